From an optimization exercise on the open Yosys and OpenROAD flow, aimed at small area, a short achievable clock period and few clock cycles per item; shortcuts taken in it are not production practice. Where RTL was checked, it was by simulation tests only, not by an equivalence proof against the original. Order is by start time. A run may have started before the one above it ended, and the first run may already hold edits. Not every run is shown, and edits may drop behaviour that the tests do not exercise. Only the layout flow was run in runs 2 to 9, 13, 15, 17 to 19, 28 and 29; the RTL was not checked for function there.

==> flow/config.mk <==
export PLATFORM = sky130hd
export DESIGN_NAME = cordic_core
export DESIGN_NICKNAME = cordic_core
export VERILOG_FILES = /design/flow/design.v
export SDC_FILE = /design/flow/constraint.sdc
export NUM_CORES = 4
export LEC_CHECK = 0
export CAP_MARGIN = 20
export CORE_MARGIN = 2
export CORE_UTILIZATION = 40
export SLEW_MARGIN = 20
==> flow/constraint.sdc <==
create_clock -name core_clock -period 5.0 [get_ports {clk}]
set_input_delay 1.0000 -clock core_clock [delete_from_list [all_inputs] [get_ports {clk}]]
set_output_delay 1.0000 -clock core_clock [all_outputs]
set_load 0.01 [all_outputs]
==> flow/design.v <==
module cordic_core (
    input wire clk,               
    input wire rst,               
    input wire start,             
    input wire [15:0] angle,      
    output reg [15:0] sin_out,    
    output reg [15:0] cos_out,    
    output reg busy               
);
    localparam PI_OVER_2      = 16'd16384;   
    localparam PI             = 16'd32768;   
    localparam THREE_PI_OVER_2 = 16'd49152;  
    localparam X_INIT         = 16'sd9951;   
    reg signed [15:0] x, y, z;    
    reg signed [15:0] angle_accum;  
    reg [3:0] iter;               
    reg [1:0] Q_reg;              
    reg [1:0] Q;                  
    reg [15:0] theta_prime;       
    always @(*) begin
        if (angle < PI_OVER_2) begin
            Q = 2'd0;
            theta_prime = angle;
        end else if (angle < PI) begin
            Q = 2'd1;
            theta_prime = angle - PI_OVER_2;
        end else if (angle < THREE_PI_OVER_2) begin
            Q = 2'd2;
            theta_prime = angle - PI;
        end else begin
            Q = 2'd3;
            theta_prime = angle - THREE_PI_OVER_2;
        end
    end
    reg [15:0] atan_val;
    always @(*) begin
        case (iter)
            4'd0:  atan_val = 16'd8192;   
            4'd1:  atan_val = 16'd4836;   
            4'd2:  atan_val = 16'd2555;   
            4'd3:  atan_val = 16'd1297;   
            4'd4:  atan_val = 16'd651;    
            4'd5:  atan_val = 16'd326;    
            4'd6:  atan_val = 16'd163;    
            4'd7:  atan_val = 16'd81;     
            4'd8:  atan_val = 16'd41;     
            4'd9:  atan_val = 16'd20;     
            4'd10: atan_val = 16'd10;     
            4'd11: atan_val = 16'd5;      
            4'd12: atan_val = 16'd3;      
            4'd13: atan_val = 16'd1;      
            4'd14: atan_val = 16'd1;      
            4'd15: atan_val = 16'd0;      
            default: atan_val = 16'd0;
        endcase
    end
    always @(posedge clk or posedge rst) begin
        if (rst) begin
            busy <= 0;
            sin_out <= 0;
            cos_out <= 0;
            x <= 0;
            y <= 0;
            z <= 0;
            iter <= 0;
            Q_reg <= 0;
            angle_accum <= 0;
        end else begin
            if (start && !busy) begin
                busy <= 1;
                iter <= 0;
                Q_reg <= Q;
                x <= X_INIT;       
                y <= 16'sd0;
                z <= theta_prime;  
                angle_accum <= 0;  
            end else if (busy) begin
                if (iter < 16) begin
                    if (z >= 0) begin
                        x <= x - (y >>> iter);
                        y <= y + (x >>> iter);
                        z <= z - atan_val;
                    end else begin
                        x <= x + (y >>> iter);
                        y <= y - (x >>> iter);
                        z <= z + atan_val;
                    end
                    angle_accum <= angle_accum + (z >= 0 ? atan_val : -atan_val);
                    iter <= iter + 1;
                end
                if (iter == 15) begin
                    busy <= 0;
                    case (Q_reg)
                        2'd0: begin   
                            sin_out <= y;
                            cos_out <= x;
                        end
                        2'd1: begin   
                            sin_out <= x;
                            cos_out <= -y;
                        end
                        2'd2: begin   
                            sin_out <= -y;
                            cos_out <= -x;
                        end
                        2'd3: begin   
                            sin_out <= -x;
                            cos_out <= y;
                        end
                    endcase
                end
            end
        end
    end
endmodule
==> flow/run.sh <==
#!/bin/bash
# synth_recipe.tcl (not shown) runs the flow's synth.tcl, then flattens the netlist and writes it again
# the make line also repeats each setting of config.mk as NAME=value (left out here)
make -C /OpenROAD-flow-scripts/flow DESIGN_CONFIG=/design/flow/config.mk WORK_HOME=/design/flow/orfs CLKGATE_MAP_FILE= SYNTH_SCRIPT=/design/flow/synth_recipe.tcl finish
==> summary.txt, run 1 <==
Critical path:
- The critical path endpoint category is a register.
- The worst register-to-register path ends at x[15].
- The slowest stage of the critical path belongs to the cell sky130_fd_sc_hd__mux4_2.
- The worst register-to-register path begins at iter[0].
- The largest single stage delay on the critical path is between 0.5 and 0.6 ns.
- The type of origin of the critical path is a register.
- The signal on the critical path passes through mux4_2 > mux4_2 > or2_1 > or3_4 > or2_1 > o31ai_2 > xnor2_1 > ha_1 > and3_1 > a221o_1 > a21oi_1 > nor2b_1 > a311oi_2 > o21ai_1 > xnor2_1 > a21o_1.
- The critical path is of the register to register type.
- The top cell family by delay on the critical path is compound AO/OA/AOI/OAI gates.
- The logic depth of the worst register-to-register path is 16.
- Data on the critical path is required at its endpoint by roughly 5.3 ns.
- The critical path contains buffers and inverters numbering 0 combined.
- Data on the critical path arrives at its endpoint at between 5 and 6 ns.
- In this run the register-to-register setup slack is about 0.25 ns.
- Of all nets on the critical path, the largest fanout is 8.

Cells and area:
- The post-layout instance count excluding filler cells is around 1,500.
- The number of antenna cells inserted is 0.
- After the last flow step, the layout net total stands at roughly 1,200.
- Of the cells placed in the final design, the portion with a size suffix greater than 1 is 0.149.
- From synthesis to final layout, the design area changed by 14.1%.

STA:
- In the finished design, the share of the clock period the worst path needs comes to 0.950.
- Headroom to the max-slew limit came out at 0.366.
- The clock period minus worst slack is 4.75 ns.
- Setup repair after global routing could not meet its margin everywhere.
- Static timing analysis puts the maximum clock frequency at approximately 210 MHz.
- For the final database, setup skew stands at between 0.01 and 0.015 ns.
- The number of failing hold endpoints at the final stage is 0.
- The max-slew violation count is 0.
- The transition time of the tightest slew-check pin is approximately 0.95 ns.
- The number of setup violations in the final report is 0.

Floorplan:
- The die width is 157 um.
- The standard cell core area is between 0.02 and 0.025 mm2.
- The site row count is 56.
- In this run the vertical extent of the chip is around 160 um.
- The initial core utilization is 0.405.
- 52 I/O pins were placed.
- The total die area is roughly 0.025 mm2.

Clocking:
- The maximum clock path buffer count is 2.
- The cell sitting at the root of the clock tree is a sky130_fd_sc_hd__clkbuf_16.
- Clock latency on the worst-skew pair, taken at its later pin, is about 0.37 ns.
- The CTS clock-pin slew for the worst setup and hold paths is about 0.080 ns.
- The total CTS buffers is 9.
- The total clock sinks is 87.
- The H-tree was split into 3 levels.
- Hold repair after CTS inserted 0 buffers.
- The TritonCTS clock tree is built.

Synth:
- After synthesis, the mean cell area works out to 8.43 um2.
- The top cell type's share of synthesized area is 0.231.
- In this run the cell area of the synthesized design comes to 0.00942 mm2.
- Ranked by total cell area, the synthesized netlist is headed by sky130_fd_sc_hd__dfrtp_1 23%, sky130_fd_sc_hd__mux4_2 12%, sky130_fd_sc_hd__ha_1 7.8%.
- The number of flops mapped to enable cells by yosys is 0.
- In this run, distinct cell masters in the synthesized netlist total 72.
- The leading area contributor after synthesis is sky130_fd_sc_hd__dfrtp_1.
- For this run, the number of Yosys warnings is 1.
- Synthesis produced between 1,000 and 1,500 cells.
- The fraction of synthesis flops using an asynchronous set or reset pin is 1.00.
- The share of the Yosys chip area taken by registers is 0.231.
- The most instantiated flip-flop cell in the synthesis netlist is sky130_fd_sc_hd__dfrtp_1.
- The number of register bits inferred by synthesis is 87.
- The post-synth net total is around 1,200.

Placement:
- The total placed cells including tap cells is roughly 1,500.
- In this run the tool buffered the top-level ports with 51 buffer cells.
- Detailed placement ended at an HPWL of between 15,000 and 20,000 um.
- The final weighted congestion in routability-driven placement is roughly 0.93.

Global routing:
- The most used routing layer in global routing is met2.
- The met1 demand-to-capacity share in global routing is 0.314.
- The first global-routing pass estimated approximately 44,000 um of wire.
- In the global route stage, overall resource usage came out at 0.223.
- The number of antenna violations at the first check in global routing is 0.
- The number of global-route vias before repair was ~8,000.
- The met2 global-route usage is 0.361.
- For met3 alone, demand over resource in global routing was 0.0278.
- For this run the aggregate overflow at the end of global routing stands at 0.
- Entering global routing, the biggest net connects 66 pins.

Routing:
- For this run, the detailed router's first-pass iteration total came to 5.
- The total number of vias is 8,510.
- The iteration-0 DRC count of the detailed router is about 800.
- The routed wire length per instance is roughly 18 um.
- Once detail routing completed, the nets flagged for antenna violations numbered 0.
- After detailed routing, the number of remaining DRC violations is 0.
- The final layout contains routed wiring with a total length of 26,500 um.
- The number of vias per cell after detailed routing is ~5.8.

Worst hold path:
- The launch instance of the worst min-delay path is cos_out[2].
- The worst min-delay path class is register to register.
- The number of cells on the worst hold path is 2.
- For hold timing, the worst endpoint is cos_out[2].

Run status:
- The flow ran to the end and the layout has no timing, DRC or antenna violations.

Flow run:
- Across the run, the number of max-cap violations was 0.
-- cell type report --
type | instances | area, um2
fillers | 2333 | 12500
multi-input cells | 901 | 6770
flip-flops and latches | 87 | 2180
repair buffers | 111 | 968
well taps | 319 | 399
clock buffers | 9 | 225
inverters | 36 | 136
clock inverters | 7 | 72.6
-- layout by cell type (no fill, tap or decap), types with 8 or more instances in the layout --
cell type	instances
sky130_fd_sc_hd__a211oi_1	9
sky130_fd_sc_hd__a21o_1	20
sky130_fd_sc_hd__a21oi_1	71
sky130_fd_sc_hd__a31oi_1	8
sky130_fd_sc_hd__buf_4	58
sky130_fd_sc_hd__clkbuf_16	9
sky130_fd_sc_hd__clkdlybuf4s50_1	51
sky130_fd_sc_hd__dfrtp_1	82
sky130_fd_sc_hd__ha_1	59
sky130_fd_sc_hd__inv_1	33
sky130_fd_sc_hd__mux2_2	22
sky130_fd_sc_hd__mux2i_1	31
sky130_fd_sc_hd__mux4_2	49
sky130_fd_sc_hd__nand2_1	146
sky130_fd_sc_hd__nand2b_1	14
sky130_fd_sc_hd__nand3_1	25
sky130_fd_sc_hd__nor2_1	48
sky130_fd_sc_hd__nor2b_1	15
sky130_fd_sc_hd__nor3_1	31
sky130_fd_sc_hd__o211ai_1	15
sky130_fd_sc_hd__o21a_1	8
sky130_fd_sc_hd__o21ai_0	108
sky130_fd_sc_hd__o31ai_1	10
sky130_fd_sc_hd__or3_1	16
sky130_fd_sc_hd__xnor2_1	44
sky130_fd_sc_hd__xor2_1	30
-- metrics by stage --
stage | TNS (ns) | utilization | setup WS (ns) | area (um2) | hold slack (ns)
after detailed placement | 0 | 0.448 | 0.106 | 10400 | 0.470
after floorplan | 0 | - | 0.124 | 9420 | 0.504
after CTS | 0 | 0.461 | 0.0622 | 10700 | 0.486
after global routing | -0.0323 | 0.462 | -0.0323 | 10800 | 0.510
after global placement | 0 | 0.448 | 0.172 | 10400 | 0.462
final | 0 | 0.462 | 0.249 | 10800 | 0.478
-- worst min-delay path: stages, from the launching register on --
cell and delay, ns:
sky130_fd_sc_hd__dfrtp_1 0.34, sky130_fd_sc_hd__nand2_1 0.04, sky130_fd_sc_hd__o21ai_0 0.06
-- repair_timing --
action,CTS,global route
buffers inserted,0,0
endpoints found under the setup margin,0,8
gates resized for setup,0,8
-- worst max path at each step --
stage	start	slack (ns)	cells after the start	to
after floorplan	iter[1]	0.12	20	z[15]
after global placement	iter[0]	0.17	17	x[15]
after detailed placement	iter[0]	0.11	17	x[15]
after CTS	iter[0]	0.06	17	x[15]
after global routing	iter[0]	-0.03	18	y[15]
final	iter[0]	0.25	16	x[15]
-- layer usage --
metal	share of wire	vias up
met1	0.47	4105
met4	0.020	0
met5	0	-
met3	0.044	30
li1	-	4147
met2	0.47	228
-- synth_stat cells, drive strengths merged (5+ instances only) --
| library cell | number |
|---|---|
| nand2 | 146 |
| o21ai | 115 |
| dfrtp | 87 |
| a21oi | 71 |
| clkbuf | 70 |
| ha | 59 |
| mux4 | 49 |
| nor2 | 48 |
| xnor2 | 44 |
| inv | 35 |
| nor3 | 32 |
| mux2i | 31 |
| xor2 | 30 |
| mux2 | 25 |
| nand3 | 25 |
| buf | 23 |
| a21o | 20 |
| or3 | 18 |
| nor2b | 15 |
| o211ai | 15 |
| nand2b | 14 |
| o31ai | 12 |
| or2 | 12 |
| a211oi | 10 |
| a31oi | 8 |
| o21a | 8 |
| and3 | 7 |
| o22ai | 7 |
| a21boi | 6 |
| a221o | 6 |
| nand4 | 5 |
| o311ai | 5 |
-- cell families after synthesis --
group,count (synthesis),share of synthesized area
buf+inv,129,0.0531
xor+xnor,74,0.0688
fa+ha+maj,62,0.0847
mux,105,0.180
compound gates,320,0.213
flops,87,0.231
simple gates,340,0.170
Testbench counts, summed over its fixed seeds: cycles 81,608, items 4,800.
Power of run 1 is left out: the tool's default activity adds up to more than one toggle a clock period on the data nets, which glitch-free logic cannot reach.
==> inputs of run 2 (changes only) <==
==> flow/design.v (replaced) <==
module cordic_core (
    input  wire        clk,
    input  wire        rst,
    input  wire        start,
    input  wire [15:0] angle,
    output wire [15:0] sin_out,
    output wire [15:0] cos_out,
    output reg         busy
);
    reg  [15:0] u, v;       
    reg  [13:0] z;          
    reg  [3:0]  i;          
    reg  [1:0]  q;          
    assign sin_out = u;
    assign cos_out = v;
    wire swp = q[0];           
    wire pu  = q[1];           
    wire pv  = q[1] ^ q[0];    
    wire last = (i == 4'd14);
    wire        acc   = start & ~busy;
    wire [13:0] z1    = {~angle[13], angle[12:0]};       
    wire [13:0] zin   = busy ? z : z1;
    wire [3:0]  ia    = busy ? i : 4'd1;
    reg  [13:0] atan;
    always @(*) begin
        case (ia)
            4'd1:  atan = 14'd4836;
            4'd2:  atan = 14'd2555;
            4'd3:  atan = 14'd1297;
            4'd4:  atan = 14'd651;
            4'd5:  atan = 14'd326;
            4'd6:  atan = 14'd163;
            4'd7:  atan = 14'd81;
            4'd8:  atan = 14'd41;
            4'd9:  atan = 14'd20;
            4'd10: atan = 14'd10;
            4'd11: atan = 14'd5;
            4'd12: atan = 14'd3;
            4'd13: atan = 14'd1;
            4'd14: atan = 14'd1;
            default: atan = 14'd0;
        endcase
    end
    wire        dz   = ~zin[13];                         
    wire [13:0] znxt = dz ? zin - atan : zin + atan;
    wire        d    = ~z[13];
    wire [15:0] su   = $signed(u) >>> i;
    wire [15:0] sv   = $signed(v) >>> i;
    wire        subu = ~(swp ^ d) ^ pu;
    wire        subv = (swp ^ d) ^ pv;
    wire [15:0] opu0 = sv ^ {16{pv ^ subu}};
    wire [15:0] opv0 = su ^ {16{pu ^ subv}};
    wire        fixu = last & pu & subu;
    wire        fixv = last & pv & subv;
    wire [15:0] opu  = fixu ? {14'd0, ~opu0[1], opu0[0]} : opu0;
    wire [15:0] opv  = fixv ? {14'd0, ~opv0[1], opv0[0]} : opv0;
    wire        ciu  = fixu ? 1'b0 : (subu | (last & pu));
    wire        civ  = fixv ? 1'b0 : (subv | (last & pv));
    wire [15:0] unxt = u + opu + {15'd0, ciu};
    wire [15:0] vnxt = v + opv + {15'd0, civ};
    wire        qa0 = angle[14], qa1 = angle[15];
    wire [15:0] xa  = angle[13] ? 16'd4976  : 16'd14926;
    wire [15:0] ya  = angle[13] ? 16'd14926 : 16'd4976;
    wire [15:0] uini = (qa0 ? xa : ya) ^ {16{qa1}};
    wire [15:0] vini = (qa0 ? ya : xa) ^ {16{qa1 ^ qa0}};
    always @(posedge clk or posedge rst) begin
        if (rst) begin
            busy <= 1'b0;
            i    <= 4'd0;
            q    <= 2'd0;
        end else if (acc) begin
            busy <= 1'b1;
            i    <= 4'd2;
            q    <= angle[15:14];
        end else if (busy) begin
            i    <= i + 4'd1;
            if (last) busy <= 1'b0;
        end
    end
    always @(posedge clk) begin
        if (acc) begin
            u <= uini;
            v <= vini;
            z <= znxt;
        end else if (busy) begin
            u <= unxt;
            v <= vnxt;
            z <= znxt;
        end
    end
endmodule
==> run 2 against run 1 <==
Non-clock buffer count shrank 45; sequential share of layout area increased by 0.64 points; register-to-register slack gained 0.27 ns; synthesized cell count fell by 34%; critical path depth rose by 1; critical path type unchanged; largest cell class unchanged.
==> summary.txt, run 2 <==
Routing:
- The number of vias per cell after detailed routing is 5.91 (was 5.79).
- The routed wire length per instance came to 18.6 um (was 18.0 um).
- The total number of vias is 5,817 (was 8,510).
- The routed wire length is 18,300 um (was 26,500 um).
- The residual DRC count is 0 (unchanged).
- The number of search-and-repair iterations in the first detailed-routing pass was 5 (unchanged).
- The post-detailed-route count of antenna-violating nets was 0 (unchanged).
- The iteration-0 DRC count of the detailed router is 458 (was 796).

Synth:
- The main combinational cell family by area after synthesis is compound AO/OA/AOI/OAI gates (unchanged).
- The mux share of post-synthesis cell area is 0.158 (was 0.180).
- The number of register bits inferred by synthesis is 53 (was 87).
- The number of flops mapped to enable cells by yosys came to 46 (was 0).
- The share of the yosys chip area belonging to registers is 0.237 (was 0.231).
- The top cell type's share of synthesized area was 0.210 (was 0.231).
- The most instantiated flip-flop cell in the synthesis netlist is sky130_fd_sc_hd__edfxtp_1 (was sky130_fd_sc_hd__dfrtp_1).
- The leading area contributor after synthesis is sky130_fd_sc_hd__edfxtp_1 (was sky130_fd_sc_hd__dfrtp_1).
- The fraction of synthesis flops using an asynchronous set or reset pin is 0.132 (was 1.00).
- Most used standard cells in the synthesized netlist: 58 x sky130_fd_sc_hd__nand2_1, 58 x sky130_fd_sc_hd__o21ai_0, 56 x sky130_fd_sc_hd__a21oi_1, 56 x sky130_fd_sc_hd__ha_1, 53 x sky130_fd_sc_hd__mux2i_1 (was 146 x sky130_fd_sc_hd__nand2_1, 109 x sky130_fd_sc_hd__o21ai_0, 87 x sky130_fd_sc_hd__dfrtp_1, 71 x sky130_fd_sc_hd__a21oi_1, 69 x sky130_fd_sc_hd__clkbuf_1).
- The post-synth net total is 818 (was 1,198).
- The unique cell type count in the Yosys netlist is 67 (was 72).
- The mean post-synth cell area is 8.91 um2 (was 8.43 um2).
- The simple logic cell fraction of the synthesized area came to 0.143 (was 0.170).
- The netlist area before placement is 0.00658 mm2 (was 0.00942 mm2).
- The adder and majority gate portion of the synthesized area came to 0.122 (was 0.0847).
- Ranking of synthesized cells by area: sky130_fd_sc_hd__edfxtp_1 21%, sky130_fd_sc_hd__ha_1 11%, sky130_fd_sc_hd__mux2i_1 8.1% (was sky130_fd_sc_hd__dfrtp_1 23%, sky130_fd_sc_hd__mux4_2 12%, sky130_fd_sc_hd__ha_1 7.8%).
- The xor/xnor cell area share of the yosys netlist is 0.0932 (was 0.0688).
- The post-synthesis compound-gate area fraction was 0.207 (was 0.213).
- The post-synthesis instance total is 738 (was 1,117).
- The number of warnings issued by yosys is 1 (unchanged).

Floorplan:
- The site row count is 46 (was 56).
- The total die area is 0.0175 mm2 (was 0.0248 mm2).
- The die width is 132 um (was 157 um).
- The die boundary height is 132 um (was 157 um).
- The standard cell core area is 0.0160 mm2 (was 0.0233 mm2).
- The initial core utilization is 0.411 (was 0.405).
- The I/O pin total is 52 (unchanged).

Critical path:
- The category of the critical setup timing path is register to register (unchanged).
- The required time of the critical path is 5.06 ns (was 5.26 ns).
- The type of origin of the critical path is a register (unchanged).
- The top cell family by delay on the critical path was compound AO/OA/AOI/OAI gates (unchanged).
- The startpoint of the lowest-slack register-to-register path is busy (was iter[0]).
- The maximum net fanout on the critical path was 13 (was 8).
- The number of buffers and inverters on the critical path is 2 (was 0).
- The worst-path cell with the longest stage delay is sky130_fd_sc_hd__dfrtp_1 (was sky130_fd_sc_hd__mux4_2).
- The largest stage delay on the critical path was 0.52 ns (was 0.59 ns).
- The setup slack of the most critical reg-to-reg path was 0.51 ns (was 0.25 ns).
- The signal arrival time at the worst endpoint was 4.55 ns (was 5.01 ns).
- The capturing point of the worst reg2reg path was z[12] (was x[15]).
- The logic depth of the worst register-to-register path is 17 (was 16).
- The critical path endpoint category is a register (unchanged).
- Ordered list of cells on the worst path: inv_2 > nor2_1 > inv_1 > ha_1 > mux2i_1 > o21ai_0 > nand2_1 > ha_1 > nand2_1 > o21ai_0 > fa_1 > a211oi_1 > o21bai_1 > a2111oi_2 > o31ai_1 > a21oi_1 > xnor2_1 (was mux4_2 > mux4_2 > or2_1 > or3_4 > or2_1 > o31ai_2 > xnor2_1 > ha_1 > and3_1 > a221o_1 > a21oi_1 > nor2b_1 > a311oi_2 > o21ai_1 > xnor2_1 > a21o_1).

Clocking:
- The maximum clock path buffer count came to 2 (unchanged).
- The number of H-tree levels came to 2 (was 3).
- The total clock sinks is 53 (was 87).
- The total CTS buffers came to 5 (was 9).
- The TritonCTS clock tree was built (unchanged).
- The post-cts gate resize count came to 0 (unchanged).
- The CTS clock-pin slew for the worst setup and hold paths is 0.07 ns (was 0.08 ns).
- The post-CTS setup buffer count was 0 (unchanged).
- The clock latency of the later-clocked register in the worst-skew pair came to 0.31 ns (was 0.37 ns).
- The clock root buffer was sky130_fd_sc_hd__clkbuf_16 (unchanged).
- The number of buffers inserted for hold repair after clock tree synthesis is 0 (unchanged).

Placement:
- The final weighted congestion in routability-driven placement came to 0.941 (was 0.926).
- The number of I/O port buffers came to 51 (unchanged).
- The total placed cells including tap cells came to 977 (was 1,454).
- The HPWL reported at the end of detailed placement came to 14,000 um (was 20,000 um).
- The cell area after placement is 0.00730 mm2 (was 0.0104 mm2).

Cells and area:
- The number of antenna cells inserted was 0 (unchanged).
- The post-layout instance count excluding filler cells is 984 (was 1,470).
- The fraction of final layout cells sized beyond drive strength 1 is 0.0964 (was 0.149).
- The area overhead of the layout relative to synthesis is 13.0% (was 14.1%).
- The largest registers in the layout are u x16, v x16, z x14.
- The final design instance area without fill came to 0.00744 mm2 (was 0.0108 mm2).
- The final net count is 848 (was 1,227).
- Highest-count cells in the layout ignoring fill and taps: 58 x sky130_fd_sc_hd__nand2_1, 58 x sky130_fd_sc_hd__o21ai_0, 56 x sky130_fd_sc_hd__a21oi_1, 56 x sky130_fd_sc_hd__ha_1, 53 x sky130_fd_sc_hd__mux2i_1 (was 146 x sky130_fd_sc_hd__nand2_1, 108 x sky130_fd_sc_hd__o21ai_0, 82 x sky130_fd_sc_hd__dfrtp_1, 71 x sky130_fd_sc_hd__a21oi_1, 59 x sky130_fd_sc_hd__ha_1).

STA:
- The headroom to the max-slew limit is 0.454 (was 0.366).
- The transition time of the tightest slew-check pin is 0.817 ns (was 0.951 ns).
- The final sum of negative setup slack is 0 ns (unchanged).
- The setup skew after layout came to 0.00871 ns (was 0.0140 ns).
- The number of setup violations in the final report is 0 (unchanged).
- The period utilization was 0.897 (was 0.950).
- The number of failing hold endpoints at the final stage was 0 (unchanged).
- The max-slew violation count is 0 (unchanged).
- Setup repair after global routing missed its margin: no (was yes).
- The fmax is 223 MHz (was 210 MHz).
- The clock period minus worst slack was 4.49 ns (was 4.75 ns).

Worst hold path:
- The worst min-delay path class is register to register (unchanged).
- The launch instance of the worst min-delay path is q[0] (was cos_out[2]).
- The capture endpoint of the worst hold path is q[0] (was cos_out[2]).
- The number of cells on the worst hold path is 2 (unchanged).

Run status:
- Result of the run: timing/DRC/antenna clean (unchanged).

Global routing:
- The number of antenna violations at the first check in global routing came to 0 (unchanged).
- The pin count of the biggest net entering global routing is 34 (was 66).
- The sum of overflow across all layers after global routing came to 0 (unchanged).
- The global router's overall resource usage was 0.209 (was 0.223).
- The number of global-route vias before repair is 5,922 (was 7,934).
- The first-pass GRT wire length is 29,800 um (was 43,600 um).

Flow run:
- The number of maximum-capacitance violations came to 0 (unchanged).
## run 2: cell count changes in the layout (fill, tap and decap cells not counted), moves of 38 or more
cell,before,now
sky130_fd_sc_hd__buf_4,58,14
sky130_fd_sc_hd__nand2_1,146,58
sky130_fd_sc_hd__mux4_2,49,11
sky130_fd_sc_hd__edfxtp_1,0,46
sky130_fd_sc_hd__dfrtp_1,82,6
sky130_fd_sc_hd__o21ai_0,108,58
## run 2: per-layer routing
layer,GRT usage,share of wire
met3,0.0319,0.042
met4,0.0615,0.018
met5,0,0
met1,0.270,0.46
met2,0.362,0.48
## run 2: area by class of cell
type	count	area, um2
clock buffer	6	129
clock inverter	1	3.75
fill	1578	8560
inverter	21	78.8
multi-input combinational	621	4750
sequential	53	1560
tap	216	270
timing repair buffer	66	643
## run 2: stage by stage
| step | setup WS (ns) | hold slack, ns | util |
|---|---|---|---|
| floorplan | 0.715 | 0.467 | - |
| global placement | 0.686 | 0.488 | 0.455 |
| detailed placement | 0.606 | 0.493 | 0.456 |
| CTS | 0.579 | 0.509 | 0.465 |
| global route | 0.170 | 0.534 | 0.465 |
| finish | 0.514 | 0.507 | 0.465 |
## run 2: worst reg2reg max path: stages, from the launching register on
cell	delay, ns
sky130_fd_sc_hd__dfrtp_1	0.52
sky130_fd_sc_hd__inv_2	0.19
sky130_fd_sc_hd__nor2_1	0.25
sky130_fd_sc_hd__inv_1	0.10
sky130_fd_sc_hd__ha_1	0.39
sky130_fd_sc_hd__mux2i_1	0.09
sky130_fd_sc_hd__o21ai_0	0.15
sky130_fd_sc_hd__nand2_1	0.10
sky130_fd_sc_hd__ha_1	0.31
sky130_fd_sc_hd__nand2_1	0.05
sky130_fd_sc_hd__o21ai_0	0.14
sky130_fd_sc_hd__fa_1	0.49
sky130_fd_sc_hd__a211oi_1	0.40
sky130_fd_sc_hd__o21bai_1	0.18
sky130_fd_sc_hd__a2111oi_2	0.47
sky130_fd_sc_hd__o31ai_1	0.13
sky130_fd_sc_hd__a21oi_1	0.20
sky130_fd_sc_hd__xnor2_1	0.08
## run 2: logic make-up after synthesis
kind of cell	after synthesis
fa+ha+maj	61
xor+xnor	70
mux	87
compound gates	212
flops	53
buf+inv	64
simple gates	191
## run 2: worst max-delay path by stage
stage | start | end | cells past startpoint | slack [ns]
2_1_floorplan | i[3] | u[13] | 18 | 0.72
3_3_place_gp | angle[13] | z[12] | 11 | 0.69
3_5_place_dp | busy | z[12] | 17 | 0.61
4_1_cts | busy | z[12] | 17 | 0.58
5_1_grt | busy | z[12] | 17 | 0.17
6_report | busy | z[12] | 17 | 0.51
Power of run 2 is left out for the same reason.
==> inputs of run 3 (changes only) <==
==> flow/design.v (replaced) <==
module cordic_core (
    input  wire        clk,
    input  wire        rst,
    input  wire        start,
    input  wire [15:0] angle,
    output wire [15:0] sin_out,
    output wire [15:0] cos_out,
    output reg         busy
);
    reg  [15:0] u, v;        
    reg  [12:0] z;           
    reg  [3:0]  i;           
    reg  [1:0]  q;           
    assign sin_out = u;
    assign cos_out = v;
    wire acc  = start & ~busy;
    wire swp  = q[0];           
    wire pu   = q[1];           
    wire pv   = q[1] ^ q[0];    
    wire last = (i == 4'd14);
    wire [13:0] th = angle[13:0];
    reg d1;
    reg d2;
    always @(*) begin
        d1 = (th >= 14'd8192);
        case ({d1})
            1'b0: d2 = (th >= 14'd3356);
            1'b1: d2 = (th >= 14'd13028);
            default: d2 = 1'b0;
        endcase
    end
    reg [15:0] x0, y0;
    reg [12:0] c0;
    always @(*) begin
        case ({d1,d2})
            2'b00: begin x0 = 16'd16170; y0 = 16'd1245; c0 = 13'd801; end
            2'b01: begin x0 = 16'd13682; y0 = 16'd8707; c0 = 13'd5911; end
            2'b10: begin x0 = 16'd8707; y0 = 16'd13682; c0 = 13'd2281; end
            2'b11: begin x0 = 16'd1245; y0 = 16'd16170; c0 = 13'd7391; end
            default: begin x0 = 16'd0; y0 = 16'd0; c0 = 13'd0; end
        endcase
    end
    wire [15:0] uini = (angle[14] ? x0 : y0) ^ {16{angle[15]}};
    wire [15:0] vini = (angle[14] ? y0 : x0) ^ {16{angle[15] ^ angle[14]}};
    reg [12:0] at;
    always @(*) begin
        case (i)
            4'd3: at = 13'd1297;
            4'd4: at = 13'd651;
            4'd5: at = 13'd326;
            4'd6: at = 13'd163;
            4'd7: at = 13'd81;
            4'd8: at = 13'd41;
            4'd9: at = 13'd20;
            4'd10: at = 13'd10;
            4'd11: at = 13'd5;
            4'd12: at = 13'd3;
            4'd13: at = 13'd1;
            4'd14: at = 13'd1;
            default: at = 13'd0;
        endcase
    end
    wire        d    = ~z[12];
    wire        zsub = busy ? d : 1'b1;
    wire [12:0] za   = busy ? z : angle[12:0];
    wire [12:0] zb   = busy ? at : c0;
    wire [12:0] znxt = za + (zb ^ {13{zsub}}) + {12'd0, zsub};
    wire [15:0] su   = $signed(u) >>> i;
    wire [15:0] sv   = $signed(v) >>> i;
    wire        subu = ~(swp ^ d) ^ pu;
    wire        subv = (swp ^ d) ^ pv;
    wire [15:0] opu0 = sv ^ {16{pv ^ subu}};
    wire [15:0] opv0 = su ^ {16{pu ^ subv}};
    wire        fixu = last & pu & subu;
    wire        fixv = last & pv & subv;
    wire [15:0] opu  = fixu ? {14'd0, ~opu0[1], opu0[0]} : opu0;
    wire [15:0] opv  = fixv ? {14'd0, ~opv0[1], opv0[0]} : opv0;
    wire        ciu  = ~fixu & (subu | (last & pu));
    wire        civ  = ~fixv & (subv | (last & pv));
    wire [15:0] unxt = u + opu + {15'd0, ciu};
    wire [15:0] vnxt = v + opv + {15'd0, civ};
    always @(posedge clk or posedge rst) begin
        if (rst)
            busy <= 1'b0;
        else
            busy <= acc | (busy & ~last);
    end
    always @(posedge clk) begin
        i <= busy ? i + 4'd1 : 4'd3;
        z <= znxt;
        if (!busy) q <= angle[15:14];
        if (acc) begin
            u <= uini;
            v <= vini;
        end else if (busy) begin
            u <= unxt;
            v <= vnxt;
        end
    end
endmodule
--- a/flow/config.mk
+++ b/flow/config.mk
@@ -6,4 +6,5 @@
 export NUM_CORES = 4
 export LEC_CHECK = 0
+export ABC_AREA = 1
 export CAP_MARGIN = 20
 export CORE_MARGIN = 2
==> run 3 against run 2 <==
Still clean on timing, DRC and antenna; critical path depth rose by 2; maximum frequency rose by 26%; utilization fell by 0.75 points; first-iteration DRC count rose by 45%; cell count rose by 48%; via count rose by 34%; sequential share of layout area fell by 1.2 points; clock skew barely moved; non-clock buffer count fell by 2; highest routed layer unchanged.
==> summary.txt, run 3 <==
Clocking:
- The post-cts gate resize count came to 0 (unchanged).
- The clock root buffer is sky130_fd_sc_hd__clkbuf_16 (unchanged).
- The number of H-tree levels came to 3 (was 2).
- The total CTS buffers is 9 (was 5).
- The number of buffers inserted for hold repair after clock tree synthesis came to 0 (unchanged).
- The clock latency of the later-clocked register in the worst-skew pair is 0.36 ns (was 0.31 ns).
- The total clock sinks came to 63 (was 53).
- The post-CTS setup buffer count is 0 (unchanged).
- The maximum clock path buffer count is 2 (unchanged).
- The TritonCTS clock tree is built (unchanged).
- The CTS clock-pin slew for the worst setup and hold paths is 0.06 ns (was 0.07 ns).

Placement:
- The number of I/O port buffers was 51 (unchanged).
- The final weighted congestion in routability-driven placement is 0.909 (was 0.941).
- The HPWL reported at the end of detailed placement is 17,800 um (was 14,000 um).

Floorplan:
- The initial core utilization came to 0.404 (was 0.411).
- The total die area is 0.0191 mm2 (was 0.0175 mm2).
- The standard cell core area is 0.0178 mm2 (was 0.0160 mm2).
- The site row count is 49 (was 46).
- The I/O pin total is 52 (unchanged).
- The die boundary height is 138 um (was 132 um).
- The die width is 138 um (was 132 um).

STA:
- The number of failing hold endpoints at the final stage is 0 (unchanged).
- The hold slack came to 0.477 ns (was 0.507 ns).
- The max-slew violation count is 0 (unchanged).
- The headroom to the max-slew limit is 0.312 (was 0.454).
- The number of setup violations in the final report is 0 (unchanged).
- The clock period minus worst slack is 3.56 ns (was 4.49 ns).
- The final sum of negative setup slack came to 0 ns (unchanged).
- The period utilization was 0.711 (was 0.897).
- Setup repair after global routing missed its margin: no (unchanged).
- The fmax came to 281 MHz (was 223 MHz).
- The setup skew after layout was 0.00864 ns (was 0.00871 ns).
- The transition time of the tightest slew-check pin is 1.02 ns (was 0.817 ns).

Synth:
- The post-synthesis instance total is 1,199 (was 738).
- The number of register bits inferred by synthesis is 63 (was 53).
- The top cell type's share of synthesized area is 0.215 (was 0.210).
- The unique cell type count in the Yosys netlist came to 42 (was 67).
- The number of warnings issued by yosys is 1 (unchanged).
- The most instantiated flip-flop cell in the synthesis netlist is sky130_fd_sc_hd__edfxtp_1 (unchanged).
- The mean post-synth cell area was 6.01 um2 (was 8.91 um2).
- The number of flops mapped to enable cells by yosys is 34 (was 46).
- The leading area contributor after synthesis is sky130_fd_sc_hd__nand2_1 (was sky130_fd_sc_hd__edfxtp_1).
- Most used standard cells in the synthesized netlist: 413 x sky130_fd_sc_hd__nand2_1, 182 x sky130_fd_sc_hd__nand3_1, 107 x sky130_fd_sc_hd__inv_1, 89 x sky130_fd_sc_hd__nor2_1, 74 x sky130_fd_sc_hd__a21oi_1 (was 58 x sky130_fd_sc_hd__nand2_1, 58 x sky130_fd_sc_hd__o21ai_0, 56 x sky130_fd_sc_hd__a21oi_1, 56 x sky130_fd_sc_hd__ha_1, 53 x sky130_fd_sc_hd__mux2i_1).
- Ranking of synthesized cells by area: sky130_fd_sc_hd__nand2_1 22%, sky130_fd_sc_hd__edfxtp_1 14%, sky130_fd_sc_hd__nand3_1 13% (was sky130_fd_sc_hd__edfxtp_1 21%, sky130_fd_sc_hd__ha_1 11%, sky130_fd_sc_hd__mux2i_1 8.1%).
- The post-synth net total is 1,270 (was 818).
- The share of the yosys chip area belonging to registers is 0.223 (was 0.237).
- The netlist area before placement is 0.00721 mm2 (was 0.00658 mm2).
- The most common cell in the netlist is sky130_fd_sc_hd__nand2_1.
- The fraction of synthesis flops using an asynchronous set or reset pin is 0.0159 (was 0.132).

Global routing:
- The met1 demand-to-capacity share in global routing is 0.321 (was 0.270).
- The sum of overflow across all layers after global routing is 0 (unchanged).
- The global router's overall resource usage is 0.237 (was 0.209).
- The met2 global-route usage was 0.388 (was 0.362).
- The global-route track usage on met3 is 0.0391 (was 0.0319).
- The first-pass GRT wire length is 36,300 um (was 29,800 um).
- The number of antenna violations at the first check in global routing is 0 (unchanged).
- The pin count of the biggest net entering global routing is 53 (was 34).
- The number of global-route vias before repair is 6,946 (was 5,922).
- The most used routing layer in global routing is met2 (unchanged).

Worst hold path:
- The worst min-delay path class is register to register (unchanged).
- The capture endpoint of the worst hold path is z[0] (was q[0]).
- The launch instance of the worst min-delay path is z[0] (was q[0]).
- The number of cells on the worst hold path is 2 (unchanged).

Routing:
- The post-detailed-route count of antenna-violating nets is 0 (unchanged).
- The number of search-and-repair iterations in the first detailed-routing pass is 5 (unchanged).
- The residual DRC count is 0 (unchanged).
- The routed wire length per instance came to 15.6 um (was 18.6 um).
- The total number of vias came to 7,801 (was 5,817).
- The routed wire length is 22,800 um (was 18,300 um).
- The number of vias per cell after detailed routing is 5.35 (was 5.91).
- The iteration-0 DRC count of the detailed router came to 663 (was 458).

Critical path:
- The maximum net fanout on the critical path is 24 (was 13).
- The startpoint of the lowest-slack register-to-register path is i[1] (was busy).
- The category of the critical setup timing path was register to register (unchanged).
- The logic depth of the worst register-to-register path is 19 (was 17).
- The required time of the critical path was 5.10 ns (was 5.06 ns).
- The capturing point of the worst reg2reg path is u[14] (was z[12]).
- The critical path endpoint category is a register (unchanged).
- The signal arrival time at the worst endpoint came to 3.66 ns (was 4.55 ns).
- The setup slack of the most critical reg-to-reg path is 1.44 ns (was 0.51 ns).
- The type of origin of the critical path is a register (unchanged).

Cells and area:
- The area overhead of the layout relative to synthesis came to 13.2% (was 13.0%).
- The fraction of final layout cells sized beyond drive strength 1 is 0.0455 (was 0.0964).
- The count of filler cells inserted in the layout is 1,894 (was 1,578).
- Leaving out fill and tap cells, the most frequent cell in the layout is sky130_fd_sc_hd__nand2_1.
- Regs by FF count: u x16, v x16, z x13 (was u x16, v x16, z x14).
- The final net count is 1,296 (was 848).
- The sequential standard cell area came to 0.00161 mm2 (was 0.00156 mm2).
- The area of the multi-input gates is 0.00491 mm2 (was 0.00475 mm2).
- The number of antenna cells inserted was 0 (unchanged).
- Highest-count cells in the layout ignoring fill and taps: 413 x sky130_fd_sc_hd__nand2_1, 182 x sky130_fd_sc_hd__nand3_1, 107 x sky130_fd_sc_hd__inv_1, 89 x sky130_fd_sc_hd__nor2_1, 74 x sky130_fd_sc_hd__a21oi_1 (was 58 x sky130_fd_sc_hd__nand2_1, 58 x sky130_fd_sc_hd__o21ai_0, 56 x sky130_fd_sc_hd__a21oi_1, 56 x sky130_fd_sc_hd__ha_1, 53 x sky130_fd_sc_hd__mux2i_1).

Flow run:
- The number of maximum-capacitance violations is 0 (unchanged).

Run status:
- Result of the run: timing/DRC/antenna clean (unchanged).
## run 3: cell types whose count changed in the layout (fill, tap and decap cells not counted), moves of 18 or more
cell	previous run	this run
sky130_fd_sc_hd__mux2_2	23	0
sky130_fd_sc_hd__mux2i_1	53	0
sky130_fd_sc_hd__nand2_1	58	413
sky130_fd_sc_hd__a21oi_1	56	74
sky130_fd_sc_hd__nor2_1	47	89
sky130_fd_sc_hd__nand3_1	15	182
sky130_fd_sc_hd__xnor2_1	46	7
sky130_fd_sc_hd__inv_1	17	107
sky130_fd_sc_hd__dfxtp_1	0	27
## run 3: cells by family (layout without fill, tap and decap cells)
logic type | count (synthesis) | after routing | synth area share
AND/OR/NAND/NOR | 724 | 724 | 0.425
AO/OA/AOI/OAI | 175 | 175 | 0.134
buffers and inverters | 163 | 194 | 0.0957
flip-flops | 63 | 63 | 0.223
adder cells (fa/ha/maj) | 52 | 52 | 0.0955
XOR/XNOR | 22 | 22 | 0.0267
## run 3: layout make-up
| type | count | area share |
|---|---|---|
| multi-input cells | 973 | 0.602 |
| flip-flops and latches | 63 | 0.197 |
| inverters | 114 | 0.0525 |
| well taps | 229 | 0.0351 |
| clock inverters | 5 | 0.00506 |
| clock buffers | 11 | 0.0337 |
| repair buffers | 64 | 0.0746 |
## run 3: worst max path at each step
stage | start | endpoint | slack, ns | cells after the start
2_1_floorplan | angle[6] | z[12] | 1.99 | 19
3_3_place_gp | angle[2] | z[7] | 1.18 | 18
3_5_place_dp | angle[2] | z[7] | 1.09 | 18
4_1_cts | i[1] | u[8] | 1.46 | 19
5_1_grt | i[1] | u[8] | 1.08 | 20
6_report | i[1] | u[14] | 1.44 | 19
## run 3: critical path, cell delays in order (launching register included)
cell and delay (ns):
sky130_fd_sc_hd__dfxtp_1 0.31, sky130_fd_sc_hd__inv_1 0.60, sky130_fd_sc_hd__buf_4 0.29, sky130_fd_sc_hd__o211ai_1 0.10, sky130_fd_sc_hd__o211ai_1 0.11, sky130_fd_sc_hd__nand3_1 0.13
sky130_fd_sc_hd__nand3_1 0.10, sky130_fd_sc_hd__nand2_1 0.08, sky130_fd_sc_hd__fa_1 0.42, sky130_fd_sc_hd__inv_1 0.10, sky130_fd_sc_hd__fa_1 0.24, sky130_fd_sc_hd__nand3_1 0.08
sky130_fd_sc_hd__nand2_1 0.14, sky130_fd_sc_hd__nand2_1 0.06, sky130_fd_sc_hd__nand2_1 0.12, sky130_fd_sc_hd__nand3_1 0.13, sky130_fd_sc_hd__nand2_1 0.09, sky130_fd_sc_hd__nand2_1 0.04
sky130_fd_sc_hd__nand3_1 0.08, sky130_fd_sc_hd__nand2_1 0.06
## run 3: through the flow
step           setup WS [ns]  utilization  area [um2]  std cells
6_report                1.44        0.457        8160       1459
4_1_cts                 1.46        0.457        8160       1459
5_1_grt                 1.08        0.457        8160       1459
2_1_floorplan           1.99            -        7210       1199
3_5_place_dp            1.09        0.439        7840       1443
3_3_place_gp            1.18        0.439        7840       1443
## run 3: metal layers
metal / wire [um] / share of wire / vias to the layer above
met5: 0 / 0 / -
met4: 598 / 0.026 / 0
met3: 1140 / 0.050 / 35
met2: 10600 / 0.46 / 213
met1: 10500 / 0.46 / 3541
li1: - / - / 4012
Power of run 3 is left out for the same reason.
==> inputs of run 4 (changes only) <==
--- a/flow/design.v
+++ b/flow/design.v
@@ -9,5 +9,5 @@
 );
     reg  [15:0] u, v;        
-    reg  [12:0] z;           
+    reg  [11:0] z;           
     reg  [3:0]  i;           
     reg  [1:0]  q;           
@@ -22,4 +22,5 @@
     reg d1;
     reg d2;
+    reg d3;
     always @(*) begin
         d1 = (th >= 14'd8192);
@@ -29,41 +30,51 @@
             default: d2 = 1'b0;
         endcase
+        case ({d1,d2})
+            2'b00: d3 = (th >= 14'd801);
+            2'b01: d3 = (th >= 14'd5911);
+            2'b10: d3 = (th >= 14'd10473);
+            2'b11: d3 = (th >= 14'd15583);
+            default: d3 = 1'b0;
+        endcase
     end
     reg [15:0] x0, y0;
-    reg [12:0] c0;
+    reg [11:0] c0;
     always @(*) begin
-        case ({d1,d2})
-            2'b00: begin x0 = 16'd16170; y0 = 16'd1245; c0 = 13'd801; end
-            2'b01: begin x0 = 16'd13682; y0 = 16'd8707; c0 = 13'd5911; end
-            2'b10: begin x0 = 16'd8707; y0 = 16'd13682; c0 = 13'd2281; end
-            2'b11: begin x0 = 16'd1245; y0 = 16'd16170; c0 = 13'd7391; end
-            default: begin x0 = 16'd0; y0 = 16'd0; c0 = 13'd0; end
+        case ({d1,d2,d3})
+            3'b000: begin x0 = 16'd16325; y0 = 16'd64760; c0 = 12'd3600; end
+            3'b001: begin x0 = 16'd16015; y0 = 16'd3266; c0 = 12'd2098; end
+            3'b010: begin x0 = 16'd14770; y0 = 16'd6997; c0 = 12'd518; end
+            3'b011: begin x0 = 16'd12594; y0 = 16'd10417; c0 = 12'd3112; end
+            3'b100: begin x0 = 16'd10417; y0 = 16'd12594; c0 = 12'd984; end
+            3'b101: begin x0 = 16'd6997; y0 = 16'd14770; c0 = 12'd3578; end
+            3'b110: begin x0 = 16'd3266; y0 = 16'd16015; c0 = 12'd1998; end
+            3'b111: begin x0 = 16'd64760; y0 = 16'd16325; c0 = 12'd496; end
+            default: begin x0 = 16'd0; y0 = 16'd0; c0 = 12'd0; end
         endcase
     end
     wire [15:0] uini = (angle[14] ? x0 : y0) ^ {16{angle[15]}};
     wire [15:0] vini = (angle[14] ? y0 : x0) ^ {16{angle[15] ^ angle[14]}};
-    reg [12:0] at;
+    reg [11:0] at;
     always @(*) begin
         case (i)
-            4'd3: at = 13'd1297;
-            4'd4: at = 13'd651;
-            4'd5: at = 13'd326;
-            4'd6: at = 13'd163;
-            4'd7: at = 13'd81;
-            4'd8: at = 13'd41;
-            4'd9: at = 13'd20;
-            4'd10: at = 13'd10;
-            4'd11: at = 13'd5;
-            4'd12: at = 13'd3;
-            4'd13: at = 13'd1;
-            4'd14: at = 13'd1;
-            default: at = 13'd0;
+            4'd4: at = 12'd651;
+            4'd5: at = 12'd326;
+            4'd6: at = 12'd163;
+            4'd7: at = 12'd81;
+            4'd8: at = 12'd41;
+            4'd9: at = 12'd20;
+            4'd10: at = 12'd10;
+            4'd11: at = 12'd5;
+            4'd12: at = 12'd3;
+            4'd13: at = 12'd1;
+            4'd14: at = 12'd1;
+            default: at = 12'd0;
         endcase
     end
-    wire        d    = ~z[12];
+    wire        d    = ~z[11];
     wire        zsub = busy ? d : 1'b1;
-    wire [12:0] za   = busy ? z : angle[12:0];
-    wire [12:0] zb   = busy ? at : c0;
-    wire [12:0] znxt = za + (zb ^ {13{zsub}}) + {12'd0, zsub};
+    wire [11:0] za   = busy ? z : angle[11:0];
+    wire [11:0] zb   = busy ? at : c0;
+    wire [11:0] znxt = za + (zb ^ {12{zsub}}) + {11'd0, zsub};
     wire [15:0] su   = $signed(u) >>> i;
     wire [15:0] sv   = $signed(v) >>> i;
@@ -87,5 +98,5 @@
     end
     always @(posedge clk) begin
-        i <= busy ? i + 4'd1 : 4'd3;
+        i <= busy ? i + 4'd1 : 4'd4;
         z <= znxt;
         if (!busy) q <= angle[15:14];
==> run 4 against run 3 <==
Cell count shrank 5.0%; register-to-register slack lost 0.57 ns; critical endpoint is now z[10]; setup slack lost 1.1 ns; still clean.
==> summary.txt, run 4 <==
Run status:
- Result of the run: timing/DRC/antenna clean (unchanged).

STA:
- The final sum of negative setup slack came to 0 ns (unchanged).
- Setup repair after global routing missed its margin: no (unchanged).
- The setup skew after layout came to 0.0152 ns (was 0.00864 ns).
- The headroom to the max-slew limit is 0.368 (was 0.312).
- The max-slew violation count is 0 (unchanged).
- The fmax is 215 MHz (was 281 MHz).
- The number of setup violations in the final report is 0 (unchanged).
- The transition time of the tightest slew-check pin was 0.947 ns (was 1.02 ns).
- The number of failing hold endpoints at the final stage is 0 (unchanged).
- The clock period minus worst slack came to 4.65 ns (was 3.56 ns).
- The period utilization is 0.929 (was 0.711).

Clocking:
- The total clock sinks came to 61 (was 63).
- The TritonCTS clock tree is built (unchanged).
- The clock root buffer was sky130_fd_sc_hd__clkbuf_16 (unchanged).
- The clock latency of the later-clocked register in the worst-skew pair is 0.33 ns (was 0.36 ns).
- The total CTS buffers came to 9 (unchanged).
- The number of H-tree levels is 3 (unchanged).
- The post-cts gate resize count is 0 (unchanged).
- The post-CTS setup buffer count is 0 (unchanged).
- The CTS clock-pin slew for the worst setup and hold paths came to 0.06 ns (about the same).
- The maximum clock path buffer count is 2 (unchanged).
- The number of buffers inserted for hold repair after clock tree synthesis is 0 (unchanged).

Placement:
- The HPWL reported at the end of detailed placement is 17,100 um (was 17,800 um).
- The number of I/O port buffers came to 51 (unchanged).
- The final weighted congestion in routability-driven placement is 0.952 (was 0.909).

Critical path:
- The type of origin of the critical path is an input pin (was register).
- The launching element of the worst setup path is angle[5] (was i[1]).
- The startpoint of the lowest-slack register-to-register path was i[0] (was i[1]).
- The category of the critical setup timing path was input pin to register (was register to register).
- The most numerous cell on the critical path is sky130_fd_sc_hd__nand2_1 (unchanged).
- The required time of the critical path is 5.23 ns (was 5.10 ns).
- The signal arrival time at the worst endpoint came to 4.87 ns (was 3.66 ns).
- The maximum net fanout on the critical path was 6 (was 24).
- The largest stage delay on the critical path is 0.48 ns (was 0.60 ns).
- The critical path endpoint category is a register (unchanged).
- The worst-path cell with the longest stage delay is sky130_fd_sc_hd__clkdlybuf4s50_1 (was sky130_fd_sc_hd__inv_1).

Synth:
- The netlist area before placement is 0.00726 mm2 (was 0.00721 mm2).
- The post-synthesis instance total was 1,121 (was 1,199).
- The number of warnings issued by yosys was 1 (unchanged).
- The post-synth net total is 1,201 (was 1,270).
- Ranking of synthesized cells by area: sky130_fd_sc_hd__nand2_1 14%, sky130_fd_sc_hd__edfxtp_1 14%, sky130_fd_sc_hd__o21ai_0 10% (was sky130_fd_sc_hd__nand2_1 22%, sky130_fd_sc_hd__edfxtp_1 14%, sky130_fd_sc_hd__nand3_1 13%).
- The fraction of synthesis flops using an asynchronous set or reset pin is 0.0164 (was 0.0159).
- The number of flops mapped to enable cells by yosys is 34 (unchanged).
- The top cell type's share of synthesized area is 0.143 (was 0.215).
- The most common cell in the netlist is sky130_fd_sc_hd__nand2_1 (unchanged).
- Most used standard cells in the synthesized netlist: 276 x sky130_fd_sc_hd__nand2_1, 150 x sky130_fd_sc_hd__o21ai_0, 101 x sky130_fd_sc_hd__inv_1, 86 x sky130_fd_sc_hd__nor2_1, 84 x sky130_fd_sc_hd__a21oi_1 (was 413 x sky130_fd_sc_hd__nand2_1, 182 x sky130_fd_sc_hd__nand3_1, 107 x sky130_fd_sc_hd__inv_1, 89 x sky130_fd_sc_hd__nor2_1, 74 x sky130_fd_sc_hd__a21oi_1).
- The share of the yosys chip area belonging to registers is 0.216 (was 0.223).
- The number of register bits inferred by synthesis is 61 (was 63).
- The most instantiated flip-flop cell in the synthesis netlist is sky130_fd_sc_hd__edfxtp_1 (unchanged).
- The leading area contributor after synthesis is sky130_fd_sc_hd__nand2_1 (unchanged).
- The unique cell type count in the Yosys netlist came to 46 (was 42).
- The mean post-synth cell area came to 6.47 um2 (was 6.01 um2).

Floorplan:
- The I/O pin total is 52 (unchanged).
- The site row count was 49 (unchanged).
- The die width was 139 um (was 138 um).
- The initial core utilization is 0.405 (was 0.404).
- The total die area is 0.0192 mm2 (was 0.0191 mm2).
- The standard cell core area is 0.0179 mm2 (was 0.0178 mm2).
- The die boundary height is 139 um (was 138 um).

Routing:
- The routed wire length is 21,900 um (was 22,800 um).
- The residual DRC count was 0 (unchanged).
- The routed wire length per instance is 15.8 um (was 15.6 um).
- The post-detailed-route count of antenna-violating nets is 0 (unchanged).
- The total number of vias is 7,370 (was 7,801).
- The number of search-and-repair iterations in the first detailed-routing pass is 5 (unchanged).
- The iteration-0 DRC count of the detailed router came to 576 (was 663).
- The number of vias per cell after detailed routing is 5.32 (was 5.35).

Cells and area:
- The most common cell after layout, fill and taps aside was sky130_fd_sc_hd__nand2_1 (unchanged).
- Regs by FF count: u x16, v x16, z x12 (was u x16, v x16, z x13).
- The count of filler cells inserted in the layout is 1,910 (was 1,894).
- The fraction of final layout cells sized beyond drive strength 1 came to 0.0726 (was 0.0455).
- The area overhead of the layout relative to synthesis is 14.3% (was 13.2%).
- The number of antenna cells inserted is 0 (unchanged).
- The final net count came to 1,232 (was 1,296).
- Highest-count cells in the layout ignoring fill and taps: 276 x sky130_fd_sc_hd__nand2_1, 150 x sky130_fd_sc_hd__o21ai_0, 101 x sky130_fd_sc_hd__inv_1, 85 x sky130_fd_sc_hd__nor2_1, 83 x sky130_fd_sc_hd__a21oi_1 (was 413 x sky130_fd_sc_hd__nand2_1, 182 x sky130_fd_sc_hd__nand3_1, 107 x sky130_fd_sc_hd__inv_1, 89 x sky130_fd_sc_hd__nor2_1, 74 x sky130_fd_sc_hd__a21oi_1).

Global routing:
- The first-pass GRT wire length came to 36,400 um (was 36,300 um).
- The met2 global-route usage came to 0.370 (was 0.388).
- The met1 demand-to-capacity share in global routing is 0.336 (was 0.321).
- The number of global-route vias before repair is 7,073 (was 6,946).
- The global-route track usage on met3 came to 0.0211 (was 0.0391).
- The pin count of the biggest net entering global routing was 52 (was 53).
- The global router's overall resource usage is 0.232 (was 0.237).
- The most used routing layer in global routing is met2 (unchanged).
- The number of antenna violations at the first check in global routing is 0 (unchanged).
- The sum of overflow across all layers after global routing is 0 (unchanged).

Flow run:
- The number of maximum-capacitance violations was 0 (unchanged).

Worst hold path:
- The worst min-delay path class is register to register (unchanged).
- The launch instance of the worst min-delay path was z[0] (unchanged).
[run 4: layout make-up]
class,instances,area (um2),share of cell area
multi-input cells,893,5000,0.603
clock buffers,12,278,0.0335
inverters,112,423,0.0510
flip-flops and latches,61,1570,0.189
well taps,229,287,0.0346
clock inverters,4,35.0,0.00422
repair buffers,75,703,0.0848
[run 4: cells by family (layout without fill, tap and decap cells)]
| family | count (synthesis) | after routing | synth area share |
|---|---|---|---|
| AND/OR/NAND/NOR | 462 | 462 | 0.265 |
| XOR/XNOR | 64 | 64 | 0.0798 |
| buffers and inverters | 167 | 203 | 0.0962 |
| multiplexers | 9 | 9 | 0.0124 |
| adder cells (fa/ha/maj) | 61 | 61 | 0.110 |
| flip-flops | 61 | 61 | 0.216 |
| AO/OA/AOI/OAI | 297 | 297 | 0.220 |
[run 4: final timing paths]
path	to	slack (ns)	cells past startpoint
hold / removal	z[0]	0.56	4
setup / recovery	z[10]	0.35	28
min in group asynchronous	busy	0.80	2
max in group asynchronous	busy	4.11	2
setup reg to reg	u[12]	0.87	22
hold reg to reg	z[0]	0.56	4
[run 4: worst max-delay path, delay by kind of cell]
family | cells | cell delay (ns)
compound gates | 7 | 0.97
xor+xnor | 1 | 0.12
fa+ha+maj | 3 | 0.96
buf+inv | 4 | 0.75
simple gates | 13 | 1.05
[run 4: per-stage QoR]
step	cells	area, um2	util	setup WS [ns]	hold slack [ns]
global placement	1370	7980	0.446	0.156	0.553
global route	1386	8290	0.463	0.00212	0.625
detailed placement	1370	7980	0.446	0.0231	0.561
floorplan	1121	7260	-	0.627	0.536
CTS	1386	8290	0.463	0.372	0.572
finish	1386	8290	0.463	0.353	0.564
[run 4: per-layer routing]
metal | part of all wire | wire length [um]
met1 | 0.49 | 10600
met2 | 0.45 | 9750
met3 | 0.052 | 1130
met4 | 0.016 | 359
met5 | 0 | 0
Power of run 4 is left out for the same reason.
==> inputs of run 5 (changes only) <==
==> flow/design.v (replaced) <==
module cordic_core (
    input  wire        clk,
    input  wire        rst,
    input  wire        start,
    input  wire [15:0] angle,
    output wire [15:0] sin_out,
    output wire [15:0] cos_out,
    output reg         busy
);
    reg  [15:0] u, v;        
    reg  [12:0] z;           
    reg  [3:0]  i;           
    reg  [3:0]  iu;          
    reg  [1:0]  q;           
    assign sin_out = u;
    assign cos_out = v;
    wire acc  = start & ~busy;
    wire swp  = q[0];           
    wire pu   = q[1];           
    wire pv   = q[1] ^ q[0];    
    wire last = (i == 4'd14);
    wire [13:0] th = angle[13:0];
    reg d1;
    reg d2;
    always @(*) begin
        d1 = (th >= 14'd8192);
        case ({d1})
            1'b0: d2 = (th >= 14'd3356);
            1'b1: d2 = (th >= 14'd13028);
            default: d2 = 1'b0;
        endcase
    end
    reg [15:0] x0, y0;
    reg [12:0] c0;
    always @(*) begin
        case ({d1,d2})
            2'b00: begin x0 = 16'd16170; y0 = 16'd1245; c0 = 13'd801; end
            2'b01: begin x0 = 16'd13682; y0 = 16'd8707; c0 = 13'd5911; end
            2'b10: begin x0 = 16'd8707; y0 = 16'd13682; c0 = 13'd2281; end
            2'b11: begin x0 = 16'd1245; y0 = 16'd16170; c0 = 13'd7391; end
            default: begin x0 = 16'd0; y0 = 16'd0; c0 = 13'd0; end
        endcase
    end
    wire [15:0] uini = (angle[14] ? x0 : y0) ^ {16{angle[15]}};
    wire [15:0] vini = (angle[14] ? y0 : x0) ^ {16{angle[15] ^ angle[14]}};
    reg [12:0] at;
    always @(*) begin
        case (i)
            4'd3: at = 13'd1297;
            4'd4: at = 13'd651;
            4'd5: at = 13'd326;
            4'd6: at = 13'd163;
            4'd7: at = 13'd81;
            4'd8: at = 13'd41;
            4'd9: at = 13'd20;
            4'd10: at = 13'd10;
            4'd11: at = 13'd5;
            4'd12: at = 13'd3;
            4'd13: at = 13'd1;
            4'd14: at = 13'd1;
            default: at = 13'd0;
        endcase
    end
    wire        d    = ~z[12];
    wire        zsub = busy ? d : 1'b1;
    wire [12:0] za   = busy ? z : angle[12:0];
    wire [12:0] zb   = busy ? at : c0;
    wire [12:0] znxt = za + (zb ^ {13{zsub}}) + {12'd0, zsub};
    wire [15:0] su   = $signed(u) >>> iu;
    wire [15:0] sv   = $signed(v) >>> i;
    wire        subu = ~(swp ^ d) ^ pu;
    wire        subv = (swp ^ d) ^ pv;
    wire [15:0] opu0 = sv ^ {16{pv ^ subu}};
    wire [15:0] opv0 = su ^ {16{pu ^ subv}};
    wire        fixu = last & pu & subu;
    wire        fixv = last & pv & subv;
    wire [15:0] opu  = fixu ? {14'd0, ~opu0[1], opu0[0]} : opu0;
    wire [15:0] opv  = fixv ? {14'd0, ~opv0[1], opv0[0]} : opv0;
    wire        ciu  = ~fixu & (subu | (last & pu));
    wire        civ  = ~fixv & (subv | (last & pv));
    wire [15:0] unxt = u + opu + {15'd0, ciu};
    wire [15:0] vnxt = v + opv + {15'd0, civ};
    always @(posedge clk or posedge rst) begin
        if (rst)
            busy <= 1'b0;
        else
            busy <= acc | (busy & ~last);
    end
    always @(posedge clk) begin
        i <= busy ? i + 4'd1 : 4'd3;
        iu <= busy ? iu + 4'd1 : 4'd3;
        z <= znxt;
        if (!busy) q <= angle[15:14];
        if (acc) begin
            u <= uini;
            v <= vini;
        end else if (busy) begin
            u <= unxt;
            v <= vnxt;
        end
    end
endmodule
--- a/flow/config.mk
+++ b/flow/config.mk
@@ -10,3 +10,5 @@
 export CORE_MARGIN = 2
 export CORE_UTILIZATION = 40
+export CTS_BUF_LIST = sky130_fd_sc_hd__clkbuf_8
+export SETUP_SLACK_MARGIN = 2.1
 export SLEW_MARGIN = 20
==> run 5 against run 4 <==
Clock skew increased by 0.0032 ns; sequential cell count up 6; still clean on timing, DRC and antenna; synthesized cell count grew 9.0%; highest routed layer unchanged.
==> summary.txt, run 5 <==
Cells and area:
- The post-layout instance count excluding filler cells was 1,572 (was 1,386).
- The final net count was 1,410 (was 1,232).
- The area overhead of the layout relative to synthesis came to 43.6% (was 14.3%).
- Regs by FF count: u x16, v x16, z x13 (was u x16, v x16, z x12).
- The most common cell after layout, fill and taps aside is sky130_fd_sc_hd__nand2_1 (unchanged).
- The number of antenna cells inserted is 0 (unchanged).
- The count of filler cells inserted in the layout is 1,727 (was 1,910).
- The fraction of final layout cells sized beyond drive strength 1 is 0.322 (was 0.0726).
- Highest-count cells in the layout ignoring fill and taps: 341 x sky130_fd_sc_hd__nand2_1, 147 x sky130_fd_sc_hd__nand3_1, 88 x sky130_fd_sc_hd__inv_1, 79 x sky130_fd_sc_hd__buf_4, 63 x sky130_fd_sc_hd__nand2_2 (was 276 x sky130_fd_sc_hd__nand2_1, 150 x sky130_fd_sc_hd__o21ai_0, 101 x sky130_fd_sc_hd__inv_1, 85 x sky130_fd_sc_hd__nor2_1, 83 x sky130_fd_sc_hd__a21oi_1).

STA:
- The period utilization is 0.581 (was 0.929).
- The max-slew violation count is 0 (unchanged).
- The final worst-path setup slack came to 2.09 ns (was 0.353 ns).
- The transition time of the tightest slew-check pin is 0.953 ns (was 0.947 ns).
- The fmax is 344 MHz (was 215 MHz).
- The setup skew after layout is 0.0184 ns (was 0.0152 ns).
- The headroom to the max-slew limit is 0.358 (was 0.368).
- The final sum of negative setup slack came to 0 ns (unchanged).
- The number of setup violations in the final report is 0 (unchanged).
- The clock period minus worst slack is 2.91 ns (was 4.65 ns).
- The number of failing hold endpoints at the final stage came to 0 (unchanged).
- Setup repair after global routing missed its margin: yes (was no).

Floorplan:
- The total die area is 0.0194 mm2 (was 0.0192 mm2).
- The initial core utilization is 0.408 (was 0.405).
- The die boundary height is 139 um (about the same).
- The site row count is 49 (unchanged).
- The die width is 139 um (about the same).
- The standard cell core area is 0.0180 mm2 (was 0.0179 mm2).
- The I/O pin total was 52 (unchanged).

Clocking:
- The maximum clock path buffer count is 2 (unchanged).
- The number of buffers inserted for hold repair after clock tree synthesis is 0 (unchanged).
- The CTS clock-pin slew for the worst setup and hold paths is 0.10 ns (was 0.06 ns).
- The TritonCTS clock tree is built (unchanged).
- The total CTS buffers was 9 (unchanged).
- The number of H-tree levels is 3 (unchanged).
- The clock latency of the later-clocked register in the worst-skew pair is 0.39 ns (was 0.33 ns).
- The clock root buffer is sky130_fd_sc_hd__clkbuf_8 (was sky130_fd_sc_hd__clkbuf_16).
- The total clock sinks is 67 (was 61).

Global routing:
- The pin count of the biggest net entering global routing was 52 (unchanged).
- The global router's overall resource usage came to 0.255 (was 0.232).
- The met2 global-route usage is 0.425 (was 0.370).
- The met1 demand-to-capacity share in global routing was 0.339 (was 0.336).
- The number of antenna violations at the first check in global routing is 0 (unchanged).
- The sum of overflow across all layers after global routing is 0 (unchanged).
- The global-route track usage on met3 is 0.0413 (was 0.0211).
- The most used routing layer in global routing is met2 (unchanged).
- The number of global-route vias before repair is 7,749 (was 7,073).
- The first-pass GRT wire length came to 39,700 um (was 36,400 um).

Placement:
- The final weighted congestion in routability-driven placement is 0.934 (was 0.952).
- The total placed cells including tap cells is 1,464 (was 1,370).
- The number of I/O port buffers is 51 (unchanged).
- The HPWL reported at the end of detailed placement is 18,500 um (was 17,100 um).
- The placement-stage worst setup slack was 1.14 ns (was 0.0231 ns).

Routing:
- The post-detailed-route count of antenna-violating nets is 0 (unchanged).
- The residual DRC count was 0 (unchanged).
- The number of search-and-repair iterations in the first detailed-routing pass is 7 (was 5).
- The routed wire length is 26,400 um (was 21,900 um).
- The total number of vias is 8,585 (was 7,370).
- The routed wire length per instance is 16.8 um (was 15.8 um).
- The iteration-0 DRC count of the detailed router is 583 (was 576).
- The number of vias per cell after detailed routing was 5.46 (was 5.32).

Synth:
- The leading area contributor after synthesis is sky130_fd_sc_hd__nand2_1 (unchanged).
- The most instantiated flip-flop cell in the synthesis netlist is sky130_fd_sc_hd__edfxtp_1 (unchanged).
- The mean post-synth cell area is 6.00 um2 (was 6.47 um2).
- Ranking of synthesized cells by area: sky130_fd_sc_hd__nand2_1 21%, sky130_fd_sc_hd__edfxtp_1 14%, sky130_fd_sc_hd__nand3_1 13% (was sky130_fd_sc_hd__nand2_1 14%, sky130_fd_sc_hd__edfxtp_1 14%, sky130_fd_sc_hd__o21ai_0 10%).
- The unique cell type count in the Yosys netlist is 42 (was 46).
- The post-synthesis instance total is 1,222 (was 1,121).
- The number of warnings issued by yosys is 1 (unchanged).
- Most used standard cells in the synthesized netlist: 419 x sky130_fd_sc_hd__nand2_1, 189 x sky130_fd_sc_hd__nand3_1, 115 x sky130_fd_sc_hd__inv_1, 97 x sky130_fd_sc_hd__nor2_1, 74 x sky130_fd_sc_hd__a21oi_1 (was 276 x sky130_fd_sc_hd__nand2_1, 150 x sky130_fd_sc_hd__o21ai_0, 101 x sky130_fd_sc_hd__inv_1, 86 x sky130_fd_sc_hd__nor2_1, 84 x sky130_fd_sc_hd__a21oi_1).
- The top cell type's share of synthesized area is 0.215 (was 0.143).
- The post-synth net total is 1,294 (was 1,201).
- The number of register bits inferred by synthesis is 67 (was 61).
- The share of the yosys chip area belonging to registers came to 0.230 (was 0.216).
- The number of flops mapped to enable cells by yosys is 34 (unchanged).
- The netlist area before placement is 0.00733 mm2 (was 0.00726 mm2).
- The fraction of synthesis flops using an asynchronous set or reset pin came to 0.0149 (was 0.0164).
- The most common cell in the netlist is sky130_fd_sc_hd__nand2_1 (unchanged).

Critical path:
- The signal arrival time at the worst endpoint is 3.02 ns (was 4.87 ns).
- The category of the critical setup timing path is register to register (was input pin to register).
- The required time of the critical path is 5.11 ns (was 5.23 ns).
- The critical path endpoint category is a register (unchanged).
- The type of origin of the critical path is a register (was input pin).
- The maximum net fanout on the critical path is 6 (unchanged).

Flow run:
- The number of maximum-capacitance violations is 0 (unchanged).

Run status:
- Result of the run: timing/DRC/antenna clean (unchanged).

Worst hold path:
- The worst min-delay path class is register to register (unchanged).
## run 5: changes by cell type after synthesis, moves of 6 or more
cell                      previous run  this run
sky130_fd_sc_hd__nand2_1           276       419
sky130_fd_sc_hd__nand3_1            62       189
sky130_fd_sc_hd__o21ai_0           150        63
sky130_fd_sc_hd__xor2_1             49        15
sky130_fd_sc_hd__o21ai_1            19         2
sky130_fd_sc_hd__inv_1             101       115
sky130_fd_sc_hd__nor2_1             86        97
sky130_fd_sc_hd__a21oi_1            84        74
sky130_fd_sc_hd__nand4_1             3        13
sky130_fd_sc_hd__buf_2              27        18
sky130_fd_sc_hd__mux2i_1             9         0
sky130_fd_sc_hd__ha_1               56        48
sky130_fd_sc_hd__dfxtp_1            26        32
## run 5: path summary, 6_finish.rpt
| path | cells after the start | startpoint | end | slack [ns] |
|---|---|---|---|---|
| worst max-delay path | 19 | iu[0] | v[8] | 2.09 |
| worst min-delay path | 2 | z[0] | z[0] | 0.49 |
| worst max register to register | 19 | iu[0] | v[8] | 2.09 |
| worst min register to register | 2 | z[0] | z[0] | 0.49 |
| max in group asynchronous | 2 | rst | busy | 4.14 |
| min in group asynchronous | 2 | rst | busy | 0.76 |
## run 5: per-layer routing
layer,up-vias,part of all wire
li1,4275,-
met1,3996,0.43
met2,271,0.49
met3,43,0.057
met4,0,0.023
met5,-,0
## run 5: logic make-up after synthesis
kind of cell	Yosys count	synth area share
XOR/XNOR	25	0.0299
flip-flops	67	0.230
AND/OR/NAND/NOR	744	0.429
AO/OA/AOI/OAI	168	0.125
adder cells (fa/ha/maj)	53	0.0956
buffers and inverters	165	0.0903
## run 5: timing repair
| action | 4_1_cts | 5_1_grt |
|---|---|---|
| endpoints found under the setup margin | 43 | 37 |
| gates resized for setup | 172 | 267 |
| buffers inserted | 49 | 39 |
| gates cloned | 4 | 0 |
| pin swaps | 58 | 107 |
## run 5: per-stage QoR
stage                util  area, um2  hold slack (ns)
global placement    0.445       8000            0.467
global route        0.586      10500            0.541
CTS                 0.515       9250            0.505
finish              0.586      10500            0.491
floorplan               -       7360            0.446
detailed placement  0.445       8000            0.491
## run 5: layout make-up
cell class	count	area, um2	share of cell area
clock buffers	10	138	0.0131
clock inverters	6	71.3	0.00678
inverters	119	497	0.0472
multi-input cells	990	6440	0.612
flip-flops and latches	67	1710	0.163
well taps	229	287	0.0272
repair buffers	150	1380	0.131
repair inverters	1	7.51	0.000713
## run 5: critical path, stage by stage (launching register included)
cell and delay [ns]:
sky130_fd_sc_hd__dfxtp_2 0.36, sky130_fd_sc_hd__buf_12 0.12, sky130_fd_sc_hd__clkinvlp_4 0.14, sky130_fd_sc_hd__buf_6 0.17
sky130_fd_sc_hd__buf_6 0.12, sky130_fd_sc_hd__o211ai_1 0.17, sky130_fd_sc_hd__nand3_1 0.11, sky130_fd_sc_hd__nand3_2 0.09
sky130_fd_sc_hd__nand2_2 0.08, sky130_fd_sc_hd__xor2_1 0.14, sky130_fd_sc_hd__buf_4 0.16, sky130_fd_sc_hd__fa_2 0.37
sky130_fd_sc_hd__nand3_2 0.09, sky130_fd_sc_hd__nand2_4 0.07, sky130_fd_sc_hd__nand2_2 0.09, sky130_fd_sc_hd__nand2_4 0.07
sky130_fd_sc_hd__nand2_2 0.08, sky130_fd_sc_hd__nand2_2 0.05, sky130_fd_sc_hd__nor2_2 0.10, sky130_fd_sc_hd__o21ai_1 0.06
Power of run 5 is left out for the same reason.
==> inputs of run 6 (changes only) <==
--- a/flow/config.mk
+++ b/flow/config.mk
@@ -11,4 +11,4 @@
 export CORE_UTILIZATION = 40
 export CTS_BUF_LIST = sky130_fd_sc_hd__clkbuf_8
-export SETUP_SLACK_MARGIN = 2.1
+export SETUP_SLACK_MARGIN = 1.5
 export SLEW_MARGIN = 20
==> run 6 against run 5 <==
Synthesized cell count unchanged; sequential share of layout area rose by 3.9 points; wire length is 11% lower; maximum frequency is 12% lower; clock skew about the same; first-iteration DRC count up 11%; final area decreased by 20%; largest cell class unchanged; worst hold slack gained 0.012 ns; non-clock buffer count shrank 74.
==> summary.txt, run 6 <==
Clocking:
- The total clock sinks is 67 (unchanged).
- The clock latency of the later-clocked register in the worst-skew pair is 0.38 ns (was 0.39 ns).
- The clock root buffer is sky130_fd_sc_hd__clkbuf_8 (unchanged).
- The maximum clock path buffer count came to 2 (unchanged).
- The CTS clock-pin slew for the worst setup and hold paths is 0.09 ns (was 0.10 ns).
- The TritonCTS clock tree is built (unchanged).
- The number of H-tree levels is 3 (unchanged).
- The total CTS buffers is 9 (unchanged).

Synth:
- The most common cell in the netlist is sky130_fd_sc_hd__nand2_1 (unchanged).
- The top cell type's share of synthesized area is 0.215 (unchanged).
- The post-synthesis instance total is 1,222 (unchanged).
- The number of register bits inferred by synthesis is 67 (unchanged).
- The unique cell type count in the Yosys netlist is 42 (unchanged).
- Ranking of synthesized cells by area: sky130_fd_sc_hd__nand2_1 21%, sky130_fd_sc_hd__edfxtp_1 14%, sky130_fd_sc_hd__nand3_1 13% (unchanged).
- The most instantiated flip-flop cell in the synthesis netlist is sky130_fd_sc_hd__edfxtp_1 (unchanged).
- The mean post-synth cell area is 6.00 um2 (unchanged).
- The post-synth net total was 1,294 (unchanged).
- The netlist area before placement was 0.00733 mm2 (unchanged).
- The leading area contributor after synthesis is sky130_fd_sc_hd__nand2_1 (unchanged).
- The fraction of synthesis flops using an asynchronous set or reset pin is 0.0149 (unchanged).
- The share of the yosys chip area belonging to registers came to 0.230 (unchanged).
- The number of warnings issued by yosys was 1 (unchanged).
- Most used standard cells in the synthesized netlist: 419 x sky130_fd_sc_hd__nand2_1, 189 x sky130_fd_sc_hd__nand3_1, 115 x sky130_fd_sc_hd__inv_1, 97 x sky130_fd_sc_hd__nor2_1, 74 x sky130_fd_sc_hd__a21oi_1 (unchanged).
- The number of flops mapped to enable cells by yosys is 34 (unchanged).

Flow run:
- The number of maximum-capacitance violations is 0 (unchanged).

Critical path:
- The critical path endpoint category is a register (unchanged).
- The most numerous cell on the critical path is sky130_fd_sc_hd__nand2_1 (was sky130_fd_sc_hd__nand2_2).
- The worst-path cell with the longest stage delay was sky130_fd_sc_hd__clkdlybuf4s50_1 (was sky130_fd_sc_hd__fa_2).
- The maximum net fanout on the critical path is 8 (was 6).
- The number of buffers and inverters on the critical path is 3 (was 5).
- The type of origin of the critical path was an input pin (was register).
- The largest stage delay on the critical path was 0.55 ns (was 0.37 ns).
- The logic depth of the worst register-to-register path is 21 (was 19).
- The required time of the critical path is 5.28 ns (was 5.11 ns).
- Ordered list of cells on the worst path: clkdlybuf4s50_1 > nand2_1 > nor2_1 > nand3_2 > nand3_4 > nand2_2 > inv_1 > nor2_2 > inv_2 > o21ai_0 > ha_1 > a21oi_2 > o21ai_1 > o21bai_2 > nand2_1 > nand2_1 > nand2_1 > nand2_1 (was buf_12 > clkinvlp_4 > buf_6 > buf_6 > o211ai_1 > nand3_1 > nand3_2 > nand2_2 > xor2_1 > buf_4 > fa_2 > nand3_2 > nand2_4 > nand2_2 > nand2_4 > nand2_2 > nand2_2 > nor2_2 > o21ai_1).
- The signal arrival time at the worst endpoint came to 3.60 ns (was 3.02 ns).
- The top cell family by delay on the critical path is simple AND/OR/NAND/NOR gates (unchanged).
- The category of the critical setup timing path is input pin to register (was register to register).
- The critical path depth is 18 (was 19).

Cells and area:
- The area overhead of the layout relative to synthesis is 14.9% (was 43.6%).
- The sequential standard cell area is 0.00170 mm2 (was 0.00171 mm2).
- Regs by FF count: u x16, v x16, z x13 (unchanged).
- The final net count is 1,336 (was 1,410).
- The number of antenna cells inserted was 0 (unchanged).
- The area of the multi-input gates was 0.00504 mm2 (was 0.00644 mm2).
- Highest-count cells in the layout ignoring fill and taps: 419 x sky130_fd_sc_hd__nand2_1, 187 x sky130_fd_sc_hd__nand3_1, 107 x sky130_fd_sc_hd__inv_1, 94 x sky130_fd_sc_hd__nor2_1, 71 x sky130_fd_sc_hd__a21oi_1 (was 341 x sky130_fd_sc_hd__nand2_1, 147 x sky130_fd_sc_hd__nand3_1, 88 x sky130_fd_sc_hd__inv_1, 79 x sky130_fd_sc_hd__buf_4, 63 x sky130_fd_sc_hd__nand2_2).
- The count of filler cells inserted in the layout came to 1,907 (was 1,727).
- The core utilization of the finished layout was 0.469 (was 0.586).
- The fraction of final layout cells sized beyond drive strength 1 is 0.0725 (was 0.322).
- The most common cell after layout, fill and taps aside was sky130_fd_sc_hd__nand2_1 (unchanged).

Global routing:
- The pin count of the biggest net entering global routing came to 54 (was 52).
- The global router's overall resource usage was 0.239 (was 0.255).
- The number of antenna violations at the first check in global routing came to 0 (unchanged).
- The sum of overflow across all layers after global routing is 0 (unchanged).
- The number of global-route vias before repair is 7,206 (was 7,749).
- The first-pass GRT wire length is 37,100 um (was 39,700 um).

Placement:
- The final weighted congestion in routability-driven placement is 0.923 (was 0.934).
- The HPWL reported at the end of detailed placement is 18,000 um (was 18,500 um).
- The placement-stage worst setup slack was 1.03 ns (was 1.14 ns).
- The number of I/O port buffers is 51 (unchanged).

STA:
- The max-slew violation count is 0 (unchanged).
- The final worst-path setup slack came to 1.68 ns (was 2.09 ns).
- The number of failing hold endpoints at the final stage is 0 (unchanged).
- The number of setup violations in the final report was 0 (unchanged).
- The clock period minus worst slack is 3.32 ns (was 2.91 ns).
- The setup skew after layout is 0.0185 ns (was 0.0184 ns).
- The period utilization came to 0.663 (was 0.581).
- The hold slack is 0.503 ns (was 0.491 ns).
- Setup repair after global routing missed its margin: yes (unchanged).
- The transition time of the tightest slew-check pin is 0.995 ns (was 0.953 ns).
- The headroom to the max-slew limit is 0.330 (was 0.358).
- The final sum of negative setup slack was 0 ns (unchanged).
- The fmax was 302 MHz (was 344 MHz).

Worst hold path:
- The number of cells on the worst hold path was 2 (unchanged).
- The worst min-delay path class is register to register (unchanged).

Routing:
- The number of vias per cell after detailed routing is 5.40 (was 5.46).
- The total number of vias was 8,087 (was 8,585).
- The routed wire length per instance came to 15.6 um (was 16.8 um).
- The iteration-0 DRC count of the detailed router was 648 (was 583).
- The routed wire length is 23,400 um (was 26,400 um).
- The post-detailed-route count of antenna-violating nets was 0 (unchanged).
- The number of search-and-repair iterations in the first detailed-routing pass is 5 (was 7).
- The residual DRC count was 0 (unchanged).

Floorplan:
- The initial core utilization is 0.408 (unchanged).
- The I/O pin total is 52 (unchanged).
- The die width is 139 um (unchanged).
- The site row count was 49 (unchanged).
- The die boundary height came to 139 um (unchanged).
- The standard cell core area is 0.0180 mm2 (unchanged).
- The total die area came to 0.0194 mm2 (unchanged).

Run status:
- Result of the run: timing/DRC/antenna clean (unchanged).
==> run 6: area by class of cell <==
cell class	instances	share of cell area
Multi-Input combinational cell	990	0.599
Clock inverter	7	0.00951
Timing Repair inverter	1	0.000892
Inverter	119	0.0560
Clock buffer	9	0.0147
Timing Repair Buffer	76	0.0838
Tap cell	229	0.0340
Sequential cell	67	0.202
==> run 6: repair_timing <==
item	CTS	global route
endpoints found under the setup margin	21	32
hold buffers	0	0
pin swaps	0	7
gates cloned	0	1
buffers inserted	1	17
gates resized for setup	9	37
==> run 6: worst paths after layout <==
path / start / slack [ns] / end
hold / removal: z[0] / 0.50 / z[0]
max in group asynchronous: rst / 4.15 / busy
hold reg to reg: z[0] / 0.50 / z[0]
setup / recovery: angle[8] / 1.68 / z[7]
setup reg to reg: i[0] / 1.71 / v[15]
min in group asynchronous: rst / 0.76 / busy
==> run 6: kinds of logic after synthesis <==
| kind of cell | after synthesis | synth area share |
|---|---|---|
| AO/OA/AOI/OAI | 168 | 0.125 |
| XOR/XNOR | 25 | 0.0299 |
| adder cells (fa/ha/maj) | 53 | 0.0956 |
| buffers and inverters | 165 | 0.0903 |
| flip-flops | 67 | 0.230 |
| AND/OR/NAND/NOR | 744 | 0.429 |
==> run 6: worst reg2reg max path, stage by stage, from the launching register on <==
cell                         delay [ns]
sky130_fd_sc_hd__dfxtp_1           0.31
sky130_fd_sc_hd__buf_6             0.18
sky130_fd_sc_hd__inv_6             0.14
sky130_fd_sc_hd__ha_1              0.18
sky130_fd_sc_hd__nand3_2           0.14
sky130_fd_sc_hd__nor2_1            0.23
sky130_fd_sc_hd__ha_4              0.22
sky130_fd_sc_hd__clkinvlp_4        0.14
sky130_fd_sc_hd__buf_4             0.15
sky130_fd_sc_hd__buf_4             0.14
sky130_fd_sc_hd__nand2_1           0.06
sky130_fd_sc_hd__nor2_1            0.04
sky130_fd_sc_hd__ha_1              0.37
sky130_fd_sc_hd__nand2_1           0.10
sky130_fd_sc_hd__inv_1             0.08
sky130_fd_sc_hd__nand3_1           0.10
sky130_fd_sc_hd__nor3_1            0.15
sky130_fd_sc_hd__nand2_1           0.10
sky130_fd_sc_hd__nand3b_1          0.09
sky130_fd_sc_hd__nand2_1           0.06
sky130_fd_sc_hd__nand2_1           0.05
sky130_fd_sc_hd__nand2_1           0.05
==> run 6: routing by layer <==
metal | GRT usage | wire length (um) | vias up
met2 | 0.398 | 11000 | 246
met3 | 0.0296 | 1380 | 27
met1 | 0.332 | 10600 | 3689
li1 | - | - | 4125
met5 | 0 | 0 | -
met4 | 0.0553 | 340 | 0
==> run 6: stage by stage <==
stage          cells  area, um2
6_report        1498       8420
5_1_grt         1498       8420
4_1_cts         1480       8180
3_5_place_dp    1463       7960
3_3_place_gp    1463       7960
2_1_floorplan   1222       7330
Power of run 6 is left out for the same reason.
==> inputs of run 7 (changes only) <==
--- a/flow/design.v
+++ b/flow/design.v
@@ -19,5 +19,5 @@
     wire pu   = q[1];           
     wire pv   = q[1] ^ q[0];    
-    wire last = (i == 4'd14);
+    reg  last;                  
     wire [13:0] th = angle[13:0];
     reg d1;
@@ -44,41 +44,47 @@
     wire [15:0] uini = (angle[14] ? x0 : y0) ^ {16{angle[15]}};
     wire [15:0] vini = (angle[14] ? y0 : x0) ^ {16{angle[15] ^ angle[14]}};
-    reg [12:0] at;
-    always @(*) begin
-        case (i)
-            4'd3: at = 13'd1297;
-            4'd4: at = 13'd651;
-            4'd5: at = 13'd326;
-            4'd6: at = 13'd163;
-            4'd7: at = 13'd81;
-            4'd8: at = 13'd41;
-            4'd9: at = 13'd20;
-            4'd10: at = 13'd10;
-            4'd11: at = 13'd5;
-            4'd12: at = 13'd3;
-            4'd13: at = 13'd1;
-            4'd14: at = 13'd1;
-            default: at = 13'd0;
-        endcase
-    end
+    wire [12:0] at =
+        (i == 4'd3) ? 13'd1297 :
+        (i == 4'd4) ? 13'd651 :
+        (i == 4'd5) ? 13'd326 :
+        (i == 4'd6) ? 13'd163 :
+        (i == 4'd7) ? 13'd81 :
+        (i == 4'd8) ? 13'd41 :
+        (i == 4'd9) ? 13'd20 :
+        (i == 4'd10) ? 13'd10 :
+        (i == 4'd11) ? 13'd5 :
+        (i == 4'd12) ? 13'd3 :
+        (i == 4'd13) ? 13'd1 :
+        (i == 4'd14) ? 13'd1 :
+        13'd0;
     wire        d    = ~z[12];
     wire        zsub = busy ? d : 1'b1;
     wire [12:0] za   = busy ? z : angle[12:0];
-    wire [12:0] zb   = busy ? at : c0;
-    wire [12:0] znxt = za + (zb ^ {13{zsub}}) + {12'd0, zsub};
-    wire [15:0] su   = $signed(u) >>> iu;
-    wire [15:0] sv   = $signed(v) >>> i;
+    wire [12:0] zb   = (busy ? at : c0) ^ {13{zsub}};
+    wire [12:0] znxt;
+    zadd ZADD (.a(za), .b(zb), .c(zsub), .y(znxt));
     wire        subu = ~(swp ^ d) ^ pu;
     wire        subv = (swp ^ d) ^ pv;
-    wire [15:0] opu0 = sv ^ {16{pv ^ subu}};
-    wire [15:0] opv0 = su ^ {16{pu ^ subv}};
+    wire        mu   = pv ^ subu;     
+    wire        mv   = pu ^ subv;
     wire        fixu = last & pu & subu;
     wire        fixv = last & pv & subv;
-    wire [15:0] opu  = fixu ? {14'd0, ~opu0[1], opu0[0]} : opu0;
-    wire [15:0] opv  = fixv ? {14'd0, ~opv0[1], opv0[0]} : opv0;
+    wire        fu   = fixu ? mu : v[15];
+    wire        fv   = fixv ? mv : u[15];
+    wire [15:0] sv1  = i[0]  ? {fu, v[15:1]} : v;
+    wire [15:0] sv2  = i[1]  ? {{2{fu}}, sv1[15:2]} : sv1;
+    wire [15:0] sv3  = i[2]  ? {{4{fu}}, sv2[15:4]} : sv2;
+    wire [15:0] sv4  = i[3]  ? {{8{fu}}, sv3[15:8]} : sv3;
+    wire [15:0] su1  = iu[0] ? {fv, u[15:1]} : u;
+    wire [15:0] su2  = iu[1] ? {{2{fv}}, su1[15:2]} : su1;
+    wire [15:0] su3  = iu[2] ? {{4{fv}}, su2[15:4]} : su2;
+    wire [15:0] su4  = iu[3] ? {{8{fv}}, su3[15:8]} : su3;
+    wire [15:0] opu  = (sv4 ^ {16{mu}}) ^ {14'd0, fixu, 1'b0};
+    wire [15:0] opv  = (su4 ^ {16{mv}}) ^ {14'd0, fixv, 1'b0};
     wire        ciu  = ~fixu & (subu | (last & pu));
     wire        civ  = ~fixv & (subv | (last & pv));
-    wire [15:0] unxt = u + opu + {15'd0, ciu};
-    wire [15:0] vnxt = v + opv + {15'd0, civ};
+    wire [15:0] unxt, vnxt;
+    uvadd UADD (.a(u), .b(opu), .c(ciu), .y(unxt));
+    uvadd VADD (.a(v), .b(opv), .c(civ), .y(vnxt));
     always @(posedge clk or posedge rst) begin
         if (rst)
@@ -88,7 +94,8 @@
     end
     always @(posedge clk) begin
-        i <= busy ? i + 4'd1 : 4'd3;
+        last <= busy & (i == 4'd13);
+        i  <= busy ? i + 4'd1 : 4'd3;
         iu <= busy ? iu + 4'd1 : 4'd3;
-        z <= znxt;
+        z  <= znxt;
         if (!busy) q <= angle[15:14];
         if (acc) begin
@@ -101,2 +108,89 @@
     end
 endmodule
+module uvadd(input [15:0] a, input [15:0] b, input c, output [15:0] y);
+  wire [15:0] p = a ^ b;
+  wire [15:0] g0 = a & b;
+  wire G_0_c = g0[0] | (p[0] & c);
+  wire G_1_c = g0[1] | (p[1] & G_0_c);
+  wire G_3_2 = g0[3] | (p[3] & g0[2]);
+  wire P_3_2 = p[3] & p[2];
+  wire G_5_4 = g0[5] | (p[5] & g0[4]);
+  wire P_5_4 = p[5] & p[4];
+  wire G_7_6 = g0[7] | (p[7] & g0[6]);
+  wire P_7_6 = p[7] & p[6];
+  wire G_9_8 = g0[9] | (p[9] & g0[8]);
+  wire P_9_8 = p[9] & p[8];
+  wire G_11_10 = g0[11] | (p[11] & g0[10]);
+  wire P_11_10 = p[11] & p[10];
+  wire G_13_12 = g0[13] | (p[13] & g0[12]);
+  wire P_13_12 = p[13] & p[12];
+  wire G_15_14 = g0[15] | (p[15] & g0[14]);
+  wire P_15_14 = p[15] & p[14];
+  wire G_2_c = g0[2] | (p[2] & G_1_c);
+  wire G_3_c = G_3_2 | (P_3_2 & G_1_c);
+  wire G_6_4 = g0[6] | (p[6] & G_5_4);
+  wire P_6_4 = p[6] & P_5_4;
+  wire G_7_4 = G_7_6 | (P_7_6 & G_5_4);
+  wire P_7_4 = P_7_6 & P_5_4;
+  wire G_10_8 = g0[10] | (p[10] & G_9_8);
+  wire P_10_8 = p[10] & P_9_8;
+  wire G_11_8 = G_11_10 | (P_11_10 & G_9_8);
+  wire P_11_8 = P_11_10 & P_9_8;
+  wire G_14_12 = g0[14] | (p[14] & G_13_12);
+  wire P_14_12 = p[14] & P_13_12;
+  wire G_15_12 = G_15_14 | (P_15_14 & G_13_12);
+  wire P_15_12 = P_15_14 & P_13_12;
+  wire G_4_c = g0[4] | (p[4] & G_3_c);
+  wire G_5_c = G_5_4 | (P_5_4 & G_3_c);
+  wire G_6_c = G_6_4 | (P_6_4 & G_3_c);
+  wire G_7_c = G_7_4 | (P_7_4 & G_3_c);
+  wire G_12_8 = g0[12] | (p[12] & G_11_8);
+  wire P_12_8 = p[12] & P_11_8;
+  wire G_13_8 = G_13_12 | (P_13_12 & G_11_8);
+  wire P_13_8 = P_13_12 & P_11_8;
+  wire G_14_8 = G_14_12 | (P_14_12 & G_11_8);
+  wire P_14_8 = P_14_12 & P_11_8;
+  wire G_15_8 = G_15_12 | (P_15_12 & G_11_8);
+  wire P_15_8 = P_15_12 & P_11_8;
+  wire G_8_c = g0[8] | (p[8] & G_7_c);
+  wire G_9_c = G_9_8 | (P_9_8 & G_7_c);
+  wire G_10_c = G_10_8 | (P_10_8 & G_7_c);
+  wire G_11_c = G_11_8 | (P_11_8 & G_7_c);
+  wire G_12_c = G_12_8 | (P_12_8 & G_7_c);
+  wire G_13_c = G_13_8 | (P_13_8 & G_7_c);
+  wire G_14_c = G_14_8 | (P_14_8 & G_7_c);
+  wire G_15_c = G_15_8 | (P_15_8 & G_7_c);
+  assign y = p ^ {G_14_c, G_13_c, G_12_c, G_11_c, G_10_c, G_9_c, G_8_c, G_7_c, G_6_c, G_5_c, G_4_c, G_3_c, G_2_c, G_1_c, G_0_c, c};
+endmodule
+module zadd(input [12:0] a, input [12:0] b, input c, output [12:0] y);
+  wire [12:0] p = a ^ b;
+  wire [12:0] g0 = a & b;
+  wire G_0_c = g0[0] | (p[0] & c);
+  wire G_1_c = g0[1] | (p[1] & G_0_c);
+  wire G_3_2 = g0[3] | (p[3] & g0[2]);
+  wire P_3_2 = p[3] & p[2];
+  wire G_5_4 = g0[5] | (p[5] & g0[4]);
+  wire P_5_4 = p[5] & p[4];
+  wire G_7_6 = g0[7] | (p[7] & g0[6]);
+  wire P_7_6 = p[7] & p[6];
+  wire G_9_8 = g0[9] | (p[9] & g0[8]);
+  wire P_9_8 = p[9] & p[8];
+  wire G_11_10 = g0[11] | (p[11] & g0[10]);
+  wire P_11_10 = p[11] & p[10];
+  wire G_3_c = G_3_2 | (P_3_2 & G_1_c);
+  wire G_7_4 = G_7_6 | (P_7_6 & G_5_4);
+  wire P_7_4 = P_7_6 & P_5_4;
+  wire G_11_8 = G_11_10 | (P_11_10 & G_9_8);
+  wire P_11_8 = P_11_10 & P_9_8;
+  wire G_7_c = G_7_4 | (P_7_4 & G_3_c);
+  wire G_11_c = G_11_8 | (P_11_8 & G_7_c);
+  wire G_5_c = G_5_4 | (P_5_4 & G_3_c);
+  wire G_9_c = G_9_8 | (P_9_8 & G_7_c);
+  wire G_2_c = g0[2] | (p[2] & G_1_c);
+  wire G_4_c = g0[4] | (p[4] & G_3_c);
+  wire G_6_c = g0[6] | (p[6] & G_5_c);
+  wire G_8_c = g0[8] | (p[8] & G_7_c);
+  wire G_10_c = g0[10] | (p[10] & G_9_c);
+  wire G_12_c = g0[12] | (p[12] & G_11_c);
+  assign y = p ^ {G_11_c, G_10_c, G_9_c, G_8_c, G_7_c, G_6_c, G_5_c, G_4_c, G_3_c, G_2_c, G_1_c, G_0_c, c};
+endmodule
==> run 7 against run 6 <==
Global-route usage down 1.3 points; largest cell class unchanged; still clean; wire length down 18%; synthesized area down 14%; setup slack worse by 0.33 ns; die area down 14%.
==> summary.txt, run 7 <==
STA:
- The transition time of the tightest slew-check pin is 0.893 ns (was 0.995 ns).
- The headroom to the max-slew limit is 0.398 (was 0.330).
- Setup repair after global routing missed its margin: yes (unchanged).
- The fmax is 275 MHz (was 302 MHz).
- The clock period minus worst slack is 3.64 ns (was 3.32 ns).
- The number of setup violations in the final report is 0 (unchanged).
- The period utilization came to 0.728 (was 0.663).
- The number of failing hold endpoints at the final stage is 0 (unchanged).
- The final sum of negative setup slack came to 0 ns (unchanged).
- The setup skew after layout is 0.0121 ns (was 0.0185 ns).
- The hold slack is 0.569 ns (was 0.503 ns).
- The max-slew violation count was 0 (unchanged).

Worst hold path:
- The capture endpoint of the worst hold path is i[0] (was z[0]).
- The launch instance of the worst min-delay path is i[0] (was z[0]).
- The worst min-delay path class is register to register (unchanged).
- The number of cells on the worst hold path is 2 (unchanged).

Clocking:
- The clock root buffer is sky130_fd_sc_hd__clkbuf_8 (unchanged).
- The TritonCTS clock tree is built (unchanged).
- The maximum clock path buffer count is 2 (unchanged).
- The total CTS buffers is 9 (unchanged).
- The number of H-tree levels is 3 (unchanged).
- The total clock sinks is 57 (was 67).
- The clock latency of the later-clocked register in the worst-skew pair is 0.36 ns (was 0.38 ns).
- The number of buffers inserted for hold repair after clock tree synthesis is 0 (unchanged).
- The CTS clock-pin slew for the worst setup and hold paths came to 0.07 ns (was 0.09 ns).

Routing:
- The number of vias per cell after detailed routing was 5.12 (was 5.40).
- The iteration-0 DRC count of the detailed router is 439 (was 648).
- The routed wire length per instance is 15.4 um (was 15.6 um).
- The number of search-and-repair iterations in the first detailed-routing pass is 5 (unchanged).
- The routed wire length came to 19,100 um (was 23,400 um).
- The post-detailed-route count of antenna-violating nets is 0 (unchanged).
- The residual DRC count is 0 (unchanged).
- The total number of vias is 6,362 (was 8,087).

Synth:
- The number of register bits inferred by synthesis is 57 (was 67).
- The top cell type's share of synthesized area is 0.167 (was 0.215).
- The fraction of synthesis flops using an asynchronous set or reset pin is 0.0175 (was 0.0149).
- The share of the yosys chip area belonging to registers is 0.236 (was 0.230).
- The netlist area before placement is 0.00631 mm2 (was 0.00733 mm2).
- The most instantiated flip-flop cell in the synthesis netlist is sky130_fd_sc_hd__edfxtp_1 (unchanged).
- The mean post-synth cell area is 6.77 um2 (was 6.00 um2).
- Most used standard cells in the synthesized netlist: 280 x sky130_fd_sc_hd__nand2_1, 106 x sky130_fd_sc_hd__inv_1, 98 x sky130_fd_sc_hd__o21ai_0, 67 x sky130_fd_sc_hd__nand3_1, 46 x sky130_fd_sc_hd__xor2_1 (was 419 x sky130_fd_sc_hd__nand2_1, 189 x sky130_fd_sc_hd__nand3_1, 115 x sky130_fd_sc_hd__inv_1, 97 x sky130_fd_sc_hd__nor2_1, 74 x sky130_fd_sc_hd__a21oi_1).
- Ranking of synthesized cells by area: sky130_fd_sc_hd__nand2_1 17%, sky130_fd_sc_hd__edfxtp_1 16%, sky130_fd_sc_hd__ha_1 8.5% (was sky130_fd_sc_hd__nand2_1 21%, sky130_fd_sc_hd__edfxtp_1 14%, sky130_fd_sc_hd__nand3_1 13%).
- The leading area contributor after synthesis is sky130_fd_sc_hd__nand2_1 (unchanged).
- The unique cell type count in the Yosys netlist is 47 (was 42).
- The most common cell in the netlist is sky130_fd_sc_hd__nand2_1 (unchanged).
- The number of flops mapped to enable cells by yosys is 34 (unchanged).
- The number of warnings issued by yosys is 1 (unchanged).
- The post-synth net total is 1,010 (was 1,294).
- The post-synthesis instance total came to 932 (was 1,222).

Floorplan:
- The total die area is 0.0168 mm2 (was 0.0194 mm2).
- The initial core utilization is 0.412 (was 0.408).
- The I/O pin total is 52 (unchanged).
- The die width is 130 um (was 139 um).
- The die boundary height is 130 um (was 139 um).
- The site row count is 45 (was 49).
- The standard cell core area is 0.0153 mm2 (was 0.0180 mm2).

Global routing:
- The first-pass GRT wire length is 29,500 um (was 37,100 um).
- The pin count of the biggest net entering global routing came to 36 (was 54).
- The global router's overall resource usage came to 0.227 (was 0.239).
- The sum of overflow across all layers after global routing is 0 (unchanged).
- The number of global-route vias before repair is 5,832 (was 7,206).
- The number of antenna violations at the first check in global routing was 0 (unchanged).

Cells and area:
- Highest-count cells in the layout ignoring fill and taps: 260 x sky130_fd_sc_hd__nand2_1, 91 x sky130_fd_sc_hd__inv_1, 76 x sky130_fd_sc_hd__o21ai_0, 52 x sky130_fd_sc_hd__buf_4, 48 x sky130_fd_sc_hd__nand3_1 (was 419 x sky130_fd_sc_hd__nand2_1, 187 x sky130_fd_sc_hd__nand3_1, 107 x sky130_fd_sc_hd__inv_1, 94 x sky130_fd_sc_hd__nor2_1, 71 x sky130_fd_sc_hd__a21oi_1).
- The fraction of final layout cells sized beyond drive strength 1 is 0.222 (was 0.0725).
- The area overhead of the layout relative to synthesis is 29.8% (was 14.9%).
- The number of antenna cells inserted is 0 (unchanged).
- Regs by FF count: u x16, v x16, z x13 (unchanged).
- The most common cell after layout, fill and taps aside is sky130_fd_sc_hd__nand2_1 (unchanged).
- The final net count is 1,104 (was 1,336).
- The post-layout instance count excluding filler cells is 1,242 (was 1,498).

Placement:
- The HPWL reported at the end of detailed placement is 13,800 um (was 18,000 um).
- The total placed cells including tap cells is 1,170 (was 1,463).
- The number of I/O port buffers was 51 (unchanged).
- The final weighted congestion in routability-driven placement is 0.913 (was 0.923).

Critical path:
- The most numerous cell on the critical path is sky130_fd_sc_hd__o21ai_2 (was sky130_fd_sc_hd__nand2_1).
- The worst-path cell with the longest stage delay is sky130_fd_sc_hd__fa_2 (was sky130_fd_sc_hd__clkdlybuf4s50_1).
- The type of origin of the critical path is a register (was input pin).
- The critical path endpoint category was a register (unchanged).
- The setup slack of the most critical reg-to-reg path is 1.36 ns (was 1.71 ns).
- The number of buffers and inverters on the critical path is 3 (unchanged).
- Ordered list of cells on the worst path: xnor2_2 > xor2_1 > inv_1 > ha_4 > inv_4 > nand2_4 > nand3_4 > nand2_2 > nand2_1 > o21ai_2 > o21ai_2 > nand2_1 > nand3_1 > xor2_1 > fa_2 > nand3b_1 > nand3_2 > nand3_2 > nand2_2 > inv_2 > fa_2 > o21ai_2 (was clkdlybuf4s50_1 > nand2_1 > nor2_1 > nand3_2 > nand3_4 > nand2_2 > inv_1 > nor2_2 > inv_2 > o21ai_0 > ha_1 > a21oi_2 > o21ai_1 > o21bai_2 > nand2_1 > nand2_1 > nand2_1 > nand2_1).
- The startpoint of the lowest-slack register-to-register path is q[1] (was i[0]).
- The signal arrival time at the worst endpoint is 3.75 ns (was 3.60 ns).
- The top cell family by delay on the critical path is adder cells (was simple AND/OR/NAND/NOR gates).
- The logic depth of the worst register-to-register path is 22 (was 21).
- The required time of the critical path is 5.11 ns (was 5.28 ns).
- The category of the critical setup timing path was register to register (was input pin to register).
- The capturing point of the worst reg2reg path is u[8] (was v[15]).
- The largest stage delay on the critical path is 0.54 ns (was 0.55 ns).
- The maximum net fanout on the critical path is 3 (was 8).

Flow run:
- The number of maximum-capacitance violations is 0 (unchanged).

Run status:
- Result of the run: timing/DRC/antenna clean (unchanged).
[run 7: tightest hold or removal path, stage by stage (launching register included)]
cell                      delay [ns]
sky130_fd_sc_hd__dfxtp_1        0.32
sky130_fd_sc_hd__buf_12         0.16
sky130_fd_sc_hd__nand2_1        0.06
[run 7: area by class of cell]
| cell class | instances | area, um2 |
|---|---|---|
| timing repair buffer | 116 | 1080 |
| sequential | 57 | 1490 |
| timing repair inverter | 1 | 5.00 |
| fill | 1507 | 7130 |
| inverter | 114 | 453 |
| clock inverter | 3 | 38.8 |
| clock buffer | 13 | 179 |
| multi-input combinational | 727 | 4680 |
| tap | 211 | 264 |
[run 7: cells by family (layout without fill, tap and decap cells)]
family / after synthesis / in the layout / synth area share
mux: 2 / 2 / 0.00317
flops: 57 / 57 / 0.236
compound gates: 188 / 188 / 0.165
buf+inv: 148 / 247 / 0.0992
xor+xnor: 55 / 55 / 0.0776
fa+ha+maj: 59 / 59 / 0.136
simple gates: 423 / 423 / 0.283
[run 7: how the worst max path moves through the flow]
stage / cells past startpoint / from / slack, ns / to
6_report: 22 / q[1] / 1.36 / u[8]
5_1_grt: 22 / q[1] / 1.19 / u[8]
4_1_cts: 22 / q[1] / 1.48 / u[8]
3_5_place_dp: 17 / angle[9] / 0.82 / z[11]
3_3_place_gp: 17 / angle[13] / 0.88 / z[11]
2_1_floorplan: 23 / q[1] / 1.51 / u[9]
[run 7: per-stage QoR]
| stage | cell area, um2 | utilization | setup WS [ns] |
|---|---|---|---|
| finish | 8180 | 0.534 | 1.36 |
| global route | 8180 | 0.534 | 1.19 |
| CTS | 7610 | 0.497 | 1.48 |
| detailed placement | 6970 | 0.455 | 0.820 |
| global placement | 6970 | 0.455 | 0.875 |
| floorplan | 6320 | - | 1.51 |
[run 7: routing by layer]
metal  wire length, um  vias to the layer above  track usage
li1                  -                     3236            -
met1              8920                     2921        0.313
met2              8820                      164        0.367
met3               890                       41       0.0285
met4               479                        0       0.0740
met5                 0                        -            0
[run 7: repair_timing]
action | CTS | global route
buffers inserted | 32 | 23
cloned | 0 | 1
pin swaps | 33 | 52
gates resized for setup | 61 | 122
setup endpoints to repair | 30 | 33
Power of run 7 is left out for the same reason.
==> inputs of run 8 (changes only) <==
--- a/flow/design.v
+++ b/flow/design.v
@@ -113,51 +113,85 @@
   wire G_0_c = g0[0] | (p[0] & c);
   wire G_1_c = g0[1] | (p[1] & G_0_c);
+  wire G_2_1 = g0[2] | (p[2] & g0[1]);
+  wire P_2_1 = p[2] & p[1];
   wire G_3_2 = g0[3] | (p[3] & g0[2]);
   wire P_3_2 = p[3] & p[2];
+  wire G_4_3 = g0[4] | (p[4] & g0[3]);
+  wire P_4_3 = p[4] & p[3];
   wire G_5_4 = g0[5] | (p[5] & g0[4]);
   wire P_5_4 = p[5] & p[4];
+  wire G_6_5 = g0[6] | (p[6] & g0[5]);
+  wire P_6_5 = p[6] & p[5];
   wire G_7_6 = g0[7] | (p[7] & g0[6]);
   wire P_7_6 = p[7] & p[6];
+  wire G_8_7 = g0[8] | (p[8] & g0[7]);
+  wire P_8_7 = p[8] & p[7];
   wire G_9_8 = g0[9] | (p[9] & g0[8]);
   wire P_9_8 = p[9] & p[8];
+  wire G_10_9 = g0[10] | (p[10] & g0[9]);
+  wire P_10_9 = p[10] & p[9];
   wire G_11_10 = g0[11] | (p[11] & g0[10]);
   wire P_11_10 = p[11] & p[10];
+  wire G_12_11 = g0[12] | (p[12] & g0[11]);
+  wire P_12_11 = p[12] & p[11];
   wire G_13_12 = g0[13] | (p[13] & g0[12]);
   wire P_13_12 = p[13] & p[12];
+  wire G_14_13 = g0[14] | (p[14] & g0[13]);
+  wire P_14_13 = p[14] & p[13];
   wire G_15_14 = g0[15] | (p[15] & g0[14]);
   wire P_15_14 = p[15] & p[14];
-  wire G_2_c = g0[2] | (p[2] & G_1_c);
+  wire G_2_c = G_2_1 | (P_2_1 & G_0_c);
   wire G_3_c = G_3_2 | (P_3_2 & G_1_c);
-  wire G_6_4 = g0[6] | (p[6] & G_5_4);
-  wire P_6_4 = p[6] & P_5_4;
+  wire G_4_1 = G_4_3 | (P_4_3 & G_2_1);
+  wire P_4_1 = P_4_3 & P_2_1;
+  wire G_5_2 = G_5_4 | (P_5_4 & G_3_2);
+  wire P_5_2 = P_5_4 & P_3_2;
+  wire G_6_3 = G_6_5 | (P_6_5 & G_4_3);
+  wire P_6_3 = P_6_5 & P_4_3;
   wire G_7_4 = G_7_6 | (P_7_6 & G_5_4);
   wire P_7_4 = P_7_6 & P_5_4;
-  wire G_10_8 = g0[10] | (p[10] & G_9_8);
-  wire P_10_8 = p[10] & P_9_8;
+  wire G_8_5 = G_8_7 | (P_8_7 & G_6_5);
+  wire P_8_5 = P_8_7 & P_6_5;
+  wire G_9_6 = G_9_8 | (P_9_8 & G_7_6);
+  wire P_9_6 = P_9_8 & P_7_6;
+  wire G_10_7 = G_10_9 | (P_10_9 & G_8_7);
+  wire P_10_7 = P_10_9 & P_8_7;
   wire G_11_8 = G_11_10 | (P_11_10 & G_9_8);
   wire P_11_8 = P_11_10 & P_9_8;
-  wire G_14_12 = g0[14] | (p[14] & G_13_12);
-  wire P_14_12 = p[14] & P_13_12;
+  wire G_12_9 = G_12_11 | (P_12_11 & G_10_9);
+  wire P_12_9 = P_12_11 & P_10_9;
+  wire G_13_10 = G_13_12 | (P_13_12 & G_11_10);
+  wire P_13_10 = P_13_12 & P_11_10;
+  wire G_14_11 = G_14_13 | (P_14_13 & G_12_11);
+  wire P_14_11 = P_14_13 & P_12_11;
   wire G_15_12 = G_15_14 | (P_15_14 & G_13_12);
   wire P_15_12 = P_15_14 & P_13_12;
-  wire G_4_c = g0[4] | (p[4] & G_3_c);
-  wire G_5_c = G_5_4 | (P_5_4 & G_3_c);
-  wire G_6_c = G_6_4 | (P_6_4 & G_3_c);
+  wire G_4_c = G_4_1 | (P_4_1 & G_0_c);
+  wire G_5_c = G_5_2 | (P_5_2 & G_1_c);
+  wire G_6_c = G_6_3 | (P_6_3 & G_2_c);
   wire G_7_c = G_7_4 | (P_7_4 & G_3_c);
-  wire G_12_8 = g0[12] | (p[12] & G_11_8);
-  wire P_12_8 = p[12] & P_11_8;
-  wire G_13_8 = G_13_12 | (P_13_12 & G_11_8);
-  wire P_13_8 = P_13_12 & P_11_8;
-  wire G_14_8 = G_14_12 | (P_14_12 & G_11_8);
-  wire P_14_8 = P_14_12 & P_11_8;
+  wire G_8_1 = G_8_5 | (P_8_5 & G_4_1);
+  wire P_8_1 = P_8_5 & P_4_1;
+  wire G_9_2 = G_9_6 | (P_9_6 & G_5_2);
+  wire P_9_2 = P_9_6 & P_5_2;
+  wire G_10_3 = G_10_7 | (P_10_7 & G_6_3);
+  wire P_10_3 = P_10_7 & P_6_3;
+  wire G_11_4 = G_11_8 | (P_11_8 & G_7_4);
+  wire P_11_4 = P_11_8 & P_7_4;
+  wire G_12_5 = G_12_9 | (P_12_9 & G_8_5);
+  wire P_12_5 = P_12_9 & P_8_5;
+  wire G_13_6 = G_13_10 | (P_13_10 & G_9_6);
+  wire P_13_6 = P_13_10 & P_9_6;
+  wire G_14_7 = G_14_11 | (P_14_11 & G_10_7);
+  wire P_14_7 = P_14_11 & P_10_7;
   wire G_15_8 = G_15_12 | (P_15_12 & G_11_8);
   wire P_15_8 = P_15_12 & P_11_8;
-  wire G_8_c = g0[8] | (p[8] & G_7_c);
-  wire G_9_c = G_9_8 | (P_9_8 & G_7_c);
-  wire G_10_c = G_10_8 | (P_10_8 & G_7_c);
-  wire G_11_c = G_11_8 | (P_11_8 & G_7_c);
-  wire G_12_c = G_12_8 | (P_12_8 & G_7_c);
-  wire G_13_c = G_13_8 | (P_13_8 & G_7_c);
-  wire G_14_c = G_14_8 | (P_14_8 & G_7_c);
+  wire G_8_c = G_8_1 | (P_8_1 & G_0_c);
+  wire G_9_c = G_9_2 | (P_9_2 & G_1_c);
+  wire G_10_c = G_10_3 | (P_10_3 & G_2_c);
+  wire G_11_c = G_11_4 | (P_11_4 & G_3_c);
+  wire G_12_c = G_12_5 | (P_12_5 & G_4_c);
+  wire G_13_c = G_13_6 | (P_13_6 & G_5_c);
+  wire G_14_c = G_14_7 | (P_14_7 & G_6_c);
   wire G_15_c = G_15_8 | (P_15_8 & G_7_c);
   assign y = p ^ {G_14_c, G_13_c, G_12_c, G_11_c, G_10_c, G_9_c, G_8_c, G_7_c, G_6_c, G_5_c, G_4_c, G_3_c, G_2_c, G_1_c, G_0_c, c};
==> run 8 against run 7 <==
Clock skew increased by 0.0026 ns; setup slack improved by 0.16 ns; final area rose by 2.3%; synthesized area rose by 3.2%; largest cell class unchanged.
==> summary.txt, run 8 <==
Run status:
- Result of the run: timing/DRC/antenna clean (unchanged).

Synth:
- The most common cell in the netlist is sky130_fd_sc_hd__nand2_1 (unchanged).
- The top cell type's share of synthesized area is 0.168 (was 0.167).
- The share of the yosys chip area belonging to registers was 0.228 (was 0.236).
- The number of warnings issued by yosys came to 1 (unchanged).
- The number of register bits inferred by synthesis is 57 (unchanged).
- The post-synthesis compound-gate area fraction is 0.199 (was 0.165).
- The adder and majority gate portion of the synthesized area is 0.117 (was 0.136).
- The main combinational cell family by area after synthesis is simple AND/OR/NAND/NOR gates (unchanged).
- The simple logic cell fraction of the synthesized area came to 0.279 (was 0.283).
- Ranking of synthesized cells by area: sky130_fd_sc_hd__nand2_1 17%, sky130_fd_sc_hd__edfxtp_1 16%, sky130_fd_sc_hd__ha_1 8.6% (was sky130_fd_sc_hd__nand2_1 17%, sky130_fd_sc_hd__edfxtp_1 16%, sky130_fd_sc_hd__ha_1 8.5%).
- The leading area contributor after synthesis is sky130_fd_sc_hd__nand2_1 (unchanged).
- Most used standard cells in the synthesized netlist: 291 x sky130_fd_sc_hd__nand2_1, 116 x sky130_fd_sc_hd__inv_1, 95 x sky130_fd_sc_hd__o21ai_0, 68 x sky130_fd_sc_hd__nand3_1, 65 x sky130_fd_sc_hd__a21oi_1 (was 280 x sky130_fd_sc_hd__nand2_1, 106 x sky130_fd_sc_hd__inv_1, 98 x sky130_fd_sc_hd__o21ai_0, 67 x sky130_fd_sc_hd__nand3_1, 46 x sky130_fd_sc_hd__xor2_1).
- The unique cell type count in the Yosys netlist came to 53 (was 47).
- The most instantiated flip-flop cell in the synthesis netlist is sky130_fd_sc_hd__edfxtp_1 (unchanged).
- The netlist area before placement is 0.00651 mm2 (was 0.00631 mm2).
- The xor/xnor cell area share of the yosys netlist was 0.0630 (was 0.0776).
- The mean post-synth cell area was 6.56 um2 (was 6.77 um2).
- The number of flops mapped to enable cells by yosys is 34 (unchanged).
- The post-synth net total is 1,067 (was 1,010).
- The fraction of synthesis flops using an asynchronous set or reset pin is 0.0175 (unchanged).
- The post-synthesis instance total is 993 (was 932).
- The mux share of post-synthesis cell area came to 0.00923 (was 0.00317).

Critical path:
- The largest stage delay on the critical path was 0.43 ns (was 0.54 ns).
- The top cell family by delay on the critical path is compound AO/OA/AOI/OAI gates (was adder cells).
- Ordered list of cells on the worst path: buf_4 > inv_8 > nand2_2 > nand2_2 > nand2_2 > nand2_1 > inv_2 > o21ai_1 > a22oi_1 > nand2_1 > xor2_2 > ha_4 > a21o_1 > a21oi_2 > nand2_2 > a21oi_2 > o21ai_1 > a21oi_1 > nor2_1 (was xnor2_2 > xor2_1 > inv_1 > ha_4 > inv_4 > nand2_4 > nand3_4 > nand2_2 > nand2_1 > o21ai_2 > o21ai_2 > nand2_1 > nand3_1 > xor2_1 > fa_2 > nand3b_1 > nand3_2 > nand3_2 > nand2_2 > inv_2 > fa_2 > o21ai_2).
- The type of origin of the critical path is a register (unchanged).
- The worst-path cell with the longest stage delay was sky130_fd_sc_hd__buf_4 (was sky130_fd_sc_hd__fa_2).
- The most numerous cell on the critical path is sky130_fd_sc_hd__nand2_2 (was sky130_fd_sc_hd__o21ai_2).
- The critical path endpoint category is a register (unchanged).
- The number of buffers and inverters on the critical path is 3 (unchanged).
- The required time of the critical path is 5.13 ns (was 5.11 ns).
- The maximum net fanout on the critical path is 23 (was 3).
- The signal arrival time at the worst endpoint is 3.61 ns (was 3.75 ns).
- The category of the critical setup timing path is register to register (unchanged).

Cells and area:
- The area of the multi-input gates is 0.00483 mm2 (was 0.00468 mm2).
- Regs by FF count: u x16, v x16, z x13 (unchanged).
- The sequential standard cell area is 0.00150 mm2 (was 0.00149 mm2).
- Highest-count cells in the layout ignoring fill and taps: 267 x sky130_fd_sc_hd__nand2_1, 101 x sky130_fd_sc_hd__inv_1, 73 x sky130_fd_sc_hd__o21ai_0, 67 x sky130_fd_sc_hd__buf_4, 57 x sky130_fd_sc_hd__nand3_1 (was 260 x sky130_fd_sc_hd__nand2_1, 91 x sky130_fd_sc_hd__inv_1, 76 x sky130_fd_sc_hd__o21ai_0, 52 x sky130_fd_sc_hd__buf_4, 48 x sky130_fd_sc_hd__nand3_1).
- The post-layout instance count excluding filler cells came to 1,313 (was 1,242).
- The final net count is 1,166 (was 1,104).
- The fraction of final layout cells sized beyond drive strength 1 is 0.220 (was 0.222).
- The count of filler cells inserted in the layout is 1,603 (was 1,507).
- The area overhead of the layout relative to synthesis is 28.7% (was 29.8%).
- The final design instance area without fill is 0.00838 mm2 (was 0.00818 mm2).
- The most common cell after layout, fill and taps aside is sky130_fd_sc_hd__nand2_1 (unchanged).
- The number of antenna cells inserted is 0 (unchanged).

Floorplan:
- The standard cell core area is 0.0159 mm2 (was 0.0153 mm2).
- The die boundary height is 132 um (was 130 um).
- The total die area is 0.0173 mm2 (was 0.0168 mm2).
- The site row count came to 46 (was 45).
- The initial core utilization is 0.410 (was 0.412).
- The die width is 132 um (was 130 um).
- The I/O pin total is 52 (unchanged).

Routing:
- The number of search-and-repair iterations in the first detailed-routing pass is 5 (unchanged).
- The iteration-0 DRC count of the detailed router is 439 (unchanged).
- The post-detailed-route count of antenna-violating nets is 0 (unchanged).
- The residual DRC count is 0 (unchanged).
- The number of vias per cell after detailed routing is 5.25 (was 5.12).
- The routed wire length per instance came to 15.8 um (was 15.4 um).
- The routed wire length is 20,800 um (was 19,100 um).
- The total number of vias is 6,899 (was 6,362).

Clocking:
- The TritonCTS clock tree is built (unchanged).
- The clock latency of the later-clocked register in the worst-skew pair is 0.37 ns (was 0.36 ns).
- The maximum clock path buffer count was 2 (unchanged).
- The CTS clock-pin slew for the worst setup and hold paths came to 0.07 ns (about the same).
- The total clock sinks came to 57 (unchanged).
- The clock root buffer is sky130_fd_sc_hd__clkbuf_8 (unchanged).
- The total CTS buffers was 9 (unchanged).
- The number of H-tree levels is 3 (unchanged).

STA:
- The number of setup violations in the final report was 0 (unchanged).
- Setup repair after global routing missed its margin: yes (unchanged).
- The clock period minus worst slack is 3.48 ns (was 3.64 ns).
- The final worst-path setup slack came to 1.52 ns (was 1.36 ns).
- The headroom to the max-slew limit is 0.434 (was 0.398).
- The transition time of the tightest slew-check pin came to 0.847 ns (was 0.893 ns).
- The period utilization is 0.696 (was 0.728).
- The max-slew violation count was 0 (unchanged).
- The final sum of negative setup slack was 0 ns (unchanged).
- The number of failing hold endpoints at the final stage is 0 (unchanged).
- The setup skew after layout is 0.0146 ns (was 0.0121 ns).
- The fmax is 287 MHz (was 275 MHz).

Global routing:
- The number of global-route vias before repair is 6,298 (was 5,832).
- The global router's overall resource usage is 0.230 (was 0.227).
- The pin count of the biggest net entering global routing is 27 (was 36).
- The first-pass GRT wire length was 31,600 um (was 29,500 um).
- The sum of overflow across all layers after global routing is 0 (unchanged).
- The number of antenna violations at the first check in global routing came to 0 (unchanged).

Worst hold path:
- The worst min-delay path class is register to register (unchanged).

Placement:
- The total placed cells including tap cells is 1,236 (was 1,170).
- The number of I/O port buffers is 51 (unchanged).
- The cell area after placement is 0.00716 mm2 (was 0.00697 mm2).
- The HPWL reported at the end of detailed placement is 15,200 um (was 13,800 um).
- The final weighted congestion in routability-driven placement is 0.909 (was 0.913).
- The placement-stage worst setup slack is 0.694 ns (was 0.820 ns).

Flow run:
- The number of maximum-capacitance violations is 0 (unchanged).
## run 8: cell count changes in the layout (fill, tap and decap cells not counted), moves of 5 or more
cell,delta
sky130_fd_sc_hd__nand2_1,+7
sky130_fd_sc_hd__ha_4,+6
sky130_fd_sc_hd__nand3_1,+9
sky130_fd_sc_hd__a21oi_2,+9
sky130_fd_sc_hd__a21oi_1,+27
sky130_fd_sc_hd__buf_6,-9
sky130_fd_sc_hd__nand3_2,-7
sky130_fd_sc_hd__inv_1,+10
sky130_fd_sc_hd__xor2_1,-12
sky130_fd_sc_hd__nand2_4,-5
sky130_fd_sc_hd__buf_4,+15
## run 8: final cells by class
cell class                      count  share of cell area
Inverter                          125              0.0589
Tap cell                          216              0.0323
Multi-Input combinational cell    777               0.577
Sequential cell                    57               0.179
Clock inverter                      4             0.00224
Clock buffer                       12              0.0197
Timing Repair Buffer              122               0.131
## run 8: logic make-up (layout without fill, tap and decap cells)
family / count (synthesis) / in the layout
multiplexers: 6 / 6
flip-flops: 57 / 57
buffers and inverters: 159 / 263
XOR/XNOR: 46 / 46
adder cells (fa/ha/maj): 55 / 55
AO/OA/AOI/OAI: 235 / 235
AND/OR/NAND/NOR: 435 / 435
## run 8: layer usage
| metal | share of wire | wire length, um | global-route usage |
|---|---|---|---|
| met2 | 0.48 | 9900 | 0.381 |
| met3 | 0.048 | 988 | 0.0332 |
| met4 | 0.034 | 710 | 0.101 |
| met1 | 0.44 | 9170 | 0.298 |
| met5 | 0 | 0 | 0 |
## run 8: worst reg2reg max path: cells and delay by family, from the launching register on
family | cells | cell delay, ns
xor+xnor | 1 | 0.27
flops | 1 | 0.42
buf+inv | 3 | 0.67
simple gates | 7 | 0.62
fa+ha+maj | 1 | 0.26
compound gates | 7 | 0.98
## run 8: worst paths after layout
check	from	end	slack [ns]	cells past startpoint
setup reg to reg	z[12]	u[9]	1.52	19
setup / recovery	z[12]	u[9]	1.52	19
hold / removal	last	busy	0.50	1
max in group asynchronous	rst	busy	4.10	2
min in group asynchronous	rst	busy	0.81	2
hold reg to reg	last	busy	0.50	1
## run 8: what timing repair did
action                                  4_1_cts  5_1_grt
endpoints found under the setup margin       27       36
pin swaps                                    23       54
hold buffers                                  0        0
buffers inserted                             23       37
hold endpoints to repair                      0        0
gates cloned                                  0        1
resized for setup                            50      130
## run 8: through the flow
stage,utilization,hold WS (ns)
2_1_floorplan,-,0.446
4_1_cts,0.482,0.505
5_1_grt,0.527,0.526
3_5_place_dp,0.451,0.493
6_report,0.527,0.504
3_3_place_gp,0.451,0.488
Power of run 8 is left out for the same reason.
==> inputs of run 9 (changes only) <==
==> flow/design.v (replaced) <==
module cordic_core (
    input  wire        clk,
    input  wire        rst,
    input  wire        start,
    input  wire [15:0] angle,
    output wire [15:0] sin_out,
    output wire [15:0] cos_out,
    output reg         busy
);
    reg  [15:0] u, v;        
    reg  [12:0] z;           
    reg  [3:0]  j;           
    reg  [3:0]  ju;          
    reg         pu, pv;      
    reg         lpu, lpv;    
    assign sin_out = u;
    assign cos_out = v;
    wire acc = start & ~busy;
    wire [13:0] th = angle[13:0];
    wire        d1 = th[13];
    wire        d2 = d1 ? (th >= 14'd13028) : (th >= 14'd3356);
    reg  [15:0] x3, y3;
    reg  [12:0] c3;          
    always @(*) begin
        case ({d1, d2})
            2'b00: begin x3 = 16'd16170; y3 = 16'd1245;  c3 = 13'd801;  end
            2'b01: begin x3 = 16'd13682; y3 = 16'd8707;  c3 = 13'd5911; end
            2'b10: begin x3 = 16'd8707;  y3 = 16'd13682; c3 = 13'd2281; end
            default: begin x3 = 16'd1245; y3 = 16'd16170; c3 = 13'd7391; end
        endcase
    end
    wire [15:0] uini = (angle[14] ? x3 : y3) ^ {16{angle[15]}};
    wire [15:0] vini = (angle[14] ? y3 : x3) ^ {16{angle[15] ^ angle[14]}};
    wire [12:0] at =
        (j == 4'd0)  ? 13'd1297 :
        (j == 4'd1)  ? 13'd651 :
        (j == 4'd2)  ? 13'd326 :
        (j == 4'd3)  ? 13'd163 :
        (j == 4'd4)  ? 13'd81 :
        (j == 4'd5)  ? 13'd41 :
        (j == 4'd6)  ? 13'd20 :
        (j == 4'd7)  ? 13'd10 :
        (j == 4'd8)  ? 13'd5 :
        (j == 4'd9)  ? 13'd3 :
        (j == 4'd10) ? 13'd1 :
        (j == 4'd11) ? 13'd1 : 13'd0;
    wire        d    = ~z[12];                  
    wire        zsub = ~busy | d;
    wire [12:0] za   = busy ? z : angle[12:0];
    wire [12:0] zb   = (busy ? at : c3) ^ {13{zsub}};
    wire [12:0] znxt;
    zadd ZADD (.a(za), .b(zb), .c(zsub), .y(znxt));
    wire        subu = d ^ ~pv;
    wire        subv = d ^ pu;
    wire        mu   = busy ? ~d : v[15];
    wire        mv   = busy ? d : u[15];
    wire        fixu = lpu & subu;
    wire        fixv = lpv & subv;
    wire        ciu  = busy & (subu ^ lpu);
    wire        civ  = busy & (subv ^ lpv);
    wire        fu   = fixu ? ~d : v[15];
    wire        fv   = fixv ? d : u[15];
    wire [12:0] sv1 = j[0] ? {fu, v[15:4]} : v[15:3];
    wire [12:0] sv2 = j[1] ? {{2{fu}}, sv1[12:2]} : sv1;
    wire [12:0] sv3 = j[2] ? {{4{fu}}, sv2[12:4]} : sv2;
    wire [12:0] sv4 = j[3] ? {{8{fu}}, sv3[12:8]} : sv3;
    wire [12:0] su1 = ju[0] ? {fv, u[15:4]} : u[15:3];
    wire [12:0] su2 = ju[1] ? {{2{fv}}, su1[12:2]} : su1;
    wire [12:0] su3 = ju[2] ? {{4{fv}}, su2[12:4]} : su2;
    wire [12:0] su4 = ju[3] ? {{8{fv}}, su3[12:8]} : su3;
    wire [15:0] opu = ({{3{fu}}, sv4} ^ {16{mu}}) ^ {14'd0, fixu, 1'b0};
    wire [15:0] opv = ({{3{fv}}, su4} ^ {16{mv}}) ^ {14'd0, fixv, 1'b0};
    wire [15:0] unxt, vnxt;
    uvadd UADD (.a(u), .b(opu), .c(ciu), .y(unxt));
    uvadd VADD (.a(v), .b(opv), .c(civ), .y(vnxt));
    wire lastn = busy & (j == 4'd10);           
    always @(posedge clk or posedge rst) begin
        if (rst)
            busy <= 1'b0;
        else
            busy <= acc | (busy & (j != 4'd11));
    end
    always @(posedge clk) begin
        j   <= busy ? j + 4'd1 : (acc ? 4'd0 : 4'd12);
        ju  <= busy ? ju + 4'd1 : (acc ? 4'd0 : 4'd12);
        lpu <= lastn & pu;
        lpv <= lastn & pv;
        z   <= znxt;
        if (!busy) begin
            pu <= angle[15];
            pv <= angle[15] ^ angle[14];
        end
        u <= acc ? uini : unxt;
        v <= acc ? vini : vnxt;
    end
endmodule
module uvadd(input [15:0] a, input [15:0] b, input c, output [15:0] y);
  wire [15:0] p = a ^ b;
  wire [15:0] g0 = a & b;
  wire G_0_c = g0[0] | (p[0] & c);
  wire G_1_c = g0[1] | (p[1] & G_0_c);
  wire G_3_2 = g0[3] | (p[3] & g0[2]);
  wire P_3_2 = p[3] & p[2];
  wire G_5_4 = g0[5] | (p[5] & g0[4]);
  wire P_5_4 = p[5] & p[4];
  wire G_7_6 = g0[7] | (p[7] & g0[6]);
  wire P_7_6 = p[7] & p[6];
  wire G_9_8 = g0[9] | (p[9] & g0[8]);
  wire P_9_8 = p[9] & p[8];
  wire G_11_10 = g0[11] | (p[11] & g0[10]);
  wire P_11_10 = p[11] & p[10];
  wire G_13_12 = g0[13] | (p[13] & g0[12]);
  wire P_13_12 = p[13] & p[12];
  wire G_15_14 = g0[15] | (p[15] & g0[14]);
  wire P_15_14 = p[15] & p[14];
  wire G_2_c = g0[2] | (p[2] & G_1_c);
  wire G_3_c = G_3_2 | (P_3_2 & G_1_c);
  wire G_6_4 = g0[6] | (p[6] & G_5_4);
  wire P_6_4 = p[6] & P_5_4;
  wire G_7_4 = G_7_6 | (P_7_6 & G_5_4);
  wire P_7_4 = P_7_6 & P_5_4;
  wire G_10_8 = g0[10] | (p[10] & G_9_8);
  wire P_10_8 = p[10] & P_9_8;
  wire G_11_8 = G_11_10 | (P_11_10 & G_9_8);
  wire P_11_8 = P_11_10 & P_9_8;
  wire G_14_12 = g0[14] | (p[14] & G_13_12);
  wire P_14_12 = p[14] & P_13_12;
  wire G_15_12 = G_15_14 | (P_15_14 & G_13_12);
  wire P_15_12 = P_15_14 & P_13_12;
  wire G_4_c = g0[4] | (p[4] & G_3_c);
  wire G_5_c = G_5_4 | (P_5_4 & G_3_c);
  wire G_6_c = G_6_4 | (P_6_4 & G_3_c);
  wire G_7_c = G_7_4 | (P_7_4 & G_3_c);
  wire G_12_8 = g0[12] | (p[12] & G_11_8);
  wire P_12_8 = p[12] & P_11_8;
  wire G_13_8 = G_13_12 | (P_13_12 & G_11_8);
  wire P_13_8 = P_13_12 & P_11_8;
  wire G_14_8 = G_14_12 | (P_14_12 & G_11_8);
  wire P_14_8 = P_14_12 & P_11_8;
  wire G_15_8 = G_15_12 | (P_15_12 & G_11_8);
  wire P_15_8 = P_15_12 & P_11_8;
  wire G_8_c = g0[8] | (p[8] & G_7_c);
  wire G_9_c = G_9_8 | (P_9_8 & G_7_c);
  wire G_10_c = G_10_8 | (P_10_8 & G_7_c);
  wire G_11_c = G_11_8 | (P_11_8 & G_7_c);
  wire G_12_c = G_12_8 | (P_12_8 & G_7_c);
  wire G_13_c = G_13_8 | (P_13_8 & G_7_c);
  wire G_14_c = G_14_8 | (P_14_8 & G_7_c);
  wire G_15_c = G_15_8 | (P_15_8 & G_7_c);
  assign y = p ^ {G_14_c, G_13_c, G_12_c, G_11_c, G_10_c, G_9_c, G_8_c, G_7_c, G_6_c, G_5_c, G_4_c, G_3_c, G_2_c, G_1_c, G_0_c, c};
endmodule
module zadd(input [12:0] a, input [12:0] b, input c, output [12:0] y);
  wire [12:0] p = a ^ b;
  wire [12:0] g0 = a & b;
  wire G_0_c = g0[0] | (p[0] & c);
  wire G_1_c = g0[1] | (p[1] & G_0_c);
  wire G_3_2 = g0[3] | (p[3] & g0[2]);
  wire P_3_2 = p[3] & p[2];
  wire G_5_4 = g0[5] | (p[5] & g0[4]);
  wire P_5_4 = p[5] & p[4];
  wire G_7_6 = g0[7] | (p[7] & g0[6]);
  wire P_7_6 = p[7] & p[6];
  wire G_9_8 = g0[9] | (p[9] & g0[8]);
  wire P_9_8 = p[9] & p[8];
  wire G_11_10 = g0[11] | (p[11] & g0[10]);
  wire P_11_10 = p[11] & p[10];
  wire G_3_c = G_3_2 | (P_3_2 & G_1_c);
  wire G_7_4 = G_7_6 | (P_7_6 & G_5_4);
  wire P_7_4 = P_7_6 & P_5_4;
  wire G_11_8 = G_11_10 | (P_11_10 & G_9_8);
  wire P_11_8 = P_11_10 & P_9_8;
  wire G_7_c = G_7_4 | (P_7_4 & G_3_c);
  wire G_11_c = G_11_8 | (P_11_8 & G_7_c);
  wire G_5_c = G_5_4 | (P_5_4 & G_3_c);
  wire G_9_c = G_9_8 | (P_9_8 & G_7_c);
  wire G_2_c = g0[2] | (p[2] & G_1_c);
  wire G_4_c = g0[4] | (p[4] & G_3_c);
  wire G_6_c = g0[6] | (p[6] & G_5_c);
  wire G_8_c = g0[8] | (p[8] & G_7_c);
  wire G_10_c = g0[10] | (p[10] & G_9_c);
  wire G_12_c = g0[12] | (p[12] & G_11_c);
  assign y = p ^ {G_11_c, G_10_c, G_9_c, G_8_c, G_7_c, G_6_c, G_5_c, G_4_c, G_3_c, G_2_c, G_1_c, G_0_c, c};
endmodule
==> run 9 against run 8 <==
Cell count decreased by 3.4%; clock skew decreased by 0.0076 ns; maximum frequency increased by 4.2%; synthesized cell count increased by 2.7%; via count decreased by 6.6%; synthesized area decreased by 5.0%; count of clock-buffer cells in the layout unchanged; still clean; worst hold slack improved by 0.048 ns.
==> summary.txt, run 9 <==
Clocking:
- The number of buffers inserted for hold repair after clock tree synthesis was 0 (unchanged).
- The clock root buffer is sky130_fd_sc_hd__clkbuf_8 (unchanged).
- The maximum clock path buffer count is 2 (unchanged).
- The number of H-tree levels was 3 (unchanged).
- The CTS clock-pin slew for the worst setup and hold paths is 0.07 ns (about the same).
- The clock latency of the later-clocked register in the worst-skew pair came to 0.36 ns (was 0.37 ns).
- The total CTS buffers is 9 (unchanged).
- The total clock sinks is 58 (was 57).
- The TritonCTS clock tree is built (unchanged).

Synth:
- The share of the yosys chip area belonging to registers is 0.192 (was 0.228).
- The fraction of synthesis flops using an asynchronous set or reset pin was 0.0172 (was 0.0175).
- The most instantiated flip-flop cell in the synthesis netlist is sky130_fd_sc_hd__dfxtp_1 (was sky130_fd_sc_hd__edfxtp_1).
- Ranking of synthesized cells by area: sky130_fd_sc_hd__nand2_1 23%, sky130_fd_sc_hd__dfxtp_1 18%, sky130_fd_sc_hd__nand3_1 9.6% (was sky130_fd_sc_hd__nand2_1 17%, sky130_fd_sc_hd__edfxtp_1 16%, sky130_fd_sc_hd__ha_1 8.6%).
- The most common cell in the netlist is sky130_fd_sc_hd__nand2_1 (unchanged).
- The number of register bits inferred by synthesis is 58 (was 57).
- The mean post-synth cell area is 6.06 um2 (was 6.56 um2).
- The post-synth net total was 1,098 (was 1,067).
- The leading area contributor after synthesis was sky130_fd_sc_hd__nand2_1 (unchanged).
- The number of warnings issued by yosys is 1 (unchanged).
- The top cell type's share of synthesized area was 0.227 (was 0.168).
- The number of flops mapped to enable cells by yosys came to 2 (was 34).
- The unique cell type count in the Yosys netlist is 39 (was 53).
- Most used standard cells in the synthesized netlist: 374 x sky130_fd_sc_hd__nand2_1, 127 x sky130_fd_sc_hd__inv_1, 118 x sky130_fd_sc_hd__nand3_1, 56 x sky130_fd_sc_hd__o21ai_0, 55 x sky130_fd_sc_hd__dfxtp_1 (was 291 x sky130_fd_sc_hd__nand2_1, 116 x sky130_fd_sc_hd__inv_1, 95 x sky130_fd_sc_hd__o21ai_0, 68 x sky130_fd_sc_hd__nand3_1, 65 x sky130_fd_sc_hd__a21oi_1).
- The post-synthesis instance total is 1,020 (was 993).
- The netlist area before placement was 0.00618 mm2 (was 0.00651 mm2).

Global routing:
- The most used routing layer in global routing was met2 (unchanged).
- The number of global-route vias before repair is 5,729 (was 6,298).
- The sum of overflow across all layers after global routing is 0 (unchanged).
- The met1 demand-to-capacity share in global routing is 0.315 (was 0.298).
- The first-pass GRT wire length is 29,500 um (was 31,600 um).
- The number of antenna violations at the first check in global routing is 0 (unchanged).
- The global-route track usage on met3 is 0.0472 (was 0.0332).
- The pin count of the biggest net entering global routing is 26 (was 27).
- The global router's overall resource usage is 0.228 (was 0.230).
- The met2 global-route usage was 0.363 (was 0.381).

Critical path:
- The startpoint of the lowest-slack register-to-register path is pu (was z[12]).
- The maximum net fanout on the critical path came to 6 (was 23).
- The type of origin of the critical path is an input pin (was register).
- The signal arrival time at the worst endpoint is 3.59 ns (was 3.61 ns).
- The capturing point of the worst reg2reg path was v[4] (was u[9]).
- The worst-path cell with the longest stage delay is sky130_fd_sc_hd__clkdlybuf4s50_1 (was sky130_fd_sc_hd__buf_4).
- The setup slack of the most critical reg-to-reg path came to 1.71 ns (was 1.52 ns).
- The logic depth of the worst register-to-register path is 21 (was 19).
- The category of the critical setup timing path is input pin to register (was register to register).
- The required time of the critical path is 5.25 ns (was 5.13 ns).
- Ordered list of cells on the worst path: clkdlybuf4s50_1 > inv_1 > a21oi_2 > nand2_2 > nand3_2 > nand2_4 > inv_2 > nand2_2 > nand3_2 > nand2_1 > fa_2 > nand3_1 > nand2_2 > nand3_2 > nand2_2 > nand3_2 > nand2_1 > fa_2 > xor2_1 (was buf_4 > inv_8 > nand2_2 > nand2_2 > nand2_2 > nand2_1 > inv_2 > o21ai_1 > a22oi_1 > nand2_1 > xor2_2 > ha_4 > a21o_1 > a21oi_2 > nand2_2 > a21oi_2 > o21ai_1 > a21oi_1 > nor2_1).
- The critical path endpoint category was a register (unchanged).
- The largest stage delay on the critical path is 0.46 ns (was 0.43 ns).

Worst hold path:
- The worst min-delay path class is register to register (unchanged).
- The launch instance of the worst min-delay path is z[0] (was last).
- The number of cells on the worst hold path is 3 (was 1).
- The capture endpoint of the worst hold path was z[0] (was busy).

Floorplan:
- The initial core utilization is 0.408 (was 0.410).
- The standard cell core area is 0.0151 mm2 (was 0.0159 mm2).
- The site row count is 45 (was 46).
- The total die area is 0.0165 mm2 (was 0.0173 mm2).
- The I/O pin total is 52 (unchanged).
- The die width is 128 um (was 132 um).
- The die boundary height is 128 um (was 132 um).

Run status:
- Result of the run: timing/DRC/antenna clean (unchanged).

Routing:
- The post-detailed-route count of antenna-violating nets came to 0 (unchanged).
- The iteration-0 DRC count of the detailed router came to 386 (was 439).
- The routed wire length was 18,200 um (was 20,800 um).
- The number of vias per cell after detailed routing is 5.08 (was 5.25).
- The total number of vias was 6,441 (was 6,899).
- The residual DRC count is 0 (unchanged).
- The routed wire length per instance was 14.4 um (was 15.8 um).
- The number of search-and-repair iterations in the first detailed-routing pass was 5 (unchanged).

STA:
- The period utilization is 0.668 (was 0.696).
- The setup skew after layout is 0.00707 ns (was 0.0146 ns).
- Setup repair after global routing missed its margin: yes (unchanged).
- The fmax is 299 MHz (was 287 MHz).
- The clock period minus worst slack is 3.34 ns (was 3.48 ns).
- The number of setup violations in the final report is 0 (unchanged).
- The number of failing hold endpoints at the final stage is 0 (unchanged).
- The max-slew violation count was 0 (unchanged).
- The headroom to the max-slew limit was 0.595 (was 0.434).
- The transition time of the tightest slew-check pin is 0.607 ns (was 0.847 ns).
- The final sum of negative setup slack is 0 ns (unchanged).
- The final worst-path setup slack was 1.66 ns (was 1.52 ns).

Cells and area:
- Regs by FF count: u x16, v x16, z x13 (unchanged).
- The final design instance area without fill is 0.00740 mm2 (was 0.00838 mm2).
- The number of antenna cells inserted is 0 (unchanged).
- The area overhead of the layout relative to synthesis is 19.7% (was 28.7%).
- The count of filler cells inserted in the layout is 1,608 (was 1,603).
- Highest-count cells in the layout ignoring fill and taps: 358 x sky130_fd_sc_hd__nand2_1, 119 x sky130_fd_sc_hd__inv_1, 108 x sky130_fd_sc_hd__nand3_1, 51 x sky130_fd_sc_hd__dfxtp_1, 49 x sky130_fd_sc_hd__o21ai_0 (was 267 x sky130_fd_sc_hd__nand2_1, 101 x sky130_fd_sc_hd__inv_1, 73 x sky130_fd_sc_hd__o21ai_0, 67 x sky130_fd_sc_hd__buf_4, 57 x sky130_fd_sc_hd__nand3_1).
- The most common cell after layout, fill and taps aside was sky130_fd_sc_hd__nand2_1 (unchanged).
- The fraction of final layout cells sized beyond drive strength 1 is 0.123 (was 0.220).
- The final net count is 1,155 (was 1,166).

Placement:
- The HPWL reported at the end of detailed placement is 14,200 um (was 15,200 um).
- The placement-stage worst setup slack was 0.762 ns (was 0.694 ns).
- The number of I/O port buffers came to 51 (unchanged).
- The cell area after placement is 0.00680 mm2 (was 0.00716 mm2).
- The final weighted congestion in routability-driven placement was 0.900 (was 0.909).

Flow run:
- The number of maximum-capacitance violations is 0 (unchanged).
==> run 9: cell types whose count changed after synthesis, moves of 29 or more <==
cell	change
sky130_fd_sc_hd__nand2_1	+83
sky130_fd_sc_hd__a21oi_1	-29
sky130_fd_sc_hd__edfxtp_1	-32
sky130_fd_sc_hd__dfxtp_1	+33
sky130_fd_sc_hd__nand3_1	+50
sky130_fd_sc_hd__o21ai_0	-39
==> run 9: critical path, delay by kind of cell <==
family | cells | cell delay (ns)
AO/OA/AOI/OAI | 1 | 0.18
XOR/XNOR | 1 | 0.16
adder cells (fa/ha/maj) | 2 | 0.70
buffers and inverters | 3 | 0.61
AND/OR/NAND/NOR | 12 | 0.95
==> run 9: kinds of logic (layout without fill, tap and decap cells) <==
kind of cell    count (synthesis)  after routing  share of synthesized area
simple gates                  579            579                      0.402
buf+inv                       168            229                      0.112
compound gates                126            126                      0.113
fa+ha+maj                      59             59                      0.139
flops                          58             58                      0.192
mux                             3              3                    0.00486
xor+xnor                       27             27                     0.0383
==> run 9: layout make-up <==
cell class / count / area, um2 / share of cell area
clock buffers: 12 / 165 / 0.0223
multi-input cells: 794 / 4460 / 0.603
flip-flops and latches: 58 / 1200 / 0.162
well taps: 188 / 235 / 0.0318
repair buffers: 76 / 742 / 0.100
inverters: 138 / 531 / 0.0717
clock inverters: 3 / 63.8 / 0.00862
==> run 9: per-layer routing <==
layer,vias to the layer above,wire length [um]
met5,-,0
met2,162,8300
met4,0,363
met3,26,929
met1,2896,8660
li1,3357,-
==> run 9: what timing repair did <==
item                       4_1_cts  5_1_grt
gates cloned                     0        1
buffers inserted                 7       12
setup endpoints to repair       25       23
pin swaps                        5       17
resized for setup               18       62
==> run 9: how the worst max path moves through the flow <==
stage | from | endpoint | cells past startpoint
finish | angle[4] | z[11] | 19
global route | pu | v[9] | 23
CTS | angle[12] | z[11] | 20
detailed placement | angle[13] | z[11] | 20
global placement | angle[13] | z[11] | 21
floorplan | angle[13] | z[11] | 19
==> run 9: through the flow <==
step / utilization / hold slack [ns] / cells
CTS: 0.470 / 0.542 / 1256
floorplan: - / 0.485 / 1020
finish: 0.489 / 0.551 / 1269
global placement: 0.449 / 0.515 / 1234
global route: 0.489 / 0.611 / 1269
detailed placement: 0.449 / 0.526 / 1234
Power of run 9 is left out for the same reason.
==> inputs of run 10 (changes only) <==
--- a/flow/design.v
+++ b/flow/design.v
@@ -96,88 +96,7 @@
 endmodule
 module uvadd(input [15:0] a, input [15:0] b, input c, output [15:0] y);
-  wire [15:0] p = a ^ b;
-  wire [15:0] g0 = a & b;
-  wire G_0_c = g0[0] | (p[0] & c);
-  wire G_1_c = g0[1] | (p[1] & G_0_c);
-  wire G_3_2 = g0[3] | (p[3] & g0[2]);
-  wire P_3_2 = p[3] & p[2];
-  wire G_5_4 = g0[5] | (p[5] & g0[4]);
-  wire P_5_4 = p[5] & p[4];
-  wire G_7_6 = g0[7] | (p[7] & g0[6]);
-  wire P_7_6 = p[7] & p[6];
-  wire G_9_8 = g0[9] | (p[9] & g0[8]);
-  wire P_9_8 = p[9] & p[8];
-  wire G_11_10 = g0[11] | (p[11] & g0[10]);
-  wire P_11_10 = p[11] & p[10];
-  wire G_13_12 = g0[13] | (p[13] & g0[12]);
-  wire P_13_12 = p[13] & p[12];
-  wire G_15_14 = g0[15] | (p[15] & g0[14]);
-  wire P_15_14 = p[15] & p[14];
-  wire G_2_c = g0[2] | (p[2] & G_1_c);
-  wire G_3_c = G_3_2 | (P_3_2 & G_1_c);
-  wire G_6_4 = g0[6] | (p[6] & G_5_4);
-  wire P_6_4 = p[6] & P_5_4;
-  wire G_7_4 = G_7_6 | (P_7_6 & G_5_4);
-  wire P_7_4 = P_7_6 & P_5_4;
-  wire G_10_8 = g0[10] | (p[10] & G_9_8);
-  wire P_10_8 = p[10] & P_9_8;
-  wire G_11_8 = G_11_10 | (P_11_10 & G_9_8);
-  wire P_11_8 = P_11_10 & P_9_8;
-  wire G_14_12 = g0[14] | (p[14] & G_13_12);
-  wire P_14_12 = p[14] & P_13_12;
-  wire G_15_12 = G_15_14 | (P_15_14 & G_13_12);
-  wire P_15_12 = P_15_14 & P_13_12;
-  wire G_4_c = g0[4] | (p[4] & G_3_c);
-  wire G_5_c = G_5_4 | (P_5_4 & G_3_c);
-  wire G_6_c = G_6_4 | (P_6_4 & G_3_c);
-  wire G_7_c = G_7_4 | (P_7_4 & G_3_c);
-  wire G_12_8 = g0[12] | (p[12] & G_11_8);
-  wire P_12_8 = p[12] & P_11_8;
-  wire G_13_8 = G_13_12 | (P_13_12 & G_11_8);
-  wire P_13_8 = P_13_12 & P_11_8;
-  wire G_14_8 = G_14_12 | (P_14_12 & G_11_8);
-  wire P_14_8 = P_14_12 & P_11_8;
-  wire G_15_8 = G_15_12 | (P_15_12 & G_11_8);
-  wire P_15_8 = P_15_12 & P_11_8;
-  wire G_8_c = g0[8] | (p[8] & G_7_c);
-  wire G_9_c = G_9_8 | (P_9_8 & G_7_c);
-  wire G_10_c = G_10_8 | (P_10_8 & G_7_c);
-  wire G_11_c = G_11_8 | (P_11_8 & G_7_c);
-  wire G_12_c = G_12_8 | (P_12_8 & G_7_c);
-  wire G_13_c = G_13_8 | (P_13_8 & G_7_c);
-  wire G_14_c = G_14_8 | (P_14_8 & G_7_c);
-  wire G_15_c = G_15_8 | (P_15_8 & G_7_c);
-  assign y = p ^ {G_14_c, G_13_c, G_12_c, G_11_c, G_10_c, G_9_c, G_8_c, G_7_c, G_6_c, G_5_c, G_4_c, G_3_c, G_2_c, G_1_c, G_0_c, c};
+  assign y = a + b + {15'd0, c};
 endmodule
 module zadd(input [12:0] a, input [12:0] b, input c, output [12:0] y);
-  wire [12:0] p = a ^ b;
-  wire [12:0] g0 = a & b;
-  wire G_0_c = g0[0] | (p[0] & c);
-  wire G_1_c = g0[1] | (p[1] & G_0_c);
-  wire G_3_2 = g0[3] | (p[3] & g0[2]);
-  wire P_3_2 = p[3] & p[2];
-  wire G_5_4 = g0[5] | (p[5] & g0[4]);
-  wire P_5_4 = p[5] & p[4];
-  wire G_7_6 = g0[7] | (p[7] & g0[6]);
-  wire P_7_6 = p[7] & p[6];
-  wire G_9_8 = g0[9] | (p[9] & g0[8]);
-  wire P_9_8 = p[9] & p[8];
-  wire G_11_10 = g0[11] | (p[11] & g0[10]);
-  wire P_11_10 = p[11] & p[10];
-  wire G_3_c = G_3_2 | (P_3_2 & G_1_c);
-  wire G_7_4 = G_7_6 | (P_7_6 & G_5_4);
-  wire P_7_4 = P_7_6 & P_5_4;
-  wire G_11_8 = G_11_10 | (P_11_10 & G_9_8);
-  wire P_11_8 = P_11_10 & P_9_8;
-  wire G_7_c = G_7_4 | (P_7_4 & G_3_c);
-  wire G_11_c = G_11_8 | (P_11_8 & G_7_c);
-  wire G_5_c = G_5_4 | (P_5_4 & G_3_c);
-  wire G_9_c = G_9_8 | (P_9_8 & G_7_c);
-  wire G_2_c = g0[2] | (p[2] & G_1_c);
-  wire G_4_c = g0[4] | (p[4] & G_3_c);
-  wire G_6_c = g0[6] | (p[6] & G_5_c);
-  wire G_8_c = g0[8] | (p[8] & G_7_c);
-  wire G_10_c = g0[10] | (p[10] & G_9_c);
-  wire G_12_c = g0[12] | (p[12] & G_11_c);
-  assign y = p ^ {G_11_c, G_10_c, G_9_c, G_8_c, G_7_c, G_6_c, G_5_c, G_4_c, G_3_c, G_2_c, G_1_c, G_0_c, c};
+  assign y = a + b + {12'd0, c};
 endmodule
==> run 10 against run 9 <==
Via count rose by 1.0%; first-iteration DRC count rose by 9.6%; sequential cell count did not move; critical path depth rose by 3; maximum frequency fell by 0.72%; sequential share of layout area rose by 0.23 points; clock skew rose by 0.0028 ns; final area fell by 1.7%; die area fell by 0.51%; non-clock buffer count fell by 5; count of clock-buffer cells in the layout did not move; setup slack got worse by 0.024 ns; critical path type unchanged; critical endpoint is now z[10].
==> summary.txt, run 10 <==
Clocking:
- The number of H-tree levels came to 3 (unchanged).
- The TritonCTS clock tree is built (unchanged).
- The CTS clock-pin slew for the worst setup and hold paths was 0.07 ns (about the same).
- The maximum clock path buffer count is 2 (unchanged).
- The total CTS buffers is 9 (unchanged).
- The number of buffers inserted for hold repair after clock tree synthesis was 0 (unchanged).
- The clock latency of the later-clocked register in the worst-skew pair is 0.37 ns (was 0.36 ns).
- The clock root buffer is sky130_fd_sc_hd__clkbuf_8 (unchanged).
- The total clock sinks was 58 (unchanged).

STA:
- The max-slew violation count came to 0 (unchanged).
- The period utilization is 0.673 (was 0.668).
- The hold slack is 0.561 ns (was 0.551 ns).
- The number of failing hold endpoints at the final stage is 0 (unchanged).
- The headroom to the max-slew limit is 0.528 (was 0.595).
- The number of setup violations in the final report came to 0 (unchanged).
- The final sum of negative setup slack is 0 ns (unchanged).
- Setup repair after global routing missed its margin: yes (unchanged).
- The transition time of the tightest slew-check pin was 0.709 ns (was 0.607 ns).
- The clock period minus worst slack is 3.36 ns (was 3.34 ns).
- The fmax is 297 MHz (was 299 MHz).
- The setup skew after layout is 0.00988 ns (was 0.00707 ns).

Critical path:
- The category of the critical setup timing path is input pin to register (unchanged).
- The type of origin of the critical path is an input pin (unchanged).
- The critical path endpoint category is a register (unchanged).
- The setup slack of the most critical reg-to-reg path is 1.64 ns (was 1.71 ns).
- The required time of the critical path was 5.26 ns (was 5.25 ns).
- The signal arrival time at the worst endpoint is 3.62 ns (was 3.59 ns).
- The maximum net fanout on the critical path was 4 (was 6).

Floorplan:
- The total die area was 0.0164 mm2 (was 0.0165 mm2).
- The site row count is 45 (unchanged).
- The I/O pin total was 52 (unchanged).
- The die width is 128 um (about the same).
- The die boundary height is 128 um (about the same).
- The initial core utilization was 0.408 (about the same).
- The standard cell core area was 0.0151 mm2 (about the same).

Synth:
- The most common cell in the netlist is sky130_fd_sc_hd__nand2_1 (unchanged).
- Ranking of synthesized cells by area: sky130_fd_sc_hd__dfxtp_1 18%, sky130_fd_sc_hd__nand2_1 17%, sky130_fd_sc_hd__ha_1 9.4% (was sky130_fd_sc_hd__nand2_1 23%, sky130_fd_sc_hd__dfxtp_1 18%, sky130_fd_sc_hd__nand3_1 9.6%).
- The number of register bits inferred by synthesis was 58 (unchanged).
- The leading area contributor after synthesis is sky130_fd_sc_hd__dfxtp_1 (was sky130_fd_sc_hd__nand2_1).
- The mean post-synth cell area was 6.21 um2 (was 6.06 um2).
- Most used standard cells in the synthesized netlist: 281 x sky130_fd_sc_hd__nand2_1, 117 x sky130_fd_sc_hd__inv_1, 101 x sky130_fd_sc_hd__o21ai_0, 67 x sky130_fd_sc_hd__a21oi_1, 60 x sky130_fd_sc_hd__nand3_1 (was 374 x sky130_fd_sc_hd__nand2_1, 127 x sky130_fd_sc_hd__inv_1, 118 x sky130_fd_sc_hd__nand3_1, 56 x sky130_fd_sc_hd__o21ai_0, 55 x sky130_fd_sc_hd__dfxtp_1).
- The top cell type's share of synthesized area came to 0.179 (was 0.227).
- The most instantiated flip-flop cell in the synthesis netlist is sky130_fd_sc_hd__dfxtp_1 (unchanged).
- The unique cell type count in the Yosys netlist is 49 (was 39).
- The number of warnings issued by yosys is 1 (unchanged).
- The fraction of synthesis flops using an asynchronous set or reset pin is 0.0172 (unchanged).
- The post-synth net total is 1,061 (was 1,098).
- The share of the yosys chip area belonging to registers is 0.193 (was 0.192).
- The number of flops mapped to enable cells by yosys was 2 (unchanged).
- The post-synthesis instance total is 991 (was 1,020).
- The netlist area before placement is 0.00615 mm2 (was 0.00618 mm2).

Global routing:
- The sum of overflow across all layers after global routing came to 0 (unchanged).
- The pin count of the biggest net entering global routing is 26 (unchanged).
- The number of antenna violations at the first check in global routing is 0 (unchanged).
- The number of global-route vias before repair came to 6,008 (was 5,729).
- The first-pass GRT wire length came to 30,300 um (was 29,500 um).
- The global router's overall resource usage is 0.237 (was 0.228).

Placement:
- The HPWL reported at the end of detailed placement is 15,000 um (was 14,200 um).
- The number of I/O port buffers is 51 (unchanged).
- The cell area after placement is 0.00676 mm2 (was 0.00680 mm2).
- The final weighted congestion in routability-driven placement is 0.899 (was 0.900).

Cells and area:
- The fraction of final layout cells sized beyond drive strength 1 came to 0.115 (was 0.123).
- The final design instance area without fill was 0.00727 mm2 (was 0.00740 mm2).
- The number of antenna cells inserted is 0 (unchanged).
- Regs by FF count: u x16, v x16, z x13 (unchanged).
- The final net count was 1,115 (was 1,155).
- The area overhead of the layout relative to synthesis is 18.3% (was 19.7%).
- Highest-count cells in the layout ignoring fill and taps: 277 x sky130_fd_sc_hd__nand2_1, 112 x sky130_fd_sc_hd__inv_1, 95 x sky130_fd_sc_hd__o21ai_0, 59 x sky130_fd_sc_hd__nand3_1, 54 x sky130_fd_sc_hd__a21oi_1 (was 358 x sky130_fd_sc_hd__nand2_1, 119 x sky130_fd_sc_hd__inv_1, 108 x sky130_fd_sc_hd__nand3_1, 51 x sky130_fd_sc_hd__dfxtp_1, 49 x sky130_fd_sc_hd__o21ai_0).
- The most common cell after layout, fill and taps aside is sky130_fd_sc_hd__nand2_1 (unchanged).

Routing:
- The iteration-0 DRC count of the detailed router was 423 (was 386).
- The routed wire length is 19,000 um (was 18,200 um).
- The number of search-and-repair iterations in the first detailed-routing pass came to 5 (unchanged).
- The post-detailed-route count of antenna-violating nets came to 0 (unchanged).
- The routed wire length per instance was 15.3 um (was 14.4 um).
- The residual DRC count is 0 (unchanged).
- The number of vias per cell after detailed routing is 5.26 (was 5.08).
- The total number of vias is 6,507 (was 6,441).

Run status:
- Result of the run: timing/DRC/antenna clean (unchanged).

Flow run:
- The number of maximum-capacitance violations was 0 (unchanged).

Worst hold path:
- The worst min-delay path class is register to register (unchanged).
## run 10: logic make-up (layout without fill, tap and decap cells)
kind of cell	after synthesis	in the layout	share of synthesized area
AND/OR/NAND/NOR	441	441	0.305
flip-flops	58	58	0.193
adder cells (fa/ha/maj)	51	51	0.110
multiplexers	2	2	0.00326
buffers and inverters	156	215	0.103
XOR/XNOR	55	55	0.0796
AO/OA/AOI/OAI	228	228	0.207
## run 10: metal layers
layer / wire (um) / track usage / up-vias
met4: 620 / 0.100 / 0
met5: 0 / 0 / -
met3: 920 / 0.0472 / 37
met2: 8720 / 0.381 / 158
li1: - / - / 3355
met1: 8700 / 0.310 / 2957
## run 10: through the flow
step | cells | worst slack, ns | utilization
global route | 1238 | 1.44 | 0.482
floorplan | 991 | 1.71 | -
global placement | 1204 | 0.962 | 0.448
detailed placement | 1204 | 0.876 | 0.448
CTS | 1226 | 1.51 | 0.465
finish | 1238 | 1.64 | 0.482
## run 10: critical path, cell delays in order
cell	delay [ns]
sky130_fd_sc_hd__clkdlybuf4s50_1	0.49
sky130_fd_sc_hd__inv_2	0.06
sky130_fd_sc_hd__nand3_1	0.07
sky130_fd_sc_hd__nor2_1	0.04
sky130_fd_sc_hd__nand2_1	0.10
sky130_fd_sc_hd__nand2_2	0.08
sky130_fd_sc_hd__nor2_2	0.10
sky130_fd_sc_hd__inv_1	0.06
sky130_fd_sc_hd__nand2_2	0.10
sky130_fd_sc_hd__inv_1	0.07
sky130_fd_sc_hd__nand2_1	0.06
sky130_fd_sc_hd__nand3_1	0.09
sky130_fd_sc_hd__o21ai_2	0.10
sky130_fd_sc_hd__inv_2	0.06
sky130_fd_sc_hd__fa_2	0.39
sky130_fd_sc_hd__nand3b_1	0.16
sky130_fd_sc_hd__and2_4	0.17
sky130_fd_sc_hd__inv_2	0.07
sky130_fd_sc_hd__a21oi_2	0.06
sky130_fd_sc_hd__nor2_1	0.12
sky130_fd_sc_hd__nor2_1	0.05
sky130_fd_sc_hd__xor2_1	0.13
## run 10: layout make-up
cell class / count / area (um2)
Clock buffer: 12 / 165
Clock inverter: 4 / 17.5
Fill cell: 1594 / 7820
Inverter: 128 / 487
Multi-Input combinational cell: 777 / 4500
Sequential cell: 58 / 1200
Tap cell: 188 / 235
Timing Repair Buffer: 71 / 671
## run 10: repair_timing
action                                  in CTS  in global routing
gates resized for setup                     16                 55
pin swaps                                    4                 16
endpoints found under the setup margin      21                 30
setup buffers                                6                 12
endpoints found under the hold margin        0                  0
## run 10: path summary, 6_finish.rpt
| kind | to | from | depth (start not counted) |
|---|---|---|---|
| worst max-delay path | z[10] | angle[11] | 22 |
| worst min-delay path | j[0] | j[0] | 1 |
| worst max register to register | u[15] | pv | 19 |
| worst min register to register | j[0] | j[0] | 1 |
| max in group asynchronous | busy | rst | 2 |
| min in group asynchronous | busy | rst | 2 |
Testbench counts for the RTL of run 10, summed over its fixed seeds: cycles 62,408, items 4,800.
Power of run 10 is left out for the same reason.
==> inputs of run 11 (changes only) <==
--- a/flow/config.mk
+++ b/flow/config.mk
@@ -6,5 +6,5 @@
 export NUM_CORES = 4
 export LEC_CHECK = 0
-export ABC_AREA = 1
+export ABC_AREA = 0
 export CAP_MARGIN = 20
 export CORE_MARGIN = 2
==> run 11 against run 10 <==
Global-route usage shrank 0.70 points; utilization up 6.0 points; non-clock buffer count up 74; die area fell by 4.3%; wire length is 3.4% lower; final area increased by 7.6%; critical path depth shrank 5; clock skew up 0.0043 ns; setup slack got worse by 0.94 ns; worst hold slack worse by 0.049 ns; cell count is 19% lower; count of clock-buffer cells in the layout down 1.
==> summary.txt, run 11 <==
Run status:
- Result of the run: timing/DRC/antenna clean (unchanged).

STA:
- The headroom to the max-slew limit is 0.382 (was 0.528).
- The number of failing hold endpoints at the final stage was 0 (unchanged).
- The final sum of negative setup slack is 0 ns (unchanged).
- Setup repair after global routing missed its margin: yes (unchanged).
- The fmax is 232 MHz (was 297 MHz).
- The transition time of the tightest slew-check pin was 0.925 ns (was 0.709 ns).
- The clock period minus worst slack is 4.30 ns (was 3.36 ns).
- The hold slack is 0.511 ns (was 0.561 ns).
- The number of setup violations in the final report is 0 (unchanged).
- The setup skew after layout came to 0.0141 ns (was 0.00988 ns).
- The max-slew violation count is 0 (unchanged).
- The period utilization is 0.861 (was 0.673).

Synth:
- Most used standard cells in the synthesized netlist: 61 x sky130_fd_sc_hd__o21ai_0, 59 x sky130_fd_sc_hd__nand2_1, 57 x sky130_fd_sc_hd__a21oi_1, 55 x sky130_fd_sc_hd__dfxtp_1, 54 x sky130_fd_sc_hd__xnor2_1 (was 281 x sky130_fd_sc_hd__nand2_1, 117 x sky130_fd_sc_hd__inv_1, 101 x sky130_fd_sc_hd__o21ai_0, 67 x sky130_fd_sc_hd__a21oi_1, 60 x sky130_fd_sc_hd__nand3_1).
- The post-synthesis instance total is 705 (was 991).
- The share of the yosys chip area belonging to registers was 0.202 (was 0.193).
- The number of warnings issued by yosys is 1 (unchanged).
- The post-synth net total is 775 (was 1,061).
- The fraction of synthesis flops using an asynchronous set or reset pin came to 0.0172 (unchanged).
- The top cell type's share of synthesized area is 0.187 (was 0.179).
- The netlist area before placement is 0.00588 mm2 (was 0.00615 mm2).
- The mean post-synth cell area was 8.34 um2 (was 6.21 um2).
- The number of register bits inferred by synthesis came to 58 (unchanged).
- The number of flops mapped to enable cells by yosys is 2 (unchanged).
- The most instantiated flip-flop cell in the synthesis netlist was sky130_fd_sc_hd__dfxtp_1 (unchanged).
- Ranking of synthesized cells by area: sky130_fd_sc_hd__dfxtp_1 19%, sky130_fd_sc_hd__ha_1 9.8%, sky130_fd_sc_hd__xnor2_1 8.0% (was sky130_fd_sc_hd__dfxtp_1 18%, sky130_fd_sc_hd__nand2_1 17%, sky130_fd_sc_hd__ha_1 9.4%).
- The most common cell in the netlist is sky130_fd_sc_hd__o21ai_0 (was sky130_fd_sc_hd__nand2_1).
- The leading area contributor after synthesis is sky130_fd_sc_hd__dfxtp_1 (unchanged).
- The unique cell type count in the Yosys netlist came to 68 (was 49).

Global routing:
- The first-pass GRT wire length is 28,800 um (was 30,300 um).
- The sum of overflow across all layers after global routing is 0 (unchanged).
- The pin count of the biggest net entering global routing was 44 (was 26).
- The number of global-route vias before repair is 5,592 (was 6,008).
- The number of antenna violations at the first check in global routing is 0 (unchanged).
- The global router's overall resource usage is 0.230 (was 0.237).

Clocking:
- The maximum clock path buffer count was 2 (unchanged).
- The clock latency of the later-clocked register in the worst-skew pair was 0.38 ns (was 0.37 ns).
- The number of H-tree levels was 3 (unchanged).
- The CTS clock-pin slew for the worst setup and hold paths is 0.07 ns (about the same).
- The TritonCTS clock tree is built (unchanged).
- The total CTS buffers came to 9 (unchanged).
- The number of buffers inserted for hold repair after clock tree synthesis is 0 (unchanged).
- The total clock sinks is 58 (unchanged).
- The clock root buffer is sky130_fd_sc_hd__clkbuf_8 (unchanged).

Routing:
- The iteration-0 DRC count of the detailed router is 452 (was 423).
- The post-detailed-route count of antenna-violating nets is 0 (unchanged).
- The routed wire length per instance is 18.2 um (was 15.3 um).
- The total number of vias is 5,705 (was 6,507).
- The number of search-and-repair iterations in the first detailed-routing pass is 5 (unchanged).
- The residual DRC count is 0 (unchanged).
- The routed wire length is 18,300 um (was 19,000 um).
- The number of vias per cell after detailed routing is 5.67 (was 5.26).

Critical path:
- The largest stage delay on the critical path was 0.51 ns (was 0.49 ns).
- The type of origin of the critical path is a register (was input pin).
- The signal arrival time at the worst endpoint is 4.60 ns (was 3.62 ns).
- The required time of the critical path is 5.29 ns (was 5.26 ns).
- Ordered list of cells on the worst path: xor2_1 > ha_2 > mux2_4 > mux4_2 > mux4_2 > xnor2_2 > ha_4 > a21o_1 > a21o_1 > a2111oi_4 > o21bai_1 > o31ai_2 > buf_4 > buf_6 > xnor2_2 > nand2_1 > o21ai_1 (was clkdlybuf4s50_1 > inv_2 > nand3_1 > nor2_1 > nand2_1 > nand2_2 > nor2_2 > inv_1 > nand2_2 > inv_1 > nand2_1 > nand3_1 > o21ai_2 > inv_2 > fa_2 > nand3b_1 > and2_4 > inv_2 > a21oi_2 > nor2_1 > nor2_1 > xor2_1).
- The category of the critical setup timing path is register to register (was input pin to register).
- The top cell family by delay on the critical path is multiplexers (was simple AND/OR/NAND/NOR gates).
- The number of buffers and inverters on the critical path came to 2 (was 6).
- The setup slack of the most critical reg-to-reg path was 0.70 ns (was 1.64 ns).
- The critical path endpoint category is a register (unchanged).
- The maximum net fanout on the critical path is 3 (was 4).
- The worst-path cell with the longest stage delay is sky130_fd_sc_hd__mux4_2 (was sky130_fd_sc_hd__clkdlybuf4s50_1).

Floorplan:
- The initial core utilization was 0.407 (was 0.408).
- The total die area is 0.0157 mm2 (was 0.0164 mm2).
- The I/O pin total is 52 (unchanged).
- The standard cell core area is 0.0144 mm2 (was 0.0151 mm2).
- The site row count is 44 (was 45).
- The die boundary height came to 125 um (was 128 um).
- The die width came to 125 um (was 128 um).

Placement:
- The HPWL reported at the end of detailed placement was 12,700 um (was 15,000 um).
- The number of I/O port buffers is 51 (unchanged).
- The final weighted congestion in routability-driven placement is 0.856 (was 0.899).

Cells and area:
- Highest-count cells in the layout ignoring fill and taps: 84 x sky130_fd_sc_hd__buf_4, 58 x sky130_fd_sc_hd__nand2_1, 49 x sky130_fd_sc_hd__dfxtp_1, 47 x sky130_fd_sc_hd__o21ai_0, 44 x sky130_fd_sc_hd__xnor2_1 (was 277 x sky130_fd_sc_hd__nand2_1, 112 x sky130_fd_sc_hd__inv_1, 95 x sky130_fd_sc_hd__o21ai_0, 59 x sky130_fd_sc_hd__nand3_1, 54 x sky130_fd_sc_hd__a21oi_1).
- The final net count is 889 (was 1,115).
- The area overhead of the layout relative to synthesis is 33.1% (was 18.3%).
- The number of antenna cells inserted came to 0 (unchanged).
- The sequential standard cell area is 0.00120 mm2 (unchanged).
- The most common cell after layout, fill and taps aside is sky130_fd_sc_hd__buf_4 (was sky130_fd_sc_hd__nand2_1).
- The area of the multi-input gates is 0.00492 mm2 (was 0.00450 mm2).
- Regs by FF count: u x16, v x16, z x13 (unchanged).
- The fraction of final layout cells sized beyond drive strength 1 is 0.292 (was 0.115).
- The count of filler cells inserted in the layout was 1,319 (was 1,594).

Worst hold path:
- The worst min-delay path class is register to register (unchanged).

Flow run:
- The number of maximum-capacitance violations is 0 (unchanged).
==> run 11: cell count changes after synthesis, sizes merged, moves of 24 or more <==
cell and change:
nand2 -230, inv -107, o21ai -57, nand3 -53
xnor2 +41, mux2i +24
==> run 11: kinds of logic after synthesis <==
kind of cell               count (synthesis)  synth area share
AOI/OAI and AO/OA                        204             0.217
and+or+nand+nor                          178             0.147
xor gates and xnor gates                  88             0.131
buffers and inverters                     64            0.0436
muxes                                     62             0.144
DFF                                       58             0.202
adders and majority gates                 51             0.115
==> run 11: area by class of cell <==
type	instances	area share
multi-input combinational	583	0.629
tap	184	0.0294
clock buffer	11	0.0194
sequential	58	0.153
timing repair buffer	145	0.157
clock inverter	3	0.00144
inverter	22	0.0109
==> run 11: worst paths after layout <==
kind	start	to	depth (start not counted)
min in group asynchronous	rst	busy	2
min reg2reg	j[0]	j[0]	1
max	pv	u[10]	17
max reg2reg	pv	u[10]	17
min	j[0]	j[0]	1
max in group asynchronous	rst	busy	2
==> run 11: stage by stage <==
| step | instances | utilization | cell area (um2) | setup slack, ns |
|---|---|---|---|---|
| finish | 1006 | 0.542 | 7820 | 0.696 |
| global route | 1006 | 0.542 | 7820 | 0.446 |
| CTS | 979 | 0.515 | 7430 | 0.868 |
| detailed placement | 912 | 0.462 | 6660 | 0.510 |
| global placement | 912 | 0.462 | 6660 | 0.616 |
| floorplan | 705 | - | 6000 | 0.682 |
==> run 11: worst reg2reg max path, cell delays in order (launching register included) <==
cell and delay (ns):
sky130_fd_sc_hd__edfxtp_1 0.40, sky130_fd_sc_hd__xor2_1 0.19, sky130_fd_sc_hd__ha_2 0.22, sky130_fd_sc_hd__mux2_4 0.30
sky130_fd_sc_hd__mux4_2 0.47, sky130_fd_sc_hd__mux4_2 0.51, sky130_fd_sc_hd__xnor2_2 0.20, sky130_fd_sc_hd__ha_4 0.24
sky130_fd_sc_hd__a21o_1 0.20, sky130_fd_sc_hd__a21o_1 0.20, sky130_fd_sc_hd__a2111oi_4 0.35, sky130_fd_sc_hd__o21bai_1 0.16
sky130_fd_sc_hd__o31ai_2 0.24, sky130_fd_sc_hd__buf_4 0.18, sky130_fd_sc_hd__buf_6 0.10, sky130_fd_sc_hd__xnor2_2 0.09
sky130_fd_sc_hd__nand2_1 0.07, sky130_fd_sc_hd__o21ai_1 0.11
==> run 11: what timing repair did <==
| item | 4_1_cts | 5_1_grt |
|---|---|---|
| endpoints found under the setup margin | 31 | 34 |
| setup buffers | 53 | 27 |
| resized for setup | 79 | 49 |
| cloned | 0 | 0 |
| pin swaps | 61 | 53 |
==> run 11: metal layers <==
layer | vias up | track usage | wire (um)
met5 | - | 0 | 0
met4 | 0 | 0.101 | 554
met3 | 36 | 0.0394 | 619
met2 | 133 | 0.380 | 9080
met1 | 2758 | 0.296 | 8050
li1 | 2778 | - | -
Power of run 11 is left out for the same reason.
==> inputs of run 12 (changes only) <==
==> flow/flow/run.sh (new file) <==
#!/bin/bash
set -o pipefail
export BUFFER_PORTS_ARGS="-buffer_cell sky130_fd_sc_hd__buf_1"
cat standard.sh > standard.sh.copy.log
bash standard.sh > standard.log 2>&1
==> flow/standard.sh (new file) <==
#!/bin/bash
# synth_recipe.tcl (not shown) runs the flow's synth.tcl, then flattens the netlist and writes it again
# the make line also repeats each setting of config.mk as NAME=value (left out here)
make -C /OpenROAD-flow-scripts/flow DESIGN_CONFIG=/design/flow/config.mk WORK_HOME=/design/flow/orfs CLKGATE_MAP_FILE= SYNTH_SCRIPT=/design/flow/synth_recipe.tcl "${@:-finish}"
--- a/flow/config.mk
+++ b/flow/config.mk
@@ -6,5 +6,5 @@
 export NUM_CORES = 4
 export LEC_CHECK = 0
-export ABC_AREA = 0
+export ABC_AREA = 1
 export CAP_MARGIN = 20
 export CORE_MARGIN = 2
removed: flow/run.sh
==> run 12 against run 11 <==
Critical path type unchanged; still clean on timing, DRC and antenna; synthesized cell count is 41% higher; critical path depth rose by 4; critical endpoint is now v[12]; count of clock-buffer cells in the layout up 1; die area is 4.5% higher; maximum frequency up 29%.
==> summary.txt, run 12 <==
Routing:
- The number of search-and-repair iterations in the first detailed-routing pass came to 8 (was 5).
- The iteration-0 DRC count of the detailed router is 413 (was 452).
- The routed wire length is 18,800 um (was 18,300 um).
- The total met2 wirelength after detailed routing is 8870 um (was 9080 um).
- The number of vias per cell after detailed routing is 5.26 (was 5.67).
- The routed wire length per instance is 15.2 um (was 18.2 um).
- The sum of met3 wire segment lengths after detailed routing is 821 um (was 619 um).
- The wire length the detailed router placed on met1 is 8840 um (was 8050 um).
- The total number of vias is 6,498 (was 5,705).
- The highest metal layer with signal wires was met4 (unchanged).
- The residual DRC count is 0 (unchanged).
- The post-detailed-route count of antenna-violating nets was 0 (unchanged).

Floorplan:
- The die width is 128 um (was 125 um).
- The I/O pin total is 52 (unchanged).
- The initial core utilization was 0.408 (was 0.407).
- The site row count is 45 (was 44).
- The standard cell core area is 0.0151 mm2 (was 0.0144 mm2).
- The die boundary height is 128 um (was 125 um).
- The total die area is 0.0164 mm2 (was 0.0157 mm2).

Clocking:
- The TritonCTS clock tree is built (unchanged).
- The total clock sinks was 58 (unchanged).
- The number of H-tree levels is 3 (unchanged).
- The total CTS buffers came to 9 (unchanged).
- The clock root buffer is sky130_fd_sc_hd__clkbuf_8 (unchanged).
- The maximum clock path buffer count is 2 (unchanged).
- The clock latency of the later-clocked register in the worst-skew pair is 0.37 ns (was 0.38 ns).
- The CTS clock-pin slew for the worst setup and hold paths was 0.07 ns (about the same).

Cells and area:
- The area overhead of the layout relative to synthesis came to 13.9% (was 33.1%).
- The most common cell after layout, fill and taps aside is sky130_fd_sc_hd__nand2_1 (was sky130_fd_sc_hd__buf_4).
- Highest-count cells in the layout ignoring fill and taps: 276 x sky130_fd_sc_hd__nand2_1, 116 x sky130_fd_sc_hd__inv_1, 94 x sky130_fd_sc_hd__o21ai_0, 56 x sky130_fd_sc_hd__a21oi_1, 55 x sky130_fd_sc_hd__nand3_1 (was 84 x sky130_fd_sc_hd__buf_4, 58 x sky130_fd_sc_hd__nand2_1, 49 x sky130_fd_sc_hd__dfxtp_1, 47 x sky130_fd_sc_hd__o21ai_0, 44 x sky130_fd_sc_hd__xnor2_1).
- The fraction of final layout cells sized beyond drive strength 1 is 0.120 (was 0.292).
- Regs by FF count: u x16, v x16, z x13 (unchanged).
- The final net count is 1,113 (was 889).
- The number of antenna cells inserted is 0 (unchanged).

Critical path:
- The required time of the critical path is 5.25 ns (was 5.29 ns).
- The signal arrival time at the worst endpoint is 3.58 ns (was 4.60 ns).
- The number of buffers and inverters on the critical path is 2 (unchanged).
- The type of origin of the critical path is a register (unchanged).
- Among the stages of the critical path, the cell type that occurs most often is sky130_fd_sc_hd__nand2_1.
- The maximum net fanout on the critical path is 6 (was 3).
- The largest stage delay on the critical path is 0.41 ns (was 0.51 ns).
- Ordered list of cells on the worst path: xnor2_1 > ha_2 > inv_2 > nand2_1 > o21ai_4 > or2_1 > o21ai_1 > inv_2 > o21ai_1 > o21ai_1 > xor2_1 > ha_1 > a21oi_1 > o21ai_1 > nand2_1 > nand3_2 > nand3_1 > nand2_1 > nand2_1 > nand2_1 > o21ai_0 (was xor2_1 > ha_2 > mux2_4 > mux4_2 > mux4_2 > xnor2_2 > ha_4 > a21o_1 > a21o_1 > a2111oi_4 > o21bai_1 > o31ai_2 > buf_4 > buf_6 > xnor2_2 > nand2_1 > o21ai_1).
- The critical path endpoint category is a register (unchanged).
- The worst-path cell with the longest stage delay was sky130_fd_sc_hd__edfxtp_1 (was sky130_fd_sc_hd__mux4_2).
- The category of the critical setup timing path is register to register (unchanged).
- The top cell family by delay on the critical path is compound AO/OA/AOI/OAI gates (was multiplexers).

Worst hold path:
- The worst min-delay path class is input pin to asynchronous set/reset pin (was register to register).

STA:
- The max-slew violation count was 0 (unchanged).
- The number of failing hold endpoints at the final stage is 0 (unchanged).
- The period utilization is 0.666 (was 0.861).
- Setup repair after global routing missed its margin: no (was yes).
- The fmax came to 300 MHz (was 232 MHz).
- The clock period minus worst slack is 3.33 ns (was 4.30 ns).
- The setup skew after layout was 0.0126 ns (was 0.0141 ns).
- The final sum of negative setup slack is 0 ns (unchanged).
- The number of setup violations in the final report is 0 (unchanged).
- The headroom to the max-slew limit was 0.479 (was 0.382).
- The transition time of the tightest slew-check pin is 0.781 ns (was 0.925 ns).

Synth:
- The netlist area before placement was 0.00615 mm2 (was 0.00588 mm2).
- Ranking of synthesized cells by area: sky130_fd_sc_hd__dfxtp_1 18%, sky130_fd_sc_hd__nand2_1 17%, sky130_fd_sc_hd__ha_1 9.4% (was sky130_fd_sc_hd__dfxtp_1 19%, sky130_fd_sc_hd__ha_1 9.8%, sky130_fd_sc_hd__xnor2_1 8.0%).
- The top cell type's share of synthesized area is 0.179 (was 0.187).
- The number of flops mapped to enable cells by yosys is 2 (unchanged).
- The fraction of synthesis flops using an asynchronous set or reset pin is 0.0172 (unchanged).
- The post-synthesis instance total is 991 (was 705).
- The number of warnings issued by yosys came to 1 (unchanged).
- The leading area contributor after synthesis was sky130_fd_sc_hd__dfxtp_1 (unchanged).
- The most instantiated flip-flop cell in the synthesis netlist is sky130_fd_sc_hd__dfxtp_1 (unchanged).
- The unique cell type count in the Yosys netlist is 49 (was 68).
- The most common cell in the netlist is sky130_fd_sc_hd__nand2_1 (was sky130_fd_sc_hd__o21ai_0).
- Most used standard cells in the synthesized netlist: 281 x sky130_fd_sc_hd__nand2_1, 117 x sky130_fd_sc_hd__inv_1, 101 x sky130_fd_sc_hd__o21ai_0, 67 x sky130_fd_sc_hd__a21oi_1, 60 x sky130_fd_sc_hd__nand3_1 (was 61 x sky130_fd_sc_hd__o21ai_0, 59 x sky130_fd_sc_hd__nand2_1, 57 x sky130_fd_sc_hd__a21oi_1, 55 x sky130_fd_sc_hd__dfxtp_1, 54 x sky130_fd_sc_hd__xnor2_1).
- The share of the yosys chip area belonging to registers is 0.193 (was 0.202).
- The mean post-synth cell area was 6.21 um2 (was 8.34 um2).
- The number of register bits inferred by synthesis came to 58 (unchanged).
- The post-synth net total is 1,061 (was 775).

Global routing:
- The pin count of the biggest net entering global routing is 26 (was 44).
- The global router's overall resource usage came to 0.232 (was 0.230).
- The sum of overflow across all layers after global routing is 0 (unchanged).
- The number of antenna violations at the first check in global routing is 0 (unchanged).
- The first-pass GRT wire length was 29,900 um (was 28,800 um).
- The number of global-route vias before repair was 5,926 (was 5,592).

Placement:
- The HPWL reported at the end of detailed placement is 14,900 um (was 12,700 um).
- The number of I/O port buffers is 51 (unchanged).
- The final weighted congestion in routability-driven placement was 0.942 (was 0.856).

Run status:
- Result of the run: timing/DRC/antenna clean (unchanged).

Flow run:
- The number of maximum-capacitance violations is 0 (unchanged).
-- run 12: cell count changes after synthesis, moves of 21 or more --
cell	before	now
sky130_fd_sc_hd__xnor2_1	54	12
sky130_fd_sc_hd__mux2i_1	25	2
sky130_fd_sc_hd__mux2_2	21	0
sky130_fd_sc_hd__inv_1	19	117
sky130_fd_sc_hd__nand2_1	59	281
sky130_fd_sc_hd__o21ai_0	61	101
sky130_fd_sc_hd__nand3_1	13	60
-- run 12: per-stage QoR --
| step | utilization | hold WS [ns] | cell area, um2 | instances | setup WS [ns] |
|---|---|---|---|---|---|
| floorplan | - | 0.485 | 6150 | 991 | 1.71 |
| global placement | 0.427 | 0.557 | 6440 | 1204 | 1.24 |
| detailed placement | 0.427 | 0.555 | 6440 | 1204 | 1.20 |
| CTS | 0.441 | 0.422 | 6660 | 1223 | 1.52 |
| global route | 0.464 | 0.434 | 7000 | 1236 | 1.48 |
| finish | 0.464 | 0.441 | 7000 | 1236 | 1.67 |
-- run 12: logic make-up after synthesis --
family | Yosys count | share of synthesized area
mux | 2 | 0.00326
fa+ha+maj | 51 | 0.110
compound gates | 228 | 0.207
flops | 58 | 0.193
buf+inv | 156 | 0.103
xor+xnor | 55 | 0.0796
simple gates | 441 | 0.305
-- run 12: cell type report --
type	count	area, um2
fill	1689	8090
multi-input combinational	777	4570
sequential	58	1200
inverter	128	487
timing repair buffer	69	328
tap	188	235
clock buffer	12	165
clock inverter	4	17.5
-- run 12: path summary, 6_finish.rpt --
path	startpoint	endpoint	slack (ns)	cells past startpoint
setup / recovery	pu	v[12]	1.67	21
hold / removal	rst	busy	0.44	2
setup reg to reg	pu	v[12]	1.67	21
hold reg to reg	j[0]	j[0]	0.56	1
max in group asynchronous	rst	busy	4.46	2
min in group core_clock	j[0]	j[0]	0.56	1
-- run 12: layer usage --
metal | vias to the layer above | GRT usage
met5 | - | 0
met4 | 0 | 0.0537
met3 | 21 | 0.0409
met2 | 159 | 0.394
met1 | 2954 | 0.309
li1 | 3364 | -
-- run 12: repair_timing --
action | in CTS | in global routing
setup buffers | 3 | 13
hold buffers | 0 | 0
gates resized for setup | 8 | 69
pin swaps | 0 | 22
setup endpoints to repair | 16 | 29
Power of run 12 is left out for the same reason.
==> inputs of run 13 (changes only) <==
--- a/flow/design.v
+++ b/flow/design.v
@@ -14,4 +14,7 @@
     reg         pu, pv;      
     reg         lpu, lpv;    
+    reg         dv;          
+    reg         cu0, cu1;    
+    reg         cv0, cv1;    
     assign sin_out = u;
     assign cos_out = v;
@@ -51,14 +54,15 @@
     wire [12:0] znxt;
     zadd ZADD (.a(za), .b(zb), .c(zsub), .y(znxt));
-    wire        subu = d ^ ~pv;
-    wire        subv = d ^ pu;
-    wire        mu   = busy ? ~d : v[15];
-    wire        mv   = busy ? d : u[15];
+    wire        du   = d;                       
+    wire        subu = du ^ ~pv;
+    wire        subv = dv ^ pu;
+    wire        mu   = busy ? ~du : v[15];
+    wire        mv   = busy ? dv : u[15];
     wire        fixu = lpu & subu;
     wire        fixv = lpv & subv;
-    wire        ciu  = busy & (subu ^ lpu);
-    wire        civ  = busy & (subv ^ lpv);
-    wire        fu   = fixu ? ~d : v[15];
-    wire        fv   = fixv ? d : u[15];
+    wire        ciu  = du ? cu1 : cu0;          
+    wire        civ  = dv ? cv1 : cv0;          
+    wire        fu   = fixu ? ~du : v[15];
+    wire        fv   = fixv ? dv : u[15];
     wire [12:0] sv1 = j[0] ? {fu, v[15:4]} : v[15:3];
     wire [12:0] sv2 = j[1] ? {{2{fu}}, sv1[12:2]} : sv1;
@@ -75,9 +79,14 @@
     uvadd VADD (.a(v), .b(opv), .c(civ), .y(vnxt));
     wire lastn = busy & (j == 4'd10);           
+    wire busyn = acc | (busy & (j != 4'd11));
+    wire pun   = busy ? pu : angle[15];
+    wire pvn   = busy ? pv : angle[15] ^ angle[14];
+    wire ku    = ~pvn ^ (lastn & pun);           
+    wire kv    = pun ^ (lastn & pvn);            
     always @(posedge clk or posedge rst) begin
         if (rst)
             busy <= 1'b0;
         else
-            busy <= acc | (busy & (j != 4'd11));
+            busy <= busyn;
     end
     always @(posedge clk) begin
@@ -87,8 +96,11 @@
         lpv <= lastn & pv;
         z   <= znxt;
-        if (!busy) begin
-            pu <= angle[15];
-            pv <= angle[15] ^ angle[14];
-        end
+        pu  <= pun;
+        pv  <= pvn;
+        dv  <= ~znxt[12];
+        cu0 <= busyn & ku;
+        cu1 <= busyn & ~ku;
+        cv0 <= busyn & kv;
+        cv1 <= busyn & ~kv;
         u <= acc ? uini : unxt;
         v <= acc ? vini : vnxt;
==> flow/run.sh (new file) <==
#!/bin/bash
# synth_recipe.tcl (not shown) runs the flow's synth.tcl, then flattens the netlist and writes it again
# the make line also repeats each setting of config.mk as NAME=value (left out here)
make -C /OpenROAD-flow-scripts/flow DESIGN_CONFIG=/design/flow/config.mk WORK_HOME=/design/flow/orfs CLKGATE_MAP_FILE= SYNTH_SCRIPT=/design/flow/synth_recipe.tcl finish
--- a/flow/config.mk
+++ b/flow/config.mk
@@ -6,9 +6,6 @@
 export NUM_CORES = 4
 export LEC_CHECK = 0
-export ABC_AREA = 1
 export CAP_MARGIN = 20
 export CORE_MARGIN = 2
 export CORE_UTILIZATION = 40
-export CTS_BUF_LIST = sky130_fd_sc_hd__clkbuf_8
-export SETUP_SLACK_MARGIN = 1.5
 export SLEW_MARGIN = 20
removed: flow/flow/run.sh
removed: flow/standard.sh
==> run 13 against run 12 <==
Cell count decreased by 22%; non-clock buffer count decreased by 3; die area decreased by 3.0%; register-to-register slack got worse by 1.3 ns; critical path depth decreased by 3; sequential cell count increased by 5; clock skew decreased by 0.0059 ns; synthesized area decreased by 3.1%; global-route usage decreased by 2.8 points; setup slack got worse by 1.3 ns.
==> summary.txt, run 13 <==
Clocking:
- The post-CTS setup buffer count is 0 (was 3).
- The number of buffers inserted for hold repair after clock tree synthesis is 0 (unchanged).
- The post-cts gate resize count is 0 (was 8).
- The clock latency of the later-clocked register in the worst-skew pair was 0.34 ns (was 0.37 ns).
- The total CTS buffers is 9 (unchanged).
- The total clock sinks is 63 (was 58).
- The CTS clock-pin slew for the worst setup and hold paths is 0.05 ns (was 0.07 ns).
- The number of H-tree levels was 3 (unchanged).
- The TritonCTS clock tree is built (unchanged).
- The clock root buffer is sky130_fd_sc_hd__clkbuf_16 (was sky130_fd_sc_hd__clkbuf_8).
- The maximum clock path buffer count came to 2 (unchanged).

Cells and area:
- The fraction of final layout cells sized beyond drive strength 1 is 0.0882 (was 0.120).
- The most common cell after layout, fill and taps aside is sky130_fd_sc_hd__a21oi_1 (was sky130_fd_sc_hd__nand2_1).
- The number of antenna cells inserted came to 0 (unchanged).
- The final net count is 845 (was 1,113).
- Highest-count cells in the layout ignoring fill and taps: 70 x sky130_fd_sc_hd__a21oi_1, 62 x sky130_fd_sc_hd__dfxtp_1, 59 x sky130_fd_sc_hd__nor2_1, 52 x sky130_fd_sc_hd__nand2_1, 52 x sky130_fd_sc_hd__o21ai_0 (was 276 x sky130_fd_sc_hd__nand2_1, 116 x sky130_fd_sc_hd__inv_1, 94 x sky130_fd_sc_hd__o21ai_0, 56 x sky130_fd_sc_hd__a21oi_1, 55 x sky130_fd_sc_hd__nand3_1).
- Regs by FF count: u x16, v x16, z x13 (unchanged).
- The area overhead of the layout relative to synthesis was 17.0% (was 13.9%).

Global routing:
- The number of global-route vias before repair is 5,219 (was 5,926).
- The first-pass GRT wire length is 26,400 um (was 29,900 um).
- The number of antenna violations at the first check in global routing came to 0 (unchanged).
- The sum of overflow across all layers after global routing was 0 (unchanged).
- The global router's overall resource usage is 0.205 (was 0.232).
- The pin count of the biggest net entering global routing came to 50 (was 26).

Floorplan:
- The initial core utilization is 0.410 (was 0.408).
- The die boundary height is 126 um (was 128 um).
- The site row count came to 44 (was 45).
- The I/O pin total is 52 (unchanged).
- The total die area is 0.0159 mm2 (was 0.0164 mm2).
- The standard cell core area is 0.0145 mm2 (was 0.0151 mm2).
- The die width is 126 um (was 128 um).

Critical path:
- The type of origin of the critical path is a register (unchanged).
- The category of the critical setup timing path is register to register (unchanged).
- The logic depth of the worst register-to-register path is 18 (was 21).
- The signal arrival time at the worst endpoint is 4.78 ns (was 3.58 ns).
- The maximum net fanout on the critical path is 7 (was 6).
- The required time of the critical path is 5.19 ns (was 5.25 ns).
- The critical path endpoint category was a register (unchanged).

STA:
- The number of failing hold endpoints at the final stage came to 0 (unchanged).
- The setup skew after layout was 0.00669 ns (was 0.0126 ns).
- The fmax was 218 MHz (was 300 MHz).
- The transition time of the tightest slew-check pin is 1.01 ns (was 0.781 ns).
- The period utilization is 0.917 (was 0.666).
- The clock period minus worst slack is 4.59 ns (was 3.33 ns).
- The max-slew violation count is 0 (unchanged).
- The final sum of negative setup slack was 0 ns (unchanged).
- Setup repair after global routing missed its margin: no (unchanged).
- The number of setup violations in the final report came to 0 (unchanged).
- The headroom to the max-slew limit was 0.315 (was 0.479).

Placement:
- The HPWL reported at the end of detailed placement is 12,600 um (was 14,900 um).
- The final weighted congestion in routability-driven placement is 0.880 (was 0.942).
- The number of I/O port buffers is 51 (unchanged).

Synth:
- Most used standard cells in the synthesized netlist: 70 x sky130_fd_sc_hd__a21oi_1, 62 x sky130_fd_sc_hd__dfxtp_1, 59 x sky130_fd_sc_hd__nor2_1, 52 x sky130_fd_sc_hd__nand2_1, 52 x sky130_fd_sc_hd__o21ai_0 (was 281 x sky130_fd_sc_hd__nand2_1, 117 x sky130_fd_sc_hd__inv_1, 101 x sky130_fd_sc_hd__o21ai_0, 67 x sky130_fd_sc_hd__a21oi_1, 60 x sky130_fd_sc_hd__nand3_1).
- The number of register bits inferred by synthesis is 63 (was 58).
- The mean post-synth cell area is 8.08 um2 (was 6.21 um2).
- The netlist area before placement was 0.00596 mm2 (was 0.00615 mm2).
- The post-synthesis instance total was 738 (was 991).
- The fraction of synthesis flops using an asynchronous set or reset pin was 0.0159 (was 0.0172).
- The number of flops mapped to enable cells by yosys was 0 (was 2).
- Ranking of synthesized cells by area: sky130_fd_sc_hd__dfxtp_1 21%, sky130_fd_sc_hd__ha_1 9.2%, sky130_fd_sc_hd__xnor2_1 7.2% (was sky130_fd_sc_hd__dfxtp_1 18%, sky130_fd_sc_hd__nand2_1 17%, sky130_fd_sc_hd__ha_1 9.4%).
- The most instantiated flip-flop cell in the synthesis netlist is sky130_fd_sc_hd__dfxtp_1 (unchanged).
- The share of the yosys chip area belonging to registers is 0.212 (was 0.193).
- The most common cell in the netlist is sky130_fd_sc_hd__a21oi_1 (was sky130_fd_sc_hd__nand2_1).
- The post-synth net total was 806 (was 1,061).
- The unique cell type count in the Yosys netlist came to 57 (was 49).
- The number of warnings issued by yosys is 1 (unchanged).
- The leading area contributor after synthesis is sky130_fd_sc_hd__dfxtp_1 (unchanged).
- The top cell type's share of synthesized area was 0.208 (was 0.179).

Flow run:
- The number of maximum-capacitance violations is 0 (unchanged).

Routing:
- The post-detailed-route count of antenna-violating nets is 0 (unchanged).
- The routed wire length came to 16,100 um (was 18,800 um).
- The iteration-0 DRC count of the detailed router is 280 (was 413).
- The total number of vias is 5,421 (was 6,498).
- The number of search-and-repair iterations in the first detailed-routing pass is 5 (was 8).
- The number of vias per cell after detailed routing is 5.61 (was 5.26).
- The routed wire length per instance is 16.6 um (was 15.2 um).
- The residual DRC count was 0 (unchanged).

Worst hold path:
- The number of cells on the worst hold path is 1.
- The worst min-delay path class is register to register (was input pin to asynchronous set/reset pin).

Run status:
- Result of the run: timing/DRC/antenna clean (unchanged).
==> run 13: changes by cell type in the layout (fill, tap and decap cells not counted), sizes merged, moves of 17 or more <==
cell / before / now
a21o: 3 / 20
buf: 68 / 15
clkdlybuf4s50: 0 / 51
inv: 127 / 23
mux2: 0 / 22
mux2i: 2 / 24
nand2: 289 / 52
nand3: 66 / 10
o21ai: 122 / 59
xnor2: 13 / 49
==> run 13: worst paths after layout <==
kind                       start    end  slack (ns)
max                           pv  u[14]        0.41
min in group asynchronous    rst   busy        0.81
min                         j[0]   j[0]        0.55
min reg2reg                 j[0]   j[0]        0.55
max reg2reg                   pv  u[14]        0.41
max in group asynchronous    rst   busy        4.10
==> run 13: cell type report <==
| cell class | count | area [um2] |
|---|---|---|
| fillers | 1438 | 7560 |
| multi-input cells | 612 | 4460 |
| flip-flops and latches | 63 | 1270 |
| repair buffers | 66 | 623 |
| clock buffers | 10 | 239 |
| well taps | 184 | 230 |
| inverters | 25 | 93.8 |
| clock inverters | 6 | 60.1 |
==> run 13: metal layers <==
layer,routed length (um),part of all wire,vias up,track usage
li1,-,-,2720,-
met1,7730,0.48,2575,0.273
met2,7500,0.47,113,0.343
met3,623,0.039,13,0.0327
met4,216,0.013,0,0.0575
met5,0,0,-,0
==> run 13: cells by family (layout without fill, tap and decap cells) <==
| family | Yosys count | count (layout) | share of synthesized area |
|---|---|---|---|
| compound gates | 227 | 227 | 0.234 |
| simple gates | 187 | 187 | 0.146 |
| xor+xnor | 93 | 93 | 0.137 |
| flops | 63 | 63 | 0.212 |
| buf+inv | 63 | 107 | 0.0418 |
| mux | 56 | 56 | 0.120 |
| fa+ha+maj | 49 | 49 | 0.109 |
==> run 13: metrics by stage <==
| step | utilization | cell area, um2 | setup WS [ns] | hold WS, ns | cells |
|---|---|---|---|---|---|
| finish | 0.480 | 6970 | 0.413 | 0.548 | 966 |
| global route | 0.480 | 6970 | 0.0304 | 0.573 | 966 |
| CTS | 0.480 | 6970 | 0.391 | 0.545 | 966 |
| detailed placement | 0.459 | 6680 | 0.124 | 0.534 | 950 |
| global placement | 0.459 | 6680 | 0.243 | 0.525 | 950 |
| floorplan | - | 5960 | 0.913 | 0.475 | 738 |
==> run 13: worst max-delay path, cell delays in order, from the launching register on <==
cell and delay (ns):
sky130_fd_sc_hd__dfxtp_1 0.40, sky130_fd_sc_hd__inv_2 0.05, sky130_fd_sc_hd__a21o_1 0.17, sky130_fd_sc_hd__a21oi_1 0.45
sky130_fd_sc_hd__nor2_1 0.10, sky130_fd_sc_hd__a21oi_1 0.12, sky130_fd_sc_hd__o21ai_0 0.11, sky130_fd_sc_hd__a21oi_1 0.26
sky130_fd_sc_hd__xor2_1 0.13, sky130_fd_sc_hd__fa_1 0.49, sky130_fd_sc_hd__fa_1 0.43, sky130_fd_sc_hd__a21o_1 0.20
sky130_fd_sc_hd__a21oi_1 0.23, sky130_fd_sc_hd__o21bai_1 0.12, sky130_fd_sc_hd__a211oi_1 0.41, sky130_fd_sc_hd__o31ai_1 0.18
sky130_fd_sc_hd__o31ai_1 0.33, sky130_fd_sc_hd__and3_1 0.21, sky130_fd_sc_hd__o31ai_1 0.07
Power of run 13 is left out for the same reason.
==> inputs of run 14 (changes only) <==
--- a/flow/design.v
+++ b/flow/design.v
@@ -14,7 +14,4 @@
     reg         pu, pv;      
     reg         lpu, lpv;    
-    reg         dv;          
-    reg         cu0, cu1;    
-    reg         cv0, cv1;    
     assign sin_out = u;
     assign cos_out = v;
@@ -54,15 +51,14 @@
     wire [12:0] znxt;
     zadd ZADD (.a(za), .b(zb), .c(zsub), .y(znxt));
-    wire        du   = d;                       
-    wire        subu = du ^ ~pv;
-    wire        subv = dv ^ pu;
-    wire        mu   = busy ? ~du : v[15];
-    wire        mv   = busy ? dv : u[15];
+    wire        subu = d ^ ~pv;
+    wire        subv = d ^ pu;
+    wire        mu   = busy ? ~d : v[15];
+    wire        mv   = busy ? d : u[15];
     wire        fixu = lpu & subu;
     wire        fixv = lpv & subv;
-    wire        ciu  = du ? cu1 : cu0;          
-    wire        civ  = dv ? cv1 : cv0;          
-    wire        fu   = fixu ? ~du : v[15];
-    wire        fv   = fixv ? dv : u[15];
+    wire        ciu  = busy & (subu ^ lpu);
+    wire        civ  = busy & (subv ^ lpv);
+    wire        fu   = fixu ? ~d : v[15];
+    wire        fv   = fixv ? d : u[15];
     wire [12:0] sv1 = j[0] ? {fu, v[15:4]} : v[15:3];
     wire [12:0] sv2 = j[1] ? {{2{fu}}, sv1[12:2]} : sv1;
@@ -79,14 +75,9 @@
     uvadd VADD (.a(v), .b(opv), .c(civ), .y(vnxt));
     wire lastn = busy & (j == 4'd10);           
-    wire busyn = acc | (busy & (j != 4'd11));
-    wire pun   = busy ? pu : angle[15];
-    wire pvn   = busy ? pv : angle[15] ^ angle[14];
-    wire ku    = ~pvn ^ (lastn & pun);           
-    wire kv    = pun ^ (lastn & pvn);            
     always @(posedge clk or posedge rst) begin
         if (rst)
             busy <= 1'b0;
         else
-            busy <= busyn;
+            busy <= acc | (busy & (j != 4'd11));
     end
     always @(posedge clk) begin
@@ -96,11 +87,8 @@
         lpv <= lastn & pv;
         z   <= znxt;
-        pu  <= pun;
-        pv  <= pvn;
-        dv  <= ~znxt[12];
-        cu0 <= busyn & ku;
-        cu1 <= busyn & ~ku;
-        cv0 <= busyn & kv;
-        cv1 <= busyn & ~kv;
+        if (!busy) begin
+            pu <= angle[15];
+            pv <= angle[15] ^ angle[14];
+        end
         u <= acc ? uini : unxt;
         v <= acc ? vini : vnxt;
==> flow/flow/run.sh (new file) <==
#!/bin/bash
set -o pipefail
export BUFFER_PORTS_ARGS="-buffer_cell sky130_fd_sc_hd__buf_1"
cat standard.sh > standard.sh.copy.log
bash standard.sh > standard.log 2>&1
==> flow/standard.sh (new file) <==
#!/bin/bash
# synth_recipe.tcl (not shown) runs the flow's synth.tcl, then flattens the netlist and writes it again
# the make line also repeats each setting of config.mk as NAME=value (left out here)
make -C /OpenROAD-flow-scripts/flow DESIGN_CONFIG=/design/flow/config.mk WORK_HOME=/design/flow/orfs CLKGATE_MAP_FILE= SYNTH_SCRIPT=/design/flow/synth_recipe.tcl "${@:-finish}"
--- a/flow/config.mk
+++ b/flow/config.mk
@@ -6,6 +6,9 @@
 export NUM_CORES = 4
 export LEC_CHECK = 0
+export ABC_AREA = 1
 export CAP_MARGIN = 20
 export CORE_MARGIN = 2
 export CORE_UTILIZATION = 40
+export CTS_BUF_LIST = sky130_fd_sc_hd__clkbuf_8
+export SETUP_SLACK_MARGIN = 2.0
 export SLEW_MARGIN = 20
removed: flow/run.sh
==> run 14 against run 13 <==
Still clean on timing, DRC and antenna; critical path depth increased by 4; count of clock-buffer cells in the layout increased by 1; global-route usage increased by 3.5 points; first-iteration DRC count increased by 67%; maximum frequency increased by 40%; utilization increased by 4.4 points; via count increased by 24%; final area increased by 13%.
==> summary.txt, run 14 <==
Critical path:
- The type of origin of the critical path is a register (unchanged).
- The required time of the critical path came to 5.32 ns (was 5.19 ns).
- The setup slack of the most critical reg-to-reg path is 1.72 ns (was 0.41 ns).
- The critical path endpoint category is a register (unchanged).
- The category of the critical setup timing path is register to register (unchanged).
- The signal arrival time at the worst endpoint is 3.60 ns (was 4.78 ns).
- The maximum net fanout on the critical path is 5 (was 7).

Worst hold path:
- The worst min-delay path class is input pin to asynchronous set/reset pin (was register to register).

Synth:
- The top cell type's share of synthesized area is 0.179 (was 0.208).
- Ranking of synthesized cells by area: sky130_fd_sc_hd__dfxtp_1 18%, sky130_fd_sc_hd__nand2_1 17%, sky130_fd_sc_hd__ha_1 9.4% (was sky130_fd_sc_hd__dfxtp_1 21%, sky130_fd_sc_hd__ha_1 9.2%, sky130_fd_sc_hd__xnor2_1 7.2%).
- The number of flops mapped to enable cells by yosys is 2 (was 0).
- The number of register bits inferred by synthesis is 58 (was 63).
- The post-synthesis instance total is 991 (was 738).
- The fraction of synthesis flops using an asynchronous set or reset pin was 0.0172 (was 0.0159).
- The share of the yosys chip area belonging to registers came to 0.193 (was 0.212).
- The netlist area before placement was 0.00615 mm2 (was 0.00596 mm2).
- The unique cell type count in the Yosys netlist is 49 (was 57).
- The leading area contributor after synthesis was sky130_fd_sc_hd__dfxtp_1 (unchanged).
- The most common cell in the netlist is sky130_fd_sc_hd__nand2_1 (was sky130_fd_sc_hd__a21oi_1).
- The most instantiated flip-flop cell in the synthesis netlist is sky130_fd_sc_hd__dfxtp_1 (unchanged).
- The post-synth net total is 1,061 (was 806).
- Most used standard cells in the synthesized netlist: 281 x sky130_fd_sc_hd__nand2_1, 117 x sky130_fd_sc_hd__inv_1, 101 x sky130_fd_sc_hd__o21ai_0, 67 x sky130_fd_sc_hd__a21oi_1, 60 x sky130_fd_sc_hd__nand3_1 (was 70 x sky130_fd_sc_hd__a21oi_1, 62 x sky130_fd_sc_hd__dfxtp_1, 59 x sky130_fd_sc_hd__nor2_1, 52 x sky130_fd_sc_hd__nand2_1, 52 x sky130_fd_sc_hd__o21ai_0).
- The number of warnings issued by yosys is 1 (unchanged).
- The mean post-synth cell area was 6.21 um2 (was 8.08 um2).

Global routing:
- The sum of overflow across all layers after global routing is 0 (unchanged).
- The first-pass GRT wire length is 30,800 um (was 26,400 um).
- The global router's overall resource usage is 0.240 (was 0.205).
- The number of antenna violations at the first check in global routing was 1 (was 0).
- The number of global-route vias before repair is 6,143 (was 5,219).
- The pin count of the biggest net entering global routing was 26 (was 50).

Clocking:
- The number of H-tree levels is 3 (unchanged).
- The total CTS buffers is 9 (unchanged).
- The clock root buffer was sky130_fd_sc_hd__clkbuf_8 (was sky130_fd_sc_hd__clkbuf_16).
- The number of buffers inserted for hold repair after clock tree synthesis is 0 (unchanged).
- The TritonCTS clock tree is built (unchanged).
- The clock latency of the later-clocked register in the worst-skew pair is 0.38 ns (was 0.34 ns).
- The CTS clock-pin slew for the worst setup and hold paths came to 0.07 ns (was 0.05 ns).
- The maximum clock path buffer count is 2 (unchanged).
- The total clock sinks is 58 (was 63).

Cells and area:
- The count of filler cells inserted in the layout is 1,487 (was 1,438).
- The most common cell after layout, fill and taps aside is sky130_fd_sc_hd__nand2_1 (was sky130_fd_sc_hd__a21oi_1).
- Regs by FF count: u x16, v x16, z x13 (unchanged).
- The area overhead of the layout relative to synthesis is 28.6% (was 17.0%).
- The number of antenna cells inserted is 0 (unchanged).
- The fraction of final layout cells sized beyond drive strength 1 came to 0.255 (was 0.0882).
- The final net count is 1,159 (was 845).
- Highest-count cells in the layout ignoring fill and taps: 251 x sky130_fd_sc_hd__nand2_1, 106 x sky130_fd_sc_hd__inv_1, 79 x sky130_fd_sc_hd__o21ai_0, 56 x sky130_fd_sc_hd__buf_4, 48 x sky130_fd_sc_hd__dfxtp_1 (was 70 x sky130_fd_sc_hd__a21oi_1, 62 x sky130_fd_sc_hd__dfxtp_1, 59 x sky130_fd_sc_hd__nor2_1, 52 x sky130_fd_sc_hd__nand2_1, 52 x sky130_fd_sc_hd__o21ai_0).

Floorplan:
- The total die area is 0.0164 mm2 (was 0.0159 mm2).
- The die boundary height is 128 um (was 126 um).
- The site row count came to 45 (was 44).
- The standard cell core area is 0.0151 mm2 (was 0.0145 mm2).
- The initial core utilization is 0.408 (was 0.410).
- The die width is 128 um (was 126 um).
- The I/O pin total came to 52 (unchanged).

Routing:
- The routed wire length is 20,100 um (was 16,100 um).
- The number of vias per cell after detailed routing came to 5.27 (was 5.61).
- The post-detailed-route count of antenna-violating nets is 0 (unchanged).
- The residual DRC count is 0 (unchanged).
- The highest metal layer with signal wires is met5 (was met4).
- The wire length the detailed router placed on met1 is 8990 um (was 7730 um).
- The total number of vias was 6,747 (was 5,421).
- The number of search-and-repair iterations in the first detailed-routing pass is 7 (was 5).
- The routed wire length per instance is 15.7 um (was 16.6 um).
- The iteration-0 DRC count of the detailed router is 468 (was 280).
- The total met2 wirelength after detailed routing is 9670 um (was 7500 um).
- The sum of met3 wire segment lengths after detailed routing is 998 um (was 623 um).

STA:
- The number of setup violations in the final report is 0 (unchanged).
- The final worst-path setup slack is 1.72 ns (was 0.413 ns).
- Setup repair after global routing missed its margin: yes (was no).
- The period utilization is 0.656 (was 0.917).
- The transition time of the tightest slew-check pin was 0.796 ns (was 1.01 ns).
- The number of failing hold endpoints at the final stage is 0 (unchanged).
- The max-slew violation count is 0 (unchanged).
- The clock period minus worst slack is 3.28 ns (was 4.59 ns).
- The headroom to the max-slew limit is 0.469 (was 0.315).
- The fmax is 305 MHz (was 218 MHz).
- The final sum of negative setup slack is 0 ns (unchanged).
- The setup skew after layout is 0.0124 ns (was 0.00669 ns).

Placement:
- The number of I/O port buffers is 51 (unchanged).
- The HPWL reported at the end of detailed placement is 14,600 um (was 12,600 um).
- The final weighted congestion in routability-driven placement came to 0.935 (was 0.880).
- The placement-stage worst setup slack is 1.31 ns (was 0.124 ns).

Run status:
- Result of the run: timing/DRC/antenna clean (unchanged).

Flow run:
- The number of maximum-capacitance violations is 0 (unchanged).
[run 14: logic make-up (layout without fill, tap and decap cells)]
family	count (synthesis)	count (layout)	share of synthesized area
AOI/OAI and AO/OA	228	228	0.207
adders and majority gates	51	51	0.110
and+or+nand+nor	441	441	0.305
DFF	58	58	0.193
buffers and inverters	156	257	0.103
xor gates and xnor gates	55	55	0.0796
muxes	2	2	0.00326
[run 14: area by class of cell]
type                       instances  area [um2]  area share
sequential                        58        1210       0.152
tap                              188         235      0.0297
timing repair buffer             115         734      0.0928
clock buffer                      11         151      0.0191
inverter                         128         499      0.0631
multi-input combinational        777        5070       0.641
clock inverter                     3        11.3     0.00142
[run 14: worst paths after layout]
path | startpoint | to | cells past startpoint
worst min register to register | j[0] | j[0] | 1
worst min-delay path | rst | busy | 2
worst max register to register | pu | v[15] | 22
min in group core_clock | j[0] | j[0] | 1
worst max-delay path | pu | v[15] | 22
max in group asynchronous | rst | busy | 2
[run 14: stage by stage]
stage | hold WS [ns] | std cells | util | area [um2]
6_report | 0.420 | 1280 | 0.524 | 7910
5_1_grt | 0.418 | 1280 | 0.524 | 7910
4_1_cts | 0.403 | 1247 | 0.477 | 7200
3_5_place_dp | 0.540 | 1204 | 0.433 | 6530
3_3_place_gp | 0.548 | 1204 | 0.433 | 6530
2_1_floorplan | 0.485 | 991 | - | 6240
[run 14: timing repair]
item                                    in CTS  in global routing
endpoints found under the setup margin      40                 40
buffers inserted                            29                 33
pin swaps                                   45                 54
resized for setup                           90                120
[run 14: per-layer routing]
metal / vias up / global-route usage
li1: 3454 / -
met1: 3064 / 0.310
met2: 190 / 0.405
met3: 37 / 0.0442
met4: 2 / 0.0782
met5: - / 0
[run 14: critical path: stages, from the launching register on]
cell,delay [ns]
sky130_fd_sc_hd__edfxtp_1,0.43
sky130_fd_sc_hd__xnor2_2,0.16
sky130_fd_sc_hd__ha_2,0.20
sky130_fd_sc_hd__inv_2,0.05
sky130_fd_sc_hd__o21ai_4,0.23
sky130_fd_sc_hd__nand2_2,0.07
sky130_fd_sc_hd__nand2_2,0.10
sky130_fd_sc_hd__o21ai_2,0.06
sky130_fd_sc_hd__nand2_1,0.08
sky130_fd_sc_hd__nand2_1,0.08
sky130_fd_sc_hd__nand2_1,0.06
sky130_fd_sc_hd__nand2_1,0.07
sky130_fd_sc_hd__xor2_1,0.15
sky130_fd_sc_hd__ha_1,0.37
sky130_fd_sc_hd__a21oi_2,0.20
sky130_fd_sc_hd__nand2_4,0.10
sky130_fd_sc_hd__buf_12,0.14
sky130_fd_sc_hd__nand4_1,0.07
sky130_fd_sc_hd__nand3_2,0.13
sky130_fd_sc_hd__a21oi_2,0.19
sky130_fd_sc_hd__nand2b_4,0.14
sky130_fd_sc_hd__nand3_1,0.06
sky130_fd_sc_hd__nand2_1,0.07
Testbench counts for the RTL of run 14, summed over its fixed seeds: cycles 62,408, items 4,800.
Power of run 14 is left out for the same reason.
==> inputs of run 15 (changes only) <==
--- a/flow/design.v
+++ b/flow/design.v
@@ -14,4 +14,7 @@
     reg         pu, pv;      
     reg         lpu, lpv;    
+    reg         dv;          
+    reg         cu0, cu1;    
+    reg         cv0, cv1;    
     assign sin_out = u;
     assign cos_out = v;
@@ -51,14 +54,15 @@
     wire [12:0] znxt;
     zadd ZADD (.a(za), .b(zb), .c(zsub), .y(znxt));
-    wire        subu = d ^ ~pv;
-    wire        subv = d ^ pu;
-    wire        mu   = busy ? ~d : v[15];
-    wire        mv   = busy ? d : u[15];
+    wire        du   = d;                       
+    wire        subu = du ^ ~pv;
+    wire        subv = dv ^ pu;
+    wire        mu   = busy ? ~du : v[15];
+    wire        mv   = busy ? dv : u[15];
     wire        fixu = lpu & subu;
     wire        fixv = lpv & subv;
-    wire        ciu  = busy & (subu ^ lpu);
-    wire        civ  = busy & (subv ^ lpv);
-    wire        fu   = fixu ? ~d : v[15];
-    wire        fv   = fixv ? d : u[15];
+    wire        ciu  = du ? cu1 : cu0;          
+    wire        civ  = dv ? cv1 : cv0;          
+    wire        fu   = fixu ? ~du : v[15];
+    wire        fv   = fixv ? dv : u[15];
     wire [12:0] sv1 = j[0] ? {fu, v[15:4]} : v[15:3];
     wire [12:0] sv2 = j[1] ? {{2{fu}}, sv1[12:2]} : sv1;
@@ -75,9 +79,14 @@
     uvadd VADD (.a(v), .b(opv), .c(civ), .y(vnxt));
     wire lastn = busy & (j == 4'd10);           
+    wire busyn = acc | (busy & (j != 4'd11));
+    wire pun   = busy ? pu : angle[15];
+    wire pvn   = busy ? pv : angle[15] ^ angle[14];
+    wire ku    = ~pvn ^ (lastn & pun);           
+    wire kv    = pun ^ (lastn & pvn);            
     always @(posedge clk or posedge rst) begin
         if (rst)
             busy <= 1'b0;
         else
-            busy <= acc | (busy & (j != 4'd11));
+            busy <= busyn;
     end
     always @(posedge clk) begin
@@ -87,8 +96,11 @@
         lpv <= lastn & pv;
         z   <= znxt;
-        if (!busy) begin
-            pu <= angle[15];
-            pv <= angle[15] ^ angle[14];
-        end
+        pu  <= pun;
+        pv  <= pvn;
+        dv  <= ~znxt[12];
+        cu0 <= busyn & ku;
+        cu1 <= busyn & ~ku;
+        cv0 <= busyn & kv;
+        cv1 <= busyn & ~kv;
         u <= acc ? uini : unxt;
         v <= acc ? vini : vnxt;
--- a/flow/config.mk
+++ b/flow/config.mk
@@ -11,4 +11,4 @@
 export CORE_UTILIZATION = 40
 export CTS_BUF_LIST = sky130_fd_sc_hd__clkbuf_8
-export SETUP_SLACK_MARGIN = 2.0
+export SETUP_SLACK_MARGIN = 1.5
 export SLEW_MARGIN = 20
==> run 15 against run 14 <==
Critical endpoint is now z[11]; synthesized cell count rose by 5.8%; count of clock-buffer cells in the layout up 1; still clean on timing, DRC and antenna; largest cell class unchanged; non-clock buffer count is 52 lower; register-to-register slack gained 0.04 ns; worst hold slack better by 0.028 ns.
==> summary.txt, run 15 <==
Floorplan:
- The standard cell core area came to 0.0158 mm2 (was 0.0151 mm2).
- The die boundary height was 131 um (was 128 um).
- The total die area came to 0.0170 mm2 (was 0.0164 mm2).
- The initial core utilization is 0.406 (was 0.408).
- The I/O pin total is 52 (unchanged).
- The site row count was 46 (was 45).
- The die width was 131 um (was 128 um).

Synth:
- The most common cell in the netlist is sky130_fd_sc_hd__nand2_1 (unchanged).
- Ranking of synthesized cells by area: sky130_fd_sc_hd__dfxtp_1 19%, sky130_fd_sc_hd__nand2_1 19%, sky130_fd_sc_hd__ha_1 8.6% (was sky130_fd_sc_hd__dfxtp_1 18%, sky130_fd_sc_hd__nand2_1 17%, sky130_fd_sc_hd__ha_1 9.4%).
- The post-synth net total is 1,116 (was 1,061).
- The number of warnings issued by yosys came to 1 (unchanged).
- The number of register bits inferred by synthesis is 63 (was 58).
- The number of flops mapped to enable cells by yosys was 0 (was 2).
- The netlist area before placement is 0.00640 mm2 (was 0.00615 mm2).
- The share of the yosys chip area belonging to registers is 0.198 (was 0.193).
- Most used standard cells in the synthesized netlist: 318 x sky130_fd_sc_hd__nand2_1, 109 x sky130_fd_sc_hd__inv_1, 104 x sky130_fd_sc_hd__o21ai_0, 76 x sky130_fd_sc_hd__nand3_1, 75 x sky130_fd_sc_hd__a21oi_1 (was 281 x sky130_fd_sc_hd__nand2_1, 117 x sky130_fd_sc_hd__inv_1, 101 x sky130_fd_sc_hd__o21ai_0, 67 x sky130_fd_sc_hd__a21oi_1, 60 x sky130_fd_sc_hd__nand3_1).
- The leading area contributor after synthesis is sky130_fd_sc_hd__dfxtp_1 (unchanged).
- The post-synthesis instance total is 1,048 (was 991).
- The unique cell type count in the Yosys netlist was 51 (was 49).
- The most instantiated flip-flop cell in the synthesis netlist was sky130_fd_sc_hd__dfxtp_1 (unchanged).
- The fraction of synthesis flops using an asynchronous set or reset pin came to 0.0159 (was 0.0172).
- The top cell type's share of synthesized area is 0.194 (was 0.179).
- The mean post-synth cell area was 6.11 um2 (was 6.21 um2).

Critical path:
- The required time of the critical path came to 5.27 ns (was 5.32 ns).
- The critical path endpoint category is a register (unchanged).
- The maximum net fanout on the critical path came to 7 (was 5).
- The signal arrival time at the worst endpoint came to 3.58 ns (was 3.60 ns).
- The type of origin of the critical path is an input pin (was register).
- The category of the critical setup timing path was input pin to register (was register to register).

STA:
- Setup repair after global routing missed its margin: no (was yes).
- The setup skew after layout was 0.00580 ns (was 0.0124 ns).
- The max-slew violation count is 0 (unchanged).
- The final sum of negative setup slack is 0 ns (unchanged).
- The period utilization is 0.662 (was 0.656).
- The clock period minus worst slack came to 3.31 ns (was 3.28 ns).
- The fmax was 302 MHz (was 305 MHz).
- The headroom to the max-slew limit is 0.508 (was 0.469).
- The number of failing hold endpoints at the final stage is 0 (unchanged).
- The transition time of the tightest slew-check pin is 0.730 ns (was 0.796 ns).
- The number of setup violations in the final report is 0 (unchanged).
- The hold slack is 0.448 ns (was 0.420 ns).

Cells and area:
- The final net count came to 1,159 (unchanged).
- The count of filler cells inserted in the layout came to 1,810 (was 1,487).
- The fraction of final layout cells sized beyond drive strength 1 is 0.0748 (was 0.255).
- The sequential standard cell area came to 0.00128 mm2 (was 0.00121 mm2).
- Regs by FF count: u x16, v x16, z x13 (unchanged).
- Highest-count cells in the layout ignoring fill and taps: 317 x sky130_fd_sc_hd__nand2_1, 110 x sky130_fd_sc_hd__inv_1, 99 x sky130_fd_sc_hd__o21ai_0, 75 x sky130_fd_sc_hd__nand3_1 (was 251 x sky130_fd_sc_hd__nand2_1, 106 x sky130_fd_sc_hd__inv_1, 79 x sky130_fd_sc_hd__o21ai_0, 56 x sky130_fd_sc_hd__buf_4, 48 x sky130_fd_sc_hd__dfxtp_1).
- The number of antenna cells inserted is 0 (unchanged).
- The most common cell after layout, fill and taps aside was sky130_fd_sc_hd__nand2_1 (unchanged).
- The area of the multi-input gates came to 0.00454 mm2 (was 0.00507 mm2).
- The area overhead of the layout relative to synthesis is 10.1% (was 28.6%).

Placement:
- The number of I/O port buffers came to 51 (unchanged).
- The HPWL reported at the end of detailed placement is 16,000 um (was 14,600 um).
- The final weighted congestion in routability-driven placement is 0.926 (was 0.935).

Clocking:
- The TritonCTS clock tree was built (unchanged).
- The maximum clock path buffer count is 2 (unchanged).
- The total clock sinks is 63 (was 58).
- The clock root buffer is sky130_fd_sc_hd__clkbuf_8 (unchanged).
- The CTS clock-pin slew for the worst setup and hold paths was 0.08 ns (was 0.07 ns).
- The number of H-tree levels is 3 (unchanged).
- The clock latency of the later-clocked register in the worst-skew pair is 0.36 ns (was 0.38 ns).
- The total CTS buffers was 9 (unchanged).
- The number of buffers inserted for hold repair after clock tree synthesis is 0 (unchanged).

Run status:
- Result of the run: timing/DRC/antenna clean (unchanged).

Global routing:
- The pin count of the biggest net entering global routing is 38 (was 26).
- The number of antenna violations at the first check in global routing came to 1 (unchanged).
- The number of global-route vias before repair came to 6,104 (was 6,143).
- The sum of overflow across all layers after global routing is 0 (unchanged).
- The global router's overall resource usage came to 0.237 (was 0.240).
- The first-pass GRT wire length is 31,200 um (was 30,800 um).

Routing:
- The iteration-0 DRC count of the detailed router came to 458 (was 468).
- The number of search-and-repair iterations in the first detailed-routing pass is 5 (was 7).
- The total number of vias is 6,779 (was 6,747).
- The post-detailed-route count of antenna-violating nets was 0 (unchanged).
- The residual DRC count is 0 (unchanged).
- The routed wire length per instance was 15.3 um (was 15.7 um).
- The number of vias per cell after detailed routing is 5.17 (was 5.27).
- The routed wire length is 20,100 um (about the same).

Flow run:
- The number of maximum-capacitance violations is 0 (unchanged).

Worst hold path:
- The worst min-delay path class is input pin to asynchronous set/reset pin (unchanged).
run 15: cell type report:
class | count | area share
clock buffer | 12 | 0.0234
clock inverter | 4 | 0.00639
inverter | 120 | 0.0659
multi-input combinational | 834 | 0.643
sequential | 63 | 0.182
tap | 216 | 0.0383
timing repair buffer | 63 | 0.0405
run 15: path summary, 6_finish.rpt:
check,startpoint,endpoint,slack [ns],depth (start not counted)
worst min-delay path,rst,busy,0.45,2
worst min register to register,pu,lpu,0.55,2
worst max-delay path,angle[13],z[11],1.69,20
max in group asynchronous,rst,busy,4.46,2
min in group core_clock,pu,lpu,0.55,2
worst max register to register,z[12],u[6],1.76,21
run 15: logic make-up after synthesis:
family	count (synthesis)	synth area share
simple gates	505	0.330
compound gates	236	0.206
buf+inv	151	0.103
flops	63	0.198
fa+ha+maj	49	0.102
xor+xnor	39	0.0534
mux	5	0.00782
run 15: worst max-delay path, stage by stage:
cell                       delay [ns]
sky130_fd_sc_hd__clkbuf_4        0.18
sky130_fd_sc_hd__nand2_1         0.07
sky130_fd_sc_hd__inv_1           0.07
sky130_fd_sc_hd__nand3_1         0.06
sky130_fd_sc_hd__nor2_1          0.08
sky130_fd_sc_hd__nand2_1         0.07
sky130_fd_sc_hd__nand2_2         0.11
sky130_fd_sc_hd__inv_1           0.06
sky130_fd_sc_hd__nand2_1         0.07
sky130_fd_sc_hd__nand2_2         0.09
sky130_fd_sc_hd__nand2_2         0.13
sky130_fd_sc_hd__o21ai_0         0.12
sky130_fd_sc_hd__xor2_1          0.16
sky130_fd_sc_hd__ha_1            0.36
sky130_fd_sc_hd__a21oi_4         0.20
sky130_fd_sc_hd__o21ai_0         0.17
sky130_fd_sc_hd__a221oi_1        0.37
sky130_fd_sc_hd__nand2_1         0.09
sky130_fd_sc_hd__nand2_1         0.07
sky130_fd_sc_hd__nand2_1         0.04
run 15: metrics by stage:
stage	utilization	cells	worst slack, ns	cell area, um2
detailed placement	0.425	1290	1.02	6700
floorplan	-	1048	1.69	6400
CTS	0.440	1307	1.46	6940
global placement	0.425	1290	1.03	6700
global route	0.447	1312	1.50	7050
finish	0.447	1312	1.69	7050
run 15: timing repair:
| item | 4_1_cts | 5_1_grt |
|---|---|---|
| gates resized for setup | 10 | 29 |
| pin swaps | 0 | 7 |
| endpoints found under the setup margin | 21 | 28 |
| buffers inserted | 1 | 5 |
run 15: metal layers:
| metal | routed length [um] | global-route usage | part of all wire |
|---|---|---|---|
| met1 | 9610 | 0.326 | 0.48 |
| met2 | 9180 | 0.387 | 0.46 |
| met3 | 945 | 0.0342 | 0.047 |
| met4 | 371 | 0.0688 | 0.018 |
| met5 | 8 | 0 | 0.00040 |
Power of run 15 is left out for the same reason.
==> inputs of run 16 (changes only) <==
--- a/flow/design.v
+++ b/flow/design.v
@@ -14,7 +14,4 @@
     reg         pu, pv;      
     reg         lpu, lpv;    
-    reg         dv;          
-    reg         cu0, cu1;    
-    reg         cv0, cv1;    
     assign sin_out = u;
     assign cos_out = v;
@@ -54,15 +51,14 @@
     wire [12:0] znxt;
     zadd ZADD (.a(za), .b(zb), .c(zsub), .y(znxt));
-    wire        du   = d;                       
-    wire        subu = du ^ ~pv;
-    wire        subv = dv ^ pu;
-    wire        mu   = busy ? ~du : v[15];
-    wire        mv   = busy ? dv : u[15];
+    wire        subu = d ^ ~pv;
+    wire        subv = d ^ pu;
+    wire        mu   = busy ? ~d : v[15];
+    wire        mv   = busy ? d : u[15];
     wire        fixu = lpu & subu;
     wire        fixv = lpv & subv;
-    wire        ciu  = du ? cu1 : cu0;          
-    wire        civ  = dv ? cv1 : cv0;          
-    wire        fu   = fixu ? ~du : v[15];
-    wire        fv   = fixv ? dv : u[15];
+    wire        ciu  = busy & (subu ^ lpu);
+    wire        civ  = busy & (subv ^ lpv);
+    wire        fu   = fixu ? ~d : v[15];
+    wire        fv   = fixv ? d : u[15];
     wire [12:0] sv1 = j[0] ? {fu, v[15:4]} : v[15:3];
     wire [12:0] sv2 = j[1] ? {{2{fu}}, sv1[12:2]} : sv1;
@@ -79,14 +75,9 @@
     uvadd VADD (.a(v), .b(opv), .c(civ), .y(vnxt));
     wire lastn = busy & (j == 4'd10);           
-    wire busyn = acc | (busy & (j != 4'd11));
-    wire pun   = busy ? pu : angle[15];
-    wire pvn   = busy ? pv : angle[15] ^ angle[14];
-    wire ku    = ~pvn ^ (lastn & pun);           
-    wire kv    = pun ^ (lastn & pvn);            
     always @(posedge clk or posedge rst) begin
         if (rst)
             busy <= 1'b0;
         else
-            busy <= busyn;
+            busy <= acc | (busy & (j != 4'd11));
     end
     always @(posedge clk) begin
@@ -96,11 +87,8 @@
         lpv <= lastn & pv;
         z   <= znxt;
-        pu  <= pun;
-        pv  <= pvn;
-        dv  <= ~znxt[12];
-        cu0 <= busyn & ku;
-        cu1 <= busyn & ~ku;
-        cv0 <= busyn & kv;
-        cv1 <= busyn & ~kv;
+        if (!busy) begin
+            pu <= angle[15];
+            pv <= angle[15] ^ angle[14];
+        end
         u <= acc ? uini : unxt;
         v <= acc ? vini : vnxt;
--- a/flow/config.mk
+++ b/flow/config.mk
@@ -11,4 +11,4 @@
 export CORE_UTILIZATION = 40
 export CTS_BUF_LIST = sky130_fd_sc_hd__clkbuf_8
-export SETUP_SLACK_MARGIN = 1.5
+export SETUP_SLACK_MARGIN = 1.0
 export SLEW_MARGIN = 20
==> run 16 against run 15 <==
Still clean; sequential share of layout area is 0.25 points lower; final area is 6.0% lower; critical path depth is 3 higher; die area is 3.8% lower; utilization is 0.79 points lower.
==> summary.txt, run 16 <==
Synth:
- The mean post-synth cell area is 6.21 um2 (was 6.11 um2).
- The adder and majority gate portion of the synthesized area is 0.110 (was 0.102).
- The number of register bits inferred by synthesis was 58 (was 63).
- The most common cell in the netlist is sky130_fd_sc_hd__nand2_1 (unchanged).
- The share of the yosys chip area belonging to registers is 0.193 (was 0.198).
- The unique cell type count in the Yosys netlist was 49 (was 51).
- The main combinational cell family by area after synthesis is simple AND/OR/NAND/NOR gates (unchanged).
- The post-synthesis instance total is 991 (was 1,048).
- The post-synthesis compound-gate area fraction is 0.207 (was 0.206).
- The top cell type's share of synthesized area was 0.179 (was 0.194).
- Ranking of synthesized cells by area: sky130_fd_sc_hd__dfxtp_1 18%, sky130_fd_sc_hd__nand2_1 17%, sky130_fd_sc_hd__ha_1 9.4% (was sky130_fd_sc_hd__dfxtp_1 19%, sky130_fd_sc_hd__nand2_1 19%, sky130_fd_sc_hd__ha_1 8.6%).
- The most instantiated flip-flop cell in the synthesis netlist is sky130_fd_sc_hd__dfxtp_1 (unchanged).
- The leading area contributor after synthesis is sky130_fd_sc_hd__dfxtp_1 (unchanged).
- The post-synth net total is 1,061 (was 1,116).
- The mux share of post-synthesis cell area came to 0.00326 (was 0.00782).
- The number of flops mapped to enable cells by yosys was 2 (was 0).
- The simple logic cell fraction of the synthesized area is 0.305 (was 0.330).
- The xor/xnor cell area share of the yosys netlist is 0.0796 (was 0.0534).
- The number of warnings issued by yosys is 1 (unchanged).
- Most used standard cells in the synthesized netlist: 281 x sky130_fd_sc_hd__nand2_1, 117 x sky130_fd_sc_hd__inv_1, 101 x sky130_fd_sc_hd__o21ai_0, 67 x sky130_fd_sc_hd__a21oi_1, 60 x sky130_fd_sc_hd__nand3_1 (was 318 x sky130_fd_sc_hd__nand2_1, 109 x sky130_fd_sc_hd__inv_1, 104 x sky130_fd_sc_hd__o21ai_0, 76 x sky130_fd_sc_hd__nand3_1, 75 x sky130_fd_sc_hd__a21oi_1).
- The netlist area before placement was 0.00615 mm2 (was 0.00640 mm2).
- The fraction of synthesis flops using an asynchronous set or reset pin is 0.0172 (was 0.0159).

Floorplan:
- The initial core utilization is 0.408 (was 0.406).
- The die width came to 128 um (was 131 um).
- The total die area is 0.0164 mm2 (was 0.0170 mm2).
- The standard cell core area is 0.0151 mm2 (was 0.0158 mm2).
- The die boundary height is 128 um (was 131 um).
- The I/O pin total is 52 (unchanged).
- The site row count is 45 (was 46).

Routing:
- The total number of vias is 6,401 (was 6,779).
- The routed wire length per instance was 15.2 um (was 15.3 um).
- The total met2 wirelength after detailed routing is 8640 um (was 9180 um).
- The sum of met3 wire segment lengths after detailed routing is 975 um (was 945 um).
- The residual DRC count is 0 (unchanged).
- The post-detailed-route count of antenna-violating nets is 0 (unchanged).
- The wire length the detailed router placed on met1 was 8580 um (was 9610 um).
- The highest metal layer with signal wires is met4 (was met5).
- The number of vias per cell after detailed routing is 5.25 (was 5.17).
- The iteration-0 DRC count of the detailed router was 447 (was 458).
- The routed wire length came to 18,500 um (was 20,100 um).
- The number of search-and-repair iterations in the first detailed-routing pass is 8 (was 5).

Cells and area:
- The most common cell after layout, fill and taps aside was sky130_fd_sc_hd__nand2_1 (unchanged).
- The number of antenna cells inserted is 0 (unchanged).
- The fraction of final layout cells sized beyond drive strength 1 is 0.0514 (was 0.0748).
- The post-layout instance count excluding filler cells came to 1,220 (was 1,312).
- The sequential standard cell area is 0.00119 mm2 (was 0.00128 mm2).
- The count of filler cells inserted in the layout is 1,728 (was 1,810).
- Regs by FF count: u x16, v x16, z x13 (unchanged).
- The area overhead of the layout relative to synthesis is 7.75% (was 10.1%).
- The area of the multi-input gates was 0.00433 mm2 (was 0.00454 mm2).
- Highest-count cells in the layout ignoring fill and taps: 281 x sky130_fd_sc_hd__nand2_1, 119 x sky130_fd_sc_hd__inv_1, 101 x sky130_fd_sc_hd__o21ai_0, 67 x sky130_fd_sc_hd__a21oi_1, 60 x sky130_fd_sc_hd__nand3_1 (was 317 x sky130_fd_sc_hd__nand2_1, 110 x sky130_fd_sc_hd__inv_1, 99 x sky130_fd_sc_hd__o21ai_0, 75 x sky130_fd_sc_hd__nand3_1).
- The final net count came to 1,097 (was 1,159).
- The final design instance area without fill is 0.00663 mm2 (was 0.00705 mm2).

Critical path:
- The logic depth of the worst register-to-register path was 23 (was 21).
- The type of origin of the critical path was a register (was input pin).
- The maximum net fanout on the critical path was 7 (unchanged).
- The setup slack of the most critical reg-to-reg path is 1.45 ns (was 1.76 ns).
- The category of the critical setup timing path is register to register (was input pin to register).
- The critical path endpoint category is a register (unchanged).
- The signal arrival time at the worst endpoint is 3.81 ns (was 3.58 ns).
- The required time of the critical path was 5.26 ns (was 5.27 ns).
- The capturing point of the worst reg2reg path is u[13] (was u[6]).
- The startpoint of the lowest-slack register-to-register path is z[12] (unchanged).

STA:
- The final sum of negative setup slack is 0 ns (unchanged).
- The fmax is 282 MHz (was 302 MHz).
- The max-slew violation count was 0 (unchanged).
- The number of setup violations in the final report came to 0 (unchanged).
- The period utilization is 0.710 (was 0.662).
- The headroom to the max-slew limit was 0.518 (was 0.508).
- The transition time of the tightest slew-check pin was 0.723 ns (was 0.730 ns).
- The number of failing hold endpoints at the final stage is 0 (unchanged).
- The setup skew after layout is 0.0107 ns (was 0.00580 ns).
- The clock period minus worst slack is 3.55 ns (was 3.31 ns).
- Setup repair after global routing missed its margin: no (unchanged).

Worst hold path:
- The worst min-delay path class was input pin to asynchronous set/reset pin (unchanged).

Global routing:
- The first-pass GRT wire length came to 29,800 um (was 31,200 um).
- The pin count of the biggest net entering global routing came to 26 (was 38).
- The number of antenna violations at the first check in global routing is 0 (was 1).
- The global router's overall resource usage is 0.232 (was 0.237).
- The sum of overflow across all layers after global routing came to 0 (unchanged).
- The number of global-route vias before repair is 5,913 (was 6,104).

Placement:
- The HPWL reported at the end of detailed placement is 14,900 um (was 16,000 um).
- The total placed cells including tap cells is 1,204 (was 1,290).
- The cell area after placement is 0.00644 mm2 (was 0.00670 mm2).
- The final weighted congestion in routability-driven placement is 0.942 (was 0.926).
- The number of I/O port buffers was 51 (unchanged).

Clocking:
- The clock root buffer is sky130_fd_sc_hd__clkbuf_8 (unchanged).
- The total clock sinks came to 58 (was 63).
- The CTS clock-pin slew for the worst setup and hold paths is 0.07 ns (was 0.08 ns).
- The clock latency of the later-clocked register in the worst-skew pair came to 0.36 ns (about the same).
- The maximum clock path buffer count is 2 (unchanged).
- The number of buffers inserted for hold repair after clock tree synthesis is 0 (unchanged).
- The number of H-tree levels is 3 (unchanged).
- The TritonCTS clock tree is built (unchanged).
- The total CTS buffers is 9 (unchanged).

Flow run:
- The number of maximum-capacitance violations came to 0 (unchanged).

Run status:
- Result of the run: timing/DRC/antenna clean (unchanged).
## run 16: changes by cell type in the layout (fill, tap and decap cells not counted), sizes merged, moves of 4 or more
cell    delta
o21bai     -4
inv        +9
nand4      +4
dfxtp      -7
o21ai     +13
nor2      -21
nand2b     +4
nand2     -41
a21oi      -9
xor2      +13
nand3     -13
buf        -9
## run 16: worst max-delay path by stage
| stage | start | endpoint | slack [ns] | depth (start not counted) |
|---|---|---|---|---|
| after floorplan | angle[11] | z[10] | 1.71 | 20 |
| after global placement | angle[8] | z[10] | 1.24 | 22 |
| after detailed placement | angle[13] | z[10] | 1.20 | 23 |
| after CTS | z[12] | u[13] | 1.30 | 23 |
| after global routing | z[12] | u[8] | 1.06 | 20 |
| final | z[12] | u[13] | 1.45 | 23 |
## run 16: per-stage QoR
stage                     hold WS, ns  utilization  setup slack [ns]
final                           0.443        0.439              1.45
after global routing            0.434        0.439              1.06
after CTS                       0.423        0.439              1.30
after detailed placement        0.555        0.427              1.20
after global placement          0.557        0.427              1.24
after floorplan                 0.485            -              1.71
## run 16: repair_timing
item,4_1_cts,5_1_grt
setup endpoints to repair,0,10
buffers inserted,0,0
resized for setup,0,4
hold endpoints to repair,0,0
## run 16: cell families (layout without fill, tap and decap cells)
logic type	after synthesis	count (layout)
DFF	58	58
buffers and inverters	156	197
AOI/OAI and AO/OA	228	228
muxes	2	2
adders and majority gates	51	51
and+or+nand+nor	441	441
xor gates and xnor gates	55	55
## run 16: final cells by class
| type | instances | area share |
|---|---|---|
| tap | 188 | 0.0355 |
| timing repair buffer | 53 | 0.0312 |
| sequential | 58 | 0.180 |
| inverter | 128 | 0.0729 |
| multi-input combinational | 777 | 0.653 |
| clock inverter | 4 | 0.00264 |
| clock buffer | 12 | 0.0249 |
## run 16: worst max-delay path, stage by stage (launching register included)
cell and delay (ns):
sky130_fd_sc_hd__dfxtp_2 0.45, sky130_fd_sc_hd__xor2_1 0.17, sky130_fd_sc_hd__ha_1 0.26, sky130_fd_sc_hd__nand2_1 0.12, sky130_fd_sc_hd__o21ai_4 0.10, sky130_fd_sc_hd__nand2_1 0.09
sky130_fd_sc_hd__nand2_1 0.08, sky130_fd_sc_hd__nand2_1 0.05, sky130_fd_sc_hd__o21ai_1 0.12, sky130_fd_sc_hd__o21ai_0 0.16, sky130_fd_sc_hd__nand2_1 0.12, sky130_fd_sc_hd__nand3_1 0.07
sky130_fd_sc_hd__nand2_1 0.13, sky130_fd_sc_hd__inv_1 0.05, sky130_fd_sc_hd__ha_1 0.34, sky130_fd_sc_hd__a21oi_1 0.17, sky130_fd_sc_hd__nand2_1 0.14, sky130_fd_sc_hd__nand2_1 0.11
sky130_fd_sc_hd__nand2_1 0.05, sky130_fd_sc_hd__a21oi_1 0.29, sky130_fd_sc_hd__or2_2 0.19, sky130_fd_sc_hd__nand3_1 0.06, sky130_fd_sc_hd__nand3_1 0.08, sky130_fd_sc_hd__nand2_1 0.04
## run 16: per-layer routing
| layer | vias up | GRT usage |
|---|---|---|
| met5 | - | 0 |
| met2 | 173 | 0.391 |
| li1 | 3317 | - |
| met4 | 0 | 0.0562 |
| met1 | 2885 | 0.307 |
| met3 | 26 | 0.0430 |
Testbench counts for the RTL of run 16, summed over its fixed seeds: cycles 62,408, items 4,800.
Power of run 16 is left out for the same reason.
==> inputs of run 17 (changes only) <==
--- a/flow/design.v
+++ b/flow/design.v
@@ -14,4 +14,7 @@
     reg         pu, pv;      
     reg         lpu, lpv;    
+    reg         dv;          
+    reg         cu0, cu1;    
+    reg         cv0, cv1;    
     assign sin_out = u;
     assign cos_out = v;
@@ -51,14 +54,15 @@
     wire [12:0] znxt;
     zadd ZADD (.a(za), .b(zb), .c(zsub), .y(znxt));
-    wire        subu = d ^ ~pv;
-    wire        subv = d ^ pu;
-    wire        mu   = busy ? ~d : v[15];
-    wire        mv   = busy ? d : u[15];
+    wire        du   = d;                       
+    wire        subu = du ^ ~pv;
+    wire        subv = dv ^ pu;
+    wire        mu   = busy ? ~du : v[15];
+    wire        mv   = busy ? dv : u[15];
     wire        fixu = lpu & subu;
     wire        fixv = lpv & subv;
-    wire        ciu  = busy & (subu ^ lpu);
-    wire        civ  = busy & (subv ^ lpv);
-    wire        fu   = fixu ? ~d : v[15];
-    wire        fv   = fixv ? d : u[15];
+    wire        ciu  = du ? cu1 : cu0;          
+    wire        civ  = dv ? cv1 : cv0;          
+    wire        fu   = fixu ? ~du : v[15];
+    wire        fv   = fixv ? dv : u[15];
     wire [12:0] sv1 = j[0] ? {fu, v[15:4]} : v[15:3];
     wire [12:0] sv2 = j[1] ? {{2{fu}}, sv1[12:2]} : sv1;
@@ -75,9 +79,14 @@
     uvadd VADD (.a(v), .b(opv), .c(civ), .y(vnxt));
     wire lastn = busy & (j == 4'd10);           
+    wire busyn = acc | (busy & (j != 4'd11));
+    wire pun   = busy ? pu : angle[15];
+    wire pvn   = busy ? pv : angle[15] ^ angle[14];
+    wire ku    = ~pvn ^ (lastn & pun);           
+    wire kv    = pun ^ (lastn & pvn);            
     always @(posedge clk or posedge rst) begin
         if (rst)
             busy <= 1'b0;
         else
-            busy <= acc | (busy & (j != 4'd11));
+            busy <= busyn;
     end
     always @(posedge clk) begin
@@ -87,8 +96,11 @@
         lpv <= lastn & pv;
         z   <= znxt;
-        if (!busy) begin
-            pu <= angle[15];
-            pv <= angle[15] ^ angle[14];
-        end
+        pu  <= pun;
+        pv  <= pvn;
+        dv  <= ~znxt[12];
+        cu0 <= busyn & ku;
+        cu1 <= busyn & ~ku;
+        cv0 <= busyn & kv;
+        cv1 <= busyn & ~kv;
         u <= acc ? uini : unxt;
         v <= acc ? vini : vnxt;
--- a/flow/config.mk
+++ b/flow/config.mk
@@ -9,6 +9,6 @@
 export CAP_MARGIN = 20
 export CORE_MARGIN = 2
-export CORE_UTILIZATION = 40
+export CORE_UTILIZATION = 60
 export CTS_BUF_LIST = sky130_fd_sc_hd__clkbuf_8
-export SETUP_SLACK_MARGIN = 1.0
+export SETUP_SLACK_MARGIN = 1.5
 export SLEW_MARGIN = 20
==> run 17 against run 16 <==
Setup slack better by 0.14 ns; still clean; register-to-register slack improved by 0.14 ns; sequential cell count is 5 higher; count of clock-buffer cells in the layout is 1 lower; synthesized cell count increased by 5.8%; via count up 7.6%; synthesized area increased by 4.1%; clock skew is 0.0026 ns lower; utilization increased by 23 points; non-clock buffer count up 9; global-route usage up 9.5 points; final area rose by 4.6%.
==> summary.txt, run 17 <==
Synth:
- The unique cell type count in the Yosys netlist is 51 (was 49).
- The share of the yosys chip area belonging to registers came to 0.198 (was 0.193).
- The number of warnings issued by yosys is 1 (unchanged).
- The most instantiated flip-flop cell in the synthesis netlist is sky130_fd_sc_hd__dfxtp_1 (unchanged).
- The number of register bits inferred by synthesis is 63 (was 58).
- The adder and majority gate portion of the synthesized area is 0.102 (was 0.110).
- The top cell type's share of synthesized area is 0.194 (was 0.179).
- The main combinational cell family by area after synthesis is simple AND/OR/NAND/NOR gates (unchanged).
- The simple logic cell fraction of the synthesized area is 0.330 (was 0.305).
- The most common cell in the netlist is sky130_fd_sc_hd__nand2_1 (unchanged).
- Most used standard cells in the synthesized netlist: 318 x sky130_fd_sc_hd__nand2_1, 109 x sky130_fd_sc_hd__inv_1, 104 x sky130_fd_sc_hd__o21ai_0, 76 x sky130_fd_sc_hd__nand3_1, 75 x sky130_fd_sc_hd__a21oi_1 (was 281 x sky130_fd_sc_hd__nand2_1, 117 x sky130_fd_sc_hd__inv_1, 101 x sky130_fd_sc_hd__o21ai_0, 67 x sky130_fd_sc_hd__a21oi_1, 60 x sky130_fd_sc_hd__nand3_1).
- The leading area contributor after synthesis is sky130_fd_sc_hd__dfxtp_1 (unchanged).
- The mux share of post-synthesis cell area is 0.00782 (was 0.00326).
- The post-synthesis instance total is 1,048 (was 991).
- The post-synthesis compound-gate area fraction is 0.206 (was 0.207).
- The fraction of synthesis flops using an asynchronous set or reset pin was 0.0159 (was 0.0172).
- The post-synth net total is 1,116 (was 1,061).
- The mean post-synth cell area is 6.11 um2 (was 6.21 um2).
- The number of flops mapped to enable cells by yosys is 0 (was 2).
- The netlist area before placement came to 0.00640 mm2 (was 0.00615 mm2).
- The xor/xnor cell area share of the yosys netlist is 0.0534 (was 0.0796).
- Ranking of synthesized cells by area: sky130_fd_sc_hd__dfxtp_1 19%, sky130_fd_sc_hd__nand2_1 19%, sky130_fd_sc_hd__ha_1 8.6% (was sky130_fd_sc_hd__dfxtp_1 18%, sky130_fd_sc_hd__nand2_1 17%, sky130_fd_sc_hd__ha_1 9.4%).

Cells and area:
- Highest-count cells in the layout ignoring fill and taps: 317 x sky130_fd_sc_hd__nand2_1, 107 x sky130_fd_sc_hd__inv_1, 101 x sky130_fd_sc_hd__o21ai_0, 75 x sky130_fd_sc_hd__nand3_1, 74 x sky130_fd_sc_hd__nor2_1 (was 281 x sky130_fd_sc_hd__nand2_1, 119 x sky130_fd_sc_hd__inv_1, 101 x sky130_fd_sc_hd__o21ai_0, 67 x sky130_fd_sc_hd__a21oi_1, 60 x sky130_fd_sc_hd__nand3_1).
- The number of antenna cells inserted is 0 (unchanged).
- The area overhead of the layout relative to synthesis is 8.23% (was 7.75%).
- The most common cell after layout, fill and taps aside is sky130_fd_sc_hd__nand2_1 (unchanged).
- The fraction of final layout cells sized beyond drive strength 1 is 0.0767 (was 0.0514).
- The count of filler cells inserted in the layout is 1,031 (was 1,728).
- The final net count is 1,158 (was 1,097).
- The area of the multi-input gates is 0.00453 mm2 (was 0.00433 mm2).
- The sequential standard cell area is 0.00128 mm2 (was 0.00119 mm2).
- The core utilization of the finished layout came to 0.671 (was 0.439).
- Regs by FF count: u x16, v x16, z x13 (unchanged).

Global routing:
- The pin count of the biggest net entering global routing is 39 (was 26).
- The first-pass GRT wire length is 29,400 um (was 29,800 um).
- The sum of overflow across all layers after global routing is 0 (unchanged).
- The number of global-route vias before repair is 6,057 (was 5,913).
- The global router's overall resource usage is 0.327 (was 0.232).
- The number of antenna violations at the first check in global routing is 0 (unchanged).

Clocking:
- The total CTS buffers is 9 (unchanged).
- The number of H-tree levels is 3 (unchanged).
- The total clock sinks is 63 (was 58).
- The clock latency of the later-clocked register in the worst-skew pair was 0.37 ns (was 0.36 ns).
- The TritonCTS clock tree was built (unchanged).
- The maximum clock path buffer count is 2 (unchanged).
- The clock root buffer is sky130_fd_sc_hd__clkbuf_8 (unchanged).
- The number of buffers inserted for hold repair after clock tree synthesis was 0 (unchanged).
- The CTS clock-pin slew for the worst setup and hold paths was 0.08 ns (was 0.07 ns).

Placement:
- The HPWL reported at the end of detailed placement is 14,600 um (was 14,900 um).
- The final weighted congestion in routability-driven placement is 1.00 (was 0.942).
- The number of I/O port buffers is 51 (unchanged).

STA:
- The period utilization is 0.683 (was 0.710).
- The max-slew violation count was 0 (unchanged).
- The number of failing hold endpoints at the final stage is 0 (unchanged).
- The transition time of the tightest slew-check pin is 0.834 ns (was 0.723 ns).
- The setup skew after layout was 0.00815 ns (was 0.0107 ns).
- The clock period minus worst slack is 3.41 ns (was 3.55 ns).
- Setup repair after global routing missed its margin: yes (was no).
- The number of setup violations in the final report is 0 (unchanged).
- The headroom to the max-slew limit is 0.438 (was 0.518).
- The fmax came to 293 MHz (was 282 MHz).
- The hold slack is 0.448 ns (was 0.443 ns).
- The final sum of negative setup slack is 0 ns (unchanged).

Floorplan:
- The standard cell core area was 0.0103 mm2 (was 0.0151 mm2).
- The initial core utilization is 0.620 (was 0.408).
- The site row count is 37 (was 45).
- The total die area is 0.0115 mm2 (was 0.0164 mm2).
- The die width was 107 um (was 128 um).
- The die boundary height is 107 um (was 128 um).
- The I/O pin total is 52 (unchanged).

Worst hold path:
- The worst min-delay path class is input pin to asynchronous set/reset pin (unchanged).

Critical path:
- The signal arrival time at the worst endpoint was 3.72 ns (was 3.81 ns).
- The required time of the critical path is 5.31 ns (was 5.26 ns).
- The maximum net fanout on the critical path is 4 (was 7).
- The type of origin of the critical path was a register (unchanged).
- The critical path endpoint category is a register (unchanged).
- The category of the critical setup timing path is register to register (unchanged).

Routing:
- The routed wire length per instance is 15.0 um (was 15.2 um).
- The total number of vias is 6,885 (was 6,401).
- The post-detailed-route count of antenna-violating nets is 0 (unchanged).
- The residual DRC count is 0 (unchanged).
- The number of search-and-repair iterations in the first detailed-routing pass came to 5 (was 8).
- The number of vias per cell after detailed routing is 5.59 (was 5.25).
- The routed wire length is 18,500 um (about the same).
- The iteration-0 DRC count of the detailed router is 547 (was 447).

Run status:
- Result of the run: timing/DRC/antenna clean (unchanged).

Flow run:
- The number of maximum-capacitance violations is 0 (unchanged).
## run 17: path summary, 6_finish.rpt
path,to,cells after the start,startpoint,slack [ns]
max,v[14],21,dv,1.59
min reg2reg,lpv,2,pv,0.56
max reg2reg,v[14],21,dv,1.59
min in group core_clock,lpv,2,pv,0.56
min,busy,2,rst,0.45
max in group asynchronous,busy,2,rst,4.42
## run 17: layer usage
layer,global-route usage,vias to the layer above,part of all wire
met5,0,-,0
met4,0.0928,0,0.017
met3,0.0436,25,0.061
met2,0.529,215,0.45
met1,0.457,3105,0.47
li1,-,3540,-
## run 17: worst max-delay path: stages (launching register included)
cell and delay [ns]:
sky130_fd_sc_hd__dfxtp_1 0.37, sky130_fd_sc_hd__inv_1 0.13, sky130_fd_sc_hd__nand3_1 0.09, sky130_fd_sc_hd__nand2_1 0.09, sky130_fd_sc_hd__nand3_1 0.08, sky130_fd_sc_hd__o21ai_2 0.11
sky130_fd_sc_hd__nand2_1 0.11, sky130_fd_sc_hd__a31oi_2 0.25, sky130_fd_sc_hd__nand2_1 0.10, sky130_fd_sc_hd__nand3_1 0.08, sky130_fd_sc_hd__nand2_1 0.08, sky130_fd_sc_hd__fa_1 0.44
sky130_fd_sc_hd__fa_1 0.43, sky130_fd_sc_hd__nand3_1 0.12, sky130_fd_sc_hd__nand3_2 0.13, sky130_fd_sc_hd__a21boi_0 0.20, sky130_fd_sc_hd__inv_1 0.10, sky130_fd_sc_hd__nand3_1 0.08
sky130_fd_sc_hd__nand2_1 0.08, sky130_fd_sc_hd__a21oi_1 0.12, sky130_fd_sc_hd__o21ai_0 0.10, sky130_fd_sc_hd__nand2_1 0.06
## run 17: stage by stage
step	cell area [um2]	setup slack (ns)	cells
final	6930	1.59	1231
after global routing	6930	1.32	1231
after CTS	6790	1.52	1223
after detailed placement	6570	1.05	1206
after global placement	6570	1.13	1206
after floorplan	6400	1.69	1048
## run 17: timing repair
item	in CTS	in global routing
setup endpoints to repair	19	25
pin swaps	0	4
buffers inserted	1	8
resized for setup	11	29
## run 17: cell families after synthesis
| logic type | Yosys count |
|---|---|
| adder cells (fa/ha/maj) | 49 |
| AND/OR/NAND/NOR | 505 |
| flip-flops | 63 |
| AO/OA/AOI/OAI | 236 |
| multiplexers | 5 |
| buffers and inverters | 151 |
| XOR/XNOR | 39 |
## run 17: layout make-up
cell class                 count  share of cell area
clock buffer                  11              0.0219
sequential                    63               0.185
timing repair buffer          62              0.0419
clock inverter                 5             0.00470
multi-input combinational    834               0.653
tap                          136              0.0246
inverter                     120              0.0681
Power of run 17 is left out for the same reason.
==> inputs of run 18 (changes only) <==
--- a/flow/design.v
+++ b/flow/design.v
@@ -14,4 +14,5 @@
     reg         pu, pv;      
     reg         lpu, lpv;    
+    reg         nu;          
     reg         dv;          
     reg         cu0, cu1;    
@@ -54,15 +55,14 @@
     wire [12:0] znxt;
     zadd ZADD (.a(za), .b(zb), .c(zsub), .y(znxt));
-    wire        du   = d;                       
-    wire        subu = du ^ ~pv;
+    wire        subu = nu ^ pv;
     wire        subv = dv ^ pu;
-    wire        mu   = busy ? ~du : v[15];
-    wire        mv   = busy ? dv : u[15];
+    wire        mu   = nu;
+    wire        mv   = dv;
     wire        fixu = lpu & subu;
     wire        fixv = lpv & subv;
-    wire        ciu  = du ? cu1 : cu0;          
+    wire        ciu  = nu ? cu1 : cu0;          
     wire        civ  = dv ? cv1 : cv0;          
-    wire        fu   = fixu ? ~du : v[15];
-    wire        fv   = fixv ? dv : u[15];
+    wire        fu   = (~busy | fixu) ? mu : v[15];
+    wire        fv   = (~busy | fixv) ? mv : u[15];
     wire [12:0] sv1 = j[0] ? {fu, v[15:4]} : v[15:3];
     wire [12:0] sv2 = j[1] ? {{2{fu}}, sv1[12:2]} : sv1;
@@ -82,6 +82,7 @@
     wire pun   = busy ? pu : angle[15];
     wire pvn   = busy ? pv : angle[15] ^ angle[14];
-    wire ku    = ~pvn ^ (lastn & pun);           
+    wire ku    = pvn ^ (lastn & pun);            
     wire kv    = pun ^ (lastn & pvn);            
+    wire [3:0] jn = busy ? ((j == 4'd11) ? 4'd13 : j + 4'd1) : (acc ? 4'd0 : 4'd13);
     always @(posedge clk or posedge rst) begin
         if (rst)
@@ -91,11 +92,12 @@
     end
     always @(posedge clk) begin
-        j   <= busy ? j + 4'd1 : (acc ? 4'd0 : 4'd12);
-        ju  <= busy ? ju + 4'd1 : (acc ? 4'd0 : 4'd12);
-        lpu <= lastn & pu;
-        lpv <= lastn & pv;
-        z   <= znxt;
+        j   <= jn;
+        ju  <= busy ? ((ju == 4'd11) ? 4'd13 : ju + 4'd1) : (acc ? 4'd0 : 4'd13);
+        lpu <= lastn & pun;
+        lpv <= lastn & pvn;
         pu  <= pun;
         pv  <= pvn;
+        z   <= znxt;
+        nu  <= busyn & znxt[12];
         dv  <= ~znxt[12];
         cu0 <= busyn & ku;
@@ -103,6 +105,6 @@
         cv0 <= busyn & kv;
         cv1 <= busyn & ~kv;
-        u <= acc ? uini : unxt;
-        v <= acc ? vini : vnxt;
+        u   <= acc ? uini : unxt;
+        v   <= acc ? vini : vnxt;
     end
 endmodule
--- a/flow/config.mk
+++ b/flow/config.mk
@@ -9,5 +9,5 @@
 export CAP_MARGIN = 20
 export CORE_MARGIN = 2
-export CORE_UTILIZATION = 60
+export CORE_UTILIZATION = 40
 export CTS_BUF_LIST = sky130_fd_sc_hd__clkbuf_8
 export SETUP_SLACK_MARGIN = 1.5
==> run 18 against run 17 <==
Critical path type unchanged; sequential share of layout area down 0.41 points; sequential cell count grew 1; first-iteration DRC count fell by 35%; still clean; count of clock-buffer cells in the layout down 1; largest cell class unchanged.
==> summary.txt, run 18 <==
Global routing:
- The pin count of the biggest net entering global routing came to 38 (was 39).
- The number of antenna violations at the first check in global routing is 1 (was 0).
- The global router's overall resource usage is 0.234 (was 0.327).
- The sum of overflow across all layers after global routing is 0 (unchanged).
- The first-pass GRT wire length is 31,100 um (was 29,400 um).
- The number of global-route vias before repair is 6,216 (was 6,057).

STA:
- The fmax came to 302 MHz (was 293 MHz).
- The final sum of negative setup slack is 0 ns (unchanged).
- The headroom to the max-slew limit is 0.569 (was 0.438).
- The number of failing hold endpoints at the final stage is 0 (unchanged).
- The number of setup violations in the final report came to 0 (unchanged).
- The clock period minus worst slack came to 3.31 ns (was 3.41 ns).
- The transition time of the tightest slew-check pin is 0.640 ns (was 0.834 ns).
- The setup skew after layout is 0.0145 ns (was 0.00815 ns).
- The max-slew violation count is 0 (unchanged).
- Setup repair after global routing missed its margin: yes (unchanged).
- The period utilization is 0.663 (was 0.683).

Cells and area:
- The area overhead of the layout relative to synthesis is 12.9% (was 8.23%).
- Highest-count cells in the layout ignoring fill and taps: 361 x sky130_fd_sc_hd__nand2_1, 112 x sky130_fd_sc_hd__inv_1, 102 x sky130_fd_sc_hd__nand3_1, 92 x sky130_fd_sc_hd__o21ai_0 (was 317 x sky130_fd_sc_hd__nand2_1, 107 x sky130_fd_sc_hd__inv_1, 101 x sky130_fd_sc_hd__o21ai_0, 75 x sky130_fd_sc_hd__nand3_1, 74 x sky130_fd_sc_hd__nor2_1).
- The most common cell after layout, fill and taps aside is sky130_fd_sc_hd__nand2_1 (unchanged).
- Regs by FF count: u x16, v x16, z x13 (unchanged).
- The number of antenna cells inserted came to 0 (unchanged).
- The fraction of final layout cells sized beyond drive strength 1 came to 0.0897 (was 0.0767).
- The final net count came to 1,200 (was 1,158).

Clocking:
- The clock root buffer is sky130_fd_sc_hd__clkbuf_8 (unchanged).
- The total clock sinks is 64 (was 63).
- The clock latency of the later-clocked register in the worst-skew pair is 0.38 ns (was 0.37 ns).
- The CTS clock-pin slew for the worst setup and hold paths is 0.08 ns (about the same).
- The total CTS buffers is 9 (unchanged).
- The number of H-tree levels came to 3 (unchanged).
- The TritonCTS clock tree is built (unchanged).
- The number of buffers inserted for hold repair after clock tree synthesis came to 0 (unchanged).
- The maximum clock path buffer count was 2 (unchanged).

Floorplan:
- The standard cell core area is 0.0158 mm2 (was 0.0103 mm2).
- The I/O pin total came to 52 (unchanged).
- The die boundary height is 130 um (was 107 um).
- The total die area is 0.0170 mm2 (was 0.0115 mm2).
- The die width is 130 um (was 107 um).
- The site row count is 46 (was 37).
- The initial core utilization is 0.405 (was 0.620).

Critical path:
- The category of the critical setup timing path is register to register (unchanged).
- The type of origin of the critical path is a register (unchanged).
- The setup slack of the most critical reg-to-reg path is 1.69 ns (was 1.59 ns).
- The required time of the critical path is 5.26 ns (was 5.31 ns).
- The critical path endpoint category is a register (unchanged).
- The maximum net fanout on the critical path was 4 (unchanged).
- The signal arrival time at the worst endpoint is 3.57 ns (was 3.72 ns).

Synth:
- The unique cell type count in the Yosys netlist is 53 (was 51).
- The mean post-synth cell area is 5.96 um2 (was 6.11 um2).
- The number of warnings issued by yosys is 1 (unchanged).
- The netlist area before placement is 0.00639 mm2 (was 0.00640 mm2).
- The most instantiated flip-flop cell in the synthesis netlist is sky130_fd_sc_hd__dfxtp_1 (unchanged).
- The post-synth net total is 1,140 (was 1,116).
- The leading area contributor after synthesis was sky130_fd_sc_hd__nand2_1 (was sky130_fd_sc_hd__dfxtp_1).
- Ranking of synthesized cells by area: sky130_fd_sc_hd__nand2_1 21%, sky130_fd_sc_hd__dfxtp_1 20%, sky130_fd_sc_hd__ha_1 8.6% (was sky130_fd_sc_hd__dfxtp_1 19%, sky130_fd_sc_hd__nand2_1 19%, sky130_fd_sc_hd__ha_1 8.6%).
- The number of register bits inferred by synthesis is 64 (was 63).
- Most used standard cells in the synthesized netlist: 361 x sky130_fd_sc_hd__nand2_1, 115 x sky130_fd_sc_hd__inv_1, 104 x sky130_fd_sc_hd__nand3_1, 101 x sky130_fd_sc_hd__o21ai_0, 63 x sky130_fd_sc_hd__dfxtp_1 (was 318 x sky130_fd_sc_hd__nand2_1, 109 x sky130_fd_sc_hd__inv_1, 104 x sky130_fd_sc_hd__o21ai_0, 76 x sky130_fd_sc_hd__nand3_1, 75 x sky130_fd_sc_hd__a21oi_1).
- The most common cell in the netlist is sky130_fd_sc_hd__nand2_1 (unchanged).
- The number of flops mapped to enable cells by yosys was 0 (unchanged).
- The share of the yosys chip area belonging to registers is 0.201 (was 0.198).
- The top cell type's share of synthesized area is 0.212 (was 0.194).
- The fraction of synthesis flops using an asynchronous set or reset pin came to 0.0156 (was 0.0159).
- The post-synthesis instance total is 1,072 (was 1,048).

Placement:
- The final weighted congestion in routability-driven placement was 0.932 (was 1.00).
- The number of I/O port buffers is 51 (unchanged).
- The HPWL reported at the end of detailed placement was 15,500 um (was 14,600 um).

Routing:
- The routed wire length is 19,800 um (was 18,500 um).
- The iteration-0 DRC count of the detailed router came to 356 (was 547).
- The residual DRC count is 0 (unchanged).
- The number of search-and-repair iterations in the first detailed-routing pass is 5 (unchanged).
- The post-detailed-route count of antenna-violating nets is 0 (unchanged).
- The number of vias per cell after detailed routing is 5.18 (was 5.59).
- The total number of vias is 7,012 (was 6,885).
- The routed wire length per instance came to 14.7 um (was 15.0 um).

Run status:
- Result of the run: timing/DRC/antenna clean (unchanged).

Flow run:
- The number of maximum-capacitance violations came to 0 (unchanged).

Worst hold path:
- The worst min-delay path class is input pin to asynchronous set/reset pin (unchanged).
-- run 18: path summary, 6_finish.rpt --
kind,from,end,depth (start not counted)
setup / recovery,u[9],v[14],19
hold / removal,rst,busy,2
setup reg to reg,u[9],v[14],19
hold reg to reg,pv,pv,2
max in group asynchronous,rst,busy,2
min in group core_clock,pv,pv,2
-- run 18: logic make-up after synthesis --
logic type / synth area share
XOR/XNOR: 0.0425
flip-flops: 0.201
adder cells (fa/ha/maj): 0.102
multiplexers: 0.00626
AO/OA/AOI/OAI: 0.184
AND/OR/NAND/NOR: 0.370
buffers and inverters: 0.0936
-- run 18: area by class of cell --
class	count	area (um2)
multi-input combinational	855	4560
clock inverter	6	60.1
tap	216	270
clock buffer	10	138
sequential	64	1310
fill	1752	8550
inverter	124	493
timing repair buffer	77	385
timing repair inverter	1	5.00
-- run 18: what timing repair did --
item,in CTS,in global routing
pin swaps,0,3
buffers inserted,1,22
gates cloned,0,1
resized for setup,11,35
endpoints found under the setup margin,15,26
-- run 18: layer usage --
metal | part of all wire | GRT usage
met5 | 0 | 0
met4 | 0.022 | 0.0795
met3 | 0.044 | 0.0252
met2 | 0.45 | 0.382
met1 | 0.49 | 0.324
-- run 18: through the flow --
step | std cells | util | setup slack [ns] | cell area (um2) | hold WS [ns]
after floorplan | 1072 | - | 1.74 | 6390 | 0.462
after global placement | 1313 | 0.428 | 1.08 | 6740 | 0.525
after detailed placement | 1313 | 0.428 | 1.03 | 6740 | 0.535
after CTS | 1330 | 0.442 | 1.47 | 6970 | 0.428
after global routing | 1353 | 0.458 | 1.45 | 7220 | 0.436
final | 1353 | 0.458 | 1.69 | 7220 | 0.450
-- run 18: worst max-delay path, stage by stage, from the launching register on --
cell and delay, ns:
sky130_fd_sc_hd__dfxtp_1 0.43, sky130_fd_sc_hd__inv_1 0.08, sky130_fd_sc_hd__o21ai_0 0.27, sky130_fd_sc_hd__mux2i_1 0.16
sky130_fd_sc_hd__o211ai_1 0.28, sky130_fd_sc_hd__nand2_1 0.09, sky130_fd_sc_hd__nand2_1 0.06, sky130_fd_sc_hd__nand2_1 0.07
sky130_fd_sc_hd__fa_2 0.38, sky130_fd_sc_hd__fa_2 0.35, sky130_fd_sc_hd__nand2_1 0.08, sky130_fd_sc_hd__inv_1 0.04
sky130_fd_sc_hd__o21ai_0 0.15, sky130_fd_sc_hd__nand2_1 0.18, sky130_fd_sc_hd__a21oi_2 0.19, sky130_fd_sc_hd__inv_1 0.07
sky130_fd_sc_hd__nand3_1 0.10, sky130_fd_sc_hd__nand3_1 0.08, sky130_fd_sc_hd__nand2_1 0.06, sky130_fd_sc_hd__o21ai_0 0.07
Power of run 18 is left out for the same reason.
==> inputs of run 19 (changes only) <==
--- a/flow/design.v
+++ b/flow/design.v
@@ -11,5 +11,4 @@
     reg  [12:0] z;           
     reg  [3:0]  j;           
-    reg  [3:0]  ju;          
     reg         pu, pv;      
     reg         lpu, lpv;    
@@ -69,8 +68,8 @@
     wire [12:0] sv3 = j[2] ? {{4{fu}}, sv2[12:4]} : sv2;
     wire [12:0] sv4 = j[3] ? {{8{fu}}, sv3[12:8]} : sv3;
-    wire [12:0] su1 = ju[0] ? {fv, u[15:4]} : u[15:3];
-    wire [12:0] su2 = ju[1] ? {{2{fv}}, su1[12:2]} : su1;
-    wire [12:0] su3 = ju[2] ? {{4{fv}}, su2[12:4]} : su2;
-    wire [12:0] su4 = ju[3] ? {{8{fv}}, su3[12:8]} : su3;
+    wire [12:0] su1 = j[0] ? {fv, u[15:4]} : u[15:3];
+    wire [12:0] su2 = j[1] ? {{2{fv}}, su1[12:2]} : su1;
+    wire [12:0] su3 = j[2] ? {{4{fv}}, su2[12:4]} : su2;
+    wire [12:0] su4 = j[3] ? {{8{fv}}, su3[12:8]} : su3;
     wire [15:0] opu = ({{3{fu}}, sv4} ^ {16{mu}}) ^ {14'd0, fixu, 1'b0};
     wire [15:0] opv = ({{3{fv}}, su4} ^ {16{mv}}) ^ {14'd0, fixv, 1'b0};
@@ -93,5 +92,4 @@
     always @(posedge clk) begin
         j   <= jn;
-        ju  <= busy ? ((ju == 4'd11) ? 4'd13 : ju + 4'd1) : (acc ? 4'd0 : 4'd13);
         lpu <= lastn & pun;
         lpv <= lastn & pvn;
==> run 19 against run 18 <==
Still clean; first-iteration DRC count grew 78%; worst hold slack lost 0.028 ns; register-to-register slack gained 0.04 ns; clock skew is essentially flat; final area shrank 1.9%; largest cell class unchanged; highest routed layer unchanged.
==> summary.txt, run 19 <==
Global routing:
- The number of global-route vias before repair is 6,256 (was 6,216).
- The sum of overflow across all layers after global routing came to 0 (unchanged).
- The global router's overall resource usage was 0.248 (was 0.234).
- The first-pass GRT wire length is 32,200 um (was 31,100 um).
- The pin count of the biggest net entering global routing is 35 (was 38).
- The number of antenna violations at the first check in global routing is 0 (was 1).

Synth:
- The post-synthesis instance total came to 1,053 (was 1,072).
- The number of register bits inferred by synthesis is 60 (was 64).
- The number of warnings issued by yosys is 1 (unchanged).
- The number of flops mapped to enable cells by yosys was 0 (unchanged).
- Most used standard cells in the synthesized netlist: 358 x sky130_fd_sc_hd__nand2_1, 117 x sky130_fd_sc_hd__inv_1, 95 x sky130_fd_sc_hd__nand3_1, 95 x sky130_fd_sc_hd__o21ai_0, 59 x sky130_fd_sc_hd__dfxtp_1 (was 361 x sky130_fd_sc_hd__nand2_1, 115 x sky130_fd_sc_hd__inv_1, 104 x sky130_fd_sc_hd__nand3_1, 101 x sky130_fd_sc_hd__o21ai_0, 63 x sky130_fd_sc_hd__dfxtp_1).
- The share of the yosys chip area belonging to registers is 0.191 (was 0.201).
- The most common cell in the netlist is sky130_fd_sc_hd__nand2_1 (unchanged).
- The fraction of synthesis flops using an asynchronous set or reset pin is 0.0167 (was 0.0156).
- The netlist area before placement was 0.00630 mm2 (was 0.00639 mm2).
- The most instantiated flip-flop cell in the synthesis netlist is sky130_fd_sc_hd__dfxtp_1 (unchanged).
- The unique cell type count in the Yosys netlist is 52 (was 53).
- The post-synth net total is 1,120 (was 1,140).
- The mean post-synth cell area came to 5.99 um2 (was 5.96 um2).
- The leading area contributor after synthesis is sky130_fd_sc_hd__nand2_1 (unchanged).
- Ranking of synthesized cells by area: sky130_fd_sc_hd__nand2_1 21%, sky130_fd_sc_hd__dfxtp_1 19%, sky130_fd_sc_hd__ha_1 8.5% (was sky130_fd_sc_hd__nand2_1 21%, sky130_fd_sc_hd__dfxtp_1 20%, sky130_fd_sc_hd__ha_1 8.6%).
- The top cell type's share of synthesized area is 0.213 (was 0.212).

Cells and area:
- The final design instance area without fill is 0.00708 mm2 (was 0.00722 mm2).
- Highest-count cells in the layout ignoring fill and taps: 354 x sky130_fd_sc_hd__nand2_1, 114 x sky130_fd_sc_hd__inv_1, 94 x sky130_fd_sc_hd__nand3_1, 89 x sky130_fd_sc_hd__o21ai_0 (was 361 x sky130_fd_sc_hd__nand2_1, 112 x sky130_fd_sc_hd__inv_1, 102 x sky130_fd_sc_hd__nand3_1, 92 x sky130_fd_sc_hd__o21ai_0).
- Regs by FF count: u x16, v x16, z x13 (unchanged).
- The final net count was 1,166 (was 1,200).
- The number of antenna cells inserted is 0 (unchanged).
- The post-layout instance count excluding filler cells was 1,315 (was 1,353).
- The count of filler cells inserted in the layout is 1,716 (was 1,752).
- The fraction of final layout cells sized beyond drive strength 1 was 0.0879 (was 0.0897).
- The most common cell after layout, fill and taps aside was sky130_fd_sc_hd__nand2_1 (unchanged).
- The area overhead of the layout relative to synthesis is 12.3% (was 12.9%).

Placement:
- The HPWL reported at the end of detailed placement is 16,000 um (was 15,500 um).
- The number of I/O port buffers was 51 (unchanged).
- The final weighted congestion in routability-driven placement is 0.964 (was 0.932).
- The cell area after placement is 0.00662 mm2 (was 0.00674 mm2).
- The total placed cells including tap cells is 1,287 (was 1,313).

Critical path:
- The logic depth of the worst register-to-register path is 19 (unchanged).
- The category of the critical setup timing path was input pin to register (was register to register).
- The required time of the critical path is 5.30 ns (was 5.26 ns).
- The capturing point of the worst reg2reg path is nu (was v[14]).
- The maximum net fanout on the critical path was 5 (was 4).
- The startpoint of the lowest-slack register-to-register path is j[1] (was u[9]).
- The setup slack of the most critical reg-to-reg path is 1.73 ns (was 1.69 ns).
- The signal arrival time at the worst endpoint was 3.60 ns (was 3.57 ns).
- The type of origin of the critical path is an input pin (was register).
- The critical path endpoint category was a register (unchanged).

Routing:
- The routed wire length is 20,500 um (was 19,800 um).
- The total met2 wirelength after detailed routing was 8790 um (was 8870 um).
- The post-detailed-route count of antenna-violating nets is 0 (unchanged).
- The residual DRC count is 0 (unchanged).
- The wire length the detailed router placed on met1 is 9930 um (was 9650 um).
- The sum of met3 wire segment lengths after detailed routing is 1250 um (was 876 um).
- The highest metal layer with signal wires was met4 (unchanged).
- The number of vias per cell after detailed routing came to 5.28 (was 5.18).
- The routed wire length per instance is 15.6 um (was 14.7 um).
- The iteration-0 DRC count of the detailed router is 634 (was 356).
- The number of search-and-repair iterations in the first detailed-routing pass is 5 (unchanged).
- The total number of vias is 6,947 (was 7,012).

Floorplan:
- The die boundary height is 130 um (about the same).
- The die width is 130 um (about the same).
- The standard cell core area came to 0.0153 mm2 (was 0.0158 mm2).
- The site row count is 45 (was 46).
- The total die area was 0.0168 mm2 (was 0.0170 mm2).
- The initial core utilization was 0.412 (was 0.405).
- The I/O pin total came to 52 (unchanged).

Clocking:
- The total clock sinks is 60 (was 64).
- The clock root buffer is sky130_fd_sc_hd__clkbuf_8 (unchanged).
- The total CTS buffers is 9 (unchanged).
- The TritonCTS clock tree was built (unchanged).
- The CTS clock-pin slew for the worst setup and hold paths is 0.07 ns (was 0.08 ns).
- The maximum clock path buffer count is 2 (unchanged).
- The clock latency of the later-clocked register in the worst-skew pair is 0.38 ns (about the same).
- The number of H-tree levels was 3 (unchanged).

Run status:
- Result of the run: timing/DRC/antenna clean (unchanged).

STA:
- The headroom to the max-slew limit is 0.580 (was 0.569).
- The setup skew after layout was 0.0147 ns (was 0.0145 ns).
- The clock period minus worst slack is 3.30 ns (was 3.31 ns).
- The fmax is 303 MHz (was 302 MHz).
- The max-slew violation count is 0 (unchanged).
- The number of setup violations in the final report is 0 (unchanged).
- The final sum of negative setup slack is 0 ns (unchanged).
- The period utilization is 0.660 (was 0.663).
- Setup repair after global routing missed its margin: yes (unchanged).
- The transition time of the tightest slew-check pin is 0.630 ns (was 0.640 ns).
- The number of failing hold endpoints at the final stage is 0 (unchanged).

Worst hold path:
- The worst min-delay path class is input pin to asynchronous set/reset pin (unchanged).

Flow run:
- The number of maximum-capacitance violations is 0 (unchanged).
==> run 19: changes by cell type after synthesis, moves of 3 or more <==
| cell | change |
|---|---|
| sky130_fd_sc_hd__buf_2 | +5 |
| sky130_fd_sc_hd__dfxtp_1 | -4 |
| sky130_fd_sc_hd__o21ai_1 | +9 |
| sky130_fd_sc_hd__o211ai_1 | -5 |
| sky130_fd_sc_hd__nor2_1 | -9 |
| sky130_fd_sc_hd__xor2_1 | +3 |
| sky130_fd_sc_hd__clkbuf_1 | -4 |
| sky130_fd_sc_hd__nand2_1 | -3 |
| sky130_fd_sc_hd__o21ai_0 | -6 |
| sky130_fd_sc_hd__nand3_1 | -9 |
==> run 19: cell type report <==
type / count / area (um2) / share of cell area
clock buffer: 12 / 165 / 0.0233
clock inverter: 4 / 70.1 / 0.00989
inverter: 126 / 500 / 0.0707
multi-input combinational: 833 / 4510 / 0.636
sequential: 60 / 1220 / 0.172
tap: 211 / 264 / 0.0373
timing repair buffer: 68 / 352 / 0.0496
timing repair inverter: 1 / 7.51 / 0.00106
==> run 19: repair_timing <==
item	4_1_cts	5_1_grt
pin swaps	1	4
hold buffers	0	0
cloned	1	0
buffers inserted	3	8
gates resized for setup	7	45
endpoints found under the setup margin	17	25
==> run 19: worst max path at each step <==
stage	start	slack (ns)	cells past startpoint	to
floorplan	angle[10]	1.71	15	z[11]
global placement	dv	1.15	23	v[10]
detailed placement	angle[13]	1.14	17	z[11]
CTS	j[3]	1.47	22	v[10]
global route	j[0]	1.46	20	v[10]
finish	angle[13]	1.70	19	nu
==> run 19: metal layers <==
layer | up-vias | GRT usage
met5 | - | 0
met4 | 0 | 0.0917
met3 | 34 | 0.0405
met2 | 230 | 0.371
met1 | 3143 | 0.358
li1 | 3540 | -
==> run 19: cell families (layout without fill, tap and decap cells) <==
kind of cell,Yosys count,in the layout,synth area share
adders and majority gates,48,48,0.101
DFF,60,60,0.191
AOI/OAI and AO/OA,204,204,0.181
buffers and inverters,160,211,0.104
muxes,4,4,0.00635
and+or+nand+nor,542,542,0.368
xor gates and xnor gates,35,35,0.0486
==> run 19: critical path, stage by stage <==
cell                       delay [ns]
sky130_fd_sc_hd__buf_1           0.14
sky130_fd_sc_hd__inv_2           0.12
sky130_fd_sc_hd__nand2_2         0.08
sky130_fd_sc_hd__nor3_4          0.13
sky130_fd_sc_hd__nand3_2         0.10
sky130_fd_sc_hd__o21ai_4         0.22
sky130_fd_sc_hd__nand2_2         0.13
sky130_fd_sc_hd__nand2_4         0.12
sky130_fd_sc_hd__nand3_1         0.07
sky130_fd_sc_hd__o21ai_0         0.10
sky130_fd_sc_hd__inv_1           0.08
sky130_fd_sc_hd__ha_1            0.37
sky130_fd_sc_hd__inv_1           0.11
sky130_fd_sc_hd__nor3_2          0.23
sky130_fd_sc_hd__nand3_1         0.12
sky130_fd_sc_hd__nand4_1         0.13
sky130_fd_sc_hd__nand3b_1        0.13
sky130_fd_sc_hd__nand2_2         0.10
sky130_fd_sc_hd__nor2_2          0.11
==> run 19: through the flow <==
step / setup WS (ns) / util / hold slack, ns
after global routing: 1.46 / 0.462 / 0.405
after global placement: 1.15 / 0.432 / 0.509
after CTS: 1.47 / 0.451 / 0.401
after floorplan: 1.71 / - / 0.477
after detailed placement: 1.14 / 0.432 / 0.523
final: 1.70 / 0.462 / 0.422
Power of run 19 is left out for the same reason.
==> inputs of run 20 (changes only) <==
--- a/flow/design.v
+++ b/flow/design.v
@@ -13,5 +13,4 @@
     reg         pu, pv;      
     reg         lpu, lpv;    
-    reg         nu;          
     reg         dv;          
     reg         cu0, cu1;    
@@ -54,14 +53,15 @@
     wire [12:0] znxt;
     zadd ZADD (.a(za), .b(zb), .c(zsub), .y(znxt));
-    wire        subu = nu ^ pv;
+    wire        du   = d;                       
+    wire        subu = du ^ ~pv;
     wire        subv = dv ^ pu;
-    wire        mu   = nu;
-    wire        mv   = dv;
+    wire        mu   = busy ? ~du : v[15];
+    wire        mv   = busy ? dv : u[15];
     wire        fixu = lpu & subu;
     wire        fixv = lpv & subv;
-    wire        ciu  = nu ? cu1 : cu0;          
+    wire        ciu  = du ? cu1 : cu0;          
     wire        civ  = dv ? cv1 : cv0;          
-    wire        fu   = (~busy | fixu) ? mu : v[15];
-    wire        fv   = (~busy | fixv) ? mv : u[15];
+    wire        fu   = fixu ? ~du : v[15];
+    wire        fv   = fixv ? dv : u[15];
     wire [12:0] sv1 = j[0] ? {fu, v[15:4]} : v[15:3];
     wire [12:0] sv2 = j[1] ? {{2{fu}}, sv1[12:2]} : sv1;
@@ -81,7 +81,6 @@
     wire pun   = busy ? pu : angle[15];
     wire pvn   = busy ? pv : angle[15] ^ angle[14];
-    wire ku    = pvn ^ (lastn & pun);            
+    wire ku    = ~pvn ^ (lastn & pun);           
     wire kv    = pun ^ (lastn & pvn);            
-    wire [3:0] jn = busy ? ((j == 4'd11) ? 4'd13 : j + 4'd1) : (acc ? 4'd0 : 4'd13);
     always @(posedge clk or posedge rst) begin
         if (rst)
@@ -91,11 +90,10 @@
     end
     always @(posedge clk) begin
-        j   <= jn;
-        lpu <= lastn & pun;
-        lpv <= lastn & pvn;
+        j   <= busy ? j + 4'd1 : (acc ? 4'd0 : 4'd12);
+        lpu <= lastn & pu;
+        lpv <= lastn & pv;
+        z   <= znxt;
         pu  <= pun;
         pv  <= pvn;
-        z   <= znxt;
-        nu  <= busyn & znxt[12];
         dv  <= ~znxt[12];
         cu0 <= busyn & ku;
@@ -103,6 +101,6 @@
         cv0 <= busyn & kv;
         cv1 <= busyn & ~kv;
-        u   <= acc ? uini : unxt;
-        v   <= acc ? vini : vnxt;
+        u <= acc ? uini : unxt;
+        v <= acc ? vini : vnxt;
     end
 endmodule
==> run 20 against run 19 <==
Wire length decreased by 5.3%; final area down 1.9%; count of clock-buffer cells in the layout down 3; via count down 3.0%; first-iteration DRC count decreased by 27%; register-to-register slack got worse by 0.04 ns.
==> summary.txt, run 20 <==
Routing:
- The highest metal layer with signal wires is met4 (unchanged).
- The number of search-and-repair iterations in the first detailed-routing pass is 5 (unchanged).
- The post-detailed-route count of antenna-violating nets came to 0 (unchanged).
- The iteration-0 DRC count of the detailed router came to 465 (was 634).
- The routed wire length per instance came to 15.4 um (was 15.6 um).
- The routed wire length came to 19,400 um (was 20,500 um).
- The residual DRC count came to 0 (unchanged).
- The wire length the detailed router placed on met1 came to 8880 um (was 9930 um).
- The sum of met3 wire segment lengths after detailed routing came to 1000 um (was 1250 um).
- The number of vias per cell after detailed routing came to 5.35 (was 5.28).
- The total met2 wirelength after detailed routing is 9030 um (was 8790 um).
- The total number of vias came to 6,742 (was 6,947).

Critical path:
- The signal arrival time at the worst endpoint came to 3.58 ns (was 3.60 ns).
- The required time of the critical path is 5.27 ns (was 5.30 ns).
- The most numerous cell on the critical path is sky130_fd_sc_hd__nand2_1 (was sky130_fd_sc_hd__nand2_2).
- The critical path endpoint category is a register (unchanged).
- The worst-path cell with the longest stage delay is sky130_fd_sc_hd__dfxtp_4 (was sky130_fd_sc_hd__ha_1).
- The largest stage delay on the critical path came to 0.43 ns (was 0.37 ns).
- Ordered list of cells on the worst path: buf_12 > mux2i_1 > nand2_1 > nand2_1 > nand2_1 > nand2_1 > inv_1 > nand2_1 > xor2_1 > inv_1 > fa_2 > fa_2 > nand2_1 > nand2_1 > nand2_1 > nand2_1 > inv_1 > nor2_1 > nor2_2 > o21ai_1 > nand2_1 > nand3_1 > nand3_1 > nand2_1 (was buf_1 > inv_2 > nand2_2 > nor3_4 > nand3_2 > o21ai_4 > nand2_2 > nand2_4 > nand3_1 > o21ai_0 > inv_1 > ha_1 > inv_1 > nor3_2 > nand3_1 > nand4_1 > nand3b_1 > nand2_2 > nor2_2).
- The maximum net fanout on the critical path came to 15 (was 5).
- The category of the critical setup timing path is register to register (was input pin to register).
- The type of origin of the critical path is a register (was input pin).

Synth:
- The post-synthesis instance total was 1,014 (was 1,053).
- The mean post-synth cell area is 6.10 um2 (was 5.99 um2).
- The most instantiated flip-flop cell in the synthesis netlist was sky130_fd_sc_hd__dfxtp_1 (unchanged).
- Most used standard cells in the synthesized netlist: 303 x sky130_fd_sc_hd__nand2_1, 110 x sky130_fd_sc_hd__inv_1, 96 x sky130_fd_sc_hd__o21ai_0, 73 x sky130_fd_sc_hd__nand3_1, 68 x sky130_fd_sc_hd__a21oi_1 (was 358 x sky130_fd_sc_hd__nand2_1, 117 x sky130_fd_sc_hd__inv_1, 95 x sky130_fd_sc_hd__nand3_1, 95 x sky130_fd_sc_hd__o21ai_0, 59 x sky130_fd_sc_hd__dfxtp_1).
- The post-synthesis compound-gate area fraction was 0.201 (was 0.181).
- The mux share of post-synthesis cell area was 0.00810 (was 0.00635).
- The leading area contributor after synthesis is sky130_fd_sc_hd__dfxtp_1 (was sky130_fd_sc_hd__nand2_1).
- The netlist area before placement is 0.00618 mm2 (was 0.00630 mm2).
- The unique cell type count in the Yosys netlist is 47 (was 52).
- The share of the yosys chip area belonging to registers is 0.192 (was 0.191).
- The fraction of synthesis flops using an asynchronous set or reset pin was 0.0169 (was 0.0167).
- Ranking of synthesized cells by area: sky130_fd_sc_hd__dfxtp_1 19%, sky130_fd_sc_hd__nand2_1 18%, sky130_fd_sc_hd__ha_1 8.7% (was sky130_fd_sc_hd__nand2_1 21%, sky130_fd_sc_hd__dfxtp_1 19%, sky130_fd_sc_hd__ha_1 8.5%).
- The most common cell in the netlist is sky130_fd_sc_hd__nand2_1 (unchanged).
- The top cell type's share of synthesized area was 0.188 (was 0.213).
- The xor/xnor cell area share of the yosys netlist was 0.0664 (was 0.0486).
- The simple logic cell fraction of the synthesized area is 0.330 (was 0.368).
- The number of warnings issued by yosys is 1 (unchanged).
- The number of register bits inferred by synthesis was 59 (was 60).
- The post-synth net total is 1,081 (was 1,120).
- The number of flops mapped to enable cells by yosys is 0 (unchanged).
- The adder and majority gate portion of the synthesized area is 0.103 (was 0.101).
- The main combinational cell family by area after synthesis was simple AND/OR/NAND/NOR gates (unchanged).

STA:
- The number of setup violations in the final report is 0 (unchanged).
- Setup repair after global routing missed its margin: yes (unchanged).
- The headroom to the max-slew limit is 0.533 (was 0.580).
- The setup skew after layout is 0.00946 ns (was 0.0147 ns).
- The number of failing hold endpoints at the final stage is 0 (unchanged).
- The clock period minus worst slack came to 3.31 ns (was 3.30 ns).
- The max-slew violation count is 0 (unchanged).
- The final sum of negative setup slack is 0 ns (unchanged).
- The transition time of the tightest slew-check pin is 0.693 ns (was 0.630 ns).
- The fmax is 302 MHz (was 303 MHz).
- The period utilization came to 0.663 (was 0.660).

Cells and area:
- The count of filler cells inserted in the layout is 1,669 (was 1,716).
- The area overhead of the layout relative to synthesis is 12.4% (was 12.3%).
- Highest-count cells in the layout ignoring fill and taps: 301 x sky130_fd_sc_hd__nand2_1, 108 x sky130_fd_sc_hd__inv_1, 87 x sky130_fd_sc_hd__o21ai_0, 72 x sky130_fd_sc_hd__nand3_1, 65 x sky130_fd_sc_hd__nor2_1 (was 354 x sky130_fd_sc_hd__nand2_1, 114 x sky130_fd_sc_hd__inv_1, 94 x sky130_fd_sc_hd__nand3_1, 89 x sky130_fd_sc_hd__o21ai_0).
- The area of the multi-input gates came to 0.00445 mm2 (was 0.00451 mm2).
- The most common cell after layout, fill and taps aside is sky130_fd_sc_hd__nand2_1 (unchanged).
- The post-layout instance count excluding filler cells is 1,260 (was 1,315).
- The number of antenna cells inserted came to 0 (unchanged).
- Regs by FF count: u x16, v x16, z x13 (unchanged).
- The fraction of final layout cells sized beyond drive strength 1 was 0.0924 (was 0.0879).
- The final design instance area without fill is 0.00695 mm2 (was 0.00708 mm2).
- The final net count is 1,134 (was 1,166).
- The sequential standard cell area is 0.00120 mm2 (was 0.00122 mm2).

Floorplan:
- The die width is 128 um (was 130 um).
- The initial core utilization is 0.408 (was 0.412).
- The site row count is 45 (unchanged).
- The die boundary height came to 128 um (was 130 um).
- The standard cell core area is 0.0151 mm2 (was 0.0153 mm2).
- The I/O pin total was 52 (unchanged).
- The total die area is 0.0165 mm2 (was 0.0168 mm2).

Clocking:
- The clock root buffer is sky130_fd_sc_hd__clkbuf_8 (unchanged).
- The total clock sinks is 59 (was 60).
- The total CTS buffers was 9 (unchanged).
- The number of H-tree levels is 3 (unchanged).
- The clock latency of the later-clocked register in the worst-skew pair is 0.37 ns (was 0.38 ns).
- The maximum clock path buffer count was 2 (unchanged).
- The TritonCTS clock tree is built (unchanged).
- The CTS clock-pin slew for the worst setup and hold paths is 0.08 ns (was 0.07 ns).

Placement:
- The total placed cells including tap cells is 1,228 (was 1,287).
- The number of I/O port buffers was 51 (unchanged).
- The HPWL reported at the end of detailed placement came to 15,000 um (was 16,000 um).
- The cell area after placement is 0.00649 mm2 (was 0.00662 mm2).
- The final weighted congestion in routability-driven placement was 0.901 (was 0.964).

Global routing:
- The pin count of the biggest net entering global routing is 33 (was 35).
- The number of antenna violations at the first check in global routing was 0 (unchanged).
- The global router's overall resource usage is 0.237 (was 0.248).
- The sum of overflow across all layers after global routing is 0 (unchanged).
- The number of global-route vias before repair is 6,066 (was 6,256).
- The first-pass GRT wire length is 30,500 um (was 32,200 um).

Flow run:
- The number of maximum-capacitance violations is 0 (unchanged).

Run status:
- Result of the run: timing/DRC/antenna clean (unchanged).

Worst hold path:
- The worst min-delay path class is input pin to asynchronous set/reset pin (unchanged).
## run 20: critical path: cells and delay by family, from the launching register on
| kind | cells | cell delay (ns) |
|---|---|---|
| AO/OA/AOI/OAI | 1 | 0.10 |
| XOR/XNOR | 1 | 0.17 |
| adder cells (fa/ha/maj) | 2 | 0.73 |
| buffers and inverters | 4 | 0.35 |
| flip-flops | 1 | 0.43 |
| multiplexers | 1 | 0.25 |
| AND/OR/NAND/NOR | 15 | 1.18 |
## run 20: worst paths after layout
kind / startpoint / endpoint / slack, ns / cells past startpoint
worst max register to register: j[0] / u[10] / 1.69 / 24
worst min-delay path: rst / busy / 0.43 / 2
worst max-delay path: j[0] / u[10] / 1.69 / 24
min in group core_clock: pv / lpv / 0.52 / 2
max in group asynchronous: rst / busy / 4.45 / 2
worst min register to register: pv / lpv / 0.52 / 2
## run 20: metal layers
layer  global-route usage  up-vias
met4               0.0866        0
met2                0.392      209
li1                     -     3439
met3               0.0430       30
met1                0.308     3064
met5                    0        -
## run 20: cells by family after synthesis
| family | count (synthesis) |
|---|---|
| mux | 5 |
| simple gates | 481 |
| flops | 59 |
| compound gates | 223 |
| buf+inv | 152 |
| xor+xnor | 46 |
| fa+ha+maj | 48 |
## run 20: what timing repair did
| item | in CTS | in global routing |
|---|---|---|
| cloned | 2 | 0 |
| resized for setup | 18 | 30 |
| pin swaps | 2 | 1 |
| setup buffers | 7 | 7 |
| endpoints found under the setup margin | 22 | 28 |
| hold buffers | 0 | 0 |
## run 20: through the flow
step	worst slack (ns)	hold slack [ns]	util
2_1_floorplan	1.73	0.475	-
3_3_place_gp	1.10	0.495	0.429
3_5_place_dp	1.07	0.503	0.429
4_1_cts	1.51	0.419	0.451
5_1_grt	1.41	0.417	0.459
6_report	1.69	0.432	0.459
## run 20: cell type report
cell class	instances	area share
repair buffers	71	0.0558
well taps	188	0.0338
flip-flops and latches	59	0.173
clock buffers	9	0.0178
clock inverters	7	0.00990
inverters	122	0.0684
repair inverters	1	0.00108
multi-input cells	803	0.640
Testbench counts for the RTL of run 20, summed over its fixed seeds: cycles 62,408, items 4,800.
Power of run 20 is left out for the same reason.
==> inputs of run 21 (changes only) <==
--- a/flow/config.mk
+++ b/flow/config.mk
@@ -11,4 +11,4 @@
 export CORE_UTILIZATION = 40
 export CTS_BUF_LIST = sky130_fd_sc_hd__clkbuf_8
-export SETUP_SLACK_MARGIN = 1.5
+export SETUP_SLACK_MARGIN = 0.5
 export SLEW_MARGIN = 20
==> run 21 against run 20 <==
Still clean; via count decreased by 2.9%; wire length decreased by 2.2%; cell count decreased by 1.2%; final area decreased by 3.6%; synthesized area unchanged; sequential share of layout area increased by 0.40 points; synthesized cell count unchanged; die area unchanged; first-iteration DRC count increased by 12%; clock skew increased by 0.00092 ns; setup slack got worse by 0.64 ns; critical path depth decreased by 11.
==> summary.txt, run 21 <==
Cells and area:
- The fraction of final layout cells sized beyond drive strength 1 was 0.0558 (was 0.0924).
- The area overhead of the layout relative to synthesis is 8.40% (was 12.4%).
- The number of antenna cells inserted came to 0 (unchanged).
- Highest-count cells in the layout ignoring fill and taps: 303 x sky130_fd_sc_hd__nand2_1, 109 x sky130_fd_sc_hd__inv_1, 96 x sky130_fd_sc_hd__o21ai_0, 73 x sky130_fd_sc_hd__nand3_1, 68 x sky130_fd_sc_hd__a21oi_1 (was 301 x sky130_fd_sc_hd__nand2_1, 108 x sky130_fd_sc_hd__inv_1, 87 x sky130_fd_sc_hd__o21ai_0, 72 x sky130_fd_sc_hd__nand3_1, 65 x sky130_fd_sc_hd__nor2_1).
- The count of filler cells inserted in the layout is 1,701 (was 1,669).
- The final net count is 1,119 (was 1,134).
- The most common cell after layout, fill and taps aside is sky130_fd_sc_hd__nand2_1 (unchanged).
- Regs by FF count: u x16, v x16, z x13 (unchanged).

Critical path:
- Ordered list of cells on the worst path: o21ai_1 > inv_2 > nand3_1 > nand2_1 > fa_1 > fa_1 > nand3_1 > nand3_1 > a21oi_1 > o21ai_0 > nand2_1 > nand2_1 > o21ai_0 (was buf_12 > mux2i_1 > nand2_1 > nand2_1 > nand2_1 > nand2_1 > inv_1 > nand2_1 > xor2_1 > inv_1 > fa_2 > fa_2 > nand2_1 > nand2_1 > nand2_1 > nand2_1 > inv_1 > nor2_1 > nor2_2 > o21ai_1 > nand2_1 > nand3_1 > nand3_1 > nand2_1).
- The critical path endpoint category is a register (unchanged).
- The capturing point of the worst reg2reg path is v[10] (was u[10]).
- The startpoint of the lowest-slack register-to-register path is busy (was j[0]).
- The largest stage delay on the critical path is 0.85 ns (was 0.43 ns).
- The type of origin of the critical path is a register (unchanged).
- The launching element of the worst setup path was busy (was j[0]).
- The logic depth of the worst register-to-register path is 13 (was 24).
- The maximum net fanout on the critical path was 25 (was 15).
- The worst-path cell with the longest stage delay is sky130_fd_sc_hd__o21ai_1 (was sky130_fd_sc_hd__dfxtp_4).
- The category of the critical setup timing path is register to register (unchanged).
- The required time of the critical path is 5.30 ns (was 5.27 ns).
- The signal arrival time at the worst endpoint is 4.25 ns (was 3.58 ns).
- The setup slack of the most critical reg-to-reg path is 1.05 ns (was 1.69 ns).

Clocking:
- The TritonCTS clock tree is built (unchanged).
- The clock root buffer is sky130_fd_sc_hd__clkbuf_8 (unchanged).
- The clock latency of the later-clocked register in the worst-skew pair is 0.38 ns (was 0.37 ns).
- The post-cts gate resize count came to 0 (was 18).
- The CTS clock-pin slew for the worst setup and hold paths is 0.08 ns (about the same).
- The total CTS buffers came to 9 (unchanged).
- The number of H-tree levels is 3 (unchanged).
- The number of buffers inserted for hold repair after clock tree synthesis came to 0 (unchanged).
- The post-CTS setup buffer count is 0 (was 7).
- The maximum clock path buffer count is 2 (unchanged).
- The total clock sinks came to 59 (unchanged).

STA:
- The setup skew after layout was 0.0104 ns (was 0.00946 ns).
- The max-slew violation count is 0 (unchanged).
- The final sum of negative setup slack came to 0 ns (unchanged).
- The transition time of the tightest slew-check pin is 0.876 ns (was 0.693 ns).
- The number of setup violations in the final report was 0 (unchanged).
- The clock period minus worst slack is 3.95 ns (was 3.31 ns).
- The number of failing hold endpoints at the final stage is 0 (unchanged).
- The headroom to the max-slew limit is 0.412 (was 0.533).
- The period utilization is 0.790 (was 0.663).
- The fmax came to 253 MHz (was 302 MHz).
- Setup repair after global routing missed its margin: no (was yes).

Synth:
- The leading area contributor after synthesis was sky130_fd_sc_hd__dfxtp_1 (unchanged).
- Most used standard cells in the synthesized netlist: 303 x sky130_fd_sc_hd__nand2_1, 110 x sky130_fd_sc_hd__inv_1, 96 x sky130_fd_sc_hd__o21ai_0, 73 x sky130_fd_sc_hd__nand3_1, 68 x sky130_fd_sc_hd__a21oi_1 (unchanged).
- The most common cell in the netlist is sky130_fd_sc_hd__nand2_1 (unchanged).
- The share of the yosys chip area belonging to registers is 0.192 (unchanged).
- The fraction of synthesis flops using an asynchronous set or reset pin is 0.0169 (unchanged).
- The number of register bits inferred by synthesis came to 59 (unchanged).
- The post-synthesis instance total is 1,014 (unchanged).
- The netlist area before placement is 0.00618 mm2 (unchanged).
- The number of flops mapped to enable cells by yosys came to 0 (unchanged).
- The most instantiated flip-flop cell in the synthesis netlist was sky130_fd_sc_hd__dfxtp_1 (unchanged).
- The mean post-synth cell area is 6.10 um2 (unchanged).
- The unique cell type count in the Yosys netlist is 47 (unchanged).
- The number of warnings issued by yosys is 1 (unchanged).
- The post-synth net total is 1,081 (unchanged).
- The top cell type's share of synthesized area was 0.188 (unchanged).
- Ranking of synthesized cells by area: sky130_fd_sc_hd__dfxtp_1 19%, sky130_fd_sc_hd__nand2_1 18%, sky130_fd_sc_hd__ha_1 8.7% (unchanged).

Global routing:
- The number of antenna violations at the first check in global routing is 0 (unchanged).
- The global router's overall resource usage was 0.232 (was 0.237).
- The sum of overflow across all layers after global routing is 0 (unchanged).
- The pin count of the biggest net entering global routing is 33 (unchanged).
- The number of global-route vias before repair is 5,948 (was 6,066).
- The first-pass GRT wire length is 30,000 um (was 30,500 um).

Floorplan:
- The initial core utilization was 0.408 (unchanged).
- The I/O pin total is 52 (unchanged).
- The die boundary height is 128 um (unchanged).
- The die width is 128 um (unchanged).
- The total die area is 0.0165 mm2 (unchanged).
- The site row count is 45 (unchanged).
- The standard cell core area is 0.0151 mm2 (unchanged).

Routing:
- The residual DRC count was 0 (unchanged).
- The routed wire length per instance was 15.2 um (was 15.4 um).
- The total number of vias was 6,545 (was 6,742).
- The number of search-and-repair iterations in the first detailed-routing pass is 5 (unchanged).
- The number of vias per cell after detailed routing is 5.26 (was 5.35).
- The post-detailed-route count of antenna-violating nets came to 0 (unchanged).
- The routed wire length is 19,000 um (was 19,400 um).
- The iteration-0 DRC count of the detailed router was 520 (was 465).

Placement:
- The HPWL reported at the end of detailed placement was 15,000 um (unchanged).
- The final weighted congestion in routability-driven placement is 0.901 (unchanged).
- The number of I/O port buffers is 51 (unchanged).

Flow run:
- The number of maximum-capacitance violations is 0 (unchanged).

Worst hold path:
- The worst min-delay path class is input pin to asynchronous set/reset pin (unchanged).

Run status:
- Result of the run: timing/DRC/antenna clean (unchanged).
-- run 21: cell count changes in the layout (fill, tap and decap cells not counted), moves of 4 or more --
cell / before / now
sky130_fd_sc_hd__a21oi_1: 64 / 68
sky130_fd_sc_hd__a21oi_2: 5 / 1
sky130_fd_sc_hd__buf_4: 16 / 5
sky130_fd_sc_hd__dfxtp_1: 52 / 58
sky130_fd_sc_hd__dfxtp_2: 4 / 0
sky130_fd_sc_hd__o21ai_0: 87 / 96
sky130_fd_sc_hd__o21ai_1: 14 / 8
-- run 21: area by class of cell --
| cell class | count | area (um2) | share of cell area |
|---|---|---|---|
| timing repair buffer | 57 | 244 | 0.0364 |
| clock buffer | 9 | 124 | 0.0185 |
| sequential | 59 | 1190 | 0.177 |
| clock inverter | 7 | 68.8 | 0.0103 |
| tap | 188 | 235 | 0.0351 |
| multi-input combinational | 803 | 4380 | 0.654 |
| inverter | 122 | 460 | 0.0687 |
-- run 21: cell families (layout without fill, tap and decap cells) --
logic type / count (synthesis) / count (layout) / share of synthesized area
AOI/OAI and AO/OA: 223 / 223 / 0.201
adders and majority gates: 48 / 48 / 0.103
buffers and inverters: 152 / 195 / 0.0992
and+or+nand+nor: 481 / 481 / 0.330
muxes: 5 / 5 / 0.00810
DFF: 59 / 59 / 0.192
xor gates and xnor gates: 46 / 46 / 0.0664
-- run 21: worst max-delay path by stage --
stage	end	slack (ns)	cells after the start
floorplan	z[10]	1.73	21
global placement	z[10]	1.10	17
detailed placement	z[10]	1.07	17
CTS	v[10]	1.07	13
global route	v[10]	0.71	13
finish	v[10]	1.05	13
-- run 21: critical path: cells and delay by family (launching register included) --
family	cells	cell delay [ns]
AO/OA/AOI/OAI	4	1.39
adder cells (fa/ha/maj)	2	0.86
flip-flops	1	0.71
AND/OR/NAND/NOR	6	0.64
buffers and inverters	1	0.27
-- run 21: metal layers --
layer | GRT usage | up-vias | part of all wire | wire length [um]
met5 | 0 | - | 0 | 0
met4 | 0.0814 | 0 | 0.024 | 450
met3 | 0.0447 | 29 | 0.042 | 803
met2 | 0.385 | 145 | 0.46 | 8800
met1 | 0.301 | 2971 | 0.47 | 8930
li1 | - | 3400 | - | -
-- run 21: through the flow --
step	utilization	std cells	instance area [um2]	hold slack, ns	worst slack (ns)
finish	0.442	1245	6700	0.436	1.05
global route	0.442	1245	6700	0.417	0.709
CTS	0.441	1244	6690	0.419	1.07
detailed placement	0.429	1228	6490	0.503	1.07
global placement	0.429	1228	6490	0.495	1.10
floorplan	-	1014	6180	0.475	1.73
Power of run 21 is left out for the same reason.
==> inputs of run 22 (changes only) <==
==> flow/flow/run.sh (replaced) <==
#!/bin/bash
set -o pipefail
export BUFFER_PORTS_ARGS="-buffer_cell sky130_fd_sc_hd__buf_1"
export RECOVER_POWER=100
cat standard.sh > standard.sh.copy.log
bash standard.sh > standard.log 2>&1
--- a/flow/config.mk
+++ b/flow/config.mk
@@ -11,4 +11,4 @@
 export CORE_UTILIZATION = 40
 export CTS_BUF_LIST = sky130_fd_sc_hd__clkbuf_8
-export SETUP_SLACK_MARGIN = 0.5
+export SETUP_SLACK_MARGIN = 1.5
 export SLEW_MARGIN = 20
==> run 22 against run 21 <==
Global-route usage grew 0.45 points; die area stayed put; critical path depth up 8; utilization grew 1.4 points; via count grew 3.1%; sequential cell count did not move; worst hold slack worse by 0.0050 ns; non-clock buffer count up 14; wire length increased by 2.2%; synthesized area unchanged; highest routed layer unchanged; cell count rose by 1.2%.
==> summary.txt, run 22 <==
Run status:
- Result of the run: timing/DRC/antenna clean (unchanged).

Clocking:
- The total CTS buffers came to 9 (unchanged).
- The total clock sinks was 59 (unchanged).
- The TritonCTS clock tree is built (unchanged).
- The clock latency of the later-clocked register in the worst-skew pair came to 0.37 ns (was 0.38 ns).
- The number of H-tree levels is 3 (unchanged).
- The CTS clock-pin slew for the worst setup and hold paths is 0.08 ns (about the same).
- The clock root buffer is sky130_fd_sc_hd__clkbuf_8 (unchanged).
- The maximum clock path buffer count is 2 (unchanged).
- The number of buffers inserted for hold repair after clock tree synthesis is 0 (unchanged).

Critical path:
- The required time of the critical path is 5.27 ns (was 5.30 ns).
- The logic depth of the worst register-to-register path came to 21 (was 13).
- Ordered list of cells on the worst path: clkbuf_1 > o21ai_1 > or2_2 > nand3_1 > nand2_1 > xor2_1 > inv_1 > fa_2 > fa_2 > nand2_1 > nand2_1 > nand2_1 > nand2_1 > inv_1 > nor2_1 > nor2_2 > o21ai_1 > nand2_1 > nand3_1 > nand3_1 > nand2_1 (was o21ai_1 > inv_2 > nand3_1 > nand2_1 > fa_1 > fa_1 > nand3_1 > nand3_1 > a21oi_1 > o21ai_0 > nand2_1 > nand2_1 > o21ai_0).
- The startpoint of the lowest-slack register-to-register path is j[1] (was busy).
- The signal arrival time at the worst endpoint came to 4.23 ns (was 4.25 ns).
- The critical path endpoint category is a register (unchanged).
- The capturing point of the worst reg2reg path is u[10] (was v[10]).
- The category of the critical setup timing path is register to register (unchanged).
- The maximum net fanout on the critical path was 24 (was 25).
- The type of origin of the critical path is a register (unchanged).
- The setup slack of the most critical reg-to-reg path is 1.03 ns (was 1.05 ns).
- The largest stage delay on the critical path was 0.79 ns (was 0.85 ns).
- The launching element of the worst setup path was j[1] (was busy).
- The worst-path cell with the longest stage delay is sky130_fd_sc_hd__clkbuf_1 (was sky130_fd_sc_hd__o21ai_1).
- By instance count, the cell type seen most on the critical path is sky130_fd_sc_hd__nand2_1.

Placement:
- The number of I/O port buffers came to 51 (unchanged).
- The HPWL reported at the end of detailed placement is 15,000 um (unchanged).
- The final weighted congestion in routability-driven placement is 0.901 (unchanged).

Cells and area:
- The sequential standard cell area was 0.00120 mm2 (was 0.00119 mm2).
- Regs by FF count: u x16, v x16, z x13 (unchanged).
- The most common cell after layout, fill and taps aside is sky130_fd_sc_hd__nand2_1 (unchanged).
- Highest-count cells in the layout ignoring fill and taps: 304 x sky130_fd_sc_hd__nand2_1, 109 x sky130_fd_sc_hd__inv_1, 89 x sky130_fd_sc_hd__o21ai_0, 73 x sky130_fd_sc_hd__nand3_1, 66 x sky130_fd_sc_hd__a21oi_1 (was 303 x sky130_fd_sc_hd__nand2_1, 109 x sky130_fd_sc_hd__inv_1, 96 x sky130_fd_sc_hd__o21ai_0, 73 x sky130_fd_sc_hd__nand3_1, 68 x sky130_fd_sc_hd__a21oi_1).
- The fraction of final layout cells sized beyond drive strength 1 is 0.0812 (was 0.0558).
- The core utilization of the finished layout is 0.456 (was 0.442).
- The area of the multi-input gates was 0.00442 mm2 (was 0.00438 mm2).
- The number of antenna cells inserted is 0 (unchanged).
- The final net count is 1,134 (was 1,119).
- The count of filler cells inserted in the layout came to 1,676 (was 1,701).
- The area overhead of the layout relative to synthesis came to 11.8% (was 8.40%).

Global routing:
- The global router's overall resource usage is 0.237 (was 0.232).
- The pin count of the biggest net entering global routing was 33 (unchanged).
- The number of antenna violations at the first check in global routing came to 0 (unchanged).
- The first-pass GRT wire length is 30,500 um (was 30,000 um).
- The sum of overflow across all layers after global routing is 0 (unchanged).
- The number of global-route vias before repair is 6,066 (was 5,948).

Routing:
- The number of search-and-repair iterations in the first detailed-routing pass came to 5 (unchanged).
- The residual DRC count came to 0 (unchanged).
- The post-detailed-route count of antenna-violating nets is 0 (unchanged).
- The iteration-0 DRC count of the detailed router is 476 (was 520).
- The total number of vias is 6,750 (was 6,545).
- The routed wire length per instance came to 15.4 um (was 15.2 um).
- The routed wire length is 19,400 um (was 19,000 um).
- The number of vias per cell after detailed routing was 5.36 (was 5.26).

STA:
- The final sum of negative setup slack is 0 ns (unchanged).
- The clock period minus worst slack is 3.97 ns (was 3.95 ns).
- Setup repair after global routing missed its margin: yes (was no).
- The max-slew violation count is 0 (unchanged).
- The setup skew after layout is 0.00863 ns (was 0.0104 ns).
- The number of failing hold endpoints at the final stage was 0 (unchanged).
- The transition time of the tightest slew-check pin is 1.02 ns (was 0.876 ns).
- The fmax is 252 MHz (was 253 MHz).
- The headroom to the max-slew limit is 0.320 (was 0.412).
- The number of setup violations in the final report is 0 (unchanged).
- The period utilization is 0.794 (was 0.790).

Synth:
- The number of warnings issued by yosys is 1 (unchanged).
- The number of register bits inferred by synthesis is 59 (unchanged).
- The mean post-synth cell area came to 6.10 um2 (unchanged).
- The netlist area before placement is 0.00618 mm2 (unchanged).
- The top cell type's share of synthesized area is 0.188 (unchanged).
- The share of the yosys chip area belonging to registers is 0.192 (unchanged).
- The unique cell type count in the Yosys netlist is 47 (unchanged).
- The leading area contributor after synthesis is sky130_fd_sc_hd__dfxtp_1 (unchanged).
- The fraction of synthesis flops using an asynchronous set or reset pin is 0.0169 (unchanged).
- Most used standard cells in the synthesized netlist: 303 x sky130_fd_sc_hd__nand2_1, 110 x sky130_fd_sc_hd__inv_1, 96 x sky130_fd_sc_hd__o21ai_0, 73 x sky130_fd_sc_hd__nand3_1, 68 x sky130_fd_sc_hd__a21oi_1 (unchanged).
- The post-synth net total is 1,081 (unchanged).
- The post-synthesis instance total is 1,014 (unchanged).
- Ranking of synthesized cells by area: sky130_fd_sc_hd__dfxtp_1 19%, sky130_fd_sc_hd__nand2_1 18%, sky130_fd_sc_hd__ha_1 8.7% (unchanged).
- The number of flops mapped to enable cells by yosys is 0 (unchanged).
- The most common cell in the netlist is sky130_fd_sc_hd__nand2_1 (unchanged).
- The most instantiated flip-flop cell in the synthesis netlist is sky130_fd_sc_hd__dfxtp_1 (unchanged).

Floorplan:
- The initial core utilization is 0.408 (unchanged).
- The I/O pin total came to 52 (unchanged).
- The site row count is 45 (unchanged).
- The total die area is 0.0165 mm2 (unchanged).
- The standard cell core area is 0.0151 mm2 (unchanged).
- The die boundary height is 128 um (unchanged).
- The die width is 128 um (unchanged).

Flow run:
- The number of maximum-capacitance violations is 0 (unchanged).

Worst hold path:
- The worst min-delay path class is input pin to asynchronous set/reset pin (unchanged).
## run 22: final cells by class
type	instances	share of cell area
Tap cell	188	0.0341
Timing Repair Buffer	71	0.0551
Clock buffer	9	0.0179
Inverter	122	0.0685
Timing Repair inverter	1	0.00109
Clock inverter	7	0.00996
Sequential cell	59	0.173
Multi-Input combinational cell	803	0.640
## run 22: worst max path at each step
stage | slack (ns) | endpoint
2_1_floorplan | 1.73 | z[10]
5_1_grt | 0.71 | u[10]
3_3_place_gp | 1.10 | z[10]
6_report | 1.03 | u[10]
4_1_cts | 1.51 | u[10]
3_5_place_dp | 1.07 | z[10]
## run 22: cell families after synthesis
logic type / after synthesis / synth area share
compound gates: 223 / 0.201
buf+inv: 152 / 0.0992
mux: 5 / 0.00810
xor+xnor: 46 / 0.0664
fa+ha+maj: 48 / 0.103
flops: 59 / 0.192
simple gates: 481 / 0.330
## run 22: timing repair
item | in CTS | in global routing
setup buffers | 7 | 7
cloned | 2 | 0
gates resized for setup | 18 | 30
pin swaps | 2 | 1
setup endpoints to repair | 22 | 28
## run 22: critical path, delay by kind of cell, from the launching register on
family / cells / cell delay [ns]
buffers and inverters: 3 / 0.94
flip-flops: 1 / 0.45
AO/OA/AOI/OAI: 2 / 0.30
AND/OR/NAND/NOR: 13 / 1.29
adder cells (fa/ha/maj): 2 / 0.74
XOR/XNOR: 1 / 0.15
## run 22: metrics by stage
stage / cell area [um2] / hold WS (ns) / setup WS (ns) / cells
2_1_floorplan: 6180 / 0.475 / 1.73 / 1014
3_3_place_gp: 6490 / 0.495 / 1.10 / 1228
3_5_place_dp: 6490 / 0.503 / 1.07 / 1228
4_1_cts: 6830 / 0.419 / 1.51 / 1253
5_1_grt: 6910 / 0.417 / 0.706 / 1260
6_report: 6910 / 0.431 / 1.03 / 1260
## run 22: layer usage
metal,part of all wire,track usage
met5,0,0
met4,0.026,0.0866
met3,0.050,0.0430
met2,0.46,0.392
met1,0.46,0.308
Power of run 22 is left out for the same reason.
==> inputs of run 23 (changes only) <==
==> flow/flow/run.sh (replaced) <==
#!/bin/bash
set -o pipefail
export BUFFER_PORTS_ARGS="-buffer_cell sky130_fd_sc_hd__buf_1"
cat standard.sh > standard.sh.copy.log
bash standard.sh > standard.log 2>&1
--- a/flow/config.mk
+++ b/flow/config.mk
@@ -11,4 +11,4 @@
 export CORE_UTILIZATION = 40
 export CTS_BUF_LIST = sky130_fd_sc_hd__clkbuf_8
-export SETUP_SLACK_MARGIN = 1.5
+export SETUP_SLACK_MARGIN = 1.25
 export SLEW_MARGIN = 20
==> run 23 against run 22 <==
Still clean; worst hold slack worse by 0.0042 ns; count of clock-buffer cells in the layout stayed put; synthesized area stayed put; critical path depth is 1 lower; critical path type unchanged; largest cell class unchanged.
==> summary.txt, run 23 <==
Run status:
- Result of the run: timing/DRC/antenna clean (unchanged).

Synth:
- The post-synthesis instance total came to 1,014 (unchanged).
- The post-synth net total is 1,081 (unchanged).
- The number of register bits inferred by synthesis is 59 (unchanged).
- The fraction of synthesis flops using an asynchronous set or reset pin is 0.0169 (unchanged).
- The mean post-synth cell area is 6.10 um2 (unchanged).
- Most used standard cells in the synthesized netlist: 303 x sky130_fd_sc_hd__nand2_1, 110 x sky130_fd_sc_hd__inv_1, 96 x sky130_fd_sc_hd__o21ai_0, 73 x sky130_fd_sc_hd__nand3_1, 68 x sky130_fd_sc_hd__a21oi_1 (unchanged).
- The leading area contributor after synthesis is sky130_fd_sc_hd__dfxtp_1 (unchanged).
- The top cell type's share of synthesized area was 0.188 (unchanged).
- The most common cell in the netlist is sky130_fd_sc_hd__nand2_1 (unchanged).
- The unique cell type count in the Yosys netlist is 47 (unchanged).
- The number of warnings issued by yosys came to 1 (unchanged).
- Ranking of synthesized cells by area: sky130_fd_sc_hd__dfxtp_1 19%, sky130_fd_sc_hd__nand2_1 18%, sky130_fd_sc_hd__ha_1 8.7% (unchanged).
- The most instantiated flip-flop cell in the synthesis netlist is sky130_fd_sc_hd__dfxtp_1 (unchanged).
- The netlist area before placement was 0.00618 mm2 (unchanged).
- The share of the yosys chip area belonging to registers is 0.192 (unchanged).
- The number of flops mapped to enable cells by yosys is 0 (unchanged).

Routing:
- The number of vias per cell after detailed routing is 5.28 (was 5.36).
- The number of search-and-repair iterations in the first detailed-routing pass was 5 (unchanged).
- The post-detailed-route count of antenna-violating nets is 0 (unchanged).
- The total met2 wirelength after detailed routing was 8950 um (was 8970 um).
- The routed wire length is 19,300 um (was 19,400 um).
- The wire length the detailed router placed on met1 came to 8890 um (was 8960 um).
- The total number of vias is 6,633 (was 6,750).
- The highest metal layer with signal wires is met4 (unchanged).
- The residual DRC count is 0 (unchanged).
- The sum of met3 wire segment lengths after detailed routing is 954 um (was 963 um).
- The routed wire length per instance is 15.3 um (was 15.4 um).
- The iteration-0 DRC count of the detailed router is 470 (was 476).

Cells and area:
- Regs by FF count: u x16, v x16, z x13 (unchanged).
- The area overhead of the layout relative to synthesis is 11.1% (was 11.8%).
- The fraction of final layout cells sized beyond drive strength 1 is 0.0758 (was 0.0812).
- The most common cell after layout, fill and taps aside is sky130_fd_sc_hd__nand2_1 (unchanged).
- The final net count is 1,131 (was 1,134).
- The number of antenna cells inserted came to 0 (unchanged).
- The post-layout instance count excluding filler cells is 1,257 (was 1,260).
- Highest-count cells in the layout ignoring fill and taps: 303 x sky130_fd_sc_hd__nand2_1, 108 x sky130_fd_sc_hd__inv_1, 92 x sky130_fd_sc_hd__o21ai_0, 73 x sky130_fd_sc_hd__nand3_1, 67 x sky130_fd_sc_hd__a21oi_1 (was 304 x sky130_fd_sc_hd__nand2_1, 109 x sky130_fd_sc_hd__inv_1, 89 x sky130_fd_sc_hd__o21ai_0, 73 x sky130_fd_sc_hd__nand3_1, 66 x sky130_fd_sc_hd__a21oi_1).

Clocking:
- The number of buffers inserted for hold repair after clock tree synthesis is 0 (unchanged).
- The TritonCTS clock tree is built (unchanged).
- The clock latency of the later-clocked register in the worst-skew pair is 0.38 ns (was 0.37 ns).
- The number of H-tree levels came to 3 (unchanged).
- The maximum clock path buffer count is 2 (unchanged).
- The clock root buffer is sky130_fd_sc_hd__clkbuf_8 (unchanged).
- The total CTS buffers is 9 (unchanged).
- The total clock sinks came to 59 (unchanged).
- The CTS clock-pin slew for the worst setup and hold paths is 0.08 ns (about the same).

STA:
- The number of failing hold endpoints at the final stage came to 0 (unchanged).
- The clock period minus worst slack is 3.46 ns (was 3.97 ns).
- The fmax came to 289 MHz (was 252 MHz).
- The setup skew after layout is 0.00887 ns (was 0.00863 ns).
- The period utilization came to 0.692 (was 0.794).
- The final sum of negative setup slack is 0 ns (unchanged).
- Setup repair after global routing missed its margin: no (was yes).
- The max-slew violation count is 0 (unchanged).
- The number of setup violations in the final report was 0 (unchanged).
- The headroom to the max-slew limit is 0.545 (was 0.320).
- The transition time of the tightest slew-check pin came to 0.675 ns (was 1.02 ns).

Placement:
- The HPWL reported at the end of detailed placement was 15,000 um (unchanged).
- The final weighted congestion in routability-driven placement is 0.901 (unchanged).
- The total placed cells including tap cells was 1,228 (unchanged).
- The number of I/O port buffers is 51 (unchanged).

Critical path:
- The category of the critical setup timing path is register to register (unchanged).
- The critical path endpoint category is a register (unchanged).
- The logic depth of the worst register-to-register path is 20 (was 21).
- The required time of the critical path is 5.26 ns (was 5.27 ns).
- The largest stage delay on the critical path is 0.44 ns (was 0.79 ns).
- The worst-path cell with the longest stage delay was sky130_fd_sc_hd__fa_1 (was sky130_fd_sc_hd__clkbuf_1).
- The number of buffers and inverters on the critical path is 4 (was 3).
- The startpoint of the lowest-slack register-to-register path is j[0] (was j[1]).
- The maximum net fanout on the critical path is 16 (was 24).
- The type of origin of the critical path is a register (unchanged).
- Ordered list of cells on the worst path: buf_4 > clkbuf_16 > o21ai_0 > nand2_1 > o211ai_1 > nand2_1 > inv_1 > nand2_1 > nand2_1 > nand2_1 > fa_1 > fa_1 > nand3_1 > nand3_1 > a31oi_1 > inv_1 > nand3_1 > nand3_1 > nand2_1 > o21ai_0 (was clkbuf_1 > o21ai_1 > or2_2 > nand3_1 > nand2_1 > xor2_1 > inv_1 > fa_2 > fa_2 > nand2_1 > nand2_1 > nand2_1 > nand2_1 > inv_1 > nor2_1 > nor2_2 > o21ai_1 > nand2_1 > nand3_1 > nand3_1 > nand2_1).
- The most numerous cell on the critical path is sky130_fd_sc_hd__nand2_1 (unchanged).
- The setup slack of the most critical reg-to-reg path came to 1.54 ns (was 1.03 ns).
- The top cell family by delay on the critical path is simple AND/OR/NAND/NOR gates (unchanged).
- The capturing point of the worst reg2reg path is v[14] (was u[10]).
- The signal arrival time at the worst endpoint was 3.72 ns (was 4.23 ns).

Global routing:
- The pin count of the biggest net entering global routing came to 33 (unchanged).
- The number of global-route vias before repair is 5,955 (was 6,066).
- The first-pass GRT wire length is 30,000 um (was 30,500 um).
- The global router's overall resource usage is 0.232 (was 0.237).
- The sum of overflow across all layers after global routing is 0 (unchanged).
- The number of antenna violations at the first check in global routing is 0 (unchanged).

Floorplan:
- The initial core utilization is 0.408 (unchanged).
- The I/O pin total was 52 (unchanged).
- The die width is 128 um (unchanged).
- The die boundary height came to 128 um (unchanged).
- The total die area was 0.0165 mm2 (unchanged).
- The standard cell core area is 0.0151 mm2 (unchanged).
- The site row count is 45 (unchanged).

Worst hold path:
- The worst min-delay path class is input pin to asynchronous set/reset pin (unchanged).

Flow run:
- The number of maximum-capacitance violations is 0 (unchanged).
==> run 23: cell counts after synthesis <==
No cell type changed its count.
==> run 23: how the worst max path moves through the flow <==
stage	from	to	slack (ns)	cells past startpoint
after floorplan	angle[13]	z[10]	1.73	21
after global placement	angle[4]	z[10]	1.10	17
after detailed placement	angle[4]	z[10]	1.07	17
after CTS	j[0]	u[10]	1.26	22
after global routing	j[0]	u[10]	1.25	24
final	j[0]	v[14]	1.54	20
==> run 23: timing repair <==
action,4_1_cts,5_1_grt
pin swaps,0,2
gates cloned,0,2
endpoints found under the setup margin,8,14
setup buffers,0,10
resized for setup,5,20
==> run 23: layout make-up <==
| type | count | area (um2) |
|---|---|---|
| Clock buffer | 9 | 124 |
| Multi-Input combinational cell | 803 | 4400 |
| Timing Repair inverter | 1 | 5.00 |
| Inverter | 122 | 472 |
| Sequential cell | 59 | 1200 |
| Clock inverter | 7 | 68.8 |
| Timing Repair Buffer | 68 | 362 |
| Fill cell | 1682 | 8280 |
| Tap cell | 188 | 235 |
==> run 23: cell families (layout without fill, tap and decap cells) <==
logic type,Yosys count,in the layout,share of synthesized area
buffers and inverters,152,207,0.0992
AOI/OAI and AO/OA,223,223,0.201
muxes,5,5,0.00810
adders and majority gates,48,48,0.103
DFF,59,59,0.192
and+or+nand+nor,481,481,0.330
xor gates and xnor gates,46,46,0.0664
==> run 23: worst register-to-register path, stage by stage, from the launching register on <==
cell and delay [ns]:
sky130_fd_sc_hd__dfxtp_4 0.39, sky130_fd_sc_hd__buf_4 0.17, sky130_fd_sc_hd__clkbuf_16 0.17, sky130_fd_sc_hd__o21ai_0 0.26, sky130_fd_sc_hd__nand2_1 0.08, sky130_fd_sc_hd__o211ai_1 0.14, sky130_fd_sc_hd__nand2_1 0.11, sky130_fd_sc_hd__inv_1 0.09
sky130_fd_sc_hd__nand2_1 0.06, sky130_fd_sc_hd__nand2_1 0.07, sky130_fd_sc_hd__nand2_1 0.08, sky130_fd_sc_hd__fa_1 0.44, sky130_fd_sc_hd__fa_1 0.42, sky130_fd_sc_hd__nand3_1 0.09, sky130_fd_sc_hd__nand3_1 0.19, sky130_fd_sc_hd__a31oi_1 0.19
sky130_fd_sc_hd__inv_1 0.08, sky130_fd_sc_hd__nand3_1 0.09, sky130_fd_sc_hd__nand3_1 0.07, sky130_fd_sc_hd__nand2_1 0.06, sky130_fd_sc_hd__o21ai_0 0.07
==> run 23: per-layer routing <==
metal	global-route usage	vias to the layer above
met2	0.386	177
met3	0.0447	29
met1	0.301	2997
li1	-	3430
met4	0.0814	0
met5	0	-
==> run 23: metrics by stage <==
stage,setup slack [ns],area [um2],hold WS [ns],utilization
floorplan,1.73,6180,0.475,-
global placement,1.10,6490,0.495,0.429
detailed placement,1.07,6490,0.503,0.429
CTS,1.26,6700,0.419,0.442
global route,1.25,6860,0.419,0.453
finish,1.54,6860,0.427,0.453
Power of run 23 is left out for the same reason.
==> inputs of run 24 (changes only) <==
--- a/flow/config.mk
+++ b/flow/config.mk
@@ -11,4 +11,5 @@
 export CORE_UTILIZATION = 40
 export CTS_BUF_LIST = sky130_fd_sc_hd__clkbuf_8
-export SETUP_SLACK_MARGIN = 1.25
+export GPL_TIMING_DRIVEN = 1
+export SETUP_SLACK_MARGIN = 1.5
 export SLEW_MARGIN = 20
==> run 24 against run 23 <==
Synthesized cell count did not move; highest routed layer unchanged; count of clock-buffer cells in the layout is the same; clock skew grew 0.00059 ns; global-route usage up 0.44 points.
==> summary.txt, run 24 <==
Run status:
- Result of the run: timing/DRC/antenna clean (unchanged).

STA:
- The number of setup violations in the final report is 0 (unchanged).
- The number of failing hold endpoints at the final stage is 0 (unchanged).
- The clock period minus worst slack is 3.31 ns (was 3.46 ns).
- The period utilization is 0.663 (was 0.692).
- The final sum of negative setup slack is 0 ns (unchanged).
- The setup skew after layout is 0.00946 ns (was 0.00887 ns).
- Setup repair after global routing missed its margin: yes (was no).
- The fmax is 302 MHz (was 289 MHz).
- The headroom to the max-slew limit was 0.533 (was 0.545).
- The max-slew violation count is 0 (unchanged).
- The transition time of the tightest slew-check pin was 0.693 ns (was 0.675 ns).

Cells and area:
- The sequential standard cell area came to 0.00120 mm2 (about the same).
- Highest-count cells in the layout ignoring fill and taps: 301 x sky130_fd_sc_hd__nand2_1, 108 x sky130_fd_sc_hd__inv_1, 87 x sky130_fd_sc_hd__o21ai_0, 72 x sky130_fd_sc_hd__nand3_1, 65 x sky130_fd_sc_hd__nor2_1 (was 303 x sky130_fd_sc_hd__nand2_1, 108 x sky130_fd_sc_hd__inv_1, 92 x sky130_fd_sc_hd__o21ai_0, 73 x sky130_fd_sc_hd__nand3_1, 67 x sky130_fd_sc_hd__a21oi_1).
- Regs by FF count: u x16, v x16, z x13 (unchanged).
- The area overhead of the layout relative to synthesis came to 12.4% (was 11.1%).
- The final net count is 1,134 (was 1,131).
- The fraction of final layout cells sized beyond drive strength 1 is 0.0924 (was 0.0758).
- The number of antenna cells inserted is 0 (unchanged).
- The final design instance area without fill came to 0.00695 mm2 (was 0.00686 mm2).
- The most common cell after layout, fill and taps aside is sky130_fd_sc_hd__nand2_1 (unchanged).
- The area of the multi-input gates is 0.00445 mm2 (was 0.00440 mm2).
- The count of filler cells inserted in the layout is 1,669 (was 1,682).

Floorplan:
- The total die area is 0.0165 mm2 (unchanged).
- The standard cell core area is 0.0151 mm2 (unchanged).
- The die width is 128 um (unchanged).
- The initial core utilization is 0.408 (unchanged).
- The site row count was 45 (unchanged).
- The die boundary height came to 128 um (unchanged).
- The I/O pin total is 52 (unchanged).

Synth:
- The number of register bits inferred by synthesis was 59 (unchanged).
- The fraction of synthesis flops using an asynchronous set or reset pin is 0.0169 (unchanged).
- The post-synth net total is 1,081 (unchanged).
- The top cell type's share of synthesized area is 0.188 (unchanged).
- Ranking of synthesized cells by area: sky130_fd_sc_hd__dfxtp_1 19%, sky130_fd_sc_hd__nand2_1 18%, sky130_fd_sc_hd__ha_1 8.7% (unchanged).
- Most used standard cells in the synthesized netlist: 303 x sky130_fd_sc_hd__nand2_1, 110 x sky130_fd_sc_hd__inv_1, 96 x sky130_fd_sc_hd__o21ai_0, 73 x sky130_fd_sc_hd__nand3_1, 68 x sky130_fd_sc_hd__a21oi_1 (unchanged).
- The most common cell in the netlist is sky130_fd_sc_hd__nand2_1 (unchanged).
- The post-synthesis instance total is 1,014 (unchanged).
- The leading area contributor after synthesis is sky130_fd_sc_hd__dfxtp_1 (unchanged).
- The mean post-synth cell area is 6.10 um2 (unchanged).
- The number of warnings issued by yosys is 1 (unchanged).
- The most instantiated flip-flop cell in the synthesis netlist is sky130_fd_sc_hd__dfxtp_1 (unchanged).
- The unique cell type count in the Yosys netlist was 47 (unchanged).
- The share of the yosys chip area belonging to registers was 0.192 (unchanged).
- The number of flops mapped to enable cells by yosys was 0 (unchanged).
- The netlist area before placement is 0.00618 mm2 (unchanged).

Flow run:
- The number of maximum-capacitance violations is 0 (unchanged).

Critical path:
- The type of origin of the critical path is a register (unchanged).
- The category of the critical setup timing path is register to register (unchanged).
- The startpoint of the lowest-slack register-to-register path is j[0] (unchanged).
- The critical path endpoint category is a register (unchanged).
- The required time of the critical path was 5.27 ns (was 5.26 ns).
- The signal arrival time at the worst endpoint is 3.58 ns (was 3.72 ns).
- The launching element of the worst setup path is j[0] (unchanged).
- The maximum net fanout on the critical path came to 15 (was 16).

Clocking:
- The TritonCTS clock tree is built (unchanged).
- The clock latency of the later-clocked register in the worst-skew pair is 0.37 ns (was 0.38 ns).
- The CTS clock-pin slew for the worst setup and hold paths is 0.08 ns (about the same).
- The total CTS buffers is 9 (unchanged).
- The total clock sinks is 59 (unchanged).
- The clock root buffer was sky130_fd_sc_hd__clkbuf_8 (unchanged).
- The number of buffers inserted for hold repair after clock tree synthesis is 0 (unchanged).
- The number of H-tree levels is 3 (unchanged).
- The maximum clock path buffer count is 2 (unchanged).

Worst hold path:
- The worst min-delay path class was input pin to asynchronous set/reset pin (unchanged).

Placement:
- The cell area after placement came to 0.00649 mm2 (unchanged).
- The final weighted congestion in routability-driven placement came to 0.901 (unchanged).
- The HPWL reported at the end of detailed placement was 15,000 um (unchanged).
- The number of I/O port buffers was 51 (unchanged).

Routing:
- The residual DRC count is 0 (unchanged).
- The sum of met3 wire segment lengths after detailed routing is 1000 um (was 954 um).
- The number of vias per cell after detailed routing came to 5.35 (was 5.28).
- The routed wire length per instance is 15.4 um (was 15.3 um).
- The number of search-and-repair iterations in the first detailed-routing pass was 5 (unchanged).
- The post-detailed-route count of antenna-violating nets is 0 (unchanged).
- The highest metal layer with signal wires was met4 (unchanged).
- The routed wire length is 19,400 um (was 19,300 um).
- The wire length the detailed router placed on met1 came to 8880 um (was 8890 um).
- The total number of vias is 6,742 (was 6,633).
- The total met2 wirelength after detailed routing is 9030 um (was 8950 um).
- The iteration-0 DRC count of the detailed router is 465 (was 470).

Global routing:
- The number of global-route vias before repair is 6,066 (was 5,955).
- The first-pass GRT wire length is 30,500 um (was 30,000 um).
- The sum of overflow across all layers after global routing is 0 (unchanged).
- The number of antenna violations at the first check in global routing was 0 (unchanged).
- The pin count of the biggest net entering global routing is 33 (unchanged).
- The global router's overall resource usage is 0.237 (was 0.232).
## run 24: cell counts after synthesis
No cell type changed its count.
## run 24: layer usage
metal | vias to the layer above | global-route usage
met1 | 3064 | 0.308
met3 | 30 | 0.0430
met4 | 0 | 0.0866
li1 | 3439 | -
met2 | 209 | 0.392
met5 | - | 0
## run 24: layout make-up
| class | count | area share |
|---|---|---|
| clock buffers | 9 | 0.0178 |
| clock inverters | 7 | 0.00990 |
| inverters | 122 | 0.0684 |
| multi-input cells | 803 | 0.640 |
| flip-flops and latches | 59 | 0.173 |
| well taps | 188 | 0.0338 |
| repair buffers | 71 | 0.0558 |
| repair inverters | 1 | 0.00108 |
## run 24: final timing paths
kind / slack (ns) / end / cells after the start
setup reg to reg: 1.69 / u[10] / 24
hold reg to reg: 0.52 / lpv / 2
min in group core_clock: 0.52 / lpv / 2
max in group asynchronous: 4.45 / busy / 2
setup / recovery: 1.69 / u[10] / 24
hold / removal: 0.43 / busy / 2
## run 24: logic make-up after synthesis
logic type	after synthesis	share of synthesized area
and+or+nand+nor	481	0.330
AOI/OAI and AO/OA	223	0.201
buffers and inverters	152	0.0992
DFF	59	0.192
adders and majority gates	48	0.103
xor gates and xnor gates	46	0.0664
muxes	5	0.00810
## run 24: through the flow
step,cells,util,hold WS (ns),worst slack [ns]
6_report,1260,0.459,0.432,1.69
5_1_grt,1260,0.459,0.417,1.41
4_1_cts,1253,0.451,0.419,1.51
3_5_place_dp,1228,0.429,0.503,1.07
3_3_place_gp,1228,0.429,0.495,1.10
2_1_floorplan,1014,-,0.475,1.73
## run 24: timing repair
| item | in CTS | in global routing |
|---|---|---|
| gates cloned | 2 | 0 |
| setup buffers | 7 | 7 |
| gates resized for setup | 18 | 30 |
| endpoints found under the setup margin | 22 | 28 |
| pin swaps | 2 | 1 |
## run 24: worst max-delay path: stages (launching register included)
cell and delay [ns]:
sky130_fd_sc_hd__dfxtp_4 0.43, sky130_fd_sc_hd__buf_12 0.16, sky130_fd_sc_hd__mux2i_1 0.25, sky130_fd_sc_hd__nand2_1 0.07, sky130_fd_sc_hd__nand2_1 0.10, sky130_fd_sc_hd__nand2_1 0.06
sky130_fd_sc_hd__nand2_1 0.06, sky130_fd_sc_hd__inv_1 0.04, sky130_fd_sc_hd__nand2_1 0.09, sky130_fd_sc_hd__xor2_1 0.17, sky130_fd_sc_hd__inv_1 0.08, sky130_fd_sc_hd__fa_2 0.38
sky130_fd_sc_hd__fa_2 0.35, sky130_fd_sc_hd__nand2_1 0.10, sky130_fd_sc_hd__nand2_1 0.06, sky130_fd_sc_hd__nand2_1 0.08, sky130_fd_sc_hd__nand2_1 0.08, sky130_fd_sc_hd__inv_1 0.07
sky130_fd_sc_hd__nor2_1 0.05, sky130_fd_sc_hd__nor2_2 0.11, sky130_fd_sc_hd__o21ai_1 0.10, sky130_fd_sc_hd__nand2_1 0.10, sky130_fd_sc_hd__nand3_1 0.07, sky130_fd_sc_hd__nand3_1 0.10
sky130_fd_sc_hd__nand2_1 0.05
Power of run 24 is left out for the same reason.
==> inputs of run 25 (changes only) <==
--- a/flow/config.mk
+++ b/flow/config.mk
@@ -11,5 +11,4 @@
 export CORE_UTILIZATION = 40
 export CTS_BUF_LIST = sky130_fd_sc_hd__clkbuf_8
-export GPL_TIMING_DRIVEN = 1
-export SETUP_SLACK_MARGIN = 1.5
+export SETUP_SLACK_MARGIN = 1.75
 export SLEW_MARGIN = 20
==> run 25 against run 24 <==
Register-to-register slack improved by 0.06 ns; clock skew increased by 0.0023 ns; count of clock-buffer cells in the layout increased by 1; cell count increased by 1.2%; synthesized cell count unchanged; critical endpoint is now u[14]; still clean; wire length increased by 2.7%; final area increased by 7.5%; critical path type unchanged; non-clock buffer count increased by 15; utilization increased by 3.4 points; sequential cell count unchanged; critical path depth unchanged.
==> summary.txt, run 25 <==
Floorplan:
- The die width is 128 um (unchanged).
- The die boundary height is 128 um (unchanged).
- The total die area is 0.0165 mm2 (unchanged).
- The I/O pin total is 52 (unchanged).
- The standard cell core area came to 0.0151 mm2 (unchanged).
- The site row count is 45 (unchanged).
- The initial core utilization is 0.408 (unchanged).

Cells and area:
- Regs by FF count: u x16, v x16, z x13 (unchanged).
- Highest-count cells in the layout ignoring fill and taps: 289 x sky130_fd_sc_hd__nand2_1, 108 x sky130_fd_sc_hd__inv_1, 70 x sky130_fd_sc_hd__o21ai_0, 63 x sky130_fd_sc_hd__nand3_1, 60 x sky130_fd_sc_hd__nor2_1 (was 301 x sky130_fd_sc_hd__nand2_1, 108 x sky130_fd_sc_hd__inv_1, 87 x sky130_fd_sc_hd__o21ai_0, 72 x sky130_fd_sc_hd__nand3_1, 65 x sky130_fd_sc_hd__nor2_1).
- The final design instance area without fill was 0.00747 mm2 (was 0.00695 mm2).
- The count of filler cells inserted in the layout is 1,591 (was 1,669).
- The area overhead of the layout relative to synthesis is 20.8% (was 12.4%).
- The fraction of final layout cells sized beyond drive strength 1 is 0.155 (was 0.0924).
- The most common cell after layout, fill and taps aside was sky130_fd_sc_hd__nand2_1 (unchanged).
- The final net count is 1,149 (was 1,134).
- The number of antenna cells inserted is 0 (unchanged).

Critical path:
- The most numerous cell on the critical path is sky130_fd_sc_hd__nand2_2 (was sky130_fd_sc_hd__nand2_1).
- The maximum net fanout on the critical path is 10 (was 15).
- The category of the critical setup timing path was register to register (unchanged).
- The type of origin of the critical path is a register (unchanged).
- The largest stage delay on the critical path is 0.41 ns (was 0.43 ns).
- The worst-path cell with the longest stage delay is sky130_fd_sc_hd__dfxtp_4 (unchanged).
- The logic depth of the worst register-to-register path is 24 (unchanged).
- Ordered list of cells on the worst path: buf_12 > inv_12 > o21ai_4 > o21ai_2 > or2_4 > nand3_2 > nand2_1 > xor2_1 > inv_1 > fa_2 > fa_2 > nand2_2 > nand2_2 > nand2_2 > nand2_2 > inv_2 > nor2_2 > nor2_2 > buf_4 > inv_4 > nand3_2 > nand3_2 > nand2_1 > o21ai_1 (was buf_12 > mux2i_1 > nand2_1 > nand2_1 > nand2_1 > nand2_1 > inv_1 > nand2_1 > xor2_1 > inv_1 > fa_2 > fa_2 > nand2_1 > nand2_1 > nand2_1 > nand2_1 > inv_1 > nor2_1 > nor2_2 > o21ai_1 > nand2_1 > nand3_1 > nand3_1 > nand2_1).
- The signal arrival time at the worst endpoint is 3.52 ns (was 3.58 ns).
- The setup slack of the most critical reg-to-reg path is 1.75 ns (was 1.69 ns).
- The required time of the critical path is 5.27 ns (about the same).
- The capturing point of the worst reg2reg path is u[14] (was u[10]).
- The startpoint of the lowest-slack register-to-register path is j[0] (unchanged).
- The critical path endpoint category is a register (unchanged).

STA:
- The number of failing hold endpoints at the final stage came to 0 (unchanged).
- The fmax is 308 MHz (was 302 MHz).
- The max-slew violation count is 0 (unchanged).
- The final sum of negative setup slack was 0 ns (unchanged).
- The hold slack is 0.423 ns (was 0.432 ns).
- The headroom to the max-slew limit is 0.574 (was 0.533).
- The clock period minus worst slack is 3.25 ns (was 3.31 ns).
- Setup repair after global routing missed its margin: yes (unchanged).
- The final worst-path setup slack was 1.75 ns (was 1.69 ns).
- The number of setup violations in the final report was 0 (unchanged).
- The setup skew after layout is 0.0117 ns (was 0.00946 ns).
- The period utilization is 0.650 (was 0.663).
- The transition time of the tightest slew-check pin is 0.632 ns (was 0.693 ns).

Global routing:
- The number of antenna violations at the first check in global routing is 0 (unchanged).
- The sum of overflow across all layers after global routing came to 0 (unchanged).
- The global router's overall resource usage is 0.246 (was 0.237).
- The number of global-route vias before repair came to 6,259 (was 6,066).
- The pin count of the biggest net entering global routing is 30 (was 33).
- The first-pass GRT wire length is 32,000 um (was 30,500 um).

Routing:
- The number of vias per cell after detailed routing is 5.39 (was 5.35).
- The routed wire length per instance is 15.6 um (was 15.4 um).
- The iteration-0 DRC count of the detailed router is 650 (was 465).
- The routed wire length is 19,900 um (was 19,400 um).
- The number of search-and-repair iterations in the first detailed-routing pass is 5 (unchanged).
- The total number of vias is 6,869 (was 6,742).
- The post-detailed-route count of antenna-violating nets is 0 (unchanged).
- The residual DRC count is 0 (unchanged).

Synth:
- The post-synthesis instance total was 1,014 (unchanged).
- The post-synth net total is 1,081 (unchanged).
- The fraction of synthesis flops using an asynchronous set or reset pin was 0.0169 (unchanged).
- The share of the yosys chip area belonging to registers is 0.192 (unchanged).
- Ranking of synthesized cells by area: sky130_fd_sc_hd__dfxtp_1 19%, sky130_fd_sc_hd__nand2_1 18%, sky130_fd_sc_hd__ha_1 8.7% (unchanged).
- The number of register bits inferred by synthesis is 59 (unchanged).
- The unique cell type count in the Yosys netlist is 47 (unchanged).
- The leading area contributor after synthesis is sky130_fd_sc_hd__dfxtp_1 (unchanged).
- The number of warnings issued by yosys is 1 (unchanged).
- The top cell type's share of synthesized area was 0.188 (unchanged).
- The number of flops mapped to enable cells by yosys is 0 (unchanged).
- The netlist area before placement is 0.00618 mm2 (unchanged).
- The most common cell in the netlist is sky130_fd_sc_hd__nand2_1 (unchanged).
- Most used standard cells in the synthesized netlist: 303 x sky130_fd_sc_hd__nand2_1, 110 x sky130_fd_sc_hd__inv_1, 96 x sky130_fd_sc_hd__o21ai_0, 73 x sky130_fd_sc_hd__nand3_1, 68 x sky130_fd_sc_hd__a21oi_1 (unchanged).
- The mean post-synth cell area was 6.10 um2 (unchanged).
- The most instantiated flip-flop cell in the synthesis netlist was sky130_fd_sc_hd__dfxtp_1 (unchanged).

Clocking:
- The number of H-tree levels is 3 (unchanged).
- The TritonCTS clock tree is built (unchanged).
- The total clock sinks is 59 (unchanged).
- The CTS clock-pin slew for the worst setup and hold paths was 0.08 ns (about the same).
- The clock latency of the later-clocked register in the worst-skew pair is 0.38 ns (was 0.37 ns).
- The maximum clock path buffer count was 2 (unchanged).
- The total CTS buffers is 9 (unchanged).
- The clock root buffer is sky130_fd_sc_hd__clkbuf_8 (unchanged).

Flow run:
- The number of maximum-capacitance violations came to 0 (unchanged).

Placement:
- The cell area after placement is 0.00650 mm2 (was 0.00649 mm2).
- The HPWL reported at the end of detailed placement came to 15,100 um (was 15,000 um).
- The final weighted congestion in routability-driven placement is 0.896 (was 0.901).
- The placement-stage worst setup slack was 1.09 ns (was 1.07 ns).
- The number of I/O port buffers is 51 (unchanged).

Run status:
- Result of the run: timing/DRC/antenna clean (unchanged).

Worst hold path:
- The worst min-delay path class is input pin to asynchronous set/reset pin (unchanged).
[run 25: layer usage]
layer  track usage  vias up  wire length [um]
li1              -     3475                 -
met1         0.331     3128              9010
met4        0.0802        0               566
met3        0.0430       40              1150
met2         0.399      226              9190
met5             0        -                 0
[run 25: kinds of logic after synthesis]
family	Yosys count	synth area share
AND/OR/NAND/NOR	481	0.330
AO/OA/AOI/OAI	223	0.201
buffers and inverters	152	0.0992
flip-flops	59	0.192
adder cells (fa/ha/maj)	48	0.103
XOR/XNOR	46	0.0664
multiplexers	5	0.00810
[run 25: worst max path at each step]
stage	from	depth (start not counted)	slack, ns	end
3_3_place_gp	j[0]	23	1.19	u[10]
5_1_grt	j[0]	25	1.51	u[10]
6_report	j[0]	24	1.75	u[14]
4_1_cts	j[0]	24	1.69	u[10]
2_1_floorplan	angle[13]	21	1.75	z[10]
3_5_place_dp	j[0]	23	1.09	u[10]
[run 25: through the flow]
stage	util	instances
after CTS	0.459	1259
final	0.493	1275
after detailed placement	0.429	1229
after floorplan	-	1014
after global routing	0.493	1275
after global placement	0.429	1229
[run 25: layout make-up]
| class | instances | area [um2] | share of cell area |
|---|---|---|---|
| Sequential cell | 59 | 1210 | 0.162 |
| Clock inverter | 6 | 81.3 | 0.0109 |
| Clock buffer | 10 | 138 | 0.0184 |
| Tap cell | 188 | 235 | 0.0315 |
| Timing Repair Buffer | 86 | 546 | 0.0730 |
| Timing Repair inverter | 1 | 7.51 | 0.00101 |
| Inverter | 122 | 482 | 0.0645 |
| Multi-Input combinational cell | 803 | 4770 | 0.639 |
[run 25: worst max-delay path: cells and delay by family (launching register included)]
| kind | cells | cell delay (ns) |
|---|---|---|
| buffers and inverters | 6 | 0.54 |
| AO/OA/AOI/OAI | 3 | 0.27 |
| flip-flops | 1 | 0.41 |
| AND/OR/NAND/NOR | 12 | 0.96 |
| adder cells (fa/ha/maj) | 2 | 0.79 |
| XOR/XNOR | 1 | 0.16 |
[run 25: timing repair]
item | 4_1_cts | 5_1_grt
setup buffers | 11 | 16
gates cloned | 3 | 0
endpoints found under the hold margin | 0 | 0
setup endpoints to repair | 31 | 32
hold buffers | 0 | 0
pin swaps | 6 | 32
gates resized for setup | 33 | 113
Power of run 25 is left out for the same reason.
==> inputs of run 26 (changes only) <==
--- a/flow/config.mk
+++ b/flow/config.mk
@@ -11,4 +11,6 @@
 export CORE_UTILIZATION = 40
 export CTS_BUF_LIST = sky130_fd_sc_hd__clkbuf_8
-export SETUP_SLACK_MARGIN = 1.75
+export CTS_CLUSTER_DIAMETER = 100
+export CTS_CLUSTER_SIZE = 40
+export SETUP_SLACK_MARGIN = 1.5
 export SLEW_MARGIN = 20
==> run 26 against run 25 <==
Highest routed layer unchanged; critical path depth unchanged; critical endpoint is now u[10]; largest cell class unchanged; final area down 7.0%; non-clock buffer count down 15; still clean on timing, DRC and antenna; first-iteration DRC count down 28%.
==> summary.txt, run 26 <==
Run status:
- Result of the run: timing/DRC/antenna clean (unchanged).

Global routing:
- The first-pass GRT wire length came to 30,500 um (was 32,000 um).
- The pin count of the biggest net entering global routing was 33 (was 30).
- The sum of overflow across all layers after global routing is 0 (unchanged).
- The number of global-route vias before repair is 6,066 (was 6,259).
- The met1 demand-to-capacity share in global routing is 0.308 (was 0.331).
- The met2 global-route usage is 0.392 (was 0.399).
- The number of antenna violations at the first check in global routing is 0 (unchanged).
- The global-route track usage on met3 is 0.0430 (unchanged).
- The most used routing layer in global routing was met2 (unchanged).
- The global router's overall resource usage came to 0.237 (was 0.246).

Floorplan:
- The I/O pin total is 52 (unchanged).
- The site row count was 45 (unchanged).
- The total die area is 0.0165 mm2 (unchanged).
- The initial core utilization came to 0.408 (unchanged).
- The standard cell core area is 0.0151 mm2 (unchanged).
- The die boundary height is 128 um (unchanged).
- The die width was 128 um (unchanged).

Cells and area:
- The most common cell after layout, fill and taps aside is sky130_fd_sc_hd__nand2_1 (unchanged).
- Regs by FF count: u x16, v x16, z x13 (unchanged).
- The area overhead of the layout relative to synthesis is 12.4% (was 20.8%).
- The count of filler cells inserted in the layout is 1,669 (was 1,591).
- The number of antenna cells inserted came to 0 (unchanged).
- The final net count is 1,134 (was 1,149).
- The final design instance area without fill was 0.00695 mm2 (was 0.00747 mm2).
- The fraction of final layout cells sized beyond drive strength 1 is 0.0924 (was 0.155).
- Highest-count cells in the layout ignoring fill and taps: 301 x sky130_fd_sc_hd__nand2_1, 108 x sky130_fd_sc_hd__inv_1, 87 x sky130_fd_sc_hd__o21ai_0, 72 x sky130_fd_sc_hd__nand3_1, 65 x sky130_fd_sc_hd__nor2_1 (was 289 x sky130_fd_sc_hd__nand2_1, 108 x sky130_fd_sc_hd__inv_1, 70 x sky130_fd_sc_hd__o21ai_0, 63 x sky130_fd_sc_hd__nand3_1, 60 x sky130_fd_sc_hd__nor2_1).

Synth:
- The fraction of synthesis flops using an asynchronous set or reset pin is 0.0169 (unchanged).
- The post-synthesis instance total is 1,014 (unchanged).
- Ranking of synthesized cells by area: sky130_fd_sc_hd__dfxtp_1 19%, sky130_fd_sc_hd__nand2_1 18%, sky130_fd_sc_hd__ha_1 8.7% (unchanged).
- Most used standard cells in the synthesized netlist: 303 x sky130_fd_sc_hd__nand2_1, 110 x sky130_fd_sc_hd__inv_1, 96 x sky130_fd_sc_hd__o21ai_0, 73 x sky130_fd_sc_hd__nand3_1, 68 x sky130_fd_sc_hd__a21oi_1 (unchanged).
- The netlist area before placement is 0.00618 mm2 (unchanged).
- The number of register bits inferred by synthesis is 59 (unchanged).
- The post-synth net total is 1,081 (unchanged).
- The top cell type's share of synthesized area is 0.188 (unchanged).
- The most common cell in the netlist is sky130_fd_sc_hd__nand2_1 (unchanged).
- The unique cell type count in the Yosys netlist came to 47 (unchanged).
- The mean post-synth cell area came to 6.10 um2 (unchanged).
- The share of the yosys chip area belonging to registers was 0.192 (unchanged).
- The most instantiated flip-flop cell in the synthesis netlist is sky130_fd_sc_hd__dfxtp_1 (unchanged).
- The number of flops mapped to enable cells by yosys was 0 (unchanged).
- The leading area contributor after synthesis is sky130_fd_sc_hd__dfxtp_1 (unchanged).
- The number of warnings issued by yosys was 1 (unchanged).

Placement:
- The number of I/O port buffers is 51 (unchanged).
- The placement-stage worst setup slack is 1.07 ns (was 1.09 ns).
- The cell area after placement was 0.00649 mm2 (was 0.00650 mm2).
- The HPWL reported at the end of detailed placement is 15,000 um (was 15,100 um).
- The final weighted congestion in routability-driven placement is 0.901 (was 0.896).

Clocking:
- The total CTS buffers is 9 (unchanged).
- The number of H-tree levels is 3 (unchanged).
- The TritonCTS clock tree is built (unchanged).
- The clock root buffer is sky130_fd_sc_hd__clkbuf_8 (unchanged).
- The maximum clock path buffer count came to 2 (unchanged).
- The number of buffers inserted for hold repair after clock tree synthesis is 0 (unchanged).
- The CTS clock-pin slew for the worst setup and hold paths came to 0.08 ns (about the same).
- The total clock sinks is 59 (unchanged).
- The clock latency of the later-clocked register in the worst-skew pair is 0.37 ns (was 0.38 ns).

Critical path:
- The critical path endpoint category is a register (unchanged).
- The category of the critical setup timing path is register to register (unchanged).
- The largest stage delay on the critical path is 0.43 ns (was 0.41 ns).
- The signal arrival time at the worst endpoint is 3.58 ns (was 3.52 ns).
- Ordered list of cells on the worst path: buf_12 > mux2i_1 > nand2_1 > nand2_1 > nand2_1 > nand2_1 > inv_1 > nand2_1 > xor2_1 > inv_1 > fa_2 > fa_2 > nand2_1 > nand2_1 > nand2_1 > nand2_1 > inv_1 > nor2_1 > nor2_2 > o21ai_1 > nand2_1 > nand3_1 > nand3_1 > nand2_1 (was buf_12 > inv_12 > o21ai_4 > o21ai_2 > or2_4 > nand3_2 > nand2_1 > xor2_1 > inv_1 > fa_2 > fa_2 > nand2_2 > nand2_2 > nand2_2 > nand2_2 > inv_2 > nor2_2 > nor2_2 > buf_4 > inv_4 > nand3_2 > nand3_2 > nand2_1 > o21ai_1).
- The type of origin of the critical path is a register (unchanged).
- The required time of the critical path is 5.27 ns (about the same).
- The worst-path cell with the longest stage delay was sky130_fd_sc_hd__dfxtp_4 (unchanged).
- The maximum net fanout on the critical path is 15 (was 10).
- The most numerous cell on the critical path is sky130_fd_sc_hd__nand2_1 (was sky130_fd_sc_hd__nand2_2).

STA:
- The period utilization came to 0.663 (was 0.650).
- The final worst-path setup slack came to 1.69 ns (was 1.75 ns).
- The number of setup violations in the final report is 0 (unchanged).
- The headroom to the max-slew limit is 0.533 (was 0.574).
- The max-slew violation count is 0 (unchanged).
- The number of failing hold endpoints at the final stage is 0 (unchanged).
- The setup skew after layout is 0.00946 ns (was 0.0117 ns).
- The hold slack is 0.432 ns (was 0.423 ns).
- The transition time of the tightest slew-check pin is 0.693 ns (was 0.632 ns).
- The fmax came to 302 MHz (was 308 MHz).
- The final sum of negative setup slack is 0 ns (unchanged).
- Setup repair after global routing missed its margin: yes (unchanged).
- The clock period minus worst slack is 3.31 ns (was 3.25 ns).

Routing:
- The residual DRC count was 0 (unchanged).
- The iteration-0 DRC count of the detailed router is 465 (was 650).
- The routed wire length came to 19,400 um (was 19,900 um).
- The number of vias per cell after detailed routing is 5.35 (was 5.39).
- The routed wire length per instance was 15.4 um (was 15.6 um).
- The number of search-and-repair iterations in the first detailed-routing pass is 5 (unchanged).
- The total number of vias was 6,742 (was 6,869).
- The post-detailed-route count of antenna-violating nets is 0 (unchanged).

Flow run:
- The number of maximum-capacitance violations is 0 (unchanged).

Worst hold path:
- The worst min-delay path class is input pin to asynchronous set/reset pin (unchanged).
run 26: cell counts after synthesis:
Identical to the previous run, type by type.
run 26: metal layers:
layer	up-vias	wire length, um
met5	-	0
met4	0	491
met3	30	1000
met2	209	9030
met1	3064	8880
li1	3439	-
run 26: worst max-delay path, delay by kind of cell (launching register included):
kind / cells / cell delay [ns]
AOI/OAI and AO/OA: 1 / 0.10
xor gates and xnor gates: 1 / 0.17
adders and majority gates: 2 / 0.73
buffers and inverters: 4 / 0.35
DFF: 1 / 0.43
muxes: 1 / 0.25
and+or+nand+nor: 15 / 1.18
run 26: final timing paths:
kind	from	end	slack (ns)	depth (start not counted)
max	j[0]	u[10]	1.69	24
min reg2reg	pv	lpv	0.52	2
min	rst	busy	0.43	2
max in group asynchronous	rst	busy	4.45	2
max reg2reg	j[0]	u[10]	1.69	24
min in group core_clock	pv	lpv	0.52	2
run 26: cell type report:
type | instances | area [um2] | area share
clock buffer | 9 | 124 | 0.0178
clock inverter | 7 | 68.8 | 0.00990
timing repair inverter | 1 | 7.51 | 0.00108
tap | 188 | 235 | 0.0338
timing repair buffer | 71 | 388 | 0.0558
inverter | 122 | 475 | 0.0684
sequential | 59 | 1200 | 0.173
multi-input combinational | 803 | 4450 | 0.640
run 26: kinds of logic (layout without fill, tap and decap cells):
group,after synthesis,count (layout),synth area share
compound gates,223,223,0.201
fa+ha+maj,48,48,0.103
flops,59,59,0.192
xor+xnor,46,46,0.0664
buf+inv,152,210,0.0992
simple gates,481,481,0.330
mux,5,5,0.00810
run 26: through the flow:
step / util / cells
6_report: 0.459 / 1260
5_1_grt: 0.459 / 1260
4_1_cts: 0.451 / 1253
3_5_place_dp: 0.429 / 1228
3_3_place_gp: 0.429 / 1228
2_1_floorplan: - / 1014
run 26: what timing repair did:
| action | 4_1_cts | 5_1_grt |
|---|---|---|
| pin swaps | 2 | 1 |
| cloned | 2 | 0 |
| setup buffers | 7 | 7 |
| endpoints found under the hold margin | 0 | 0 |
| endpoints found under the setup margin | 22 | 28 |
| gates resized for setup | 18 | 30 |
Power of run 26 is left out for the same reason.
==> inputs of run 27 (changes only) <==
==> flow/flow/run.sh (replaced) <==
#!/bin/bash
set -o pipefail
export BUFFER_PORTS_ARGS="-buffer_cell sky130_fd_sc_hd__buf_1"
export CTS_ARGS="-sink_clustering_enable -repair_clock_nets -buf_list sky130_fd_sc_hd__clkbuf_8 -dont_use_dummy_load"
cat standard.sh > standard.sh.copy.log
bash standard.sh > standard.log 2>&1
--- a/flow/config.mk
+++ b/flow/config.mk
@@ -11,6 +11,4 @@
 export CORE_UTILIZATION = 40
 export CTS_BUF_LIST = sky130_fd_sc_hd__clkbuf_8
-export CTS_CLUSTER_DIAMETER = 100
-export CTS_CLUSTER_SIZE = 40
 export SETUP_SLACK_MARGIN = 1.5
 export SLEW_MARGIN = 20
==> run 27 against run 26 <==
Wire length about the same; count of clock-buffer cells in the layout unchanged; maximum frequency down 0.59%; utilization down 0.19 points; sequential share of layout area about the same; cell count down 0.40%; via count about the same; setup slack worse by 0.020 ns; non-clock buffer count up 2; clock skew up 0.0083 ns.
==> summary.txt, run 27 <==
Synth:
- The most instantiated flip-flop cell in the synthesis netlist is sky130_fd_sc_hd__dfxtp_1 (unchanged).
- The post-synth net total is 1,081 (unchanged).
- The most common cell in the netlist is sky130_fd_sc_hd__nand2_1 (unchanged).
- The top cell type's share of synthesized area came to 0.188 (unchanged).
- The netlist area before placement was 0.00618 mm2 (unchanged).
- The leading area contributor after synthesis is sky130_fd_sc_hd__dfxtp_1 (unchanged).
- The post-synthesis instance total is 1,014 (unchanged).
- The number of register bits inferred by synthesis was 59 (unchanged).
- The number of flops mapped to enable cells by yosys was 0 (unchanged).
- Ranking of synthesized cells by area: sky130_fd_sc_hd__dfxtp_1 19%, sky130_fd_sc_hd__nand2_1 18%, sky130_fd_sc_hd__ha_1 8.7% (unchanged).
- The fraction of synthesis flops using an asynchronous set or reset pin is 0.0169 (unchanged).
- The share of the yosys chip area belonging to registers is 0.192 (unchanged).
- The number of warnings issued by yosys is 1 (unchanged).
- The unique cell type count in the Yosys netlist is 47 (unchanged).
- The mean post-synth cell area is 6.10 um2 (unchanged).
- Most used standard cells in the synthesized netlist: 303 x sky130_fd_sc_hd__nand2_1, 110 x sky130_fd_sc_hd__inv_1, 96 x sky130_fd_sc_hd__o21ai_0, 73 x sky130_fd_sc_hd__nand3_1, 68 x sky130_fd_sc_hd__a21oi_1 (unchanged).

Cells and area:
- The number of antenna cells inserted is 0 (unchanged).
- Highest-count cells in the layout ignoring fill and taps: 301 x sky130_fd_sc_hd__nand2_1, 108 x sky130_fd_sc_hd__inv_1, 88 x sky130_fd_sc_hd__o21ai_0, 72 x sky130_fd_sc_hd__nand3_1, 65 x sky130_fd_sc_hd__nor2_1 (was 301 x sky130_fd_sc_hd__nand2_1, 108 x sky130_fd_sc_hd__inv_1, 87 x sky130_fd_sc_hd__o21ai_0, 72 x sky130_fd_sc_hd__nand3_1, 65 x sky130_fd_sc_hd__nor2_1).
- The most common cell after layout, fill and taps aside is sky130_fd_sc_hd__nand2_1 (unchanged).
- The sequential standard cell area came to 0.00120 mm2 (about the same).
- The fraction of final layout cells sized beyond drive strength 1 is 0.0881 (was 0.0924).
- The area of the multi-input gates was 0.00446 mm2 (was 0.00445 mm2).
- The count of filler cells inserted in the layout is 1,672 (was 1,669).
- The area overhead of the layout relative to synthesis is 12.0% (was 12.4%).
- The final net count is 1,136 (was 1,134).
- Regs by FF count: u x16, v x16, z x13 (unchanged).

STA:
- The final sum of negative setup slack is 0 ns (unchanged).
- The number of failing hold endpoints at the final stage was 0 (unchanged).
- The period utilization was 0.667 (was 0.663).
- The max-slew violation count is 0 (unchanged).
- The clock period minus worst slack came to 3.33 ns (was 3.31 ns).
- The headroom to the max-slew limit is 0.547 (was 0.533).
- The transition time of the tightest slew-check pin came to 0.673 ns (was 0.693 ns).
- The fmax is 300 MHz (was 302 MHz).
- The number of setup violations in the final report is 0 (unchanged).
- The setup skew after layout is 0.0177 ns (was 0.00946 ns).
- Setup repair after global routing missed its margin: yes (unchanged).

Global routing:
- The number of global-route vias before repair is 6,080 (was 6,066).
- The pin count of the biggest net entering global routing is 33 (unchanged).
- The first-pass GRT wire length is 30,500 um (about the same).
- The number of antenna violations at the first check in global routing came to 0 (unchanged).
- The sum of overflow across all layers after global routing is 0 (unchanged).
- The global router's overall resource usage is 0.236 (was 0.237).

Critical path:
- The maximum net fanout on the critical path is 7 (was 15).
- The critical path endpoint category is a register (unchanged).
- The top cell family by delay on the critical path was simple AND/OR/NAND/NOR gates (unchanged).
- The required time of the critical path is 5.25 ns (was 5.27 ns).
- Ordered list of cells on the worst path: buf_12 > mux2i_1 > nand2_1 > nand2_1 > nand2_1 > nand2_1 > inv_1 > nand2_1 > xor2_1 > inv_1 > fa_2 > fa_2 > nand2_1 > nand2_1 > nand2_1 > nand2_1 > inv_1 > nor2_1 > nor2_2 > o21ai_2 > nand2_1 > nand3_1 > nand3_1 > nand2_1 (was buf_12 > mux2i_1 > nand2_1 > nand2_1 > nand2_1 > nand2_1 > inv_1 > nand2_1 > xor2_1 > inv_1 > fa_2 > fa_2 > nand2_1 > nand2_1 > nand2_1 > nand2_1 > inv_1 > nor2_1 > nor2_2 > o21ai_1 > nand2_1 > nand3_1 > nand3_1 > nand2_1).
- The signal arrival time at the worst endpoint is 3.58 ns (about the same).
- The type of origin of the critical path is a register (unchanged).
- The most numerous cell on the critical path was sky130_fd_sc_hd__nand2_1 (unchanged).
- The worst-path cell with the longest stage delay is sky130_fd_sc_hd__dfxtp_4 (unchanged).
- The number of buffers and inverters on the critical path is 4 (unchanged).
- The category of the critical setup timing path is register to register (unchanged).
- The largest stage delay on the critical path came to 0.45 ns (was 0.43 ns).

Floorplan:
- The initial core utilization is 0.408 (unchanged).
- The die boundary height is 128 um (unchanged).
- The die width is 128 um (unchanged).
- The standard cell core area is 0.0151 mm2 (unchanged).
- The I/O pin total came to 52 (unchanged).
- The total die area is 0.0165 mm2 (unchanged).
- The site row count is 45 (unchanged).

Worst hold path:
- The worst min-delay path class is input pin to asynchronous set/reset pin (unchanged).

Clocking:
- The total CTS buffers is 9 (unchanged).
- The total clock sinks was 59 (unchanged).
- The maximum clock path buffer count was 2 (unchanged).
- The clock latency of the later-clocked register in the worst-skew pair came to 0.37 ns (about the same).
- The clock root buffer is sky130_fd_sc_hd__clkbuf_8 (unchanged).
- The CTS clock-pin slew for the worst setup and hold paths is 0.08 ns (about the same).
- The TritonCTS clock tree is built (unchanged).
- The number of H-tree levels is 3 (unchanged).

Placement:
- The HPWL reported at the end of detailed placement is 15,000 um (unchanged).
- The number of I/O port buffers is 51 (unchanged).
- The final weighted congestion in routability-driven placement is 0.901 (unchanged).

Routing:
- The wire length the detailed router placed on met1 is 8790 um (was 8880 um).
- The highest metal layer with signal wires is met4 (unchanged).
- The number of search-and-repair iterations in the first detailed-routing pass is 5 (unchanged).
- The sum of met3 wire segment lengths after detailed routing was 1110 um (was 1000 um).
- The total met2 wirelength after detailed routing is 8930 um (was 9030 um).
- The iteration-0 DRC count of the detailed router came to 471 (was 465).
- The routed wire length came to 19,400 um (about the same).
- The post-detailed-route count of antenna-violating nets is 0 (unchanged).
- The residual DRC count is 0 (unchanged).
- The number of vias per cell after detailed routing is 5.37 (was 5.35).
- The total number of vias is 6,737 (was 6,742).
- The routed wire length per instance is 15.5 um (was 15.4 um).

Run status:
- Result of the run: timing/DRC/antenna clean (unchanged).

Flow run:
- The number of maximum-capacitance violations is 0 (unchanged).
[run 27: cell counts after synthesis]
Identical to the previous run, type by type.
[run 27: cell families after synthesis]
group | synth area share
AOI/OAI and AO/OA | 0.201
xor gates and xnor gates | 0.0664
adders and majority gates | 0.103
buffers and inverters | 0.0992
DFF | 0.192
muxes | 0.00810
and+or+nand+nor | 0.330
[run 27: layout make-up]
cell class	instances	share of cell area
timing repair buffer	73	0.0618
timing repair inverter	1	0.00108
tap	188	0.0340
sequential	59	0.173
clock buffer	9	0.0179
inverter	122	0.0682
multi-input combinational	803	0.644
[run 27: metrics by stage]
| step | hold slack, ns | cells | instance area (um2) | util | worst slack, ns |
|---|---|---|---|---|---|
| 2_1_floorplan | 0.475 | 1014 | 6180 | - | 1.73 |
| 3_3_place_gp | 0.495 | 1228 | 6490 | 0.429 | 1.10 |
| 3_5_place_dp | 0.503 | 1228 | 6490 | 0.429 | 1.07 |
| 4_1_cts | 0.422 | 1246 | 6760 | 0.446 | 1.53 |
| 5_1_grt | 0.418 | 1255 | 6920 | 0.457 | 1.42 |
| 6_report | 0.434 | 1255 | 6920 | 0.457 | 1.67 |
[run 27: per-layer routing]
metal / GRT usage / vias to the layer above
met3: 0.0459 / 37
met4: 0.0931 / 0
met5: 0 / -
met2: 0.389 / 207
met1: 0.305 / 3058
li1: - / 3435
[run 27: final timing paths]
check | start | to | slack, ns | cells past startpoint
setup / recovery | j[0] | u[10] | 1.67 | 24
hold / removal | rst | busy | 0.43 | 2
setup reg to reg | j[0] | u[10] | 1.67 | 24
hold reg to reg | pv | lpv | 0.52 | 2
max in group asynchronous | rst | busy | 4.44 | 2
min in group core_clock | pv | lpv | 0.52 | 2
[run 27: timing repair]
action / in CTS / in global routing
pin swaps: 2 / 4
hold buffers: 0 / 0
setup endpoints to repair: 23 / 22
resized for setup: 19 / 27
gates cloned: 2 / 1
setup buffers: 7 / 7
endpoints found under the hold margin: 0 / 0
Power of run 27 is left out for the same reason.
==> inputs of run 28 (changes only) <==
--- a/flow/design.v
+++ b/flow/design.v
@@ -106,5 +106,57 @@
 endmodule
 module uvadd(input [15:0] a, input [15:0] b, input c, output [15:0] y);
-  assign y = a + b + {15'd0, c};
+  wire [15:0] p = a ^ b;
+  wire [15:0] g0 = a & b;
+  wire G_0_c = g0[0] | (p[0] & c);
+  wire G_1_c = g0[1] | (p[1] & G_0_c);
+  wire G_3_2 = g0[3] | (p[3] & g0[2]);
+  wire P_3_2 = p[3] & p[2];
+  wire G_5_4 = g0[5] | (p[5] & g0[4]);
+  wire P_5_4 = p[5] & p[4];
+  wire G_7_6 = g0[7] | (p[7] & g0[6]);
+  wire P_7_6 = p[7] & p[6];
+  wire G_9_8 = g0[9] | (p[9] & g0[8]);
+  wire P_9_8 = p[9] & p[8];
+  wire G_11_10 = g0[11] | (p[11] & g0[10]);
+  wire P_11_10 = p[11] & p[10];
+  wire G_13_12 = g0[13] | (p[13] & g0[12]);
+  wire P_13_12 = p[13] & p[12];
+  wire G_15_14 = g0[15] | (p[15] & g0[14]);
+  wire P_15_14 = p[15] & p[14];
+  wire G_2_c = g0[2] | (p[2] & G_1_c);
+  wire G_3_c = G_3_2 | (P_3_2 & G_1_c);
+  wire G_6_4 = g0[6] | (p[6] & G_5_4);
+  wire P_6_4 = p[6] & P_5_4;
+  wire G_7_4 = G_7_6 | (P_7_6 & G_5_4);
+  wire P_7_4 = P_7_6 & P_5_4;
+  wire G_10_8 = g0[10] | (p[10] & G_9_8);
+  wire P_10_8 = p[10] & P_9_8;
+  wire G_11_8 = G_11_10 | (P_11_10 & G_9_8);
+  wire P_11_8 = P_11_10 & P_9_8;
+  wire G_14_12 = g0[14] | (p[14] & G_13_12);
+  wire P_14_12 = p[14] & P_13_12;
+  wire G_15_12 = G_15_14 | (P_15_14 & G_13_12);
+  wire P_15_12 = P_15_14 & P_13_12;
+  wire G_4_c = g0[4] | (p[4] & G_3_c);
+  wire G_5_c = G_5_4 | (P_5_4 & G_3_c);
+  wire G_6_c = G_6_4 | (P_6_4 & G_3_c);
+  wire G_7_c = G_7_4 | (P_7_4 & G_3_c);
+  wire G_12_8 = g0[12] | (p[12] & G_11_8);
+  wire P_12_8 = p[12] & P_11_8;
+  wire G_13_8 = G_13_12 | (P_13_12 & G_11_8);
+  wire P_13_8 = P_13_12 & P_11_8;
+  wire G_14_8 = G_14_12 | (P_14_12 & G_11_8);
+  wire P_14_8 = P_14_12 & P_11_8;
+  wire G_15_8 = G_15_12 | (P_15_12 & G_11_8);
+  wire P_15_8 = P_15_12 & P_11_8;
+  wire G_8_c = g0[8] | (p[8] & G_7_c);
+  wire G_9_c = G_9_8 | (P_9_8 & G_7_c);
+  wire G_10_c = G_10_8 | (P_10_8 & G_7_c);
+  wire G_11_c = G_11_8 | (P_11_8 & G_7_c);
+  wire G_12_c = G_12_8 | (P_12_8 & G_7_c);
+  wire G_13_c = G_13_8 | (P_13_8 & G_7_c);
+  wire G_14_c = G_14_8 | (P_14_8 & G_7_c);
+  wire G_15_c = G_15_8 | (P_15_8 & G_7_c);
+  assign y = p ^ {G_14_c, G_13_c, G_12_c, G_11_c, G_10_c, G_9_c, G_8_c, G_7_c, G_6_c, G_5_c, G_4_c, G_3_c, G_2_c, G_1_c, G_0_c, c};
 endmodule
 module zadd(input [12:0] a, input [12:0] b, input c, output [12:0] y);
==> flow/flow/run.sh (replaced) <==
#!/bin/bash
set -o pipefail
export BUFFER_PORTS_ARGS="-buffer_cell sky130_fd_sc_hd__buf_1"
cat standard.sh > standard.sh.copy.log
bash standard.sh > standard.log 2>&1
==> run 28 against run 27 <==
Largest cell class unchanged; critical path depth fell by 2; sequential cell count did not move; maximum frequency decreased by 2.3%; still clean; count of clock-buffer cells in the layout stayed put; clock skew decreased by 0.0041 ns; via count decreased by 3.9%; worst hold slack got worse by 0.017 ns.
==> summary.txt, run 28 <==
Floorplan:
- The site row count is 44 (was 45).
- The die boundary height is 126 um (was 128 um).
- The die width is 126 um (was 128 um).
- The I/O pin total is 52 (unchanged).
- The standard cell core area is 0.0145 mm2 (was 0.0151 mm2).
- The initial core utilization is 0.409 (was 0.408).
- The total die area came to 0.0159 mm2 (was 0.0165 mm2).

Placement:
- The final weighted congestion in routability-driven placement is 0.974 (was 0.901).
- The number of I/O port buffers is 51 (unchanged).
- The total placed cells including tap cells is 1,187 (was 1,228).
- The HPWL reported at the end of detailed placement is 14,300 um (was 15,000 um).

Critical path:
- The signal arrival time at the worst endpoint is 3.69 ns (was 3.58 ns).
- The critical path depth is 22 (was 24).
- The critical path endpoint category is a register (unchanged).
- The largest stage delay on the critical path was 0.42 ns (was 0.45 ns).
- The worst-path cell with the longest stage delay is sky130_fd_sc_hd__fa_2 (was sky130_fd_sc_hd__dfxtp_4).
- The category of the critical setup timing path is register to register (unchanged).
- The type of origin of the critical path was a register (unchanged).
- The most numerous cell on the critical path is sky130_fd_sc_hd__nand2_1 (unchanged).
- The required time of the critical path came to 5.27 ns (was 5.25 ns).
- The logic depth of the worst register-to-register path is 22 (was 24).
- The maximum net fanout on the critical path is 13 (was 7).
- The top cell family by delay on the critical path is adder cells (was simple AND/OR/NAND/NOR gates).
- The number of buffers and inverters on the critical path is 5 (was 4).
- Ordered list of cells on the worst path: buf_12 > inv_8 > nand2_1 > nand2_1 > nand2_1 > o21ai_1 > o21ai_1 > inv_1 > nand2_1 > nand2_1 > nand2_2 > fa_2 > fa_2 > inv_1 > nand3_1 > nand3_2 > nand4_1 > nand3_2 > inv_2 > fa_2 > xnor2_1 > o21a_1 (was buf_12 > mux2i_1 > nand2_1 > nand2_1 > nand2_1 > nand2_1 > inv_1 > nand2_1 > xor2_1 > inv_1 > fa_2 > fa_2 > nand2_1 > nand2_1 > nand2_1 > nand2_1 > inv_1 > nor2_1 > nor2_2 > o21ai_2 > nand2_1 > nand3_1 > nand3_1 > nand2_1).

Cells and area:
- The area overhead of the layout relative to synthesis is 17.4% (was 12.0%).
- The number of antenna cells inserted is 0 (unchanged).
- The final net count is 1,109 (was 1,136).
- Regs by FF count: u x16, v x16, z x13 (unchanged).
- The fraction of final layout cells sized beyond drive strength 1 was 0.118 (was 0.0881).
- The area of the multi-input gates is 0.00425 mm2 (was 0.00446 mm2).
- Highest-count cells in the layout ignoring fill and taps: 315 x sky130_fd_sc_hd__nand2_1, 114 x sky130_fd_sc_hd__inv_1, 86 x sky130_fd_sc_hd__nand3_1, 50 x sky130_fd_sc_hd__dfxtp_1, 50 x sky130_fd_sc_hd__buf_1 (was 301 x sky130_fd_sc_hd__nand2_1, 108 x sky130_fd_sc_hd__inv_1, 88 x sky130_fd_sc_hd__o21ai_0, 72 x sky130_fd_sc_hd__nand3_1, 65 x sky130_fd_sc_hd__nor2_1).
- The sequential standard cell area is 0.00121 mm2 (was 0.00120 mm2).
- The most common cell after layout, fill and taps aside is sky130_fd_sc_hd__nand2_1 (unchanged).
- The count of filler cells inserted in the layout is 1,618 (was 1,672).
- The post-layout instance count excluding filler cells is 1,227 (was 1,255).

STA:
- Setup repair after global routing missed its margin: yes (unchanged).
- The number of setup violations in the final report came to 0 (unchanged).
- The max-slew violation count was 0 (unchanged).
- The transition time of the tightest slew-check pin is 0.574 ns (was 0.673 ns).
- The fmax is 293 MHz (was 300 MHz).
- The setup skew after layout is 0.0136 ns (was 0.0177 ns).
- The period utilization was 0.683 (was 0.667).
- The final sum of negative setup slack came to 0 ns (unchanged).
- The headroom to the max-slew limit is 0.617 (was 0.547).
- The number of failing hold endpoints at the final stage was 0 (unchanged).
- The clock period minus worst slack is 3.41 ns (was 3.33 ns).
- The hold slack is 0.417 ns (was 0.434 ns).

Global routing:
- The global router's overall resource usage was 0.236 (about the same).
- The number of antenna violations at the first check in global routing was 0 (unchanged).
- The first-pass GRT wire length is 29,800 um (was 30,500 um).
- The pin count of the biggest net entering global routing is 33 (unchanged).
- The number of global-route vias before repair is 5,796 (was 6,080).
- The sum of overflow across all layers after global routing is 0 (unchanged).

Routing:
- The sum of met3 wire segment lengths after detailed routing was 997 um (was 1110 um).
- The routed wire length per instance is 15.5 um (about the same).
- The total met2 wirelength after detailed routing came to 8530 um (was 8930 um).
- The total number of vias came to 6,477 (was 6,737).
- The residual DRC count came to 0 (unchanged).
- The wire length the detailed router placed on met1 is 9100 um (was 8790 um).
- The number of search-and-repair iterations in the first detailed-routing pass is 5 (unchanged).
- The iteration-0 DRC count of the detailed router is 464 (was 471).
- The routed wire length is 19,000 um (was 19,400 um).
- The highest metal layer with signal wires is met4 (unchanged).
- The number of vias per cell after detailed routing is 5.28 (was 5.37).
- The post-detailed-route count of antenna-violating nets came to 0 (unchanged).

Synth:
- The number of register bits inferred by synthesis was 59 (unchanged).
- The post-synthesis instance total came to 976 (was 1,014).
- Most used standard cells in the synthesized netlist: 325 x sky130_fd_sc_hd__nand2_1, 116 x sky130_fd_sc_hd__inv_1, 94 x sky130_fd_sc_hd__nand3_1, 58 x sky130_fd_sc_hd__dfxtp_1, 53 x sky130_fd_sc_hd__o21ai_0 (was 303 x sky130_fd_sc_hd__nand2_1, 110 x sky130_fd_sc_hd__inv_1, 96 x sky130_fd_sc_hd__o21ai_0, 73 x sky130_fd_sc_hd__nand3_1, 68 x sky130_fd_sc_hd__a21oi_1).
- The post-synth net total is 1,047 (was 1,081).
- Ranking of synthesized cells by area: sky130_fd_sc_hd__nand2_1 21%, sky130_fd_sc_hd__dfxtp_1 20%, sky130_fd_sc_hd__ha_1 8.6% (was sky130_fd_sc_hd__dfxtp_1 19%, sky130_fd_sc_hd__nand2_1 18%, sky130_fd_sc_hd__ha_1 8.7%).
- The most common cell in the netlist is sky130_fd_sc_hd__nand2_1 (unchanged).
- The most instantiated flip-flop cell in the synthesis netlist is sky130_fd_sc_hd__dfxtp_1 (unchanged).
- The number of flops mapped to enable cells by yosys came to 0 (unchanged).
- The number of warnings issued by yosys is 1 (unchanged).
- The netlist area before placement is 0.00595 mm2 (was 0.00618 mm2).
- The mean post-synth cell area is 6.09 um2 (was 6.10 um2).
- The top cell type's share of synthesized area was 0.205 (was 0.188).
- The share of the yosys chip area belonging to registers is 0.199 (was 0.192).
- The leading area contributor after synthesis is sky130_fd_sc_hd__nand2_1 (was sky130_fd_sc_hd__dfxtp_1).
- The unique cell type count in the Yosys netlist was 46 (was 47).
- The fraction of synthesis flops using an asynchronous set or reset pin came to 0.0169 (unchanged).

Clocking:
- The number of H-tree levels was 3 (unchanged).
- The maximum clock path buffer count is 2 (unchanged).
- The total CTS buffers is 9 (unchanged).
- The TritonCTS clock tree is built (unchanged).
- The clock latency of the later-clocked register in the worst-skew pair is 0.39 ns (was 0.37 ns).
- The total clock sinks came to 59 (unchanged).
- The clock root buffer was sky130_fd_sc_hd__clkbuf_8 (unchanged).
- The CTS clock-pin slew for the worst setup and hold paths came to 0.07 ns (was 0.08 ns).

Run status:
- Result of the run: timing/DRC/antenna clean (unchanged).

Flow run:
- The number of maximum-capacitance violations is 0 (unchanged).

Worst hold path:
- The worst min-delay path class is input pin to asynchronous set/reset pin (unchanged).
run 28: changes by cell type in the layout (fill, tap and decap cells not counted), moves of 5 or more:
cell / before / now
sky130_fd_sc_hd__a21oi_1: 64 / 37
sky130_fd_sc_hd__o21ai_2: 5 / 10
sky130_fd_sc_hd__o211ai_1: 18 / 6
sky130_fd_sc_hd__o21ai_1: 11 / 43
sky130_fd_sc_hd__buf_4: 16 / 24
sky130_fd_sc_hd__nand3_1: 72 / 86
sky130_fd_sc_hd__inv_1: 108 / 114
sky130_fd_sc_hd__nor2_1: 65 / 35
sky130_fd_sc_hd__nand2_1: 301 / 315
sky130_fd_sc_hd__o21ai_0: 88 / 43
run 28: final cells by class:
class / instances / area share
multi-input cells: 754 / 0.609
flip-flops and latches: 59 / 0.173
repair buffers: 82 / 0.0757
inverters: 130 / 0.0715
well taps: 184 / 0.0330
clock buffers: 9 / 0.0177
clock inverters: 7 / 0.0177
repair inverters: 2 / 0.00215
run 28: logic make-up (layout without fill, tap and decap cells):
group / after synthesis / after routing / share of synthesized area
buffers and inverters: 163 / 230 / 0.109
DFF: 59 / 59 / 0.199
AOI/OAI and AO/OA: 173 / 173 / 0.164
and+or+nand+nor: 484 / 484 / 0.338
muxes: 4 / 4 / 0.00673
adders and majority gates: 52 / 52 / 0.123
xor gates and xnor gates: 41 / 41 / 0.0604
run 28: repair_timing:
action                     4_1_cts  5_1_grt
setup buffers                    2       16
setup endpoints to repair       18       23
cloned                           2        4
pin swaps                        0       12
resized for setup               29       50
hold buffers                     0        0
run 28: routing by layer:
| layer | up-vias | global-route usage |
|---|---|---|
| li1 | 3290 | - |
| met1 | 2957 | 0.331 |
| met2 | 201 | 0.374 |
| met3 | 29 | 0.0412 |
| met4 | 0 | 0.0653 |
| met5 | - | 0 |
run 28: final timing paths:
kind                       slack [ns]  start   end
max                              1.59   j[0]  u[9]
min                              0.42    rst  busy
max reg2reg                      1.59   j[0]  u[9]
min reg2reg                      0.54     pu   lpu
max in group asynchronous        4.48    rst  busy
min in group core_clock          0.54     pu   lpu
run 28: worst reg2reg max path: stages, from the launching register on:
cell,delay [ns]
sky130_fd_sc_hd__dfxtp_4,0.41
sky130_fd_sc_hd__buf_12,0.16
sky130_fd_sc_hd__inv_8,0.09
sky130_fd_sc_hd__nand2_1,0.06
sky130_fd_sc_hd__nand2_1,0.08
sky130_fd_sc_hd__nand2_1,0.05
sky130_fd_sc_hd__o21ai_1,0.11
sky130_fd_sc_hd__o21ai_1,0.10
sky130_fd_sc_hd__inv_1,0.09
sky130_fd_sc_hd__nand2_1,0.06
sky130_fd_sc_hd__nand2_1,0.07
sky130_fd_sc_hd__nand2_2,0.10
sky130_fd_sc_hd__fa_2,0.42
sky130_fd_sc_hd__fa_2,0.40
sky130_fd_sc_hd__inv_1,0.06
sky130_fd_sc_hd__nand3_1,0.07
sky130_fd_sc_hd__nand3_2,0.10
sky130_fd_sc_hd__nand4_1,0.10
sky130_fd_sc_hd__nand3_2,0.12
sky130_fd_sc_hd__inv_2,0.05
sky130_fd_sc_hd__fa_2,0.33
sky130_fd_sc_hd__xnor2_1,0.13
sky130_fd_sc_hd__o21a_1,0.16
run 28: metrics by stage:
stage                     utilization  setup slack (ns)  area, um2
after floorplan                     -              1.58       5950
after global placement          0.432              1.14       6280
after detailed placement        0.432              1.07       6280
after CTS                       0.456              1.49       6620
after global routing            0.480              1.44       6980
final                           0.480              1.59       6980
Power of run 28 is left out for the same reason.
==> inputs of run 29 (changes only) <==
--- a/flow/design.v
+++ b/flow/design.v
@@ -124,38 +124,26 @@
   wire G_15_14 = g0[15] | (p[15] & g0[14]);
   wire P_15_14 = p[15] & p[14];
-  wire G_2_c = g0[2] | (p[2] & G_1_c);
   wire G_3_c = G_3_2 | (P_3_2 & G_1_c);
-  wire G_6_4 = g0[6] | (p[6] & G_5_4);
-  wire P_6_4 = p[6] & P_5_4;
   wire G_7_4 = G_7_6 | (P_7_6 & G_5_4);
   wire P_7_4 = P_7_6 & P_5_4;
-  wire G_10_8 = g0[10] | (p[10] & G_9_8);
-  wire P_10_8 = p[10] & P_9_8;
   wire G_11_8 = G_11_10 | (P_11_10 & G_9_8);
   wire P_11_8 = P_11_10 & P_9_8;
-  wire G_14_12 = g0[14] | (p[14] & G_13_12);
-  wire P_14_12 = p[14] & P_13_12;
   wire G_15_12 = G_15_14 | (P_15_14 & G_13_12);
   wire P_15_12 = P_15_14 & P_13_12;
-  wire G_4_c = g0[4] | (p[4] & G_3_c);
-  wire G_5_c = G_5_4 | (P_5_4 & G_3_c);
-  wire G_6_c = G_6_4 | (P_6_4 & G_3_c);
   wire G_7_c = G_7_4 | (P_7_4 & G_3_c);
-  wire G_12_8 = g0[12] | (p[12] & G_11_8);
-  wire P_12_8 = p[12] & P_11_8;
-  wire G_13_8 = G_13_12 | (P_13_12 & G_11_8);
-  wire P_13_8 = P_13_12 & P_11_8;
-  wire G_14_8 = G_14_12 | (P_14_12 & G_11_8);
-  wire P_14_8 = P_14_12 & P_11_8;
   wire G_15_8 = G_15_12 | (P_15_12 & G_11_8);
   wire P_15_8 = P_15_12 & P_11_8;
+  wire G_15_c = G_15_8 | (P_15_8 & G_7_c);
+  wire G_11_c = G_11_8 | (P_11_8 & G_7_c);
+  wire G_5_c = G_5_4 | (P_5_4 & G_3_c);
+  wire G_9_c = G_9_8 | (P_9_8 & G_7_c);
+  wire G_13_c = G_13_12 | (P_13_12 & G_11_c);
+  wire G_2_c = g0[2] | (p[2] & G_1_c);
+  wire G_4_c = g0[4] | (p[4] & G_3_c);
+  wire G_6_c = g0[6] | (p[6] & G_5_c);
   wire G_8_c = g0[8] | (p[8] & G_7_c);
-  wire G_9_c = G_9_8 | (P_9_8 & G_7_c);
-  wire G_10_c = G_10_8 | (P_10_8 & G_7_c);
-  wire G_11_c = G_11_8 | (P_11_8 & G_7_c);
-  wire G_12_c = G_12_8 | (P_12_8 & G_7_c);
-  wire G_13_c = G_13_8 | (P_13_8 & G_7_c);
-  wire G_14_c = G_14_8 | (P_14_8 & G_7_c);
-  wire G_15_c = G_15_8 | (P_15_8 & G_7_c);
+  wire G_10_c = g0[10] | (p[10] & G_9_c);
+  wire G_12_c = g0[12] | (p[12] & G_11_c);
+  wire G_14_c = g0[14] | (p[14] & G_13_c);
   assign y = p ^ {G_14_c, G_13_c, G_12_c, G_11_c, G_10_c, G_9_c, G_8_c, G_7_c, G_6_c, G_5_c, G_4_c, G_3_c, G_2_c, G_1_c, G_0_c, c};
 endmodule
==> run 29 against run 28 <==
Maximum frequency is 8.5% lower; global-route usage decreased by 0.15 points; worst hold slack gained 0.022 ns; non-clock buffer count increased by 27; synthesized area up 0.17%; sequential cell count is the same; via count decreased by 3.1%; count of clock-buffer cells in the layout grew 4; clock skew down 0.0036 ns; wire length down 2.1%; cell count down 0.65%; register-to-register slack worse by 0.32 ns; highest routed layer unchanged.
==> summary.txt, run 29 <==
STA:
- The final worst-path setup slack is 1.27 ns (was 1.59 ns).
- The hold slack is 0.439 ns (was 0.417 ns).
- The headroom to the max-slew limit is 0.591 (was 0.617).
- The fmax is 268 MHz (was 293 MHz).
- The number of failing hold endpoints at the final stage was 0 (unchanged).
- Setup repair after global routing missed its margin: yes (unchanged).
- The number of setup violations in the final report was 0 (unchanged).
- The transition time of the tightest slew-check pin is 0.612 ns (was 0.574 ns).
- The setup skew after layout came to 0.0100 ns (was 0.0136 ns).
- The final sum of negative setup slack is 0 ns (unchanged).
- The max-slew violation count was 0 (unchanged).
- The period utilization came to 0.746 (was 0.683).
- The clock period minus worst slack came to 3.73 ns (was 3.41 ns).

Cells and area:
- Regs by FF count: u x16, v x16, z x13 (unchanged).
- The final net count was 1,107 (was 1,109).
- The count of filler cells inserted in the layout came to 1,488 (was 1,618).
- The core utilization of the finished layout is 0.504 (was 0.480).
- The number of antenna cells inserted came to 0 (unchanged).
- The area overhead of the layout relative to synthesis is 22.9% (was 17.4%).
- The fraction of final layout cells sized beyond drive strength 1 is 0.209 (was 0.118).
- The area of the multi-input gates is 0.00445 mm2 (was 0.00425 mm2).
- The sequential standard cell area is 0.00122 mm2 (was 0.00121 mm2).
- The most common cell after layout, fill and taps aside is sky130_fd_sc_hd__nand2_1 (unchanged).
- Highest-count cells in the layout ignoring fill and taps: 274 x sky130_fd_sc_hd__nand2_1, 105 x sky130_fd_sc_hd__inv_1, 62 x sky130_fd_sc_hd__o21ai_0, 51 x sky130_fd_sc_hd__buf_4, 50 x sky130_fd_sc_hd__buf_1 (was 315 x sky130_fd_sc_hd__nand2_1, 114 x sky130_fd_sc_hd__inv_1, 86 x sky130_fd_sc_hd__nand3_1, 50 x sky130_fd_sc_hd__dfxtp_1, 50 x sky130_fd_sc_hd__buf_1).

Global routing:
- The global router's overall resource usage is 0.235 (was 0.236).
- The first-pass GRT wire length came to 29,600 um (was 29,800 um).
- The number of global-route vias before repair was 5,791 (was 5,796).
- The pin count of the biggest net entering global routing is 36 (was 33).
- The met1 demand-to-capacity share in global routing is 0.326 (was 0.331).
- The most used routing layer in global routing was met2 (unchanged).
- The global-route track usage on met3 is 0.0374 (was 0.0412).
- The sum of overflow across all layers after global routing is 0 (unchanged).
- The met2 global-route usage came to 0.378 (was 0.374).
- The number of antenna violations at the first check in global routing is 0 (unchanged).

Routing:
- The routed wire length per instance is 15.2 um (was 15.5 um).
- The residual DRC count is 0 (unchanged).
- The iteration-0 DRC count of the detailed router came to 466 (was 464).
- The number of search-and-repair iterations in the first detailed-routing pass is 5 (unchanged).
- The post-detailed-route count of antenna-violating nets was 0 (unchanged).
- The number of vias per cell after detailed routing is 5.15 (was 5.28).
- The routed wire length is 18,600 um (was 19,000 um).
- The total number of vias was 6,277 (was 6,477).

Clocking:
- The TritonCTS clock tree is built (unchanged).
- The maximum clock path buffer count is 2 (unchanged).
- The number of H-tree levels is 3 (unchanged).
- The clock latency of the later-clocked register in the worst-skew pair is 0.37 ns (was 0.39 ns).
- The total clock sinks is 59 (unchanged).
- The total CTS buffers is 9 (unchanged).
- The clock root buffer is sky130_fd_sc_hd__clkbuf_8 (unchanged).
- The CTS clock-pin slew for the worst setup and hold paths is 0.07 ns (about the same).
- The number of buffers inserted for hold repair after clock tree synthesis came to 0 (unchanged).

Placement:
- The number of I/O port buffers is 51 (unchanged).
- The placement-stage worst setup slack came to 0.826 ns (was 1.07 ns).
- The final weighted congestion in routability-driven placement is 0.912 (was 0.974).
- The HPWL reported at the end of detailed placement was 14,100 um (was 14,300 um).

Synth:
- The share of the yosys chip area belonging to registers is 0.199 (about the same).
- The number of warnings issued by yosys is 1 (unchanged).
- The number of register bits inferred by synthesis is 59 (unchanged).
- Ranking of synthesized cells by area: sky130_fd_sc_hd__dfxtp_1 19%, sky130_fd_sc_hd__nand2_1 18%, sky130_fd_sc_hd__ha_1 8.2% (was sky130_fd_sc_hd__nand2_1 21%, sky130_fd_sc_hd__dfxtp_1 20%, sky130_fd_sc_hd__ha_1 8.6%).
- The number of flops mapped to enable cells by yosys is 0 (unchanged).
- The xor/xnor cell area share of the yosys netlist came to 0.0630 (was 0.0604).
- The post-synthesis compound-gate area fraction came to 0.183 (was 0.164).
- The fraction of synthesis flops using an asynchronous set or reset pin came to 0.0169 (unchanged).
- The leading area contributor after synthesis is sky130_fd_sc_hd__dfxtp_1 (was sky130_fd_sc_hd__nand2_1).
- The mux share of post-synthesis cell area is 0.00504 (was 0.00673).
- The mean post-synth cell area is 6.32 um2 (was 6.09 um2).
- The most instantiated flip-flop cell in the synthesis netlist is sky130_fd_sc_hd__dfxtp_1 (unchanged).
- The main combinational cell family by area after synthesis is simple AND/OR/NAND/NOR gates (unchanged).
- The top cell type's share of synthesized area came to 0.195 (was 0.205).
- Most used standard cells in the synthesized netlist: 292 x sky130_fd_sc_hd__nand2_1, 114 x sky130_fd_sc_hd__inv_1, 92 x sky130_fd_sc_hd__o21ai_0, 58 x sky130_fd_sc_hd__dfxtp_1, 55 x sky130_fd_sc_hd__nand3_1 (was 325 x sky130_fd_sc_hd__nand2_1, 116 x sky130_fd_sc_hd__inv_1, 94 x sky130_fd_sc_hd__nand3_1, 58 x sky130_fd_sc_hd__dfxtp_1, 53 x sky130_fd_sc_hd__o21ai_0).
- The simple logic cell fraction of the synthesized area is 0.292 (was 0.338).
- The post-synth net total is 1,020 (was 1,047).
- The most common cell in the netlist is sky130_fd_sc_hd__nand2_1 (unchanged).
- The unique cell type count in the Yosys netlist was 42 (was 46).
- The post-synthesis instance total is 943 (was 976).
- The adder and majority gate portion of the synthesized area is 0.146 (was 0.123).
- The netlist area before placement is 0.00596 mm2 (was 0.00595 mm2).

Critical path:
- The type of origin of the critical path is a register (unchanged).
- The maximum net fanout on the critical path was 10 (was 13).
- The signal arrival time at the worst endpoint is 3.99 ns (was 3.69 ns).
- The category of the critical setup timing path is register to register (unchanged).
- The critical path endpoint category is a register (unchanged).
- The required time of the critical path is 5.26 ns (was 5.27 ns).
- The setup slack of the most critical reg-to-reg path was 1.27 ns (was 1.59 ns).

Floorplan:
- The die boundary height was 126 um (about the same).
- The initial core utilization is 0.410 (was 0.409).
- The site row count is 44 (unchanged).
- The die width is 126 um (about the same).
- The standard cell core area was 0.0145 mm2 (unchanged).
- The I/O pin total is 52 (unchanged).
- The total die area is 0.0159 mm2 (about the same).

Worst hold path:
- The worst min-delay path class is input pin to asynchronous set/reset pin (unchanged).

Flow run:
- The number of maximum-capacitance violations came to 0 (unchanged).

Run status:
- Result of the run: timing/DRC/antenna clean (unchanged).
run 29: path summary, 6_finish.rpt:
check | from | end | cells past startpoint
max reg2reg | j[0] | v[15] | 23
min | rst | busy | 2
min reg2reg | pv | lpv | 2
max | j[0] | v[15] | 23
max in group asynchronous | rst | busy | 2
min in group core_clock | pv | lpv | 2
run 29: critical path, cell delays in order, from the launching register on:
cell                       delay (ns)
sky130_fd_sc_hd__dfxtp_4         0.42
sky130_fd_sc_hd__buf_12          0.12
sky130_fd_sc_hd__buf_16          0.11
sky130_fd_sc_hd__o21ai_2         0.05
sky130_fd_sc_hd__nand2_1         0.08
sky130_fd_sc_hd__nand2_2         0.05
sky130_fd_sc_hd__o211ai_1        0.22
sky130_fd_sc_hd__nand2_1         0.08
sky130_fd_sc_hd__nand2_1         0.08
sky130_fd_sc_hd__nand2_2         0.07
sky130_fd_sc_hd__fa_2            0.40
sky130_fd_sc_hd__fa_2            0.39
sky130_fd_sc_hd__inv_2           0.07
sky130_fd_sc_hd__a31o_4          0.18
sky130_fd_sc_hd__nand2_4         0.05
sky130_fd_sc_hd__nand2_4         0.07
sky130_fd_sc_hd__a21boi_4        0.06
sky130_fd_sc_hd__o21ai_2         0.17
sky130_fd_sc_hd__a21boi_2        0.08
sky130_fd_sc_hd__fa_2            0.37
sky130_fd_sc_hd__xnor2_2         0.15
sky130_fd_sc_hd__buf_4           0.13
sky130_fd_sc_hd__a21oi_1         0.14
sky130_fd_sc_hd__nor2_1          0.07
run 29: kinds of logic (layout without fill, tap and decap cells):
group	after synthesis	count (layout)
AO/OA/AOI/OAI	197	197
XOR/XNOR	42	42
adder cells (fa/ha/maj)	58	58
buffers and inverters	167	259
flip-flops	59	59
multiplexers	3	3
AND/OR/NAND/NOR	417	417
run 29: final cells by class:
cell class              count  share of cell area
clock inverters             3             0.00513
repair buffers            109              0.0945
flip-flops and latches     59               0.167
multi-input cells         717               0.608
well taps                 184              0.0314
clock buffers              13              0.0244
inverters                 134              0.0701
run 29: repair_timing:
action	4_1_cts	5_1_grt
gates cloned	1	0
pin swaps	28	26
resized for setup	59	68
setup buffers	30	18
setup endpoints to repair	24	18
run 29: metrics by stage:
stage	std cells	instance area, um2
after floorplan	943	6040
after global placement	1154	6320
after detailed placement	1154	6320
after CTS	1201	6980
after global routing	1219	7320
final	1219	7320
run 29: layer usage:
metal,up-vias,part of all wire
met5,-,0
met4,0,0.019
met3,21,0.061
met2,192,0.46
met1,2862,0.46
li1,3202,-
Power of run 29 is left out for the same reason.
==> inputs of run 30 (changes only) <==
--- a/flow/design.v
+++ b/flow/design.v
@@ -106,45 +106,5 @@
 endmodule
 module uvadd(input [15:0] a, input [15:0] b, input c, output [15:0] y);
-  wire [15:0] p = a ^ b;
-  wire [15:0] g0 = a & b;
-  wire G_0_c = g0[0] | (p[0] & c);
-  wire G_1_c = g0[1] | (p[1] & G_0_c);
-  wire G_3_2 = g0[3] | (p[3] & g0[2]);
-  wire P_3_2 = p[3] & p[2];
-  wire G_5_4 = g0[5] | (p[5] & g0[4]);
-  wire P_5_4 = p[5] & p[4];
-  wire G_7_6 = g0[7] | (p[7] & g0[6]);
-  wire P_7_6 = p[7] & p[6];
-  wire G_9_8 = g0[9] | (p[9] & g0[8]);
-  wire P_9_8 = p[9] & p[8];
-  wire G_11_10 = g0[11] | (p[11] & g0[10]);
-  wire P_11_10 = p[11] & p[10];
-  wire G_13_12 = g0[13] | (p[13] & g0[12]);
-  wire P_13_12 = p[13] & p[12];
-  wire G_15_14 = g0[15] | (p[15] & g0[14]);
-  wire P_15_14 = p[15] & p[14];
-  wire G_3_c = G_3_2 | (P_3_2 & G_1_c);
-  wire G_7_4 = G_7_6 | (P_7_6 & G_5_4);
-  wire P_7_4 = P_7_6 & P_5_4;
-  wire G_11_8 = G_11_10 | (P_11_10 & G_9_8);
-  wire P_11_8 = P_11_10 & P_9_8;
-  wire G_15_12 = G_15_14 | (P_15_14 & G_13_12);
-  wire P_15_12 = P_15_14 & P_13_12;
-  wire G_7_c = G_7_4 | (P_7_4 & G_3_c);
-  wire G_15_8 = G_15_12 | (P_15_12 & G_11_8);
-  wire P_15_8 = P_15_12 & P_11_8;
-  wire G_15_c = G_15_8 | (P_15_8 & G_7_c);
-  wire G_11_c = G_11_8 | (P_11_8 & G_7_c);
-  wire G_5_c = G_5_4 | (P_5_4 & G_3_c);
-  wire G_9_c = G_9_8 | (P_9_8 & G_7_c);
-  wire G_13_c = G_13_12 | (P_13_12 & G_11_c);
-  wire G_2_c = g0[2] | (p[2] & G_1_c);
-  wire G_4_c = g0[4] | (p[4] & G_3_c);
-  wire G_6_c = g0[6] | (p[6] & G_5_c);
-  wire G_8_c = g0[8] | (p[8] & G_7_c);
-  wire G_10_c = g0[10] | (p[10] & G_9_c);
-  wire G_12_c = g0[12] | (p[12] & G_11_c);
-  wire G_14_c = g0[14] | (p[14] & G_13_c);
-  assign y = p ^ {G_14_c, G_13_c, G_12_c, G_11_c, G_10_c, G_9_c, G_8_c, G_7_c, G_6_c, G_5_c, G_4_c, G_3_c, G_2_c, G_1_c, G_0_c, c};
+  assign y = a + b + {15'd0, c};
 endmodule
 module zadd(input [12:0] a, input [12:0] b, input c, output [12:0] y);
--- a/flow/config.mk
+++ b/flow/config.mk
@@ -9,5 +9,5 @@
 export CAP_MARGIN = 20
 export CORE_MARGIN = 2
-export CORE_UTILIZATION = 40
+export CORE_UTILIZATION = 30
 export CTS_BUF_LIST = sky130_fd_sc_hd__clkbuf_8
 export SETUP_SLACK_MARGIN = 1.5
==> run 30 against run 29 <==
Final area is 2.1% lower; setup slack better by 0.41 ns; sequential cell count did not move; largest cell class unchanged; non-clock buffer count decreased by 36; synthesized area grew 3.8%; sequential share of layout area increased by 0.058 points; critical path depth is the same; critical path type unchanged; critical endpoint is now u[10]; utilization is 15 points lower; highest routed layer unchanged.
==> summary.txt, run 30 <==
Run status:
- Result of the run: timing/DRC/antenna clean (unchanged).

Placement:
- The final weighted congestion in routability-driven placement is 0.919 (was 0.912).
- The total placed cells including tap cells is 1,311 (was 1,154).
- The number of I/O port buffers is 51 (unchanged).
- The HPWL reported at the end of detailed placement is 15,500 um (was 14,100 um).

Cells and area:
- The area overhead of the layout relative to synthesis is 16.0% (was 22.9%).
- The number of antenna cells inserted was 0 (unchanged).
- Highest-count cells in the layout ignoring fill and taps: 299 x sky130_fd_sc_hd__nand2_1, 108 x sky130_fd_sc_hd__inv_1, 91 x sky130_fd_sc_hd__o21ai_0, 71 x sky130_fd_sc_hd__nand3_1 (was 274 x sky130_fd_sc_hd__nand2_1, 105 x sky130_fd_sc_hd__inv_1, 62 x sky130_fd_sc_hd__o21ai_0, 51 x sky130_fd_sc_hd__buf_4, 50 x sky130_fd_sc_hd__buf_1).
- Regs by FF count: u x16, v x16, z x13 (unchanged).
- The final net count is 1,136 (was 1,107).
- The post-layout instance count excluding filler cells was 1,344 (was 1,219).
- The most common cell after layout, fill and taps aside was sky130_fd_sc_hd__nand2_1 (unchanged).
- The fraction of final layout cells sized beyond drive strength 1 was 0.102 (was 0.209).

Routing:
- The routed wire length was 19,800 um (was 18,600 um).
- The post-detailed-route count of antenna-violating nets is 0 (unchanged).
- The routed wire length per instance is 14.8 um (was 15.2 um).
- The residual DRC count came to 0 (unchanged).
- The iteration-0 DRC count of the detailed router was 532 (was 466).
- The number of search-and-repair iterations in the first detailed-routing pass is 5 (unchanged).
- The total number of vias is 6,669 (was 6,277).
- The number of vias per cell after detailed routing is 4.96 (was 5.15).

Clocking:
- The clock latency of the later-clocked register in the worst-skew pair is 0.38 ns (was 0.37 ns).
- The clock root buffer is sky130_fd_sc_hd__clkbuf_8 (unchanged).
- The total CTS buffers is 9 (unchanged).
- The number of H-tree levels was 3 (unchanged).
- The CTS clock-pin slew for the worst setup and hold paths is 0.08 ns (was 0.07 ns).
- The total clock sinks is 59 (unchanged).
- The maximum clock path buffer count is 2 (unchanged).
- The TritonCTS clock tree was built (unchanged).

Critical path:
- The maximum net fanout on the critical path is 8 (was 10).
- The required time of the critical path is 5.26 ns (about the same).
- The signal arrival time at the worst endpoint was 3.58 ns (was 3.99 ns).
- The setup slack of the most critical reg-to-reg path is 1.68 ns (was 1.27 ns).
- The capturing point of the worst reg2reg path is u[10] (was v[15]).
- The category of the critical setup timing path is register to register (unchanged).
- The logic depth of the worst register-to-register path is 23 (unchanged).
- The startpoint of the lowest-slack register-to-register path is j[1] (was j[0]).
- The type of origin of the critical path is a register (unchanged).
- The critical path endpoint category is a register (unchanged).

Floorplan:
- The die width is 148 um (was 126 um).
- The site row count is 52 (was 44).
- The standard cell core area is 0.0202 mm2 (was 0.0145 mm2).
- The I/O pin total is 52 (unchanged).
- The total die area is 0.0218 mm2 (was 0.0159 mm2).
- The initial core utilization was 0.305 (was 0.410).
- The die boundary height is 148 um (was 126 um).

Synth:
- Ranking of synthesized cells by area: sky130_fd_sc_hd__dfxtp_1 19%, sky130_fd_sc_hd__nand2_1 18%, sky130_fd_sc_hd__ha_1 8.7% (was sky130_fd_sc_hd__dfxtp_1 19%, sky130_fd_sc_hd__nand2_1 18%, sky130_fd_sc_hd__ha_1 8.2%).
- The number of warnings issued by yosys was 1 (unchanged).
- The fraction of synthesis flops using an asynchronous set or reset pin is 0.0169 (unchanged).
- The post-synth net total is 1,081 (was 1,020).
- The unique cell type count in the Yosys netlist is 47 (was 42).
- The mean post-synth cell area is 6.10 um2 (was 6.32 um2).
- The top cell type's share of synthesized area is 0.188 (was 0.195).
- The number of register bits inferred by synthesis came to 59 (unchanged).
- The most instantiated flip-flop cell in the synthesis netlist is sky130_fd_sc_hd__dfxtp_1 (unchanged).
- The most common cell in the netlist is sky130_fd_sc_hd__nand2_1 (unchanged).
- The netlist area before placement is 0.00618 mm2 (was 0.00596 mm2).
- The share of the yosys chip area belonging to registers is 0.192 (was 0.199).
- The post-synthesis instance total was 1,014 (was 943).
- Most used standard cells in the synthesized netlist: 303 x sky130_fd_sc_hd__nand2_1, 110 x sky130_fd_sc_hd__inv_1, 96 x sky130_fd_sc_hd__o21ai_0, 73 x sky130_fd_sc_hd__nand3_1, 68 x sky130_fd_sc_hd__a21oi_1 (was 292 x sky130_fd_sc_hd__nand2_1, 114 x sky130_fd_sc_hd__inv_1, 92 x sky130_fd_sc_hd__o21ai_0, 58 x sky130_fd_sc_hd__dfxtp_1, 55 x sky130_fd_sc_hd__nand3_1).
- The leading area contributor after synthesis is sky130_fd_sc_hd__dfxtp_1 (unchanged).
- The number of flops mapped to enable cells by yosys is 0 (unchanged).

STA:
- The number of setup violations in the final report is 0 (unchanged).
- The period utilization is 0.663 (was 0.746).
- The number of failing hold endpoints at the final stage came to 0 (unchanged).
- The headroom to the max-slew limit is 0.572 (was 0.591).
- The setup skew after layout is 0.0124 ns (was 0.0100 ns).
- Setup repair after global routing missed its margin: yes (unchanged).
- The fmax came to 301 MHz (was 268 MHz).
- The final sum of negative setup slack is 0 ns (unchanged).
- The transition time of the tightest slew-check pin is 0.635 ns (was 0.612 ns).
- The max-slew violation count is 0 (unchanged).
- The clock period minus worst slack is 3.32 ns (was 3.73 ns).

Global routing:
- The number of global-route vias before repair is 6,151 (was 5,791).
- The first-pass GRT wire length is 31,600 um (was 29,600 um).
- The number of antenna violations at the first check in global routing is 0 (unchanged).
- The pin count of the biggest net entering global routing is 38 (was 36).
- The global router's overall resource usage is 0.181 (was 0.235).
- The sum of overflow across all layers after global routing is 0 (unchanged).

Worst hold path:
- The worst min-delay path class is input pin to asynchronous set/reset pin (unchanged).

Flow run:
- The number of maximum-capacitance violations is 0 (unchanged).
run 30: changes by cell type in the layout (fill, tap and decap cells not counted), sizes merged, moves of 14 or more:
cell | before | now
nand3 | 62 | 78
fa | 19 | 5
buf | 108 | 69
a21oi | 42 | 69
nor2 | 44 | 71
inv | 136 | 122
run 30: final cells by class:
cell class	count	area (um2)
Clock buffer	9	124
Clock inverter	7	125
Fill cell	2212	13100
Inverter	122	472
Multi-Input combinational cell	803	4480
Sequential cell	59	1200
Tap cell	270	338
Timing Repair Buffer	73	427
Timing Repair inverter	1	7.51
run 30: worst max-delay path by stage:
stage,end,from,slack (ns)
2_1_floorplan,z[10],angle[13],1.73
3_3_place_gp,u[10],j[1],1.19
3_5_place_dp,u[10],j[1],1.21
4_1_cts,u[10],j[3],1.47
5_1_grt,u[10],j[0],1.44
6_report,u[10],j[1],1.68
run 30: worst max-delay path: stages (launching register included):
cell and delay, ns:
sky130_fd_sc_hd__dfxtp_2 0.43, sky130_fd_sc_hd__clkinvlp_4 0.20, sky130_fd_sc_hd__buf_4 0.17, sky130_fd_sc_hd__o21ai_0 0.06, sky130_fd_sc_hd__o211ai_1 0.17, sky130_fd_sc_hd__nand2_1 0.11
sky130_fd_sc_hd__inv_1 0.05, sky130_fd_sc_hd__nand2_1 0.08, sky130_fd_sc_hd__xor2_1 0.15, sky130_fd_sc_hd__inv_1 0.07, sky130_fd_sc_hd__fa_2 0.36, sky130_fd_sc_hd__fa_2 0.35
sky130_fd_sc_hd__nand2_1 0.10, sky130_fd_sc_hd__nand2_1 0.08, sky130_fd_sc_hd__nand2_2 0.07, sky130_fd_sc_hd__nand2_2 0.06, sky130_fd_sc_hd__inv_1 0.07, sky130_fd_sc_hd__nor2_1 0.05
sky130_fd_sc_hd__nor2_2 0.18, sky130_fd_sc_hd__o21ai_2 0.09, sky130_fd_sc_hd__nand2_1 0.11, sky130_fd_sc_hd__nand3_1 0.07, sky130_fd_sc_hd__nand3_1 0.09, sky130_fd_sc_hd__nand2_1 0.04
run 30: stage by stage:
stage / instance area [um2] / hold slack (ns) / utilization / worst slack, ns
6_report: 7170 / 0.442 / 0.354 / 1.68
3_3_place_gp: 6600 / 0.523 / 0.326 / 1.19
3_5_place_dp: 6600 / 0.518 / 0.326 / 1.21
4_1_cts: 6910 / 0.440 / 0.341 / 1.47
2_1_floorplan: 6180 / 0.475 / - / 1.73
5_1_grt: 7170 / 0.450 / 0.354 / 1.44
run 30: repair_timing:
item / 4_1_cts / 5_1_grt
hold buffers: 0 / 0
pin swaps: 1 / 7
gates resized for setup: 11 / 41
gates cloned: 1 / 3
setup buffers: 3 / 10
setup endpoints to repair: 14 / 26
run 30: logic make-up (layout without fill, tap and decap cells):
| group | count (synthesis) | count (layout) | synth area share |
|---|---|---|---|
| AOI/OAI and AO/OA | 223 | 223 | 0.201 |
| xor gates and xnor gates | 46 | 46 | 0.0664 |
| adders and majority gates | 48 | 48 | 0.103 |
| buffers and inverters | 152 | 212 | 0.0992 |
| DFF | 59 | 59 | 0.192 |
| muxes | 5 | 5 | 0.00810 |
| and+or+nand+nor | 481 | 481 | 0.330 |
run 30: metal layers:
layer / GRT usage / vias up / part of all wire
met4: 0.0760 / 0 / 0.033
li1: - / 3435 / -
met2: 0.286 / 215 / 0.45
met3: 0.0352 / 37 / 0.059
met1: 0.240 / 2982 / 0.46
met5: 0 / - / 0
Testbench counts for the RTL of run 30, summed over its fixed seeds: cycles 62,408, items 4,800.
Power of run 30 is left out for the same reason.
==> inputs of run 31 (changes only) <==
--- a/flow/config.mk
+++ b/flow/config.mk
@@ -9,5 +9,5 @@
 export CAP_MARGIN = 20
 export CORE_MARGIN = 2
-export CORE_UTILIZATION = 30
+export CORE_UTILIZATION = 50
 export CTS_BUF_LIST = sky130_fd_sc_hd__clkbuf_8
 export SETUP_SLACK_MARGIN = 1.5
==> run 31 against run 30 <==
Count of clock-buffer cells in the layout unchanged; utilization increased by 23 points; maximum frequency increased by 0.67%; register-to-register slack improved by 0.02 ns; first-iteration DRC count increased by 17%; clock skew decreased by 0.0025 ns; sequential cell count unchanged; setup slack improved by 0.022 ns.
==> summary.txt, run 31 <==
Global routing:
- The number of antenna violations at the first check in global routing is 1 (was 0).
- The number of global-route vias before repair is 6,131 (was 6,151).
- The pin count of the biggest net entering global routing is 38 (unchanged).
- The global router's overall resource usage is 0.301 (was 0.181).
- The sum of overflow across all layers after global routing is 0 (unchanged).
- The first-pass GRT wire length is 30,800 um (was 31,600 um).

Flow run:
- The number of maximum-capacitance violations came to 0 (unchanged).

Floorplan:
- The standard cell core area is 0.0121 mm2 (was 0.0202 mm2).
- The total die area came to 0.0133 mm2 (was 0.0218 mm2).
- The die boundary height is 115 um (was 148 um).
- The die width is 115 um (was 148 um).
- The site row count was 40 (was 52).
- The initial core utilization is 0.512 (was 0.305).
- The I/O pin total was 52 (unchanged).

Clocking:
- The clock latency of the later-clocked register in the worst-skew pair came to 0.38 ns (about the same).
- The total clock sinks is 59 (unchanged).
- The number of H-tree levels is 3 (unchanged).
- The total CTS buffers came to 9 (unchanged).
- The TritonCTS clock tree was built (unchanged).
- The maximum clock path buffer count is 2 (unchanged).
- The CTS clock-pin slew for the worst setup and hold paths came to 0.08 ns (about the same).
- The clock root buffer is sky130_fd_sc_hd__clkbuf_8 (unchanged).

Routing:
- The number of search-and-repair iterations in the first detailed-routing pass is 5 (unchanged).
- The routed wire length per instance is 16.1 um (was 14.8 um).
- The routed wire length came to 20,000 um (was 19,800 um).
- The iteration-0 DRC count of the detailed router was 621 (was 532).
- The residual DRC count came to 0 (unchanged).
- The number of vias per cell after detailed routing is 5.44 (was 4.96).
- The total number of vias is 6,773 (was 6,669).
- The post-detailed-route count of antenna-violating nets is 0 (unchanged).

Placement:
- The final weighted congestion in routability-driven placement is 0.940 (was 0.919).
- The HPWL reported at the end of detailed placement is 15,400 um (was 15,500 um).
- The number of I/O port buffers is 51 (unchanged).

Synth:
- The fraction of synthesis flops using an asynchronous set or reset pin was 0.0169 (unchanged).
- The share of the yosys chip area belonging to registers is 0.192 (unchanged).
- The adder and majority gate portion of the synthesized area is 0.103 (unchanged).
- The top cell type's share of synthesized area is 0.188 (unchanged).
- The xor/xnor cell area share of the yosys netlist was 0.0664 (unchanged).
- The most instantiated flip-flop cell in the synthesis netlist is sky130_fd_sc_hd__dfxtp_1 (unchanged).
- The netlist area before placement is 0.00618 mm2 (unchanged).
- The number of flops mapped to enable cells by yosys is 0 (unchanged).
- The simple logic cell fraction of the synthesized area was 0.330 (unchanged).
- The mean post-synth cell area came to 6.10 um2 (unchanged).
- The main combinational cell family by area after synthesis is simple AND/OR/NAND/NOR gates (unchanged).
- The unique cell type count in the Yosys netlist is 47 (unchanged).
- The number of warnings issued by yosys is 1 (unchanged).
- The post-synth net total is 1,081 (unchanged).
- The number of register bits inferred by synthesis is 59 (unchanged).
- The mux share of post-synthesis cell area is 0.00810 (unchanged).
- The leading area contributor after synthesis is sky130_fd_sc_hd__dfxtp_1 (unchanged).
- The post-synthesis instance total is 1,014 (unchanged).
- The post-synthesis compound-gate area fraction is 0.201 (unchanged).
- Most used standard cells in the synthesized netlist: 303 x sky130_fd_sc_hd__nand2_1, 110 x sky130_fd_sc_hd__inv_1, 96 x sky130_fd_sc_hd__o21ai_0, 73 x sky130_fd_sc_hd__nand3_1, 68 x sky130_fd_sc_hd__a21oi_1 (unchanged).
- Ranking of synthesized cells by area: sky130_fd_sc_hd__dfxtp_1 19%, sky130_fd_sc_hd__nand2_1 18%, sky130_fd_sc_hd__ha_1 8.7% (unchanged).
- The most common cell in the netlist is sky130_fd_sc_hd__nand2_1 (unchanged).

Critical path:
- The logic depth of the worst register-to-register path is 24 (was 23).
- The top cell family by delay on the critical path is simple AND/OR/NAND/NOR gates (unchanged).
- The largest stage delay on the critical path is 0.39 ns (was 0.43 ns).
- The startpoint of the lowest-slack register-to-register path was j[1] (unchanged).
- The type of origin of the critical path is a register (unchanged).
- The capturing point of the worst reg2reg path is u[10] (unchanged).
- The most numerous cell on the critical path is sky130_fd_sc_hd__nand2_1 (unchanged).
- The critical path endpoint category is a register (unchanged).
- The setup slack of the most critical reg-to-reg path is 1.70 ns (was 1.68 ns).
- The maximum net fanout on the critical path is 14 (was 8).
- The category of the critical setup timing path is register to register (unchanged).
- The signal arrival time at the worst endpoint is 3.56 ns (was 3.58 ns).
- The required time of the critical path is 5.26 ns (about the same).
- The worst-path cell with the longest stage delay is sky130_fd_sc_hd__dfxtp_4 (was sky130_fd_sc_hd__dfxtp_2).
- Ordered list of cells on the worst path: buf_12 > clkinvlp_4 > buf_4 > o21ai_0 > o211ai_1 > nand2_1 > inv_1 > nand2_1 > xor2_1 > inv_1 > fa_2 > fa_2 > nand2_1 > nand2_1 > nand2_1 > nand2_1 > inv_1 > nor2_1 > nor2_2 > o21ai_1 > nand2_1 > nand3_1 > nand3_1 > nand2_1 (was clkinvlp_4 > buf_4 > o21ai_0 > o211ai_1 > nand2_1 > inv_1 > nand2_1 > xor2_1 > inv_1 > fa_2 > fa_2 > nand2_1 > nand2_1 > nand2_2 > nand2_2 > inv_1 > nor2_1 > nor2_2 > o21ai_2 > nand2_1 > nand3_1 > nand3_1 > nand2_1).
- The number of buffers and inverters on the critical path is 6 (was 5).

STA:
- The max-slew violation count is 0 (unchanged).
- The number of failing hold endpoints at the final stage was 0 (unchanged).
- The setup skew after layout is 0.00984 ns (was 0.0124 ns).
- The period utilization is 0.659 (was 0.663).
- The number of setup violations in the final report is 0 (unchanged).
- The final sum of negative setup slack came to 0 ns (unchanged).
- The headroom to the max-slew limit is 0.583 (was 0.572).
- The fmax came to 303 MHz (was 301 MHz).
- The clock period minus worst slack is 3.30 ns (was 3.32 ns).
- The transition time of the tightest slew-check pin is 0.619 ns (was 0.635 ns).
- Setup repair after global routing missed its margin: yes (unchanged).

Cells and area:
- Regs by FF count: u x16, v x16, z x13 (unchanged).
- The fraction of final layout cells sized beyond drive strength 1 is 0.101 (was 0.102).
- The number of antenna cells inserted is 0 (unchanged).
- The most common cell after layout, fill and taps aside was sky130_fd_sc_hd__nand2_1 (unchanged).
- The count of filler cells inserted in the layout is 1,256 (was 2,212).
- Highest-count cells in the layout ignoring fill and taps: 301 x sky130_fd_sc_hd__nand2_1, 109 x sky130_fd_sc_hd__inv_1, 88 x sky130_fd_sc_hd__o21ai_0, 69 x sky130_fd_sc_hd__nand3_1, 65 x sky130_fd_sc_hd__a21oi_1 (was 299 x sky130_fd_sc_hd__nand2_1, 108 x sky130_fd_sc_hd__inv_1, 91 x sky130_fd_sc_hd__o21ai_0, 71 x sky130_fd_sc_hd__nand3_1).
- The area overhead of the layout relative to synthesis was 14.2% (was 16.0%).
- The final net count is 1,139 (was 1,136).

Worst hold path:
- The worst min-delay path class is input pin to asynchronous set/reset pin (unchanged).

Run status:
- Result of the run: timing/DRC/antenna clean (unchanged).
run 31: kinds of logic (layout without fill, tap and decap cells):
| family | count (synthesis) | after routing |
|---|---|---|
| flip-flops | 59 | 59 |
| adder cells (fa/ha/maj) | 48 | 48 |
| AO/OA/AOI/OAI | 223 | 223 |
| AND/OR/NAND/NOR | 481 | 481 |
| XOR/XNOR | 46 | 46 |
| multiplexers | 5 | 5 |
| buffers and inverters | 152 | 215 |
run 31: final cells by class:
type                            count  area [um2]  area share
Tap cell                          168         210      0.0298
Multi-Input combinational cell    803        4480       0.635
Sequential cell                    59        1200       0.171
Timing Repair inverter              2        15.0     0.00213
Clock inverter                      7         100      0.0142
Clock buffer                        9         124      0.0176
Inverter                          122         474      0.0672
Timing Repair Buffer               75         450      0.0638
run 31: worst max-delay path by stage:
stage / start / slack (ns) / to / cells past startpoint
2_1_floorplan: angle[13] / 1.73 / z[10] / 21
3_5_place_dp: j[1] / 1.14 / u[10] / 23
5_1_grt: j[0] / 1.46 / v[10] / 19
3_3_place_gp: angle[4] / 1.20 / dv / 17
4_1_cts: j[2] / 1.50 / u[10] / 22
6_report: j[1] / 1.70 / u[10] / 24
run 31: metal layers:
layer | track usage | share of wire | vias to the layer above | wire length, um
li1 | - | - | 3443 | -
met3 | 0.0527 | 0.066 | 44 | 1320
met5 | 0 | 0 | - | 0
met1 | 0.407 | 0.46 | 3047 | 9230
met2 | 0.468 | 0.44 | 239 | 8750
met4 | 0.139 | 0.037 | 0 | 735
run 31: per-stage QoR:
stage | utilization | worst slack (ns) | hold WS [ns] | area [um2] | instances
2_1_floorplan | - | 1.73 | 0.475 | 6180 | 1014
3_3_place_gp | 0.537 | 1.20 | 0.507 | 6480 | 1210
3_5_place_dp | 0.537 | 1.14 | 0.509 | 6480 | 1210
4_1_cts | 0.561 | 1.50 | 0.406 | 6770 | 1232
5_1_grt | 0.585 | 1.46 | 0.415 | 7060 | 1245
6_report | 0.585 | 1.70 | 0.420 | 7060 | 1245
run 31: what timing repair did:
action	in CTS	in global routing
resized for setup	10	46
gates cloned	2	3
setup endpoints to repair	17	30
pin swaps	0	3
buffers inserted	4	10
hold buffers	0	0
Power of run 31 is left out for the same reason.
==> inputs of run 32 (changes only) <==
--- a/flow/config.mk
+++ b/flow/config.mk
@@ -9,6 +9,7 @@
 export CAP_MARGIN = 20
 export CORE_MARGIN = 2
-export CORE_UTILIZATION = 50
+export CORE_UTILIZATION = 40
 export CTS_BUF_LIST = sky130_fd_sc_hd__clkbuf_8
 export SETUP_SLACK_MARGIN = 1.5
 export SLEW_MARGIN = 20
+export TNS_END_PERCENT = 5
==> run 32 against run 31 <==
Setup slack lost 0.19 ns; wire length fell by 3.7%; critical path type is now input pin to register; register-to-register slack worse by 0.19 ns; sequential share of layout area up 0.42 points; worst hold slack improved by 0.012 ns; sequential cell count unchanged; maximum frequency shrank 5.4%; synthesized cell count is the same; die area up 24%.
==> summary.txt, run 32 <==
Flow run:
- The number of maximum-capacitance violations was 0 (unchanged).

Routing:
- The total number of vias is 6,664 (was 6,773).
- The number of search-and-repair iterations in the first detailed-routing pass is 5 (unchanged).
- The number of vias per cell after detailed routing is 5.32 (was 5.44).
- The residual DRC count is 0 (unchanged).
- The post-detailed-route count of antenna-violating nets is 0 (unchanged).
- The routed wire length was 19,300 um (was 20,000 um).
- The routed wire length per instance is 15.4 um (was 16.1 um).
- The iteration-0 DRC count of the detailed router is 439 (was 621).

STA:
- The fmax is 287 MHz (was 303 MHz).
- The period utilization is 0.697 (was 0.659).
- The number of failing hold endpoints at the final stage is 0 (unchanged).
- The final sum of negative setup slack is 0 ns (unchanged).
- The clock period minus worst slack is 3.48 ns (was 3.30 ns).
- The number of setup violations in the final report is 0 (unchanged).
- The setup skew after layout is 0.00804 ns (was 0.00984 ns).
- The transition time of the tightest slew-check pin is 0.697 ns (was 0.619 ns).
- The max-slew violation count came to 0 (unchanged).
- Setup repair after global routing missed its margin: yes (unchanged).
- The headroom to the max-slew limit came to 0.531 (was 0.583).

Clocking:
- The number of H-tree levels is 3 (unchanged).
- The CTS clock-pin slew for the worst setup and hold paths is 0.08 ns (about the same).
- The total clock sinks is 59 (unchanged).
- The clock root buffer is sky130_fd_sc_hd__clkbuf_8 (unchanged).
- The maximum clock path buffer count is 2 (unchanged).
- The total CTS buffers is 9 (unchanged).
- The clock latency of the later-clocked register in the worst-skew pair is 0.37 ns (was 0.38 ns).
- The TritonCTS clock tree is built (unchanged).

Critical path:
- The category of the critical setup timing path is input pin to register (was register to register).
- The type of origin of the critical path is an input pin (was register).
- The logic depth of the worst register-to-register path is 23 (was 24).
- The maximum net fanout on the critical path is 6 (was 14).
- The required time of the critical path came to 5.30 ns (was 5.26 ns).
- The signal arrival time at the worst endpoint is 3.78 ns (was 3.56 ns).
- The critical path endpoint category is a register (unchanged).

Global routing:
- The global router's overall resource usage is 0.237 (was 0.301).
- The pin count of the biggest net entering global routing came to 33 (was 38).
- The number of antenna violations at the first check in global routing is 0 (was 1).
- The number of global-route vias before repair is 6,066 (was 6,131).
- The sum of overflow across all layers after global routing is 0 (unchanged).
- The first-pass GRT wire length is 30,500 um (was 30,800 um).

Cells and area:
- The most common cell after layout, fill and taps aside is sky130_fd_sc_hd__nand2_1 (unchanged).
- The final net count came to 1,127 (was 1,139).
- The number of antenna cells inserted is 0 (unchanged).
- The count of filler cells inserted in the layout is 1,680 (was 1,256).
- The area overhead of the layout relative to synthesis was 10.5% (was 14.2%).
- Highest-count cells in the layout ignoring fill and taps: 303 x sky130_fd_sc_hd__nand2_1, 108 x sky130_fd_sc_hd__inv_1, 94 x sky130_fd_sc_hd__o21ai_0, 73 x sky130_fd_sc_hd__nand3_1, 68 x sky130_fd_sc_hd__a21oi_1 (was 301 x sky130_fd_sc_hd__nand2_1, 109 x sky130_fd_sc_hd__inv_1, 88 x sky130_fd_sc_hd__o21ai_0, 69 x sky130_fd_sc_hd__nand3_1, 65 x sky130_fd_sc_hd__a21oi_1).
- The post-layout instance count excluding filler cells was 1,253 (was 1,245).
- Regs by FF count: u x16, v x16, z x13 (unchanged).
- The fraction of final layout cells sized beyond drive strength 1 was 0.0714 (was 0.101).
- The core utilization of the finished layout was 0.451 (was 0.585).

Synth:
- The top cell type's share of synthesized area was 0.188 (unchanged).
- The most common cell in the netlist was sky130_fd_sc_hd__nand2_1 (unchanged).
- The most instantiated flip-flop cell in the synthesis netlist is sky130_fd_sc_hd__dfxtp_1 (unchanged).
- The mean post-synth cell area is 6.10 um2 (unchanged).
- The netlist area before placement came to 0.00618 mm2 (unchanged).
- The number of flops mapped to enable cells by yosys was 0 (unchanged).
- The number of warnings issued by yosys is 1 (unchanged).
- The post-synth net total is 1,081 (unchanged).
- The share of the yosys chip area belonging to registers was 0.192 (unchanged).
- The leading area contributor after synthesis is sky130_fd_sc_hd__dfxtp_1 (unchanged).
- Most used standard cells in the synthesized netlist: 303 x sky130_fd_sc_hd__nand2_1, 110 x sky130_fd_sc_hd__inv_1, 96 x sky130_fd_sc_hd__o21ai_0, 73 x sky130_fd_sc_hd__nand3_1, 68 x sky130_fd_sc_hd__a21oi_1 (unchanged).
- The fraction of synthesis flops using an asynchronous set or reset pin is 0.0169 (unchanged).
- Ranking of synthesized cells by area: sky130_fd_sc_hd__dfxtp_1 19%, sky130_fd_sc_hd__nand2_1 18%, sky130_fd_sc_hd__ha_1 8.7% (unchanged).
- The post-synthesis instance total was 1,014 (unchanged).
- The unique cell type count in the Yosys netlist is 47 (unchanged).
- The number of register bits inferred by synthesis is 59 (unchanged).

Floorplan:
- The total die area is 0.0165 mm2 (was 0.0133 mm2).
- The standard cell core area is 0.0151 mm2 (was 0.0121 mm2).
- The die width is 128 um (was 115 um).
- The I/O pin total is 52 (unchanged).
- The initial core utilization is 0.408 (was 0.512).
- The die boundary height is 128 um (was 115 um).
- The site row count was 45 (was 40).

Worst hold path:
- The worst min-delay path class was input pin to asynchronous set/reset pin (unchanged).

Placement:
- The number of I/O port buffers is 51 (unchanged).
- The final weighted congestion in routability-driven placement is 0.901 (was 0.940).
- The total placed cells including tap cells is 1,228 (was 1,210).
- The HPWL reported at the end of detailed placement is 15,000 um (was 15,400 um).

Run status:
- Result of the run: timing/DRC/antenna clean (unchanged).
run 32: cell counts after synthesis:
No cell type changed its count.
run 32: metal layers:
metal  track usage  part of all wire
met1         0.308              0.46
met5             0                 0
met2         0.392              0.46
met4        0.0866             0.025
met3        0.0430             0.052
run 32: final timing paths:
kind	from	endpoint	slack (ns)
min reg2reg	pv	lpv	0.53
max	angle[13]	z[10]	1.52
min in group core_clock	pv	lpv	0.53
max reg2reg	j[0]	u[10]	1.52
max in group asynchronous	rst	busy	4.45
min	rst	busy	0.43
run 32: cell type report:
class                           instances  area [um2]  share of cell area
Clock buffer                            9         124              0.0181
Inverter                              122         475              0.0696
Clock inverter                          7        68.8              0.0101
Sequential cell                        59        1190               0.175
Timing Repair Buffer                   64         330              0.0484
Multi-Input combinational cell        803        4400               0.644
Tap cell                              188         235              0.0344
Timing Repair inverter                  1        5.00            0.000733
run 32: timing repair:
action / CTS / global route
gates resized for setup: 17 / 3
pin swaps: 2 / 0
endpoints found under the setup margin: 22 / 31
hold buffers: 0 / 0
buffers inserted: 7 / 0
cloned: 2 / 0
run 32: worst max-delay path, cell delays in order:
cell,delay (ns)
sky130_fd_sc_hd__buf_1,0.30
sky130_fd_sc_hd__nand2_1,0.09
sky130_fd_sc_hd__inv_1,0.07
sky130_fd_sc_hd__nand3_1,0.06
sky130_fd_sc_hd__nor2_1,0.08
sky130_fd_sc_hd__nand2_1,0.07
sky130_fd_sc_hd__nand2_2,0.13
sky130_fd_sc_hd__inv_2,0.05
sky130_fd_sc_hd__nand2_1,0.05
sky130_fd_sc_hd__nand2_1,0.15
sky130_fd_sc_hd__nand2_1,0.23
sky130_fd_sc_hd__nand2_1,0.10
sky130_fd_sc_hd__xor2_1,0.15
sky130_fd_sc_hd__ha_1,0.35
sky130_fd_sc_hd__nand3b_1,0.09
sky130_fd_sc_hd__and2_1,0.16
sky130_fd_sc_hd__inv_1,0.08
sky130_fd_sc_hd__a21oi_1,0.25
sky130_fd_sc_hd__nor2_1,0.07
sky130_fd_sc_hd__nor2_1,0.11
sky130_fd_sc_hd__xor2_1,0.14
run 32: kinds of logic after synthesis:
family / count (synthesis) / synth area share
muxes: 5 / 0.00810
adders and majority gates: 48 / 0.103
xor gates and xnor gates: 46 / 0.0664
buffers and inverters: 152 / 0.0992
AOI/OAI and AO/OA: 223 / 0.201
and+or+nand+nor: 481 / 0.330
DFF: 59 / 0.192
run 32: per-stage QoR:
stage          area, um2  hold WS (ns)  worst slack [ns]
2_1_floorplan       6180         0.475              1.73
3_3_place_gp        6490         0.495              1.10
3_5_place_dp        6490         0.503              1.07
4_1_cts             6820         0.419              1.49
5_1_grt             6830         0.417              1.20
6_report            6830         0.432              1.52
Power of run 32 is left out for the same reason.
==> inputs of run 33 (changes only) <==
--- a/flow/config.mk
+++ b/flow/config.mk
@@ -7,9 +7,8 @@
 export LEC_CHECK = 0
 export ABC_AREA = 1
-export CAP_MARGIN = 20
+export CAP_MARGIN = 5
 export CORE_MARGIN = 2
 export CORE_UTILIZATION = 40
 export CTS_BUF_LIST = sky130_fd_sc_hd__clkbuf_8
 export SETUP_SLACK_MARGIN = 1.5
-export SLEW_MARGIN = 20
-export TNS_END_PERCENT = 5
+export SLEW_MARGIN = 5
==> run 33 against run 32 <==
Worst hold slack improved by 0.0022 ns; non-clock buffer count is 7 higher; highest routed layer unchanged; synthesized area unchanged; synthesized cell count unchanged; global-route usage unchanged; final area up 2.0%; sequential cell count did not move; maximum frequency increased by 5.5%; cell count increased by 0.64%; first-iteration DRC count rose by 21%; via count up 0.93%; die area is the same.
==> summary.txt, run 33 <==
Run status:
- Result of the run: timing/DRC/antenna clean (unchanged).

Critical path:
- The setup slack of the most critical reg-to-reg path came to 1.70 ns (was 1.52 ns).
- The critical path endpoint category is a register (unchanged).
- The startpoint of the lowest-slack register-to-register path is j[0] (unchanged).
- The category of the critical setup timing path is register to register (was input pin to register).
- The type of origin of the critical path is a register (was input pin).
- The signal arrival time at the worst endpoint was 3.56 ns (was 3.78 ns).
- The maximum net fanout on the critical path is 8 (was 6).
- The launching element of the worst setup path is j[0] (was angle[13]).
- The capturing point of the worst reg2reg path was u[10] (unchanged).
- The logic depth of the worst register-to-register path came to 24 (was 23).
- The required time of the critical path is 5.26 ns (was 5.30 ns).

Global routing:
- The number of global-route vias before repair is 6,066 (unchanged).
- The global router's overall resource usage is 0.237 (unchanged).
- The first-pass GRT wire length is 30,500 um (unchanged).
- The number of antenna violations at the first check in global routing is 0 (unchanged).
- The pin count of the biggest net entering global routing was 33 (unchanged).
- The sum of overflow across all layers after global routing is 0 (unchanged).

Clocking:
- The number of buffers inserted for hold repair after clock tree synthesis is 0 (unchanged).
- The TritonCTS clock tree was built (unchanged).
- The CTS clock-pin slew for the worst setup and hold paths was 0.08 ns (about the same).
- The total clock sinks is 59 (unchanged).
- The maximum clock path buffer count was 2 (unchanged).
- The total CTS buffers is 9 (unchanged).
- The number of H-tree levels was 3 (unchanged).
- The clock root buffer is sky130_fd_sc_hd__clkbuf_8 (unchanged).
- The clock latency of the later-clocked register in the worst-skew pair is 0.37 ns (about the same).

Routing:
- The number of search-and-repair iterations in the first detailed-routing pass came to 5 (unchanged).
- The number of vias per cell after detailed routing was 5.33 (was 5.32).
- The post-detailed-route count of antenna-violating nets is 0 (unchanged).
- The routed wire length per instance is 15.4 um (about the same).
- The residual DRC count is 0 (unchanged).
- The iteration-0 DRC count of the detailed router was 530 (was 439).
- The routed wire length came to 19,400 um (was 19,300 um).
- The total number of vias is 6,726 (was 6,664).

Synth:
- The most common cell in the netlist is sky130_fd_sc_hd__nand2_1 (unchanged).
- The mux share of post-synthesis cell area is 0.00810 (unchanged).
- The mean post-synth cell area is 6.10 um2 (unchanged).
- The share of the yosys chip area belonging to registers is 0.192 (unchanged).
- The post-synth net total is 1,081 (unchanged).
- The simple logic cell fraction of the synthesized area is 0.330 (unchanged).
- The adder and majority gate portion of the synthesized area is 0.103 (unchanged).
- Ranking of synthesized cells by area: sky130_fd_sc_hd__dfxtp_1 19%, sky130_fd_sc_hd__nand2_1 18%, sky130_fd_sc_hd__ha_1 8.7% (unchanged).
- The number of warnings issued by yosys is 1 (unchanged).
- Most used standard cells in the synthesized netlist: 303 x sky130_fd_sc_hd__nand2_1, 110 x sky130_fd_sc_hd__inv_1, 96 x sky130_fd_sc_hd__o21ai_0, 73 x sky130_fd_sc_hd__nand3_1, 68 x sky130_fd_sc_hd__a21oi_1 (unchanged).
- The number of register bits inferred by synthesis is 59 (unchanged).
- The post-synthesis compound-gate area fraction is 0.201 (unchanged).
- The number of flops mapped to enable cells by yosys came to 0 (unchanged).
- The post-synthesis instance total is 1,014 (unchanged).
- The most instantiated flip-flop cell in the synthesis netlist is sky130_fd_sc_hd__dfxtp_1 (unchanged).
- The xor/xnor cell area share of the yosys netlist is 0.0664 (unchanged).
- The unique cell type count in the Yosys netlist is 47 (unchanged).
- The netlist area before placement is 0.00618 mm2 (unchanged).
- The main combinational cell family by area after synthesis is simple AND/OR/NAND/NOR gates (unchanged).
- The fraction of synthesis flops using an asynchronous set or reset pin is 0.0169 (unchanged).
- The leading area contributor after synthesis is sky130_fd_sc_hd__dfxtp_1 (unchanged).
- The top cell type's share of synthesized area was 0.188 (unchanged).

Cells and area:
- Highest-count cells in the layout ignoring fill and taps: 301 x sky130_fd_sc_hd__nand2_1, 109 x sky130_fd_sc_hd__inv_1, 88 x sky130_fd_sc_hd__o21ai_0, 72 x sky130_fd_sc_hd__nand3_1, 65 x sky130_fd_sc_hd__nor2_1 (was 303 x sky130_fd_sc_hd__nand2_1, 108 x sky130_fd_sc_hd__inv_1, 94 x sky130_fd_sc_hd__o21ai_0, 73 x sky130_fd_sc_hd__nand3_1, 68 x sky130_fd_sc_hd__a21oi_1).
- Regs by FF count: u x16, v x16, z x13 (unchanged).
- The number of antenna cells inserted was 0 (unchanged).
- The fraction of final layout cells sized beyond drive strength 1 was 0.0913 (was 0.0714).
- The count of filler cells inserted in the layout is 1,673 (was 1,680).
- The most common cell after layout, fill and taps aside is sky130_fd_sc_hd__nand2_1 (unchanged).
- The final net count is 1,135 (was 1,127).
- The area overhead of the layout relative to synthesis is 12.8% (was 10.5%).

STA:
- The number of setup violations in the final report was 0 (unchanged).
- The transition time of the tightest slew-check pin is 1.17 ns (was 0.697 ns).
- The number of failing hold endpoints at the final stage is 0 (unchanged).
- The setup skew after layout came to 0.00884 ns (was 0.00804 ns).
- The final sum of negative setup slack is 0 ns (unchanged).
- The headroom to the max-slew limit is 0.219 (was 0.531).
- Setup repair after global routing missed its margin: yes (unchanged).
- The fmax came to 303 MHz (was 287 MHz).
- The clock period minus worst slack was 3.30 ns (was 3.48 ns).
- The period utilization is 0.660 (was 0.697).
- The max-slew violation count came to 0 (unchanged).

Floorplan:
- The I/O pin total is 52 (unchanged).
- The die boundary height came to 128 um (unchanged).
- The standard cell core area was 0.0151 mm2 (unchanged).
- The total die area is 0.0165 mm2 (unchanged).
- The initial core utilization came to 0.408 (unchanged).
- The site row count was 45 (unchanged).
- The die width came to 128 um (unchanged).

Worst hold path:
- The worst min-delay path class is input pin to asynchronous set/reset pin (unchanged).

Flow run:
- The number of maximum-capacitance violations is 0 (unchanged).

Placement:
- The number of I/O port buffers is 51 (unchanged).
- The final weighted congestion in routability-driven placement is 0.901 (unchanged).
- The HPWL reported at the end of detailed placement was 15,000 um (unchanged).
[run 33: cell types whose count changed in the layout (fill, tap and decap cells not counted), sizes merged]
cell,previous run,this run
buf,63,69
inv,120,121
clkbuf,9,10
[run 33: worst max-delay path, cell delays in order, from the launching register on]
cell and delay [ns]:
sky130_fd_sc_hd__dfxtp_4 0.44, sky130_fd_sc_hd__buf_12 0.15, sky130_fd_sc_hd__mux2i_1 0.25, sky130_fd_sc_hd__nand2_1 0.07, sky130_fd_sc_hd__nand2_1 0.10, sky130_fd_sc_hd__nand2_1 0.06, sky130_fd_sc_hd__nand2_1 0.06, sky130_fd_sc_hd__inv_1 0.04
sky130_fd_sc_hd__nand2_1 0.09, sky130_fd_sc_hd__xor2_1 0.17, sky130_fd_sc_hd__inv_1 0.07, sky130_fd_sc_hd__fa_2 0.35, sky130_fd_sc_hd__fa_2 0.35, sky130_fd_sc_hd__nand2_1 0.10, sky130_fd_sc_hd__nand2_1 0.06, sky130_fd_sc_hd__nand2_1 0.08
sky130_fd_sc_hd__nand2_1 0.08, sky130_fd_sc_hd__inv_1 0.08, sky130_fd_sc_hd__nor2_1 0.05, sky130_fd_sc_hd__nor2_2 0.13, sky130_fd_sc_hd__o21ai_1 0.10, sky130_fd_sc_hd__nand2_1 0.10, sky130_fd_sc_hd__nand3_1 0.07, sky130_fd_sc_hd__nand3_1 0.10
sky130_fd_sc_hd__nand2_1 0.05
[run 33: layer usage]
layer  up-vias  GRT usage  part of all wire
met2       184      0.392              0.46
met5         -          0                 0
met3        34     0.0430             0.047
met1      3066      0.308              0.46
li1       3442          -                 -
met4         0     0.0866             0.029
[run 33: kinds of logic (layout without fill, tap and decap cells)]
family / count (synthesis) / after routing
compound gates: 223 / 223
xor+xnor: 46 / 46
fa+ha+maj: 48 / 48
buf+inv: 152 / 211
flops: 59 / 59
mux: 5 / 5
simple gates: 481 / 481
[run 33: worst max-delay path by stage]
stage	to	slack [ns]
2_1_floorplan	z[10]	1.73
3_3_place_gp	z[10]	1.10
3_5_place_dp	z[10]	1.07
4_1_cts	u[10]	1.51
5_1_grt	u[10]	1.42
6_report	u[10]	1.70
[run 33: layout make-up]
type	instances	area, um2	area share
clock inverter	7	68.8	0.00987
sequential	59	1200	0.172
inverter	122	472	0.0677
timing repair inverter	2	15.0	0.00215
timing repair buffer	71	405	0.0582
tap	188	235	0.0338
multi-input combinational	803	4450	0.638
clock buffer	9	124	0.0178
[run 33: stage by stage]
stage	hold slack, ns	instance area [um2]	setup WS [ns]	utilization	cells
floorplan	0.475	6180	1.73	-	1014
CTS	0.419	6830	1.51	0.451	1253
detailed placement	0.503	6490	1.07	0.429	1228
global route	0.417	6970	1.42	0.460	1261
finish	0.434	6970	1.70	0.460	1261
global placement	0.495	6490	1.10	0.429	1228
[run 33: timing repair]
action,in CTS,in global routing
endpoints found under the setup margin,22,21
setup buffers,7,6
hold endpoints to repair,0,0
pin swaps,2,4
gates cloned,2,2
gates resized for setup,18,28
Power of run 33 is left out for the same reason.

-- re-timing with driven ports --
The flow's constraints put no driver on any port. The routed layouts listed below were extracted and timed again, unchanged, in two steps. Step 1 sets driving cells, clkbuf_16 on the clock port and buf_2 on the other inputs (assumed; they add their load-dependent delay and slew). Step 2, shift: input delay + t, output delay - t, t = (earliest + latest rising clock arrival at the registers) / 2. This alone moves slack from input paths to output paths. Three values: ideal ports, drivers, drivers and shift; two values: the first two.
run | shift t [ns] | slack for setup (ns) | worst hold slack (ns) | slew at the worst register clock pin (ns)
run 1 | 0.410 | 0.249 / 0.249 / 0.249 | 0.478 / 0.478 / 0.478 | 0.08 / 0.08
run 2 | 0.348 | 0.514 / 0.514 / 0.514 | 0.507 / 0.507 / 0.507 | 0.07 / 0.07
run 3 | 0.400 | 1.443 / 1.443 / 1.094 | 0.477 / 0.477 / 0.477 | 0.07 / 0.07
run 4 | 0.368 | 0.353 / 0.375 / 0.007 | 0.564 / 0.564 / 0.564 | 0.06 / 0.06
run 5 | 0.418 | 2.093 / 2.093 / 1.724 | 0.491 / 0.491 / 0.491 | 0.10 / 0.10
run 6 | 0.410 | 1.684 / 1.689 / 1.279 | 0.503 / 0.503 / 0.503 | 0.10 / 0.10
run 7 | 0.399 | 1.358 / 1.358 / 1.334 | 0.569 / 0.569 / 0.569 | 0.08 / 0.08
run 8 | 0.399 | 1.521 / 1.521 / 1.210 | 0.504 / 0.504 / 0.504 | 0.08 / 0.08
run 9 | 0.394 | 1.660 / 1.676 / 1.282 | 0.551 / 0.551 / 0.551 | 0.07 / 0.07
run 10 | 0.401 | 1.636 / 1.639 / 1.243 | 0.561 / 0.561 / 0.561 | 0.07 / 0.07
run 11 | 0.414 | 0.696 / 0.696 / 0.696 | 0.511 / 0.511 / 0.511 | 0.08 / 0.08
run 12 | 0.393 | 1.670 / 1.670 / 1.375 | 0.441 / 0.433 / 0.555 | 0.07 / 0.07
run 13 | 0.381 | 0.413 / 0.413 / 0.130 | 0.548 / 0.548 / 0.548 | 0.06 / 0.06
run 14 | 0.405 | 1.720 / 1.720 / 1.602 | 0.420 / 0.412 / 0.509 | 0.07 / 0.07
run 15 | 0.402 | 1.690 / 1.707 / 1.305 | 0.448 / 0.431 / 0.550 | 0.08 / 0.08
run 16 | 0.392 | 1.449 / 1.449 / 1.193 | 0.443 / 0.435 / 0.569 | 0.07 / 0.07
run 17 | 0.402 | 1.587 / 1.587 / 1.374 | 0.448 / 0.431 / 0.559 | 0.08 / 0.08
run 18 | 0.409 | 1.686 / 1.686 / 1.331 | 0.450 / 0.436 / 0.551 | 0.08 / 0.08
run 19 | 0.410 | 1.701 / 1.721 / 1.310 | 0.422 / 0.409 / 0.560 | 0.08 / 0.08
run 20 | 0.405 | 1.687 / 1.687 / 1.416 | 0.432 / 0.415 / 0.523 | 0.08 / 0.08
run 21 | 0.406 | 1.051 / 1.051 / 1.051 | 0.436 / 0.419 / 0.515 | 0.08 / 0.08
run 22 | 0.404 | 1.031 / 1.031 / 1.031 | 0.431 / 0.415 / 0.522 | 0.08 / 0.08
run 23 | 0.411 | 1.542 / 1.542 / 1.245 | 0.427 / 0.410 / 0.514 | 0.08 / 0.08
run 24 | 0.405 | 1.687 / 1.687 / 1.416 | 0.432 / 0.415 / 0.523 | 0.08 / 0.08
run 25 | 0.406 | 1.751 / 1.751 / 1.499 | 0.423 / 0.407 / 0.508 | 0.08 / 0.08
run 26 | 0.405 | 1.687 / 1.687 / 1.416 | 0.432 / 0.415 / 0.523 | 0.08 / 0.08
run 27 | 0.397 | 1.667 / 1.667 / 1.397 | 0.434 / 0.417 / 0.524 | 0.08 / 0.08
run 28 | 0.416 | 1.587 / 1.587 / 1.322 | 0.417 / 0.400 / 0.544 | 0.09 / 0.09
run 29 | 0.405 | 1.271 / 1.271 / 1.271 | 0.439 / 0.419 / 0.533 | 0.07 / 0.07
run 30 | 0.410 | 1.683 / 1.683 / 1.397 | 0.442 / 0.425 / 0.530 | 0.08 / 0.08
run 31 | 0.408 | 1.705 / 1.705 / 1.358 | 0.420 / 0.404 / 0.523 | 0.09 / 0.09
run 32 | 0.405 | 1.517 / 1.523 / 1.126 | 0.432 / 0.416 / 0.529 | 0.08 / 0.08
run 33 | 0.402 | 1.700 / 1.700 / 1.410 | 0.434 / 0.418 / 0.522 | 0.08 / 0.08
After both steps setup and hold are still met in every run listed. The setup slack of run 6, which loses most, moves by +0.005 ns with the drivers and by -0.405 ns with both steps.
